From an optimization exercise on the open Yosys and OpenROAD flow, aimed at small area and a short achievable clock period; shortcuts taken in it are not production practice. RTL that was checked went through simulation tests only; none was proved equivalent to the original. The runs stand in the order in which they began. Some may have run side by side, so a run need not build on the results above it, and the first need not be the original design. Some runs may be left out. An edit can pass the tests and still lose a function that they never use. For run 1, only the layout was checked, not whether the RTL still works.

**flow/design.v**
```verilog
`timescale 1ns / 1ps
module DelayNUnit#( parameter BITSIZE = 8, N = 16  )
    ( input clk,
      input reset,
      input [BITSIZE-1:0] reg_in,
      output [BITSIZE-1:0] reg_out
    );
    reg [BITSIZE-1:0] shift_reg[N-1:0];
    assign reg_out = shift_reg[N-1];
    always @ (posedge clk)
    if( reset )
    begin
        shift_reg[0] <= 0;
    end
    else
    begin
        shift_reg[0] <= reg_in;            
    end
    genvar i;
    generate
        for( i = 1; i < N; i = i+1 )
        begin:stage
            always @ (posedge clk)
            if( reset )
            begin
                shift_reg[i] <= 0;            
            end
            else
            begin
                shift_reg[i] <= shift_reg[i-1];            
            end
       end
    endgenerate
    endmodule
`timescale 1ns / 1ps
module pipeline#( parameter BITSIZE = 8, N = 16 )
    ( input clk,
      input reset,
      input [BITSIZE-1:0] reg_in,
      output [N*BITSIZE-1:0] reg_out_packed
    );
    reg [BITSIZE-1:0] shift_reg[N-1:0];
    assign reg_out = shift_reg[N-1];
    always @ (posedge clk)
    if( reset )
    begin
        shift_reg[0] <= 0;
    end
    else
    begin
        shift_reg[0] <= reg_in;            
    end
    genvar i;
    generate
        for( i = 1; i < N; i = i+1 )
        begin:stage
            always @ (posedge clk)
            if( reset )
            begin
                shift_reg[i] <= 0;            
            end
            else
            begin
                shift_reg[i] <= shift_reg[i-1];            
            end
       end
    endgenerate
    genvar ind;
    generate
      for ( ind = 0; ind < N; ind=ind+1 )
        begin:outreg
          assign reg_out_packed[BITSIZE*ind+:BITSIZE] = shift_reg[ind];
        end
    endgenerate
    endmodule
`timescale 1ns / 1ps
module adder_tree
#(parameter WIDTH=16, LEN=1024, piping_start_stage=3)
(
    input [LEN*WIDTH-1:0] adder_tree_in_packed,
    input clk,reset,
    output [WIDTH-1:0] adder_tree_out
);
    wire signed [WIDTH-1:0] stage[$clog2(LEN)-1:0][LEN/2-1:0];
    wire signed [WIDTH-1:0] adder_tree_in[LEN-1:0];
    parameter max_possible_stage = $clog2(LEN)-1;
    genvar i;
    generate
        for ( i = 0; i < LEN; i=i+1 )
        begin:unpack
            assign adder_tree_in[i] = adder_tree_in_packed[WIDTH*i+:WIDTH];
        end
    endgenerate
    genvar j;
    generate
    for(j = 0; j < LEN/2; j = j+1)
        begin : tree0
            assign stage[0][j] = adder_tree_in[2*j] + adder_tree_in[2*j+1];
        end
    endgenerate 
    genvar p,q,r,s,t,u,v,w,x;
    generate
        if (max_possible_stage-piping_start_stage > 0) 
        begin    
            for (p = 1; p <= piping_start_stage; p = p+1)
            begin : tree_before_pipeline_stage
                for(q = 0; q < LEN/4; q = q+1)
                begin : tree_before_pipeline_stage_inner
                    assign stage[p][q] = stage[p-1][2*q] + stage[p-1][(2*q)+1];
                end
            end
            for(r = piping_start_stage; r < max_possible_stage; r = r+(piping_start_stage+1)) 
            begin: multipipe
                wire [WIDTH-1:0] pip_reg[(LEN/2**(r+1))-1:0]; 
                for (s=0; s < ((LEN/2**(r+1))); s=s+1)
                begin: pipe_in 
                    DelayNUnit #(WIDTH, 1) piping(clk, reset, stage[r][s], pip_reg[s]);
                end
                for (t=0; t < (LEN/2**(r+1))/2; t=t+1)
                begin: pipe_out 
                    assign stage[r+1][t] = pip_reg[2*t] + pip_reg[(2*t)+1];
                end
                for(u = r+2; (u <= max_possible_stage) && (u <= r+(piping_start_stage+1)); u = u+1)
                begin : tree_after_pipeline_stage
                    for(v = 0; v < LEN/4; v = v+1)
                    begin : tree_after_pipeline_stage_inner
                        assign stage[u][v] = stage[u-1][2*v] + stage[u-1][(2*v)+1];
                    end
                end
            end
        end
        else 
        begin
            for(w = 1; (w <= max_possible_stage); w = w+1)
            begin : tree_with_no_pipeline
                for(x = 0; x < LEN/4; x = x+1)
                begin : tree_with_no_pipeline_inner
                    assign stage[w][x] = stage[w-1][2*x] + stage[w-1][2*x+1];
                end
            end
        end
    endgenerate 
    assign adder_tree_out = stage[max_possible_stage][0];
endmodule
`timescale 1ns / 1ps
module error_compute
#(parameter WIDTH = 16)
(
    input [WIDTH-1:0] desired_in,
    input [WIDTH-1:0] filter_out,
    output [WIDTH-1:0] error
);
    assign error = desired_in - filter_out;
endmodule
`timescale 1ns / 1ps
module fir_taps
#(parameter WIDTH = 16, QP = 12, ORD = 64, SHIFT = 0)
(
    input [ORD*WIDTH-1:0] filter_in_packed,
    input [ORD*WIDTH-1:0] weight_in_packed,
    output [ORD*WIDTH-1:0] tap_out_packed
);
    wire signed [2*WIDTH-1:0] tap_out_full[ORD-1:0], tap_out_rnd[ORD-1:0];
    wire signed [WIDTH-1:0] filter_in[ORD-1:0], weight[ORD-1:0], tap_out[ORD-1:0];
    genvar i;
    generate
        for(i = 0; i < ORD; i = i + 1)
        begin:taps
            assign tap_out_full[i] = $signed(filter_in[i]) * $signed(weight[i]);
            assign tap_out_rnd[i] = tap_out_full[i] + (1'b1 << ((QP+SHIFT)-1));
            assign tap_out[i] = tap_out_rnd[i][(QP+SHIFT)+:WIDTH];
        end
    endgenerate
    genvar ind;
    generate
        for ( ind = 0; ind < ORD; ind=ind+1 )
        begin:filter_pack
            assign filter_in[ind] = filter_in_packed[WIDTH*ind+:WIDTH];
        end
    endgenerate
    generate
        for ( ind = 0; ind < ORD; ind=ind+1 )
        begin:weight_pack
            assign weight[ind] = weight_in_packed[WIDTH*ind+:WIDTH];
        end
    endgenerate
    generate
        for ( ind = 0; ind < ORD; ind=ind+1 )
        begin:tap_pack
            assign tap_out_packed[WIDTH*ind+:WIDTH] = tap_out[ind];
        end
    endgenerate
endmodule
`timescale 1ns / 1ps
module w_update_d
#(parameter WIDTH = 16, QP = 12, SHIFT = 0)
(
    input clk,
    input reset,
    input [WIDTH-1:0] mu_error,
    input [WIDTH-1:0] x_n,
    output reg [WIDTH-1:0] weight
);
    wire signed [2*WIDTH-1:0] x_n_error_full, x_n_error_rnd; 
    wire signed [WIDTH-1:0] x_n_error, new_weight, x_n_error_d, x_n_error_rnd_2;
    DelayNUnit #(WIDTH, 1) IN_PIP(clk, reset, x_n_error, x_n_error_d);         
    assign x_n_error_full = $signed(x_n) * $signed(mu_error);
    assign x_n_error_rnd = x_n_error_full + (1<<((QP+SHIFT)-1));
    assign x_n_error = x_n_error_rnd[(QP+SHIFT)+:WIDTH];
    assign new_weight = weight + x_n_error_d;
    always @ ( posedge clk )
    if ( reset )
        weight <= 0;
    else
        weight <= new_weight;
endmodule
`timescale 1ns / 1ps
module angle_map_pib2
#(parameter LUT_WIDTH = 5, TRUNC_WIDTH = 8)
(
    input signed [TRUNC_WIDTH-1:0] x_in,
    output reg   [LUT_WIDTH-1:0]   x_map,
    output reg                     sign_cos,
    output reg                     sign_sin
);
    localparam LUT_QP = LUT_WIDTH - 1;
    wire sign_sin_in;
    wire gr_0_5, gr_1, gr_1_5, gr_2;
    wire [TRUNC_WIDTH-2:0] x_abs, x_map_lvl1;
    localparam TWO_Q3_1  = 4'b010_0;      
    localparam ONE_Q3_1  = 4'b001_0;      
    localparam ZR_5_Q3_1 = 4'b000_1;      
    localparam ON_5_Q3_1 = 4'b001_1;      
    assign sign_sin_in = x_in[TRUNC_WIDTH-1];
    assign x_abs       = sign_sin_in ? -x_in: x_in;
    assign gr_2   = x_abs > (TWO_Q3_1 <<< (LUT_WIDTH-1));
    assign x_map_lvl1 = gr_2 ? x_abs - (TWO_Q3_1 <<< (LUT_WIDTH-1)) : x_abs;
    assign gr_0_5 = x_map_lvl1 > (ZR_5_Q3_1 <<< (LUT_WIDTH-1));
    assign gr_1   = x_map_lvl1 > (ONE_Q3_1 <<< (LUT_WIDTH-1));
    assign gr_1_5 = x_map_lvl1 > (ON_5_Q3_1 <<< (LUT_WIDTH-1));
    always @(*)
    begin
        case ({gr_1_5, gr_1, gr_0_5})
            3'b111: begin     
                x_map    = (TWO_Q3_1 <<< (LUT_WIDTH-1)) - x_map_lvl1;
                sign_sin = ~sign_sin_in;
                sign_cos = 1'b0;    
            end
            3'b011: begin     
                x_map    = x_map_lvl1 - (ONE_Q3_1 <<< (LUT_WIDTH-1));
                sign_sin = ~sign_sin_in;
                sign_cos = 1'b1;
            end
            3'b001: begin     
                x_map    = (ONE_Q3_1 <<< (LUT_WIDTH-1)) - x_map_lvl1;
                sign_sin = sign_sin_in;
                sign_cos = 1'b1;
            end
            3'b000: begin     
                x_map    = x_map_lvl1;
                sign_sin = sign_sin_in;
                sign_cos = 1'b0;
            end
            default: begin 
                x_map    = 16'bx;
                sign_sin = 1'bx;
                sign_cos = 1'bx;
            end
        endcase
    end
endmodule
`timescale 1ns / 1ps
module sin_cos_LUT_7QP
(
    input      [ 6:0] x_in1, x_in2, x_in3,
    output reg [15:0] sin1, sin2, sin3, cos1, cos2, cos3
);
    wire [15:0] mux_in_cos0, mux_in_sin0, mux_in_cos1, mux_in_sin1, mux_in_cos2, mux_in_sin2, mux_in_cos3, mux_in_sin3, mux_in_cos4, mux_in_sin4, mux_in_cos5, mux_in_sin5, mux_in_cos6, mux_in_sin6, mux_in_cos7, mux_in_sin7, mux_in_cos8, mux_in_sin8, mux_in_cos9, mux_in_sin9, mux_in_cos10, mux_in_sin10, mux_in_cos11, mux_in_sin11, mux_in_cos12, mux_in_sin12, mux_in_cos13, mux_in_sin13, mux_in_cos14, mux_in_sin14, mux_in_cos15, mux_in_sin15, mux_in_cos16, mux_in_sin16, mux_in_cos17, mux_in_sin17, mux_in_cos18, mux_in_sin18, mux_in_cos19, mux_in_sin19, mux_in_cos20, mux_in_sin20, mux_in_cos21, mux_in_sin21, mux_in_cos22, mux_in_sin22, mux_in_cos23, mux_in_sin23, mux_in_cos24, mux_in_sin24, mux_in_cos25, mux_in_sin25, mux_in_cos26, mux_in_sin26, mux_in_cos27, mux_in_sin27, mux_in_cos28, mux_in_sin28, mux_in_cos29, mux_in_sin29, mux_in_cos30, mux_in_sin30, mux_in_cos31, mux_in_sin31, mux_in_cos32, mux_in_sin32, mux_in_cos33, mux_in_sin33, mux_in_cos34, mux_in_sin34, mux_in_cos35, mux_in_sin35, mux_in_cos36, mux_in_sin36, mux_in_cos37, mux_in_sin37, mux_in_cos38, mux_in_sin38, mux_in_cos39, mux_in_sin39, mux_in_cos40, mux_in_sin40, mux_in_cos41, mux_in_sin41, mux_in_cos42, mux_in_sin42, mux_in_cos43, mux_in_sin43, mux_in_cos44, mux_in_sin44, mux_in_cos45, mux_in_sin45, mux_in_cos46, mux_in_sin46, mux_in_cos47, mux_in_sin47, mux_in_cos48, mux_in_sin48, mux_in_cos49, mux_in_sin49, mux_in_cos50, mux_in_sin50, mux_in_cos51, mux_in_sin51, mux_in_cos52, mux_in_sin52, mux_in_cos53, mux_in_sin53, mux_in_cos54, mux_in_sin54, mux_in_cos55, mux_in_sin55, mux_in_cos56, mux_in_sin56, mux_in_cos57, mux_in_sin57, mux_in_cos58, mux_in_sin58, mux_in_cos59, mux_in_sin59, mux_in_cos60, mux_in_sin60, mux_in_cos61, mux_in_sin61, mux_in_cos62, mux_in_sin62, mux_in_cos63, mux_in_sin63, mux_in_cos64, mux_in_sin64;
    assign mux_in_cos0 = 16'b1000000000000000;
    assign mux_in_sin0 = 16'b0000000000000000;
    assign mux_in_cos1 = 16'b0111111111110110;
    assign mux_in_sin1 = 16'b0000001100100100;
    assign mux_in_cos2 = 16'b0111111111011001;
    assign mux_in_sin2 = 16'b0000011001001000;
    assign mux_in_cos3 = 16'b0111111110100111;
    assign mux_in_sin3 = 16'b0000100101101011;
    assign mux_in_cos4 = 16'b0111111101100010;
    assign mux_in_sin4 = 16'b0000110010001100;
    assign mux_in_cos5 = 16'b0111111100001010;
    assign mux_in_sin5 = 16'b0000111110101011;
    assign mux_in_cos6 = 16'b0111111010011101;
    assign mux_in_sin6 = 16'b0001001011001000;
    assign mux_in_cos7 = 16'b0111111000011110;
    assign mux_in_sin7 = 16'b0001010111100010;
    assign mux_in_cos8 = 16'b0111110110001010;
    assign mux_in_sin8 = 16'b0001100011111001;
    assign mux_in_cos9 = 16'b0111110011100100;
    assign mux_in_sin9 = 16'b0001110000001100;
    assign mux_in_cos10 = 16'b0111110000101010;
    assign mux_in_sin10 = 16'b0001111100011010;
    assign mux_in_cos11 = 16'b0111101101011101;
    assign mux_in_sin11 = 16'b0010001000100100;
    assign mux_in_cos12 = 16'b0111101001111101;
    assign mux_in_sin12 = 16'b0010010100101000;
    assign mux_in_cos13 = 16'b0111100110001010;
    assign mux_in_sin13 = 16'b0010100000100111;
    assign mux_in_cos14 = 16'b0111100010000101;
    assign mux_in_sin14 = 16'b0010101100011111;
    assign mux_in_cos15 = 16'b0111011101101100;
    assign mux_in_sin15 = 16'b0010111000010001;
    assign mux_in_cos16 = 16'b0111011001000010;
    assign mux_in_sin16 = 16'b0011000011111100;
    assign mux_in_cos17 = 16'b0111010100000101;
    assign mux_in_sin17 = 16'b0011001111011111;
    assign mux_in_cos18 = 16'b0111001110110110;
    assign mux_in_sin18 = 16'b0011011010111010;
    assign mux_in_cos19 = 16'b0111001001010101;
    assign mux_in_sin19 = 16'b0011100110001101;
    assign mux_in_cos20 = 16'b0111000011100011;
    assign mux_in_sin20 = 16'b0011110001010111;
    assign mux_in_cos21 = 16'b0110111101011111;
    assign mux_in_sin21 = 16'b0011111100010111;
    assign mux_in_cos22 = 16'b0110110111001010;
    assign mux_in_sin22 = 16'b0100000111001110;
    assign mux_in_cos23 = 16'b0110110000100100;
    assign mux_in_sin23 = 16'b0100010001111011;
    assign mux_in_cos24 = 16'b0110101001101110;
    assign mux_in_sin24 = 16'b0100011100011101;
    assign mux_in_cos25 = 16'b0110100010100111;
    assign mux_in_sin25 = 16'b0100100110110100;
    assign mux_in_cos26 = 16'b0110011011010000;
    assign mux_in_sin26 = 16'b0100110001000000;
    assign mux_in_cos27 = 16'b0110010011101001;
    assign mux_in_sin27 = 16'b0100111011000000;
    assign mux_in_cos28 = 16'b0110001011110010;
    assign mux_in_sin28 = 16'b0101000100110100;
    assign mux_in_cos29 = 16'b0110000011101100;
    assign mux_in_sin29 = 16'b0101001110011011;
    assign mux_in_cos30 = 16'b0101111011010111;
    assign mux_in_sin30 = 16'b0101010111110110;
    assign mux_in_cos31 = 16'b0101110010110100;
    assign mux_in_sin31 = 16'b0101100001000011;
    assign mux_in_cos32 = 16'b0101101010000010;
    assign mux_in_sin32 = 16'b0101101010000010;
    assign mux_in_cos33 = 16'b0101100001000011;
    assign mux_in_sin33 = 16'b0101110010110100;
    assign mux_in_cos34 = 16'b0101010111110110;
    assign mux_in_sin34 = 16'b0101111011010111;
    assign mux_in_cos35 = 16'b0101001110011011;
    assign mux_in_sin35 = 16'b0110000011101100;
    assign mux_in_cos36 = 16'b0101000100110100;
    assign mux_in_sin36 = 16'b0110001011110010;
    assign mux_in_cos37 = 16'b0100111011000000;
    assign mux_in_sin37 = 16'b0110010011101001;
    assign mux_in_cos38 = 16'b0100110001000000;
    assign mux_in_sin38 = 16'b0110011011010000;
    assign mux_in_cos39 = 16'b0100100110110100;
    assign mux_in_sin39 = 16'b0110100010100111;
    assign mux_in_cos40 = 16'b0100011100011101;
    assign mux_in_sin40 = 16'b0110101001101110;
    assign mux_in_cos41 = 16'b0100010001111011;
    assign mux_in_sin41 = 16'b0110110000100100;
    assign mux_in_cos42 = 16'b0100000111001110;
    assign mux_in_sin42 = 16'b0110110111001010;
    assign mux_in_cos43 = 16'b0011111100010111;
    assign mux_in_sin43 = 16'b0110111101011111;
    assign mux_in_cos44 = 16'b0011110001010111;
    assign mux_in_sin44 = 16'b0111000011100011;
    assign mux_in_cos45 = 16'b0011100110001101;
    assign mux_in_sin45 = 16'b0111001001010101;
    assign mux_in_cos46 = 16'b0011011010111010;
    assign mux_in_sin46 = 16'b0111001110110110;
    assign mux_in_cos47 = 16'b0011001111011111;
    assign mux_in_sin47 = 16'b0111010100000101;
    assign mux_in_cos48 = 16'b0011000011111100;
    assign mux_in_sin48 = 16'b0111011001000010;
    assign mux_in_cos49 = 16'b0010111000010001;
    assign mux_in_sin49 = 16'b0111011101101100;
    assign mux_in_cos50 = 16'b0010101100011111;
    assign mux_in_sin50 = 16'b0111100010000101;
    assign mux_in_cos51 = 16'b0010100000100111;
    assign mux_in_sin51 = 16'b0111100110001010;
    assign mux_in_cos52 = 16'b0010010100101000;
    assign mux_in_sin52 = 16'b0111101001111101;
    assign mux_in_cos53 = 16'b0010001000100100;
    assign mux_in_sin53 = 16'b0111101101011101;
    assign mux_in_cos54 = 16'b0001111100011010;
    assign mux_in_sin54 = 16'b0111110000101010;
    assign mux_in_cos55 = 16'b0001110000001100;
    assign mux_in_sin55 = 16'b0111110011100100;
    assign mux_in_cos56 = 16'b0001100011111001;
    assign mux_in_sin56 = 16'b0111110110001010;
    assign mux_in_cos57 = 16'b0001010111100010;
    assign mux_in_sin57 = 16'b0111111000011110;
    assign mux_in_cos58 = 16'b0001001011001000;
    assign mux_in_sin58 = 16'b0111111010011101;
    assign mux_in_cos59 = 16'b0000111110101011;
    assign mux_in_sin59 = 16'b0111111100001010;
    assign mux_in_cos60 = 16'b0000110010001100;
    assign mux_in_sin60 = 16'b0111111101100010;
    assign mux_in_cos61 = 16'b0000100101101011;
    assign mux_in_sin61 = 16'b0111111110100111;
    assign mux_in_cos62 = 16'b0000011001001000;
    assign mux_in_sin62 = 16'b0111111111011001;
    assign mux_in_cos63 = 16'b0000001100100100;
    assign mux_in_sin63 = 16'b0111111111110110;
    assign mux_in_cos64 = 16'b0000000000000000;
    assign mux_in_sin64 = 16'b1000000000000000;
    always @ (*)
    begin
        case(x_in1)
        7'b0000000 : sin1 = mux_in_sin0;
        7'b0000001 : sin1 = mux_in_sin1;
        7'b0000010 : sin1 = mux_in_sin2;
        7'b0000011 : sin1 = mux_in_sin3;
        7'b0000100 : sin1 = mux_in_sin4;
        7'b0000101 : sin1 = mux_in_sin5;
        7'b0000110 : sin1 = mux_in_sin6;
        7'b0000111 : sin1 = mux_in_sin7;
        7'b0001000 : sin1 = mux_in_sin8;
        7'b0001001 : sin1 = mux_in_sin9;
        7'b0001010 : sin1 = mux_in_sin10;
        7'b0001011 : sin1 = mux_in_sin11;
        7'b0001100 : sin1 = mux_in_sin12;
        7'b0001101 : sin1 = mux_in_sin13;
        7'b0001110 : sin1 = mux_in_sin14;
        7'b0001111 : sin1 = mux_in_sin15;
        7'b0010000 : sin1 = mux_in_sin16;
        7'b0010001 : sin1 = mux_in_sin17;
        7'b0010010 : sin1 = mux_in_sin18;
        7'b0010011 : sin1 = mux_in_sin19;
        7'b0010100 : sin1 = mux_in_sin20;
        7'b0010101 : sin1 = mux_in_sin21;
        7'b0010110 : sin1 = mux_in_sin22;
        7'b0010111 : sin1 = mux_in_sin23;
        7'b0011000 : sin1 = mux_in_sin24;
        7'b0011001 : sin1 = mux_in_sin25;
        7'b0011010 : sin1 = mux_in_sin26;
        7'b0011011 : sin1 = mux_in_sin27;
        7'b0011100 : sin1 = mux_in_sin28;
        7'b0011101 : sin1 = mux_in_sin29;
        7'b0011110 : sin1 = mux_in_sin30;
        7'b0011111 : sin1 = mux_in_sin31;
        7'b0100000 : sin1 = mux_in_sin32;
        7'b0100001 : sin1 = mux_in_sin33;
        7'b0100010 : sin1 = mux_in_sin34;
        7'b0100011 : sin1 = mux_in_sin35;
        7'b0100100 : sin1 = mux_in_sin36;
        7'b0100101 : sin1 = mux_in_sin37;
        7'b0100110 : sin1 = mux_in_sin38;
        7'b0100111 : sin1 = mux_in_sin39;
        7'b0101000 : sin1 = mux_in_sin40;
        7'b0101001 : sin1 = mux_in_sin41;
        7'b0101010 : sin1 = mux_in_sin42;
        7'b0101011 : sin1 = mux_in_sin43;
        7'b0101100 : sin1 = mux_in_sin44;
        7'b0101101 : sin1 = mux_in_sin45;
        7'b0101110 : sin1 = mux_in_sin46;
        7'b0101111 : sin1 = mux_in_sin47;
        7'b0110000 : sin1 = mux_in_sin48;
        7'b0110001 : sin1 = mux_in_sin49;
        7'b0110010 : sin1 = mux_in_sin50;
        7'b0110011 : sin1 = mux_in_sin51;
        7'b0110100 : sin1 = mux_in_sin52;
        7'b0110101 : sin1 = mux_in_sin53;
        7'b0110110 : sin1 = mux_in_sin54;
        7'b0110111 : sin1 = mux_in_sin55;
        7'b0111000 : sin1 = mux_in_sin56;
        7'b0111001 : sin1 = mux_in_sin57;
        7'b0111010 : sin1 = mux_in_sin58;
        7'b0111011 : sin1 = mux_in_sin59;
        7'b0111100 : sin1 = mux_in_sin60;
        7'b0111101 : sin1 = mux_in_sin61;
        7'b0111110 : sin1 = mux_in_sin62;
        7'b0111111 : sin1 = mux_in_sin63;
        7'b1000000 : sin1 = mux_in_sin64;
        default: sin1 = 15'bx;
        endcase
    end
    always @ (*)
    begin
        case(x_in2)
        7'b0000000 : sin2 = mux_in_sin0;
        7'b0000001 : sin2 = mux_in_sin1;
        7'b0000010 : sin2 = mux_in_sin2;
        7'b0000011 : sin2 = mux_in_sin3;
        7'b0000100 : sin2 = mux_in_sin4;
        7'b0000101 : sin2 = mux_in_sin5;
        7'b0000110 : sin2 = mux_in_sin6;
        7'b0000111 : sin2 = mux_in_sin7;
        7'b0001000 : sin2 = mux_in_sin8;
        7'b0001001 : sin2 = mux_in_sin9;
        7'b0001010 : sin2 = mux_in_sin10;
        7'b0001011 : sin2 = mux_in_sin11;
        7'b0001100 : sin2 = mux_in_sin12;
        7'b0001101 : sin2 = mux_in_sin13;
        7'b0001110 : sin2 = mux_in_sin14;
        7'b0001111 : sin2 = mux_in_sin15;
        7'b0010000 : sin2 = mux_in_sin16;
        7'b0010001 : sin2 = mux_in_sin17;
        7'b0010010 : sin2 = mux_in_sin18;
        7'b0010011 : sin2 = mux_in_sin19;
        7'b0010100 : sin2 = mux_in_sin20;
        7'b0010101 : sin2 = mux_in_sin21;
        7'b0010110 : sin2 = mux_in_sin22;
        7'b0010111 : sin2 = mux_in_sin23;
        7'b0011000 : sin2 = mux_in_sin24;
        7'b0011001 : sin2 = mux_in_sin25;
        7'b0011010 : sin2 = mux_in_sin26;
        7'b0011011 : sin2 = mux_in_sin27;
        7'b0011100 : sin2 = mux_in_sin28;
        7'b0011101 : sin2 = mux_in_sin29;
        7'b0011110 : sin2 = mux_in_sin30;
        7'b0011111 : sin2 = mux_in_sin31;
        7'b0100000 : sin2 = mux_in_sin32;
        7'b0100001 : sin2 = mux_in_sin33;
        7'b0100010 : sin2 = mux_in_sin34;
        7'b0100011 : sin2 = mux_in_sin35;
        7'b0100100 : sin2 = mux_in_sin36;
        7'b0100101 : sin2 = mux_in_sin37;
        7'b0100110 : sin2 = mux_in_sin38;
        7'b0100111 : sin2 = mux_in_sin39;
        7'b0101000 : sin2 = mux_in_sin40;
        7'b0101001 : sin2 = mux_in_sin41;
        7'b0101010 : sin2 = mux_in_sin42;
        7'b0101011 : sin2 = mux_in_sin43;
        7'b0101100 : sin2 = mux_in_sin44;
        7'b0101101 : sin2 = mux_in_sin45;
        7'b0101110 : sin2 = mux_in_sin46;
        7'b0101111 : sin2 = mux_in_sin47;
        7'b0110000 : sin2 = mux_in_sin48;
        7'b0110001 : sin2 = mux_in_sin49;
        7'b0110010 : sin2 = mux_in_sin50;
        7'b0110011 : sin2 = mux_in_sin51;
        7'b0110100 : sin2 = mux_in_sin52;
        7'b0110101 : sin2 = mux_in_sin53;
        7'b0110110 : sin2 = mux_in_sin54;
        7'b0110111 : sin2 = mux_in_sin55;
        7'b0111000 : sin2 = mux_in_sin56;
        7'b0111001 : sin2 = mux_in_sin57;
        7'b0111010 : sin2 = mux_in_sin58;
        7'b0111011 : sin2 = mux_in_sin59;
        7'b0111100 : sin2 = mux_in_sin60;
        7'b0111101 : sin2 = mux_in_sin61;
        7'b0111110 : sin2 = mux_in_sin62;
        7'b0111111 : sin2 = mux_in_sin63;
        7'b1000000 : sin2 = mux_in_sin64;
        default: sin2 = 15'bx;
        endcase
    end
    always @ (*)
    begin
        case(x_in3)
        7'b0000000 : sin3 = mux_in_sin0;
        7'b0000001 : sin3 = mux_in_sin1;
        7'b0000010 : sin3 = mux_in_sin2;
        7'b0000011 : sin3 = mux_in_sin3;
        7'b0000100 : sin3 = mux_in_sin4;
        7'b0000101 : sin3 = mux_in_sin5;
        7'b0000110 : sin3 = mux_in_sin6;
        7'b0000111 : sin3 = mux_in_sin7;
        7'b0001000 : sin3 = mux_in_sin8;
        7'b0001001 : sin3 = mux_in_sin9;
        7'b0001010 : sin3 = mux_in_sin10;
        7'b0001011 : sin3 = mux_in_sin11;
        7'b0001100 : sin3 = mux_in_sin12;
        7'b0001101 : sin3 = mux_in_sin13;
        7'b0001110 : sin3 = mux_in_sin14;
        7'b0001111 : sin3 = mux_in_sin15;
        7'b0010000 : sin3 = mux_in_sin16;
        7'b0010001 : sin3 = mux_in_sin17;
        7'b0010010 : sin3 = mux_in_sin18;
        7'b0010011 : sin3 = mux_in_sin19;
        7'b0010100 : sin3 = mux_in_sin20;
        7'b0010101 : sin3 = mux_in_sin21;
        7'b0010110 : sin3 = mux_in_sin22;
        7'b0010111 : sin3 = mux_in_sin23;
        7'b0011000 : sin3 = mux_in_sin24;
        7'b0011001 : sin3 = mux_in_sin25;
        7'b0011010 : sin3 = mux_in_sin26;
        7'b0011011 : sin3 = mux_in_sin27;
        7'b0011100 : sin3 = mux_in_sin28;
        7'b0011101 : sin3 = mux_in_sin29;
        7'b0011110 : sin3 = mux_in_sin30;
        7'b0011111 : sin3 = mux_in_sin31;
        7'b0100000 : sin3 = mux_in_sin32;
        7'b0100001 : sin3 = mux_in_sin33;
        7'b0100010 : sin3 = mux_in_sin34;
        7'b0100011 : sin3 = mux_in_sin35;
        7'b0100100 : sin3 = mux_in_sin36;
        7'b0100101 : sin3 = mux_in_sin37;
        7'b0100110 : sin3 = mux_in_sin38;
        7'b0100111 : sin3 = mux_in_sin39;
        7'b0101000 : sin3 = mux_in_sin40;
        7'b0101001 : sin3 = mux_in_sin41;
        7'b0101010 : sin3 = mux_in_sin42;
        7'b0101011 : sin3 = mux_in_sin43;
        7'b0101100 : sin3 = mux_in_sin44;
        7'b0101101 : sin3 = mux_in_sin45;
        7'b0101110 : sin3 = mux_in_sin46;
        7'b0101111 : sin3 = mux_in_sin47;
        7'b0110000 : sin3 = mux_in_sin48;
        7'b0110001 : sin3 = mux_in_sin49;
        7'b0110010 : sin3 = mux_in_sin50;
        7'b0110011 : sin3 = mux_in_sin51;
        7'b0110100 : sin3 = mux_in_sin52;
        7'b0110101 : sin3 = mux_in_sin53;
        7'b0110110 : sin3 = mux_in_sin54;
        7'b0110111 : sin3 = mux_in_sin55;
        7'b0111000 : sin3 = mux_in_sin56;
        7'b0111001 : sin3 = mux_in_sin57;
        7'b0111010 : sin3 = mux_in_sin58;
        7'b0111011 : sin3 = mux_in_sin59;
        7'b0111100 : sin3 = mux_in_sin60;
        7'b0111101 : sin3 = mux_in_sin61;
        7'b0111110 : sin3 = mux_in_sin62;
        7'b0111111 : sin3 = mux_in_sin63;
        7'b1000000 : sin3 = mux_in_sin64;
        default: sin3 = 15'bx;
        endcase
    end
    always @ (*)
    begin
        case(x_in1)
        7'b0000000 : cos1 = mux_in_cos0;
        7'b0000001 : cos1 = mux_in_cos1;
        7'b0000010 : cos1 = mux_in_cos2;
        7'b0000011 : cos1 = mux_in_cos3;
        7'b0000100 : cos1 = mux_in_cos4;
        7'b0000101 : cos1 = mux_in_cos5;
        7'b0000110 : cos1 = mux_in_cos6;
        7'b0000111 : cos1 = mux_in_cos7;
        7'b0001000 : cos1 = mux_in_cos8;
        7'b0001001 : cos1 = mux_in_cos9;
        7'b0001010 : cos1 = mux_in_cos10;
        7'b0001011 : cos1 = mux_in_cos11;
        7'b0001100 : cos1 = mux_in_cos12;
        7'b0001101 : cos1 = mux_in_cos13;
        7'b0001110 : cos1 = mux_in_cos14;
        7'b0001111 : cos1 = mux_in_cos15;
        7'b0010000 : cos1 = mux_in_cos16;
        7'b0010001 : cos1 = mux_in_cos17;
        7'b0010010 : cos1 = mux_in_cos18;
        7'b0010011 : cos1 = mux_in_cos19;
        7'b0010100 : cos1 = mux_in_cos20;
        7'b0010101 : cos1 = mux_in_cos21;
        7'b0010110 : cos1 = mux_in_cos22;
        7'b0010111 : cos1 = mux_in_cos23;
        7'b0011000 : cos1 = mux_in_cos24;
        7'b0011001 : cos1 = mux_in_cos25;
        7'b0011010 : cos1 = mux_in_cos26;
        7'b0011011 : cos1 = mux_in_cos27;
        7'b0011100 : cos1 = mux_in_cos28;
        7'b0011101 : cos1 = mux_in_cos29;
        7'b0011110 : cos1 = mux_in_cos30;
        7'b0011111 : cos1 = mux_in_cos31;
        7'b0100000 : cos1 = mux_in_cos32;
        7'b0100001 : cos1 = mux_in_cos33;
        7'b0100010 : cos1 = mux_in_cos34;
        7'b0100011 : cos1 = mux_in_cos35;
        7'b0100100 : cos1 = mux_in_cos36;
        7'b0100101 : cos1 = mux_in_cos37;
        7'b0100110 : cos1 = mux_in_cos38;
        7'b0100111 : cos1 = mux_in_cos39;
        7'b0101000 : cos1 = mux_in_cos40;
        7'b0101001 : cos1 = mux_in_cos41;
        7'b0101010 : cos1 = mux_in_cos42;
        7'b0101011 : cos1 = mux_in_cos43;
        7'b0101100 : cos1 = mux_in_cos44;
        7'b0101101 : cos1 = mux_in_cos45;
        7'b0101110 : cos1 = mux_in_cos46;
        7'b0101111 : cos1 = mux_in_cos47;
        7'b0110000 : cos1 = mux_in_cos48;
        7'b0110001 : cos1 = mux_in_cos49;
        7'b0110010 : cos1 = mux_in_cos50;
        7'b0110011 : cos1 = mux_in_cos51;
        7'b0110100 : cos1 = mux_in_cos52;
        7'b0110101 : cos1 = mux_in_cos53;
        7'b0110110 : cos1 = mux_in_cos54;
        7'b0110111 : cos1 = mux_in_cos55;
        7'b0111000 : cos1 = mux_in_cos56;
        7'b0111001 : cos1 = mux_in_cos57;
        7'b0111010 : cos1 = mux_in_cos58;
        7'b0111011 : cos1 = mux_in_cos59;
        7'b0111100 : cos1 = mux_in_cos60;
        7'b0111101 : cos1 = mux_in_cos61;
        7'b0111110 : cos1 = mux_in_cos62;
        7'b0111111 : cos1 = mux_in_cos63;
        7'b1000000 : cos1 = mux_in_cos64;
        default: cos1 = 15'bx;
        endcase
    end
    always @ (*)
    begin
        case(x_in2)
        7'b0000000 : cos2 = mux_in_cos0;
        7'b0000001 : cos2 = mux_in_cos1;
        7'b0000010 : cos2 = mux_in_cos2;
        7'b0000011 : cos2 = mux_in_cos3;
        7'b0000100 : cos2 = mux_in_cos4;
        7'b0000101 : cos2 = mux_in_cos5;
        7'b0000110 : cos2 = mux_in_cos6;
        7'b0000111 : cos2 = mux_in_cos7;
        7'b0001000 : cos2 = mux_in_cos8;
        7'b0001001 : cos2 = mux_in_cos9;
        7'b0001010 : cos2 = mux_in_cos10;
        7'b0001011 : cos2 = mux_in_cos11;
        7'b0001100 : cos2 = mux_in_cos12;
        7'b0001101 : cos2 = mux_in_cos13;
        7'b0001110 : cos2 = mux_in_cos14;
        7'b0001111 : cos2 = mux_in_cos15;
        7'b0010000 : cos2 = mux_in_cos16;
        7'b0010001 : cos2 = mux_in_cos17;
        7'b0010010 : cos2 = mux_in_cos18;
        7'b0010011 : cos2 = mux_in_cos19;
        7'b0010100 : cos2 = mux_in_cos20;
        7'b0010101 : cos2 = mux_in_cos21;
        7'b0010110 : cos2 = mux_in_cos22;
        7'b0010111 : cos2 = mux_in_cos23;
        7'b0011000 : cos2 = mux_in_cos24;
        7'b0011001 : cos2 = mux_in_cos25;
        7'b0011010 : cos2 = mux_in_cos26;
        7'b0011011 : cos2 = mux_in_cos27;
        7'b0011100 : cos2 = mux_in_cos28;
        7'b0011101 : cos2 = mux_in_cos29;
        7'b0011110 : cos2 = mux_in_cos30;
        7'b0011111 : cos2 = mux_in_cos31;
        7'b0100000 : cos2 = mux_in_cos32;
        7'b0100001 : cos2 = mux_in_cos33;
        7'b0100010 : cos2 = mux_in_cos34;
        7'b0100011 : cos2 = mux_in_cos35;
        7'b0100100 : cos2 = mux_in_cos36;
        7'b0100101 : cos2 = mux_in_cos37;
        7'b0100110 : cos2 = mux_in_cos38;
        7'b0100111 : cos2 = mux_in_cos39;
        7'b0101000 : cos2 = mux_in_cos40;
        7'b0101001 : cos2 = mux_in_cos41;
        7'b0101010 : cos2 = mux_in_cos42;
        7'b0101011 : cos2 = mux_in_cos43;
        7'b0101100 : cos2 = mux_in_cos44;
        7'b0101101 : cos2 = mux_in_cos45;
        7'b0101110 : cos2 = mux_in_cos46;
        7'b0101111 : cos2 = mux_in_cos47;
        7'b0110000 : cos2 = mux_in_cos48;
        7'b0110001 : cos2 = mux_in_cos49;
        7'b0110010 : cos2 = mux_in_cos50;
        7'b0110011 : cos2 = mux_in_cos51;
        7'b0110100 : cos2 = mux_in_cos52;
        7'b0110101 : cos2 = mux_in_cos53;
        7'b0110110 : cos2 = mux_in_cos54;
        7'b0110111 : cos2 = mux_in_cos55;
        7'b0111000 : cos2 = mux_in_cos56;
        7'b0111001 : cos2 = mux_in_cos57;
        7'b0111010 : cos2 = mux_in_cos58;
        7'b0111011 : cos2 = mux_in_cos59;
        7'b0111100 : cos2 = mux_in_cos60;
        7'b0111101 : cos2 = mux_in_cos61;
        7'b0111110 : cos2 = mux_in_cos62;
        7'b0111111 : cos2 = mux_in_cos63;
        7'b1000000 : cos2 = mux_in_cos64;
        default: cos2 = 15'bx;
        endcase
    end
    always @ (*)
    begin
        case(x_in3)
        7'b0000000 : cos3 = mux_in_cos0;
        7'b0000001 : cos3 = mux_in_cos1;
        7'b0000010 : cos3 = mux_in_cos2;
        7'b0000011 : cos3 = mux_in_cos3;
        7'b0000100 : cos3 = mux_in_cos4;
        7'b0000101 : cos3 = mux_in_cos5;
        7'b0000110 : cos3 = mux_in_cos6;
        7'b0000111 : cos3 = mux_in_cos7;
        7'b0001000 : cos3 = mux_in_cos8;
        7'b0001001 : cos3 = mux_in_cos9;
        7'b0001010 : cos3 = mux_in_cos10;
        7'b0001011 : cos3 = mux_in_cos11;
        7'b0001100 : cos3 = mux_in_cos12;
        7'b0001101 : cos3 = mux_in_cos13;
        7'b0001110 : cos3 = mux_in_cos14;
        7'b0001111 : cos3 = mux_in_cos15;
        7'b0010000 : cos3 = mux_in_cos16;
        7'b0010001 : cos3 = mux_in_cos17;
        7'b0010010 : cos3 = mux_in_cos18;
        7'b0010011 : cos3 = mux_in_cos19;
        7'b0010100 : cos3 = mux_in_cos20;
        7'b0010101 : cos3 = mux_in_cos21;
        7'b0010110 : cos3 = mux_in_cos22;
        7'b0010111 : cos3 = mux_in_cos23;
        7'b0011000 : cos3 = mux_in_cos24;
        7'b0011001 : cos3 = mux_in_cos25;
        7'b0011010 : cos3 = mux_in_cos26;
        7'b0011011 : cos3 = mux_in_cos27;
        7'b0011100 : cos3 = mux_in_cos28;
        7'b0011101 : cos3 = mux_in_cos29;
        7'b0011110 : cos3 = mux_in_cos30;
        7'b0011111 : cos3 = mux_in_cos31;
        7'b0100000 : cos3 = mux_in_cos32;
        7'b0100001 : cos3 = mux_in_cos33;
        7'b0100010 : cos3 = mux_in_cos34;
        7'b0100011 : cos3 = mux_in_cos35;
        7'b0100100 : cos3 = mux_in_cos36;
        7'b0100101 : cos3 = mux_in_cos37;
        7'b0100110 : cos3 = mux_in_cos38;
        7'b0100111 : cos3 = mux_in_cos39;
        7'b0101000 : cos3 = mux_in_cos40;
        7'b0101001 : cos3 = mux_in_cos41;
        7'b0101010 : cos3 = mux_in_cos42;
        7'b0101011 : cos3 = mux_in_cos43;
        7'b0101100 : cos3 = mux_in_cos44;
        7'b0101101 : cos3 = mux_in_cos45;
        7'b0101110 : cos3 = mux_in_cos46;
        7'b0101111 : cos3 = mux_in_cos47;
        7'b0110000 : cos3 = mux_in_cos48;
        7'b0110001 : cos3 = mux_in_cos49;
        7'b0110010 : cos3 = mux_in_cos50;
        7'b0110011 : cos3 = mux_in_cos51;
        7'b0110100 : cos3 = mux_in_cos52;
        7'b0110101 : cos3 = mux_in_cos53;
        7'b0110110 : cos3 = mux_in_cos54;
        7'b0110111 : cos3 = mux_in_cos55;
        7'b0111000 : cos3 = mux_in_cos56;
        7'b0111001 : cos3 = mux_in_cos57;
        7'b0111010 : cos3 = mux_in_cos58;
        7'b0111011 : cos3 = mux_in_cos59;
        7'b0111100 : cos3 = mux_in_cos60;
        7'b0111101 : cos3 = mux_in_cos61;
        7'b0111110 : cos3 = mux_in_cos62;
        7'b0111111 : cos3 = mux_in_cos63;
        7'b1000000 : cos3 = mux_in_cos64;
        default: cos3 = 15'bx;
        endcase
    end
endmodule
`timescale 1ns / 1ps
module nonl_PhiMap_pip_lut
#( parameter Q_ORD = 7, WIDTH = 16, QP = 12, LUT_WIDTH = 7)
( 
    input signed [WIDTH-1:0] x_in,
    output signed [Q_ORD*WIDTH-1:0] nonl_x_out_packed     
);
    localparam TRUNC_WIDTH = LUT_WIDTH + 3;      
    wire signed [WIDTH-1:0] x_in_d, x_trunc_rnd;
    wire signed [TRUNC_WIDTH-1:0] x_trunc, x_trunc2, x_trunc3;
    wire signed [WIDTH-1:0] nonl_x_out[Q_ORD-1:0];       
    wire signed [2*WIDTH:0] theta_full[(Q_ORD-1)/2-1:0], theta_rnd[(Q_ORD-1)/2-1:0];
    wire signed [2*WIDTH:0] pi_x_in[3:0];
    wire signed [WIDTH:0] theta_in[(Q_ORD-1)/2-1:0], theta_in_d[(Q_ORD-1)/2-1:0];
    wire [LUT_WIDTH-1:0] x_map1, x_map_d, x_map2, x_map3;
    wire sign_sin1, sign_sin2, sign_sin3, sign_cos1, sign_cos2, sign_cos3;
    wire [Q_ORD*WIDTH-1:0] nonl_x_out_packed_out;
    assign nonl_x_out_packed[WIDTH-1:0] = x_in;      
    assign x_trunc_rnd = x_in + (16'b1 << (QP-LUT_WIDTH)-1 );
    assign x_trunc     = x_trunc_rnd[(QP-LUT_WIDTH)+:TRUNC_WIDTH] ;
    assign x_trunc2    = (x_trunc <<< 1);
    assign x_trunc3    = x_trunc + x_trunc2;
    angle_map_pib2 #(.LUT_WIDTH(LUT_WIDTH),
                     .TRUNC_WIDTH(TRUNC_WIDTH)) 
                 AM1(.x_in(x_trunc),
                     .x_map(x_map1),
                     .sign_cos(sign_cos1),
                     .sign_sin(sign_sin1));
    angle_map_pib2 #(.LUT_WIDTH(LUT_WIDTH),
                     .TRUNC_WIDTH(TRUNC_WIDTH)) 
                 AM2(.x_in(x_trunc2),
                     .x_map(x_map2),
                     .sign_cos(sign_cos2),
                     .sign_sin(sign_sin2));
    angle_map_pib2 #(.LUT_WIDTH(LUT_WIDTH),
                     .TRUNC_WIDTH(TRUNC_WIDTH)) 
                 AM3(.x_in(x_trunc3),
                     .x_map(x_map3),
                     .sign_cos(sign_cos3),
                     .sign_sin(sign_sin3));
    wire [WIDTH-1:0] sin1_usgn, sin2_usgn, sin3_usgn, cos1_usgn, cos2_usgn, cos3_usgn;
    sin_cos_LUT_7QP SC_LUT(.x_in1(x_map1), .x_in2(x_map2), .x_in3(x_map3), .sin1(sin1_usgn), .cos1(cos1_usgn), .sin2(sin2_usgn), .cos2(cos2_usgn), .sin3(sin3_usgn), .cos3(cos3_usgn));
    assign nonl_x_out[1] = sign_sin1 ? -(sin1_usgn >> 1): (sin1_usgn >> 1);
    assign nonl_x_out[2] = sign_cos1 ? -(cos1_usgn >> 1): (cos1_usgn >> 1);
    assign nonl_x_out[3] = sign_sin2 ? -(sin2_usgn >> 1): (sin2_usgn >> 1);
    assign nonl_x_out[4] = sign_cos2 ? -(cos2_usgn >> 1): (cos2_usgn >> 1);
    assign nonl_x_out[5] = sign_sin3 ? -(sin3_usgn >> 1): (sin3_usgn >> 1);
    assign nonl_x_out[6] = sign_cos3 ? -(cos3_usgn >> 1): (cos3_usgn >> 1);
    genvar ind;
    generate
        for ( ind = 1; ind < Q_ORD; ind=ind+1 )
        begin:out_pack
            assign nonl_x_out_packed[WIDTH*ind+:WIDTH] = (nonl_x_out[ind]);
        end
    endgenerate
endmodule
`timescale 1ns / 1ps
module tflaf_top
#(parameter L_ORD = 2, Q_ORD = 7, WIDTH = 16, QP = 12)
(
    input clk,
    input reset, 
    input [WIDTH-1:0] signal_in,
    input [WIDTH-1:0] desired_in,
    output [WIDTH-1:0] filter_out_d,
    output reg [WIDTH-1:0] error_d
);
    localparam WRET = 1, NON_PIP = 1, E_PIP = 1;
    localparam LIN_PIP = 2 + (($clog2(L_ORD*Q_ORD+1)-1)/4);
    localparam RET = NON_PIP + LIN_PIP + WRET + E_PIP;
    localparam W_PIP = LIN_PIP + E_PIP;
    localparam LIN_ADD_LEN = 2**$clog2(L_ORD*Q_ORD+1);
    localparam LIN_ADD_ZERO_PAD = LIN_ADD_LEN - L_ORD*Q_ORD - 1;
    reg signed [WIDTH-1:0] signal_in_d, desired_in_d;
    wire signed [WIDTH-1:0] filter_in[Q_ORD-1:0][L_ORD+W_PIP-1:0], weight[Q_ORD-1:0][L_ORD-1:0], mu_error, mu_error_d, error_rnd, adder_out, adder_out_d[Q_ORD-1:0];
    wire signed [WIDTH-1:0] adder_tree_out, adder_tree_out_rnd;
    wire signed [WIDTH-1:0] error, filter_out, desired_in_ret_d;
    wire signed [L_ORD*WIDTH-1:0] tap_out_packed[Q_ORD-1:0], tap_out_packed_d[Q_ORD-1:0], weight_packed[Q_ORD-1:0];
    wire signed [L_ORD*Q_ORD*WIDTH-1:0] tap_out_packed_adder;
    wire signed [(L_ORD+W_PIP-1)*WIDTH-1:0] filter_in_packed[Q_ORD-1:0];
    wire signed [Q_ORD*WIDTH-1:0] nonl_x_out_packed;
    wire signed [WIDTH-1:0] nonl_x_out[Q_ORD-1:0], nonl_x_out_d[Q_ORD-1:0];
    wire signed [WIDTH-1:0] weight_const, tap_out_const, tap_out_const_d;
    nonl_PhiMap_pip_lut #(Q_ORD, WIDTH, QP) Phi( .x_in(signal_in_d), .nonl_x_out_packed(nonl_x_out_packed));
    genvar f;
    generate
        for (f = 0; f < Q_ORD; f = f+1)
        begin:pipe
            DelayNUnit #(WIDTH, 1) NONL_PIP(clk, reset, nonl_x_out[f], nonl_x_out_d[f]);       
            assign filter_in[f][0] = nonl_x_out_d[f];
            pipeline #(WIDTH, (L_ORD+W_PIP-1)) PIP(clk, reset, filter_in[f][0], filter_in_packed[f]);
        end
    endgenerate
    fir_taps #(WIDTH, QP, L_ORD) FIR_0({filter_in_packed[0][(L_ORD-1)*WIDTH-1:0], filter_in[0][0]}, weight_packed[0], tap_out_packed[0]); 
    DelayNUnit #(L_ORD*WIDTH, 1) MULT_PIP_0(clk, reset, tap_out_packed[0], tap_out_packed_d[0]);       
    genvar i;
    generate
        for (i = 1; i < Q_ORD ; i = i+1) 
        begin: filters
            fir_taps #(WIDTH, QP, L_ORD,2) FIR({filter_in_packed[i][(L_ORD-1)*WIDTH-1:0], filter_in[i][0]}, weight_packed[i], tap_out_packed[i]); 
            DelayNUnit #(L_ORD*WIDTH, 1) MULT_PIP(clk, reset, tap_out_packed[i], tap_out_packed_d[i]);       
        end
    endgenerate
    fir_taps #(WIDTH, QP, 1) FIR_CONST(({{(WIDTH-1){1'b0}}, 1'b1} << QP), weight_const, tap_out_const);
    DelayNUnit #(WIDTH, 1) MULT_PIP_CONST(clk, reset, tap_out_const, tap_out_const_d);       
    adder_tree #(WIDTH, LIN_ADD_LEN) ADD1(.clk(clk), .reset(reset), .adder_tree_in_packed({tap_out_packed_adder,tap_out_const_d,{(LIN_ADD_ZERO_PAD*WIDTH){1'b0}}}), .adder_tree_out(adder_out)); 
    assign filter_out = adder_out;
    DelayNUnit #(WIDTH, 1) FILT_OUT_PIP(clk, reset, filter_out, filter_out_d);               
    error_compute #(WIDTH) EC( .desired_in(desired_in_ret_d), .filter_out(filter_out_d), .error(error));
    assign error_rnd = error + (1<<(7-1));
    assign mu_error = error_rnd >>> 7;        
    DelayNUnit #(WIDTH, 1) ERR_PIP(clk, reset, mu_error, mu_error_d);               
    genvar w_q, w_l;
    generate
    for ( w_l = 0; w_l < L_ORD; w_l = w_l+1 ) 
    begin: weights_l_0
        w_update_d #(WIDTH, QP, 0) WUB_0( clk, reset, mu_error_d, filter_in[0][w_l+W_PIP], weight[0][w_l]); 
    end
    endgenerate
    generate
        for( w_q = 1; w_q < Q_ORD; w_q = w_q+1 )
        begin: weights_q
            for ( w_l = 0; w_l < L_ORD; w_l = w_l+1 ) 
            begin: weights_l
                w_update_d #(WIDTH, QP, 2) WUB( clk, reset, mu_error_d, filter_in[w_q][w_l+W_PIP], weight[w_q][w_l]); 
            end
        end
    endgenerate
    w_update_d #(WIDTH, QP) WUB_CONST( clk, reset, mu_error_d, ({{(WIDTH-1){1'b0}}, 1'b1} << QP), weight_const); 
    always @ (posedge clk)
    begin
        if (reset)
        begin
            signal_in_d <= 0;
            desired_in_d <= 0;           
        end
        else
        begin
            signal_in_d <= signal_in;
            desired_in_d <= desired_in;
        end
    end
    always @ (posedge clk)
    begin
        if (reset)
        begin
            error_d <= 0;
        end
        else
        begin
            error_d <= error;
        end
    end
    DelayNUnit #(WIDTH, RET-WRET-E_PIP) DES_PIP(clk, reset, desired_in_d, desired_in_ret_d);
    genvar ind_l, ind_q;
    generate
        for ( ind_q = 0; ind_q < Q_ORD; ind_q=ind_q+1 )
        begin:filter_pack
            for ( ind_l = 0; ind_l < L_ORD+W_PIP-1; ind_l=ind_l+1 ) 
            begin:filter_inner
                assign filter_in[ind_q][ind_l+1] = filter_in_packed[ind_q][WIDTH*ind_l+:WIDTH];
            end
        end
    endgenerate
    generate
        for ( ind_q = 0; ind_q < Q_ORD; ind_q=ind_q+1 )
        begin:weight_pack
            for ( ind_l = 0; ind_l < L_ORD; ind_l=ind_l+1 ) 
            begin:weight_inner
                assign weight_packed[ind_q][WIDTH*ind_l+:WIDTH] = weight[ind_q][ind_l];
            end
        end
    endgenerate
    genvar ind;
    generate
        for ( ind = 0; ind < Q_ORD; ind=ind+1 )
        begin:nonl_x_pack
            assign nonl_x_out[ind] = nonl_x_out_packed[WIDTH*ind+:WIDTH];
        end
    endgenerate
    generate
        for ( ind = 0; ind < Q_ORD; ind=ind+1 )
        begin:tap_out_pack
            assign tap_out_packed_adder[L_ORD*WIDTH*ind+:L_ORD*WIDTH] = tap_out_packed_d[ind];
        end
    endgenerate
endmodule
```
**flow/run.sh**
```bash
#!/bin/bash
# synth_recipe.tcl (not shown) runs the flow's synth.tcl, then flattens the netlist and writes it again
# the make line also repeats each setting of config.mk as NAME=value (left out here)
make -C /OpenROAD-flow-scripts/flow DESIGN_CONFIG=/design/flow/config.mk WORK_HOME=/design/flow/orfs CLKGATE_MAP_FILE= SYNTH_SCRIPT=/design/flow/synth_recipe.tcl finish
```
**flow/config.mk**
```make
export PLATFORM = sky130hd
export DESIGN_NAME = tflaf_top
export DESIGN_NICKNAME = tflaf_top
export VERILOG_FILES = /design/flow/design.v
export SDC_FILE = /design/flow/constraint.sdc
export NUM_CORES = 4
export LEC_CHECK = 0
export CAP_MARGIN = 20
export CORE_MARGIN = 2
export CORE_UTILIZATION = 45
export PLACE_DENSITY = 0.6
export SLEW_MARGIN = 20
```
**flow/constraint.sdc**
```tcl
create_clock -name core_clock -period 8.5 [get_ports {clk}]
set_input_delay 1.7000 -clock core_clock [delete_from_list [all_inputs] [get_ports {clk}]]
set_output_delay 1.7000 -clock core_clock [all_outputs]
set_load 0.01 [all_outputs]
```
==> flow_results.org, run 1 <==
** Outcome
- Run status :: complete, no violations

** Worst setup path
- Data required time at the worst endpoint :: 9320 ps
- The worst setup path is captured at a register.
- The worst setup path is launched from a register.
- The slowest stage of the critical path belongs to the cell dfxtp_1.
- Arrival time at the worst endpoint :: 8920 ps
- Crit path top cell by count :: fa_1
- The critical path in this run is classified as register to register.
- Peak per-stage delay on the critical path :: 950 ps
- Walking the worst path, the cells encountered are nand2_1 -> fa_1 -> inv_1 -> fa_1 -> inv_1 -> fa_1 -> fa_1 -> inv_1 -> fa_1 -> inv_1 -> fa_1 -> inv_1 -> ha_1 -> a211oi_1 -> o21ai_0 -> nand3_1 -> a31oi_1 -> a211oi_1 -> o21ai_0 -> a2111oi_0 -> o21ai_0 -> and3b_1.
- Peak fanout along the critical path :: 17

** Timing
- Setup repair after global routing left no endpoint under its margin.
- Total negative slack for setup checks :: 0 ps
- Period Utilization, post-route :: 95.4%
- Between clock sinks in the finished design, the worst skew comes to 115 ps.
- Final setup fails :: 0
- Pin slew with the least headroom to its limit :: 1360 ps
- Static timing analysis puts the maximum clock frequency at 123 MHz.
- Hold Vio Cnt, Final :: 0
- For the finished layout, the period the worst path requires is 8110 ps.
- Measured against its own limit, the worst slew margin works out to 8.90%.
- Count of pins over their slew limit :: 0

** Clocking
- H-tree depth reported by CTS :: 4
- Clock tree synthesis found a total of 1394 sinks.
- At the later pin of the worst-skew pair, clock insertion delay measures 1020 ps.
- The number of clock buffers added by TritonCTS is 189.
- Root buffer selected by CTS :: clkbuf_16
- After clock tree synthesis, the clock-pin slew on the worst setup and hold paths is 60 ps.
- CTS tree :: built
- The clock passes through at most 4 buffers.

** Synth
- Dominant register cell in the synthesized netlist :: dfxtp_1
- Top cell type's share of synthesized area :: 41.8%
- During synthesis, Yosys emitted a total of 20 warnings.
- Post-synthesis instance total :: 27600
- Synthesis instantiated 134 different standard cells from the library.
- Yosys attributes the largest share of cell area to fa_1 42%, dfxtp_1 11%, ha_1 10%.
- FFs w/ async S/R, synth :: 0%
- The cell area that synthesis handed to floorplanning was 253000 µm².
- The largest total area in the synthesized netlist belongs to fa_1.
- In this run, synthesis produced a sequential element count of 1394.
- Proportion of synthesized chip area in sequential cells :: 11.0%
- A synthesized cell averages 9.18 µm².
- Syn nets :: 34900
- Number of enable-type register cells in the synthesized netlist :: 0

** Routing
- DR iter-0 viols :: 11800
- Overall via count from detail_route :: 180000
- Using the TritonRoute via totals, the vias-per-cell ratio works out to 5.18.
- For this block, the routed nets add up to 670000 µm of wire.
- After detailed routing, the number of remaining DRC violations is 0.
- Average wire per cell in the routed design :: 19.3 µm
- The first detailed-routing pass took 7 iterations.
- Once detail routing completed, the nets flagged for antenna violations numbered 0.

** Layout
- Most frequent standard cell in the layout excluding fill and tap cells :: inv_1
- Registers take 27900 µm².
- Final cell count without fillers :: 34700
- The register with the most flip-flops in the layout has 448 of them.
- The library cells used most frequently in the layout, excluding fill and tap cells, are 5744 x inv_1, 5288 x fa_1, 3455 x nand2_1.
- Multi-input combinational cell area :: 199000 µm²
- Total number of nets in the final design :: 34400
- Filler cell count in the final layout :: 53300
- Share of final-layout standard cells stronger than drive strength 1 :: 3.77%
- The area growth from synthesis to layout is 6.17%.

** Global routing
- First-pass GRT wire length :: 1090000 µm
- Largest net degree at the start of global routing :: 138
- Residual overflow from global routing :: 0
- Number of antenna violations at the first check in global routing :: 31
- The number of global-route vias before repair is 192000.
- Global routing used 24.2% of the available tracks across all layers.

** Floorplanning
- DIE AREA :: 568000 µm²
- During I/O placement, the number of pins put on the boundary was 66.
- Initial Util :: 45.1%
- Floorplan core area :: 561000 µm²
- Die outline height :: 754 µm
- Die X-Extent :: 754 µm
- Rows :: 275

** Placement
- Global placement routability congestion :: 0.938
- Sum of net half-perimeters after detailed placement :: 537000 µm
- Port buffering added 65 buffers.
- After detailed placement, the design holds a cell count of 34300.

** Run
- Across the run, the number of max-cap violations was 0.

** Min path
- Worst hold-check path type :: register to register
[cells by family (layout without fill, tap and decap cells)]
kind of cell	after synthesis	after routing	share of synthesized area [%]
compound gates	2075	2075	5.61
simple gates	8587	8587	16.8
flops	1394	1394	11.0
buf+inv	6985	6606	10.4
other cells	0	84	0
xor+xnor	1161	1161	4.09
fa+ha+maj	7307	7307	51.8
mux	51	51	0.225
[path summary, 6_finish.rpt]
path | start | end | slack, ps | cells past startpoint
max | pipe[1].NONL_PIP.shift_reg[0][10] | filters[1].MULT_PIP.shift_reg[0][15] | 390 | 22
min | DES_PIP.shift_reg[0][0] | DES_PIP.shift_reg[1][0] | 340 | 1
max reg2reg | pipe[1].NONL_PIP.shift_reg[0][10] | filters[1].MULT_PIP.shift_reg[0][15] | 390 | 22
min reg2reg | DES_PIP.shift_reg[0][0] | DES_PIP.shift_reg[1][0] | 340 | 1
[area by class of cell]
cell class	count	area share [%]
multi-input combinational	19200	74.0
tap	7479	3.48
sequential	1394	10.4
antenna	84	0.0783
timing repair buffer	505	1.58
clock buffer	236	1.93
clock inverter	108	0.505
inverter	5757	8.05
[worst max-delay path, delay by kind of cell, from the launching register on]
| family | cells | cell delay (ps) |
|---|---|---|
| flip-flops | 1 | 950 |
| adder cells (fa/ha/maj) | 7 | 3390 |
| buffers and inverters | 5 | 280 |
| AO/OA/AOI/OAI | 7 | 2830 |
| AND/OR/NAND/NOR | 3 | 530 |
[what timing repair did]
item                                    in CTS  in global routing
hold buffers                                 0                  0
gates resized for setup                      0                  4
setup buffers                                0                  1
endpoints found under the setup margin       0                  8
[per-layer routing]
metal	GRT usage, %	share of wire [%]
met5	0	0.010
met3	3.28	6.4
met1	34.7	45
met4	6.45	3.0
met2	38.5	46
[synthesized netlist by cell type, types with 50 or more instances]
cell      count
nor3_1      284
o21bai_1    144
xor2_1      292
nand2_1    3455
nand3_1     172
a21oi_1     491
nor2_1     1052
o21a_1       58
a21o_1      231
nand2b_1    445
o21ai_0     335
fa_1       5288
clkbuf_1    932
nor4_1       50
dfxtp_1    1394
inv_1      5745
or3_1        64
buf_1       213
and2_1     2001
ha_1       2014
xnor2_1     854
a211oi_1     80
and3_1       95
buf_2        53
a31oi_1     105
nor2b_1     711
o211ai_1     70
[stage by stage]
step,utilization (%),cell area [µm²],worst slack (ps),hold slack (ps)
after global placement,46.7,262000,399,415
final,47.9,269000,393,343
after detailed placement,46.7,262000,260,420
after global routing,47.9,268000,6.99,377
after floorplan,-,253000,968,414
after CTS,47.9,268000,227,367
Power of run 1 is not shown: the default activity estimate is doubtful for this run.
==> run 2: too many edits to list; what changed since run 1 <==
flow/design.v: 1022 -> 2474 lines; modules unchanged: 5
  mul_fir_k12: new, 383 lines, not shown
  mul_fir_k14: new, 388 lines, not shown
  booth_enc9: new, 20 lines
  mul_upd_k12: new, 220 lines
  mul_upd_k14: new, 220 lines
  add15x16: new, 413 lines, shown in part
  tflaf_top: edited, 130 -> 75 lines
  removed: adder_tree, error_compute, fir_taps, w_update_d
==> module booth_enc9 as of run 2 <==
module booth_enc9 (
    input [8:0] a,
    output [4:0] one, two, neg
);
    assign one[0] = a[0] ^ 1'b0;
    assign two[0] = (a[1] & ~a[0] & ~1'b0) | (~a[1] & a[0] & 1'b0);
    assign neg[0] = a[1];
    assign one[1] = a[2] ^ a[1];
    assign two[1] = (a[3] & ~a[2] & ~a[1]) | (~a[3] & a[2] & a[1]);
    assign neg[1] = a[3];
    assign one[2] = a[4] ^ a[3];
    assign two[2] = (a[5] & ~a[4] & ~a[3]) | (~a[5] & a[4] & a[3]);
    assign neg[2] = a[5];
    assign one[3] = a[6] ^ a[5];
    assign two[3] = (a[7] & ~a[6] & ~a[5]) | (~a[7] & a[6] & a[5]);
    assign neg[3] = a[7];
    assign one[4] = a[8] ^ a[7];
    assign two[4] = (a[8] & ~a[8] & ~a[7]) | (~a[8] & a[8] & a[7]);
    assign neg[4] = a[8];
endmodule
==> module mul_upd_k12 as of run 2 <==
module mul_upd_k12 (
    input [4:0] one, two, neg,
    input [15:0] b,
    output [15:0] y
);
    wire t1 = (one[0] & b[0]) ^ neg[0];
    wire t2 = ((one[0] & b[1]) | (two[0] & b[0])) ^ neg[0];
    wire t3 = ((one[0] & b[2]) | (two[0] & b[1])) ^ neg[0];
    wire t4 = ((one[0] & b[3]) | (two[0] & b[2])) ^ neg[0];
    wire t5 = ((one[0] & b[4]) | (two[0] & b[3])) ^ neg[0];
    wire t6 = ((one[0] & b[5]) | (two[0] & b[4])) ^ neg[0];
    wire t7 = ((one[0] & b[6]) | (two[0] & b[5])) ^ neg[0];
    wire t8 = ((one[0] & b[7]) | (two[0] & b[6])) ^ neg[0];
    wire t9 = ((one[0] & b[8]) | (two[0] & b[7])) ^ neg[0];
    wire t10 = ((one[0] & b[9]) | (two[0] & b[8])) ^ neg[0];
    wire t11 = ((one[0] & b[10]) | (two[0] & b[9])) ^ neg[0];
    wire t12 = ((one[0] & b[11]) | (two[0] & b[10])) ^ neg[0];
    wire t13 = ((one[0] & b[12]) | (two[0] & b[11])) ^ neg[0];
    wire t14 = ((one[0] & b[13]) | (two[0] & b[12])) ^ neg[0];
    wire t15 = ((one[0] & b[14]) | (two[0] & b[13])) ^ neg[0];
    wire t16 = ((one[0] & b[15]) | (two[0] & b[14])) ^ neg[0];
    wire t17 = ~(((one[0] & b[15]) | (two[0] & b[15])) ^ neg[0]);
    wire t18 = (one[1] & b[0]) ^ neg[1];
    wire t19 = ((one[1] & b[1]) | (two[1] & b[0])) ^ neg[1];
    wire t20 = ((one[1] & b[2]) | (two[1] & b[1])) ^ neg[1];
    wire t21 = ((one[1] & b[3]) | (two[1] & b[2])) ^ neg[1];
    wire t22 = ((one[1] & b[4]) | (two[1] & b[3])) ^ neg[1];
    wire t23 = ((one[1] & b[5]) | (two[1] & b[4])) ^ neg[1];
    wire t24 = ((one[1] & b[6]) | (two[1] & b[5])) ^ neg[1];
    wire t25 = ((one[1] & b[7]) | (two[1] & b[6])) ^ neg[1];
    wire t26 = ((one[1] & b[8]) | (two[1] & b[7])) ^ neg[1];
    wire t27 = ((one[1] & b[9]) | (two[1] & b[8])) ^ neg[1];
    wire t28 = ((one[1] & b[10]) | (two[1] & b[9])) ^ neg[1];
    wire t29 = ((one[1] & b[11]) | (two[1] & b[10])) ^ neg[1];
    wire t30 = ((one[1] & b[12]) | (two[1] & b[11])) ^ neg[1];
    wire t31 = ((one[1] & b[13]) | (two[1] & b[12])) ^ neg[1];
    wire t32 = ((one[1] & b[14]) | (two[1] & b[13])) ^ neg[1];
    wire t33 = ((one[1] & b[15]) | (two[1] & b[14])) ^ neg[1];
    wire t34 = ~(((one[1] & b[15]) | (two[1] & b[15])) ^ neg[1]);
    wire t35 = (one[2] & b[0]) ^ neg[2];
    wire t36 = ((one[2] & b[1]) | (two[2] & b[0])) ^ neg[2];
    wire t37 = ((one[2] & b[2]) | (two[2] & b[1])) ^ neg[2];
    wire t38 = ((one[2] & b[3]) | (two[2] & b[2])) ^ neg[2];
    wire t39 = ((one[2] & b[4]) | (two[2] & b[3])) ^ neg[2];
    wire t40 = ((one[2] & b[5]) | (two[2] & b[4])) ^ neg[2];
    wire t41 = ((one[2] & b[6]) | (two[2] & b[5])) ^ neg[2];
    wire t42 = ((one[2] & b[7]) | (two[2] & b[6])) ^ neg[2];
    wire t43 = ((one[2] & b[8]) | (two[2] & b[7])) ^ neg[2];
    wire t44 = ((one[2] & b[9]) | (two[2] & b[8])) ^ neg[2];
    wire t45 = ((one[2] & b[10]) | (two[2] & b[9])) ^ neg[2];
    wire t46 = ((one[2] & b[11]) | (two[2] & b[10])) ^ neg[2];
    wire t47 = ((one[2] & b[12]) | (two[2] & b[11])) ^ neg[2];
    wire t48 = ((one[2] & b[13]) | (two[2] & b[12])) ^ neg[2];
    wire t49 = ((one[2] & b[14]) | (two[2] & b[13])) ^ neg[2];
    wire t50 = ((one[2] & b[15]) | (two[2] & b[14])) ^ neg[2];
    wire t51 = ~(((one[2] & b[15]) | (two[2] & b[15])) ^ neg[2]);
    wire t52 = (one[3] & b[0]) ^ neg[3];
    wire t53 = ((one[3] & b[1]) | (two[3] & b[0])) ^ neg[3];
    wire t54 = ((one[3] & b[2]) | (two[3] & b[1])) ^ neg[3];
    wire t55 = ((one[3] & b[3]) | (two[3] & b[2])) ^ neg[3];
    wire t56 = ((one[3] & b[4]) | (two[3] & b[3])) ^ neg[3];
    wire t57 = ((one[3] & b[5]) | (two[3] & b[4])) ^ neg[3];
    wire t58 = ((one[3] & b[6]) | (two[3] & b[5])) ^ neg[3];
    wire t59 = ((one[3] & b[7]) | (two[3] & b[6])) ^ neg[3];
    wire t60 = ((one[3] & b[8]) | (two[3] & b[7])) ^ neg[3];
    wire t61 = ((one[3] & b[9]) | (two[3] & b[8])) ^ neg[3];
    wire t62 = ((one[3] & b[10]) | (two[3] & b[9])) ^ neg[3];
    wire t63 = ((one[3] & b[11]) | (two[3] & b[10])) ^ neg[3];
    wire t64 = ((one[3] & b[12]) | (two[3] & b[11])) ^ neg[3];
    wire t65 = ((one[3] & b[13]) | (two[3] & b[12])) ^ neg[3];
    wire t66 = ((one[3] & b[14]) | (two[3] & b[13])) ^ neg[3];
    wire t67 = ((one[3] & b[15]) | (two[3] & b[14])) ^ neg[3];
    wire t68 = ~(((one[3] & b[15]) | (two[3] & b[15])) ^ neg[3]);
    wire t69 = (one[4] & b[0]) ^ neg[4];
    wire t70 = ((one[4] & b[1]) | (two[4] & b[0])) ^ neg[4];
    wire t71 = ((one[4] & b[2]) | (two[4] & b[1])) ^ neg[4];
    wire t72 = ((one[4] & b[3]) | (two[4] & b[2])) ^ neg[4];
    wire t73 = ((one[4] & b[4]) | (two[4] & b[3])) ^ neg[4];
    wire t74 = ((one[4] & b[5]) | (two[4] & b[4])) ^ neg[4];
    wire t75 = ((one[4] & b[6]) | (two[4] & b[5])) ^ neg[4];
    wire t76 = ((one[4] & b[7]) | (two[4] & b[6])) ^ neg[4];
    wire t77 = ((one[4] & b[8]) | (two[4] & b[7])) ^ neg[4];
    wire t78 = ((one[4] & b[9]) | (two[4] & b[8])) ^ neg[4];
    wire t79 = ((one[4] & b[10]) | (two[4] & b[9])) ^ neg[4];
    wire t80 = ((one[4] & b[11]) | (two[4] & b[10])) ^ neg[4];
    wire t81 = ((one[4] & b[12]) | (two[4] & b[11])) ^ neg[4];
    wire t82 = ((one[4] & b[13]) | (two[4] & b[12])) ^ neg[4];
    wire t83 = ((one[4] & b[14]) | (two[4] & b[13])) ^ neg[4];
    wire t84 = ((one[4] & b[15]) | (two[4] & b[14])) ^ neg[4];
    wire t85 = ~(((one[4] & b[15]) | (two[4] & b[15])) ^ neg[4]);
    wire t86 = t7 ^ t22;
    wire t87 = t7 & t22;
    wire t88 = t8 ^ t23;
    wire t89 = t8 & t23;
    wire t90 = t9 ^ t24 ^ t39;
    wire t91 = (t9 & t24) | (t9 & t39) | (t24 & t39);
    wire t92 = t54 ^ t69;
    wire t93 = t54 & t69;
    wire t94 = t10 ^ t25 ^ t40;
    wire t95 = (t10 & t25) | (t10 & t40) | (t25 & t40);
    wire t96 = t55 ^ t70;
    wire t97 = t55 & t70;
    wire t98 = t11 ^ t26 ^ t41;
    wire t99 = (t11 & t26) | (t11 & t41) | (t26 & t41);
    wire t100 = t56 ^ t71;
    wire t101 = t56 & t71;
    wire t102 = ~(t12 ^ t27);
    wire t103 = t12 | t27;
    wire t104 = t42 ^ t57 ^ t72;
    wire t105 = (t42 & t57) | (t42 & t72) | (t57 & t72);
    wire t106 = t13 ^ t28 ^ t43;
    wire t107 = (t13 & t28) | (t13 & t43) | (t28 & t43);
    wire t108 = t58 ^ t73;
    wire t109 = t58 & t73;
    wire t110 = t14 ^ t29 ^ t44;
    wire t111 = (t14 & t29) | (t14 & t44) | (t29 & t44);
    wire t112 = t59 ^ t74;
    wire t113 = t59 & t74;
    wire t114 = t15 ^ t30 ^ t45;
    wire t115 = (t15 & t30) | (t15 & t45) | (t30 & t45);
    wire t116 = t60 ^ t75;
    wire t117 = t60 & t75;
    wire t118 = t16 ^ t31 ^ t46;
    wire t119 = (t16 & t31) | (t16 & t46) | (t31 & t46);
    wire t120 = t61 ^ t76;
    wire t121 = t61 & t76;
    wire t122 = ~(t17 ^ t32);
    wire t123 = t17 | t32;
    wire t124 = t47 ^ t62 ^ t77;
    wire t125 = (t47 & t62) | (t47 & t77) | (t62 & t77);
    wire t126 = ~(t33 ^ t48);
    wire t127 = t33 | t48;
    wire t128 = t63 ^ t78;
    wire t129 = t63 & t78;
    wire t130 = t34 ^ t49 ^ t64;
    wire t131 = (t34 & t49) | (t34 & t64) | (t49 & t64);
    wire t132 = ~t50;
    wire t133 = t5 ^ t20;
    wire t134 = t5 & t20;
    wire t135 = t6 ^ t21;
    wire t136 = t6 & t21;
    wire t137 = t86 ^ t37 ^ t52;
    wire t138 = (t86 & t37) | (t86 & t52) | (t37 & t52);
    wire t139 = t87 ^ t88 ^ t38;
    wire t140 = (t87 & t88) | (t87 & t38) | (t88 & t38);
    wire t141 = t89 ^ t90 ^ t92;
    wire t142 = (t89 & t90) | (t89 & t92) | (t90 & t92);
    wire t143 = t91 ^ t93 ^ t94;
    wire t144 = (t91 & t93) | (t91 & t94) | (t93 & t94);
    wire t145 = t95 ^ t97 ^ t98;
    wire t146 = (t95 & t97) | (t95 & t98) | (t97 & t98);
    wire t147 = t99 ^ t101 ^ t102;
    wire t148 = (t99 & t101) | (t99 & t102) | (t101 & t102);
    wire t149 = t103 ^ t105 ^ t106;
    wire t150 = (t103 & t105) | (t103 & t106) | (t105 & t106);
    wire t151 = t107 ^ t109 ^ t110;
    wire t152 = (t107 & t109) | (t107 & t110) | (t109 & t110);
    wire t153 = t111 ^ t113 ^ t114;
    wire t154 = (t111 & t113) | (t111 & t114) | (t113 & t114);
    wire t155 = t115 ^ t117 ^ t118;
    wire t156 = (t115 & t117) | (t115 & t118) | (t117 & t118);
    wire t157 = t119 ^ t121 ^ t122;
    wire t158 = (t119 & t121) | (t119 & t122) | (t121 & t122);
    wire t159 = t123 ^ t125 ^ t126;
    wire t160 = (t123 & t125) | (t123 & t126) | (t125 & t126);
    wire t161 = t127 ^ t129 ^ t130;
    wire t162 = (t127 & t129) | (t127 & t130) | (t129 & t130);
    wire t163 = t131 ^ t132 ^ t65;
    wire t164 = (t131 & t132) | (t131 & t65) | (t132 & t65);
    wire t165 = t50 ^ t51 ^ t66;
    wire t166 = (t50 & t51) | (t50 & t66) | (t51 & t66);
    wire t167 = ~t67;
    wire t168 = t3 ^ t18;
    wire t169 = t3 & t18;
    wire t170 = t4 ^ t19;
    wire t171 = t4 & t19;
    wire t172 = t133 ^ t35 ^ neg[2];
    wire t173 = (t133 & t35) | (t133 & neg[2]) | (t35 & neg[2]);
    wire t174 = t134 ^ t135 ^ t36;
    wire t175 = (t134 & t135) | (t134 & t36) | (t135 & t36);
    wire t176 = t136 ^ t137 ^ neg[3];
    wire t177 = (t136 & t137) | (t136 & neg[3]) | (t137 & neg[3]);
    wire t178 = t138 ^ t139 ^ t53;
    wire t179 = (t138 & t139) | (t138 & t53) | (t139 & t53);
    wire t180 = t140 ^ t141 ^ neg[4];
    wire t181 = (t140 & t141) | (t140 & neg[4]) | (t141 & neg[4]);
    wire t182 = t142 ^ t143 ^ t96;
    wire t183 = (t142 & t143) | (t142 & t96) | (t143 & t96);
    wire t184 = t144 ^ t145 ^ t100;
    wire t185 = (t144 & t145) | (t144 & t100) | (t145 & t100);
    wire t186 = t146 ^ t147 ^ t104;
    wire t187 = (t146 & t147) | (t146 & t104) | (t147 & t104);
    wire t188 = t148 ^ t149 ^ t108;
    wire t189 = (t148 & t149) | (t148 & t108) | (t149 & t108);
    wire t190 = t150 ^ t151 ^ t112;
    wire t191 = (t150 & t151) | (t150 & t112) | (t151 & t112);
    wire t192 = t152 ^ t153 ^ t116;
    wire t193 = (t152 & t153) | (t152 & t116) | (t153 & t116);
    wire t194 = t154 ^ t155 ^ t120;
    wire t195 = (t154 & t155) | (t154 & t120) | (t155 & t120);
    wire t196 = t156 ^ t157 ^ t124;
    wire t197 = (t156 & t157) | (t156 & t124) | (t157 & t124);
    wire t198 = t158 ^ t159 ^ t128;
    wire t199 = (t158 & t159) | (t158 & t128) | (t159 & t128);
    wire t200 = t160 ^ t161 ^ t79;
    wire t201 = (t160 & t161) | (t160 & t79) | (t161 & t79);
    wire t202 = t162 ^ t163 ^ t80;
    wire t203 = (t162 & t163) | (t162 & t80) | (t163 & t80);
    wire t204 = t164 ^ t165 ^ t81;
    wire t205 = (t164 & t165) | (t164 & t81) | (t165 & t81);
    wire t206 = t166 ^ t167 ^ t82;
    wire t207 = (t166 & t167) | (t166 & t82) | (t167 & t82);
    wire t208 = t67 ^ t68 ^ t83;
    wire t209 = (t67 & t68) | (t67 & t83) | (t68 & t83);
    wire t210 = ~t84;
    wire [27:0] ra_y = {1'b1, 1'b1, 1'b1, t84, t209, t207, t205, t203, t201, t199, t197, t195, t193, t191, t189, t187, t185, t183, t181, t179, t177, t175, t173, t171, t169, t168, t2, t1};
    wire [27:0] rb_y = {1'b0, 1'b0, 1'b0, t85, t210, t208, t206, t204, t202, t200, t198, t196, t194, t192, t190, t188, t186, t184, t182, t180, t178, t176, t174, t172, t170, neg[1], 1'b0, neg[0]};
    wire [27:0] s_y = ra_y + rb_y;
    assign y = s_y[27:12];
endmodule
==> module mul_upd_k14 as of run 2 <==
module mul_upd_k14 (
    input [4:0] one, two, neg,
    input [15:0] b,
    output [15:0] y
);
    wire t1 = (one[0] & b[0]) ^ neg[0];
    wire t2 = ((one[0] & b[1]) | (two[0] & b[0])) ^ neg[0];
    wire t3 = ((one[0] & b[2]) | (two[0] & b[1])) ^ neg[0];
    wire t4 = ((one[0] & b[3]) | (two[0] & b[2])) ^ neg[0];
    wire t5 = ((one[0] & b[4]) | (two[0] & b[3])) ^ neg[0];
    wire t6 = ((one[0] & b[5]) | (two[0] & b[4])) ^ neg[0];
    wire t7 = ((one[0] & b[6]) | (two[0] & b[5])) ^ neg[0];
    wire t8 = ((one[0] & b[7]) | (two[0] & b[6])) ^ neg[0];
    wire t9 = ((one[0] & b[8]) | (two[0] & b[7])) ^ neg[0];
    wire t10 = ((one[0] & b[9]) | (two[0] & b[8])) ^ neg[0];
    wire t11 = ((one[0] & b[10]) | (two[0] & b[9])) ^ neg[0];
    wire t12 = ((one[0] & b[11]) | (two[0] & b[10])) ^ neg[0];
    wire t13 = ((one[0] & b[12]) | (two[0] & b[11])) ^ neg[0];
    wire t14 = ((one[0] & b[13]) | (two[0] & b[12])) ^ neg[0];
    wire t15 = ((one[0] & b[14]) | (two[0] & b[13])) ^ neg[0];
    wire t16 = ((one[0] & b[15]) | (two[0] & b[14])) ^ neg[0];
    wire t17 = ~(((one[0] & b[15]) | (two[0] & b[15])) ^ neg[0]);
    wire t18 = (one[1] & b[0]) ^ neg[1];
    wire t19 = ((one[1] & b[1]) | (two[1] & b[0])) ^ neg[1];
    wire t20 = ((one[1] & b[2]) | (two[1] & b[1])) ^ neg[1];
    wire t21 = ((one[1] & b[3]) | (two[1] & b[2])) ^ neg[1];
    wire t22 = ((one[1] & b[4]) | (two[1] & b[3])) ^ neg[1];
    wire t23 = ((one[1] & b[5]) | (two[1] & b[4])) ^ neg[1];
    wire t24 = ((one[1] & b[6]) | (two[1] & b[5])) ^ neg[1];
    wire t25 = ((one[1] & b[7]) | (two[1] & b[6])) ^ neg[1];
    wire t26 = ((one[1] & b[8]) | (two[1] & b[7])) ^ neg[1];
    wire t27 = ((one[1] & b[9]) | (two[1] & b[8])) ^ neg[1];
    wire t28 = ((one[1] & b[10]) | (two[1] & b[9])) ^ neg[1];
    wire t29 = ((one[1] & b[11]) | (two[1] & b[10])) ^ neg[1];
    wire t30 = ((one[1] & b[12]) | (two[1] & b[11])) ^ neg[1];
    wire t31 = ((one[1] & b[13]) | (two[1] & b[12])) ^ neg[1];
    wire t32 = ((one[1] & b[14]) | (two[1] & b[13])) ^ neg[1];
    wire t33 = ((one[1] & b[15]) | (two[1] & b[14])) ^ neg[1];
    wire t34 = ~(((one[1] & b[15]) | (two[1] & b[15])) ^ neg[1]);
    wire t35 = (one[2] & b[0]) ^ neg[2];
    wire t36 = ((one[2] & b[1]) | (two[2] & b[0])) ^ neg[2];
    wire t37 = ((one[2] & b[2]) | (two[2] & b[1])) ^ neg[2];
    wire t38 = ((one[2] & b[3]) | (two[2] & b[2])) ^ neg[2];
    wire t39 = ((one[2] & b[4]) | (two[2] & b[3])) ^ neg[2];
    wire t40 = ((one[2] & b[5]) | (two[2] & b[4])) ^ neg[2];
    wire t41 = ((one[2] & b[6]) | (two[2] & b[5])) ^ neg[2];
    wire t42 = ((one[2] & b[7]) | (two[2] & b[6])) ^ neg[2];
    wire t43 = ((one[2] & b[8]) | (two[2] & b[7])) ^ neg[2];
    wire t44 = ((one[2] & b[9]) | (two[2] & b[8])) ^ neg[2];
    wire t45 = ((one[2] & b[10]) | (two[2] & b[9])) ^ neg[2];
    wire t46 = ((one[2] & b[11]) | (two[2] & b[10])) ^ neg[2];
    wire t47 = ((one[2] & b[12]) | (two[2] & b[11])) ^ neg[2];
    wire t48 = ((one[2] & b[13]) | (two[2] & b[12])) ^ neg[2];
    wire t49 = ((one[2] & b[14]) | (two[2] & b[13])) ^ neg[2];
    wire t50 = ((one[2] & b[15]) | (two[2] & b[14])) ^ neg[2];
    wire t51 = ~(((one[2] & b[15]) | (two[2] & b[15])) ^ neg[2]);
    wire t52 = (one[3] & b[0]) ^ neg[3];
    wire t53 = ((one[3] & b[1]) | (two[3] & b[0])) ^ neg[3];
    wire t54 = ((one[3] & b[2]) | (two[3] & b[1])) ^ neg[3];
    wire t55 = ((one[3] & b[3]) | (two[3] & b[2])) ^ neg[3];
    wire t56 = ((one[3] & b[4]) | (two[3] & b[3])) ^ neg[3];
    wire t57 = ((one[3] & b[5]) | (two[3] & b[4])) ^ neg[3];
    wire t58 = ((one[3] & b[6]) | (two[3] & b[5])) ^ neg[3];
    wire t59 = ((one[3] & b[7]) | (two[3] & b[6])) ^ neg[3];
    wire t60 = ((one[3] & b[8]) | (two[3] & b[7])) ^ neg[3];
    wire t61 = ((one[3] & b[9]) | (two[3] & b[8])) ^ neg[3];
    wire t62 = ((one[3] & b[10]) | (two[3] & b[9])) ^ neg[3];
    wire t63 = ((one[3] & b[11]) | (two[3] & b[10])) ^ neg[3];
    wire t64 = ((one[3] & b[12]) | (two[3] & b[11])) ^ neg[3];
    wire t65 = ((one[3] & b[13]) | (two[3] & b[12])) ^ neg[3];
    wire t66 = ((one[3] & b[14]) | (two[3] & b[13])) ^ neg[3];
    wire t67 = ((one[3] & b[15]) | (two[3] & b[14])) ^ neg[3];
    wire t68 = ~(((one[3] & b[15]) | (two[3] & b[15])) ^ neg[3]);
    wire t69 = (one[4] & b[0]) ^ neg[4];
    wire t70 = ((one[4] & b[1]) | (two[4] & b[0])) ^ neg[4];
    wire t71 = ((one[4] & b[2]) | (two[4] & b[1])) ^ neg[4];
    wire t72 = ((one[4] & b[3]) | (two[4] & b[2])) ^ neg[4];
    wire t73 = ((one[4] & b[4]) | (two[4] & b[3])) ^ neg[4];
    wire t74 = ((one[4] & b[5]) | (two[4] & b[4])) ^ neg[4];
    wire t75 = ((one[4] & b[6]) | (two[4] & b[5])) ^ neg[4];
    wire t76 = ((one[4] & b[7]) | (two[4] & b[6])) ^ neg[4];
    wire t77 = ((one[4] & b[8]) | (two[4] & b[7])) ^ neg[4];
    wire t78 = ((one[4] & b[9]) | (two[4] & b[8])) ^ neg[4];
    wire t79 = ((one[4] & b[10]) | (two[4] & b[9])) ^ neg[4];
    wire t80 = ((one[4] & b[11]) | (two[4] & b[10])) ^ neg[4];
    wire t81 = ((one[4] & b[12]) | (two[4] & b[11])) ^ neg[4];
    wire t82 = ((one[4] & b[13]) | (two[4] & b[12])) ^ neg[4];
    wire t83 = ((one[4] & b[14]) | (two[4] & b[13])) ^ neg[4];
    wire t84 = ((one[4] & b[15]) | (two[4] & b[14])) ^ neg[4];
    wire t85 = ~(((one[4] & b[15]) | (two[4] & b[15])) ^ neg[4]);
    wire t86 = t7 ^ t22;
    wire t87 = t7 & t22;
    wire t88 = t8 ^ t23;
    wire t89 = t8 & t23;
    wire t90 = t9 ^ t24 ^ t39;
    wire t91 = (t9 & t24) | (t9 & t39) | (t24 & t39);
    wire t92 = t54 ^ t69;
    wire t93 = t54 & t69;
    wire t94 = t10 ^ t25 ^ t40;
    wire t95 = (t10 & t25) | (t10 & t40) | (t25 & t40);
    wire t96 = t55 ^ t70;
    wire t97 = t55 & t70;
    wire t98 = t11 ^ t26 ^ t41;
    wire t99 = (t11 & t26) | (t11 & t41) | (t26 & t41);
    wire t100 = t56 ^ t71;
    wire t101 = t56 & t71;
    wire t102 = t12 ^ t27 ^ t42;
    wire t103 = (t12 & t27) | (t12 & t42) | (t27 & t42);
    wire t104 = t57 ^ t72;
    wire t105 = t57 & t72;
    wire t106 = t13 ^ t28 ^ t43;
    wire t107 = (t13 & t28) | (t13 & t43) | (t28 & t43);
    wire t108 = t58 ^ t73;
    wire t109 = t58 & t73;
    wire t110 = ~(t14 ^ t29);
    wire t111 = t14 | t29;
    wire t112 = t44 ^ t59 ^ t74;
    wire t113 = (t44 & t59) | (t44 & t74) | (t59 & t74);
    wire t114 = t15 ^ t30 ^ t45;
    wire t115 = (t15 & t30) | (t15 & t45) | (t30 & t45);
    wire t116 = t60 ^ t75;
    wire t117 = t60 & t75;
    wire t118 = t16 ^ t31 ^ t46;
    wire t119 = (t16 & t31) | (t16 & t46) | (t31 & t46);
    wire t120 = t61 ^ t76;
    wire t121 = t61 & t76;
    wire t122 = ~(t17 ^ t32);
    wire t123 = t17 | t32;
    wire t124 = t47 ^ t62 ^ t77;
    wire t125 = (t47 & t62) | (t47 & t77) | (t62 & t77);
    wire t126 = ~(t33 ^ t48);
    wire t127 = t33 | t48;
    wire t128 = t63 ^ t78;
    wire t129 = t63 & t78;
    wire t130 = t34 ^ t49 ^ t64;
    wire t131 = (t34 & t49) | (t34 & t64) | (t49 & t64);
    wire t132 = ~t50;
    wire t133 = t5 ^ t20;
    wire t134 = t5 & t20;
    wire t135 = t6 ^ t21;
    wire t136 = t6 & t21;
    wire t137 = t86 ^ t37 ^ t52;
    wire t138 = (t86 & t37) | (t86 & t52) | (t37 & t52);
    wire t139 = t87 ^ t88 ^ t38;
    wire t140 = (t87 & t88) | (t87 & t38) | (t88 & t38);
    wire t141 = t89 ^ t90 ^ t92;
    wire t142 = (t89 & t90) | (t89 & t92) | (t90 & t92);
    wire t143 = t91 ^ t93 ^ t94;
    wire t144 = (t91 & t93) | (t91 & t94) | (t93 & t94);
    wire t145 = t95 ^ t97 ^ t98;
    wire t146 = (t95 & t97) | (t95 & t98) | (t97 & t98);
    wire t147 = t99 ^ t101 ^ t102;
    wire t148 = (t99 & t101) | (t99 & t102) | (t101 & t102);
    wire t149 = t103 ^ t105 ^ t106;
    wire t150 = (t103 & t105) | (t103 & t106) | (t105 & t106);
    wire t151 = t107 ^ t109 ^ t110;
    wire t152 = (t107 & t109) | (t107 & t110) | (t109 & t110);
    wire t153 = t111 ^ t113 ^ t114;
    wire t154 = (t111 & t113) | (t111 & t114) | (t113 & t114);
    wire t155 = t115 ^ t117 ^ t118;
    wire t156 = (t115 & t117) | (t115 & t118) | (t117 & t118);
    wire t157 = t119 ^ t121 ^ t122;
    wire t158 = (t119 & t121) | (t119 & t122) | (t121 & t122);
    wire t159 = t123 ^ t125 ^ t126;
    wire t160 = (t123 & t125) | (t123 & t126) | (t125 & t126);
    wire t161 = t127 ^ t129 ^ t130;
    wire t162 = (t127 & t129) | (t127 & t130) | (t129 & t130);
    wire t163 = t131 ^ t132 ^ t65;
    wire t164 = (t131 & t132) | (t131 & t65) | (t132 & t65);
    wire t165 = t50 ^ t51 ^ t66;
    wire t166 = (t50 & t51) | (t50 & t66) | (t51 & t66);
    wire t167 = ~t67;
    wire t168 = t3 ^ t18;
    wire t169 = t3 & t18;
    wire t170 = t4 ^ t19;
    wire t171 = t4 & t19;
    wire t172 = t133 ^ t35 ^ neg[2];
    wire t173 = (t133 & t35) | (t133 & neg[2]) | (t35 & neg[2]);
    wire t174 = t134 ^ t135 ^ t36;
    wire t175 = (t134 & t135) | (t134 & t36) | (t135 & t36);
    wire t176 = t136 ^ t137 ^ neg[3];
    wire t177 = (t136 & t137) | (t136 & neg[3]) | (t137 & neg[3]);
    wire t178 = t138 ^ t139 ^ t53;
    wire t179 = (t138 & t139) | (t138 & t53) | (t139 & t53);
    wire t180 = t140 ^ t141 ^ neg[4];
    wire t181 = (t140 & t141) | (t140 & neg[4]) | (t141 & neg[4]);
    wire t182 = t142 ^ t143 ^ t96;
    wire t183 = (t142 & t143) | (t142 & t96) | (t143 & t96);
    wire t184 = t144 ^ t145 ^ t100;
    wire t185 = (t144 & t145) | (t144 & t100) | (t145 & t100);
    wire t186 = t146 ^ t147 ^ t104;
    wire t187 = (t146 & t147) | (t146 & t104) | (t147 & t104);
    wire t188 = t148 ^ t149 ^ t108;
    wire t189 = (t148 & t149) | (t148 & t108) | (t149 & t108);
    wire t190 = t150 ^ t151 ^ t112;
    wire t191 = (t150 & t151) | (t150 & t112) | (t151 & t112);
    wire t192 = t152 ^ t153 ^ t116;
    wire t193 = (t152 & t153) | (t152 & t116) | (t153 & t116);
    wire t194 = t154 ^ t155 ^ t120;
    wire t195 = (t154 & t155) | (t154 & t120) | (t155 & t120);
    wire t196 = t156 ^ t157 ^ t124;
    wire t197 = (t156 & t157) | (t156 & t124) | (t157 & t124);
    wire t198 = t158 ^ t159 ^ t128;
    wire t199 = (t158 & t159) | (t158 & t128) | (t159 & t128);
    wire t200 = t160 ^ t161 ^ t79;
    wire t201 = (t160 & t161) | (t160 & t79) | (t161 & t79);
    wire t202 = t162 ^ t163 ^ t80;
    wire t203 = (t162 & t163) | (t162 & t80) | (t163 & t80);
    wire t204 = t164 ^ t165 ^ t81;
    wire t205 = (t164 & t165) | (t164 & t81) | (t165 & t81);
    wire t206 = t166 ^ t167 ^ t82;
    wire t207 = (t166 & t167) | (t166 & t82) | (t167 & t82);
    wire t208 = t67 ^ t68 ^ t83;
    wire t209 = (t67 & t68) | (t67 & t83) | (t68 & t83);
    wire t210 = ~t84;
    wire [29:0] ra_y = {1'b1, 1'b1, 1'b1, 1'b1, 1'b1, t84, t209, t207, t205, t203, t201, t199, t197, t195, t193, t191, t189, t187, t185, t183, t181, t179, t177, t175, t173, t171, t169, t168, t2, t1};
    wire [29:0] rb_y = {1'b0, 1'b0, 1'b0, 1'b0, 1'b0, t85, t210, t208, t206, t204, t202, t200, t198, t196, t194, t192, t190, t188, t186, t184, t182, t180, t178, t176, t174, t172, t170, neg[1], 1'b0, neg[0]};
    wire [29:0] s_y = ra_y + rb_y;
    assign y = s_y[29:14];
endmodule
==> module add15x16 as of run 2, first 38 of 413 lines <==
module add15x16 (
    input [239:0] x,
    output [15:0] y
);
    wire t1 = x[0] ^ x[16] ^ x[32];
    wire t2 = (x[0] & x[16]) | (x[0] & x[32]) | (x[16] & x[32]);
    wire t3 = x[1] ^ x[17] ^ x[33];
    wire t4 = (x[1] & x[17]) | (x[1] & x[33]) | (x[17] & x[33]);
    wire t5 = x[49] ^ x[65];
    wire t6 = x[49] & x[65];
    wire t7 = x[2] ^ x[18] ^ x[34];
    wire t8 = (x[2] & x[18]) | (x[2] & x[34]) | (x[18] & x[34]);
    wire t9 = x[50] ^ x[66] ^ x[82];
    wire t10 = (x[50] & x[66]) | (x[50] & x[82]) | (x[66] & x[82]);
    wire t11 = x[3] ^ x[19] ^ x[35];
    wire t12 = (x[3] & x[19]) | (x[3] & x[35]) | (x[19] & x[35]);
    wire t13 = x[51] ^ x[67] ^ x[83];
    wire t14 = (x[51] & x[67]) | (x[51] & x[83]) | (x[67] & x[83]);
    wire t15 = x[4] ^ x[20] ^ x[36];
    wire t16 = (x[4] & x[20]) | (x[4] & x[36]) | (x[20] & x[36]);
    wire t17 = x[52] ^ x[68] ^ x[84];
    wire t18 = (x[52] & x[68]) | (x[52] & x[84]) | (x[68] & x[84]);
    wire t19 = x[5] ^ x[21] ^ x[37];
    wire t20 = (x[5] & x[21]) | (x[5] & x[37]) | (x[21] & x[37]);
    wire t21 = x[53] ^ x[69] ^ x[85];
    wire t22 = (x[53] & x[69]) | (x[53] & x[85]) | (x[69] & x[85]);
    wire t23 = x[6] ^ x[22] ^ x[38];
    wire t24 = (x[6] & x[22]) | (x[6] & x[38]) | (x[22] & x[38]);
    wire t25 = x[54] ^ x[70] ^ x[86];
    wire t26 = (x[54] & x[70]) | (x[54] & x[86]) | (x[70] & x[86]);
    wire t27 = x[7] ^ x[23] ^ x[39];
    wire t28 = (x[7] & x[23]) | (x[7] & x[39]) | (x[23] & x[39]);
    wire t29 = x[55] ^ x[71] ^ x[87];
    wire t30 = (x[55] & x[71]) | (x[55] & x[87]) | (x[71] & x[87]);
    wire t31 = x[8] ^ x[24] ^ x[40];
    wire t32 = (x[8] & x[24]) | (x[8] & x[40]) | (x[24] & x[40]);
    wire t33 = x[56] ^ x[72] ^ x[88];
    wire t34 = (x[56] & x[72]) | (x[56] & x[88]) | (x[72] & x[88]);
==> module tflaf_top as of run 2 <==
module tflaf_top
#(parameter L_ORD = 2, Q_ORD = 7, WIDTH = 16, QP = 12)
(
    input clk,
    input reset,
    input [WIDTH-1:0] signal_in,
    input [WIDTH-1:0] desired_in,
    output [WIDTH-1:0] filter_out_d,
    output reg [WIDTH-1:0] error_d
);
    reg  [15:0] s1, d1, d2, d3, d4;
    wire [7*16-1:0] phi;
    reg  [15:0] f0 [0:6], f1 [0:6], f2 [0:6], f3 [0:6], f4 [0:6];
    reg  [15:0] w0 [0:6], w1 [0:6], wc;
    reg  [15:0] m0 [0:6], m1 [0:6], mc;
    reg  [15:0] xe0 [0:6], xe1 [0:6], xec;
    reg  [15:0] y;
    reg  [8:0]  mu;
    wire [15:0] p0 [0:6], p1 [0:6], q0 [0:6], q1 [0:6];
    wire [4:0] mu_one, mu_two, mu_neg;
    booth_enc9 MUENC(.a(mu), .one(mu_one), .two(mu_two), .neg(mu_neg));
    nonl_PhiMap_pip_lut #(Q_ORD, WIDTH, QP) Phi(.x_in(s1), .nonl_x_out_packed(phi));
    genvar g;
    generate
        for (g = 0; g < 7; g = g + 1) begin : br
            if (g == 0) begin : k12
                mul_fir_k12 FM0(.a(f0[g]), .b(w0[g]), .y(p0[g]));
                mul_fir_k12 FM1(.a(f1[g]), .b(w1[g]), .y(p1[g]));
                mul_upd_k12 UM0(.one(mu_one), .two(mu_two), .neg(mu_neg), .b(f3[g]), .y(q0[g]));
                mul_upd_k12 UM1(.one(mu_one), .two(mu_two), .neg(mu_neg), .b(f4[g]), .y(q1[g]));
            end else begin : k14
                mul_fir_k14 FM0(.a(f0[g]), .b(w0[g]), .y(p0[g]));
                mul_fir_k14 FM1(.a(f1[g]), .b(w1[g]), .y(p1[g]));
                mul_upd_k14 UM0(.one(mu_one), .two(mu_two), .neg(mu_neg), .b(f3[g]), .y(q0[g]));
                mul_upd_k14 UM1(.one(mu_one), .two(mu_two), .neg(mu_neg), .b(f4[g]), .y(q1[g]));
            end
            always @(posedge clk) begin
                if (reset) begin
                    f0[g] <= 16'd0; f1[g] <= 16'd0; f2[g] <= 16'd0; f3[g] <= 16'd0; f4[g] <= 16'd0;
                    m0[g] <= 16'd0; m1[g] <= 16'd0;
                    xe0[g] <= 16'd0; xe1[g] <= 16'd0;
                    w0[g] <= 16'd0; w1[g] <= 16'd0;
                end else begin
                    f0[g] <= phi[16*g +: 16];
                    f1[g] <= f0[g]; f2[g] <= f1[g]; f3[g] <= f2[g]; f4[g] <= f3[g];
                    m0[g] <= p0[g]; m1[g] <= p1[g];
                    xe0[g] <= q0[g]; xe1[g] <= q1[g];
                    w0[g] <= w0[g] + xe0[g]; w1[g] <= w1[g] + xe1[g];
                end
            end
        end
    endgenerate
    wire [15:0] ysum;
    add15x16 YADD(.x({m0[0], m1[0], m0[1], m1[1], m0[2], m1[2], m0[3], m1[3],
                      m0[4], m1[4], m0[5], m1[5], m0[6], m1[6], mc}), .y(ysum));
    wire [15:0] err = d4 - y;
    wire [15:0] err_rnd = err + 16'd64;
    always @(posedge clk) begin
        if (reset) begin
            s1 <= 16'd0; d1 <= 16'd0; d2 <= 16'd0; d3 <= 16'd0; d4 <= 16'd0;
            mc <= 16'd0; xec <= 16'd0; wc <= 16'd0;
            y <= 16'd0; mu <= 9'd0; error_d <= 16'd0;
        end else begin
            s1 <= signal_in;
            d1 <= desired_in; d2 <= d1; d3 <= d2; d4 <= d3;
            mc <= wc;
            xec <= {{7{mu[8]}}, mu};
            wc <= wc + xec;
            y <= ysum;
            mu <= err_rnd[15:7];
            error_d <= err;
        end
    end
    assign filter_out_d = y;
endmodule
--- a/flow/config.mk
+++ b/flow/config.mk
@@ -5,6 +5,7 @@
 export SDC_FILE = /design/flow/constraint.sdc
 export NUM_CORES = 4
 export LEC_CHECK = 0
+export ABC_AREA = 1
 export CAP_MARGIN = 20
 export CORE_MARGIN = 2
 export CORE_UTILIZATION = 45
==> flow_results.org, run 2 <==
** Routing
- DR iter-0 viols :: 15700
- The first detailed-routing pass took 7 iterations.
- After detailed routing, the number of vias per cell comes to 5.55.
- The routed layout has 164000 vias.
- In this run the remaining antenna-violating nets after routing total 0.
- Average wire per cell in the routed design :: 21.0 µm
- Post-detailed-routing wire length :: 620000 µm
- Remaining routing DRC violations :: 0

** Timing
- Achievable Freq :: 134 MHz
- For the pin with the worst max-slew slack, the measured transition is 1120 ps.
- Max_slew headroom :: 24.6%
- Setup violations remaining at the end of the flow were counted as 0.
- The max-slew violation count was 0.
- Dividing the final minimum period by the clock period gives 87.9%.
- Final setup slack of the worst path :: 1030 ps
- The hold violation count in the final report was 0.
- Total negative slack for setup checks :: 0 ps
- Final Skew :: 71.5 ps
- The worst path needs 7470 ps of the cycle, external delays included.
- Setup repair after global routing missed its margin :: no

** Worst setup path
- Critical path type :: register to register
- Data required time at the worst endpoint :: 9260 ps
- The largest individual stage delay along the critical path comes from the cell dfxtp_1.
- Kind of end point of the critical path :: register
- Data on the critical path arrives at its endpoint at 8230 ps.
- Peak fanout along the critical path :: 15
- Counting both buffers and inverters, the worst setup path holds a total of 7.
- In this design, the critical path's most frequently occurring cell is nand2_1.
- The cell family contributing the most delay on the critical path is adder cells.
- Launching element type of the critical path :: register
- On the worst path, the slowest cell contributes a delay of 740 ps.

** Synth
- The commonest cells after synthesis are 4954 x inv_1, 2796 x nand2_1, 2610 x xor2_1.
- #FFs+latches synth :: 1356
- During synthesis, Yosys emitted a total of 26 warnings.
- Averaged over all synthesized cells, the footprint is 7.57 µm².
- Proportion of synthesized chip area in sequential cells :: 14.5%
- The share of synthesized area in the top cell type comes to 21.2%.
- The synthesized design spends more area on one cell type than any other, namely fa_1.
- Cell Area, Synth :: 187000 µm²
- Counting every net in the synthesized netlist gives 28200.
- FFs w/ async S/R, synth :: 0%
- Number of enable-type register cells in the synthesized netlist :: 0
- For this run, the leading register cell type out of synthesis is dfxtp_1.
- Distinct cells, synth :: 74
- inv_1 is the most common cell in the netlist.
- Post-synthesis instance total :: 24700
- Top cells by area in the synthesized netlist :: fa_1 21%, dfxtp_1 15%, xor2_1 12%

** Global routing
- For met3 alone, demand over resource in global routing was 5.07%.
- Global-route met2 utilization :: 43.5%
- Overall track demand over capacity in global routing :: 29.1%
- M1 GR Usage :: 42.3%
- Largest net degree at the start of global routing :: 162
- Number of antenna violations at the first check in global routing :: 40
- The first global-routing pass estimated 956000 µm of wire.
- Global routing finished with a remaining overflow of 0.
- In this run the most used layer during global routing was met2.
- The number of global-route vias before repair was 159000.

** Floorplanning
- Rows :: 236
- Initial Util :: 45.2%
- The floorplan step set the die width to 648 µm.
- The floorplan step set the die height to 648 µm.
- The floorplan step defined a core boundary enclosing 413000 µm².
- DIE AREA :: 420000 µm²
- IO Count :: 66

** Clocking
- CTS tree :: built
- At the later pin of the worst-skew pair, clock insertion delay measures 940 ps.
- After clock tree synthesis, the flow added hold-fix buffers numbering 0.
- The cell sitting at the root of the clock tree is a clkbuf_16.
- The tree built by TritonCTS fans out to 1356 sinks.
- CTS resizes :: 0
- After clock tree synthesis, the clock-pin slew on the worst setup and hold paths is 60 ps.
- Buffers inserted during clock tree synthesis total 182.
- Deepest clock path buffer count :: 4
- The number of setup buffers added after CTS is 0.
- The H-tree was split into 4 levels.

** Outcome
- The run finished with no timing, DRC or antenna violations.

** Min path
- The path class of the tightest hold or removal check is register to register.

** Layout
- Total number of nets in the final design :: 27500
- Relative to the synthesized area, the layout overhead comes to 6.17%.
- Most frequent standard cell in the layout excluding fill and tap cells :: inv_1
- The top cell types in the final layout, fill and taps aside, are 4949 x inv_1, 2792 x nand2_1, 2610 x xor2_1.
- Cells with a size suffix above 1 make up 3.36% of the layout.
- Final cell count without fillers :: 29600

** Placement
- # placed instances :: 29200
- PortBufs :: 65
- Routability-driven placement finished with a final weighted congestion of 0.962.
- Timing analysis after detailed placement gives a worst setup slack of 1150 ps.
- Sum of net half-perimeters after detailed placement :: 473000 µm

** Run
- The tool flagged a number of max-cap violations equal to 0.
run 2: through the flow:
stage	instance area [µm²]	utilization, %	hold slack (ps)
2_1_floorplan	187000	-	388
3_5_place_dp	192000	46.4	393
6_report	198000	48.0	368
4_1_cts	198000	48.0	373
3_3_place_gp	192000	46.4	390
5_1_grt	198000	48.0	412
run 2: final timing paths:
check / startpoint / end / slack [ps] / cells after the start
max: f0[4][3] / m0[4][10] / 1030 / 34
min: f2[2][12] / f3[2][12] / 370 / 2
max reg2reg: f0[4][3] / m0[4][10] / 1030 / 34
min reg2reg: f2[2][12] / f3[2][12] / 370 / 2
run 2: worst register-to-register path, delay by kind of cell (launching register included):
family | cells | cell delay [ps]
flip-flops | 1 | 740
adder cells (fa/ha/maj) | 5 | 2360
buffers and inverters | 7 | 1040
XOR/XNOR | 1 | 220
AO/OA/AOI/OAI | 9 | 1850
AND/OR/NAND/NOR | 12 | 1130
run 2: kinds of logic (layout without fill, tap and decap cells):
kind of cell               after synthesis  after routing  share of synthesized area, %
DFF                                   1356           1356                          14.5
muxes                                    8              8                        0.0429
adders and majority gates             3500           3500                          31.4
other                                    0             12                             0
xor gates and xnor gates              2693           2693                          12.7
AOI/OAI and AO/OA                     5262           5262                          16.5
buffers and inverters                 6394           5807                          13.0
and+or+nand+nor                       5453           5453                          11.9
run 2: per-layer routing:
metal,part of all wire (%),wire length (µm)
met2,42,261000
met4,3.6,22100
met1,46,283000
met5,0.014,88
met3,8.7,53700
run 2: area by class of cell:
type | count | area, µm²
Fill cell | 41100 | 215000
Clock buffer | 233 | 5050
Sequential cell | 1356 | 27200
Inverter | 5150 | 19400
Antenna cell | 12 | 30.0
Tap cell | 5474 | 6850
Clock inverter | 94 | 1330
Timing Repair Buffer | 330 | 2950
Multi-Input combinational cell | 16900 | 135000
Power of run 2 is left out: the tool's default activity adds up to more than one toggle a clock period on the data nets, which glitch-free logic cannot reach.
==> run 3: changes to the inputs <==
--- a/flow/design.v
+++ b/flow/design.v
@@ -461,389 +461,398 @@
 endmodule
 module mul_fir_k14 (
     input [15:0] a,
+    input sgn,
     input [15:0] b,
     output [15:0] y
 );
     wire t1 = a[0] ^ 1'b0;
     wire t2 = (a[1] & ~a[0] & ~1'b0) | (~a[1] & a[0] & 1'b0);
     wire t3 = a[1];
-    wire t4 = (t1 & b[0]) ^ t3;
-    wire t5 = ((t1 & b[1]) | (t2 & b[0])) ^ t3;
-    wire t6 = ((t1 & b[2]) | (t2 & b[1])) ^ t3;
-    wire t7 = ((t1 & b[3]) | (t2 & b[2])) ^ t3;
-    wire t8 = ((t1 & b[4]) | (t2 & b[3])) ^ t3;
-    wire t9 = ((t1 & b[5]) | (t2 & b[4])) ^ t3;
-    wire t10 = ((t1 & b[6]) | (t2 & b[5])) ^ t3;
-    wire t11 = ((t1 & b[7]) | (t2 & b[6])) ^ t3;
-    wire t12 = ((t1 & b[8]) | (t2 & b[7])) ^ t3;
-    wire t13 = ((t1 & b[9]) | (t2 & b[8])) ^ t3;
-    wire t14 = ((t1 & b[10]) | (t2 & b[9])) ^ t3;
-    wire t15 = ((t1 & b[11]) | (t2 & b[10])) ^ t3;
-    wire t16 = ((t1 & b[12]) | (t2 & b[11])) ^ t3;
-    wire t17 = ((t1 & b[13]) | (t2 & b[12])) ^ t3;
-    wire t18 = ((t1 & b[14]) | (t2 & b[13])) ^ t3;
-    wire t19 = ((t1 & b[15]) | (t2 & b[14])) ^ t3;
-    wire t20 = ~(((t1 & b[15]) | (t2 & b[15])) ^ t3);
-    wire t21 = a[2] ^ a[1];
-    wire t22 = (a[3] & ~a[2] & ~a[1]) | (~a[3] & a[2] & a[1]);
-    wire t23 = a[3];
-    wire t24 = (t21 & b[0]) ^ t23;
-    wire t25 = ((t21 & b[1]) | (t22 & b[0])) ^ t23;
-    wire t26 = ((t21 & b[2]) | (t22 & b[1])) ^ t23;
-    wire t27 = ((t21 & b[3]) | (t22 & b[2])) ^ t23;
-    wire t28 = ((t21 & b[4]) | (t22 & b[3])) ^ t23;
-    wire t29 = ((t21 & b[5]) | (t22 & b[4])) ^ t23;
-    wire t30 = ((t21 & b[6]) | (t22 & b[5])) ^ t23;
-    wire t31 = ((t21 & b[7]) | (t22 & b[6])) ^ t23;
-    wire t32 = ((t21 & b[8]) | (t22 & b[7])) ^ t23;
-    wire t33 = ((t21 & b[9]) | (t22 & b[8])) ^ t23;
-    wire t34 = ((t21 & b[10]) | (t22 & b[9])) ^ t23;
-    wire t35 = ((t21 & b[11]) | (t22 & b[10])) ^ t23;
-    wire t36 = ((t21 & b[12]) | (t22 & b[11])) ^ t23;
-    wire t37 = ((t21 & b[13]) | (t22 & b[12])) ^ t23;
-    wire t38 = ((t21 & b[14]) | (t22 & b[13])) ^ t23;
-    wire t39 = ((t21 & b[15]) | (t22 & b[14])) ^ t23;
-    wire t40 = ~(((t21 & b[15]) | (t22 & b[15])) ^ t23);
-    wire t41 = a[4] ^ a[3];
-    wire t42 = (a[5] & ~a[4] & ~a[3]) | (~a[5] & a[4] & a[3]);
-    wire t43 = a[5];
-    wire t44 = (t41 & b[0]) ^ t43;
-    wire t45 = ((t41 & b[1]) | (t42 & b[0])) ^ t43;
-    wire t46 = ((t41 & b[2]) | (t42 & b[1])) ^ t43;
-    wire t47 = ((t41 & b[3]) | (t42 & b[2])) ^ t43;
-    wire t48 = ((t41 & b[4]) | (t42 & b[3])) ^ t43;
-    wire t49 = ((t41 & b[5]) | (t42 & b[4])) ^ t43;
-    wire t50 = ((t41 & b[6]) | (t42 & b[5])) ^ t43;
-    wire t51 = ((t41 & b[7]) | (t42 & b[6])) ^ t43;
-    wire t52 = ((t41 & b[8]) | (t42 & b[7])) ^ t43;
-    wire t53 = ((t41 & b[9]) | (t42 & b[8])) ^ t43;
-    wire t54 = ((t41 & b[10]) | (t42 & b[9])) ^ t43;
-    wire t55 = ((t41 & b[11]) | (t42 & b[10])) ^ t43;
-    wire t56 = ((t41 & b[12]) | (t42 & b[11])) ^ t43;
-    wire t57 = ((t41 & b[13]) | (t42 & b[12])) ^ t43;
-    wire t58 = ((t41 & b[14]) | (t42 & b[13])) ^ t43;
-    wire t59 = ((t41 & b[15]) | (t42 & b[14])) ^ t43;
-    wire t60 = ~(((t41 & b[15]) | (t42 & b[15])) ^ t43);
-    wire t61 = a[6] ^ a[5];
-    wire t62 = (a[7] & ~a[6] & ~a[5]) | (~a[7] & a[6] & a[5]);
-    wire t63 = a[7];
-    wire t64 = (t61 & b[0]) ^ t63;
-    wire t65 = ((t61 & b[1]) | (t62 & b[0])) ^ t63;
-    wire t66 = ((t61 & b[2]) | (t62 & b[1])) ^ t63;
-    wire t67 = ((t61 & b[3]) | (t62 & b[2])) ^ t63;
-    wire t68 = ((t61 & b[4]) | (t62 & b[3])) ^ t63;
-    wire t69 = ((t61 & b[5]) | (t62 & b[4])) ^ t63;
-    wire t70 = ((t61 & b[6]) | (t62 & b[5])) ^ t63;
-    wire t71 = ((t61 & b[7]) | (t62 & b[6])) ^ t63;
-    wire t72 = ((t61 & b[8]) | (t62 & b[7])) ^ t63;
-    wire t73 = ((t61 & b[9]) | (t62 & b[8])) ^ t63;
-    wire t74 = ((t61 & b[10]) | (t62 & b[9])) ^ t63;
-    wire t75 = ((t61 & b[11]) | (t62 & b[10])) ^ t63;
-    wire t76 = ((t61 & b[12]) | (t62 & b[11])) ^ t63;
-    wire t77 = ((t61 & b[13]) | (t62 & b[12])) ^ t63;
-    wire t78 = ((t61 & b[14]) | (t62 & b[13])) ^ t63;
-    wire t79 = ((t61 & b[15]) | (t62 & b[14])) ^ t63;
-    wire t80 = ~(((t61 & b[15]) | (t62 & b[15])) ^ t63);
-    wire t81 = a[8] ^ a[7];
-    wire t82 = (a[9] & ~a[8] & ~a[7]) | (~a[9] & a[8] & a[7]);
-    wire t83 = a[9];
-    wire t84 = (t81 & b[0]) ^ t83;
-    wire t85 = ((t81 & b[1]) | (t82 & b[0])) ^ t83;
-    wire t86 = ((t81 & b[2]) | (t82 & b[1])) ^ t83;
-    wire t87 = ((t81 & b[3]) | (t82 & b[2])) ^ t83;
-    wire t88 = ((t81 & b[4]) | (t82 & b[3])) ^ t83;
-    wire t89 = ((t81 & b[5]) | (t82 & b[4])) ^ t83;
-    wire t90 = ((t81 & b[6]) | (t82 & b[5])) ^ t83;
-    wire t91 = ((t81 & b[7]) | (t82 & b[6])) ^ t83;
-    wire t92 = ((t81 & b[8]) | (t82 & b[7])) ^ t83;
-    wire t93 = ((t81 & b[9]) | (t82 & b[8])) ^ t83;
-    wire t94 = ((t81 & b[10]) | (t82 & b[9])) ^ t83;
-    wire t95 = ((t81 & b[11]) | (t82 & b[10])) ^ t83;
-    wire t96 = ((t81 & b[12]) | (t82 & b[11])) ^ t83;
-    wire t97 = ((t81 & b[13]) | (t82 & b[12])) ^ t83;
-    wire t98 = ((t81 & b[14]) | (t82 & b[13])) ^ t83;
-    wire t99 = ((t81 & b[15]) | (t82 & b[14])) ^ t83;
-    wire t100 = ~(((t81 & b[15]) | (t82 & b[15])) ^ t83);
-    wire t101 = a[10] ^ a[9];
-    wire t102 = (a[11] & ~a[10] & ~a[9]) | (~a[11] & a[10] & a[9]);
-    wire t103 = a[11];
-    wire t104 = (t101 & b[0]) ^ t103;
-    wire t105 = ((t101 & b[1]) | (t102 & b[0])) ^ t103;
-    wire t106 = ((t101 & b[2]) | (t102 & b[1])) ^ t103;
-    wire t107 = ((t101 & b[3]) | (t102 & b[2])) ^ t103;
-    wire t108 = ((t101 & b[4]) | (t102 & b[3])) ^ t103;
-    wire t109 = ((t101 & b[5]) | (t102 & b[4])) ^ t103;
-    wire t110 = ((t101 & b[6]) | (t102 & b[5])) ^ t103;
-    wire t111 = ((t101 & b[7]) | (t102 & b[6])) ^ t103;
-    wire t112 = ((t101 & b[8]) | (t102 & b[7])) ^ t103;
-    wire t113 = ((t101 & b[9]) | (t102 & b[8])) ^ t103;
-    wire t114 = ((t101 & b[10]) | (t102 & b[9])) ^ t103;
-    wire t115 = ((t101 & b[11]) | (t102 & b[10])) ^ t103;
-    wire t116 = ((t101 & b[12]) | (t102 & b[11])) ^ t103;
-    wire t117 = ((t101 & b[13]) | (t102 & b[12])) ^ t103;
-    wire t118 = ((t101 & b[14]) | (t102 & b[13])) ^ t103;
-    wire t119 = ((t101 & b[15]) | (t102 & b[14])) ^ t103;
-    wire t120 = ~(((t101 & b[15]) | (t102 & b[15])) ^ t103);
-    wire t121 = a[12] ^ a[11];
-    wire t122 = (a[13] & ~a[12] & ~a[11]) | (~a[13] & a[12] & a[11]);
-    wire t123 = a[13];
-    wire t124 = (t121 & b[0]) ^ t123;
-    wire t125 = ((t121 & b[1]) | (t122 & b[0])) ^ t123;
-    wire t126 = ((t121 & b[2]) | (t122 & b[1])) ^ t123;
-    wire t127 = ((t121 & b[3]) | (t122 & b[2])) ^ t123;
-    wire t128 = ((t121 & b[4]) | (t122 & b[3])) ^ t123;
-    wire t129 = ((t121 & b[5]) | (t122 & b[4])) ^ t123;
-    wire t130 = ((t121 & b[6]) | (t122 & b[5])) ^ t123;
-    wire t131 = ((t121 & b[7]) | (t122 & b[6])) ^ t123;
-    wire t132 = ((t121 & b[8]) | (t122 & b[7])) ^ t123;
-    wire t133 = ((t121 & b[9]) | (t122 & b[8])) ^ t123;
-    wire t134 = ((t121 & b[10]) | (t122 & b[9])) ^ t123;
-    wire t135 = ((t121 & b[11]) | (t122 & b[10])) ^ t123;
-    wire t136 = ((t121 & b[12]) | (t122 & b[11])) ^ t123;
-    wire t137 = ((t121 & b[13]) | (t122 & b[12])) ^ t123;
-    wire t138 = ((t121 & b[14]) | (t122 & b[13])) ^ t123;
-    wire t139 = ((t121 & b[15]) | (t122 & b[14])) ^ t123;
-    wire t140 = ~(((t121 & b[15]) | (t122 & b[15])) ^ t123);
-    wire t141 = a[14] ^ a[13];
-    wire t142 = a[15];
-    wire t143 = (t141 & b[0]) ^ t142;
-    wire t144 = (t141 & b[1]) ^ t142;
-    wire t145 = (t141 & b[2]) ^ t142;
-    wire t146 = (t141 & b[3]) ^ t142;
-    wire t147 = (t141 & b[4]) ^ t142;
-    wire t148 = (t141 & b[5]) ^ t142;
-    wire t149 = (t141 & b[6]) ^ t142;
-    wire t150 = (t141 & b[7]) ^ t142;
-    wire t151 = (t141 & b[8]) ^ t142;
-    wire t152 = (t141 & b[9]) ^ t142;
-    wire t153 = (t141 & b[10]) ^ t142;
-    wire t154 = (t141 & b[11]) ^ t142;
-    wire t155 = (t141 & b[12]) ^ t142;
-    wire t156 = (t141 & b[13]) ^ t142;
-    wire t157 = (t141 & b[14]) ^ t142;
-    wire t158 = (t141 & b[15]) ^ t142;
-    wire t159 = t14 ^ t32;
-    wire t160 = t14 & t32;
-    wire t161 = t15 ^ t33;
-    wire t162 = t15 & t33;
-    wire t163 = t16 ^ t34 ^ t52;
-    wire t164 = (t16 & t34) | (t16 & t52) | (t34 & t52);
-    wire t165 = t70 ^ t88;
-    wire t166 = t70 & t88;
-    wire t167 = ~(t17 ^ t35);
-    wire t168 = t17 | t35;
-    wire t169 = t53 ^ t71 ^ t89;
-    wire t170 = (t53 & t71) | (t53 & t89) | (t71 & t89);
-    wire t171 = t18 ^ t36 ^ t54;
-    wire t172 = (t18 & t36) | (t18 & t54) | (t36 & t54);
-    wire t173 = t72 ^ t90 ^ t108;
-    wire t174 = (t72 & t90) | (t72 & t108) | (t90 & t108);
-    wire t175 = t126 ^ t143;
-    wire t176 = t126 & t143;
-    wire t177 = t19 ^ t37 ^ t55;
-    wire t178 = (t19 & t37) | (t19 & t55) | (t37 & t55);
-    wire t179 = t73 ^ t91 ^ t109;
-    wire t180 = (t73 & t91) | (t73 & t109) | (t91 & t109);
-    wire t181 = t127 ^ t144;
-    wire t182 = t127 & t144;
-    wire t183 = ~(t20 ^ t38);
-    wire t184 = t20 | t38;
-    wire t185 = t56 ^ t74 ^ t92;
-    wire t186 = (t56 & t74) | (t56 & t92) | (t74 & t92);
-    wire t187 = t110 ^ t128 ^ t145;
-    wire t188 = (t110 & t128) | (t110 & t145) | (t128 & t145);
-    wire t189 = ~(t39 ^ t57);
-    wire t190 = t39 | t57;
-    wire t191 = t75 ^ t93 ^ t111;
-    wire t192 = (t75 & t93) | (t75 & t111) | (t93 & t111);
-    wire t193 = t129 ^ t146;
-    wire t194 = t129 & t146;
-    wire t195 = t40 ^ t58 ^ t76;
-    wire t196 = (t40 & t58) | (t40 & t76) | (t58 & t76);
-    wire t197 = t94 ^ t112 ^ t130;
-    wire t198 = (t94 & t112) | (t94 & t130) | (t112 & t130);
-    wire t199 = ~(t59 ^ t77);
-    wire t200 = t59 | t77;
-    wire t201 = t95 ^ t113;
-    wire t202 = t95 & t113;
-    wire t203 = t60 ^ t78 ^ t96;
-    wire t204 = (t60 & t78) | (t60 & t96) | (t78 & t96);
-    wire t205 = ~t79;
-    wire t206 = t10 ^ t28;
-    wire t207 = t10 & t28;
-    wire t208 = t11 ^ t29;
-    wire t209 = t11 & t29;
-    wire t210 = t12 ^ t30 ^ t48;
-    wire t211 = (t12 & t30) | (t12 & t48) | (t30 & t48);
-    wire t212 = t66 ^ t84;
-    wire t213 = t66 & t84;
-    wire t214 = t13 ^ t31 ^ t49;
-    wire t215 = (t13 & t31) | (t13 & t49) | (t31 & t49);
-    wire t216 = t67 ^ t85;
-    wire t217 = t67 & t85;
-    wire t218 = t159 ^ t50 ^ t68;
-    wire t219 = (t159 & t50) | (t159 & t68) | (t50 & t68);
-    wire t220 = t86 ^ t104 ^ t103;
-    wire t221 = (t86 & t104) | (t86 & t103) | (t104 & t103);
-    wire t222 = t160 ^ t161 ^ t51;
-    wire t223 = (t160 & t161) | (t160 & t51) | (t161 & t51);
-    wire t224 = t69 ^ t87 ^ t105;
-    wire t225 = (t69 & t87) | (t69 & t105) | (t87 & t105);
-    wire t226 = t162 ^ t163 ^ t165;
-    wire t227 = (t162 & t163) | (t162 & t165) | (t163 & t165);
-    wire t228 = t106 ^ t124 ^ t123;
-    wire t229 = (t106 & t124) | (t106 & t123) | (t124 & t123);
-    wire t230 = t164 ^ t166 ^ t167;
-    wire t231 = (t164 & t166) | (t164 & t167) | (t166 & t167);
-    wire t232 = t169 ^ t107 ^ t125;
-    wire t233 = (t169 & t107) | (t169 & t125) | (t107 & t125);
-    wire t234 = t168 ^ t170 ^ t171;
-    wire t235 = (t168 & t170) | (t168 & t171) | (t170 & t171);
-    wire t236 = t173 ^ t175 ^ t142;
-    wire t237 = (t173 & t175) | (t173 & t142) | (t175 & t142);
-    wire t238 = t172 ^ t174 ^ t176;
-    wire t239 = (t172 & t174) | (t172 & t176) | (t174 & t176);
-    wire t240 = t177 ^ t179 ^ t181;
-    wire t241 = (t177 & t179) | (t177 & t181) | (t179 & t181);
-    wire t242 = t178 ^ t180 ^ t182;
-    wire t243 = (t178 & t180) | (t178 & t182) | (t180 & t182);
-    wire t244 = t183 ^ t185 ^ t187;
-    wire t245 = (t183 & t185) | (t183 & t187) | (t185 & t187);
-    wire t246 = t184 ^ t186 ^ t188;
-    wire t247 = (t184 & t186) | (t184 & t188) | (t186 & t188);
-    wire t248 = t189 ^ t191 ^ t193;
-    wire t249 = (t189 & t191) | (t189 & t193) | (t191 & t193);
-    wire t250 = t190 ^ t192 ^ t194;
-    wire t251 = (t190 & t192) | (t190 & t194) | (t192 & t194);
-    wire t252 = t195 ^ t197 ^ t147;
-    wire t253 = (t195 & t197) | (t195 & t147) | (t197 & t147);
-    wire t254 = t196 ^ t198 ^ t199;
-    wire t255 = (t196 & t198) | (t196 & t199) | (t198 & t199);
-    wire t256 = t201 ^ t131 ^ t148;
-    wire t257 = (t201 & t131) | (t201 & t148) | (t131 & t148);
-    wire t258 = t200 ^ t202 ^ t203;
-    wire t259 = (t200 & t202) | (t200 & t203) | (t202 & t203);
-    wire t260 = t114 ^ t132 ^ t149;
-    wire t261 = (t114 & t132) | (t114 & t149) | (t132 & t149);
-    wire t262 = t204 ^ t205 ^ t97;
-    wire t263 = (t204 & t205) | (t204 & t97) | (t205 & t97);
-    wire t264 = t115 ^ t133 ^ t150;
-    wire t265 = (t115 & t133) | (t115 & t150) | (t133 & t150);
-    wire t266 = t79 ^ t80 ^ t98;
-    wire t267 = (t79 & t80) | (t79 & t98) | (t80 & t98);
-    wire t268 = t116 ^ t134 ^ t151;
-    wire t269 = (t116 & t134) | (t116 & t151) | (t134 & t151);
-    wire t270 = ~(t99 ^ t117);
-    wire t271 = t99 | t117;
-    wire t272 = t135 ^ t152;
-    wire t273 = t135 & t152;
-    wire t274 = t100 ^ t118 ^ t136;
-    wire t275 = (t100 & t118) | (t100 & t136) | (t118 & t136);
-    wire t276 = ~t119;
-    wire t277 = t8 ^ t26;
-    wire t278 = t8 & t26;
-    wire t279 = t9 ^ t27;
-    wire t280 = t9 & t27;
-    wire t281 = t206 ^ t46 ^ t64;
-    wire t282 = (t206 & t46) | (t206 & t64) | (t46 & t64);
-    wire t283 = t207 ^ t208 ^ t47;
-    wire t284 = (t207 & t208) | (t207 & t47) | (t208 & t47);
-    wire t285 = t209 ^ t210 ^ t212;
-    wire t286 = (t209 & t210) | (t209 & t212) | (t210 & t212);
-    wire t287 = t211 ^ t213 ^ t214;
-    wire t288 = (t211 & t213) | (t211 & t214) | (t213 & t214);
-    wire t289 = t215 ^ t217 ^ t218;
-    wire t290 = (t215 & t217) | (t215 & t218) | (t217 & t218);
-    wire t291 = t219 ^ t221 ^ t222;
-    wire t292 = (t219 & t221) | (t219 & t222) | (t221 & t222);
-    wire t293 = t223 ^ t225 ^ t226;
-    wire t294 = (t223 & t225) | (t223 & t226) | (t225 & t226);
-    wire t295 = t227 ^ t229 ^ t230;
-    wire t296 = (t227 & t229) | (t227 & t230) | (t229 & t230);
-    wire t297 = t231 ^ t233 ^ t234;
-    wire t298 = (t231 & t233) | (t231 & t234) | (t233 & t234);
-    wire t299 = t235 ^ t237 ^ t238;
-    wire t300 = (t235 & t237) | (t235 & t238) | (t237 & t238);
-    wire t301 = t239 ^ t241 ^ t242;
-    wire t302 = (t239 & t241) | (t239 & t242) | (t241 & t242);
-    wire t303 = t243 ^ t245 ^ t246;
-    wire t304 = (t243 & t245) | (t243 & t246) | (t245 & t246);
-    wire t305 = t247 ^ t249 ^ t250;
-    wire t306 = (t247 & t249) | (t247 & t250) | (t249 & t250);
-    wire t307 = t251 ^ t253 ^ t254;
-    wire t308 = (t251 & t253) | (t251 & t254) | (t253 & t254);
-    wire t309 = t255 ^ t257 ^ t258;
-    wire t310 = (t255 & t257) | (t255 & t258) | (t257 & t258);
-    wire t311 = t259 ^ t261 ^ t262;
-    wire t312 = (t259 & t261) | (t259 & t262) | (t261 & t262);
-    wire t313 = t263 ^ t265 ^ t266;
-    wire t314 = (t263 & t265) | (t263 & t266) | (t265 & t266);
-    wire t315 = t267 ^ t269 ^ t270;
-    wire t316 = (t267 & t269) | (t267 & t270) | (t269 & t270);
-    wire t317 = t271 ^ t273 ^ t274;
-    wire t318 = (t271 & t273) | (t271 & t274) | (t273 & t274);
-    wire t319 = t275 ^ t276 ^ t137;
-    wire t320 = (t275 & t276) | (t275 & t137) | (t276 & t137);
-    wire t321 = t119 ^ t120 ^ t138;
-    wire t322 = (t119 & t120) | (t119 & t138) | (t120 & t138);
-    wire t323 = ~t139;
-    wire t324 = t6 ^ t24;
-    wire t325 = t6 & t24;
-    wire t326 = t7 ^ t25;
-    wire t327 = t7 & t25;
-    wire t328 = t277 ^ t44 ^ t43;
-    wire t329 = (t277 & t44) | (t277 & t43) | (t44 & t43);
-    wire t330 = t278 ^ t279 ^ t45;
-    wire t331 = (t278 & t279) | (t278 & t45) | (t279 & t45);
-    wire t332 = t280 ^ t281 ^ t63;
-    wire t333 = (t280 & t281) | (t280 & t63) | (t281 & t63);
-    wire t334 = t282 ^ t283 ^ t65;
-    wire t335 = (t282 & t283) | (t282 & t65) | (t283 & t65);
-    wire t336 = t284 ^ t285 ^ t83;
-    wire t337 = (t284 & t285) | (t284 & t83) | (t285 & t83);
-    wire t338 = t286 ^ t287 ^ t216;
-    wire t339 = (t286 & t287) | (t286 & t216) | (t287 & t216);
-    wire t340 = t288 ^ t289 ^ t220;
-    wire t341 = (t288 & t289) | (t288 & t220) | (t289 & t220);
-    wire t342 = t290 ^ t291 ^ t224;
-    wire t343 = (t290 & t291) | (t290 & t224) | (t291 & t224);
-    wire t344 = t292 ^ t293 ^ t228;
-    wire t345 = (t292 & t293) | (t292 & t228) | (t293 & t228);
-    wire t346 = t294 ^ t295 ^ t232;
-    wire t347 = (t294 & t295) | (t294 & t232) | (t295 & t232);
-    wire t348 = t296 ^ t297 ^ t236;
-    wire t349 = (t296 & t297) | (t296 & t236) | (t297 & t236);
-    wire t350 = t298 ^ t299 ^ t240;
-    wire t351 = (t298 & t299) | (t298 & t240) | (t299 & t240);
-    wire t352 = t300 ^ t301 ^ t244;
-    wire t353 = (t300 & t301) | (t300 & t244) | (t301 & t244);
-    wire t354 = t302 ^ t303 ^ t248;
-    wire t355 = (t302 & t303) | (t302 & t248) | (t303 & t248);
-    wire t356 = t304 ^ t305 ^ t252;
-    wire t357 = (t304 & t305) | (t304 & t252) | (t305 & t252);
-    wire t358 = t306 ^ t307 ^ t256;
-    wire t359 = (t306 & t307) | (t306 & t256) | (t307 & t256);
-    wire t360 = t308 ^ t309 ^ t260;
-    wire t361 = (t308 & t309) | (t308 & t260) | (t309 & t260);
-    wire t362 = t310 ^ t311 ^ t264;
-    wire t363 = (t310 & t311) | (t310 & t264) | (t311 & t264);
-    wire t364 = t312 ^ t313 ^ t268;
-    wire t365 = (t312 & t313) | (t312 & t268) | (t313 & t268);
-    wire t366 = t314 ^ t315 ^ t272;
-    wire t367 = (t314 & t315) | (t314 & t272) | (t315 & t272);
-    wire t368 = t316 ^ t317 ^ t153;
-    wire t369 = (t316 & t317) | (t316 & t153) | (t317 & t153);
-    wire t370 = t318 ^ t319 ^ t154;
-    wire t371 = (t318 & t319) | (t318 & t154) | (t319 & t154);
-    wire t372 = t320 ^ t321 ^ t155;
-    wire t373 = (t320 & t321) | (t320 & t155) | (t321 & t155);
-    wire t374 = t322 ^ t323 ^ t156;
-    wire t375 = (t322 & t323) | (t322 & t156) | (t323 & t156);
-    wire t376 = t139 ^ t140 ^ t157;
-    wire t377 = (t139 & t140) | (t139 & t157) | (t140 & t157);
-    wire t378 = ~t158;
-    wire [29:0] ra_y = {t377, t375, t373, t371, t369, t367, t365, t363, t361, t359, t357, t355, t353, t351, t349, t347, t345, t343, t341, t339, t337, t335, t333, t331, t329, t327, t325, t324, t5, t4};
-    wire [29:0] rb_y = {t378, t376, t374, t372, t370, t368, t366, t364, t362, t360, t358, t356, t354, t352, t350, t348, t346, t344, t342, t340, t338, t336, t334, t332, t330, t328, t326, t23, 1'b0, t3};
+    wire t4 = t3 ^ sgn;
+    wire t5 = (t1 & b[0]) ^ t4;
+    wire t6 = ((t1 & b[1]) | (t2 & b[0])) ^ t4;
+    wire t7 = ((t1 & b[2]) | (t2 & b[1])) ^ t4;
+    wire t8 = ((t1 & b[3]) | (t2 & b[2])) ^ t4;
+    wire t9 = ((t1 & b[4]) | (t2 & b[3])) ^ t4;
+    wire t10 = ((t1 & b[5]) | (t2 & b[4])) ^ t4;
+    wire t11 = ((t1 & b[6]) | (t2 & b[5])) ^ t4;
+    wire t12 = ((t1 & b[7]) | (t2 & b[6])) ^ t4;
+    wire t13 = ((t1 & b[8]) | (t2 & b[7])) ^ t4;
+    wire t14 = ((t1 & b[9]) | (t2 & b[8])) ^ t4;
+    wire t15 = ((t1 & b[10]) | (t2 & b[9])) ^ t4;
+    wire t16 = ((t1 & b[11]) | (t2 & b[10])) ^ t4;
+    wire t17 = ((t1 & b[12]) | (t2 & b[11])) ^ t4;
+    wire t18 = ((t1 & b[13]) | (t2 & b[12])) ^ t4;
+    wire t19 = ((t1 & b[14]) | (t2 & b[13])) ^ t4;
+    wire t20 = ((t1 & b[15]) | (t2 & b[14])) ^ t4;
+    wire t21 = ~(((t1 & b[15]) | (t2 & b[15])) ^ t4);
+    wire t22 = a[2] ^ a[1];
+    wire t23 = (a[3] & ~a[2] & ~a[1]) | (~a[3] & a[2] & a[1]);
+    wire t24 = a[3];
+    wire t25 = t24 ^ sgn;
+    wire t26 = (t22 & b[0]) ^ t25;
+    wire t27 = ((t22 & b[1]) | (t23 & b[0])) ^ t25;
+    wire t28 = ((t22 & b[2]) | (t23 & b[1])) ^ t25;
+    wire t29 = ((t22 & b[3]) | (t23 & b[2])) ^ t25;
+    wire t30 = ((t22 & b[4]) | (t23 & b[3])) ^ t25;
+    wire t31 = ((t22 & b[5]) | (t23 & b[4])) ^ t25;
+    wire t32 = ((t22 & b[6]) | (t23 & b[5])) ^ t25;
+    wire t33 = ((t22 & b[7]) | (t23 & b[6])) ^ t25;
+    wire t34 = ((t22 & b[8]) | (t23 & b[7])) ^ t25;
+    wire t35 = ((t22 & b[9]) | (t23 & b[8])) ^ t25;
+    wire t36 = ((t22 & b[10]) | (t23 & b[9])) ^ t25;
+    wire t37 = ((t22 & b[11]) | (t23 & b[10])) ^ t25;
+    wire t38 = ((t22 & b[12]) | (t23 & b[11])) ^ t25;
+    wire t39 = ((t22 & b[13]) | (t23 & b[12])) ^ t25;
+    wire t40 = ((t22 & b[14]) | (t23 & b[13])) ^ t25;
+    wire t41 = ((t22 & b[15]) | (t23 & b[14])) ^ t25;
+    wire t42 = ~(((t22 & b[15]) | (t23 & b[15])) ^ t25);
+    wire t43 = a[4] ^ a[3];
+    wire t44 = (a[5] & ~a[4] & ~a[3]) | (~a[5] & a[4] & a[3]);
+    wire t45 = a[5];
+    wire t46 = t45 ^ sgn;
+    wire t47 = (t43 & b[0]) ^ t46;
+    wire t48 = ((t43 & b[1]) | (t44 & b[0])) ^ t46;
+    wire t49 = ((t43 & b[2]) | (t44 & b[1])) ^ t46;
+    wire t50 = ((t43 & b[3]) | (t44 & b[2])) ^ t46;
+    wire t51 = ((t43 & b[4]) | (t44 & b[3])) ^ t46;
+    wire t52 = ((t43 & b[5]) | (t44 & b[4])) ^ t46;
+    wire t53 = ((t43 & b[6]) | (t44 & b[5])) ^ t46;
+    wire t54 = ((t43 & b[7]) | (t44 & b[6])) ^ t46;
+    wire t55 = ((t43 & b[8]) | (t44 & b[7])) ^ t46;
+    wire t56 = ((t43 & b[9]) | (t44 & b[8])) ^ t46;
+    wire t57 = ((t43 & b[10]) | (t44 & b[9])) ^ t46;
+    wire t58 = ((t43 & b[11]) | (t44 & b[10])) ^ t46;
+    wire t59 = ((t43 & b[12]) | (t44 & b[11])) ^ t46;
+    wire t60 = ((t43 & b[13]) | (t44 & b[12])) ^ t46;
+    wire t61 = ((t43 & b[14]) | (t44 & b[13])) ^ t46;
+    wire t62 = ((t43 & b[15]) | (t44 & b[14])) ^ t46;
+    wire t63 = ~(((t43 & b[15]) | (t44 & b[15])) ^ t46);
+    wire t64 = a[6] ^ a[5];
+    wire t65 = (a[7] & ~a[6] & ~a[5]) | (~a[7] & a[6] & a[5]);
+    wire t66 = a[7];
+    wire t67 = t66 ^ sgn;
+    wire t68 = (t64 & b[0]) ^ t67;
+    wire t69 = ((t64 & b[1]) | (t65 & b[0])) ^ t67;
+    wire t70 = ((t64 & b[2]) | (t65 & b[1])) ^ t67;
+    wire t71 = ((t64 & b[3]) | (t65 & b[2])) ^ t67;
+    wire t72 = ((t64 & b[4]) | (t65 & b[3])) ^ t67;
+    wire t73 = ((t64 & b[5]) | (t65 & b[4])) ^ t67;
+    wire t74 = ((t64 & b[6]) | (t65 & b[5])) ^ t67;
+    wire t75 = ((t64 & b[7]) | (t65 & b[6])) ^ t67;
+    wire t76 = ((t64 & b[8]) | (t65 & b[7])) ^ t67;
+    wire t77 = ((t64 & b[9]) | (t65 & b[8])) ^ t67;
+    wire t78 = ((t64 & b[10]) | (t65 & b[9])) ^ t67;
+    wire t79 = ((t64 & b[11]) | (t65 & b[10])) ^ t67;
+    wire t80 = ((t64 & b[12]) | (t65 & b[11])) ^ t67;
+    wire t81 = ((t64 & b[13]) | (t65 & b[12])) ^ t67;
+    wire t82 = ((t64 & b[14]) | (t65 & b[13])) ^ t67;
+    wire t83 = ((t64 & b[15]) | (t65 & b[14])) ^ t67;
+    wire t84 = ~(((t64 & b[15]) | (t65 & b[15])) ^ t67);
+    wire t85 = a[8] ^ a[7];
+    wire t86 = (a[9] & ~a[8] & ~a[7]) | (~a[9] & a[8] & a[7]);
+    wire t87 = a[9];
+    wire t88 = t87 ^ sgn;
+    wire t89 = (t85 & b[0]) ^ t88;
+    wire t90 = ((t85 & b[1]) | (t86 & b[0])) ^ t88;
+    wire t91 = ((t85 & b[2]) | (t86 & b[1])) ^ t88;
+    wire t92 = ((t85 & b[3]) | (t86 & b[2])) ^ t88;
+    wire t93 = ((t85 & b[4]) | (t86 & b[3])) ^ t88;
+    wire t94 = ((t85 & b[5]) | (t86 & b[4])) ^ t88;
+    wire t95 = ((t85 & b[6]) | (t86 & b[5])) ^ t88;
+    wire t96 = ((t85 & b[7]) | (t86 & b[6])) ^ t88;
+    wire t97 = ((t85 & b[8]) | (t86 & b[7])) ^ t88;
+    wire t98 = ((t85 & b[9]) | (t86 & b[8])) ^ t88;
+    wire t99 = ((t85 & b[10]) | (t86 & b[9])) ^ t88;
+    wire t100 = ((t85 & b[11]) | (t86 & b[10])) ^ t88;
+    wire t101 = ((t85 & b[12]) | (t86 & b[11])) ^ t88;
+    wire t102 = ((t85 & b[13]) | (t86 & b[12])) ^ t88;
+    wire t103 = ((t85 & b[14]) | (t86 & b[13])) ^ t88;
+    wire t104 = ((t85 & b[15]) | (t86 & b[14])) ^ t88;
+    wire t105 = ~(((t85 & b[15]) | (t86 & b[15])) ^ t88);
+    wire t106 = a[10] ^ a[9];
+    wire t107 = (a[11] & ~a[10] & ~a[9]) | (~a[11] & a[10] & a[9]);
+    wire t108 = a[11];
+    wire t109 = t108 ^ sgn;
+    wire t110 = (t106 & b[0]) ^ t109;
+    wire t111 = ((t106 & b[1]) | (t107 & b[0])) ^ t109;
+    wire t112 = ((t106 & b[2]) | (t107 & b[1])) ^ t109;
+    wire t113 = ((t106 & b[3]) | (t107 & b[2])) ^ t109;
+    wire t114 = ((t106 & b[4]) | (t107 & b[3])) ^ t109;
+    wire t115 = ((t106 & b[5]) | (t107 & b[4])) ^ t109;
+    wire t116 = ((t106 & b[6]) | (t107 & b[5])) ^ t109;
+    wire t117 = ((t106 & b[7]) | (t107 & b[6])) ^ t109;
+    wire t118 = ((t106 & b[8]) | (t107 & b[7])) ^ t109;
+    wire t119 = ((t106 & b[9]) | (t107 & b[8])) ^ t109;
+    wire t120 = ((t106 & b[10]) | (t107 & b[9])) ^ t109;
+    wire t121 = ((t106 & b[11]) | (t107 & b[10])) ^ t109;
+    wire t122 = ((t106 & b[12]) | (t107 & b[11])) ^ t109;
+    wire t123 = ((t106 & b[13]) | (t107 & b[12])) ^ t109;
+    wire t124 = ((t106 & b[14]) | (t107 & b[13])) ^ t109;
+    wire t125 = ((t106 & b[15]) | (t107 & b[14])) ^ t109;
+    wire t126 = ~(((t106 & b[15]) | (t107 & b[15])) ^ t109);
+    wire t127 = a[12] ^ a[11];
+    wire t128 = (a[13] & ~a[12] & ~a[11]) | (~a[13] & a[12] & a[11]);
+    wire t129 = a[13];
+    wire t130 = t129 ^ sgn;
+    wire t131 = (t127 & b[0]) ^ t130;
+    wire t132 = ((t127 & b[1]) | (t128 & b[0])) ^ t130;
+    wire t133 = ((t127 & b[2]) | (t128 & b[1])) ^ t130;
+    wire t134 = ((t127 & b[3]) | (t128 & b[2])) ^ t130;
+    wire t135 = ((t127 & b[4]) | (t128 & b[3])) ^ t130;
+    wire t136 = ((t127 & b[5]) | (t128 & b[4])) ^ t130;
+    wire t137 = ((t127 & b[6]) | (t128 & b[5])) ^ t130;
+    wire t138 = ((t127 & b[7]) | (t128 & b[6])) ^ t130;
+    wire t139 = ((t127 & b[8]) | (t128 & b[7])) ^ t130;
+    wire t140 = ((t127 & b[9]) | (t128 & b[8])) ^ t130;
+    wire t141 = ((t127 & b[10]) | (t128 & b[9])) ^ t130;
+    wire t142 = ((t127 & b[11]) | (t128 & b[10])) ^ t130;
+    wire t143 = ((t127 & b[12]) | (t128 & b[11])) ^ t130;
+    wire t144 = ((t127 & b[13]) | (t128 & b[12])) ^ t130;
+    wire t145 = ((t127 & b[14]) | (t128 & b[13])) ^ t130;
+    wire t146 = ((t127 & b[15]) | (t128 & b[14])) ^ t130;
+    wire t147 = ~(((t127 & b[15]) | (t128 & b[15])) ^ t130);
+    wire t148 = a[14] ^ a[13];
+    wire t149 = a[15];
+    wire t150 = t149 ^ sgn;
+    wire t151 = (t148 & b[0]) ^ t150;
+    wire t152 = (t148 & b[1]) ^ t150;
+    wire t153 = (t148 & b[2]) ^ t150;
+    wire t154 = (t148 & b[3]) ^ t150;
+    wire t155 = (t148 & b[4]) ^ t150;
+    wire t156 = (t148 & b[5]) ^ t150;
+    wire t157 = (t148 & b[6]) ^ t150;
+    wire t158 = (t148 & b[7]) ^ t150;
+    wire t159 = (t148 & b[8]) ^ t150;
+    wire t160 = (t148 & b[9]) ^ t150;
+    wire t161 = (t148 & b[10]) ^ t150;
+    wire t162 = (t148 & b[11]) ^ t150;
+    wire t163 = (t148 & b[12]) ^ t150;
+    wire t164 = (t148 & b[13]) ^ t150;
+    wire t165 = (t148 & b[14]) ^ t150;
+    wire t166 = (t148 & b[15]) ^ t150;
+    wire t167 = t15 ^ t34;
+    wire t168 = t15 & t34;
+    wire t169 = t16 ^ t35;
+    wire t170 = t16 & t35;
+    wire t171 = t17 ^ t36 ^ t55;
+    wire t172 = (t17 & t36) | (t17 & t55) | (t36 & t55);
+    wire t173 = t74 ^ t93;
+    wire t174 = t74 & t93;
+    wire t175 = ~(t18 ^ t37);
+    wire t176 = t18 | t37;
+    wire t177 = t56 ^ t75 ^ t94;
+    wire t178 = (t56 & t75) | (t56 & t94) | (t75 & t94);
+    wire t179 = t19 ^ t38 ^ t57;
+    wire t180 = (t19 & t38) | (t19 & t57) | (t38 & t57);
+    wire t181 = t76 ^ t95 ^ t114;
+    wire t182 = (t76 & t95) | (t76 & t114) | (t95 & t114);
+    wire t183 = t133 ^ t151;
+    wire t184 = t133 & t151;
+    wire t185 = t20 ^ t39 ^ t58;
+    wire t186 = (t20 & t39) | (t20 & t58) | (t39 & t58);
+    wire t187 = t77 ^ t96 ^ t115;
+    wire t188 = (t77 & t96) | (t77 & t115) | (t96 & t115);
+    wire t189 = t134 ^ t152;
+    wire t190 = t134 & t152;
+    wire t191 = ~(t21 ^ t40);
+    wire t192 = t21 | t40;
+    wire t193 = t59 ^ t78 ^ t97;
+    wire t194 = (t59 & t78) | (t59 & t97) | (t78 & t97);
+    wire t195 = t116 ^ t135 ^ t153;
+    wire t196 = (t116 & t135) | (t116 & t153) | (t135 & t153);
+    wire t197 = ~(t41 ^ t60);
+    wire t198 = t41 | t60;
+    wire t199 = t79 ^ t98 ^ t117;
+    wire t200 = (t79 & t98) | (t79 & t117) | (t98 & t117);
+    wire t201 = t136 ^ t154;
+    wire t202 = t136 & t154;
+    wire t203 = t42 ^ t61 ^ t80;
+    wire t204 = (t42 & t61) | (t42 & t80) | (t61 & t80);
+    wire t205 = t99 ^ t118 ^ t137;
+    wire t206 = (t99 & t118) | (t99 & t137) | (t118 & t137);
+    wire t207 = ~(t62 ^ t81);
+    wire t208 = t62 | t81;
+    wire t209 = t100 ^ t119;
+    wire t210 = t100 & t119;
+    wire t211 = t63 ^ t82 ^ t101;
+    wire t212 = (t63 & t82) | (t63 & t101) | (t82 & t101);
+    wire t213 = ~t83;
+    wire t214 = t11 ^ t30;
+    wire t215 = t11 & t30;
+    wire t216 = t12 ^ t31;
+    wire t217 = t12 & t31;
+    wire t218 = t13 ^ t32 ^ t51;
+    wire t219 = (t13 & t32) | (t13 & t51) | (t32 & t51);
+    wire t220 = t70 ^ t89;
+    wire t221 = t70 & t89;
+    wire t222 = t14 ^ t33 ^ t52;
+    wire t223 = (t14 & t33) | (t14 & t52) | (t33 & t52);
+    wire t224 = t71 ^ t90;
+    wire t225 = t71 & t90;
+    wire t226 = t167 ^ t53 ^ t72;
+    wire t227 = (t167 & t53) | (t167 & t72) | (t53 & t72);
+    wire t228 = t91 ^ t110 ^ t109;
+    wire t229 = (t91 & t110) | (t91 & t109) | (t110 & t109);
+    wire t230 = t168 ^ t169 ^ t54;
+    wire t231 = (t168 & t169) | (t168 & t54) | (t169 & t54);
+    wire t232 = t73 ^ t92 ^ t111;
+    wire t233 = (t73 & t92) | (t73 & t111) | (t92 & t111);
+    wire t234 = t170 ^ t171 ^ t173;
+    wire t235 = (t170 & t171) | (t170 & t173) | (t171 & t173);
+    wire t236 = t112 ^ t131 ^ t130;
+    wire t237 = (t112 & t131) | (t112 & t130) | (t131 & t130);
+    wire t238 = t172 ^ t174 ^ t175;
+    wire t239 = (t172 & t174) | (t172 & t175) | (t174 & t175);
+    wire t240 = t177 ^ t113 ^ t132;
+    wire t241 = (t177 & t113) | (t177 & t132) | (t113 & t132);
+    wire t242 = t176 ^ t178 ^ t179;
+    wire t243 = (t176 & t178) | (t176 & t179) | (t178 & t179);
+    wire t244 = t181 ^ t183 ^ t150;
+    wire t245 = (t181 & t183) | (t181 & t150) | (t183 & t150);
+    wire t246 = t180 ^ t182 ^ t184;
+    wire t247 = (t180 & t182) | (t180 & t184) | (t182 & t184);
+    wire t248 = t185 ^ t187 ^ t189;
+    wire t249 = (t185 & t187) | (t185 & t189) | (t187 & t189);
+    wire t250 = t186 ^ t188 ^ t190;
+    wire t251 = (t186 & t188) | (t186 & t190) | (t188 & t190);
+    wire t252 = t191 ^ t193 ^ t195;
+    wire t253 = (t191 & t193) | (t191 & t195) | (t193 & t195);
+    wire t254 = t192 ^ t194 ^ t196;
+    wire t255 = (t192 & t194) | (t192 & t196) | (t194 & t196);
+    wire t256 = t197 ^ t199 ^ t201;
+    wire t257 = (t197 & t199) | (t197 & t201) | (t199 & t201);
+    wire t258 = t198 ^ t200 ^ t202;
+    wire t259 = (t198 & t200) | (t198 & t202) | (t200 & t202);
+    wire t260 = t203 ^ t205 ^ t155;
+    wire t261 = (t203 & t205) | (t203 & t155) | (t205 & t155);
+    wire t262 = t204 ^ t206 ^ t207;
+    wire t263 = (t204 & t206) | (t204 & t207) | (t206 & t207);
+    wire t264 = t209 ^ t138 ^ t156;
+    wire t265 = (t209 & t138) | (t209 & t156) | (t138 & t156);
+    wire t266 = t208 ^ t210 ^ t211;
+    wire t267 = (t208 & t210) | (t208 & t211) | (t210 & t211);
+    wire t268 = t120 ^ t139 ^ t157;
+    wire t269 = (t120 & t139) | (t120 & t157) | (t139 & t157);
+    wire t270 = t212 ^ t213 ^ t102;
+    wire t271 = (t212 & t213) | (t212 & t102) | (t213 & t102);
+    wire t272 = t121 ^ t140 ^ t158;
+    wire t273 = (t121 & t140) | (t121 & t158) | (t140 & t158);
+    wire t274 = t83 ^ t84 ^ t103;
+    wire t275 = (t83 & t84) | (t83 & t103) | (t84 & t103);
+    wire t276 = t122 ^ t141 ^ t159;
+    wire t277 = (t122 & t141) | (t122 & t159) | (t141 & t159);
+    wire t278 = ~(t104 ^ t123);
+    wire t279 = t104 | t123;
+    wire t280 = t142 ^ t160;
+    wire t281 = t142 & t160;
+    wire t282 = t105 ^ t124 ^ t143;
+    wire t283 = (t105 & t124) | (t105 & t143) | (t124 & t143);
+    wire t284 = ~t125;
+    wire t285 = t9 ^ t28;
+    wire t286 = t9 & t28;
+    wire t287 = t10 ^ t29;
+    wire t288 = t10 & t29;
+    wire t289 = t214 ^ t49 ^ t68;
+    wire t290 = (t214 & t49) | (t214 & t68) | (t49 & t68);
+    wire t291 = t215 ^ t216 ^ t50;
+    wire t292 = (t215 & t216) | (t215 & t50) | (t216 & t50);
+    wire t293 = t217 ^ t218 ^ t220;
+    wire t294 = (t217 & t218) | (t217 & t220) | (t218 & t220);
+    wire t295 = t219 ^ t221 ^ t222;
+    wire t296 = (t219 & t221) | (t219 & t222) | (t221 & t222);
+    wire t297 = t223 ^ t225 ^ t226;
+    wire t298 = (t223 & t225) | (t223 & t226) | (t225 & t226);
+    wire t299 = t227 ^ t229 ^ t230;
+    wire t300 = (t227 & t229) | (t227 & t230) | (t229 & t230);
+    wire t301 = t231 ^ t233 ^ t234;
+    wire t302 = (t231 & t233) | (t231 & t234) | (t233 & t234);
+    wire t303 = t235 ^ t237 ^ t238;
+    wire t304 = (t235 & t237) | (t235 & t238) | (t237 & t238);
+    wire t305 = t239 ^ t241 ^ t242;
+    wire t306 = (t239 & t241) | (t239 & t242) | (t241 & t242);
+    wire t307 = t243 ^ t245 ^ t246;
+    wire t308 = (t243 & t245) | (t243 & t246) | (t245 & t246);
+    wire t309 = t247 ^ t249 ^ t250;
+    wire t310 = (t247 & t249) | (t247 & t250) | (t249 & t250);
+    wire t311 = t251 ^ t253 ^ t254;
+    wire t312 = (t251 & t253) | (t251 & t254) | (t253 & t254);
+    wire t313 = t255 ^ t257 ^ t258;
+    wire t314 = (t255 & t257) | (t255 & t258) | (t257 & t258);
+    wire t315 = t259 ^ t261 ^ t262;
+    wire t316 = (t259 & t261) | (t259 & t262) | (t261 & t262);
+    wire t317 = t263 ^ t265 ^ t266;
+    wire t318 = (t263 & t265) | (t263 & t266) | (t265 & t266);
+    wire t319 = t267 ^ t269 ^ t270;
+    wire t320 = (t267 & t269) | (t267 & t270) | (t269 & t270);
+    wire t321 = t271 ^ t273 ^ t274;
+    wire t322 = (t271 & t273) | (t271 & t274) | (t273 & t274);
+    wire t323 = t275 ^ t277 ^ t278;
+    wire t324 = (t275 & t277) | (t275 & t278) | (t277 & t278);
+    wire t325 = t279 ^ t281 ^ t282;
+    wire t326 = (t279 & t281) | (t279 & t282) | (t281 & t282);
+    wire t327 = t283 ^ t284 ^ t144;
+    wire t328 = (t283 & t284) | (t283 & t144) | (t284 & t144);
+    wire t329 = t125 ^ t126 ^ t145;
+    wire t330 = (t125 & t126) | (t125 & t145) | (t126 & t145);
+    wire t331 = ~t146;
+    wire t332 = t7 ^ t26;
+    wire t333 = t7 & t26;
+    wire t334 = t8 ^ t27;
+    wire t335 = t8 & t27;
+    wire t336 = t285 ^ t47 ^ t46;
+    wire t337 = (t285 & t47) | (t285 & t46) | (t47 & t46);
+    wire t338 = t286 ^ t287 ^ t48;
+    wire t339 = (t286 & t287) | (t286 & t48) | (t287 & t48);
+    wire t340 = t288 ^ t289 ^ t67;
+    wire t341 = (t288 & t289) | (t288 & t67) | (t289 & t67);
+    wire t342 = t290 ^ t291 ^ t69;
+    wire t343 = (t290 & t291) | (t290 & t69) | (t291 & t69);
+    wire t344 = t292 ^ t293 ^ t88;
+    wire t345 = (t292 & t293) | (t292 & t88) | (t293 & t88);
+    wire t346 = t294 ^ t295 ^ t224;
+    wire t347 = (t294 & t295) | (t294 & t224) | (t295 & t224);
+    wire t348 = t296 ^ t297 ^ t228;
+    wire t349 = (t296 & t297) | (t296 & t228) | (t297 & t228);
+    wire t350 = t298 ^ t299 ^ t232;
+    wire t351 = (t298 & t299) | (t298 & t232) | (t299 & t232);
+    wire t352 = t300 ^ t301 ^ t236;
+    wire t353 = (t300 & t301) | (t300 & t236) | (t301 & t236);
+    wire t354 = t302 ^ t303 ^ t240;
+    wire t355 = (t302 & t303) | (t302 & t240) | (t303 & t240);
+    wire t356 = t304 ^ t305 ^ t244;
+    wire t357 = (t304 & t305) | (t304 & t244) | (t305 & t244);
+    wire t358 = t306 ^ t307 ^ t248;
+    wire t359 = (t306 & t307) | (t306 & t248) | (t307 & t248);
+    wire t360 = t308 ^ t309 ^ t252;
+    wire t361 = (t308 & t309) | (t308 & t252) | (t309 & t252);
+    wire t362 = t310 ^ t311 ^ t256;
+    wire t363 = (t310 & t311) | (t310 & t256) | (t311 & t256);
+    wire t364 = t312 ^ t313 ^ t260;
+    wire t365 = (t312 & t313) | (t312 & t260) | (t313 & t260);
+    wire t366 = t314 ^ t315 ^ t264;
+    wire t367 = (t314 & t315) | (t314 & t264) | (t315 & t264);
+    wire t368 = t316 ^ t317 ^ t268;
+    wire t369 = (t316 & t317) | (t316 & t268) | (t317 & t268);
+    wire t370 = t318 ^ t319 ^ t272;
+    wire t371 = (t318 & t319) | (t318 & t272) | (t319 & t272);
+    wire t372 = t320 ^ t321 ^ t276;
+    wire t373 = (t320 & t321) | (t320 & t276) | (t321 & t276);
+    wire t374 = t322 ^ t323 ^ t280;
+    wire t375 = (t322 & t323) | (t322 & t280) | (t323 & t280);
+    wire t376 = t324 ^ t325 ^ t161;
+    wire t377 = (t324 & t325) | (t324 & t161) | (t325 & t161);
+    wire t378 = t326 ^ t327 ^ t162;
+    wire t379 = (t326 & t327) | (t326 & t162) | (t327 & t162);
+    wire t380 = t328 ^ t329 ^ t163;
+    wire t381 = (t328 & t329) | (t328 & t163) | (t329 & t163);
+    wire t382 = t330 ^ t331 ^ t164;
+    wire t383 = (t330 & t331) | (t330 & t164) | (t331 & t164);
+    wire t384 = t146 ^ t147 ^ t165;
+    wire t385 = (t146 & t147) | (t146 & t165) | (t147 & t165);
+    wire t386 = ~t166;
+    wire [29:0] ra_y = {t385, t383, t381, t379, t377, t375, t373, t371, t369, t367, t365, t363, t361, t359, t357, t355, t353, t351, t349, t347, t345, t343, t341, t339, t337, t335, t333, t332, t6, t5};
+    wire [29:0] rb_y = {t386, t384, t382, t380, t378, t376, t374, t372, t370, t368, t366, t364, t362, t360, t358, t356, t354, t352, t350, t348, t346, t344, t342, t340, t338, t336, t334, t25, 1'b0, t4};
     wire [29:0] s_y = ra_y + rb_y;
     assign y = s_y[29:14];
 endmodule
@@ -870,7 +879,7 @@
 module mul_upd_k12 (
     input [4:0] one, two, neg,
     input [15:0] b,
-    output [15:0] y
+    output [12:0] y
 );
     wire t1 = (one[0] & b[0]) ^ neg[0];
     wire t2 = ((one[0] & b[1]) | (two[0] & b[0])) ^ neg[0];
@@ -1082,234 +1091,239 @@
     wire t208 = t67 ^ t68 ^ t83;
     wire t209 = (t67 & t68) | (t67 & t83) | (t68 & t83);
     wire t210 = ~t84;
-    wire [27:0] ra_y = {1'b1, 1'b1, 1'b1, t84, t209, t207, t205, t203, t201, t199, t197, t195, t193, t191, t189, t187, t185, t183, t181, t179, t177, t175, t173, t171, t169, t168, t2, t1};
-    wire [27:0] rb_y = {1'b0, 1'b0, 1'b0, t85, t210, t208, t206, t204, t202, t200, t198, t196, t194, t192, t190, t188, t186, t184, t182, t180, t178, t176, t174, t172, t170, neg[1], 1'b0, neg[0]};
-    wire [27:0] s_y = ra_y + rb_y;
-    assign y = s_y[27:12];
+    wire [24:0] ra_y = {t84, t209, t207, t205, t203, t201, t199, t197, t195, t193, t191, t189, t187, t185, t183, t181, t179, t177, t175, t173, t171, t169, t168, t2, t1};
+    wire [24:0] rb_y = {t85, t210, t208, t206, t204, t202, t200, t198, t196, t194, t192, t190, t188, t186, t184, t182, t180, t178, t176, t174, t172, t170, neg[1], 1'b0, neg[0]};
+    wire [24:0] s_y = ra_y + rb_y;
+    assign y = s_y[24:12];
 endmodule
 module mul_upd_k14 (
     input [4:0] one, two, neg,
+    input sgn,
     input [15:0] b,
-    output [15:0] y
+    output [9:0] y
 );
-    wire t1 = (one[0] & b[0]) ^ neg[0];
-    wire t2 = ((one[0] & b[1]) | (two[0] & b[0])) ^ neg[0];
-    wire t3 = ((one[0] & b[2]) | (two[0] & b[1])) ^ neg[0];
-    wire t4 = ((one[0] & b[3]) | (two[0] & b[2])) ^ neg[0];
-    wire t5 = ((one[0] & b[4]) | (two[0] & b[3])) ^ neg[0];
-    wire t6 = ((one[0] & b[5]) | (two[0] & b[4])) ^ neg[0];
-    wire t7 = ((one[0] & b[6]) | (two[0] & b[5])) ^ neg[0];
-    wire t8 = ((one[0] & b[7]) | (two[0] & b[6])) ^ neg[0];
-    wire t9 = ((one[0] & b[8]) | (two[0] & b[7])) ^ neg[0];
-    wire t10 = ((one[0] & b[9]) | (two[0] & b[8])) ^ neg[0];
-    wire t11 = ((one[0] & b[10]) | (two[0] & b[9])) ^ neg[0];
-    wire t12 = ((one[0] & b[11]) | (two[0] & b[10])) ^ neg[0];
-    wire t13 = ((one[0] & b[12]) | (two[0] & b[11])) ^ neg[0];
-    wire t14 = ((one[0] & b[13]) | (two[0] & b[12])) ^ neg[0];
-    wire t15 = ((one[0] & b[14]) | (two[0] & b[13])) ^ neg[0];
-    wire t16 = ((one[0] & b[15]) | (two[0] & b[14])) ^ neg[0];
-    wire t17 = ~(((one[0] & b[15]) | (two[0] & b[15])) ^ neg[0]);
-    wire t18 = (one[1] & b[0]) ^ neg[1];
-    wire t19 = ((one[1] & b[1]) | (two[1] & b[0])) ^ neg[1];
-    wire t20 = ((one[1] & b[2]) | (two[1] & b[1])) ^ neg[1];
-    wire t21 = ((one[1] & b[3]) | (two[1] & b[2])) ^ neg[1];
-    wire t22 = ((one[1] & b[4]) | (two[1] & b[3])) ^ neg[1];
-    wire t23 = ((one[1] & b[5]) | (two[1] & b[4])) ^ neg[1];
-    wire t24 = ((one[1] & b[6]) | (two[1] & b[5])) ^ neg[1];
-    wire t25 = ((one[1] & b[7]) | (two[1] & b[6])) ^ neg[1];
-    wire t26 = ((one[1] & b[8]) | (two[1] & b[7])) ^ neg[1];
-    wire t27 = ((one[1] & b[9]) | (two[1] & b[8])) ^ neg[1];
-    wire t28 = ((one[1] & b[10]) | (two[1] & b[9])) ^ neg[1];
-    wire t29 = ((one[1] & b[11]) | (two[1] & b[10])) ^ neg[1];
-    wire t30 = ((one[1] & b[12]) | (two[1] & b[11])) ^ neg[1];
-    wire t31 = ((one[1] & b[13]) | (two[1] & b[12])) ^ neg[1];
-    wire t32 = ((one[1] & b[14]) | (two[1] & b[13])) ^ neg[1];
-    wire t33 = ((one[1] & b[15]) | (two[1] & b[14])) ^ neg[1];
-    wire t34 = ~(((one[1] & b[15]) | (two[1] & b[15])) ^ neg[1]);
-    wire t35 = (one[2] & b[0]) ^ neg[2];
-    wire t36 = ((one[2] & b[1]) | (two[2] & b[0])) ^ neg[2];
-    wire t37 = ((one[2] & b[2]) | (two[2] & b[1])) ^ neg[2];
-    wire t38 = ((one[2] & b[3]) | (two[2] & b[2])) ^ neg[2];
-    wire t39 = ((one[2] & b[4]) | (two[2] & b[3])) ^ neg[2];
-    wire t40 = ((one[2] & b[5]) | (two[2] & b[4])) ^ neg[2];
-    wire t41 = ((one[2] & b[6]) | (two[2] & b[5])) ^ neg[2];
-    wire t42 = ((one[2] & b[7]) | (two[2] & b[6])) ^ neg[2];
-    wire t43 = ((one[2] & b[8]) | (two[2] & b[7])) ^ neg[2];
-    wire t44 = ((one[2] & b[9]) | (two[2] & b[8])) ^ neg[2];
-    wire t45 = ((one[2] & b[10]) | (two[2] & b[9])) ^ neg[2];
-    wire t46 = ((one[2] & b[11]) | (two[2] & b[10])) ^ neg[2];
-    wire t47 = ((one[2] & b[12]) | (two[2] & b[11])) ^ neg[2];
-    wire t48 = ((one[2] & b[13]) | (two[2] & b[12])) ^ neg[2];
-    wire t49 = ((one[2] & b[14]) | (two[2] & b[13])) ^ neg[2];
-    wire t50 = ((one[2] & b[15]) | (two[2] & b[14])) ^ neg[2];
-    wire t51 = ~(((one[2] & b[15]) | (two[2] & b[15])) ^ neg[2]);
-    wire t52 = (one[3] & b[0]) ^ neg[3];
-    wire t53 = ((one[3] & b[1]) | (two[3] & b[0])) ^ neg[3];
-    wire t54 = ((one[3] & b[2]) | (two[3] & b[1])) ^ neg[3];
-    wire t55 = ((one[3] & b[3]) | (two[3] & b[2])) ^ neg[3];
-    wire t56 = ((one[3] & b[4]) | (two[3] & b[3])) ^ neg[3];
-    wire t57 = ((one[3] & b[5]) | (two[3] & b[4])) ^ neg[3];
-    wire t58 = ((one[3] & b[6]) | (two[3] & b[5])) ^ neg[3];
-    wire t59 = ((one[3] & b[7]) | (two[3] & b[6])) ^ neg[3];
-    wire t60 = ((one[3] & b[8]) | (two[3] & b[7])) ^ neg[3];
-    wire t61 = ((one[3] & b[9]) | (two[3] & b[8])) ^ neg[3];
-    wire t62 = ((one[3] & b[10]) | (two[3] & b[9])) ^ neg[3];
-    wire t63 = ((one[3] & b[11]) | (two[3] & b[10])) ^ neg[3];
-    wire t64 = ((one[3] & b[12]) | (two[3] & b[11])) ^ neg[3];
-    wire t65 = ((one[3] & b[13]) | (two[3] & b[12])) ^ neg[3];
-    wire t66 = ((one[3] & b[14]) | (two[3] & b[13])) ^ neg[3];
-    wire t67 = ((one[3] & b[15]) | (two[3] & b[14])) ^ neg[3];
-    wire t68 = ~(((one[3] & b[15]) | (two[3] & b[15])) ^ neg[3]);
-    wire t69 = (one[4] & b[0]) ^ neg[4];
-    wire t70 = ((one[4] & b[1]) | (two[4] & b[0])) ^ neg[4];
-    wire t71 = ((one[4] & b[2]) | (two[4] & b[1])) ^ neg[4];
-    wire t72 = ((one[4] & b[3]) | (two[4] & b[2])) ^ neg[4];
-    wire t73 = ((one[4] & b[4]) | (two[4] & b[3])) ^ neg[4];
-    wire t74 = ((one[4] & b[5]) | (two[4] & b[4])) ^ neg[4];
-    wire t75 = ((one[4] & b[6]) | (two[4] & b[5])) ^ neg[4];
-    wire t76 = ((one[4] & b[7]) | (two[4] & b[6])) ^ neg[4];
-    wire t77 = ((one[4] & b[8]) | (two[4] & b[7])) ^ neg[4];
-    wire t78 = ((one[4] & b[9]) | (two[4] & b[8])) ^ neg[4];
-    wire t79 = ((one[4] & b[10]) | (two[4] & b[9])) ^ neg[4];
-    wire t80 = ((one[4] & b[11]) | (two[4] & b[10])) ^ neg[4];
-    wire t81 = ((one[4] & b[12]) | (two[4] & b[11])) ^ neg[4];
-    wire t82 = ((one[4] & b[13]) | (two[4] & b[12])) ^ neg[4];
-    wire t83 = ((one[4] & b[14]) | (two[4] & b[13])) ^ neg[4];
-    wire t84 = ((one[4] & b[15]) | (two[4] & b[14])) ^ neg[4];
-    wire t85 = ~(((one[4] & b[15]) | (two[4] & b[15])) ^ neg[4]);
-    wire t86 = t7 ^ t22;
-    wire t87 = t7 & t22;
-    wire t88 = t8 ^ t23;
-    wire t89 = t8 & t23;
-    wire t90 = t9 ^ t24 ^ t39;
-    wire t91 = (t9 & t24) | (t9 & t39) | (t24 & t39);
-    wire t92 = t54 ^ t69;
-    wire t93 = t54 & t69;
-    wire t94 = t10 ^ t25 ^ t40;
-    wire t95 = (t10 & t25) | (t10 & t40) | (t25 & t40);
-    wire t96 = t55 ^ t70;
-    wire t97 = t55 & t70;
-    wire t98 = t11 ^ t26 ^ t41;
-    wire t99 = (t11 & t26) | (t11 & t41) | (t26 & t41);
-    wire t100 = t56 ^ t71;
-    wire t101 = t56 & t71;
-    wire t102 = t12 ^ t27 ^ t42;
-    wire t103 = (t12 & t27) | (t12 & t42) | (t27 & t42);
-    wire t104 = t57 ^ t72;
-    wire t105 = t57 & t72;
-    wire t106 = t13 ^ t28 ^ t43;
-    wire t107 = (t13 & t28) | (t13 & t43) | (t28 & t43);
-    wire t108 = t58 ^ t73;
-    wire t109 = t58 & t73;
-    wire t110 = ~(t14 ^ t29);
-    wire t111 = t14 | t29;
-    wire t112 = t44 ^ t59 ^ t74;
-    wire t113 = (t44 & t59) | (t44 & t74) | (t59 & t74);
-    wire t114 = t15 ^ t30 ^ t45;
-    wire t115 = (t15 & t30) | (t15 & t45) | (t30 & t45);
-    wire t116 = t60 ^ t75;
-    wire t117 = t60 & t75;
-    wire t118 = t16 ^ t31 ^ t46;
-    wire t119 = (t16 & t31) | (t16 & t46) | (t31 & t46);
-    wire t120 = t61 ^ t76;
-    wire t121 = t61 & t76;
-    wire t122 = ~(t17 ^ t32);
-    wire t123 = t17 | t32;
-    wire t124 = t47 ^ t62 ^ t77;
-    wire t125 = (t47 & t62) | (t47 & t77) | (t62 & t77);
-    wire t126 = ~(t33 ^ t48);
-    wire t127 = t33 | t48;
-    wire t128 = t63 ^ t78;
-    wire t129 = t63 & t78;
-    wire t130 = t34 ^ t49 ^ t64;
-    wire t131 = (t34 & t49) | (t34 & t64) | (t49 & t64);
-    wire t132 = ~t50;
-    wire t133 = t5 ^ t20;
-    wire t134 = t5 & t20;
-    wire t135 = t6 ^ t21;
-    wire t136 = t6 & t21;
-    wire t137 = t86 ^ t37 ^ t52;
-    wire t138 = (t86 & t37) | (t86 & t52) | (t37 & t52);
-    wire t139 = t87 ^ t88 ^ t38;
-    wire t140 = (t87 & t88) | (t87 & t38) | (t88 & t38);
-    wire t141 = t89 ^ t90 ^ t92;
-    wire t142 = (t89 & t90) | (t89 & t92) | (t90 & t92);
-    wire t143 = t91 ^ t93 ^ t94;
-    wire t144 = (t91 & t93) | (t91 & t94) | (t93 & t94);
-    wire t145 = t95 ^ t97 ^ t98;
-    wire t146 = (t95 & t97) | (t95 & t98) | (t97 & t98);
-    wire t147 = t99 ^ t101 ^ t102;
-    wire t148 = (t99 & t101) | (t99 & t102) | (t101 & t102);
-    wire t149 = t103 ^ t105 ^ t106;
-    wire t150 = (t103 & t105) | (t103 & t106) | (t105 & t106);
-    wire t151 = t107 ^ t109 ^ t110;
-    wire t152 = (t107 & t109) | (t107 & t110) | (t109 & t110);
-    wire t153 = t111 ^ t113 ^ t114;
-    wire t154 = (t111 & t113) | (t111 & t114) | (t113 & t114);
-    wire t155 = t115 ^ t117 ^ t118;
-    wire t156 = (t115 & t117) | (t115 & t118) | (t117 & t118);
-    wire t157 = t119 ^ t121 ^ t122;
-    wire t158 = (t119 & t121) | (t119 & t122) | (t121 & t122);
-    wire t159 = t123 ^ t125 ^ t126;
-    wire t160 = (t123 & t125) | (t123 & t126) | (t125 & t126);
-    wire t161 = t127 ^ t129 ^ t130;
-    wire t162 = (t127 & t129) | (t127 & t130) | (t129 & t130);
-    wire t163 = t131 ^ t132 ^ t65;
-    wire t164 = (t131 & t132) | (t131 & t65) | (t132 & t65);
-    wire t165 = t50 ^ t51 ^ t66;
-    wire t166 = (t50 & t51) | (t50 & t66) | (t51 & t66);
-    wire t167 = ~t67;
-    wire t168 = t3 ^ t18;
-    wire t169 = t3 & t18;
-    wire t170 = t4 ^ t19;
-    wire t171 = t4 & t19;
-    wire t172 = t133 ^ t35 ^ neg[2];
-    wire t173 = (t133 & t35) | (t133 & neg[2]) | (t35 & neg[2]);
-    wire t174 = t134 ^ t135 ^ t36;
-    wire t175 = (t134 & t135) | (t134 & t36) | (t135 & t36);
-    wire t176 = t136 ^ t137 ^ neg[3];
-    wire t177 = (t136 & t137) | (t136 & neg[3]) | (t137 & neg[3]);
-    wire t178 = t138 ^ t139 ^ t53;
-    wire t179 = (t138 & t139) | (t138 & t53) | (t139 & t53);
-    wire t180 = t140 ^ t141 ^ neg[4];
-    wire t181 = (t140 & t141) | (t140 & neg[4]) | (t141 & neg[4]);
-    wire t182 = t142 ^ t143 ^ t96;
-    wire t183 = (t142 & t143) | (t142 & t96) | (t143 & t96);
-    wire t184 = t144 ^ t145 ^ t100;
-    wire t185 = (t144 & t145) | (t144 & t100) | (t145 & t100);
-    wire t186 = t146 ^ t147 ^ t104;
-    wire t187 = (t146 & t147) | (t146 & t104) | (t147 & t104);
-    wire t188 = t148 ^ t149 ^ t108;
-    wire t189 = (t148 & t149) | (t148 & t108) | (t149 & t108);
-    wire t190 = t150 ^ t151 ^ t112;
-    wire t191 = (t150 & t151) | (t150 & t112) | (t151 & t112);
-    wire t192 = t152 ^ t153 ^ t116;
-    wire t193 = (t152 & t153) | (t152 & t116) | (t153 & t116);
-    wire t194 = t154 ^ t155 ^ t120;
-    wire t195 = (t154 & t155) | (t154 & t120) | (t155 & t120);
-    wire t196 = t156 ^ t157 ^ t124;
-    wire t197 = (t156 & t157) | (t156 & t124) | (t157 & t124);
-    wire t198 = t158 ^ t159 ^ t128;
-    wire t199 = (t158 & t159) | (t158 & t128) | (t159 & t128);
-    wire t200 = t160 ^ t161 ^ t79;
-    wire t201 = (t160 & t161) | (t160 & t79) | (t161 & t79);
-    wire t202 = t162 ^ t163 ^ t80;
-    wire t203 = (t162 & t163) | (t162 & t80) | (t163 & t80);
-    wire t204 = t164 ^ t165 ^ t81;
-    wire t205 = (t164 & t165) | (t164 & t81) | (t165 & t81);
-    wire t206 = t166 ^ t167 ^ t82;
-    wire t207 = (t166 & t167) | (t166 & t82) | (t167 & t82);
-    wire t208 = t67 ^ t68 ^ t83;
-    wire t209 = (t67 & t68) | (t67 & t83) | (t68 & t83);
-    wire t210 = ~t84;
-    wire [29:0] ra_y = {1'b1, 1'b1, 1'b1, 1'b1, 1'b1, t84, t209, t207, t205, t203, t201, t199, t197, t195, t193, t191, t189, t187, t185, t183, t181, t179, t177, t175, t173, t171, t169, t168, t2, t1};
-    wire [29:0] rb_y = {1'b0, 1'b0, 1'b0, 1'b0, 1'b0, t85, t210, t208, t206, t204, t202, t200, t198, t196, t194, t192, t190, t188, t186, t184, t182, t180, t178, t176, t174, t172, t170, neg[1], 1'b0, neg[0]};
-    wire [29:0] s_y = ra_y + rb_y;
-    assign y = s_y[29:14];
+    wire t1 = neg[0] ^ sgn;
+    wire t2 = (one[0] & b[0]) ^ t1;
+    wire t3 = ((one[0] & b[1]) | (two[0] & b[0])) ^ t1;
+    wire t4 = ((one[0] & b[2]) | (two[0] & b[1])) ^ t1;
+    wire t5 = ((one[0] & b[3]) | (two[0] & b[2])) ^ t1;
+    wire t6 = ((one[0] & b[4]) | (two[0] & b[3])) ^ t1;
+    wire t7 = ((one[0] & b[5]) | (two[0] & b[4])) ^ t1;
+    wire t8 = ((one[0] & b[6]) | (two[0] & b[5])) ^ t1;
+    wire t9 = ((one[0] & b[7]) | (two[0] & b[6])) ^ t1;
+    wire t10 = ((one[0] & b[8]) | (two[0] & b[7])) ^ t1;
+    wire t11 = ((one[0] & b[9]) | (two[0] & b[8])) ^ t1;
+    wire t12 = ((one[0] & b[10]) | (two[0] & b[9])) ^ t1;
+    wire t13 = ((one[0] & b[11]) | (two[0] & b[10])) ^ t1;
+    wire t14 = ((one[0] & b[12]) | (two[0] & b[11])) ^ t1;
+    wire t15 = ((one[0] & b[13]) | (two[0] & b[12])) ^ t1;
+    wire t16 = ((one[0] & b[14]) | (two[0] & b[13])) ^ t1;
+    wire t17 = ((one[0] & b[15]) | (two[0] & b[14])) ^ t1;
+    wire t18 = ~(((one[0] & b[15]) | (two[0] & b[15])) ^ t1);
+    wire t19 = neg[1] ^ sgn;
+    wire t20 = (one[1] & b[0]) ^ t19;
+    wire t21 = ((one[1] & b[1]) | (two[1] & b[0])) ^ t19;
+    wire t22 = ((one[1] & b[2]) | (two[1] & b[1])) ^ t19;
+    wire t23 = ((one[1] & b[3]) | (two[1] & b[2])) ^ t19;
+    wire t24 = ((one[1] & b[4]) | (two[1] & b[3])) ^ t19;
+    wire t25 = ((one[1] & b[5]) | (two[1] & b[4])) ^ t19;
+    wire t26 = ((one[1] & b[6]) | (two[1] & b[5])) ^ t19;
+    wire t27 = ((one[1] & b[7]) | (two[1] & b[6])) ^ t19;
+    wire t28 = ((one[1] & b[8]) | (two[1] & b[7])) ^ t19;
+    wire t29 = ((one[1] & b[9]) | (two[1] & b[8])) ^ t19;
+    wire t30 = ((one[1] & b[10]) | (two[1] & b[9])) ^ t19;
+    wire t31 = ((one[1] & b[11]) | (two[1] & b[10])) ^ t19;
+    wire t32 = ((one[1] & b[12]) | (two[1] & b[11])) ^ t19;
+    wire t33 = ((one[1] & b[13]) | (two[1] & b[12])) ^ t19;
+    wire t34 = ((one[1] & b[14]) | (two[1] & b[13])) ^ t19;
+    wire t35 = ((one[1] & b[15]) | (two[1] & b[14])) ^ t19;
+    wire t36 = ~(((one[1] & b[15]) | (two[1] & b[15])) ^ t19);
+    wire t37 = neg[2] ^ sgn;
+    wire t38 = (one[2] & b[0]) ^ t37;
+    wire t39 = ((one[2] & b[1]) | (two[2] & b[0])) ^ t37;
+    wire t40 = ((one[2] & b[2]) | (two[2] & b[1])) ^ t37;
+    wire t41 = ((one[2] & b[3]) | (two[2] & b[2])) ^ t37;
+    wire t42 = ((one[2] & b[4]) | (two[2] & b[3])) ^ t37;
+    wire t43 = ((one[2] & b[5]) | (two[2] & b[4])) ^ t37;
+    wire t44 = ((one[2] & b[6]) | (two[2] & b[5])) ^ t37;
+    wire t45 = ((one[2] & b[7]) | (two[2] & b[6])) ^ t37;
+    wire t46 = ((one[2] & b[8]) | (two[2] & b[7])) ^ t37;
+    wire t47 = ((one[2] & b[9]) | (two[2] & b[8])) ^ t37;
+    wire t48 = ((one[2] & b[10]) | (two[2] & b[9])) ^ t37;
+    wire t49 = ((one[2] & b[11]) | (two[2] & b[10])) ^ t37;
+    wire t50 = ((one[2] & b[12]) | (two[2] & b[11])) ^ t37;
+    wire t51 = ((one[2] & b[13]) | (two[2] & b[12])) ^ t37;
+    wire t52 = ((one[2] & b[14]) | (two[2] & b[13])) ^ t37;
+    wire t53 = ((one[2] & b[15]) | (two[2] & b[14])) ^ t37;
+    wire t54 = ~(((one[2] & b[15]) | (two[2] & b[15])) ^ t37);
+    wire t55 = neg[3] ^ sgn;
+    wire t56 = (one[3] & b[0]) ^ t55;
+    wire t57 = ((one[3] & b[1]) | (two[3] & b[0])) ^ t55;
+    wire t58 = ((one[3] & b[2]) | (two[3] & b[1])) ^ t55;
+    wire t59 = ((one[3] & b[3]) | (two[3] & b[2])) ^ t55;
+    wire t60 = ((one[3] & b[4]) | (two[3] & b[3])) ^ t55;
+    wire t61 = ((one[3] & b[5]) | (two[3] & b[4])) ^ t55;
+    wire t62 = ((one[3] & b[6]) | (two[3] & b[5])) ^ t55;
+    wire t63 = ((one[3] & b[7]) | (two[3] & b[6])) ^ t55;
+    wire t64 = ((one[3] & b[8]) | (two[3] & b[7])) ^ t55;
+    wire t65 = ((one[3] & b[9]) | (two[3] & b[8])) ^ t55;
+    wire t66 = ((one[3] & b[10]) | (two[3] & b[9])) ^ t55;
+    wire t67 = ((one[3] & b[11]) | (two[3] & b[10])) ^ t55;
+    wire t68 = ((one[3] & b[12]) | (two[3] & b[11])) ^ t55;
+    wire t69 = ((one[3] & b[13]) | (two[3] & b[12])) ^ t55;
+    wire t70 = ((one[3] & b[14]) | (two[3] & b[13])) ^ t55;
+    wire t71 = ((one[3] & b[15]) | (two[3] & b[14])) ^ t55;
+    wire t72 = ~(((one[3] & b[15]) | (two[3] & b[15])) ^ t55);
+    wire t73 = neg[4] ^ sgn;
+    wire t74 = (one[4] & b[0]) ^ t73;
+    wire t75 = ((one[4] & b[1]) | (two[4] & b[0])) ^ t73;
+    wire t76 = ((one[4] & b[2]) | (two[4] & b[1])) ^ t73;
+    wire t77 = ((one[4] & b[3]) | (two[4] & b[2])) ^ t73;
+    wire t78 = ((one[4] & b[4]) | (two[4] & b[3])) ^ t73;
+    wire t79 = ((one[4] & b[5]) | (two[4] & b[4])) ^ t73;
+    wire t80 = ((one[4] & b[6]) | (two[4] & b[5])) ^ t73;
+    wire t81 = ((one[4] & b[7]) | (two[4] & b[6])) ^ t73;
+    wire t82 = ((one[4] & b[8]) | (two[4] & b[7])) ^ t73;
+    wire t83 = ((one[4] & b[9]) | (two[4] & b[8])) ^ t73;
+    wire t84 = ((one[4] & b[10]) | (two[4] & b[9])) ^ t73;
+    wire t85 = ((one[4] & b[11]) | (two[4] & b[10])) ^ t73;
+    wire t86 = ((one[4] & b[12]) | (two[4] & b[11])) ^ t73;
+    wire t87 = ((one[4] & b[13]) | (two[4] & b[12])) ^ t73;
+    wire t88 = ((one[4] & b[14]) | (two[4] & b[13])) ^ t73;
+    wire t89 = ((one[4] & b[15]) | (two[4] & b[14])) ^ t73;
+    wire t90 = t8 ^ t24;
+    wire t91 = t8 & t24;
+    wire t92 = t9 ^ t25;
+    wire t93 = t9 & t25;
+    wire t94 = t10 ^ t26 ^ t42;
+    wire t95 = (t10 & t26) | (t10 & t42) | (t26 & t42);
+    wire t96 = t58 ^ t74;
+    wire t97 = t58 & t74;
+    wire t98 = t11 ^ t27 ^ t43;
+    wire t99 = (t11 & t27) | (t11 & t43) | (t27 & t43);
+    wire t100 = t59 ^ t75;
+    wire t101 = t59 & t75;
+    wire t102 = t12 ^ t28 ^ t44;
+    wire t103 = (t12 & t28) | (t12 & t44) | (t28 & t44);
+    wire t104 = t60 ^ t76;
+    wire t105 = t60 & t76;
+    wire t106 = t13 ^ t29 ^ t45;
+    wire t107 = (t13 & t29) | (t13 & t45) | (t29 & t45);
+    wire t108 = t61 ^ t77;
+    wire t109 = t61 & t77;
+    wire t110 = t14 ^ t30 ^ t46;
+    wire t111 = (t14 & t30) | (t14 & t46) | (t30 & t46);
+    wire t112 = t62 ^ t78;
+    wire t113 = t62 & t78;
+    wire t114 = ~(t15 ^ t31);
+    wire t115 = t15 | t31;
+    wire t116 = t47 ^ t63 ^ t79;
+    wire t117 = (t47 & t63) | (t47 & t79) | (t63 & t79);
+    wire t118 = t16 ^ t32 ^ t48;
+    wire t119 = (t16 & t32) | (t16 & t48) | (t32 & t48);
+    wire t120 = t64 ^ t80;
+    wire t121 = t64 & t80;
+    wire t122 = t17 ^ t33 ^ t49;
+    wire t123 = (t17 & t33) | (t17 & t49) | (t33 & t49);
+    wire t124 = t65 ^ t81;
+    wire t125 = t65 & t81;
+    wire t126 = ~(t18 ^ t34);
+    wire t127 = t18 | t34;
+    wire t128 = t50 ^ t66 ^ t82;
+    wire t129 = (t50 & t66) | (t50 & t82) | (t66 & t82);
+    wire t130 = ~(t35 ^ t51);
+    wire t131 = t35 | t51;
+    wire t132 = t67 ^ t83;
+    wire t133 = t67 & t83;
+    wire t134 = t36 ^ t52 ^ t68;
+    wire t135 = (t36 & t52) | (t36 & t68) | (t52 & t68);
+    wire t136 = ~t53;
+    wire t137 = t6 ^ t22;
+    wire t138 = t6 & t22;
+    wire t139 = t7 ^ t23;
+    wire t140 = t7 & t23;
+    wire t141 = t90 ^ t40 ^ t56;
+    wire t142 = (t90 & t40) | (t90 & t56) | (t40 & t56);
+    wire t143 = t91 ^ t92 ^ t41;
+    wire t144 = (t91 & t92) | (t91 & t41) | (t92 & t41);
+    wire t145 = t93 ^ t94 ^ t96;
+    wire t146 = (t93 & t94) | (t93 & t96) | (t94 & t96);
+    wire t147 = t95 ^ t97 ^ t98;
+    wire t148 = (t95 & t97) | (t95 & t98) | (t97 & t98);
+    wire t149 = t99 ^ t101 ^ t102;
+    wire t150 = (t99 & t101) | (t99 & t102) | (t101 & t102);
+    wire t151 = t103 ^ t105 ^ t106;
+    wire t152 = (t103 & t105) | (t103 & t106) | (t105 & t106);
+    wire t153 = t107 ^ t109 ^ t110;
+    wire t154 = (t107 & t109) | (t107 & t110) | (t109 & t110);
+    wire t155 = t111 ^ t113 ^ t114;
+    wire t156 = (t111 & t113) | (t111 & t114) | (t113 & t114);
+    wire t157 = t115 ^ t117 ^ t118;
+    wire t158 = (t115 & t117) | (t115 & t118) | (t117 & t118);
+    wire t159 = t119 ^ t121 ^ t122;
+    wire t160 = (t119 & t121) | (t119 & t122) | (t121 & t122);
+    wire t161 = t123 ^ t125 ^ t126;
+    wire t162 = (t123 & t125) | (t123 & t126) | (t125 & t126);
+    wire t163 = t127 ^ t129 ^ t130;
+    wire t164 = (t127 & t129) | (t127 & t130) | (t129 & t130);
+    wire t165 = t131 ^ t133 ^ t134;
+    wire t166 = (t131 & t133) | (t131 & t134) | (t133 & t134);
+    wire t167 = t135 ^ t136 ^ t69;
+    wire t168 = (t135 & t136) | (t135 & t69) | (t136 & t69);
+    wire t169 = t53 ^ t54 ^ t70;
+    wire t170 = (t53 & t54) | (t53 & t70) | (t54 & t70);
+    wire t171 = ~t71;
+    wire t172 = t4 ^ t20;
+    wire t173 = t4 & t20;
+    wire t174 = t5 ^ t21;
+    wire t175 = t5 & t21;
+    wire t176 = t137 ^ t38 ^ t37;
+    wire t177 = (t137 & t38) | (t137 & t37) | (t38 & t37);
+    wire t178 = t138 ^ t139 ^ t39;
+    wire t179 = (t138 & t139) | (t138 & t39) | (t139 & t39);
+    wire t180 = t140 ^ t141 ^ t55;
+    wire t181 = (t140 & t141) | (t140 & t55) | (t141 & t55);
+    wire t182 = t142 ^ t143 ^ t57;
+    wire t183 = (t142 & t143) | (t142 & t57) | (t143 & t57);
+    wire t184 = t144 ^ t145 ^ t73;
+    wire t185 = (t144 & t145) | (t144 & t73) | (t145 & t73);
+    wire t186 = t146 ^ t147 ^ t100;
+    wire t187 = (t146 & t147) | (t146 & t100) | (t147 & t100);
+    wire t188 = t148 ^ t149 ^ t104;
+    wire t189 = (t148 & t149) | (t148 & t104) | (t149 & t104);
+    wire t190 = t150 ^ t151 ^ t108;
+    wire t191 = (t150 & t151) | (t150 & t108) | (t151 & t108);
+    wire t192 = t152 ^ t153 ^ t112;
+    wire t193 = (t152 & t153) | (t152 & t112) | (t153 & t112);
+    wire t194 = t154 ^ t155 ^ t116;
+    wire t195 = (t154 & t155) | (t154 & t116) | (t155 & t116);
+    wire t196 = t156 ^ t157 ^ t120;
+    wire t197 = (t156 & t157) | (t156 & t120) | (t157 & t120);
+    wire t198 = t158 ^ t159 ^ t124;
+    wire t199 = (t158 & t159) | (t158 & t124) | (t159 & t124);
+    wire t200 = t160 ^ t161 ^ t128;
+    wire t201 = (t160 & t161) | (t160 & t128) | (t161 & t128);
+    wire t202 = t162 ^ t163 ^ t132;
+    wire t203 = (t162 & t163) | (t162 & t132) | (t163 & t132);
+    wire t204 = t164 ^ t165 ^ t84;
+    wire t205 = (t164 & t165) | (t164 & t84) | (t165 & t84);
+    wire t206 = t166 ^ t167 ^ t85;
+    wire t207 = (t166 & t167) | (t166 & t85) | (t167 & t85);
+    wire t208 = t168 ^ t169 ^ t86;
+    wire t209 = (t168 & t169) | (t168 & t86) | (t169 & t86);
+    wire t210 = t170 ^ t171 ^ t87;
+    wire t211 = (t170 & t171) | (t170 & t87) | (t171 & t87);
+    wire t212 = t71 ^ t72 ^ t88;
+    wire t213 = (t71 & t72) | (t71 & t88) | (t72 & t88);
+    wire t214 = ~t89;
+    wire [23:0] ra_y = {t213, t211, t209, t207, t205, t203, t201, t199, t197, t195, t193, t191, t189, t187, t185, t183, t181, t179, t177, t175, t173, t172, t3, t2};
+    wire [23:0] rb_y = {t214, t212, t210, t208, t206, t204, t202, t200, t198, t196, t194, t192, t190, t188, t186, t184, t182, t180, t178, t176, t174, t19, 1'b0, t1};
+    wire [23:0] s_y = ra_y + rb_y;
+    assign y = s_y[23:14];
 endmodule
-module add15x16 (
+module add15x16cs (
     input [239:0] x,
-    output [15:0] y
+    output [15:0] ya, yb
 );
     wire t1 = x[0] ^ x[16] ^ x[32];
     wire t2 = (x[0] & x[16]) | (x[0] & x[32]) | (x[16] & x[32]);
@@ -1715,10 +1729,8 @@
     wire t402 = (t368 & t369) | (t368 & t335) | (t369 & t335);
     wire t403 = t370 ^ t371 ^ t339;
     wire t404 = (t370 & t371) | (t370 & t339) | (t371 & t339);
-    wire [15:0] ra_y = {t402, t400, t398, t396, t394, t392, t390, t388, t386, t384, t382, t380, t378, t376, t374, t373};
-    wire [15:0] rb_y = {t403, t401, t399, t397, t395, t393, t391, t389, t387, t385, t383, t381, t379, t377, t375, x[224]};
-    wire [15:0] s_y = ra_y + rb_y;
-    assign y = s_y[15:0];
+    assign ya = {t402, t400, t398, t396, t394, t392, t390, t388, t386, t384, t382, t380, t378, t376, t374, t373};
+    assign yb = {t403, t401, t399, t397, t395, t393, t391, t389, t387, t385, t383, t381, t379, t377, t375, x[224]};
 endmodule
 `timescale 1ns / 1ps
 `timescale 1ns / 1ps
@@ -2343,58 +2355,34 @@
 `timescale 1ns / 1ps
 module nonl_PhiMap_pip_lut
 #( parameter Q_ORD = 7, WIDTH = 16, QP = 12, LUT_WIDTH = 7)
-( 
+(
     input signed [WIDTH-1:0] x_in,
-    output signed [Q_ORD*WIDTH-1:0] nonl_x_out_packed     
+    output signed [Q_ORD*WIDTH-1:0] nonl_x_out_packed
 );
     localparam TRUNC_WIDTH = LUT_WIDTH + 3;      
-    wire signed [WIDTH-1:0] x_in_d, x_trunc_rnd;
+    wire signed [WIDTH-1:0] x_trunc_rnd;
     wire signed [TRUNC_WIDTH-1:0] x_trunc, x_trunc2, x_trunc3;
-    wire signed [WIDTH-1:0] nonl_x_out[Q_ORD-1:0];       
-    wire signed [2*WIDTH:0] theta_full[(Q_ORD-1)/2-1:0], theta_rnd[(Q_ORD-1)/2-1:0];
-    wire signed [2*WIDTH:0] pi_x_in[3:0];
-    wire signed [WIDTH:0] theta_in[(Q_ORD-1)/2-1:0], theta_in_d[(Q_ORD-1)/2-1:0];
-    wire [LUT_WIDTH-1:0] x_map1, x_map_d, x_map2, x_map3;
+    wire [LUT_WIDTH-1:0] x_map1, x_map2, x_map3;
     wire sign_sin1, sign_sin2, sign_sin3, sign_cos1, sign_cos2, sign_cos3;
-    wire [Q_ORD*WIDTH-1:0] nonl_x_out_packed_out;
     assign nonl_x_out_packed[WIDTH-1:0] = x_in;      
     assign x_trunc_rnd = x_in + (16'b1 << (QP-LUT_WIDTH)-1 );
     assign x_trunc     = x_trunc_rnd[(QP-LUT_WIDTH)+:TRUNC_WIDTH] ;
     assign x_trunc2    = (x_trunc <<< 1);
     assign x_trunc3    = x_trunc + x_trunc2;
-    angle_map_pib2 #(.LUT_WIDTH(LUT_WIDTH),
-                     .TRUNC_WIDTH(TRUNC_WIDTH)) 
-                 AM1(.x_in(x_trunc),
-                     .x_map(x_map1),
-                     .sign_cos(sign_cos1),
-                     .sign_sin(sign_sin1));
-    angle_map_pib2 #(.LUT_WIDTH(LUT_WIDTH),
-                     .TRUNC_WIDTH(TRUNC_WIDTH)) 
-                 AM2(.x_in(x_trunc2),
-                     .x_map(x_map2),
-                     .sign_cos(sign_cos2),
-                     .sign_sin(sign_sin2));
-    angle_map_pib2 #(.LUT_WIDTH(LUT_WIDTH),
-                     .TRUNC_WIDTH(TRUNC_WIDTH)) 
-                 AM3(.x_in(x_trunc3),
-                     .x_map(x_map3),
-                     .sign_cos(sign_cos3),
-                     .sign_sin(sign_sin3));
+    angle_map_pib2 #(.LUT_WIDTH(LUT_WIDTH), .TRUNC_WIDTH(TRUNC_WIDTH))
+                 AM1(.x_in(x_trunc), .x_map(x_map1), .sign_cos(sign_cos1), .sign_sin(sign_sin1));
+    angle_map_pib2 #(.LUT_WIDTH(LUT_WIDTH), .TRUNC_WIDTH(TRUNC_WIDTH))
+                 AM2(.x_in(x_trunc2), .x_map(x_map2), .sign_cos(sign_cos2), .sign_sin(sign_sin2));
+    angle_map_pib2 #(.LUT_WIDTH(LUT_WIDTH), .TRUNC_WIDTH(TRUNC_WIDTH))
+                 AM3(.x_in(x_trunc3), .x_map(x_map3), .sign_cos(sign_cos3), .sign_sin(sign_sin3));
     wire [WIDTH-1:0] sin1_usgn, sin2_usgn, sin3_usgn, cos1_usgn, cos2_usgn, cos3_usgn;
     sin_cos_LUT_7QP SC_LUT(.x_in1(x_map1), .x_in2(x_map2), .x_in3(x_map3), .sin1(sin1_usgn), .cos1(cos1_usgn), .sin2(sin2_usgn), .cos2(cos2_usgn), .sin3(sin3_usgn), .cos3(cos3_usgn));
-    assign nonl_x_out[1] = sign_sin1 ? -(sin1_usgn >> 1): (sin1_usgn >> 1);
-    assign nonl_x_out[2] = sign_cos1 ? -(cos1_usgn >> 1): (cos1_usgn >> 1);
-    assign nonl_x_out[3] = sign_sin2 ? -(sin2_usgn >> 1): (sin2_usgn >> 1);
-    assign nonl_x_out[4] = sign_cos2 ? -(cos2_usgn >> 1): (cos2_usgn >> 1);
-    assign nonl_x_out[5] = sign_sin3 ? -(sin3_usgn >> 1): (sin3_usgn >> 1);
-    assign nonl_x_out[6] = sign_cos3 ? -(cos3_usgn >> 1): (cos3_usgn >> 1);
-    genvar ind;
-    generate
-        for ( ind = 1; ind < Q_ORD; ind=ind+1 )
-        begin:out_pack
-            assign nonl_x_out_packed[WIDTH*ind+:WIDTH] = (nonl_x_out[ind]);
-        end
-    endgenerate
+    assign nonl_x_out_packed[1*WIDTH+:WIDTH] = {sign_sin1, sin1_usgn[15:1]};
+    assign nonl_x_out_packed[2*WIDTH+:WIDTH] = {sign_cos1, cos1_usgn[15:1]};
+    assign nonl_x_out_packed[3*WIDTH+:WIDTH] = {sign_sin2, sin2_usgn[15:1]};
+    assign nonl_x_out_packed[4*WIDTH+:WIDTH] = {sign_cos2, cos2_usgn[15:1]};
+    assign nonl_x_out_packed[5*WIDTH+:WIDTH] = {sign_sin3, sin3_usgn[15:1]};
+    assign nonl_x_out_packed[6*WIDTH+:WIDTH] = {sign_cos3, cos3_usgn[15:1]};
 endmodule
 `timescale 1ns / 1ps
 module tflaf_top
@@ -2412,12 +2400,13 @@
     reg  [15:0] f0 [0:6], f1 [0:6], f2 [0:6], f3 [0:6], f4 [0:6];
     reg  [15:0] w0 [0:6], w1 [0:6], wc;
     reg  [15:0] m0 [0:6], m1 [0:6], mc;
-    reg  [15:0] xe0 [0:6], xe1 [0:6], xec;
-    reg  [15:0] y;
+    reg  [12:0] xe0 [0:6], xe1 [0:6];
+    reg  [8:0]  xec;
+    reg  [15:0] ya, yb;
     reg  [8:0]  mu;
-    wire [15:0] p0 [0:6], p1 [0:6], q0 [0:6], q1 [0:6];
-    wire [4:0] mu_one, mu_two, mu_neg;
-    booth_enc9 MUENC(.a(mu), .one(mu_one), .two(mu_two), .neg(mu_neg));
+    reg  [4:0]  mu_one, mu_two, mu_neg;
+    wire [15:0] p0 [0:6], p1 [0:6];
+    wire [12:0] q0 [0:6], q1 [0:6];
     nonl_PhiMap_pip_lut #(Q_ORD, WIDTH, QP) Phi(.x_in(s1), .nonl_x_out_packed(phi));
     genvar g;
     generate
@@ -2428,47 +2417,58 @@
                 mul_upd_k12 UM0(.one(mu_one), .two(mu_two), .neg(mu_neg), .b(f3[g]), .y(q0[g]));
                 mul_upd_k12 UM1(.one(mu_one), .two(mu_two), .neg(mu_neg), .b(f4[g]), .y(q1[g]));
             end else begin : k14
-                mul_fir_k14 FM0(.a(f0[g]), .b(w0[g]), .y(p0[g]));
-                mul_fir_k14 FM1(.a(f1[g]), .b(w1[g]), .y(p1[g]));
-                mul_upd_k14 UM0(.one(mu_one), .two(mu_two), .neg(mu_neg), .b(f3[g]), .y(q0[g]));
-                mul_upd_k14 UM1(.one(mu_one), .two(mu_two), .neg(mu_neg), .b(f4[g]), .y(q1[g]));
+                mul_fir_k14 FM0(.a({1'b0, f0[g][14:0]}), .sgn(f0[g][15]), .b(w0[g]), .y(p0[g]));
+                mul_fir_k14 FM1(.a({1'b0, f1[g][14:0]}), .sgn(f1[g][15]), .b(w1[g]), .y(p1[g]));
+                wire [9:0] r0, r1;
+                mul_upd_k14 UM0(.one(mu_one), .two(mu_two), .neg(mu_neg), .sgn(f3[g][15]),
+                                .b({1'b0, f3[g][14:0]}), .y(r0));
+                mul_upd_k14 UM1(.one(mu_one), .two(mu_two), .neg(mu_neg), .sgn(f4[g][15]),
+                                .b({1'b0, f4[g][14:0]}), .y(r1));
+                assign q0[g] = {{3{r0[9]}}, r0};
+                assign q1[g] = {{3{r1[9]}}, r1};
             end
             always @(posedge clk) begin
                 if (reset) begin
                     f0[g] <= 16'd0; f1[g] <= 16'd0; f2[g] <= 16'd0; f3[g] <= 16'd0; f4[g] <= 16'd0;
                     m0[g] <= 16'd0; m1[g] <= 16'd0;
-                    xe0[g] <= 16'd0; xe1[g] <= 16'd0;
+                    xe0[g] <= 13'd0; xe1[g] <= 13'd0;
                     w0[g] <= 16'd0; w1[g] <= 16'd0;
                 end else begin
                     f0[g] <= phi[16*g +: 16];
                     f1[g] <= f0[g]; f2[g] <= f1[g]; f3[g] <= f2[g]; f4[g] <= f3[g];
                     m0[g] <= p0[g]; m1[g] <= p1[g];
                     xe0[g] <= q0[g]; xe1[g] <= q1[g];
-                    w0[g] <= w0[g] + xe0[g]; w1[g] <= w1[g] + xe1[g];
+                    w0[g] <= w0[g] + {{3{xe0[g][12]}}, xe0[g]};
+                    w1[g] <= w1[g] + {{3{xe1[g][12]}}, xe1[g]};
                 end
             end
         end
     endgenerate
-    wire [15:0] ysum;
-    add15x16 YADD(.x({m0[0], m1[0], m0[1], m1[1], m0[2], m1[2], m0[3], m1[3],
-                      m0[4], m1[4], m0[5], m1[5], m0[6], m1[6], mc}), .y(ysum));
-    wire [15:0] err = d4 - y;
-    wire [15:0] err_rnd = err + 16'd64;
+    wire [15:0] sa, sb;
+    add15x16cs YADD(.x({m0[0], m1[0], m0[1], m1[1], m0[2], m1[2], m0[3], m1[3],
+                        m0[4], m1[4], m0[5], m1[5], m0[6], m1[6], mc}), .ya(sa), .yb(sb));
+    wire [15:0] err = d4 - ya - yb;
+    wire [15:0] err_rnd = d4 - ya - yb + 16'd64;
+    wire [8:0]  mu_n = err_rnd[15:7];
+    wire [4:0]  mu_n_one, mu_n_two, mu_n_neg;
+    booth_enc9 MUENC(.a(mu_n), .one(mu_n_one), .two(mu_n_two), .neg(mu_n_neg));
     always @(posedge clk) begin
         if (reset) begin
             s1 <= 16'd0; d1 <= 16'd0; d2 <= 16'd0; d3 <= 16'd0; d4 <= 16'd0;
-            mc <= 16'd0; xec <= 16'd0; wc <= 16'd0;
-            y <= 16'd0; mu <= 9'd0; error_d <= 16'd0;
+            mc <= 16'd0; xec <= 9'd0; wc <= 16'd0;
+            ya <= 16'd0; yb <= 16'd0; mu <= 9'd0; error_d <= 16'd0;
+            mu_one <= 5'd0; mu_two <= 5'd0; mu_neg <= 5'd0;
         end else begin
             s1 <= signal_in;
             d1 <= desired_in; d2 <= d1; d3 <= d2; d4 <= d3;
             mc <= wc;
-            xec <= {{7{mu[8]}}, mu};
-            wc <= wc + xec;
-            y <= ysum;
-            mu <= err_rnd[15:7];
+            xec <= mu;
+            wc <= wc + {{7{xec[8]}}, xec};
+            ya <= sa; yb <= sb;
+            mu <= mu_n;
+            mu_one <= mu_n_one; mu_two <= mu_n_two; mu_neg <= mu_n_neg;
             error_d <= err;
         end
     end
-    assign filter_out_d = y;
+    assign filter_out_d = ya + yb;
 endmodule
--- a/flow/config.mk
+++ b/flow/config.mk
@@ -10,4 +10,5 @@
 export CORE_MARGIN = 2
 export CORE_UTILIZATION = 45
 export PLACE_DENSITY = 0.6
+export SETUP_SLACK_MARGIN = 2.5
 export SLEW_MARGIN = 20
==> flow_results.org, run 3 <==
** Routing
- For this run, the detailed router's first-pass iteration total came to 6.
- Remaining routing DRC violations :: 0
- Once detail routing completed, the nets flagged for antenna violations numbered 0.
- Dividing the detail-routed wire length by the instance count gives 21.3 µm.
- DR iter-0 viols :: 15000
- The final route contains 162000 vias.
- Post-detailed-routing wire length :: 617000 µm
- Using the TritonRoute via totals, the vias-per-cell ratio works out to 5.59.

** Worst setup path
- The startpoint identified for the worst register-to-register timing path is f0[6][15].
- Peak fanout along the critical path :: 16
- For the worst setup path, the data required time is 9260 ps.
- Launching element type of the critical path :: register
- The largest individual stage delay along the critical path comes from the cell fa_1.
- The signal on the critical path passes through buf_4 -> xnor2_2 -> buf_4 -> clkinvlp_4 -> xor2_1 -> fa_1 -> inv_1 -> fa_1 -> fa_1 -> inv_1 -> fa_1 -> ha_1 -> nand2_1 -> nor3_1 -> nand4_1 -> nand3_1 -> nand2_1 -> nor2_2.
- Setup crit end :: m0[6][14]
- Arrival time at the worst endpoint :: 6630 ps
- The critical path crosses 18 cells after its start point.
- The cell that appears most often on the critical path is fa_1.
- STA classifies the critical path endpoint as a register.
- Critical path origin :: f0[6][15]
- Number of cells on the worst reg-to-reg path :: 18
- Setup slack on the worst flop-to-flop path :: 2620 ps
- Together, buffers and inverters on the worst path number 5.
- R2R Path End :: m0[6][14]
- The worst setup path is of the register to register kind.
- In this design, the largest share of critical-path delay is due to adder cells.
- The largest single stage delay on the critical path is 550 ps.

** Synth
- For this run, the number of Yosys warnings is 25.
- #FFs+latches synth :: 1340
- The number of nets in the synthesized netlist is 27300.
- Dominant register cell in the synthesized netlist :: dfxtp_1
- By count the netlist is led by 4213 x inv_1, 2912 x xor2_1, 2669 x nand2_1.
- In the post-synthesis netlist, the cell with the most instances is inv_1.
- Cell accounting for the most synthesized area :: fa_1
- For this run, the register share of the synthesized area comes to 14.5%.
- Counting flops with a built-in enable in the synthesized netlist gives 0.
- After synthesis, the netlist uses 70 different library cells.
- In the synthesized netlist, the number of instances is 23800.
- Top cell type's share of synthesized area :: 21.3%
- FFs w/ async S/R, synth :: 0%
- Cell Area, Synth :: 185000 µm²
- Avg Cell Area, Syn :: 7.78 µm²
- Top cells by area in the synthesized netlist :: fa_1 21%, dfxtp_1 15%, xor2_1 14%

** Timing
- In this run the tightest slew margin relative to its limit is 15.8%.
- Fin crit period :: 5880 ps
- After routing, the total negative slack on setup checks comes to 0 ps.
- Period Utilization, post-route :: 69.1%
- Count of pins over their slew limit :: 0
- For the final database, setup skew stands at 52.4 ps.
- The hold violation count in the final report was 0.
- Final setup fails :: 0
- Pin slew with the least headroom to its limit :: 1260 ps
- Setup repair after global routing missed its margin :: yes
- Timing would allow up to 170 MHz.

** Floorplanning
- The die covers 416000 µm².
- The core region is 409000 µm².
- Die outline height :: 645 µm
- IO Count :: 66
- The floorplan step set the die width to 645 µm.
- Rows :: 235
- For this configuration, the core starts out at a cell density of 45.2%.

** Run
- Max-cap violations in this run came to 0.

** Clocking
- Clock latency on the worst-skew pair :: 920 ps
- TritonCTS built the clock tree.
- H-tree depth reported by CTS :: 4
- Deepest clock path buffer count :: 4
- Clock transition at the registers of the reported paths :: 60 ps
- TritonCTS buffer count :: 173
- Clk sink count :: 1340
- Root buffer selected by CTS :: clkbuf_16

** Layout
- Most used cells in the layout excluding fill and tap cells :: 4186 x inv_1, 2904 x xor2_1, 2594 x nand2_1
- Summing all multi-input logic gate instances after layout gives 138000 µm².
- Total number of nets in the final design :: 26900
- Area added between synthesis and finish :: 7.85%
- Most frequent standard cell in the layout excluding fill and tap cells :: inv_1
- The sequential cells in the finished layout cover a total of 26900 µm².
- The filler cells instantiated in the layout total 40600.
- Share of final-layout standard cells stronger than drive strength 1 :: 5.20%

** Placement
- PortBufs :: 65
- Global placement routability congestion :: 0.977
- Detailed placement finished with a half-perimeter wire length of 470000 µm.

** Global routing
- The first global-routing pass estimated 955000 µm of wire.
- The initial antenna violation count came to 39.
- Overall track demand over capacity in global routing :: 29.2%
- Entering global routing, the biggest net connects 154 pins.
- The number of global-route vias before repair was 159000.
- The total overflow left after global routing is 0.

** Min path
- Counting instances, the worst hold path has a depth of 2.
- Worst hold-check path type :: register to register

** Outcome
- The run finished with no timing, DRC or antenna violations.
run 3: worst min-delay path: stages (launching register included):
cell	delay (ps)
dfxtp_1	290
inv_1	40
nor2_1	30
run 3: cells by family after synthesis:
family                     Yosys count  share of synthesized area (%)
DFF                               1340                           14.5
xor gates and xnor gates          3200                           15.2
AOI/OAI and AO/OA                 5151                           16.3
and+or+nand+nor                   5059                           11.1
buffers and inverters             5508                           11.3
muxes                                6                         0.0325
adders and majority gates         3499                           31.7
run 3: through the flow:
step | hold slack (ps) | cells | cell area (µm²) | worst slack, ps | utilization [%]
3_3_place_gp | 389 | 28500 | 191000 | 1580 | 46.7
4_1_cts | 371 | 28900 | 198000 | 2380 | 48.3
3_5_place_dp | 392 | 28500 | 191000 | 1580 | 46.7
2_1_floorplan | 388 | 23800 | 185000 | 2630 | -
5_1_grt | 399 | 29000 | 199000 | 2350 | 48.7
6_report | 375 | 29000 | 199000 | 2620 | 48.7
run 3: worst min path at each step:
stage / end / from
2_1_floorplan: d2[0] / d1[0]
3_3_place_gp: d2[3] / d1[3]
3_5_place_dp: d2[4] / d1[4]
4_1_cts: f3[4][10] / f2[4][10]
5_1_grt: f3[4][10] / f2[4][10]
6_report: f3[4][10] / f2[4][10]
run 3: metal layers:
layer | global-route usage [%] | vias to the layer above | share of wire, %
met5 | 0 | - | 0.029
met4 | 11.0 | 18 | 4.3
met3 | 6.15 | 1099 | 9.3
met2 | 44.2 | 6757 | 43
met1 | 40.8 | 78000 | 44
li1 | - | 75900 | -
run 3: area by class of cell:
class                   count  area share (%)
clock buffers             210            2.35
flip-flops and latches   1340            13.5
well taps                5451            3.42
clock inverters           106           0.709
repair buffers            466            2.04
diodes                     24          0.0301
repair inverters            1         0.00251
inverters                4458            8.52
multi-input cells       16900            69.4
run 3: what timing repair did:
item                       4_1_cts  5_1_grt
gates cloned                     0        1
pin swaps                        0       10
setup endpoints to repair       98      261
buffers inserted                20       78
hold buffers                     0        0
resized for setup               75      277
Power of run 3 is left out for the same reason.
==> run 4: too many edits to list; what changed since run 3 <==
flow/design.v: 2474 -> 2456 lines; modules unchanged: 8
  booth_enc16: new, 29 lines
  mul_fir_k12: edited, 383 -> 359 lines
  mul_fir_k14: edited, 397 -> 365 lines, shown in part
  nonl_PhiMap_pip_lut: edited, 31 -> 22 lines
  tflaf_top: edited, 87 -> 105 lines
==> module booth_enc16 as of run 4 <==
module booth_enc16 (
    input [15:0] a,
    output [7:0] one, two, neg
);
    assign one[0] = a[0] ^ 1'b0;
    assign two[0] = (a[1] & ~a[0] & ~1'b0) | (~a[1] & a[0] & 1'b0);
    assign neg[0] = a[1];
    assign one[1] = a[2] ^ a[1];
    assign two[1] = (a[3] & ~a[2] & ~a[1]) | (~a[3] & a[2] & a[1]);
    assign neg[1] = a[3];
    assign one[2] = a[4] ^ a[3];
    assign two[2] = (a[5] & ~a[4] & ~a[3]) | (~a[5] & a[4] & a[3]);
    assign neg[2] = a[5];
    assign one[3] = a[6] ^ a[5];
    assign two[3] = (a[7] & ~a[6] & ~a[5]) | (~a[7] & a[6] & a[5]);
    assign neg[3] = a[7];
    assign one[4] = a[8] ^ a[7];
    assign two[4] = (a[9] & ~a[8] & ~a[7]) | (~a[9] & a[8] & a[7]);
    assign neg[4] = a[9];
    assign one[5] = a[10] ^ a[9];
    assign two[5] = (a[11] & ~a[10] & ~a[9]) | (~a[11] & a[10] & a[9]);
    assign neg[5] = a[11];
    assign one[6] = a[12] ^ a[11];
    assign two[6] = (a[13] & ~a[12] & ~a[11]) | (~a[13] & a[12] & a[11]);
    assign neg[6] = a[13];
    assign one[7] = a[14] ^ a[13];
    assign two[7] = (a[15] & ~a[14] & ~a[13]) | (~a[15] & a[14] & a[13]);
    assign neg[7] = a[15];
endmodule
==> module mul_fir_k12 as of run 4 <==
module mul_fir_k12 (
    input [7:0] one, two, neg,
    input [15:0] b,
    output [15:0] y
);
    wire t1 = (one[0] & b[0]) ^ neg[0];
    wire t2 = ((one[0] & b[1]) | (two[0] & b[0])) ^ neg[0];
    wire t3 = ((one[0] & b[2]) | (two[0] & b[1])) ^ neg[0];
    wire t4 = ((one[0] & b[3]) | (two[0] & b[2])) ^ neg[0];
    wire t5 = ((one[0] & b[4]) | (two[0] & b[3])) ^ neg[0];
    wire t6 = ((one[0] & b[5]) | (two[0] & b[4])) ^ neg[0];
    wire t7 = ((one[0] & b[6]) | (two[0] & b[5])) ^ neg[0];
    wire t8 = ((one[0] & b[7]) | (two[0] & b[6])) ^ neg[0];
    wire t9 = ((one[0] & b[8]) | (two[0] & b[7])) ^ neg[0];
    wire t10 = ((one[0] & b[9]) | (two[0] & b[8])) ^ neg[0];
    wire t11 = ((one[0] & b[10]) | (two[0] & b[9])) ^ neg[0];
    wire t12 = ((one[0] & b[11]) | (two[0] & b[10])) ^ neg[0];
    wire t13 = ((one[0] & b[12]) | (two[0] & b[11])) ^ neg[0];
    wire t14 = ((one[0] & b[13]) | (two[0] & b[12])) ^ neg[0];
    wire t15 = ((one[0] & b[14]) | (two[0] & b[13])) ^ neg[0];
    wire t16 = ((one[0] & b[15]) | (two[0] & b[14])) ^ neg[0];
    wire t17 = ~(((one[0] & b[15]) | (two[0] & b[15])) ^ neg[0]);
    wire t18 = (one[1] & b[0]) ^ neg[1];
    wire t19 = ((one[1] & b[1]) | (two[1] & b[0])) ^ neg[1];
    wire t20 = ((one[1] & b[2]) | (two[1] & b[1])) ^ neg[1];
    wire t21 = ((one[1] & b[3]) | (two[1] & b[2])) ^ neg[1];
    wire t22 = ((one[1] & b[4]) | (two[1] & b[3])) ^ neg[1];
    wire t23 = ((one[1] & b[5]) | (two[1] & b[4])) ^ neg[1];
    wire t24 = ((one[1] & b[6]) | (two[1] & b[5])) ^ neg[1];
    wire t25 = ((one[1] & b[7]) | (two[1] & b[6])) ^ neg[1];
    wire t26 = ((one[1] & b[8]) | (two[1] & b[7])) ^ neg[1];
    wire t27 = ((one[1] & b[9]) | (two[1] & b[8])) ^ neg[1];
    wire t28 = ((one[1] & b[10]) | (two[1] & b[9])) ^ neg[1];
    wire t29 = ((one[1] & b[11]) | (two[1] & b[10])) ^ neg[1];
    wire t30 = ((one[1] & b[12]) | (two[1] & b[11])) ^ neg[1];
    wire t31 = ((one[1] & b[13]) | (two[1] & b[12])) ^ neg[1];
    wire t32 = ((one[1] & b[14]) | (two[1] & b[13])) ^ neg[1];
    wire t33 = ((one[1] & b[15]) | (two[1] & b[14])) ^ neg[1];
    wire t34 = ~(((one[1] & b[15]) | (two[1] & b[15])) ^ neg[1]);
    wire t35 = (one[2] & b[0]) ^ neg[2];
    wire t36 = ((one[2] & b[1]) | (two[2] & b[0])) ^ neg[2];
    wire t37 = ((one[2] & b[2]) | (two[2] & b[1])) ^ neg[2];
    wire t38 = ((one[2] & b[3]) | (two[2] & b[2])) ^ neg[2];
    wire t39 = ((one[2] & b[4]) | (two[2] & b[3])) ^ neg[2];
    wire t40 = ((one[2] & b[5]) | (two[2] & b[4])) ^ neg[2];
    wire t41 = ((one[2] & b[6]) | (two[2] & b[5])) ^ neg[2];
    wire t42 = ((one[2] & b[7]) | (two[2] & b[6])) ^ neg[2];
    wire t43 = ((one[2] & b[8]) | (two[2] & b[7])) ^ neg[2];
    wire t44 = ((one[2] & b[9]) | (two[2] & b[8])) ^ neg[2];
    wire t45 = ((one[2] & b[10]) | (two[2] & b[9])) ^ neg[2];
    wire t46 = ((one[2] & b[11]) | (two[2] & b[10])) ^ neg[2];
    wire t47 = ((one[2] & b[12]) | (two[2] & b[11])) ^ neg[2];
    wire t48 = ((one[2] & b[13]) | (two[2] & b[12])) ^ neg[2];
    wire t49 = ((one[2] & b[14]) | (two[2] & b[13])) ^ neg[2];
    wire t50 = ((one[2] & b[15]) | (two[2] & b[14])) ^ neg[2];
    wire t51 = ~(((one[2] & b[15]) | (two[2] & b[15])) ^ neg[2]);
    wire t52 = (one[3] & b[0]) ^ neg[3];
    wire t53 = ((one[3] & b[1]) | (two[3] & b[0])) ^ neg[3];
    wire t54 = ((one[3] & b[2]) | (two[3] & b[1])) ^ neg[3];
    wire t55 = ((one[3] & b[3]) | (two[3] & b[2])) ^ neg[3];
    wire t56 = ((one[3] & b[4]) | (two[3] & b[3])) ^ neg[3];
    wire t57 = ((one[3] & b[5]) | (two[3] & b[4])) ^ neg[3];
    wire t58 = ((one[3] & b[6]) | (two[3] & b[5])) ^ neg[3];
    wire t59 = ((one[3] & b[7]) | (two[3] & b[6])) ^ neg[3];
    wire t60 = ((one[3] & b[8]) | (two[3] & b[7])) ^ neg[3];
    wire t61 = ((one[3] & b[9]) | (two[3] & b[8])) ^ neg[3];
    wire t62 = ((one[3] & b[10]) | (two[3] & b[9])) ^ neg[3];
    wire t63 = ((one[3] & b[11]) | (two[3] & b[10])) ^ neg[3];
    wire t64 = ((one[3] & b[12]) | (two[3] & b[11])) ^ neg[3];
    wire t65 = ((one[3] & b[13]) | (two[3] & b[12])) ^ neg[3];
    wire t66 = ((one[3] & b[14]) | (two[3] & b[13])) ^ neg[3];
    wire t67 = ((one[3] & b[15]) | (two[3] & b[14])) ^ neg[3];
    wire t68 = ~(((one[3] & b[15]) | (two[3] & b[15])) ^ neg[3]);
    wire t69 = (one[4] & b[0]) ^ neg[4];
    wire t70 = ((one[4] & b[1]) | (two[4] & b[0])) ^ neg[4];
    wire t71 = ((one[4] & b[2]) | (two[4] & b[1])) ^ neg[4];
    wire t72 = ((one[4] & b[3]) | (two[4] & b[2])) ^ neg[4];
    wire t73 = ((one[4] & b[4]) | (two[4] & b[3])) ^ neg[4];
    wire t74 = ((one[4] & b[5]) | (two[4] & b[4])) ^ neg[4];
    wire t75 = ((one[4] & b[6]) | (two[4] & b[5])) ^ neg[4];
    wire t76 = ((one[4] & b[7]) | (two[4] & b[6])) ^ neg[4];
    wire t77 = ((one[4] & b[8]) | (two[4] & b[7])) ^ neg[4];
    wire t78 = ((one[4] & b[9]) | (two[4] & b[8])) ^ neg[4];
    wire t79 = ((one[4] & b[10]) | (two[4] & b[9])) ^ neg[4];
    wire t80 = ((one[4] & b[11]) | (two[4] & b[10])) ^ neg[4];
    wire t81 = ((one[4] & b[12]) | (two[4] & b[11])) ^ neg[4];
    wire t82 = ((one[4] & b[13]) | (two[4] & b[12])) ^ neg[4];
    wire t83 = ((one[4] & b[14]) | (two[4] & b[13])) ^ neg[4];
    wire t84 = ((one[4] & b[15]) | (two[4] & b[14])) ^ neg[4];
    wire t85 = ~(((one[4] & b[15]) | (two[4] & b[15])) ^ neg[4]);
    wire t86 = (one[5] & b[0]) ^ neg[5];
    wire t87 = ((one[5] & b[1]) | (two[5] & b[0])) ^ neg[5];
    wire t88 = ((one[5] & b[2]) | (two[5] & b[1])) ^ neg[5];
    wire t89 = ((one[5] & b[3]) | (two[5] & b[2])) ^ neg[5];
    wire t90 = ((one[5] & b[4]) | (two[5] & b[3])) ^ neg[5];
    wire t91 = ((one[5] & b[5]) | (two[5] & b[4])) ^ neg[5];
    wire t92 = ((one[5] & b[6]) | (two[5] & b[5])) ^ neg[5];
    wire t93 = ((one[5] & b[7]) | (two[5] & b[6])) ^ neg[5];
    wire t94 = ((one[5] & b[8]) | (two[5] & b[7])) ^ neg[5];
    wire t95 = ((one[5] & b[9]) | (two[5] & b[8])) ^ neg[5];
    wire t96 = ((one[5] & b[10]) | (two[5] & b[9])) ^ neg[5];
    wire t97 = ((one[5] & b[11]) | (two[5] & b[10])) ^ neg[5];
    wire t98 = ((one[5] & b[12]) | (two[5] & b[11])) ^ neg[5];
    wire t99 = ((one[5] & b[13]) | (two[5] & b[12])) ^ neg[5];
    wire t100 = ((one[5] & b[14]) | (two[5] & b[13])) ^ neg[5];
    wire t101 = ((one[5] & b[15]) | (two[5] & b[14])) ^ neg[5];
    wire t102 = ~(((one[5] & b[15]) | (two[5] & b[15])) ^ neg[5]);
    wire t103 = (one[6] & b[0]) ^ neg[6];
    wire t104 = ((one[6] & b[1]) | (two[6] & b[0])) ^ neg[6];
    wire t105 = ((one[6] & b[2]) | (two[6] & b[1])) ^ neg[6];
    wire t106 = ((one[6] & b[3]) | (two[6] & b[2])) ^ neg[6];
    wire t107 = ((one[6] & b[4]) | (two[6] & b[3])) ^ neg[6];
    wire t108 = ((one[6] & b[5]) | (two[6] & b[4])) ^ neg[6];
    wire t109 = ((one[6] & b[6]) | (two[6] & b[5])) ^ neg[6];
    wire t110 = ((one[6] & b[7]) | (two[6] & b[6])) ^ neg[6];
    wire t111 = ((one[6] & b[8]) | (two[6] & b[7])) ^ neg[6];
    wire t112 = ((one[6] & b[9]) | (two[6] & b[8])) ^ neg[6];
    wire t113 = ((one[6] & b[10]) | (two[6] & b[9])) ^ neg[6];
    wire t114 = ((one[6] & b[11]) | (two[6] & b[10])) ^ neg[6];
    wire t115 = ((one[6] & b[12]) | (two[6] & b[11])) ^ neg[6];
    wire t116 = ((one[6] & b[13]) | (two[6] & b[12])) ^ neg[6];
    wire t117 = ((one[6] & b[14]) | (two[6] & b[13])) ^ neg[6];
    wire t118 = ((one[6] & b[15]) | (two[6] & b[14])) ^ neg[6];
    wire t119 = (one[7] & b[0]) ^ neg[7];
    wire t120 = ((one[7] & b[1]) | (two[7] & b[0])) ^ neg[7];
    wire t121 = ((one[7] & b[2]) | (two[7] & b[1])) ^ neg[7];
    wire t122 = ((one[7] & b[3]) | (two[7] & b[2])) ^ neg[7];
    wire t123 = ((one[7] & b[4]) | (two[7] & b[3])) ^ neg[7];
    wire t124 = ((one[7] & b[5]) | (two[7] & b[4])) ^ neg[7];
    wire t125 = ((one[7] & b[6]) | (two[7] & b[5])) ^ neg[7];
    wire t126 = ((one[7] & b[7]) | (two[7] & b[6])) ^ neg[7];
    wire t127 = ((one[7] & b[8]) | (two[7] & b[7])) ^ neg[7];
    wire t128 = ((one[7] & b[9]) | (two[7] & b[8])) ^ neg[7];
    wire t129 = ((one[7] & b[10]) | (two[7] & b[9])) ^ neg[7];
    wire t130 = ((one[7] & b[11]) | (two[7] & b[10])) ^ neg[7];
    wire t131 = ((one[7] & b[12]) | (two[7] & b[11])) ^ neg[7];
    wire t132 = ((one[7] & b[13]) | (two[7] & b[12])) ^ neg[7];
    wire t133 = t11 ^ t26;
    wire t134 = t11 & t26;
    wire t135 = ~(t12 ^ t27);
    wire t136 = t12 | t27;
    wire t137 = t13 ^ t28 ^ t43;
    wire t138 = (t13 & t28) | (t13 & t43) | (t28 & t43);
    wire t139 = t58 ^ t73;
    wire t140 = t58 & t73;
    wire t141 = t14 ^ t29 ^ t44;
    wire t142 = (t14 & t29) | (t14 & t44) | (t29 & t44);
    wire t143 = t59 ^ t74;
    wire t144 = t59 & t74;
    wire t145 = t15 ^ t30 ^ t45;
    wire t146 = (t15 & t30) | (t15 & t45) | (t30 & t45);
    wire t147 = t60 ^ t75 ^ t90;
    wire t148 = (t60 & t75) | (t60 & t90) | (t75 & t90);
    wire t149 = t105 ^ t119;
    wire t150 = t105 & t119;
    wire t151 = t16 ^ t31 ^ t46;
    wire t152 = (t16 & t31) | (t16 & t46) | (t31 & t46);
    wire t153 = t61 ^ t76 ^ t91;
    wire t154 = (t61 & t76) | (t61 & t91) | (t76 & t91);
    wire t155 = t106 ^ t120;
    wire t156 = t106 & t120;
    wire t157 = ~(t17 ^ t32);
    wire t158 = t17 | t32;
    wire t159 = t47 ^ t62 ^ t77;
    wire t160 = (t47 & t62) | (t47 & t77) | (t62 & t77);
    wire t161 = t92 ^ t107 ^ t121;
    wire t162 = (t92 & t107) | (t92 & t121) | (t107 & t121);
    wire t163 = ~(t33 ^ t48);
    wire t164 = t33 | t48;
    wire t165 = t63 ^ t78 ^ t93;
    wire t166 = (t63 & t78) | (t63 & t93) | (t78 & t93);
    wire t167 = t108 ^ t122;
    wire t168 = t108 & t122;
    wire t169 = t34 ^ t49 ^ t64;
    wire t170 = (t34 & t49) | (t34 & t64) | (t49 & t64);
    wire t171 = t79 ^ t94 ^ t109;
    wire t172 = (t79 & t94) | (t79 & t109) | (t94 & t109);
    wire t173 = ~(t50 ^ t65);
    wire t174 = t50 | t65;
    wire t175 = t80 ^ t95;
    wire t176 = t80 & t95;
    wire t177 = t51 ^ t66 ^ t81;
    wire t178 = (t51 & t66) | (t51 & t81) | (t66 & t81);
    wire t179 = ~t67;
    wire t180 = t7 ^ t22;
    wire t181 = t7 & t22;
    wire t182 = t8 ^ t23;
    wire t183 = t8 & t23;
    wire t184 = t9 ^ t24 ^ t39;
    wire t185 = (t9 & t24) | (t9 & t39) | (t24 & t39);
    wire t186 = t54 ^ t69;
    wire t187 = t54 & t69;
    wire t188 = t10 ^ t25 ^ t40;
    wire t189 = (t10 & t25) | (t10 & t40) | (t25 & t40);
    wire t190 = t55 ^ t70;
    wire t191 = t55 & t70;
    wire t192 = t133 ^ t41 ^ t56;
    wire t193 = (t133 & t41) | (t133 & t56) | (t41 & t56);
    wire t194 = t71 ^ t86 ^ neg[5];
    wire t195 = (t71 & t86) | (t71 & neg[5]) | (t86 & neg[5]);
    wire t196 = t134 ^ t135 ^ t42;
    wire t197 = (t134 & t135) | (t134 & t42) | (t135 & t42);
    wire t198 = t57 ^ t72 ^ t87;
    wire t199 = (t57 & t72) | (t57 & t87) | (t72 & t87);
    wire t200 = t136 ^ t137 ^ t139;
    wire t201 = (t136 & t137) | (t136 & t139) | (t137 & t139);
    wire t202 = t88 ^ t103 ^ neg[6];
    wire t203 = (t88 & t103) | (t88 & neg[6]) | (t103 & neg[6]);
    wire t204 = t138 ^ t140 ^ t141;
    wire t205 = (t138 & t140) | (t138 & t141) | (t140 & t141);
    wire t206 = t143 ^ t89 ^ t104;
    wire t207 = (t143 & t89) | (t143 & t104) | (t89 & t104);
    wire t208 = t142 ^ t144 ^ t145;
    wire t209 = (t142 & t144) | (t142 & t145) | (t144 & t145);
    wire t210 = t147 ^ t149 ^ neg[7];
    wire t211 = (t147 & t149) | (t147 & neg[7]) | (t149 & neg[7]);
    wire t212 = t146 ^ t148 ^ t150;
    wire t213 = (t146 & t148) | (t146 & t150) | (t148 & t150);
    wire t214 = t151 ^ t153 ^ t155;
    wire t215 = (t151 & t153) | (t151 & t155) | (t153 & t155);
    wire t216 = t152 ^ t154 ^ t156;
    wire t217 = (t152 & t154) | (t152 & t156) | (t154 & t156);
    wire t218 = t157 ^ t159 ^ t161;
    wire t219 = (t157 & t159) | (t157 & t161) | (t159 & t161);
    wire t220 = t158 ^ t160 ^ t162;
    wire t221 = (t158 & t160) | (t158 & t162) | (t160 & t162);
    wire t222 = t163 ^ t165 ^ t167;
    wire t223 = (t163 & t165) | (t163 & t167) | (t165 & t167);
    wire t224 = t164 ^ t166 ^ t168;
    wire t225 = (t164 & t166) | (t164 & t168) | (t166 & t168);
    wire t226 = t169 ^ t171 ^ t123;
    wire t227 = (t169 & t171) | (t169 & t123) | (t171 & t123);
    wire t228 = t170 ^ t172 ^ t173;
    wire t229 = (t170 & t172) | (t170 & t173) | (t172 & t173);
    wire t230 = t175 ^ t110 ^ t124;
    wire t231 = (t175 & t110) | (t175 & t124) | (t110 & t124);
    wire t232 = t174 ^ t176 ^ t177;
    wire t233 = (t174 & t176) | (t174 & t177) | (t176 & t177);
    wire t234 = t96 ^ t111 ^ t125;
    wire t235 = (t96 & t111) | (t96 & t125) | (t111 & t125);
    wire t236 = t178 ^ t179 ^ t82;
    wire t237 = (t178 & t179) | (t178 & t82) | (t179 & t82);
    wire t238 = t97 ^ t112 ^ t126;
    wire t239 = (t97 & t112) | (t97 & t126) | (t112 & t126);
    wire t240 = t67 ^ t68 ^ t83;
    wire t241 = (t67 & t68) | (t67 & t83) | (t68 & t83);
    wire t242 = t98 ^ t113 ^ t127;
    wire t243 = (t98 & t113) | (t98 & t127) | (t113 & t127);
    wire t244 = ~(t84 ^ t99);
    wire t245 = t84 | t99;
    wire t246 = t114 ^ t128;
    wire t247 = t114 & t128;
    wire t248 = t85 ^ t100 ^ t115;
    wire t249 = (t85 & t100) | (t85 & t115) | (t100 & t115);
    wire t250 = ~t101;
    wire t251 = t5 ^ t20;
    wire t252 = t5 & t20;
    wire t253 = t6 ^ t21;
    wire t254 = t6 & t21;
    wire t255 = t180 ^ t37 ^ t52;
    wire t256 = (t180 & t37) | (t180 & t52) | (t37 & t52);
    wire t257 = t181 ^ t182 ^ t38;
    wire t258 = (t181 & t182) | (t181 & t38) | (t182 & t38);
    wire t259 = t183 ^ t184 ^ t186;
    wire t260 = (t183 & t184) | (t183 & t186) | (t184 & t186);
    wire t261 = t185 ^ t187 ^ t188;
    wire t262 = (t185 & t187) | (t185 & t188) | (t187 & t188);
    wire t263 = t189 ^ t191 ^ t192;
    wire t264 = (t189 & t191) | (t189 & t192) | (t191 & t192);
    wire t265 = t193 ^ t195 ^ t196;
    wire t266 = (t193 & t195) | (t193 & t196) | (t195 & t196);
    wire t267 = t197 ^ t199 ^ t200;
    wire t268 = (t197 & t199) | (t197 & t200) | (t199 & t200);
    wire t269 = t201 ^ t203 ^ t204;
    wire t270 = (t201 & t203) | (t201 & t204) | (t203 & t204);
    wire t271 = t205 ^ t207 ^ t208;
    wire t272 = (t205 & t207) | (t205 & t208) | (t207 & t208);
    wire t273 = t209 ^ t211 ^ t212;
    wire t274 = (t209 & t211) | (t209 & t212) | (t211 & t212);
    wire t275 = t213 ^ t215 ^ t216;
    wire t276 = (t213 & t215) | (t213 & t216) | (t215 & t216);
    wire t277 = t217 ^ t219 ^ t220;
    wire t278 = (t217 & t219) | (t217 & t220) | (t219 & t220);
    wire t279 = t221 ^ t223 ^ t224;
    wire t280 = (t221 & t223) | (t221 & t224) | (t223 & t224);
    wire t281 = t225 ^ t227 ^ t228;
    wire t282 = (t225 & t227) | (t225 & t228) | (t227 & t228);
    wire t283 = t229 ^ t231 ^ t232;
    wire t284 = (t229 & t231) | (t229 & t232) | (t231 & t232);
    wire t285 = t233 ^ t235 ^ t236;
    wire t286 = (t233 & t235) | (t233 & t236) | (t235 & t236);
    wire t287 = t237 ^ t239 ^ t240;
    wire t288 = (t237 & t239) | (t237 & t240) | (t239 & t240);
    wire t289 = t241 ^ t243 ^ t244;
    wire t290 = (t241 & t243) | (t241 & t244) | (t243 & t244);
    wire t291 = t245 ^ t247 ^ t248;
    wire t292 = (t245 & t247) | (t245 & t248) | (t247 & t248);
    wire t293 = t249 ^ t250 ^ t116;
    wire t294 = (t249 & t250) | (t249 & t116) | (t250 & t116);
    wire t295 = t101 ^ t102 ^ t117;
    wire t296 = (t101 & t102) | (t101 & t117) | (t102 & t117);
    wire t297 = ~t118;
    wire t298 = t3 ^ t18;
    wire t299 = t3 & t18;
    wire t300 = t4 ^ t19;
    wire t301 = t4 & t19;
    wire t302 = t251 ^ t35 ^ neg[2];
    wire t303 = (t251 & t35) | (t251 & neg[2]) | (t35 & neg[2]);
    wire t304 = t252 ^ t253 ^ t36;
    wire t305 = (t252 & t253) | (t252 & t36) | (t253 & t36);
    wire t306 = t254 ^ t255 ^ neg[3];
    wire t307 = (t254 & t255) | (t254 & neg[3]) | (t255 & neg[3]);
    wire t308 = t256 ^ t257 ^ t53;
    wire t309 = (t256 & t257) | (t256 & t53) | (t257 & t53);
    wire t310 = t258 ^ t259 ^ neg[4];
    wire t311 = (t258 & t259) | (t258 & neg[4]) | (t259 & neg[4]);
    wire t312 = t260 ^ t261 ^ t190;
    wire t313 = (t260 & t261) | (t260 & t190) | (t261 & t190);
    wire t314 = t262 ^ t263 ^ t194;
    wire t315 = (t262 & t263) | (t262 & t194) | (t263 & t194);
    wire t316 = t264 ^ t265 ^ t198;
    wire t317 = (t264 & t265) | (t264 & t198) | (t265 & t198);
    wire t318 = t266 ^ t267 ^ t202;
    wire t319 = (t266 & t267) | (t266 & t202) | (t267 & t202);
    wire t320 = t268 ^ t269 ^ t206;
    wire t321 = (t268 & t269) | (t268 & t206) | (t269 & t206);
    wire t322 = t270 ^ t271 ^ t210;
    wire t323 = (t270 & t271) | (t270 & t210) | (t271 & t210);
    wire t324 = t272 ^ t273 ^ t214;
    wire t325 = (t272 & t273) | (t272 & t214) | (t273 & t214);
    wire t326 = t274 ^ t275 ^ t218;
    wire t327 = (t274 & t275) | (t274 & t218) | (t275 & t218);
    wire t328 = t276 ^ t277 ^ t222;
    wire t329 = (t276 & t277) | (t276 & t222) | (t277 & t222);
    wire t330 = t278 ^ t279 ^ t226;
    wire t331 = (t278 & t279) | (t278 & t226) | (t279 & t226);
    wire t332 = t280 ^ t281 ^ t230;
    wire t333 = (t280 & t281) | (t280 & t230) | (t281 & t230);
    wire t334 = t282 ^ t283 ^ t234;
    wire t335 = (t282 & t283) | (t282 & t234) | (t283 & t234);
    wire t336 = t284 ^ t285 ^ t238;
    wire t337 = (t284 & t285) | (t284 & t238) | (t285 & t238);
    wire t338 = t286 ^ t287 ^ t242;
    wire t339 = (t286 & t287) | (t286 & t242) | (t287 & t242);
    wire t340 = t288 ^ t289 ^ t246;
    wire t341 = (t288 & t289) | (t288 & t246) | (t289 & t246);
    wire t342 = t290 ^ t291 ^ t129;
    wire t343 = (t290 & t291) | (t290 & t129) | (t291 & t129);
    wire t344 = t292 ^ t293 ^ t130;
    wire t345 = (t292 & t293) | (t292 & t130) | (t293 & t130);
    wire t346 = t294 ^ t295 ^ t131;
    wire t347 = (t294 & t295) | (t294 & t131) | (t295 & t131);
    wire t348 = t296 ^ t297 ^ t132;
    wire t349 = (t296 & t297) | (t296 & t132) | (t297 & t132);
    wire [27:0] ra_y = {t347, t345, t343, t341, t339, t337, t335, t333, t331, t329, t327, t325, t323, t321, t319, t317, t315, t313, t311, t309, t307, t305, t303, t301, t299, t298, t2, t1};
    wire [27:0] rb_y = {t348, t346, t344, t342, t340, t338, t336, t334, t332, t330, t328, t326, t324, t322, t320, t318, t316, t314, t312, t310, t308, t306, t304, t302, t300, neg[1], 1'b0, neg[0]};
    wire [27:0] s_y = ra_y + rb_y;
    assign y = s_y[27:12];
endmodule
==> module mul_fir_k14 as of run 4, first 33 of 365 lines <==
module mul_fir_k14 (
    input [7:0] one, two, neg,
    input [15:0] b,
    output [15:0] y
);
    wire t1 = (one[0] & b[0]) ^ neg[0];
    wire t2 = ((one[0] & b[1]) | (two[0] & b[0])) ^ neg[0];
    wire t3 = ((one[0] & b[2]) | (two[0] & b[1])) ^ neg[0];
    wire t4 = ((one[0] & b[3]) | (two[0] & b[2])) ^ neg[0];
    wire t5 = ((one[0] & b[4]) | (two[0] & b[3])) ^ neg[0];
    wire t6 = ((one[0] & b[5]) | (two[0] & b[4])) ^ neg[0];
    wire t7 = ((one[0] & b[6]) | (two[0] & b[5])) ^ neg[0];
    wire t8 = ((one[0] & b[7]) | (two[0] & b[6])) ^ neg[0];
    wire t9 = ((one[0] & b[8]) | (two[0] & b[7])) ^ neg[0];
    wire t10 = ((one[0] & b[9]) | (two[0] & b[8])) ^ neg[0];
    wire t11 = ((one[0] & b[10]) | (two[0] & b[9])) ^ neg[0];
    wire t12 = ((one[0] & b[11]) | (two[0] & b[10])) ^ neg[0];
    wire t13 = ((one[0] & b[12]) | (two[0] & b[11])) ^ neg[0];
    wire t14 = ((one[0] & b[13]) | (two[0] & b[12])) ^ neg[0];
    wire t15 = ((one[0] & b[14]) | (two[0] & b[13])) ^ neg[0];
    wire t16 = ((one[0] & b[15]) | (two[0] & b[14])) ^ neg[0];
    wire t17 = ~(((one[0] & b[15]) | (two[0] & b[15])) ^ neg[0]);
    wire t18 = (one[1] & b[0]) ^ neg[1];
    wire t19 = ((one[1] & b[1]) | (two[1] & b[0])) ^ neg[1];
    wire t20 = ((one[1] & b[2]) | (two[1] & b[1])) ^ neg[1];
    wire t21 = ((one[1] & b[3]) | (two[1] & b[2])) ^ neg[1];
    wire t22 = ((one[1] & b[4]) | (two[1] & b[3])) ^ neg[1];
    wire t23 = ((one[1] & b[5]) | (two[1] & b[4])) ^ neg[1];
    wire t24 = ((one[1] & b[6]) | (two[1] & b[5])) ^ neg[1];
    wire t25 = ((one[1] & b[7]) | (two[1] & b[6])) ^ neg[1];
    wire t26 = ((one[1] & b[8]) | (two[1] & b[7])) ^ neg[1];
    wire t27 = ((one[1] & b[9]) | (two[1] & b[8])) ^ neg[1];
    wire t28 = ((one[1] & b[10]) | (two[1] & b[9])) ^ neg[1];
==> module nonl_PhiMap_pip_lut as of run 4 <==
module nonl_PhiMap_pip_lut
#( parameter LUT_WIDTH = 7, TRUNC_WIDTH = 10)
(
    input  [TRUNC_WIDTH-1:0] x_trunc,
    input  [TRUNC_WIDTH-1:0] x_trunc3,
    output [6*15-1:0]        mag_packed,
    output [5:0]             sign_packed
);
    wire [TRUNC_WIDTH-1:0] x_trunc2 = x_trunc << 1;
    wire [LUT_WIDTH-1:0] x_map1, x_map2, x_map3;
    wire sign_sin1, sign_sin2, sign_sin3, sign_cos1, sign_cos2, sign_cos3;
    angle_map_pib2 #(.LUT_WIDTH(LUT_WIDTH), .TRUNC_WIDTH(TRUNC_WIDTH))
                 AM1(.x_in(x_trunc), .x_map(x_map1), .sign_cos(sign_cos1), .sign_sin(sign_sin1));
    angle_map_pib2 #(.LUT_WIDTH(LUT_WIDTH), .TRUNC_WIDTH(TRUNC_WIDTH))
                 AM2(.x_in(x_trunc2), .x_map(x_map2), .sign_cos(sign_cos2), .sign_sin(sign_sin2));
    angle_map_pib2 #(.LUT_WIDTH(LUT_WIDTH), .TRUNC_WIDTH(TRUNC_WIDTH))
                 AM3(.x_in(x_trunc3), .x_map(x_map3), .sign_cos(sign_cos3), .sign_sin(sign_sin3));
    wire [15:0] sin1_usgn, sin2_usgn, sin3_usgn, cos1_usgn, cos2_usgn, cos3_usgn;
    sin_cos_LUT_7QP SC_LUT(.x_in1(x_map1), .x_in2(x_map2), .x_in3(x_map3), .sin1(sin1_usgn), .cos1(cos1_usgn), .sin2(sin2_usgn), .cos2(cos2_usgn), .sin3(sin3_usgn), .cos3(cos3_usgn));
    assign mag_packed  = {cos3_usgn[15:1], sin3_usgn[15:1], cos2_usgn[15:1], sin2_usgn[15:1], cos1_usgn[15:1], sin1_usgn[15:1]};
    assign sign_packed = {sign_cos3, sign_sin3, sign_cos2, sign_sin2, sign_cos1, sign_sin1};
endmodule
==> module tflaf_top as of run 4 <==
module tflaf_top
#(parameter L_ORD = 2, Q_ORD = 7, WIDTH = 16, QP = 12)
(
    input clk,
    input reset,
    input [WIDTH-1:0] signal_in,
    input [WIDTH-1:0] desired_in,
    output [WIDTH-1:0] filter_out_d,
    output reg [WIDTH-1:0] error_d
);
    reg  [15:0] s1, d1, d2, d3, d4;
    reg  [9:0]  xt1, xt3;
    reg  [15:0] f0 [0:6], f1 [0:6], f2 [0:6], f3 [0:6], f4 [0:6];
    reg  [23:0] e0 [0:6], e1 [0:6];
    reg  [15:0] w0 [0:6], w1 [0:6], wc;
    reg  [15:0] m0 [0:6], m1 [0:6], mc;
    reg  [12:0] xe0 [0:6], xe1 [0:6];
    reg  [8:0]  xec;
    reg  [15:0] ya, yb;
    reg  [8:0]  mu;
    reg  [4:0]  mu_one, mu_two, mu_neg;
    wire [15:0] p0 [0:6], p1 [0:6];
    wire [12:0] q0 [0:6], q1 [0:6];
    wire [15:0] fn [0:6];
    wire [23:0] en [0:6];
    wire [15:0] x_rnd  = signal_in + 16'd16;
    wire [9:0]  xt1_n  = x_rnd[14:5];
    wire [9:0]  xt3_n  = xt1_n + {xt1_n[8:0], 1'b0};
    wire [6*15-1:0] mag;
    wire [5:0]      sgn;
    nonl_PhiMap_pip_lut Phi(.x_trunc(xt1), .x_trunc3(xt3), .mag_packed(mag), .sign_packed(sgn));
    genvar g;
    generate
        for (g = 0; g < 7; g = g + 1) begin : br
            wire [7:0] one, two, neg;
            if (g == 0) begin : k12
                assign fn[g] = s1;
                booth_enc16 ENC(.a(s1), .one(one), .two(two), .neg(neg));
                assign en[g] = {one, two, neg};
                mul_fir_k12 FM0(.one(e0[g][23:16]), .two(e0[g][15:8]), .neg(e0[g][7:0]), .b(w0[g]), .y(p0[g]));
                mul_fir_k12 FM1(.one(e1[g][23:16]), .two(e1[g][15:8]), .neg(e1[g][7:0]), .b(w1[g]), .y(p1[g]));
                mul_upd_k12 UM0(.one(mu_one), .two(mu_two), .neg(mu_neg), .b(f3[g]), .y(q0[g]));
                mul_upd_k12 UM1(.one(mu_one), .two(mu_two), .neg(mu_neg), .b(f4[g]), .y(q1[g]));
            end else begin : k14
                assign fn[g] = {sgn[g-1], mag[15*(g-1) +: 15]};
                booth_enc16 ENC(.a({1'b0, mag[15*(g-1) +: 15]}), .one(one), .two(two), .neg(neg));
                assign en[g] = {one, 1'b0, two[6:0], neg ^ {8{sgn[g-1]}}};
                mul_fir_k14 FM0(.one(e0[g][23:16]), .two(e0[g][15:8]), .neg(e0[g][7:0]), .b(w0[g]), .y(p0[g]));
                mul_fir_k14 FM1(.one(e1[g][23:16]), .two(e1[g][15:8]), .neg(e1[g][7:0]), .b(w1[g]), .y(p1[g]));
                wire [9:0] r0, r1;
                mul_upd_k14 UM0(.one(mu_one), .two(mu_two), .neg(mu_neg), .sgn(f3[g][15]),
                                .b({1'b0, f3[g][14:0]}), .y(r0));
                mul_upd_k14 UM1(.one(mu_one), .two(mu_two), .neg(mu_neg), .sgn(f4[g][15]),
                                .b({1'b0, f4[g][14:0]}), .y(r1));
                assign q0[g] = {{3{r0[9]}}, r0};
                assign q1[g] = {{3{r1[9]}}, r1};
            end
            always @(posedge clk) begin
                if (reset) begin
                    f0[g] <= 16'd0; f1[g] <= 16'd0; f2[g] <= 16'd0; f3[g] <= 16'd0; f4[g] <= 16'd0;
                    e0[g] <= 24'd0; e1[g] <= 24'd0;
                    m0[g] <= 16'd0; m1[g] <= 16'd0;
                    xe0[g] <= 13'd0; xe1[g] <= 13'd0;
                    w0[g] <= 16'd0; w1[g] <= 16'd0;
                end else begin
                    f0[g] <= fn[g];
                    f1[g] <= f0[g]; f2[g] <= f1[g]; f3[g] <= f2[g]; f4[g] <= f3[g];
                    e0[g] <= en[g]; e1[g] <= e0[g];
                    m0[g] <= p0[g]; m1[g] <= p1[g];
                    xe0[g] <= q0[g]; xe1[g] <= q1[g];
                    w0[g] <= w0[g] + {{3{xe0[g][12]}}, xe0[g]};
                    w1[g] <= w1[g] + {{3{xe1[g][12]}}, xe1[g]};
                end
            end
        end
    endgenerate
    wire [15:0] sa, sb;
    add15x16cs YADD(.x({m0[0], m1[0], m0[1], m1[1], m0[2], m1[2], m0[3], m1[3],
                        m0[4], m1[4], m0[5], m1[5], m0[6], m1[6], mc}), .ya(sa), .yb(sb));
    wire [15:0] err = d4 - ya - yb;
    wire [15:0] err_rnd = d4 - ya - yb + 16'd64;
    wire [8:0]  mu_n = err_rnd[15:7];
    wire [4:0]  mu_n_one, mu_n_two, mu_n_neg;
    booth_enc9 MUENC(.a(mu_n), .one(mu_n_one), .two(mu_n_two), .neg(mu_n_neg));
    always @(posedge clk) begin
        if (reset) begin
            s1 <= 16'd0; xt1 <= 10'd0; xt3 <= 10'd0;
            d1 <= 16'd0; d2 <= 16'd0; d3 <= 16'd0; d4 <= 16'd0;
            mc <= 16'd0; xec <= 9'd0; wc <= 16'd0;
            ya <= 16'd0; yb <= 16'd0; mu <= 9'd0; error_d <= 16'd0;
            mu_one <= 5'd0; mu_two <= 5'd0; mu_neg <= 5'd0;
        end else begin
            s1 <= signal_in; xt1 <= xt1_n; xt3 <= xt3_n;
            d1 <= desired_in; d2 <= d1; d3 <= d2; d4 <= d3;
            mc <= wc;
            xec <= mu;
            wc <= wc + {{7{xec[8]}}, xec};
            ya <= sa; yb <= sb;
            mu <= mu_n;
            mu_one <= mu_n_one; mu_two <= mu_n_two; mu_neg <= mu_n_neg;
            error_d <= err;
        end
    end
    assign filter_out_d = ya + yb;
endmodule
--- a/flow/config.mk
+++ b/flow/config.mk
@@ -10,5 +10,5 @@
 export CORE_MARGIN = 2
 export CORE_UTILIZATION = 45
 export PLACE_DENSITY = 0.6
-export SETUP_SLACK_MARGIN = 2.5
+export SETUP_SLACK_MARGIN = 3.5
 export SLEW_MARGIN = 20
==> flow_results.org, run 4 <==
** Outcome
- The run finished with no timing, DRC or antenna violations.

** Floorplanning
- Floorplan core area :: 437000 µm²
- Die X-Extent :: 666 µm
- Die outline height :: 666 µm
- In this run the core area contains 243 standard-cell rows.
- Initial Util :: 45.1%
- The die covers 444000 µm².
- IO Count :: 66

** Routing
- The detail route stage leaves a number of antenna-violating nets equal to 0.
- The routed design uses 83500 µm of met3 wire.
- Total length of routed met2 wires :: 306000 µm
- Post-detailed-routing wire length :: 739000 µm
- In the final routing, the length of wire on met1 measures 300000 µm.
- For this block, the initial DRC count from the detailed router was 19900.
- After detailed routing, the average wire length per cell comes to 22.7 µm.
- In the routed design, unresolved DRC markers number 0.
- Overall via count from detail_route :: 184000
- In this run the top signal layer used is met5.
- The pre-antenna-repair detailed-routing pass consisted of 9 iterations.
- After detailed routing, the number of vias per cell comes to 5.67.

** Synth
- Cell accounting for the most synthesized area :: fa_1
- In the synthesized netlist, the number of instances is 25700.
- Compound-cell area share of the yosys netlist :: 16.2%
- Leading cell types by count after synthesis :: 4995 x inv_1, 2952 x xor2_1, 2875 x nand2_1
- Counting flops with a built-in enable in the synthesized netlist gives 0.
- Syn nets :: 29200
- Top cell type's share of synthesized area :: 19.9%
- Area share of xor/xnor cells in the synthesized design :: 13.8%
- Fraction of the mapped netlist area in adder cells :: 29.7%
- Distinct cells, synth :: 65
- Yosys instantiated no cell more often than inv_1.
- After synthesis, the cell types taking the most area are fa_1 20%, dfxtp_1 17%, xor2_1 13%.
- Sequential elements use 16.7% of the synthesized area.
- For this run, the number of Yosys warnings is 29.
- Cell Area, Synth :: 197000 µm²
- Dominant register cell in the synthesized netlist :: dfxtp_1
- #FFs+latches synth :: 1641
- After synthesis, the largest family of logic cells by area is adder cells.
- In the synthesized netlist, mux cells make up 0.0171% of the area.
- A synthesized cell averages 7.68 µm².
- After synthesis, the share of flip-flops with an asynchronous set or reset is 0%.
- Simple-gate area share of the yosys netlist :: 11.3%

** Timing
- Pin slew with the least headroom to its limit :: 1220 ps
- Count of pins over their slew limit :: 0
- Dividing the final minimum period by the clock period gives 63.4%.
- Headroom to the max-slew limit came out at 18.3%.
- Achievable Freq :: 186 MHz
- Fin crit period :: 5390 ps
- On the final layout, the worst hold slack is 354 ps.
- Total negative slack for setup checks :: 0 ps
- Final Skew :: 97.0 ps
- Setup repair after global routing could not meet its margin everywhere.
- Setup violations remaining at the end of the flow were counted as 0.
- Hold Vio Cnt, Final :: 0

** Global routing
- Global routing consumed, over all layers together, 30.9% of the routing resources.
- Number of antenna violations at the first check in global routing :: 70
- First-pass GRT wire length :: 1060000 µm
- The number of global-route vias before repair was 174000.
- Residual overflow from global routing :: 0
- Largest net degree at the start of global routing :: 180

** Run
- Across the run, the number of max-cap violations was 0.

** Worst setup path
- STA puts the critical path data arrival time at 3690 ps.
- Number of cells on the worst reg-to-reg path :: 23
- In this run the worst path has a maximum fanout of 3.
- Setup slack on the worst flop-to-flop path :: 3350 ps
- Source of the worst register-to-register timing path :: w0[2][13]
- Critical path type :: register to output pin
- STA puts the critical path data required time at 6800 ps.
- Launching element type of the critical path :: register
- The worst register-to-register path ends at m0[2][14].
- The worst setup path is captured at an output pin.

** Clocking
- Clock latency on the worst-skew pair, taken at its later pin, is 990 ps.
- CTS Hold Buffers Added :: 0
- After clock tree synthesis, the clock-pin slew on the worst setup and hold paths is 60 ps.
- CTS built an H-tree with a depth of 4.
- Root buffer selected by CTS :: clkbuf_16
- Deepest clock path buffer count :: 4
- CTS tree :: built
- Counting every sink on the clock net gives 1641.
- Clock tree synthesis inserted a total of 197 buffers.

** Placement
- The count of buffers added on input and output ports is 65.
- Summed over all nets, the half-perimeter wirelength after detailed placement is 517000 µm.
- The congestion estimate from routability-driven global placement came to 1.01.

** Layout
- In the final layout, the share of cells above drive strength 1 is 15.9%.
- The largest registers in the layout are e0 (148), e1 (148).
- In the final design database the tool counted 30100 nets.
- The top cell types in the final layout, fill and taps aside, are 4564 x inv_1, 2868 x xor2_1, 2725 x nand2_1.
- Cells fill 53.2% of the core in the end.
- Counting the fill cells in the layout gives 41300.
- From synthesis to final layout, the design area changed by 17.9%.
- Most frequent standard cell in the layout excluding fill and tap cells :: inv_1

** Min path
- Worst hold-check path type :: register to register
- Endpoint, Worst Hold :: f3[5][15]
- Worst Hold Depth :: 2
- Beginning of the worst hold path :: f2[5][15]
-- run 4: area by class of cell --
class                      count  area, µm²  share of cell area [%]
multi-input combinational  17600     147000                    63.4
sequential                  1641      33700                    14.5
inverter                    5263      21500                    9.26
timing repair buffer        1758      15500                    6.66
tap                         5757       7200                    3.10
clock buffer                 251       5460                    2.35
clock inverter               108       1290                   0.554
timing repair inverter        35        308                   0.132
antenna                       48        120                  0.0517
-- run 4: kinds of logic after synthesis --
kind of cell / after synthesis
buffers and inverters: 6407
AND/OR/NAND/NOR: 5524
AO/OA/AOI/OAI: 5495
adder cells (fa/ha/maj): 3499
XOR/XNOR: 3108
flip-flops: 1641
multiplexers: 3
-- run 4: worst max path at each step --
stage	start	to	cells after the start
global placement	e0[1][20]	m0[1][14]	19
detailed placement	e0[1][17]	m0[1][14]	18
floorplan	e0[2][7]	m0[2][14]	21
global route	ya[1]	filter_out_d[15]	18
finish	ya[1]	filter_out_d[15]	18
CTS	ya[0]	filter_out_d[14]	14
-- run 4: per-stage QoR --
| step | cell area, µm² | setup slack, ps | instances |
|---|---|---|---|
| floorplan | 197000 | 3500 | 25700 |
| global route | 232000 | 3050 | 32500 |
| finish | 233000 | 3110 | 32500 |
| global placement | 202000 | 2460 | 30500 |
| detailed placement | 202000 | 2400 | 30500 |
| CTS | 219000 | 3020 | 31700 |
-- run 4: worst max-delay path: stages (launching register included) --
cell and delay, ps:
dfxtp_4 360, ha_4 280, inv_4 40, o21bai_4 160, a21oi_4 80, o21ai_2 180
nand3_2 100, nand2_2 90, nand3_2 80, nand2_4 90, nand3_2 70, nand2_2 100
nand3_2 100, nand2_4 100, a21oi_2 60, nor2_2 160, nor2_4 70, xor2_4 410
buf_6 170
-- run 4: per-layer routing --
layer	vias to the layer above	GRT usage (%)
met5	-	0
met4	28	15.6
met3	2152	7.57
met2	9884	45.6
met1	88300	41.8
li1	83900	-
-- run 4: repair_timing --
action / CTS / global route
endpoints found under the setup margin: 396 / 365
cloned: 6 / 51
gates resized for setup: 1156 / 1619
pin swaps: 152 / 565
buffers inserted: 846 / 676
Power of run 4 is left out for the same reason.
==> run 5: too many edits to list; what changed since run 4 <==
flow/design.v: 2456 -> 2983 lines; modules unchanged: 7
  mul_fir_k12: edited, 359 -> 362 lines, not shown
  mul_fir_k14: edited, 365 -> 368 lines, not shown
  mul_upd_k12: edited, 220 -> 223 lines
  mul_upd_k14: edited, 225 -> 228 lines
  add_tree_cs: new, 902 lines, shown in part
  tflaf_top: edited, 105 -> 129 lines
  removed: add15x16cs
==> module mul_upd_k12 as of run 5 <==
module mul_upd_k12 (
    input [4:0] one, two, neg,
    input [15:0] b,
    output [12:0] ya, yb,
    output c
);
    wire t1 = (one[0] & b[0]) ^ neg[0];
    wire t2 = ((one[0] & b[1]) | (two[0] & b[0])) ^ neg[0];
    wire t3 = ((one[0] & b[2]) | (two[0] & b[1])) ^ neg[0];
    wire t4 = ((one[0] & b[3]) | (two[0] & b[2])) ^ neg[0];
    wire t5 = ((one[0] & b[4]) | (two[0] & b[3])) ^ neg[0];
    wire t6 = ((one[0] & b[5]) | (two[0] & b[4])) ^ neg[0];
    wire t7 = ((one[0] & b[6]) | (two[0] & b[5])) ^ neg[0];
    wire t8 = ((one[0] & b[7]) | (two[0] & b[6])) ^ neg[0];
    wire t9 = ((one[0] & b[8]) | (two[0] & b[7])) ^ neg[0];
    wire t10 = ((one[0] & b[9]) | (two[0] & b[8])) ^ neg[0];
    wire t11 = ((one[0] & b[10]) | (two[0] & b[9])) ^ neg[0];
    wire t12 = ((one[0] & b[11]) | (two[0] & b[10])) ^ neg[0];
    wire t13 = ((one[0] & b[12]) | (two[0] & b[11])) ^ neg[0];
    wire t14 = ((one[0] & b[13]) | (two[0] & b[12])) ^ neg[0];
    wire t15 = ((one[0] & b[14]) | (two[0] & b[13])) ^ neg[0];
    wire t16 = ((one[0] & b[15]) | (two[0] & b[14])) ^ neg[0];
    wire t17 = ~(((one[0] & b[15]) | (two[0] & b[15])) ^ neg[0]);
    wire t18 = (one[1] & b[0]) ^ neg[1];
    wire t19 = ((one[1] & b[1]) | (two[1] & b[0])) ^ neg[1];
    wire t20 = ((one[1] & b[2]) | (two[1] & b[1])) ^ neg[1];
    wire t21 = ((one[1] & b[3]) | (two[1] & b[2])) ^ neg[1];
    wire t22 = ((one[1] & b[4]) | (two[1] & b[3])) ^ neg[1];
    wire t23 = ((one[1] & b[5]) | (two[1] & b[4])) ^ neg[1];
    wire t24 = ((one[1] & b[6]) | (two[1] & b[5])) ^ neg[1];
    wire t25 = ((one[1] & b[7]) | (two[1] & b[6])) ^ neg[1];
    wire t26 = ((one[1] & b[8]) | (two[1] & b[7])) ^ neg[1];
    wire t27 = ((one[1] & b[9]) | (two[1] & b[8])) ^ neg[1];
    wire t28 = ((one[1] & b[10]) | (two[1] & b[9])) ^ neg[1];
    wire t29 = ((one[1] & b[11]) | (two[1] & b[10])) ^ neg[1];
    wire t30 = ((one[1] & b[12]) | (two[1] & b[11])) ^ neg[1];
    wire t31 = ((one[1] & b[13]) | (two[1] & b[12])) ^ neg[1];
    wire t32 = ((one[1] & b[14]) | (two[1] & b[13])) ^ neg[1];
    wire t33 = ((one[1] & b[15]) | (two[1] & b[14])) ^ neg[1];
    wire t34 = ~(((one[1] & b[15]) | (two[1] & b[15])) ^ neg[1]);
    wire t35 = (one[2] & b[0]) ^ neg[2];
    wire t36 = ((one[2] & b[1]) | (two[2] & b[0])) ^ neg[2];
    wire t37 = ((one[2] & b[2]) | (two[2] & b[1])) ^ neg[2];
    wire t38 = ((one[2] & b[3]) | (two[2] & b[2])) ^ neg[2];
    wire t39 = ((one[2] & b[4]) | (two[2] & b[3])) ^ neg[2];
    wire t40 = ((one[2] & b[5]) | (two[2] & b[4])) ^ neg[2];
    wire t41 = ((one[2] & b[6]) | (two[2] & b[5])) ^ neg[2];
    wire t42 = ((one[2] & b[7]) | (two[2] & b[6])) ^ neg[2];
    wire t43 = ((one[2] & b[8]) | (two[2] & b[7])) ^ neg[2];
    wire t44 = ((one[2] & b[9]) | (two[2] & b[8])) ^ neg[2];
    wire t45 = ((one[2] & b[10]) | (two[2] & b[9])) ^ neg[2];
    wire t46 = ((one[2] & b[11]) | (two[2] & b[10])) ^ neg[2];
    wire t47 = ((one[2] & b[12]) | (two[2] & b[11])) ^ neg[2];
    wire t48 = ((one[2] & b[13]) | (two[2] & b[12])) ^ neg[2];
    wire t49 = ((one[2] & b[14]) | (two[2] & b[13])) ^ neg[2];
    wire t50 = ((one[2] & b[15]) | (two[2] & b[14])) ^ neg[2];
    wire t51 = ~(((one[2] & b[15]) | (two[2] & b[15])) ^ neg[2]);
    wire t52 = (one[3] & b[0]) ^ neg[3];
    wire t53 = ((one[3] & b[1]) | (two[3] & b[0])) ^ neg[3];
    wire t54 = ((one[3] & b[2]) | (two[3] & b[1])) ^ neg[3];
    wire t55 = ((one[3] & b[3]) | (two[3] & b[2])) ^ neg[3];
    wire t56 = ((one[3] & b[4]) | (two[3] & b[3])) ^ neg[3];
    wire t57 = ((one[3] & b[5]) | (two[3] & b[4])) ^ neg[3];
    wire t58 = ((one[3] & b[6]) | (two[3] & b[5])) ^ neg[3];
    wire t59 = ((one[3] & b[7]) | (two[3] & b[6])) ^ neg[3];
    wire t60 = ((one[3] & b[8]) | (two[3] & b[7])) ^ neg[3];
    wire t61 = ((one[3] & b[9]) | (two[3] & b[8])) ^ neg[3];
    wire t62 = ((one[3] & b[10]) | (two[3] & b[9])) ^ neg[3];
    wire t63 = ((one[3] & b[11]) | (two[3] & b[10])) ^ neg[3];
    wire t64 = ((one[3] & b[12]) | (two[3] & b[11])) ^ neg[3];
    wire t65 = ((one[3] & b[13]) | (two[3] & b[12])) ^ neg[3];
    wire t66 = ((one[3] & b[14]) | (two[3] & b[13])) ^ neg[3];
    wire t67 = ((one[3] & b[15]) | (two[3] & b[14])) ^ neg[3];
    wire t68 = ~(((one[3] & b[15]) | (two[3] & b[15])) ^ neg[3]);
    wire t69 = (one[4] & b[0]) ^ neg[4];
    wire t70 = ((one[4] & b[1]) | (two[4] & b[0])) ^ neg[4];
    wire t71 = ((one[4] & b[2]) | (two[4] & b[1])) ^ neg[4];
    wire t72 = ((one[4] & b[3]) | (two[4] & b[2])) ^ neg[4];
    wire t73 = ((one[4] & b[4]) | (two[4] & b[3])) ^ neg[4];
    wire t74 = ((one[4] & b[5]) | (two[4] & b[4])) ^ neg[4];
    wire t75 = ((one[4] & b[6]) | (two[4] & b[5])) ^ neg[4];
    wire t76 = ((one[4] & b[7]) | (two[4] & b[6])) ^ neg[4];
    wire t77 = ((one[4] & b[8]) | (two[4] & b[7])) ^ neg[4];
    wire t78 = ((one[4] & b[9]) | (two[4] & b[8])) ^ neg[4];
    wire t79 = ((one[4] & b[10]) | (two[4] & b[9])) ^ neg[4];
    wire t80 = ((one[4] & b[11]) | (two[4] & b[10])) ^ neg[4];
    wire t81 = ((one[4] & b[12]) | (two[4] & b[11])) ^ neg[4];
    wire t82 = ((one[4] & b[13]) | (two[4] & b[12])) ^ neg[4];
    wire t83 = ((one[4] & b[14]) | (two[4] & b[13])) ^ neg[4];
    wire t84 = ((one[4] & b[15]) | (two[4] & b[14])) ^ neg[4];
    wire t85 = ~(((one[4] & b[15]) | (two[4] & b[15])) ^ neg[4]);
    wire t86 = neg[3] ^ t7;
    wire t87 = neg[3] & t7;
    wire t88 = t8 ^ t23;
    wire t89 = t8 & t23;
    wire t90 = neg[4] ^ t9 ^ t24;
    wire t91 = (neg[4] & t9) | (neg[4] & t24) | (t9 & t24);
    wire t92 = t39 ^ t54;
    wire t93 = t39 & t54;
    wire t94 = t10 ^ t25 ^ t40;
    wire t95 = (t10 & t25) | (t10 & t40) | (t25 & t40);
    wire t96 = t55 ^ t70;
    wire t97 = t55 & t70;
    wire t98 = t11 ^ t26 ^ t41;
    wire t99 = (t11 & t26) | (t11 & t41) | (t26 & t41);
    wire t100 = t56 ^ t71;
    wire t101 = t56 & t71;
    wire t102 = ~(t12 ^ t27);
    wire t103 = t12 | t27;
    wire t104 = t42 ^ t57 ^ t72;
    wire t105 = (t42 & t57) | (t42 & t72) | (t57 & t72);
    wire t106 = t13 ^ t28 ^ t43;
    wire t107 = (t13 & t28) | (t13 & t43) | (t28 & t43);
    wire t108 = t58 ^ t73;
    wire t109 = t58 & t73;
    wire t110 = t14 ^ t29 ^ t44;
    wire t111 = (t14 & t29) | (t14 & t44) | (t29 & t44);
    wire t112 = t59 ^ t74;
    wire t113 = t59 & t74;
    wire t114 = t15 ^ t30 ^ t45;
    wire t115 = (t15 & t30) | (t15 & t45) | (t30 & t45);
    wire t116 = t60 ^ t75;
    wire t117 = t60 & t75;
    wire t118 = t16 ^ t31 ^ t46;
    wire t119 = (t16 & t31) | (t16 & t46) | (t31 & t46);
    wire t120 = t61 ^ t76;
    wire t121 = t61 & t76;
    wire t122 = ~(t17 ^ t32);
    wire t123 = t17 | t32;
    wire t124 = t47 ^ t62 ^ t77;
    wire t125 = (t47 & t62) | (t47 & t77) | (t62 & t77);
    wire t126 = ~(t33 ^ t48);
    wire t127 = t33 | t48;
    wire t128 = t63 ^ t78;
    wire t129 = t63 & t78;
    wire t130 = t34 ^ t49 ^ t64;
    wire t131 = (t34 & t49) | (t34 & t64) | (t49 & t64);
    wire t132 = ~t50;
    wire t133 = neg[2] ^ t5;
    wire t134 = neg[2] & t5;
    wire t135 = t6 ^ t21;
    wire t136 = t6 & t21;
    wire t137 = t22 ^ t37 ^ t52;
    wire t138 = (t22 & t37) | (t22 & t52) | (t37 & t52);
    wire t139 = t38 ^ t53 ^ t87;
    wire t140 = (t38 & t53) | (t38 & t87) | (t53 & t87);
    wire t141 = t69 ^ t89 ^ t92;
    wire t142 = (t69 & t89) | (t69 & t92) | (t89 & t92);
    wire t143 = t93 ^ t96 ^ t91;
    wire t144 = (t93 & t96) | (t93 & t91) | (t96 & t91);
    wire t145 = t97 ^ t100 ^ t95;
    wire t146 = (t97 & t100) | (t97 & t95) | (t100 & t95);
    wire t147 = t101 ^ t99 ^ t102;
    wire t148 = (t101 & t99) | (t101 & t102) | (t99 & t102);
    wire t149 = t108 ^ t103 ^ t105;
    wire t150 = (t108 & t103) | (t108 & t105) | (t103 & t105);
    wire t151 = t109 ^ t112 ^ t107;
    wire t152 = (t109 & t112) | (t109 & t107) | (t112 & t107);
    wire t153 = t113 ^ t116 ^ t111;
    wire t154 = (t113 & t116) | (t113 & t111) | (t116 & t111);
    wire t155 = t117 ^ t120 ^ t115;
    wire t156 = (t117 & t120) | (t117 & t115) | (t120 & t115);
    wire t157 = t121 ^ t119 ^ t122;
    wire t158 = (t121 & t119) | (t121 & t122) | (t119 & t122);
    wire t159 = t128 ^ t123 ^ t125;
    wire t160 = (t128 & t123) | (t128 & t125) | (t123 & t125);
    wire t161 = t79 ^ t129 ^ t127;
    wire t162 = (t79 & t129) | (t79 & t127) | (t129 & t127);
    wire t163 = t65 ^ t80 ^ t132;
    wire t164 = (t65 & t80) | (t65 & t132) | (t80 & t132);
    wire t165 = t51 ^ t66 ^ t81;
    wire t166 = (t51 & t66) | (t51 & t81) | (t66 & t81);
    wire t167 = ~t67;
    wire t168 = neg[1] ^ t3;
    wire t169 = neg[1] & t3;
    wire t170 = t4 ^ t19;
    wire t171 = t4 & t19;
    wire t172 = t20 ^ t35 ^ t133;
    wire t173 = (t20 & t35) | (t20 & t133) | (t35 & t133);
    wire t174 = t36 ^ t134 ^ t135;
    wire t175 = (t36 & t134) | (t36 & t135) | (t134 & t135);
    wire t176 = t136 ^ t86 ^ t137;
    wire t177 = (t136 & t86) | (t136 & t137) | (t86 & t137);
    wire t178 = t88 ^ t138 ^ t139;
    wire t179 = (t88 & t138) | (t88 & t139) | (t138 & t139);
    wire t180 = t90 ^ t140 ^ t141;
    wire t181 = (t90 & t140) | (t90 & t141) | (t140 & t141);
    wire t182 = t94 ^ t142 ^ t143;
    wire t183 = (t94 & t142) | (t94 & t143) | (t142 & t143);
    wire t184 = t98 ^ t144 ^ t145;
    wire t185 = (t98 & t144) | (t98 & t145) | (t144 & t145);
    wire t186 = t104 ^ t146 ^ t147;
    wire t187 = (t104 & t146) | (t104 & t147) | (t146 & t147);
    wire t188 = t106 ^ t148 ^ t149;
    wire t189 = (t106 & t148) | (t106 & t149) | (t148 & t149);
    wire t190 = t110 ^ t150 ^ t151;
    wire t191 = (t110 & t150) | (t110 & t151) | (t150 & t151);
    wire t192 = t114 ^ t152 ^ t153;
    wire t193 = (t114 & t152) | (t114 & t153) | (t152 & t153);
    wire t194 = t118 ^ t154 ^ t155;
    wire t195 = (t118 & t154) | (t118 & t155) | (t154 & t155);
    wire t196 = t124 ^ t156 ^ t157;
    wire t197 = (t124 & t156) | (t124 & t157) | (t156 & t157);
    wire t198 = t126 ^ t158 ^ t159;
    wire t199 = (t126 & t158) | (t126 & t159) | (t158 & t159);
    wire t200 = t130 ^ t160 ^ t161;
    wire t201 = (t130 & t160) | (t130 & t161) | (t160 & t161);
    wire t202 = t131 ^ t162 ^ t163;
    wire t203 = (t131 & t162) | (t131 & t163) | (t162 & t163);
    wire t204 = t50 ^ t165 ^ t164;
    wire t205 = (t50 & t165) | (t50 & t164) | (t165 & t164);
    wire t206 = t82 ^ t167 ^ t166;
    wire t207 = (t82 & t167) | (t82 & t166) | (t167 & t166);
    wire t208 = t68 ^ t83 ^ t67;
    wire t209 = (t68 & t83) | (t68 & t67) | (t83 & t67);
    wire t210 = ~t84;
    wire [24:0] ra = {t84, t209, t207, t205, t203, t201, t199, t197, t195, t193, t191, t189, t187, t185, t183, t181, t179, t177, t175, t173, t171, t169, t168, t2, neg[0]};
    wire [24:0] rb = {t85, t210, t208, t206, t204, t202, t200, t198, t196, t194, t192, t190, t188, t186, t184, t182, t180, t178, t176, t174, t172, t170, t18, 1'b0, t1};
    wire [12:0] lsum = ra[11:0] + rb[11:0];
    assign c = lsum[12];
    assign ya = ra[24:12];
    assign yb = rb[24:12];
endmodule
==> module mul_upd_k14 as of run 5 <==
module mul_upd_k14 (
    input [4:0] one, two, neg,
    input sgn,
    input [15:0] b,
    output [9:0] ya, yb,
    output c
);
    wire t1 = neg[0] ^ sgn;
    wire t2 = (one[0] & b[0]) ^ t1;
    wire t3 = ((one[0] & b[1]) | (two[0] & b[0])) ^ t1;
    wire t4 = ((one[0] & b[2]) | (two[0] & b[1])) ^ t1;
    wire t5 = ((one[0] & b[3]) | (two[0] & b[2])) ^ t1;
    wire t6 = ((one[0] & b[4]) | (two[0] & b[3])) ^ t1;
    wire t7 = ((one[0] & b[5]) | (two[0] & b[4])) ^ t1;
    wire t8 = ((one[0] & b[6]) | (two[0] & b[5])) ^ t1;
    wire t9 = ((one[0] & b[7]) | (two[0] & b[6])) ^ t1;
    wire t10 = ((one[0] & b[8]) | (two[0] & b[7])) ^ t1;
    wire t11 = ((one[0] & b[9]) | (two[0] & b[8])) ^ t1;
    wire t12 = ((one[0] & b[10]) | (two[0] & b[9])) ^ t1;
    wire t13 = ((one[0] & b[11]) | (two[0] & b[10])) ^ t1;
    wire t14 = ((one[0] & b[12]) | (two[0] & b[11])) ^ t1;
    wire t15 = ((one[0] & b[13]) | (two[0] & b[12])) ^ t1;
    wire t16 = ((one[0] & b[14]) | (two[0] & b[13])) ^ t1;
    wire t17 = ((one[0] & b[15]) | (two[0] & b[14])) ^ t1;
    wire t18 = ~(((one[0] & b[15]) | (two[0] & b[15])) ^ t1);
    wire t19 = neg[1] ^ sgn;
    wire t20 = (one[1] & b[0]) ^ t19;
    wire t21 = ((one[1] & b[1]) | (two[1] & b[0])) ^ t19;
    wire t22 = ((one[1] & b[2]) | (two[1] & b[1])) ^ t19;
    wire t23 = ((one[1] & b[3]) | (two[1] & b[2])) ^ t19;
    wire t24 = ((one[1] & b[4]) | (two[1] & b[3])) ^ t19;
    wire t25 = ((one[1] & b[5]) | (two[1] & b[4])) ^ t19;
    wire t26 = ((one[1] & b[6]) | (two[1] & b[5])) ^ t19;
    wire t27 = ((one[1] & b[7]) | (two[1] & b[6])) ^ t19;
    wire t28 = ((one[1] & b[8]) | (two[1] & b[7])) ^ t19;
    wire t29 = ((one[1] & b[9]) | (two[1] & b[8])) ^ t19;
    wire t30 = ((one[1] & b[10]) | (two[1] & b[9])) ^ t19;
    wire t31 = ((one[1] & b[11]) | (two[1] & b[10])) ^ t19;
    wire t32 = ((one[1] & b[12]) | (two[1] & b[11])) ^ t19;
    wire t33 = ((one[1] & b[13]) | (two[1] & b[12])) ^ t19;
    wire t34 = ((one[1] & b[14]) | (two[1] & b[13])) ^ t19;
    wire t35 = ((one[1] & b[15]) | (two[1] & b[14])) ^ t19;
    wire t36 = ~(((one[1] & b[15]) | (two[1] & b[15])) ^ t19);
    wire t37 = neg[2] ^ sgn;
    wire t38 = (one[2] & b[0]) ^ t37;
    wire t39 = ((one[2] & b[1]) | (two[2] & b[0])) ^ t37;
    wire t40 = ((one[2] & b[2]) | (two[2] & b[1])) ^ t37;
    wire t41 = ((one[2] & b[3]) | (two[2] & b[2])) ^ t37;
    wire t42 = ((one[2] & b[4]) | (two[2] & b[3])) ^ t37;
    wire t43 = ((one[2] & b[5]) | (two[2] & b[4])) ^ t37;
    wire t44 = ((one[2] & b[6]) | (two[2] & b[5])) ^ t37;
    wire t45 = ((one[2] & b[7]) | (two[2] & b[6])) ^ t37;
    wire t46 = ((one[2] & b[8]) | (two[2] & b[7])) ^ t37;
    wire t47 = ((one[2] & b[9]) | (two[2] & b[8])) ^ t37;
    wire t48 = ((one[2] & b[10]) | (two[2] & b[9])) ^ t37;
    wire t49 = ((one[2] & b[11]) | (two[2] & b[10])) ^ t37;
    wire t50 = ((one[2] & b[12]) | (two[2] & b[11])) ^ t37;
    wire t51 = ((one[2] & b[13]) | (two[2] & b[12])) ^ t37;
    wire t52 = ((one[2] & b[14]) | (two[2] & b[13])) ^ t37;
    wire t53 = ((one[2] & b[15]) | (two[2] & b[14])) ^ t37;
    wire t54 = ~(((one[2] & b[15]) | (two[2] & b[15])) ^ t37);
    wire t55 = neg[3] ^ sgn;
    wire t56 = (one[3] & b[0]) ^ t55;
    wire t57 = ((one[3] & b[1]) | (two[3] & b[0])) ^ t55;
    wire t58 = ((one[3] & b[2]) | (two[3] & b[1])) ^ t55;
    wire t59 = ((one[3] & b[3]) | (two[3] & b[2])) ^ t55;
    wire t60 = ((one[3] & b[4]) | (two[3] & b[3])) ^ t55;
    wire t61 = ((one[3] & b[5]) | (two[3] & b[4])) ^ t55;
    wire t62 = ((one[3] & b[6]) | (two[3] & b[5])) ^ t55;
    wire t63 = ((one[3] & b[7]) | (two[3] & b[6])) ^ t55;
    wire t64 = ((one[3] & b[8]) | (two[3] & b[7])) ^ t55;
    wire t65 = ((one[3] & b[9]) | (two[3] & b[8])) ^ t55;
    wire t66 = ((one[3] & b[10]) | (two[3] & b[9])) ^ t55;
    wire t67 = ((one[3] & b[11]) | (two[3] & b[10])) ^ t55;
    wire t68 = ((one[3] & b[12]) | (two[3] & b[11])) ^ t55;
    wire t69 = ((one[3] & b[13]) | (two[3] & b[12])) ^ t55;
    wire t70 = ((one[3] & b[14]) | (two[3] & b[13])) ^ t55;
    wire t71 = ((one[3] & b[15]) | (two[3] & b[14])) ^ t55;
    wire t72 = ~(((one[3] & b[15]) | (two[3] & b[15])) ^ t55);
    wire t73 = neg[4] ^ sgn;
    wire t74 = (one[4] & b[0]) ^ t73;
    wire t75 = ((one[4] & b[1]) | (two[4] & b[0])) ^ t73;
    wire t76 = ((one[4] & b[2]) | (two[4] & b[1])) ^ t73;
    wire t77 = ((one[4] & b[3]) | (two[4] & b[2])) ^ t73;
    wire t78 = ((one[4] & b[4]) | (two[4] & b[3])) ^ t73;
    wire t79 = ((one[4] & b[5]) | (two[4] & b[4])) ^ t73;
    wire t80 = ((one[4] & b[6]) | (two[4] & b[5])) ^ t73;
    wire t81 = ((one[4] & b[7]) | (two[4] & b[6])) ^ t73;
    wire t82 = ((one[4] & b[8]) | (two[4] & b[7])) ^ t73;
    wire t83 = ((one[4] & b[9]) | (two[4] & b[8])) ^ t73;
    wire t84 = ((one[4] & b[10]) | (two[4] & b[9])) ^ t73;
    wire t85 = ((one[4] & b[11]) | (two[4] & b[10])) ^ t73;
    wire t86 = ((one[4] & b[12]) | (two[4] & b[11])) ^ t73;
    wire t87 = ((one[4] & b[13]) | (two[4] & b[12])) ^ t73;
    wire t88 = ((one[4] & b[14]) | (two[4] & b[13])) ^ t73;
    wire t89 = ((one[4] & b[15]) | (two[4] & b[14])) ^ t73;
    wire t90 = t55 ^ t8;
    wire t91 = t55 & t8;
    wire t92 = t9 ^ t25;
    wire t93 = t9 & t25;
    wire t94 = t73 ^ t10 ^ t26;
    wire t95 = (t73 & t10) | (t73 & t26) | (t10 & t26);
    wire t96 = t42 ^ t58;
    wire t97 = t42 & t58;
    wire t98 = t11 ^ t27 ^ t43;
    wire t99 = (t11 & t27) | (t11 & t43) | (t27 & t43);
    wire t100 = t59 ^ t75;
    wire t101 = t59 & t75;
    wire t102 = t12 ^ t28 ^ t44;
    wire t103 = (t12 & t28) | (t12 & t44) | (t28 & t44);
    wire t104 = t60 ^ t76;
    wire t105 = t60 & t76;
    wire t106 = t13 ^ t29 ^ t45;
    wire t107 = (t13 & t29) | (t13 & t45) | (t29 & t45);
    wire t108 = t61 ^ t77;
    wire t109 = t61 & t77;
    wire t110 = t14 ^ t30 ^ t46;
    wire t111 = (t14 & t30) | (t14 & t46) | (t30 & t46);
    wire t112 = t62 ^ t78;
    wire t113 = t62 & t78;
    wire t114 = ~(t15 ^ t31);
    wire t115 = t15 | t31;
    wire t116 = t47 ^ t63 ^ t79;
    wire t117 = (t47 & t63) | (t47 & t79) | (t63 & t79);
    wire t118 = t16 ^ t32 ^ t48;
    wire t119 = (t16 & t32) | (t16 & t48) | (t32 & t48);
    wire t120 = t64 ^ t80;
    wire t121 = t64 & t80;
    wire t122 = t17 ^ t33 ^ t49;
    wire t123 = (t17 & t33) | (t17 & t49) | (t33 & t49);
    wire t124 = t65 ^ t81;
    wire t125 = t65 & t81;
    wire t126 = ~(t18 ^ t34);
    wire t127 = t18 | t34;
    wire t128 = t50 ^ t66 ^ t82;
    wire t129 = (t50 & t66) | (t50 & t82) | (t66 & t82);
    wire t130 = ~(t35 ^ t51);
    wire t131 = t35 | t51;
    wire t132 = t67 ^ t83;
    wire t133 = t67 & t83;
    wire t134 = t36 ^ t52 ^ t68;
    wire t135 = (t36 & t52) | (t36 & t68) | (t52 & t68);
    wire t136 = ~t53;
    wire t137 = t37 ^ t6;
    wire t138 = t37 & t6;
    wire t139 = t7 ^ t23;
    wire t140 = t7 & t23;
    wire t141 = t24 ^ t40 ^ t56;
    wire t142 = (t24 & t40) | (t24 & t56) | (t40 & t56);
    wire t143 = t41 ^ t57 ^ t91;
    wire t144 = (t41 & t57) | (t41 & t91) | (t57 & t91);
    wire t145 = t74 ^ t93 ^ t96;
    wire t146 = (t74 & t93) | (t74 & t96) | (t93 & t96);
    wire t147 = t97 ^ t100 ^ t95;
    wire t148 = (t97 & t100) | (t97 & t95) | (t100 & t95);
    wire t149 = t101 ^ t104 ^ t99;
    wire t150 = (t101 & t104) | (t101 & t99) | (t104 & t99);
    wire t151 = t105 ^ t108 ^ t103;
    wire t152 = (t105 & t108) | (t105 & t103) | (t108 & t103);
    wire t153 = t109 ^ t112 ^ t107;
    wire t154 = (t109 & t112) | (t109 & t107) | (t112 & t107);
    wire t155 = t113 ^ t111 ^ t114;
    wire t156 = (t113 & t111) | (t113 & t114) | (t111 & t114);
    wire t157 = t120 ^ t115 ^ t117;
    wire t158 = (t120 & t115) | (t120 & t117) | (t115 & t117);
    wire t159 = t121 ^ t124 ^ t119;
    wire t160 = (t121 & t124) | (t121 & t119) | (t124 & t119);
    wire t161 = t125 ^ t123 ^ t126;
    wire t162 = (t125 & t123) | (t125 & t126) | (t123 & t126);
    wire t163 = t132 ^ t127 ^ t129;
    wire t164 = (t132 & t127) | (t132 & t129) | (t127 & t129);
    wire t165 = t84 ^ t133 ^ t131;
    wire t166 = (t84 & t133) | (t84 & t131) | (t133 & t131);
    wire t167 = t69 ^ t85 ^ t136;
    wire t168 = (t69 & t85) | (t69 & t136) | (t85 & t136);
    wire t169 = t54 ^ t70 ^ t86;
    wire t170 = (t54 & t70) | (t54 & t86) | (t70 & t86);
    wire t171 = ~t71;
    wire t172 = t19 ^ t4;
    wire t173 = t19 & t4;
    wire t174 = t5 ^ t21;
    wire t175 = t5 & t21;
    wire t176 = t22 ^ t38 ^ t137;
    wire t177 = (t22 & t38) | (t22 & t137) | (t38 & t137);
    wire t178 = t39 ^ t138 ^ t139;
    wire t179 = (t39 & t138) | (t39 & t139) | (t138 & t139);
    wire t180 = t140 ^ t90 ^ t141;
    wire t181 = (t140 & t90) | (t140 & t141) | (t90 & t141);
    wire t182 = t92 ^ t142 ^ t143;
    wire t183 = (t92 & t142) | (t92 & t143) | (t142 & t143);
    wire t184 = t94 ^ t144 ^ t145;
    wire t185 = (t94 & t144) | (t94 & t145) | (t144 & t145);
    wire t186 = t98 ^ t146 ^ t147;
    wire t187 = (t98 & t146) | (t98 & t147) | (t146 & t147);
    wire t188 = t102 ^ t148 ^ t149;
    wire t189 = (t102 & t148) | (t102 & t149) | (t148 & t149);
    wire t190 = t106 ^ t150 ^ t151;
    wire t191 = (t106 & t150) | (t106 & t151) | (t150 & t151);
    wire t192 = t110 ^ t152 ^ t153;
    wire t193 = (t110 & t152) | (t110 & t153) | (t152 & t153);
    wire t194 = t116 ^ t154 ^ t155;
    wire t195 = (t116 & t154) | (t116 & t155) | (t154 & t155);
    wire t196 = t118 ^ t156 ^ t157;
    wire t197 = (t118 & t156) | (t118 & t157) | (t156 & t157);
    wire t198 = t122 ^ t158 ^ t159;
    wire t199 = (t122 & t158) | (t122 & t159) | (t158 & t159);
    wire t200 = t128 ^ t160 ^ t161;
    wire t201 = (t128 & t160) | (t128 & t161) | (t160 & t161);
    wire t202 = t130 ^ t162 ^ t163;
    wire t203 = (t130 & t162) | (t130 & t163) | (t162 & t163);
    wire t204 = t134 ^ t164 ^ t165;
    wire t205 = (t134 & t164) | (t134 & t165) | (t164 & t165);
    wire t206 = t135 ^ t166 ^ t167;
    wire t207 = (t135 & t166) | (t135 & t167) | (t166 & t167);
    wire t208 = t53 ^ t169 ^ t168;
    wire t209 = (t53 & t169) | (t53 & t168) | (t169 & t168);
    wire t210 = t87 ^ t171 ^ t170;
    wire t211 = (t87 & t171) | (t87 & t170) | (t171 & t170);
    wire t212 = t72 ^ t88 ^ t71;
    wire t213 = (t72 & t88) | (t72 & t71) | (t88 & t71);
    wire t214 = ~t89;
    wire [23:0] ra = {t213, t211, t209, t207, t205, t203, t201, t199, t197, t195, t193, t191, t189, t187, t185, t183, t181, t179, t177, t175, t173, t172, t3, t1};
    wire [23:0] rb = {t214, t212, t210, t208, t206, t204, t202, t200, t198, t196, t194, t192, t190, t188, t186, t184, t182, t180, t178, t176, t174, t20, 1'b0, t2};
    wire [14:0] lsum = ra[13:0] + rb[13:0];
    assign c = lsum[14];
    assign ya = ra[23:14];
    assign yb = rb[23:14];
endmodule
==> module add_tree_cs as of run 5, first 46 of 902 lines <==
module add_tree_cs (
    input [463:0] x,
    input [13:0] c,
    output [15:0] ya, yb
);
    wire t1 = c[0] ^ c[1];
    wire t2 = c[0] & c[1];
    wire t3 = c[2] ^ c[3] ^ c[4];
    wire t4 = (c[2] & c[3]) | (c[2] & c[4]) | (c[3] & c[4]);
    wire t5 = c[5] ^ c[6] ^ c[7];
    wire t6 = (c[5] & c[6]) | (c[5] & c[7]) | (c[6] & c[7]);
    wire t7 = c[8] ^ c[9] ^ c[10];
    wire t8 = (c[8] & c[9]) | (c[8] & c[10]) | (c[9] & c[10]);
    wire t9 = c[11] ^ c[12];
    wire t10 = c[11] & c[12];
    wire t11 = c[13] ^ t9 ^ t1;
    wire t12 = (c[13] & t9) | (c[13] & t1) | (t9 & t1);
    wire t13 = t10 ^ t2 ^ t8;
    wire t14 = (t10 & t2) | (t10 & t8) | (t2 & t8);
    wire t15 = t7 ^ t3;
    wire t16 = t7 & t3;
    wire t17 = t4 ^ t6 ^ t12;
    wire t18 = (t4 & t6) | (t4 & t12) | (t6 & t12);
    wire t19 = t5 ^ t15;
    wire t20 = t5 & t15;
    wire t21 = t16 ^ t13 ^ t17;
    wire t22 = (t16 & t13) | (t16 & t17) | (t13 & t17);
    wire t23 = t14 ^ t18;
    wire t24 = t14 & t18;
    wire t25 = x[0] ^ x[16] ^ x[32];
    wire t26 = (x[0] & x[16]) | (x[0] & x[32]) | (x[16] & x[32]);
    wire t27 = x[48] ^ x[64];
    wire t28 = x[48] & x[64];
    wire t29 = x[1] ^ x[17] ^ x[33];
    wire t30 = (x[1] & x[17]) | (x[1] & x[33]) | (x[17] & x[33]);
    wire t31 = x[49] ^ x[65] ^ x[81];
    wire t32 = (x[49] & x[65]) | (x[49] & x[81]) | (x[65] & x[81]);
    wire t33 = x[97] ^ x[113];
    wire t34 = x[97] & x[113];
    wire t35 = x[2] ^ x[18] ^ x[34];
    wire t36 = (x[2] & x[18]) | (x[2] & x[34]) | (x[18] & x[34]);
    wire t37 = x[50] ^ x[66] ^ x[82];
    wire t38 = (x[50] & x[66]) | (x[50] & x[82]) | (x[66] & x[82]);
    wire t39 = x[98] ^ x[114] ^ x[130];
    wire t40 = (x[98] & x[114]) | (x[98] & x[130]) | (x[114] & x[130]);
    wire t41 = x[3] ^ x[19] ^ x[35];
==> module tflaf_top as of run 5 <==
module tflaf_top
#(parameter L_ORD = 2, Q_ORD = 7, WIDTH = 16, QP = 12)
(
    input clk,
    input reset,
    input [WIDTH-1:0] signal_in,
    input [WIDTH-1:0] desired_in,
    output [WIDTH-1:0] filter_out_d,
    output reg [WIDTH-1:0] error_d
);
    reg  [15:0] s1, d1, d2, d3, d4;
    reg  [9:0]  xt1, xt3;
    reg  [15:0] f0 [0:6], f1 [0:6], f2 [0:6], f3 [0:6], f4 [0:6];
    reg  [23:0] e1 [0:6];
    reg  [15:0] w0 [0:6], w1 [0:6], wc;
    reg  [15:0] m0a [0:6], m0b [0:6], m1a [0:6], m1b [0:6], mc;
    reg  [6:0]  m0c, m1c;
    reg  [12:0] xe0a [0:6], xe0b [0:6], xe1a [0:6], xe1b [0:6];
    reg  [6:0]  xe0c, xe1c;
    reg  [8:0]  xec;
    reg  [15:0] ya, yb;
    reg  [8:0]  mu;
    reg  [4:0]  mu_one, mu_two, mu_neg;
    wire [15:0] p0a [0:6], p0b [0:6], p1a [0:6], p1b [0:6];
    wire [6:0]  p0c, p1c;
    wire [12:0] q0a [0:6], q0b [0:6], q1a [0:6], q1b [0:6];
    wire [6:0]  q0c, q1c;
    wire [12:0] xe0 [0:6], xe1 [0:6];
    wire [15:0] fn [0:6];
    wire [23:0] en [0:6];
    wire [15:0] x_rnd  = signal_in + 16'd16;
    wire [9:0]  xt1_n  = x_rnd[14:5];
    wire [9:0]  xt3_n  = xt1_n + {xt1_n[8:0], 1'b0};
    wire [6*15-1:0] mag;
    wire [5:0]      sgn;
    nonl_PhiMap_pip_lut Phi(.x_trunc(xt1), .x_trunc3(xt3), .mag_packed(mag), .sign_packed(sgn));
    genvar g;
    generate
        for (g = 0; g < 7; g = g + 1) begin : br
            wire [7:0] one, two, neg;
            if (g == 0) begin : k12
                assign fn[g] = s1;
                booth_enc16 ENC(.a(f0[g]), .one(one), .two(two), .neg(neg));
                assign en[g] = {one, two, neg};
                mul_fir_k12 FM0(.one(en[g][23:16]), .two(en[g][15:8]), .neg(en[g][7:0]), .b(w0[g]),
                                .ya(p0a[g]), .yb(p0b[g]), .c(p0c[g]));
                mul_fir_k12 FM1(.one(e1[g][23:16]), .two(e1[g][15:8]), .neg(e1[g][7:0]), .b(w1[g]),
                                .ya(p1a[g]), .yb(p1b[g]), .c(p1c[g]));
                mul_upd_k12 UM0(.one(mu_one), .two(mu_two), .neg(mu_neg), .b(f3[g]),
                                .ya(q0a[g]), .yb(q0b[g]), .c(q0c[g]));
                mul_upd_k12 UM1(.one(mu_one), .two(mu_two), .neg(mu_neg), .b(f4[g]),
                                .ya(q1a[g]), .yb(q1b[g]), .c(q1c[g]));
                assign xe0[g] = xe0a[g] + xe0b[g] + xe0c[g];
                assign xe1[g] = xe1a[g] + xe1b[g] + xe1c[g];
            end else begin : k14
                assign fn[g] = {sgn[g-1], mag[15*(g-1) +: 15]};
                booth_enc16 ENC(.a({1'b0, f0[g][14:0]}), .one(one), .two(two), .neg(neg));
                assign en[g] = {one, 1'b0, two[6:0], neg ^ {8{f0[g][15]}}};
                mul_fir_k14 FM0(.one(en[g][23:16]), .two(en[g][15:8]), .neg(en[g][7:0]), .b(w0[g]),
                                .ya(p0a[g]), .yb(p0b[g]), .c(p0c[g]));
                mul_fir_k14 FM1(.one(e1[g][23:16]), .two(e1[g][15:8]), .neg(e1[g][7:0]), .b(w1[g]),
                                .ya(p1a[g]), .yb(p1b[g]), .c(p1c[g]));
                wire [9:0] r0a, r0b, r1a, r1b;
                mul_upd_k14 UM0(.one(mu_one), .two(mu_two), .neg(mu_neg), .sgn(f3[g][15]),
                                .b({1'b0, f3[g][14:0]}), .ya(r0a), .yb(r0b), .c(q0c[g]));
                mul_upd_k14 UM1(.one(mu_one), .two(mu_two), .neg(mu_neg), .sgn(f4[g][15]),
                                .b({1'b0, f4[g][14:0]}), .ya(r1a), .yb(r1b), .c(q1c[g]));
                assign q0a[g] = {3'd0, r0a}; assign q0b[g] = {3'd0, r0b};
                assign q1a[g] = {3'd0, r1a}; assign q1b[g] = {3'd0, r1b};
                wire [9:0] x0 = xe0a[g][9:0] + xe0b[g][9:0] + xe0c[g];
                wire [9:0] x1 = xe1a[g][9:0] + xe1b[g][9:0] + xe1c[g];
                assign xe0[g] = {{3{x0[9]}}, x0};
                assign xe1[g] = {{3{x1[9]}}, x1};
            end
            always @(posedge clk) begin
                f0[g] <= fn[g];
                f1[g] <= f0[g]; f2[g] <= f1[g]; f3[g] <= f2[g]; f4[g] <= f3[g];
                e1[g] <= en[g];
            end
            always @(posedge clk) begin
                if (reset) begin
                    m0a[g] <= 16'd0; m0b[g] <= 16'd0; m0c[g] <= 1'b0;
                    m1a[g] <= 16'd0; m1b[g] <= 16'd0; m1c[g] <= 1'b0;
                    xe0a[g] <= 13'd0; xe0b[g] <= 13'd0; xe0c[g] <= 1'b0;
                    xe1a[g] <= 13'd0; xe1b[g] <= 13'd0; xe1c[g] <= 1'b0;
                    w0[g] <= 16'd0; w1[g] <= 16'd0;
                end else begin
                    m0a[g] <= p0a[g]; m0b[g] <= p0b[g]; m0c[g] <= p0c[g];
                    m1a[g] <= p1a[g]; m1b[g] <= p1b[g]; m1c[g] <= p1c[g];
                    xe0a[g] <= q0a[g]; xe0b[g] <= q0b[g]; xe0c[g] <= q0c[g];
                    xe1a[g] <= q1a[g]; xe1b[g] <= q1b[g]; xe1c[g] <= q1c[g];
                    w0[g] <= w0[g] + {{3{xe0[g][12]}}, xe0[g]};
                    w1[g] <= w1[g] + {{3{xe1[g][12]}}, xe1[g]};
                end
            end
        end
    endgenerate
    wire [15:0] sa, sb;
    add_tree_cs YADD(.x({m0a[0], m0b[0], m1a[0], m1b[0], m0a[1], m0b[1], m1a[1], m1b[1],
                         m0a[2], m0b[2], m1a[2], m1b[2], m0a[3], m0b[3], m1a[3], m1b[3],
                         m0a[4], m0b[4], m1a[4], m1b[4], m0a[5], m0b[5], m1a[5], m1b[5],
                         m0a[6], m0b[6], m1a[6], m1b[6], mc}),
                     .c({m0c, m1c}), .ya(sa), .yb(sb));
    wire [15:0] err = d4 - ya - yb;
    wire [15:0] err_rnd = d4 - ya - yb + 16'd64;
    wire [8:0]  mu_n = err_rnd[15:7];
    wire [4:0]  mu_n_one, mu_n_two, mu_n_neg;
    booth_enc9 MUENC(.a(mu_n), .one(mu_n_one), .two(mu_n_two), .neg(mu_n_neg));
    always @(posedge clk) begin
        if (reset) begin
            s1 <= 16'd0; xt1 <= 10'd0; xt3 <= 10'd0;
            d1 <= 16'd0; d2 <= 16'd0; d3 <= 16'd0; d4 <= 16'd0;
            mc <= 16'd0; xec <= 9'd0; wc <= 16'd0;
            ya <= 16'd0; yb <= 16'd0; mu <= 9'd0; error_d <= 16'd0;
            mu_one <= 5'd0; mu_two <= 5'd0; mu_neg <= 5'd0;
        end else begin
            s1 <= signal_in; xt1 <= xt1_n; xt3 <= xt3_n;
            d1 <= desired_in; d2 <= d1; d3 <= d2; d4 <= d3;
            mc <= wc;
            xec <= mu;
            wc <= wc + {{7{xec[8]}}, xec};
            ya <= sa; yb <= sb;
            mu <= mu_n;
            mu_one <= mu_n_one; mu_two <= mu_n_two; mu_neg <= mu_n_neg;
            error_d <= err;
        end
    end
    assign filter_out_d = ya + yb;
endmodule
--- a/flow/config.mk
+++ b/flow/config.mk
@@ -10,5 +10,5 @@
 export CORE_MARGIN = 2
 export CORE_UTILIZATION = 45
 export PLACE_DENSITY = 0.6
-export SETUP_SLACK_MARGIN = 3.5
+export SETUP_SLACK_MARGIN = 3.0
 export SLEW_MARGIN = 20
==> flow_results.org, run 5 <==
** Timing
- Total negative slack for setup checks :: 0 ps
- For the final database, setup skew stands at 56.6 ps.
- Final setup fails :: 0
- Achievable Freq :: 190 MHz
- Fin crit period :: 5250 ps
- Max_slew headroom :: 20.6%
- Pin slew with the least headroom to its limit :: 1190 ps
- Setup repair after global routing missed its margin :: no
- Period Utilization, post-route :: 61.8%
- The max-slew violation count is 0.
- Hold Vio Cnt, Final :: 0

** Worst setup path
- Counting stages on the worst path, the most repeated cell is nand2_1.
- Walking the worst path, the cells encountered are ha_1 -> inv_1 -> fa_1 -> o21ai_2 -> a21oi_1 -> o21bai_2 -> nand3_1 -> nand2_1 -> a21oi_1 -> o21ai_1 -> nand2_1 -> inv_1 -> o21ai_0 -> nand2_1 -> xor2_1 -> clkbuf_2.
- In this run the critical register-to-register path is launched from f0[0][1].
- Data required time at the worst endpoint :: 6800 ps
- The worst setup path is of the register to output pin kind.
- Worst-path cell with the longest stage delay :: fa_1
- Launching element type of the critical path :: register
- Grouping stages by cell kind, the critical path spends the most delay in compound AO/OA/AOI/OAI gates.
- Kind of end point of the critical path :: output pin
- Arrival time at the worst endpoint :: 3550 ps
- Peak fanout along the critical path :: 3
- Peak per-stage delay on the critical path :: 410 ps
- The critical path contains buffers and inverters numbering 3 combined.
- The most critical setup path has its startpoint at ya[0].

** Layout
- Cells fill 48.5% of the core in the end.
- In the layout the commonest cells are 4794 x inv_1, 2839 x xor2_1, 2269 x fa_1.
- In the final layout, the multi-input gates occupy 129000 µm².
- Total number of nets in the final design :: 25600
- The sequential cells in the finished layout cover a total of 38000 µm².
- Flip-flop count of the largest register, all copies and words added :: 156
- From synthesis to final layout, the design area changed by 7.25%.
- Filler cell count in the final layout :: 40900
- Share of final-layout standard cells stronger than drive strength 1 :: 4.11%
- Leaving out fill and tap cells, the most frequent cell in the layout is inv_1.

** Routing
- Dividing the detail-routed wire length by the instance count gives 22.8 µm.
- Remaining routing DRC violations :: 0
- Via density per instance :: 5.44
- Overall via count from detail_route :: 151000
- Length of the first detailed-routing pass in iterations :: 9
- In this run, the number of DRC markers left after iteration 0 of detailed routing was 15200.
- Antenna violation net count after detailed routing :: 0
- Post-detailed-routing wire length :: 634000 µm

** Min path
- Beginning of the worst hold path :: f2[5][13]
- The tightest min-delay check is of the register to register type.

** Clocking
- For this design, the sink count on the clock tree is 1896.
- The H-tree was split into 4 levels.
- TritonCTS buffer count :: 224
- For this design, the CTS-stage hold fixing added 0 buffers.
- Root buffer selected by CTS :: clkbuf_16
- Clock latency on the worst-skew pair :: 1010 ps
- Clock transition at the registers of the reported paths :: 60 ps
- No sink is reached through more buffers than the 4 on the longest clock path.
- TritonCTS built the clock tree.

** Floorplanning
- Floorplan core area :: 420000 µm²
- IO Count :: 66
- Rows :: 238
- DIE AREA :: 427000 µm²
- Initial Util :: 45.2%
- Measured along the y axis, the die boundary spans 654 µm.
- Die X-Extent :: 654 µm

** Synth
- Proportion of synthesized chip area in sequential cells :: 20.0%
- Count of warnings emitted by yosys :: 35
- Cell Area, Synth :: 190000 µm²
- Dividing the synthesized area by the synthesized cell count gives 8.42 µm².
- Top cells by area in the synthesized netlist :: fa_1 24%, dfxtp_1 20%, xor2_1 13%
- The synthesized design contains 0 enable-type register cells.
- The most used flip-flop cell after synthesis is dfxtp_1.
- Most common cell in the synthesized netlist :: inv_1
- Syn nets :: 26200
- Post-synthesis instance total :: 22600
- Distinct cells, synth :: 59
- In the synthesized netlist the async set-or-reset flop fraction comes to 0%.
- #FFs+latches synth :: 1896
- Leading cell types by count after synthesis :: 4800 x inv_1, 2856 x xor2_1, 2269 x fa_1
- Cell accounting for the most synthesized area :: fa_1
- The synthesized design devotes to its leading area cell type 23.9% of total area.

** Global routing
- After global routing the overflow that remains totals 0.
- Across every metal layer, demand over resource in global routing totals 29.3%.
- The first global-routing pass estimated 952000 µm of wire.
- The number of global-route vias before repair is 149000.
- Largest net degree at the start of global routing :: 165
- The initial antenna violation count is 55.

** Placement
- Port buffering added 65 buffers.
- Routability-driven placement finished with a final weighted congestion of 1.02.
- Sum of net half-perimeters after detailed placement :: 487000 µm

** Run
- Max-cap violations in this run came to 0.

** Outcome
- The flow ran to the end and the layout has no timing, DRC or antenna violations.
==> run 5: changes by cell type after synthesis, sizes merged, moves of 94 or more <==
cell	delta
nor2	-363
a21oi	-761
fa	+305
ha	-204
o21a	-149
xor2	-94
nand2	-882
nand3	-229
inv	-190
dfxtp	+255
clkinv	-112
xnor2	+189
o21ai	-386
==> run 5: through the flow <==
stage	instance area, µm²	hold slack, ps	instances	worst slack (ps)
floorplan	190000	310	22600	3890
global placement	196000	310	27400	2980
detailed placement	196000	312	27400	3300
CTS	204000	282	27800	3010
global route	204000	311	27800	2990
finish	204000	294	27900	3250
==> run 5: cells by family (layout without fill, tap and decap cells) <==
kind of cell | Yosys count | after routing | synth area share (%)
AND/OR/NAND/NOR | 3848 | 3848 | 8.14
AO/OA/AOI/OAI | 3993 | 3993 | 12.4
other | 0 | 26 | 0
adder cells (fa/ha/maj) | 3600 | 3600 | 32.7
buffers and inverters | 6020 | 5656 | 12.0
XOR/XNOR | 3203 | 3203 | 14.8
flip-flops | 1896 | 1896 | 20.0
==> run 5: final timing paths <==
check | cells after the start | endpoint | slack (ps)
hold / removal | 0 | f3[5][13] | 290
setup / recovery | 16 | filter_out_d[12] | 3250
setup reg to reg | 14 | m0c[0] | 3300
hold reg to reg | 0 | f3[5][13] | 290
==> run 5: area by class of cell <==
| cell class | instances | area share [%] |
|---|---|---|
| inverters | 4961 | 9.17 |
| well taps | 5640 | 3.46 |
| diodes | 26 | 0.0319 |
| clock inverters | 151 | 0.962 |
| multi-input cells | 14600 | 63.5 |
| repair buffers | 277 | 1.17 |
| flip-flops and latches | 1896 | 18.6 |
| clock buffers | 267 | 3.00 |
==> run 5: what timing repair did <==
| action | in CTS | in global routing |
|---|---|---|
| gates resized for setup | 7 | 13 |
| setup buffers | 0 | 0 |
| endpoints found under the setup margin | 4 | 14 |
| pin swaps | 0 | 1 |
==> run 5: layer usage <==
metal | global-route usage [%] | routed length (µm)
met5 | 0 | 112
met4 | 14.5 | 35900
met3 | 6.60 | 61400
met2 | 43.6 | 269000
met1 | 40.1 | 268000
Power of run 5 is left out for the same reason.
==> run 6: changes to the inputs <==
--- a/flow/config.mk
+++ b/flow/config.mk
@@ -10,5 +10,5 @@
 export CORE_MARGIN = 2
 export CORE_UTILIZATION = 45
 export PLACE_DENSITY = 0.6
-export SETUP_SLACK_MARGIN = 3.0
+export SETUP_SLACK_MARGIN = 3.6
 export SLEW_MARGIN = 20
==> flow_results.org, run 6 <==
** Synth
- Cell Area, Synth :: 190000 µm²
- By count the netlist is led by 4800 x inv_1, 2856 x xor2_1, 2269 x fa_1.
- The biggest area contributor in the post-synthesis netlist is fa_1.
- Among all cell types in the netlist, the one instantiated most often is inv_1.
- After synthesis, the netlist uses 59 different library cells.
- Number of enable-type register cells in the synthesized netlist :: 0
- For this run, the number of Yosys warnings is 35.
- Proportion of synthesized chip area in sequential cells :: 20.0%
- By area the synthesized netlist is led by fa_1 24%, dfxtp_1 20%, xor2_1 13%.
- Avg Cell Area, Syn :: 8.42 µm²
- Post-synthesis instance total :: 22600
- Top cell type's share of synthesized area :: 23.9%
- FFs w/ async S/R, synth :: 0%
- Syn nets :: 26200
- The synthesized design contains 1896 register bits.
- Dominant register cell in the synthesized netlist :: dfxtp_1

** Timing
- The max-slew violation count came to 0.
- Across all hold checks on the routed design, the worst slack comes to 293 ps.
- Pin slew with the least headroom to its limit :: 1170 ps
- Total negative slack for setup checks :: 0 ps
- Fin crit period :: 5010 ps
- Hold Vio Cnt, Final :: 0
- Setup repair after global routing could not meet its margin everywhere.
- Static timing analysis puts the maximum clock frequency at 199 MHz.
- Setup violations remaining at the end of the flow were counted as 0.
- Dividing the final minimum period by the clock period gives 59.0%.
- Final Skew :: 62.5 ps
- In this run the tightest slew margin relative to its limit is 22.1%.

** Worst setup path
- Of all nets on the critical path, the largest fanout is 2.
- Kind of end point of the critical path :: output pin
- The worst setup path is launched from a register.
- For the worst setup path, the data arrival time is 3310 ps.
- Ordered list of cells on the worst path :: ha_4 -> inv_2 -> fa_2 -> o21ai_2 -> a21oi_2 -> o21bai_2 -> nand3_1 -> nand2_2 -> a21oi_2 -> o21ai_2 -> nand2_1 -> inv_1 -> o21ai_1 -> nand2_1 -> xor2_2 -> buf_2
- Critical path type :: register to output pin
- At the worst endpoint, the required time is 6800 ps.
- The number of buffers and inverters on the critical path is 3.
- Family with the most delay on the worst path :: compound AO/OA/AOI/OAI gates
- Among all stages on the critical path, the largest delay is contributed by fa_2.
- Peak per-stage delay on the critical path :: 360 ps

** Floorplanning
- DIE AREA :: 427000 µm²
- Rows :: 238
- For this configuration, the core starts out at a cell density of 45.2%.
- The region available for standard cell placement spans 420000 µm².
- The die is 654 µm tall.
- IO Count :: 66
- Die X-Extent :: 654 µm

** Clocking
- The root buffer cell chosen for the clock tree is clkbuf_16.
- TritonCTS built the clock tree.
- TritonCTS buffer count :: 224
- Clock transition at the registers of the reported paths :: 60 ps
- The number of hold buffers added after CTS was 0.
- The clock net in this run drives a total of 1896 sinks.
- The H-tree was split into 4 levels.
- The clock passes through at most 4 buffers.
- Clock latency on the worst-skew pair :: 1020 ps

** Routing
- Average wire per cell in the routed design :: 22.7 µm
- Antenna violation net count after detailed routing :: 0
- Via density per instance :: 5.43
- The first detailed-routing pass took 9 iterations.
- Post-detailed-routing wire length :: 635000 µm
- DR iter-0 viols :: 15400
- Overall via count from detail_route :: 152000
- In the routed design, unresolved DRC markers number 0.

** Layout
- Leaving out fill and tap cells, the most frequent cell in the layout is inv_1.
- At the end of the flow, the number of nets in the layout was 25700.
- Cells with a size suffix above 1 make up 4.86% of the layout.
- Area added between synthesis and finish :: 7.68%
- Flip-flop count of the largest register, all copies and words added :: 156
- The library cells used most frequently in the layout, excluding fill and tap cells, are 4771 x inv_1, 2838 x xor2_1, 2268 x fa_1.

** Min path
- In this run the worst hold path is classified as register to register.

** Global routing
- Global routing consumed, over all layers together, 29.3% of the routing resources.
- Entering global routing, the biggest net connects 165 pins.
- Vias in the first global route :: 150000
- The first global-routing pass estimated 952000 µm of wire.
- Residual overflow from global routing :: 0
- Number of antenna violations at the first check in global routing :: 56

** Placement
- Sum of net half-perimeters after detailed placement :: 487000 µm
- Routability-driven placement finished with a final weighted congestion of 1.02.
- Input and output buffers added on the ports amount to 65.

** Outcome
- Run status :: complete, no violations

** Run
- The tool flagged a number of max-cap violations equal to 0.
==> run 6: routing by layer <==
layer | wire length [µm] | vias up | track usage [%]
li1 | - | 69600 | -
met1 | 269000 | 73900 | 40.1
met2 | 268000 | 6771 | 43.5
met3 | 59800 | 1260 | 6.61
met4 | 37100 | 18 | 14.6
met5 | 125 | - | 0
==> run 6: repair_timing <==
| action | CTS | global route |
|---|---|---|
| resized for setup | 56 | 118 |
| setup endpoints to repair | 51 | 99 |
| setup buffers | 4 | 53 |
| pin swaps | 7 | 16 |
==> run 6: worst register-to-register path, cell delays in order, from the launching register on <==
cell	delay, ps
dfxtp_1	390
fa_1	1080
fa_1	590
fa_1	480
fa_1	540
inv_1	60
fa_1	440
fa_1	540
inv_1	50
fa_1	530
inv_1	40
nor2_1	70
==> run 6: cells by family (layout without fill, tap and decap cells) <==
kind of cell	Yosys count	count (layout)	synth area share (%)
buffers and inverters	6020	5713	12.0
AOI/OAI and AO/OA	3993	3993	12.4
and+or+nand+nor	3848	3848	8.14
xor gates and xnor gates	3203	3203	14.8
DFF	1896	1896	20.0
adders and majority gates	3600	3600	32.7
other	0	27	0
==> run 6: final timing paths <==
check	start	end	slack, ps	depth (start not counted)
worst min register to register	f1[4][11]	f2[4][11]	290	0
worst min-delay path	f1[4][11]	f2[4][11]	290	0
worst max register to register	m0b[0][3]	yb[4]	3670	11
worst max-delay path	yb[0]	filter_out_d[12]	3490	16
==> run 6: area by class of cell <==
type | count | area (µm²)
sequential | 1896 | 38000
clock buffer | 267 | 6120
tap | 5640 | 7060
inverter | 4961 | 18800
timing repair buffer | 334 | 2860
antenna | 27 | 67.6
fill | 40800 | 216000
multi-input combinational | 14600 | 130000
clock inverter | 151 | 1960
==> run 6: stage by stage <==
step | instance area (µm²) | setup slack, ps | utilization (%) | cells
floorplan | 190000 | 3890 | - | 22600
global placement | 196000 | 2980 | 46.5 | 27400
detailed placement | 196000 | 3300 | 46.5 | 27400
CTS | 204000 | 3360 | 48.5 | 27800
global route | 204000 | 3310 | 48.7 | 27900
finish | 205000 | 3490 | 48.7 | 27900
Power of run 6 is left out for the same reason.
==> run 7: changes to the inputs <==
--- a/flow/design.v
+++ b/flow/design.v
@@ -2873,6 +2873,7 @@
     reg  [6:0]  xe0c, xe1c;
     reg  [8:0]  xec;
     reg  [15:0] ya, yb;
+    reg         reset_d;
     reg  [8:0]  mu;
     reg  [4:0]  mu_one, mu_two, mu_neg;
     wire [15:0] p0a [0:6], p0b [0:6], p1a [0:6], p1b [0:6];
@@ -2932,17 +2933,15 @@
                 e1[g] <= en[g];
             end
             always @(posedge clk) begin
-                if (reset) begin
-                    m0a[g] <= 16'd0; m0b[g] <= 16'd0; m0c[g] <= 1'b0;
-                    m1a[g] <= 16'd0; m1b[g] <= 16'd0; m1c[g] <= 1'b0;
-                    xe0a[g] <= 13'd0; xe0b[g] <= 13'd0; xe0c[g] <= 1'b0;
-                    xe1a[g] <= 13'd0; xe1b[g] <= 13'd0; xe1c[g] <= 1'b0;
+                m0a[g] <= p0a[g]; m0b[g] <= p0b[g]; m0c[g] <= p0c[g];
+                m1a[g] <= p1a[g]; m1b[g] <= p1b[g]; m1c[g] <= p1c[g];
+                xe0a[g] <= q0a[g]; xe0b[g] <= q0b[g]; xe0c[g] <= q0c[g];
+                xe1a[g] <= q1a[g]; xe1b[g] <= q1b[g]; xe1c[g] <= q1c[g];
+            end
+            always @(posedge clk) begin
+                if (reset | reset_d) begin
                     w0[g] <= 16'd0; w1[g] <= 16'd0;
                 end else begin
-                    m0a[g] <= p0a[g]; m0b[g] <= p0b[g]; m0c[g] <= p0c[g];
-                    m1a[g] <= p1a[g]; m1b[g] <= p1b[g]; m1c[g] <= p1c[g];
-                    xe0a[g] <= q0a[g]; xe0b[g] <= q0b[g]; xe0c[g] <= q0c[g];
-                    xe1a[g] <= q1a[g]; xe1b[g] <= q1b[g]; xe1c[g] <= q1c[g];
                     w0[g] <= w0[g] + {{3{xe0[g][12]}}, xe0[g]};
                     w1[g] <= w1[g] + {{3{xe1[g][12]}}, xe1[g]};
                 end
@@ -2964,20 +2963,27 @@
         if (reset) begin
             s1 <= 16'd0; xt1 <= 10'd0; xt3 <= 10'd0;
             d1 <= 16'd0; d2 <= 16'd0; d3 <= 16'd0; d4 <= 16'd0;
-            mc <= 16'd0; xec <= 9'd0; wc <= 16'd0;
-            ya <= 16'd0; yb <= 16'd0; mu <= 9'd0; error_d <= 16'd0;
+            mu <= 9'd0; error_d <= 16'd0;
             mu_one <= 5'd0; mu_two <= 5'd0; mu_neg <= 5'd0;
         end else begin
             s1 <= signal_in; xt1 <= xt1_n; xt3 <= xt3_n;
             d1 <= desired_in; d2 <= d1; d3 <= d2; d4 <= d3;
-            mc <= wc;
-            xec <= mu;
-            wc <= wc + {{7{xec[8]}}, xec};
-            ya <= sa; yb <= sb;
             mu <= mu_n;
             mu_one <= mu_n_one; mu_two <= mu_n_two; mu_neg <= mu_n_neg;
             error_d <= err;
         end
     end
+    always @(posedge clk) begin
+        reset_d <= reset;
+        mc <= wc;
+        xec <= mu;
+        if (reset | reset_d) begin
+            wc <= 16'd0;
+            ya <= 16'd0; yb <= 16'd0;
+        end else begin
+            wc <= wc + {{7{xec[8]}}, xec};
+            ya <= sa; yb <= sb;
+        end
+    end
     assign filter_out_d = ya + yb;
 endmodule
--- a/flow/config.mk
+++ b/flow/config.mk
@@ -10,5 +10,5 @@
 export CORE_MARGIN = 2
 export CORE_UTILIZATION = 45
 export PLACE_DENSITY = 0.6
-export SETUP_SLACK_MARGIN = 3.6
+export SETUP_SLACK_MARGIN = 3.8
 export SLEW_MARGIN = 20
==> flow_results.org, run 7 <==
** Timing
- Subtracting the final worst setup slack from the clock period gives 5270 ps.
- In this run the tightest slew margin relative to its limit is 3.34%.
- The max-slew violation count came to 0.
- For the pin with the worst max-slew slack, the measured transition is 1440 ps.
- Period Utilization, post-route :: 62.0%
- Static timing analysis puts the maximum clock frequency at 190 MHz.
- Across the routed clock network, the largest skew measured is 73.0 ps.
- Setup violations remaining at the end of the flow were counted as 0.
- Total negative slack for setup checks :: 0 ps
- Setup repair after global routing missed its margin :: yes
- The hold violation count in the final report is 0.

** Global routing
- After global routing the overflow that remains totals 0.
- The initial antenna violation count came to 70.
- Vias in the first global route :: 145000
- Largest net degree at the start of global routing :: 139
- For this run, the total global-route usage over all layers was measured as 29.5%.
- The first global-routing pass estimated 930000 µm of wire.

** Synth
- After synthesis, the cell types taking the most area are fa_1 25%, dfxtp_1 21%, xor2_1 14%.
- Cell Area, Synth :: 185000 µm²
- The share of synthesized area in the top cell type comes to 24.6%.
- After technology mapping, the gate count stands at 21200.
- Proportion of synthesized chip area in sequential cells :: 20.5%
- Syn nets :: 24800
- A synthesized cell averages 8.73 µm².
- Leading cell types by count after synthesis :: 4234 x inv_1, 2893 x xor2_1, 2269 x fa_1
- The largest total area in the synthesized netlist belongs to fa_1.
- Synthesis inferred 1897 register bits.
- Most common cell in the synthesized netlist :: inv_1
- Number of enable-type register cells in the synthesized netlist :: 0
- For this run, the number of Yosys warnings is 35.
- Distinct cells, synth :: 58
- FFs w/ async S/R, synth :: 0%
- For this run, the leading register cell type out of synthesis is dfxtp_1.

** Routing
- Remaining routing DRC violations :: 0
- In this run the remaining antenna-violating nets after routing total 0.
- After detailed routing, the average wire length per cell comes to 23.5 µm.
- DR iter-0 viols :: 14100
- The pre-antenna-repair detailed-routing pass consisted of 8 iterations.
- The final route contains 145000 vias.
- Post-detailed-routing wire length :: 622000 µm
- In the routed layout, each cell is associated on average with a via count of 5.49.

** Clocking
- Clock transition at the registers of the reported paths :: 70 ps
- CTS Hold Buffers Added :: 0
- Root buffer selected by CTS :: clkbuf_16
- At the later pin of the worst-skew pair, clock insertion delay measures 1000 ps.
- TritonCTS built the clock tree.
- Deepest clock path buffer count :: 4
- The clock tree synthesis step divided the H-tree into 4 levels.
- CTS saw 1897 sinks.
- In this run, CTS created clock tree buffers numbering 222.

** Worst setup path
- R2R Path End :: m1c[2]
- STA classifies the critical path endpoint as an output pin.
- Data arrives at the worst endpoint at 3570 ps.
- The worst register-to-register path has a depth of 13.
- The worst setup path is launched from a register.
- Setup slack on the worst flop-to-flop path :: 3860 ps
- Data on the critical path is required at its endpoint by 6800 ps.
- Source of the worst register-to-register timing path :: e1[2][17]
- Along the worst path, the maximum fanout reaches 2.
- The worst setup path is of the register to output pin kind.

** Placement
- Global placement routability congestion :: 1.02
- Summed over all nets, the half-perimeter wirelength after detailed placement is 475000 µm.
- Port buffering added 65 buffers.

** Floorplanning
- IO Count :: 66
- The die is 645 µm tall.
- The die covers 416000 µm².
- The initialized floorplan defines 235 standard-cell rows.
- Initial Util :: 45.2%
- Floorplan core area :: 409000 µm²
- The floorplan step set the die width to 645 µm.

** Layout
- Most used cells in the layout excluding fill and tap cells :: 4203 x inv_1, 2874 x xor2_1, 2255 x fa_1
- Compared with the post-synthesis result, the final layout area differs by 8.14%.
- Filler cell count in the final layout :: 39300
- Share of final-layout standard cells stronger than drive strength 1 :: 5.16%
- Most frequent standard cell in the layout excluding fill and tap cells :: inv_1
- Flip-flop count of the largest register, all copies and words added :: 156
- For this run, the post-layout net count is 24400.

** Min path
- For hold timing, the worst endpoint is f3[2][11].
- In this run the most critical hold path is launched from f2[2][11].
- The worst hold path passes through 0 cells.
- The path class of the tightest hold or removal check is register to register.

** Outcome
- The run finished with no timing, DRC or antenna violations.

** Run
- The tool flagged a number of max-cap violations equal to 0.
-- run 7: cell types whose count changed after synthesis, sizes merged, moves of 12 or more --
cell	before	now
buf	262	274
o21ai	622	598
a21oi	826	793
inv	4936	4367
xor2	2860	2894
nor3	53	38
o211ai	50	33
nand2	2019	2038
o221ai	3	20
nor2	1348	606
xnor2	343	356
clkbuf	797	706
-- run 7: logic make-up after synthesis --
group / synth area share, %
buffers and inverters: 11.0
AO/OA/AOI/OAI: 12.6
adder cells (fa/ha/maj): 33.6
XOR/XNOR: 15.5
AND/OR/NAND/NOR: 6.78
flip-flops: 20.5
-- run 7: cell type report --
type                            instances  area, µm²  share of cell area, %
Antenna cell                           87        218                  0.109
Clock buffer                          269       6040                   3.02
Clock inverter                        142       1810                  0.906
Inverter                             4388      16600                   8.32
Multi-Input combinational cell      13900     127000                   63.7
Sequential cell                      1897      38000                   19.0
Tap cell                             5451       6820                   3.41
Timing Repair Buffer                  346       3000                   1.50
-- run 7: repair_timing --
action,in CTS,in global routing
endpoints found under the setup margin,98,130
pin swaps,23,26
setup buffers,12,43
resized for setup,126,122
gates cloned,0,1
-- run 7: stage by stage --
stage / hold WS (ps) / instance area, µm² / util (%) / setup slack, ps / std cells
3_3_place_gp: 310 / 191000 / 46.6 / 2880 / 25900
3_5_place_dp: 312 / 191000 / 46.6 / 2870 / 25900
2_1_floorplan: 310 / 185000 / - / 3830 / 21200
6_report: 313 / 200000 / 48.8 / 3230 / 26500
4_1_cts: 306 / 199000 / 48.6 / 3010 / 26400
5_1_grt: 324 / 200000 / 48.8 / 3100 / 26500
-- run 7: worst max-delay path by stage --
| stage | startpoint | to | cells after the start |
|---|---|---|---|
| after floorplan | xt1[0] | f0[2][4] | 26 |
| final | ya[0] | filter_out_d[14] | 17 |
| after CTS | yb[0] | filter_out_d[14] | 17 |
| after global routing | ya[0] | filter_out_d[14] | 17 |
| after detailed placement | ya[0] | filter_out_d[14] | 17 |
| after global placement | ya[0] | filter_out_d[14] | 17 |
-- run 7: worst max-delay path, cell delays in order (launching register included) --
cell	delay, ps
dfxtp_2	360
ha_4	140
inv_2	30
fa_2	360
inv_2	70
nand2_2	50
nand2_2	70
a21oi_4	60
o21ai_4	160
a21oi_2	110
o21bai_2	170
a21oi_2	90
o21bai_4	260
and3_4	240
nand2_2	50
nand2_2	50
xor2_1	140
buf_2	150
-- run 7: per-layer routing --
layer  wire length (µm)  share of wire, %  up-vias  GRT usage (%)
met4              39300               6.3       18           15.8
li1                   -                 -    66300              -
met2             265000                43     6629           44.2
met1             260000                42    71200           39.9
met3              58400               9.4     1249           6.30
met5                107             0.017        -              0
Power of run 7 is left out for the same reason.
==> run 8: changes to the inputs <==
--- a/flow/design.v
+++ b/flow/design.v
@@ -2865,7 +2865,6 @@
     reg  [15:0] s1, d1, d2, d3, d4;
     reg  [9:0]  xt1, xt3;
     reg  [15:0] f0 [0:6], f1 [0:6], f2 [0:6], f3 [0:6], f4 [0:6];
-    reg  [23:0] e1 [0:6];
     reg  [15:0] w0 [0:6], w1 [0:6], wc;
     reg  [15:0] m0a [0:6], m0b [0:6], m1a [0:6], m1b [0:6], mc;
     reg  [6:0]  m0c, m1c;
@@ -2882,7 +2881,7 @@
     wire [6:0]  q0c, q1c;
     wire [12:0] xe0 [0:6], xe1 [0:6];
     wire [15:0] fn [0:6];
-    wire [23:0] en [0:6];
+    wire [23:0] en [0:6], en1 [0:6];
     wire [15:0] x_rnd  = signal_in + 16'd16;
     wire [9:0]  xt1_n  = x_rnd[14:5];
     wire [9:0]  xt3_n  = xt1_n + {xt1_n[8:0], 1'b0};
@@ -2897,9 +2896,12 @@
                 assign fn[g] = s1;
                 booth_enc16 ENC(.a(f0[g]), .one(one), .two(two), .neg(neg));
                 assign en[g] = {one, two, neg};
+                wire [7:0] one1, two1, neg1;
+                booth_enc16 ENC1(.a(f1[g]), .one(one1), .two(two1), .neg(neg1));
+                assign en1[g] = {one1, two1, neg1};
                 mul_fir_k12 FM0(.one(en[g][23:16]), .two(en[g][15:8]), .neg(en[g][7:0]), .b(w0[g]),
                                 .ya(p0a[g]), .yb(p0b[g]), .c(p0c[g]));
-                mul_fir_k12 FM1(.one(e1[g][23:16]), .two(e1[g][15:8]), .neg(e1[g][7:0]), .b(w1[g]),
+                mul_fir_k12 FM1(.one(en1[g][23:16]), .two(en1[g][15:8]), .neg(en1[g][7:0]), .b(w1[g]),
                                 .ya(p1a[g]), .yb(p1b[g]), .c(p1c[g]));
                 mul_upd_k12 UM0(.one(mu_one), .two(mu_two), .neg(mu_neg), .b(f3[g]),
                                 .ya(q0a[g]), .yb(q0b[g]), .c(q0c[g]));
@@ -2911,9 +2913,12 @@
                 assign fn[g] = {sgn[g-1], mag[15*(g-1) +: 15]};
                 booth_enc16 ENC(.a({1'b0, f0[g][14:0]}), .one(one), .two(two), .neg(neg));
                 assign en[g] = {one, 1'b0, two[6:0], neg ^ {8{f0[g][15]}}};
+                wire [7:0] one1, two1, neg1;
+                booth_enc16 ENC1(.a({1'b0, f1[g][14:0]}), .one(one1), .two(two1), .neg(neg1));
+                assign en1[g] = {one1, 1'b0, two1[6:0], neg1 ^ {8{f1[g][15]}}};
                 mul_fir_k14 FM0(.one(en[g][23:16]), .two(en[g][15:8]), .neg(en[g][7:0]), .b(w0[g]),
                                 .ya(p0a[g]), .yb(p0b[g]), .c(p0c[g]));
-                mul_fir_k14 FM1(.one(e1[g][23:16]), .two(e1[g][15:8]), .neg(e1[g][7:0]), .b(w1[g]),
+                mul_fir_k14 FM1(.one(en1[g][23:16]), .two(en1[g][15:8]), .neg(en1[g][7:0]), .b(w1[g]),
                                 .ya(p1a[g]), .yb(p1b[g]), .c(p1c[g]));
                 wire [9:0] r0a, r0b, r1a, r1b;
                 mul_upd_k14 UM0(.one(mu_one), .two(mu_two), .neg(mu_neg), .sgn(f3[g][15]),
@@ -2930,7 +2935,6 @@
             always @(posedge clk) begin
                 f0[g] <= fn[g];
                 f1[g] <= f0[g]; f2[g] <= f1[g]; f3[g] <= f2[g]; f4[g] <= f3[g];
-                e1[g] <= en[g];
             end
             always @(posedge clk) begin
                 m0a[g] <= p0a[g]; m0b[g] <= p0b[g]; m0c[g] <= p0c[g];
==> flow_results.org, run 8 <==
** Synth
- The mapped netlist covers 183000 µm².
- Top cells by area in the synthesized netlist :: fa_1 25%, dfxtp_1 19%, xor2_1 14%
- Syn nets :: 24800
- Distinct cells, synth :: 60
- Of all cell types, the one taking the most synthesized area is fa_1.
- FFs w/ async S/R, synth :: 0%
- Top cell type's share of synthesized area :: 24.9%
- After synthesis the netlist holds a flip-flop and latch count of 1756.
- inv_1 is the most common cell in the netlist.
- Post-synthesis instance total :: 21100
- Count of warnings emitted by yosys :: 33
- Dominant register cell in the synthesized netlist :: dfxtp_1
- Avg Cell Area, Syn :: 8.64 µm²
- Sequential elements use 19.2% of the synthesized area.
- Sorting the synthesized cells by how often they occur yields 4100 x inv_1, 2838 x xor2_1, 2270 x o22ai_1.
- In this run, synthesis inferred 0 flip-flops with an integrated enable.

** Floorplanning
- Pin placement for this block handled 66 I/O pins.
- The die covers 411000 µm².
- Floorplan core area :: 403000 µm²
- Once the floorplan was initialized, standard cells occupied 45.3% of the core.
- Row generation in the floorplan step produced 233 rows.
- In this run the horizontal extent of the chip is 641 µm.
- The die is 641 µm tall.

** Worst setup path
- The setup path with the least slack is of type register to output pin.
- In this run the worst path has a maximum fanout of 2.
- Arrival time at the worst endpoint :: 3570 ps
- Data on the critical path is required at its endpoint by 6800 ps.
- Number of cells on the worst reg-to-reg path :: 13
- Launching element type of the critical path :: register
- STA classifies the critical path endpoint as an output pin.
- Setup slack on the worst flop-to-flop path :: 3850 ps

** Clocking
- CTS saw 1756 sinks.
- CTS tree :: built
- TritonCTS buffer count :: 212
- The H-tree was split into 4 levels.
- After clock tree synthesis, the clock-pin slew on the worst setup and hold paths is 60 ps.
- The clock passes through at most 4 buffers.
- Clock latency on the worst-skew pair :: 990 ps
- Root buffer selected by CTS :: clkbuf_16

** Routing
- Antenna violation net count after detailed routing :: 0
- Post-detailed-routing wire length :: 600000 µm
- Average wire per cell in the routed design :: 22.8 µm
- For this run, design rule violations remaining after detail routing come to 0.
- The final route contains 146000 vias.
- Length of the first detailed-routing pass in iterations :: 6
- DR iter-0 viols :: 14700
- Via density per instance :: 5.52

** Placement
- PortBufs :: 65
- Once detailed placement completed, the half-perimeter wirelength came to 457000 µm.
- Global placement routability congestion :: 0.976

** Timing
- Setup violations remaining at the end of the flow were counted as 0.
- Fin crit period :: 5270 ps
- The max-slew violation count came to 0.
- At the pin with the least slew margin, the transition time is 1350 ps.
- Max_slew headroom :: 9.44%
- Period Utilization, post-route :: 62.0%
- Adding up every negative setup slack in the final design gives 0 ps.
- Achievable Freq :: 190 MHz
- Hold Vio Cnt, Final :: 0
- Setup repair after global routing could not meet its margin everywhere.
- Final Skew :: 104 ps

** Global routing
- Overall track demand over capacity in global routing :: 28.9%
- Number of antenna violations at the first check in global routing :: 53
- The first global-routing pass estimated 906000 µm of wire.
- Vias in the first global route :: 142000
- Entering global routing, the biggest net connects 113 pins.
- Summed over all layers, the global routing overflow is 0.

** Min path
- Worst Hold Depth :: 0
- The min-delay analysis places its worst path in the category register to register.

** Layout
- The final layout contains 24400 nets.
- Share of final-layout standard cells stronger than drive strength 1 :: 5.23%
- Most used cells in the layout excluding fill and tap cells :: 4074 x inv_1, 2816 x xor2_1, 2269 x o22ai_1
- Most frequent standard cell in the layout excluding fill and tap cells :: inv_1
- Compared with the post-synthesis result, the final layout area differs by 8.18%.

** Outcome
- Run status :: complete, no violations

** Run
- MaxCap Viol Count :: 0
[run 8: cell count changes after synthesis, sizes merged, moves of 20 or more]
| cell | before | now |
|---|---|---|
| a21oi | 793 | 946 |
| buf | 274 | 185 |
| clkbuf | 706 | 788 |
| dfxtp | 1897 | 1756 |
| inv | 4367 | 4235 |
| nand2 | 2038 | 2059 |
| nor2 | 606 | 748 |
| o21ai | 598 | 500 |
| o21bai | 58 | 38 |
| o22ai | 2248 | 2270 |
| xnor2 | 356 | 451 |
| xor2 | 2894 | 2839 |
[run 8: critical path, cell delays in order, from the launching register on]
cell and delay [ps]:
dfxtp_2 360, ha_4 150, inv_2 40, fa_2 360
o21ai_4 170, a21oi_2 100, o21bai_4 150, nand2_2 70
nand2_2 80, a21oi_4 60, nor2_1 90, o21ai_1 60
nand2_1 100, nand2_1 60, nand2_1 60, nand2_1 60
nand2_2 110, xor2_4 350, buf_6 160
[run 8: worst paths after layout]
kind                              from          endpoint
worst min register to register   mu[4]            xec[4]
worst min-delay path             mu[4]            xec[4]
worst max-delay path             ya[0]  filter_out_d[12]
worst max register to register  mc[12]            yb[15]
[run 8: final cells by class]
cell class                 count  area, µm²
multi-input combinational  14200     129000
inverter                    4237      16000
antenna                       28       70.1
fill                       38900     206000
clock buffer                 280       5980
clock inverter               110       1580
tap                         5405       6760
sequential                  1756      35200
timing repair buffer         379       3210
[run 8: routing by layer]
layer / up-vias / global-route usage [%] / wire length, µm
li1: 66400 / - / -
met1: 71300 / 41.0 / 257000
met2: 6709 / 43.8 / 261000
met3: 1068 / 5.16 / 55700
met4: 20 / 11.2 / 26400
met5: - / 0 / 144
[run 8: kinds of logic after synthesis]
group / count (synthesis) / synth area share, %
AO/OA/AOI/OAI: 3976 / 12.9
XOR/XNOR: 3298 / 15.9
adder cells (fa/ha/maj): 3600 / 34.0
buffers and inverters: 5210 / 10.8
flip-flops: 1756 / 19.2
AND/OR/NAND/NOR: 3298 / 7.27
[run 8: per-stage QoR]
stage / hold slack, ps / area [µm²] / utilization [%] / instances / setup WS [ps]
CTS: 305 / 197000 / 48.8 / 26300 / 3180
floorplan: 310 / 183000 / - / 21100 / 4010
finish: 304 / 198000 / 49.0 / 26400 / 3230
global placement: 310 / 189000 / 46.8 / 25900 / 1780
detailed placement: 312 / 189000 / 46.8 / 25900 / 3040
global route: 305 / 198000 / 49.0 / 26300 / 3140
[run 8: repair_timing]
| action | in CTS | in global routing |
|---|---|---|
| hold buffers | 0 | 0 |
| setup buffers | 13 | 32 |
| hold endpoints to repair | 0 | 0 |
| cloned | 0 | 0 |
| setup endpoints to repair | 54 | 120 |
| pin swaps | 15 | 26 |
| gates resized for setup | 138 | 139 |
Power of run 8 is left out for the same reason.
==> run 9: changes to the inputs <==
--- a/flow/design.v
+++ b/flow/design.v
@@ -2872,7 +2872,6 @@
     reg  [6:0]  xe0c, xe1c;
     reg  [8:0]  xec;
     reg  [15:0] ya, yb;
-    reg         reset_d;
     reg  [8:0]  mu;
     reg  [4:0]  mu_one, mu_two, mu_neg;
     wire [15:0] p0a [0:6], p0b [0:6], p1a [0:6], p1b [0:6];
@@ -2933,19 +2932,20 @@
                 assign xe1[g] = {{3{x1[9]}}, x1};
             end
             always @(posedge clk) begin
-                f0[g] <= fn[g];
-                f1[g] <= f0[g]; f2[g] <= f1[g]; f3[g] <= f2[g]; f4[g] <= f3[g];
-            end
-            always @(posedge clk) begin
-                m0a[g] <= p0a[g]; m0b[g] <= p0b[g]; m0c[g] <= p0c[g];
-                m1a[g] <= p1a[g]; m1b[g] <= p1b[g]; m1c[g] <= p1c[g];
-                xe0a[g] <= q0a[g]; xe0b[g] <= q0b[g]; xe0c[g] <= q0c[g];
-                xe1a[g] <= q1a[g]; xe1b[g] <= q1b[g]; xe1c[g] <= q1c[g];
-            end
-            always @(posedge clk) begin
-                if (reset | reset_d) begin
+                if (reset) begin
+                    f0[g] <= 16'd0; f1[g] <= 16'd0; f2[g] <= 16'd0; f3[g] <= 16'd0; f4[g] <= 16'd0;
+                    m0a[g] <= 16'd0; m0b[g] <= 16'd0; m0c[g] <= 1'b0;
+                    m1a[g] <= 16'd0; m1b[g] <= 16'd0; m1c[g] <= 1'b0;
+                    xe0a[g] <= 13'd0; xe0b[g] <= 13'd0; xe0c[g] <= 1'b0;
+                    xe1a[g] <= 13'd0; xe1b[g] <= 13'd0; xe1c[g] <= 1'b0;
                     w0[g] <= 16'd0; w1[g] <= 16'd0;
                 end else begin
+                    f0[g] <= fn[g];
+                    f1[g] <= f0[g]; f2[g] <= f1[g]; f3[g] <= f2[g]; f4[g] <= f3[g];
+                    m0a[g] <= p0a[g]; m0b[g] <= p0b[g]; m0c[g] <= p0c[g];
+                    m1a[g] <= p1a[g]; m1b[g] <= p1b[g]; m1c[g] <= p1c[g];
+                    xe0a[g] <= q0a[g]; xe0b[g] <= q0b[g]; xe0c[g] <= q0c[g];
+                    xe1a[g] <= q1a[g]; xe1b[g] <= q1b[g]; xe1c[g] <= q1c[g];
                     w0[g] <= w0[g] + {{3{xe0[g][12]}}, xe0[g]};
                     w1[g] <= w1[g] + {{3{xe1[g][12]}}, xe1[g]};
                 end
@@ -2978,13 +2978,12 @@
         end
     end
     always @(posedge clk) begin
-        reset_d <= reset;
-        mc <= wc;
-        xec <= mu;
-        if (reset | reset_d) begin
-            wc <= 16'd0;
+        if (reset) begin
+            mc <= 16'd0; xec <= 9'd0; wc <= 16'd0;
             ya <= 16'd0; yb <= 16'd0;
         end else begin
+            mc <= wc;
+            xec <= mu;
             wc <= wc + {{7{xec[8]}}, xec};
             ya <= sa; yb <= sb;
         end
==> flow_results.org, run 9 <==
** Worst setup path
- The kind of cell with the highest combined delay along the critical path is compound AO/OA/AOI/OAI gates.
- Data required time at the worst endpoint :: 6800 ps
- The worst setup path is of the register to output pin kind.
- In this run the register-to-register setup slack is 3780 ps.
- The worst setup path is captured at an output pin.
- Total number of cells along the worst setup path :: 14
- The largest single stage delay on the critical path is 340 ps.
- R2R Path End :: xe0c[6]
- STA puts the critical path data arrival time at 3390 ps.
- Number of cells on the worst reg-to-reg path :: 18
- Peak fanout along the critical path :: 5
- Walking the worst path, the cells encountered are inv_1 -> ha_4 -> a21oi_1 -> o211ai_1 -> a21oi_1 -> o21ai_1 -> nand2_1 -> inv_2 -> o21ai_1 -> nand2_2 -> nand3_4 -> o21ai_4 -> xnor2_4 -> buf_6.
- Launching element type of the critical path :: register
- The worst register-to-register path begins at mu_one[1].
- Critical path buffer and inverter count :: 3
- On the critical path, the stage with the largest delay is an instance of dfxtp_1.

** Clocking
- In this run, post-CTS hold repair placed 0 buffers.
- Clk sink count :: 1755
- The H-tree was split into 4 levels.
- Buffers inserted during clock tree synthesis total 215.
- Deepest clock path buffer count :: 4
- Clock transition at the registers of the reported paths :: 60 ps
- The clock reaches the later pin of the worst-skew pair after 980 ps.
- The tree is rooted in a clkbuf_16.
- CTS tree :: built

** Global routing
- Global routing consumed, on the met1 layer, 38.7% of the routing resources.
- Layer carrying the most global-route usage :: met2
- First-pass GRT wire length :: 958000 µm
- Largest net degree at the start of global routing :: 182
- Residual overflow from global routing :: 0
- Vias in the first global route :: 154000
- The initial antenna violation count was 32.
- Global-route met2 utilization :: 45.4%
- Overall track demand over capacity in global routing :: 29.2%
- Met3 track demand over resource in global routing :: 5.09%

** Timing
- Setup violations remaining at the end of the flow were counted as 0.
- Hold Vio Cnt, Final :: 0
- Max_slew headroom :: 23.3%
- Period Utilization, post-route :: 59.9%
- The max-slew violation count is 0.
- After layout, the minimum clock period comes to 5090 ps.
- Setup repair after global routing missed its margin :: yes
- On the final layout, the worst clock skew is 79.9 ps.
- After layout, the worst setup slack is 3410 ps.
- For the final routed database, the setup TNS stands at 0 ps.
- For this run, the top clock speed supported by timing is 196 MHz.
- Pin slew with the least headroom to its limit :: 1150 ps

** Routing
- In the routed design, unresolved DRC markers number 0.
- Detailed routing inserted a total of 155000 vias.
- After detailed routing, the total wire length is 633000 µm.
- In this run, the number of DRC markers left after iteration 0 of detailed routing was 14500.
- After detailed routing, the number of vias per cell comes to 5.38.
- The count of nets left with antenna violations once routing finished came out at 0.
- The first detailed-routing pass took 8 iterations.
- Average wire per cell in the routed design :: 22.0 µm

** Synth
- Sequential cells were found to cover 18.4% of the synthesized design area.
- Counting flops and latches in the post-synthesis netlist gives 1755.
- Distinct cells, synth :: 60
- Count of warnings emitted by yosys :: 33
- Cell Area, Synth :: 191000 µm²
- The most common cell in the synthesized netlist is inv_1.
- Syn nets :: 27000
- Among all flip-flop cells after synthesis, the most frequent one is dfxtp_1.
- fa_1 takes more of the synthesized area than any other cell.
- In the synthesized netlist, the number of instances is 23300.
- Of all flip-flops after synthesis, the portion carrying an async set or reset was 0%.
- Top cell type's share of synthesized area :: 23.8%
- Leading cell types by count after synthesis :: 4883 x inv_1, 2790 x xor2_1, 2269 x fa_1
- Avg Cell Area, Syn :: 8.18 µm²
- Number of enable-type register cells in the synthesized netlist :: 0
- In the post-synthesis netlist, the biggest area contributors are fa_1 24%, dfxtp_1 18%, xor2_1 13%.

** Floorplanning
- The die covers 429000 µm².
- Die X-Extent :: 655 µm
- Die outline height :: 655 µm
- IO Count :: 66
- Initial Util :: 45.1%
- The initialized floorplan defines 239 standard-cell rows.
- After floorplanning, the core was sized to cover 423000 µm².

** Placement
- Sum of net half-perimeters after detailed placement :: 488000 µm
- The count of buffers added on input and output ports is 65.
- Post-place setup slack :: 3080 ps
- Global placement routability congestion :: 0.988

** Layout
- In the layout the commonest cells are 4853 x inv_1, 2763 x xor2_1, 2267 x o22ai_1.
- Measured on the finished design, the core utilization comes to 48.7%.
- Total number of nets in the final design :: 26500
- Share of final-layout standard cells stronger than drive strength 1 :: 5.47%
- Area added between synthesis and finish :: 8.07%
- Leaving out fill and tap cells, the most frequent cell in the layout is inv_1.

** Min path
- Beginning of the worst hold path :: mu[4]
- Along the worst hold path, the cell count comes to 2.
- Worst hold-check path type :: register to register
- The path with the worst hold slack has its endpoint at xec[4].

** Outcome
- Run status :: complete, no violations

** Run
- MaxCap Viol Count :: 0
run 9: cell count changes after synthesis, moves of 68 or more:
cell / change
a21oi_1: -68
clkbuf_1: +119
clkinv_1: +111
inv_1: +783
nand2_1: -123
nor2_1: +1326
o21ai_1: +77
run 9: worst max path at each step:
stage	start	to	slack (ps)
floorplan	f0[4][15]	m0c[4]	3960
global placement	xt1[0]	f0[3][1]	3140
detailed placement	xt1[0]	f0[4][7]	3080
CTS	ya[0]	filter_out_d[12]	3300
global route	yb[3]	filter_out_d[12]	3240
finish	ya[4]	filter_out_d[15]	3410
run 9: cell families (layout without fill, tap and decap cells):
| logic type | count (synthesis) | after routing | share of synthesized area, % |
|---|---|---|---|
| adder cells (fa/ha/maj) | 3598 | 3598 | 32.5 |
| XOR/XNOR | 3265 | 3265 | 15.0 |
| AND/OR/NAND/NOR | 4480 | 4480 | 9.28 |
| flip-flops | 1755 | 1755 | 18.4 |
| other | 0 | 22 | 0 |
| AO/OA/AOI/OAI | 4008 | 4008 | 12.4 |
| buffers and inverters | 6227 | 5963 | 12.4 |
run 9: timing repair:
action	4_1_cts	5_1_grt
gates resized for setup	194	197
endpoints found under the setup margin	134	173
buffers inserted	14	56
gates cloned	0	1
hold endpoints to repair	0	0
pin swaps	21	57
run 9: metrics by stage:
stage	instances	hold WS, ps	instance area (µm²)
6_report	28800	382	206000
5_1_grt	28700	404	206000
4_1_cts	28700	392	205000
3_5_place_dp	28300	394	197000
3_3_place_gp	28300	389	197000
2_1_floorplan	23300	388	191000
run 9: area by class of cell:
type | instances | area [µm²]
well taps | 5663 | 7090
inverters | 5135 | 19500
flip-flops and latches | 1755 | 35200
clock inverters | 122 | 1570
repair buffers | 431 | 3730
fillers | 41100 | 217000
diodes | 22 | 55.1
multi-input cells | 15400 | 133000
clock buffers | 275 | 5980
run 9: layer usage:
| layer | part of all wire, % | vias up |
|---|---|---|
| met5 | 0.0060 | - |
| met4 | 6.1 | 6 |
| li1 | - | 71800 |
| met2 | 44 | 6246 |
| met3 | 8.1 | 1217 |
| met1 | 41 | 75500 |
run 9: worst register-to-register path: cells and delay by family (launching register included):
kind | cells | cell delay (ps)
and+or+nand+nor | 3 | 310
adders and majority gates | 4 | 1560
DFF | 1 | 310
AOI/OAI and AO/OA | 4 | 1190
xor gates and xnor gates | 1 | 260
buffers and inverters | 6 | 1010
Power of run 9 is left out for the same reason.

-- what the ideal ports hide --
In the flow no input, the clock included, has a driving cell. The finished layouts below were timed again as built, in two steps. Step 1, drivers: a clkbuf_16 drives clk and a buf_2 each remaining input, both assumed. Step 2 adds t to the input delays and takes it off the output delays; t is the mean of the earliest and latest rising clock arrival at the registers after step 1. Input paths then give back, and output paths get back, about the clock's delay inside the block. a / b / c = ideal ports / drivers / drivers and shift; a / b = the first two.
run	t (ns)	setup WS [ns]	worst setup path after step 2	slew at the worst register clock pin (ns)	worst data-port slew with drivers (ns)
run 1	1.095	0.393 / 0.393 / 0.393	register to register	0.08 / 0.08	0.06
run 2	1.043	1.032 / 1.032 / 1.032	register to register	0.07 / 0.07	0.09
run 3	1.015	2.622 / 2.622 / 2.622	register to register	0.07 / 0.07	0.09
run 4	1.073	3.114 / 2.987 / 3.285	input to register	0.08 / 0.08	0.25
run 5	1.087	3.249 / 3.148 / 3.299	register to register	0.08 / 0.08	0.15
run 6	1.091	3.486 / 3.386 / 3.307	input to register	0.08 / 0.08	0.14
run 7	1.075	3.231 / 3.117 / 3.573	input to register	0.08 / 0.08	0.17
run 8	1.067	3.233 / 3.108 / 3.670	input to register	0.08 / 0.08	0.14
run 9	1.062	3.410 / 3.294 / 3.613	input to register	0.07 / 0.07	0.06
After both steps setup and hold are still met in every run listed. The setup slack of run 6, which loses most, moves by -0.100 ns with the drivers and by -0.179 ns with both steps.
